Source: an optimization exercise on an open RTL-to-GDS flow (aim: small area). Production flows keep margins and buffers that such runs may drop. At most, simulation tests tie the RTL to the original design; equivalence was not proved. The runs stand in the order in which they began. Some may have run side by side, so a run need not build on the results above it, and the first need not be the original design. Some runs may be left out. An edit can pass the tests and still lose a function that they never use. No functional check of the RTL was part of runs 2 to 5 and 11 to 13.

<file path="config.mk">
export PLATFORM = sky130hd
export DESIGN_NAME = RV32I_Processor
export DESIGN_NICKNAME = RV32I_Processor
export VERILOG_FILES = /design/flow/design.v
export SDC_FILE = /design/flow/constraint.sdc
export NUM_CORES = 8
export LEC_CHECK = 0
export CAP_MARGIN = 20
export CORE_MARGIN = 2
export CORE_UTILIZATION = 35
export PLACE_DENSITY = 0.4
export SLEW_MARGIN = 20
</file>
<file path="constraint.sdc">
create_clock -name core_clock -period 240.0 [get_ports {clk}]
set_input_delay 48.0000 -clock core_clock [delete_from_list [all_inputs] [get_ports {clk}]]
set_output_delay 48.0000 -clock core_clock [all_outputs]
set_load 0.01 [all_outputs]
</file>
<file path="design.v">
`timescale 1ns / 1ps
module ALU (
    input [31:0] operand_a,
    input [31:0] operand_b,
    input [5:0] alu_control,  
    output reg [31:0] alu_result,
    output reg carry_out,
    output reg overflow,
    output reg negative,
    output zero
);
    assign zero = (alu_result == 0);
    always @(*) begin
        carry_out = 0;
        overflow = 0;
        negative = 0;
        case (alu_control)
            6'b000000: alu_result = operand_a + operand_b;              
            6'b000001: alu_result = operand_a - operand_b;              
            6'b000010: alu_result = operand_a * operand_b;              
            6'b000011: alu_result = (operand_b == 32'd0) ? 32'hFFFFFFFF : operand_a / operand_b;  
            6'b000100: alu_result = (operand_b == 32'd0) ? operand_a : operand_a % operand_b;  
            6'b000101: alu_result = -operand_a;                         
            6'b000110: alu_result = operand_a + 1;                      
            6'b000111: alu_result = operand_a - 1;                      
            6'b001001: alu_result = (operand_a < operand_b) ? operand_a : operand_b;  
            6'b001010: alu_result = (operand_a > operand_b) ? operand_a : operand_b;  
            6'b010000: alu_result = operand_a & operand_b;              
            6'b010001: alu_result = operand_a | operand_b;              
            6'b010010: alu_result = operand_a ^ operand_b;              
            6'b010011: alu_result = ~(operand_a & operand_b);           
            6'b010100: alu_result = ~(operand_a | operand_b);           
            6'b010101: alu_result = ~(operand_a ^ operand_b);           
            6'b010110: alu_result = ~operand_a;                         
            6'b010111: alu_result = operand_a & ~operand_b;             
            6'b011000: alu_result = |operand_a;                         
            6'b011001: alu_result = ^operand_a;                         
            6'b011010: alu_result = (operand_a != 0) ? 32'hFFFFFFFF : 0;  
            6'b100000: alu_result = operand_a << operand_b[4:0];        
            6'b100001: alu_result = operand_a >> operand_b[4:0];        
            6'b100010: alu_result = $signed(operand_a) >>> operand_b[4:0];  
            6'b100011: alu_result = {operand_a[30:0], operand_a[31]};   
            6'b100100: alu_result = {operand_a[0], operand_a[31:1]};    
            6'b100101: alu_result = operand_a << (32 - operand_b);      
            6'b100110: alu_result = operand_a >> (32 - operand_b);      
            6'b101000: alu_result = (operand_a == operand_b) ? 1 : 0;   
            6'b101001: alu_result = (operand_a < operand_b) ? 1 : 0;    
            6'b101010: alu_result = (operand_a > operand_b) ? 1 : 0;    
            6'b101011: alu_result = (operand_a <= operand_b) ? 1 : 0;   
            6'b101100: alu_result = (operand_a >= operand_b) ? 1 : 0;   
            6'b110000: alu_result = operand_a ^ operand_b;              
            6'b110001: alu_result = ~operand_a;                         
            6'b110010: alu_result = operand_a[operand_b[4:0]];          
            6'b110011: alu_result = {operand_a, operand_b};             
            6'b110100: alu_result = operand_a ^ (operand_a >> 1);       
            6'b111000: alu_result = operand_a * operand_a;              
            6'b111001: alu_result = operand_a / 2;                      
            6'b111010: alu_result = operand_a * operand_b / 1000;       
            6'b111100: alu_result = (operand_a & operand_b) ? 32'h1 : 0;  
            6'b111101: alu_result = operand_a | operand_b;              
            6'b111110: alu_result = ^(operand_a & operand_b);           
            default: alu_result = 32'b0;
        endcase
        if (alu_control == 6'b000000 || alu_control == 6'b000001) begin
            overflow = (~operand_a[31] & ~operand_b[31] & alu_result[31]) |
                       (operand_a[31] & operand_b[31] & ~alu_result[31]);
        end
        negative = alu_result[31];
    end
endmodule
`timescale 1ns / 1ps
module RegisterFile (
    input clk,
    input reset,
    input [4:0] rs1,            
    input [4:0] rs2,            
    input [4:0] rd,             
    input [31:0] write_data,    
    input reg_write,            
    output [31:0] read_data1,   
    output [31:0] read_data2    
);
    reg [31:0] registers [0:31];
    integer i;
    always @(posedge clk or posedge reset) begin
        if (reset) begin
            for (i = 0; i < 32; i = i + 1) begin
                registers[i] <= 32'b0;
            end
        end else if (reg_write && rd != 5'b0) begin
            registers[rd] <= write_data;
        end
    end
    assign read_data1 = registers[rs1];   
    assign read_data2 = registers[rs2];   
endmodule
`timescale 1ns / 1ps
module ControlUnit (
    input [6:0] opcode,           
    input [2:0] funct3,           
    input [6:0] funct7,           
    output reg reg_write,         
    output reg mem_read,          
    output reg mem_write,         
    output reg mem_to_reg,        
    output reg branch_taken,      
    output reg imm_select,        
    output reg jump               
);
    always @(*) begin
        reg_write = 0;
        mem_read = 0;
        mem_write = 0;
        mem_to_reg = 0;
        branch_taken = 0;
        imm_select = 0;
        jump = 0;
        case (opcode)
            7'b0110011: begin  
                reg_write = 1;          
                imm_select = 0;         
                mem_read = 0;
                mem_write = 0;
                mem_to_reg = 0;
                branch_taken = 0;
                jump = 0;
            end
            7'b0010011: begin  
                reg_write = 1;
                imm_select = 1;         
                mem_read = 0;
                mem_write = 0;
                mem_to_reg = 0;
                branch_taken = 0;
                jump = 0;
            end
            7'b0000011: begin  
                reg_write = 1;          
                mem_read = 1;           
                mem_write = 0;
                mem_to_reg = 1;         
                imm_select = 1;         
                branch_taken = 0;
                jump = 0;
            end
            7'b0100011: begin  
                reg_write = 0;          
                mem_read = 0;
                mem_write = 1;          
                mem_to_reg = 0;
                imm_select = 1;         
                branch_taken = 0;
                jump = 0;
            end
            7'b1100011: begin  
                reg_write = 0;          
                mem_read = 0;
                mem_write = 0;
                mem_to_reg = 0;
                imm_select = 1;         
                branch_taken = 1;       
                jump = 0;
            end
            7'b1101111: begin  
                reg_write = 1;          
                mem_read = 0;
                mem_write = 0;
                mem_to_reg = 0;
                imm_select = 1;         
                branch_taken = 0;
                jump = 1;               
            end
            7'b1100111: begin  
                reg_write = 1;          
                mem_read = 0;
                mem_write = 0;
                mem_to_reg = 0;
                imm_select = 1;         
                branch_taken = 0;
                jump = 1;               
            end
            default: begin
                reg_write = 0;
                mem_read = 0;
                mem_write = 0;
                mem_to_reg = 0;
                imm_select = 0;
                branch_taken = 0;
                jump = 0;
            end
        endcase
    end
endmodule
`timescale 1ns / 1ps
module InstructionFetch (
    input clk,
    input reset,
    input [31:0] branch_target,
    input branch_taken,
    input jump_taken,
    input [31:0] jump_target,
    input interrupt_taken,
    input [31:0] interrupt_vector,
    input stall,
    input [255:0] instruction_memory_input,
    output reg [31:0] pc,
    output reg [31:0] instruction,
    output reg exception
);
    reg [31:0] cache [0:15];
    reg cache_valid [0:15];
    integer i;
    always @(*) begin
        if (pc[31:8] == 24'd0 && cache_valid[pc[7:4]]) begin
            instruction = cache[pc[7:4]];
        end else begin
            instruction = instruction_memory_input[pc[4:2] * 32 +: 32];
        end
    end
    always @(posedge clk or posedge reset) begin
        if (reset) begin
            pc <= 32'b0;
        end else if (stall) begin
            pc <= pc;   
        end else if (interrupt_taken) begin
            pc <= interrupt_vector;
        end else if (branch_taken) begin
            pc <= branch_target;
        end else if (jump_taken) begin
            pc <= jump_target;
        end else begin
            pc <= pc + 4;
        end
    end
    always @(posedge clk or posedge reset) begin
        if (reset) begin
            for (i = 0; i < 16; i = i + 1) begin
                cache_valid[i] <= 1'b0;
            end
        end else if (!stall) begin
            if (pc[31:8] == 24'd0) begin
                cache[pc[7:4]] <= instruction_memory_input[pc[4:2] * 32 +: 32];
                cache_valid[pc[7:4]] <= 1'b1;
            end
        end
    end
    always @(*) begin
        if (pc > 255 || instruction == 32'hFFFFFFFF) begin
            exception = 1'b1;
        end else begin
            exception = 1'b0;
        end
    end
endmodule
`timescale 1ns / 1ps
module RV32I_Processor (
    input clk,
    input reset,
    input [31:0] branch_target,
    input [31:0] jump_target,
    input interrupt_taken,
    input [31:0] interrupt_vector,
    input stall,
    input [255:0] instruction_memory_input,   
    output [31:0] pc,
    output [31:0] alu_result,
    output wire [31:0] instruction,
    output reg_write,
    output [31:0] read_data1,
    output [31:0] read_data2,
    output zero,
    input [5:0] alu_control,
    output exception
);
    wire [31:0] branch_target_wire, jump_target_wire, interrupt_vector_wire;
    wire stall_wire, interrupt_taken_wire;
    wire [31:0] write_data;
    wire branch_taken, jump_taken, imm_select, mem_read, mem_write, mem_to_reg;
    wire [4:0] rs1, rs2, rd;
    assign rs1 = instruction[19:15];
    assign rs2 = instruction[24:20];
    assign rd = instruction[11:7];
    InstructionFetch IF (
        .clk(clk),
        .reset(reset),
        .branch_target(branch_target),   
        .branch_taken(branch_taken),        
        .jump_taken(jump_taken),            
        .jump_target(jump_target),       
        .interrupt_taken(interrupt_taken),   
        .interrupt_vector(interrupt_vector),  
        .stall(stall),   
        .instruction_memory_input(instruction_memory_input),
        .pc(pc),
        .instruction(instruction),       
        .exception(exception)
    );
    RegisterFile RF (
        .clk(clk),
        .reset(reset),
        .rs1(rs1),
        .rs2(rs2),
        .rd(rd),
        .write_data(write_data),
        .reg_write(reg_write),
        .read_data1(read_data1),
        .read_data2(read_data2)
    );
    ControlUnit CU (
        .opcode(instruction[6:0]),
        .funct3(instruction[14:12]),
        .funct7(instruction[31:25]),
        .reg_write(reg_write),
        .mem_read(mem_read),
        .mem_write(mem_write),
        .mem_to_reg(mem_to_reg),
        .branch_taken(branch_taken),
        .imm_select(imm_select),
        .jump(jump_taken)  
    );
    ALU ALU (
        .operand_a(read_data1),
        .operand_b(imm_select ? {{20{instruction[31]}}, instruction[31:20]} : read_data2),
        .alu_control(alu_control),
        .alu_result(alu_result),
        .carry_out(),
        .overflow(),
        .negative(),
        .zero(zero)
    );
    assign write_data = mem_to_reg ? alu_result : alu_result;  
    assign branch_target_wire = pc + {{19{instruction[31]}}, instruction[31], instruction[7], instruction[30:25], instruction[11:8], 1'b0};  
    assign jump_target_wire = pc + {{11{instruction[31]}}, instruction[31], instruction[19:12], instruction[20], instruction[30:21], 1'b0};  
endmodule
</file>
<file path="run.sh">
#!/bin/bash
# synth_recipe.tcl (not shown) runs the flow's synth.tcl, then flattens the netlist and writes it again
# the make line also repeats each setting of config.mk as NAME=value (left out here)
make -C /OpenROAD-flow-scripts/flow DESIGN_CONFIG=/design/flow/config.mk WORK_HOME=/design/flow/orfs CLKGATE_MAP_FILE= SYNTH_SCRIPT=/design/flow/synth_recipe.tcl finish
</file>
==> flow_summary.toml, run 1 <==
[global_route]
antenna_found_initial = 181
grt_usage = 0.462
grt_pass1_wl_um = 1530000
overflow = 0
grt_pass1_vias = 168763
grt_max_degree = 150

[floorplanning]
fp.dieH_um = 696
start_util = 0.351
die-area_um2 = 484000
die_w_um = 696
io_pins = 525
coreArea_um2 = 478000
num_rows = 254

[hold_path]
whs_endpoint = "RF.registers[0][1]$_DFFE_PP0P_"
min_path_type = "register to register"
min_path_cells = 0
min_from = "RF.registers[0][1]$_DFFE_PP0P_"

[clock_network]
cts_made_buffers = 170
clock_sink_count = 1584
htree_num_levels = 4
clockBufferDepth = 4
cts.clk_slew.worst_paths_ps = 60
cts_resized = 0
cts_tree = "built"
cts_root_buf = "clkbuf_16"
post_cts_buffers = 0
clock_latency_ps = 900
cts.hold.buffers_added = 0

[synth]
ys_warn_count = 7
async_reset_ff_frac = 0.677
ys_ff_latch = 1584
synth_area_um2 = 168000
synth_edf_count = 512
synth_top_area_share = 0.160
synth_area_leaders = "dfrtp_1, fa_1, edfxtp_1, nand2_1, ha_1"
synthCells = 20468
synth_cell_types = 163
ys_seq_area_frac = 0.252
synthTopCellsByCount = "nand2_1, inv_1, nor2_1, a21oi_1, o21ai_0"
post-synth-top-count-cell = "nand2_1"
synth_area_per_cell_um2 = 8.19
syn-num-nets = 22606
ys.flop_type = "dfrtp_1"
yosys.area.top_type = "dfrtp_1"

[worst_setup_path]
cp_num_cells = 674
r2r_cells = 684
critPathMostFrequentCell = "a21o_1"
start_kind = "input port"
critPathArrivalTime_ps = 181430
critPathLaunch = "instruction_memory_input[143]"
slowest_stage = "a2111oi_1"
timing.rr.start = "IF.pc[4]$_DFFE_PP0N_"
required_ps = 192000
critPathMaxFanout = 43
path_buf_inv = 43
crit_end = "zero"
cp-end-kind = "output pin"
cpPeakStageDelay_ps = 720
r2r-end = "RF.registers[20][31]$_DFFE_PP0P_"
rrSetupSlack_ps = 105880
setup.worst_path.class = "input port to output pin"
cpLargestDelayFamily = "compound AO/OA/AOI/OAI gates"

[place]
io_buffers = 524
place_congestion = 1.07
place_hpwl_um = 827000

[sta]
finalMaxSlewViolations = 0
skew_ps = 93.9
period_share = 0.956
tightest_slew_ps = 1310
tns_ps = 0
slew-limit-headroom = 0.124
rsz0062_at_grt = "no"
min_period_ps = 229430
setup_violations = 0
clock.fmax_mhz = 4.36
hold_viol = 0

[flow_run]
drv_cap = 0

[drt]
num_vias = 182978
drc = 0
avgRoutedWirePerCell_um = 42.0
antenna_left = 0
drt_first_iter_violations = 27748
wl_um = 1160000
via_per_inst = 6.64
drtPass1Iterations = 12

[final_layout]
syn2layout_area_growth_pct = 14.1
nets = 22987
drive_above_1_share = 0.105

[status]
status = "no timing/DRC/antenna violations"
-- state kept, by name, indices dropped and copies added (netlist names) --
register,flops
RF.registers,1024
IF.cache,512
IF.cache_valid,16
IF.pc,32
-- cell usage in the layout (no fill, tap or decap), types with 512 or more instances in the layout --
cell type / n
nand2_1: 3736
inv_1: 1434
nor2_1: 1336
a21oi_1: 1086
dfrtp_1: 1066
o21ai_0: 1065
ha_1: 998
buf_4: 906
fa_1: 778
xnor2_1: 650
clkdlybuf4s50_1: 520
edfxtp_1: 512
-- layer usage --
layer | global-route usage | up-vias | share of wire
met2 | 0.657 | 13788 | 0.41
met4 | 0.339 | 68 | 0.092
met5 | 0.0300 | - | 0.0015
met3 | 0.178 | 4461 | 0.12
met1 | 0.563 | 90755 | 0.38
li1 | - | 73906 | -
-- stage by stage --
step	hold slack (ps)	area (um^2)	cells	util	setup WS [ps]
2_1_floorplan	419	168000	20468	-	26910
3_3_place_gp	365	185000	27067	0.387	11100
3_5_place_dp	368	185000	27070	0.387	9650
4_1_cts	382	191000	27368	0.399	9080
5_1_grt	396	191000	27423	0.400	96.0
6_report	382	191000	27576	0.401	10570
-- final cells by class --
type                    instances  area [um^2]
inverters                    1492         5620
fillers                     48986       286000
flip-flops and latches       1584        42200
repair buffers               1442        12300
diodes                        201          503
clock inverters                72          886
well taps                    6400         8010
clock buffers                 226         4650
multi-input cells           16159       117000
-- cells by family (layout without fill, tap and decap cells) --
kind of cell,after synthesis,after routing,synth area share
simple gates,7302,7302,0.195
buf+inv,2728,3232,0.0670
mux,632,632,0.0452
fa+ha+maj,1792,1792,0.168
xor+xnor,918,918,0.0482
compound gates,5510,5513,0.225
other cells,2,203,0.0000448
flops,1584,1584,0.252
Power of run 1 is not shown: the default activity estimate is doubtful for this run.
==> run 2: changes to the inputs <==
==> design.v (replaced) <==
module ALU (
    input  [31:0] a,
    input  [31:0] b,
    input  [5:0]  op,
    output reg [31:0] alu_result,
    output        zero
);
    wire is_mul  = (op == 6'b000010);
    wire is_div  = (op == 6'b000011);
    wire is_mod  = (op == 6'b000100);
    wire is_sqr  = (op == 6'b111000);
    wire divmode = is_div | is_mod;
    wire [31:0] m = is_sqr ? a : b;            
    wire [32:0] big;                           
    assign big[0] = 1'b0;
    genvar gi;
    generate
        for (gi = 1; gi < 32; gi = gi + 1) begin : g_big
            assign big[gi] = big[gi-1] | b[32-gi];
        end
    endgenerate
    wire [31:0] e = {32{divmode}} & ~big[31:0];
    wire [31:0] f = {32{~divmode}} & m;
    wire [31:0] arr_y = divmode ? ~b : a;
    wire [31:0] arr_r0 = {32{divmode}} & a;
    wire [31:0] arr_r, arr_q;
    mdarr u_arr (
        .r_init(arr_r0), .y(arr_y), .cin(divmode), .e(e), .f(f),
        .r_out(arr_r), .sel(arr_q)
    );
    wire [22:0] scaled;
    cdiv125 u_cdiv (.y(arr_r[31:3]), .q(scaled));
    wire op_add = (op == 6'b000000);
    wire op_neg = (op == 6'b000101);
    wire op_inc = (op == 6'b000110);
    wire op_dec = (op == 6'b000111);
    wire [31:0] add_x = op_neg ? 32'd0 : a;
    wire [31:0] add_y = op_add ? b : op_inc ? 32'd0 : op_dec ? 32'hFFFFFFFF : op_neg ? ~a : ~b;
    wire        add_c = ~(op_add | op_dec);
    wire [31:0] sum;
    wire        cout;
    rca32 u_add (.x(add_x), .y(add_y), .ci(add_c), .s(sum), .co(cout));
    wire lt = ~cout;                           
    wire eq = ~|(a ^ b);
    wire sh_l   = (op == 6'b100000) | (op == 6'b100101);
    wire sh_rev = (op == 6'b100101) | (op == 6'b100110);
    wire sh_one = (op == 6'b111001);
    wire sh_sra = (op == 6'b100010);
    wire [4:0] nb = ~b[4:0] + 5'd1;            
    wire [4:0] amt = sh_rev ? nb : sh_one ? 5'd1 : b[4:0];
    wire rev_ok = ~|b[31:6] & (b[5] ? ~|b[4:0] : |b[4:0]);
    reg  [31:0] a_rev, sh_out_rev;
    integer k;
    always @(*) for (k = 0; k < 32; k = k + 1) a_rev[k] = a[31-k];
    wire [31:0] sh_in = sh_l ? a_rev : a;
    wire [31:0] sh_out = $signed({sh_sra & a[31], sh_in}) >>> amt;
    always @(*) for (k = 0; k < 32; k = k + 1) sh_out_rev[k] = sh_out[31-k];
    wire [31:0] ab_and = a & (op[5] ? b : 32'hFFFFFFFF);
    wire red_or  = |ab_and;
    wire red_xor = ^ab_and;
    always @(*) begin
        case (op)
            6'b000000: alu_result = sum;
            6'b000001: alu_result = sum;
            6'b000010: alu_result = arr_r;
            6'b000011: alu_result = arr_q;
            6'b000100: alu_result = arr_r;
            6'b000101: alu_result = sum;
            6'b000110: alu_result = sum;
            6'b000111: alu_result = sum;
            6'b001001: alu_result = lt ? a : b;
            6'b001010: alu_result = lt ? b : a;
            6'b010000: alu_result = a & b;
            6'b010001: alu_result = a | b;
            6'b010010: alu_result = a ^ b;
            6'b010011: alu_result = ~(a & b);
            6'b010100: alu_result = ~(a | b);
            6'b010101: alu_result = ~(a ^ b);
            6'b010110: alu_result = ~a;
            6'b010111: alu_result = a & ~b;
            6'b011000: alu_result = {31'd0, red_or};
            6'b011001: alu_result = {31'd0, red_xor};
            6'b011010: alu_result = {32{red_or}};
            6'b100000: alu_result = sh_out_rev;
            6'b100001: alu_result = sh_out;
            6'b100010: alu_result = sh_out;
            6'b100011: alu_result = {a[30:0], a[31]};
            6'b100100: alu_result = {a[0], a[31:1]};
            6'b100101: alu_result = rev_ok ? sh_out_rev : 32'd0;
            6'b100110: alu_result = rev_ok ? sh_out : 32'd0;
            6'b101000: alu_result = {31'd0, eq};
            6'b101001: alu_result = {31'd0, lt};
            6'b101010: alu_result = {31'd0, ~lt & ~eq};
            6'b101011: alu_result = {31'd0, lt | eq};
            6'b101100: alu_result = {31'd0, ~lt};
            6'b110000: alu_result = a ^ b;
            6'b110001: alu_result = ~a;
            6'b110010: alu_result = {31'd0, sh_out[0]};
            6'b110011: alu_result = b;
            6'b110100: alu_result = a ^ {1'b0, a[31:1]};
            6'b111000: alu_result = arr_r;
            6'b111001: alu_result = sh_out;
            6'b111010: alu_result = {9'd0, scaled};
            6'b111100: alu_result = {31'd0, red_or};
            6'b111101: alu_result = a | b;
            6'b111110: alu_result = {31'd0, red_xor};
            default:   alu_result = 32'd0;
        endcase
    end
    assign zero = ~|alu_result;
endmodule
module rca32 (
    input  [31:0] x,
    input  [31:0] y,
    input         ci,
    output [31:0] s,
    output        co
);
    wire [32:0] c;
    assign c[0] = ci;
    genvar k;
    generate
        for (k = 0; k < 32; k = k + 1) begin : g_fa
            assign s[k]   = x[k] ^ y[k] ^ c[k];
            assign c[k+1] = (x[k] & y[k]) | (x[k] & c[k]) | (y[k] & c[k]);
        end
    endgenerate
    assign co = c[32];
endmodule
module cdiv125 (
    input  [28:0] y,
    output [22:0] q
);
    wire [6:0]  r [0:29];
    wire [28:0] qq;
    assign r[29] = 7'd0;
    genvar k;
    generate
        for (k = 28; k >= 0; k = k - 1) begin : g_row
            wire [7:0] v = {r[k+1], y[k]};
            wire [6:0] c;
            wire [6:0] s;
            assign qq[k] = v[7] | (&v[6:2] & (v[1] | v[0]));
            assign s[0] = ~v[0];
            assign s[1] = ~(v[1] ^ v[0]);
            assign c[2] = v[1] | v[0];
            assign s[2] = v[2] ^ c[2];
            assign c[3] = v[2] & c[2];
            assign s[3] = v[3] ^ c[3];
            assign c[4] = v[3] & c[3];
            assign s[4] = v[4] ^ c[4];
            assign c[5] = v[4] & c[4];
            assign s[5] = v[5] ^ c[5];
            assign c[6] = v[5] & c[5];
            assign s[6] = v[6] ^ c[6];
            assign r[k] = qq[k] ? s : v[6:0];
        end
    endgenerate
    assign q = qq[22:0];
endmodule
module mdarr (
    input  [31:0] r_init,    
    input  [31:0] y,         
    input         cin,       
    input  [31:0] e,         
    input  [31:0] f,         
    output [31:0] r_out,     
    output [31:0] sel        
);
    wire [0:0] x31 = r_init[31:31];
    wire [1:0] c31;
    wire [0:0] t31;
    assign c31[0] = cin;
    wire [0:0] p31 = x31 ^ y[0:0];
    wire [0:0] g31 = x31 & y[0:0];
    assign c31[1] = (g31[0]) | (p31[0] & c31[0]);
    assign t31[0] = p31[0] ^ c31[0];
    assign sel[31] = (e[31] & c31[1]) | f[31];
    wire [31:0] r31 = {sel[31] ? t31 : x31, r_init[30:0]};
    wire [1:0] x30 = r31[31:30];
    wire [2:0] c30;
    wire [1:0] t30;
    assign c30[0] = cin;
    wire [1:0] p30 = x30 ^ y[1:0];
    wire [1:0] g30 = x30 & y[1:0];
    assign c30[1] = g30[0] | (p30[0] & c30[0]);
    assign c30[2] = (g30[0] & p30[1]) | (g30[1]) | (p30[0] & p30[1] & c30[0]);
    assign t30[0] = p30[0] ^ c30[0];
    assign t30[1] = p30[1] ^ c30[1];
    assign sel[30] = (e[30] & c30[2]) | f[30];
    wire [31:0] r30 = {sel[30] ? t30 : x30, r31[29:0]};
    wire [2:0] x29 = r30[31:29];
    wire [3:0] c29;
    wire [2:0] t29;
    assign c29[0] = cin;
    wire [2:0] p29 = x29 ^ y[2:0];
    wire [2:0] g29 = x29 & y[2:0];
    assign c29[1] = g29[0] | (p29[0] & c29[0]);
    assign c29[2] = (g29[0] & p29[1]) | (g29[1]) | (p29[0] & p29[1] & c29[0]);
    assign c29[3] = (g29[2]) | (p29[2] & c29[2]);
    assign t29[0] = p29[0] ^ c29[0];
    assign t29[1] = p29[1] ^ c29[1];
    assign t29[2] = p29[2] ^ c29[2];
    assign sel[29] = (e[29] & c29[3]) | f[29];
    wire [31:0] r29 = {sel[29] ? t29 : x29, r30[28:0]};
    wire [3:0] x28 = r29[31:28];
    wire [4:0] c28;
    wire [3:0] t28;
    assign c28[0] = cin;
    wire [3:0] p28 = x28 ^ y[3:0];
    wire [3:0] g28 = x28 & y[3:0];
    assign c28[1] = g28[0] | (p28[0] & c28[0]);
    assign c28[2] = (g28[0] & p28[1]) | (g28[1]) | (p28[0] & p28[1] & c28[0]);
    assign c28[3] = g28[2] | (p28[2] & c28[2]);
    assign c28[4] = (g28[2] & p28[3]) | (g28[3]) | (p28[2] & p28[3] & c28[2]);
    assign t28[0] = p28[0] ^ c28[0];
    assign t28[1] = p28[1] ^ c28[1];
    assign t28[2] = p28[2] ^ c28[2];
    assign t28[3] = p28[3] ^ c28[3];
    assign sel[28] = (e[28] & c28[4]) | f[28];
    wire [31:0] r28 = {sel[28] ? t28 : x28, r29[27:0]};
    wire [4:0] x27 = r28[31:27];
    wire [5:0] c27;
    wire [4:0] t27;
    assign c27[0] = cin;
    wire [4:0] p27 = x27 ^ y[4:0];
    wire [4:0] g27 = x27 & y[4:0];
    assign c27[1] = g27[0] | (p27[0] & c27[0]);
    assign c27[2] = (g27[0] & p27[1]) | (g27[1]) | (p27[0] & p27[1] & c27[0]);
    assign c27[3] = g27[2] | (p27[2] & c27[2]);
    assign c27[4] = (g27[2] & p27[3]) | (g27[3]) | (p27[2] & p27[3] & c27[2]);
    assign c27[5] = (g27[4]) | (p27[4] & c27[4]);
    assign t27[0] = p27[0] ^ c27[0];
    assign t27[1] = p27[1] ^ c27[1];
    assign t27[2] = p27[2] ^ c27[2];
    assign t27[3] = p27[3] ^ c27[3];
    assign t27[4] = p27[4] ^ c27[4];
    assign sel[27] = (e[27] & c27[5]) | f[27];
    wire [31:0] r27 = {sel[27] ? t27 : x27, r28[26:0]};
    wire [5:0] x26 = r27[31:26];
    wire [6:0] c26;
    wire [5:0] t26;
    assign c26[0] = cin;
    wire [5:0] p26 = x26 ^ y[5:0];
    wire [5:0] g26 = x26 & y[5:0];
    assign c26[1] = g26[0] | (p26[0] & c26[0]);
    assign c26[2] = (g26[0] & p26[1]) | (g26[1]) | (p26[0] & p26[1] & c26[0]);
    assign c26[3] = g26[2] | (p26[2] & c26[2]);
    assign c26[4] = (g26[2] & p26[3]) | (g26[3]) | (p26[2] & p26[3] & c26[2]);
    assign c26[5] = g26[4] | (p26[4] & c26[4]);
    assign c26[6] = (g26[4] & p26[5]) | (g26[5]) | (p26[4] & p26[5] & c26[4]);
    assign t26[0] = p26[0] ^ c26[0];
    assign t26[1] = p26[1] ^ c26[1];
    assign t26[2] = p26[2] ^ c26[2];
    assign t26[3] = p26[3] ^ c26[3];
    assign t26[4] = p26[4] ^ c26[4];
    assign t26[5] = p26[5] ^ c26[5];
    assign sel[26] = (e[26] & c26[6]) | f[26];
    wire [31:0] r26 = {sel[26] ? t26 : x26, r27[25:0]};
    wire [6:0] x25 = r26[31:25];
    wire [7:0] c25;
    wire [6:0] t25;
    assign c25[0] = cin;
    wire [6:0] p25 = x25 ^ y[6:0];
    wire [6:0] g25 = x25 & y[6:0];
    assign c25[1] = g25[0] | (p25[0] & c25[0]);
    assign c25[2] = (g25[0] & p25[1]) | (g25[1]) | (p25[0] & p25[1] & c25[0]);
    assign c25[3] = g25[2] | (p25[2] & c25[2]);
    assign c25[4] = (g25[2] & p25[3]) | (g25[3]) | (p25[2] & p25[3] & c25[2]);
    assign c25[5] = g25[4] | (p25[4] & c25[4]);
    assign c25[6] = (g25[4] & p25[5]) | (g25[5]) | (p25[4] & p25[5] & c25[4]);
    assign c25[7] = (g25[6]) | (p25[6] & c25[6]);
    assign t25[0] = p25[0] ^ c25[0];
    assign t25[1] = p25[1] ^ c25[1];
    assign t25[2] = p25[2] ^ c25[2];
    assign t25[3] = p25[3] ^ c25[3];
    assign t25[4] = p25[4] ^ c25[4];
    assign t25[5] = p25[5] ^ c25[5];
    assign t25[6] = p25[6] ^ c25[6];
    assign sel[25] = (e[25] & c25[7]) | f[25];
    wire [31:0] r25 = {sel[25] ? t25 : x25, r26[24:0]};
    wire [7:0] x24 = r25[31:24];
    wire [8:0] c24;
    wire [7:0] t24;
    assign c24[0] = cin;
    wire [7:0] p24 = x24 ^ y[7:0];
    wire [7:0] g24 = x24 & y[7:0];
    assign c24[1] = g24[0] | (p24[0] & c24[0]);
    assign c24[2] = (g24[0] & p24[1]) | (g24[1]) | (p24[0] & p24[1] & c24[0]);
    assign c24[3] = g24[2] | (p24[2] & c24[2]);
    assign c24[4] = (g24[2] & p24[3]) | (g24[3]) | (p24[2] & p24[3] & c24[2]);
    assign c24[5] = g24[4] | (p24[4] & c24[4]);
    assign c24[6] = (g24[4] & p24[5]) | (g24[5]) | (p24[4] & p24[5] & c24[4]);
    assign c24[7] = g24[6] | (p24[6] & c24[6]);
    assign c24[8] = (g24[6] & p24[7]) | (g24[7]) | (p24[6] & p24[7] & c24[6]);
    assign t24[0] = p24[0] ^ c24[0];
    assign t24[1] = p24[1] ^ c24[1];
    assign t24[2] = p24[2] ^ c24[2];
    assign t24[3] = p24[3] ^ c24[3];
    assign t24[4] = p24[4] ^ c24[4];
    assign t24[5] = p24[5] ^ c24[5];
    assign t24[6] = p24[6] ^ c24[6];
    assign t24[7] = p24[7] ^ c24[7];
    assign sel[24] = (e[24] & c24[8]) | f[24];
    wire [31:0] r24 = {sel[24] ? t24 : x24, r25[23:0]};
    wire [8:0] x23 = r24[31:23];
    wire [9:0] c23;
    wire [8:0] t23;
    assign c23[0] = cin;
    wire [8:0] p23 = x23 ^ y[8:0];
    wire [8:0] g23 = x23 & y[8:0];
    assign c23[1] = g23[0] | (p23[0] & c23[0]);
    assign c23[2] = (g23[0] & p23[1]) | (g23[1]) | (p23[0] & p23[1] & c23[0]);
    assign c23[3] = g23[2] | (p23[2] & c23[2]);
    assign c23[4] = (g23[2] & p23[3]) | (g23[3]) | (p23[2] & p23[3] & c23[2]);
    assign c23[5] = g23[4] | (p23[4] & c23[4]);
    assign c23[6] = (g23[4] & p23[5]) | (g23[5]) | (p23[4] & p23[5] & c23[4]);
    assign c23[7] = g23[6] | (p23[6] & c23[6]);
    assign c23[8] = (g23[6] & p23[7]) | (g23[7]) | (p23[6] & p23[7] & c23[6]);
    assign c23[9] = (g23[8]) | (p23[8] & c23[8]);
    assign t23[0] = p23[0] ^ c23[0];
    assign t23[1] = p23[1] ^ c23[1];
    assign t23[2] = p23[2] ^ c23[2];
    assign t23[3] = p23[3] ^ c23[3];
    assign t23[4] = p23[4] ^ c23[4];
    assign t23[5] = p23[5] ^ c23[5];
    assign t23[6] = p23[6] ^ c23[6];
    assign t23[7] = p23[7] ^ c23[7];
    assign t23[8] = p23[8] ^ c23[8];
    assign sel[23] = (e[23] & c23[9]) | f[23];
    wire [31:0] r23 = {sel[23] ? t23 : x23, r24[22:0]};
    wire [9:0] x22 = r23[31:22];
    wire [10:0] c22;
    wire [9:0] t22;
    assign c22[0] = cin;
    wire [9:0] p22 = x22 ^ y[9:0];
    wire [9:0] g22 = x22 & y[9:0];
    assign c22[1] = g22[0] | (p22[0] & c22[0]);
    assign c22[2] = (g22[0] & p22[1]) | (g22[1]) | (p22[0] & p22[1] & c22[0]);
    assign c22[3] = g22[2] | (p22[2] & c22[2]);
    assign c22[4] = (g22[2] & p22[3]) | (g22[3]) | (p22[2] & p22[3] & c22[2]);
    assign c22[5] = g22[4] | (p22[4] & c22[4]);
    assign c22[6] = (g22[4] & p22[5]) | (g22[5]) | (p22[4] & p22[5] & c22[4]);
    assign c22[7] = g22[6] | (p22[6] & c22[6]);
    assign c22[8] = (g22[6] & p22[7]) | (g22[7]) | (p22[6] & p22[7] & c22[6]);
    assign c22[9] = g22[8] | (p22[8] & c22[8]);
    assign c22[10] = (g22[8] & p22[9]) | (g22[9]) | (p22[8] & p22[9] & c22[8]);
    assign t22[0] = p22[0] ^ c22[0];
    assign t22[1] = p22[1] ^ c22[1];
    assign t22[2] = p22[2] ^ c22[2];
    assign t22[3] = p22[3] ^ c22[3];
    assign t22[4] = p22[4] ^ c22[4];
    assign t22[5] = p22[5] ^ c22[5];
    assign t22[6] = p22[6] ^ c22[6];
    assign t22[7] = p22[7] ^ c22[7];
    assign t22[8] = p22[8] ^ c22[8];
    assign t22[9] = p22[9] ^ c22[9];
    assign sel[22] = (e[22] & c22[10]) | f[22];
    wire [31:0] r22 = {sel[22] ? t22 : x22, r23[21:0]};
    wire [10:0] x21 = r22[31:21];
    wire [11:0] c21;
    wire [10:0] t21;
    assign c21[0] = cin;
    wire [10:0] p21 = x21 ^ y[10:0];
    wire [10:0] g21 = x21 & y[10:0];
    assign c21[1] = g21[0] | (p21[0] & c21[0]);
    assign c21[2] = (g21[0] & p21[1]) | (g21[1]) | (p21[0] & p21[1] & c21[0]);
    assign c21[3] = g21[2] | (p21[2] & c21[2]);
    assign c21[4] = (g21[2] & p21[3]) | (g21[3]) | (p21[2] & p21[3] & c21[2]);
    assign c21[5] = g21[4] | (p21[4] & c21[4]);
    assign c21[6] = (g21[4] & p21[5]) | (g21[5]) | (p21[4] & p21[5] & c21[4]);
    assign c21[7] = g21[6] | (p21[6] & c21[6]);
    assign c21[8] = (g21[6] & p21[7]) | (g21[7]) | (p21[6] & p21[7] & c21[6]);
    assign c21[9] = g21[8] | (p21[8] & c21[8]);
    assign c21[10] = (g21[8] & p21[9]) | (g21[9]) | (p21[8] & p21[9] & c21[8]);
    assign c21[11] = (g21[10]) | (p21[10] & c21[10]);
    assign t21[0] = p21[0] ^ c21[0];
    assign t21[1] = p21[1] ^ c21[1];
    assign t21[2] = p21[2] ^ c21[2];
    assign t21[3] = p21[3] ^ c21[3];
    assign t21[4] = p21[4] ^ c21[4];
    assign t21[5] = p21[5] ^ c21[5];
    assign t21[6] = p21[6] ^ c21[6];
    assign t21[7] = p21[7] ^ c21[7];
    assign t21[8] = p21[8] ^ c21[8];
    assign t21[9] = p21[9] ^ c21[9];
    assign t21[10] = p21[10] ^ c21[10];
    assign sel[21] = (e[21] & c21[11]) | f[21];
    wire [31:0] r21 = {sel[21] ? t21 : x21, r22[20:0]};
    wire [11:0] x20 = r21[31:20];
    wire [12:0] c20;
    wire [11:0] t20;
    assign c20[0] = cin;
    wire [11:0] p20 = x20 ^ y[11:0];
    wire [11:0] g20 = x20 & y[11:0];
    assign c20[1] = g20[0] | (p20[0] & c20[0]);
    assign c20[2] = (g20[0] & p20[1]) | (g20[1]) | (p20[0] & p20[1] & c20[0]);
    assign c20[3] = g20[2] | (p20[2] & c20[2]);
    assign c20[4] = (g20[2] & p20[3]) | (g20[3]) | (p20[2] & p20[3] & c20[2]);
    assign c20[5] = g20[4] | (p20[4] & c20[4]);
    assign c20[6] = (g20[4] & p20[5]) | (g20[5]) | (p20[4] & p20[5] & c20[4]);
    assign c20[7] = g20[6] | (p20[6] & c20[6]);
    assign c20[8] = (g20[6] & p20[7]) | (g20[7]) | (p20[6] & p20[7] & c20[6]);
    assign c20[9] = g20[8] | (p20[8] & c20[8]);
    assign c20[10] = (g20[8] & p20[9]) | (g20[9]) | (p20[8] & p20[9] & c20[8]);
    assign c20[11] = g20[10] | (p20[10] & c20[10]);
    assign c20[12] = (g20[10] & p20[11]) | (g20[11]) | (p20[10] & p20[11] & c20[10]);
    assign t20[0] = p20[0] ^ c20[0];
    assign t20[1] = p20[1] ^ c20[1];
    assign t20[2] = p20[2] ^ c20[2];
    assign t20[3] = p20[3] ^ c20[3];
    assign t20[4] = p20[4] ^ c20[4];
    assign t20[5] = p20[5] ^ c20[5];
    assign t20[6] = p20[6] ^ c20[6];
    assign t20[7] = p20[7] ^ c20[7];
    assign t20[8] = p20[8] ^ c20[8];
    assign t20[9] = p20[9] ^ c20[9];
    assign t20[10] = p20[10] ^ c20[10];
    assign t20[11] = p20[11] ^ c20[11];
    assign sel[20] = (e[20] & c20[12]) | f[20];
    wire [31:0] r20 = {sel[20] ? t20 : x20, r21[19:0]};
    wire [12:0] x19 = r20[31:19];
    wire [13:0] c19;
    wire [12:0] t19;
    assign c19[0] = cin;
    wire [12:0] p19 = x19 ^ y[12:0];
    wire [12:0] g19 = x19 & y[12:0];
    assign c19[1] = g19[0] | (p19[0] & c19[0]);
    assign c19[2] = (g19[0] & p19[1]) | (g19[1]) | (p19[0] & p19[1] & c19[0]);
    assign c19[3] = g19[2] | (p19[2] & c19[2]);
    assign c19[4] = (g19[2] & p19[3]) | (g19[3]) | (p19[2] & p19[3] & c19[2]);
    assign c19[5] = g19[4] | (p19[4] & c19[4]);
    assign c19[6] = (g19[4] & p19[5]) | (g19[5]) | (p19[4] & p19[5] & c19[4]);
    assign c19[7] = g19[6] | (p19[6] & c19[6]);
    assign c19[8] = (g19[6] & p19[7]) | (g19[7]) | (p19[6] & p19[7] & c19[6]);
    assign c19[9] = g19[8] | (p19[8] & c19[8]);
    assign c19[10] = (g19[8] & p19[9]) | (g19[9]) | (p19[8] & p19[9] & c19[8]);
    assign c19[11] = g19[10] | (p19[10] & c19[10]);
    assign c19[12] = (g19[10] & p19[11]) | (g19[11]) | (p19[10] & p19[11] & c19[10]);
    assign c19[13] = (g19[12]) | (p19[12] & c19[12]);
    assign t19[0] = p19[0] ^ c19[0];
    assign t19[1] = p19[1] ^ c19[1];
    assign t19[2] = p19[2] ^ c19[2];
    assign t19[3] = p19[3] ^ c19[3];
    assign t19[4] = p19[4] ^ c19[4];
    assign t19[5] = p19[5] ^ c19[5];
    assign t19[6] = p19[6] ^ c19[6];
    assign t19[7] = p19[7] ^ c19[7];
    assign t19[8] = p19[8] ^ c19[8];
    assign t19[9] = p19[9] ^ c19[9];
    assign t19[10] = p19[10] ^ c19[10];
    assign t19[11] = p19[11] ^ c19[11];
    assign t19[12] = p19[12] ^ c19[12];
    assign sel[19] = (e[19] & c19[13]) | f[19];
    wire [31:0] r19 = {sel[19] ? t19 : x19, r20[18:0]};
    wire [13:0] x18 = r19[31:18];
    wire [14:0] c18;
    wire [13:0] t18;
    assign c18[0] = cin;
    wire [13:0] p18 = x18 ^ y[13:0];
    wire [13:0] g18 = x18 & y[13:0];
    assign c18[1] = g18[0] | (p18[0] & c18[0]);
    assign c18[2] = (g18[0] & p18[1]) | (g18[1]) | (p18[0] & p18[1] & c18[0]);
    assign c18[3] = g18[2] | (p18[2] & c18[2]);
    assign c18[4] = (g18[2] & p18[3]) | (g18[3]) | (p18[2] & p18[3] & c18[2]);
    assign c18[5] = g18[4] | (p18[4] & c18[4]);
    assign c18[6] = (g18[4] & p18[5]) | (g18[5]) | (p18[4] & p18[5] & c18[4]);
    assign c18[7] = g18[6] | (p18[6] & c18[6]);
    assign c18[8] = (g18[6] & p18[7]) | (g18[7]) | (p18[6] & p18[7] & c18[6]);
    assign c18[9] = g18[8] | (p18[8] & c18[8]);
    assign c18[10] = (g18[8] & p18[9]) | (g18[9]) | (p18[8] & p18[9] & c18[8]);
    assign c18[11] = g18[10] | (p18[10] & c18[10]);
    assign c18[12] = (g18[10] & p18[11]) | (g18[11]) | (p18[10] & p18[11] & c18[10]);
    assign c18[13] = g18[12] | (p18[12] & c18[12]);
    assign c18[14] = (g18[12] & p18[13]) | (g18[13]) | (p18[12] & p18[13] & c18[12]);
    assign t18[0] = p18[0] ^ c18[0];
    assign t18[1] = p18[1] ^ c18[1];
    assign t18[2] = p18[2] ^ c18[2];
    assign t18[3] = p18[3] ^ c18[3];
    assign t18[4] = p18[4] ^ c18[4];
    assign t18[5] = p18[5] ^ c18[5];
    assign t18[6] = p18[6] ^ c18[6];
    assign t18[7] = p18[7] ^ c18[7];
    assign t18[8] = p18[8] ^ c18[8];
    assign t18[9] = p18[9] ^ c18[9];
    assign t18[10] = p18[10] ^ c18[10];
    assign t18[11] = p18[11] ^ c18[11];
    assign t18[12] = p18[12] ^ c18[12];
    assign t18[13] = p18[13] ^ c18[13];
    assign sel[18] = (e[18] & c18[14]) | f[18];
    wire [31:0] r18 = {sel[18] ? t18 : x18, r19[17:0]};
    wire [14:0] x17 = r18[31:17];
    wire [15:0] c17;
    wire [14:0] t17;
    assign c17[0] = cin;
    wire [14:0] p17 = x17 ^ y[14:0];
    wire [14:0] g17 = x17 & y[14:0];
    assign c17[1] = g17[0] | (p17[0] & c17[0]);
    assign c17[2] = (g17[0] & p17[1]) | (g17[1]) | (p17[0] & p17[1] & c17[0]);
    assign c17[3] = g17[2] | (p17[2] & c17[2]);
    assign c17[4] = (g17[2] & p17[3]) | (g17[3]) | (p17[2] & p17[3] & c17[2]);
    assign c17[5] = g17[4] | (p17[4] & c17[4]);
    assign c17[6] = (g17[4] & p17[5]) | (g17[5]) | (p17[4] & p17[5] & c17[4]);
    assign c17[7] = g17[6] | (p17[6] & c17[6]);
    assign c17[8] = (g17[6] & p17[7]) | (g17[7]) | (p17[6] & p17[7] & c17[6]);
    assign c17[9] = g17[8] | (p17[8] & c17[8]);
    assign c17[10] = (g17[8] & p17[9]) | (g17[9]) | (p17[8] & p17[9] & c17[8]);
    assign c17[11] = g17[10] | (p17[10] & c17[10]);
    assign c17[12] = (g17[10] & p17[11]) | (g17[11]) | (p17[10] & p17[11] & c17[10]);
    assign c17[13] = g17[12] | (p17[12] & c17[12]);
    assign c17[14] = (g17[12] & p17[13]) | (g17[13]) | (p17[12] & p17[13] & c17[12]);
    assign c17[15] = (g17[14]) | (p17[14] & c17[14]);
    assign t17[0] = p17[0] ^ c17[0];
    assign t17[1] = p17[1] ^ c17[1];
    assign t17[2] = p17[2] ^ c17[2];
    assign t17[3] = p17[3] ^ c17[3];
    assign t17[4] = p17[4] ^ c17[4];
    assign t17[5] = p17[5] ^ c17[5];
    assign t17[6] = p17[6] ^ c17[6];
    assign t17[7] = p17[7] ^ c17[7];
    assign t17[8] = p17[8] ^ c17[8];
    assign t17[9] = p17[9] ^ c17[9];
    assign t17[10] = p17[10] ^ c17[10];
    assign t17[11] = p17[11] ^ c17[11];
    assign t17[12] = p17[12] ^ c17[12];
    assign t17[13] = p17[13] ^ c17[13];
    assign t17[14] = p17[14] ^ c17[14];
    assign sel[17] = (e[17] & c17[15]) | f[17];
    wire [31:0] r17 = {sel[17] ? t17 : x17, r18[16:0]};
    wire [15:0] x16 = r17[31:16];
    wire [16:0] c16;
    wire [15:0] t16;
    assign c16[0] = cin;
    wire [15:0] p16 = x16 ^ y[15:0];
    wire [15:0] g16 = x16 & y[15:0];
    assign c16[1] = g16[0] | (p16[0] & c16[0]);
    assign c16[2] = (g16[0] & p16[1]) | (g16[1]) | (p16[0] & p16[1] & c16[0]);
    assign c16[3] = g16[2] | (p16[2] & c16[2]);
    assign c16[4] = (g16[2] & p16[3]) | (g16[3]) | (p16[2] & p16[3] & c16[2]);
    assign c16[5] = g16[4] | (p16[4] & c16[4]);
    assign c16[6] = (g16[4] & p16[5]) | (g16[5]) | (p16[4] & p16[5] & c16[4]);
    assign c16[7] = g16[6] | (p16[6] & c16[6]);
    assign c16[8] = (g16[6] & p16[7]) | (g16[7]) | (p16[6] & p16[7] & c16[6]);
    assign c16[9] = g16[8] | (p16[8] & c16[8]);
    assign c16[10] = (g16[8] & p16[9]) | (g16[9]) | (p16[8] & p16[9] & c16[8]);
    assign c16[11] = g16[10] | (p16[10] & c16[10]);
    assign c16[12] = (g16[10] & p16[11]) | (g16[11]) | (p16[10] & p16[11] & c16[10]);
    assign c16[13] = g16[12] | (p16[12] & c16[12]);
    assign c16[14] = (g16[12] & p16[13]) | (g16[13]) | (p16[12] & p16[13] & c16[12]);
    assign c16[15] = g16[14] | (p16[14] & c16[14]);
    assign c16[16] = (g16[14] & p16[15]) | (g16[15]) | (p16[14] & p16[15] & c16[14]);
    assign t16[0] = p16[0] ^ c16[0];
    assign t16[1] = p16[1] ^ c16[1];
    assign t16[2] = p16[2] ^ c16[2];
    assign t16[3] = p16[3] ^ c16[3];
    assign t16[4] = p16[4] ^ c16[4];
    assign t16[5] = p16[5] ^ c16[5];
    assign t16[6] = p16[6] ^ c16[6];
    assign t16[7] = p16[7] ^ c16[7];
    assign t16[8] = p16[8] ^ c16[8];
    assign t16[9] = p16[9] ^ c16[9];
    assign t16[10] = p16[10] ^ c16[10];
    assign t16[11] = p16[11] ^ c16[11];
    assign t16[12] = p16[12] ^ c16[12];
    assign t16[13] = p16[13] ^ c16[13];
    assign t16[14] = p16[14] ^ c16[14];
    assign t16[15] = p16[15] ^ c16[15];
    assign sel[16] = (e[16] & c16[16]) | f[16];
    wire [31:0] r16 = {sel[16] ? t16 : x16, r17[15:0]};
    wire [16:0] x15 = r16[31:15];
    wire [17:0] c15;
    wire [16:0] t15;
    assign c15[0] = cin;
    wire [16:0] p15 = x15 ^ y[16:0];
    wire [16:0] g15 = x15 & y[16:0];
    assign c15[1] = g15[0] | (p15[0] & c15[0]);
    assign c15[2] = (g15[0] & p15[1]) | (g15[1]) | (p15[0] & p15[1] & c15[0]);
    assign c15[3] = g15[2] | (p15[2] & c15[2]);
    assign c15[4] = (g15[2] & p15[3]) | (g15[3]) | (p15[2] & p15[3] & c15[2]);
    assign c15[5] = g15[4] | (p15[4] & c15[4]);
    assign c15[6] = (g15[4] & p15[5]) | (g15[5]) | (p15[4] & p15[5] & c15[4]);
    assign c15[7] = g15[6] | (p15[6] & c15[6]);
    assign c15[8] = (g15[6] & p15[7]) | (g15[7]) | (p15[6] & p15[7] & c15[6]);
    assign c15[9] = g15[8] | (p15[8] & c15[8]);
    assign c15[10] = (g15[8] & p15[9]) | (g15[9]) | (p15[8] & p15[9] & c15[8]);
    assign c15[11] = g15[10] | (p15[10] & c15[10]);
    assign c15[12] = (g15[10] & p15[11]) | (g15[11]) | (p15[10] & p15[11] & c15[10]);
    assign c15[13] = g15[12] | (p15[12] & c15[12]);
    assign c15[14] = (g15[12] & p15[13]) | (g15[13]) | (p15[12] & p15[13] & c15[12]);
    assign c15[15] = g15[14] | (p15[14] & c15[14]);
    assign c15[16] = (g15[14] & p15[15]) | (g15[15]) | (p15[14] & p15[15] & c15[14]);
    assign c15[17] = (g15[16]) | (p15[16] & c15[16]);
    assign t15[0] = p15[0] ^ c15[0];
    assign t15[1] = p15[1] ^ c15[1];
    assign t15[2] = p15[2] ^ c15[2];
    assign t15[3] = p15[3] ^ c15[3];
    assign t15[4] = p15[4] ^ c15[4];
    assign t15[5] = p15[5] ^ c15[5];
    assign t15[6] = p15[6] ^ c15[6];
    assign t15[7] = p15[7] ^ c15[7];
    assign t15[8] = p15[8] ^ c15[8];
    assign t15[9] = p15[9] ^ c15[9];
    assign t15[10] = p15[10] ^ c15[10];
    assign t15[11] = p15[11] ^ c15[11];
    assign t15[12] = p15[12] ^ c15[12];
    assign t15[13] = p15[13] ^ c15[13];
    assign t15[14] = p15[14] ^ c15[14];
    assign t15[15] = p15[15] ^ c15[15];
    assign t15[16] = p15[16] ^ c15[16];
    assign sel[15] = (e[15] & c15[17]) | f[15];
    wire [31:0] r15 = {sel[15] ? t15 : x15, r16[14:0]};
    wire [17:0] x14 = r15[31:14];
    wire [18:0] c14;
    wire [17:0] t14;
    assign c14[0] = cin;
    wire [17:0] p14 = x14 ^ y[17:0];
    wire [17:0] g14 = x14 & y[17:0];
    assign c14[1] = g14[0] | (p14[0] & c14[0]);
    assign c14[2] = (g14[0] & p14[1]) | (g14[1]) | (p14[0] & p14[1] & c14[0]);
    assign c14[3] = g14[2] | (p14[2] & c14[2]);
    assign c14[4] = (g14[2] & p14[3]) | (g14[3]) | (p14[2] & p14[3] & c14[2]);
    assign c14[5] = g14[4] | (p14[4] & c14[4]);
    assign c14[6] = (g14[4] & p14[5]) | (g14[5]) | (p14[4] & p14[5] & c14[4]);
    assign c14[7] = g14[6] | (p14[6] & c14[6]);
    assign c14[8] = (g14[6] & p14[7]) | (g14[7]) | (p14[6] & p14[7] & c14[6]);
    assign c14[9] = g14[8] | (p14[8] & c14[8]);
    assign c14[10] = (g14[8] & p14[9]) | (g14[9]) | (p14[8] & p14[9] & c14[8]);
    assign c14[11] = g14[10] | (p14[10] & c14[10]);
    assign c14[12] = (g14[10] & p14[11]) | (g14[11]) | (p14[10] & p14[11] & c14[10]);
    assign c14[13] = g14[12] | (p14[12] & c14[12]);
    assign c14[14] = (g14[12] & p14[13]) | (g14[13]) | (p14[12] & p14[13] & c14[12]);
    assign c14[15] = g14[14] | (p14[14] & c14[14]);
    assign c14[16] = (g14[14] & p14[15]) | (g14[15]) | (p14[14] & p14[15] & c14[14]);
    assign c14[17] = g14[16] | (p14[16] & c14[16]);
    assign c14[18] = (g14[16] & p14[17]) | (g14[17]) | (p14[16] & p14[17] & c14[16]);
    assign t14[0] = p14[0] ^ c14[0];
    assign t14[1] = p14[1] ^ c14[1];
    assign t14[2] = p14[2] ^ c14[2];
    assign t14[3] = p14[3] ^ c14[3];
    assign t14[4] = p14[4] ^ c14[4];
    assign t14[5] = p14[5] ^ c14[5];
    assign t14[6] = p14[6] ^ c14[6];
    assign t14[7] = p14[7] ^ c14[7];
    assign t14[8] = p14[8] ^ c14[8];
    assign t14[9] = p14[9] ^ c14[9];
    assign t14[10] = p14[10] ^ c14[10];
    assign t14[11] = p14[11] ^ c14[11];
    assign t14[12] = p14[12] ^ c14[12];
    assign t14[13] = p14[13] ^ c14[13];
    assign t14[14] = p14[14] ^ c14[14];
    assign t14[15] = p14[15] ^ c14[15];
    assign t14[16] = p14[16] ^ c14[16];
    assign t14[17] = p14[17] ^ c14[17];
    assign sel[14] = (e[14] & c14[18]) | f[14];
    wire [31:0] r14 = {sel[14] ? t14 : x14, r15[13:0]};
    wire [18:0] x13 = r14[31:13];
    wire [19:0] c13;
    wire [18:0] t13;
    assign c13[0] = cin;
    wire [18:0] p13 = x13 ^ y[18:0];
    wire [18:0] g13 = x13 & y[18:0];
    assign c13[1] = g13[0] | (p13[0] & c13[0]);
    assign c13[2] = (g13[0] & p13[1]) | (g13[1]) | (p13[0] & p13[1] & c13[0]);
    assign c13[3] = g13[2] | (p13[2] & c13[2]);
    assign c13[4] = (g13[2] & p13[3]) | (g13[3]) | (p13[2] & p13[3] & c13[2]);
    assign c13[5] = g13[4] | (p13[4] & c13[4]);
    assign c13[6] = (g13[4] & p13[5]) | (g13[5]) | (p13[4] & p13[5] & c13[4]);
    assign c13[7] = g13[6] | (p13[6] & c13[6]);
    assign c13[8] = (g13[6] & p13[7]) | (g13[7]) | (p13[6] & p13[7] & c13[6]);
    assign c13[9] = g13[8] | (p13[8] & c13[8]);
    assign c13[10] = (g13[8] & p13[9]) | (g13[9]) | (p13[8] & p13[9] & c13[8]);
    assign c13[11] = g13[10] | (p13[10] & c13[10]);
    assign c13[12] = (g13[10] & p13[11]) | (g13[11]) | (p13[10] & p13[11] & c13[10]);
    assign c13[13] = g13[12] | (p13[12] & c13[12]);
    assign c13[14] = (g13[12] & p13[13]) | (g13[13]) | (p13[12] & p13[13] & c13[12]);
    assign c13[15] = g13[14] | (p13[14] & c13[14]);
    assign c13[16] = (g13[14] & p13[15]) | (g13[15]) | (p13[14] & p13[15] & c13[14]);
    assign c13[17] = g13[16] | (p13[16] & c13[16]);
    assign c13[18] = (g13[16] & p13[17]) | (g13[17]) | (p13[16] & p13[17] & c13[16]);
    assign c13[19] = (g13[18]) | (p13[18] & c13[18]);
    assign t13[0] = p13[0] ^ c13[0];
    assign t13[1] = p13[1] ^ c13[1];
    assign t13[2] = p13[2] ^ c13[2];
    assign t13[3] = p13[3] ^ c13[3];
    assign t13[4] = p13[4] ^ c13[4];
    assign t13[5] = p13[5] ^ c13[5];
    assign t13[6] = p13[6] ^ c13[6];
    assign t13[7] = p13[7] ^ c13[7];
    assign t13[8] = p13[8] ^ c13[8];
    assign t13[9] = p13[9] ^ c13[9];
    assign t13[10] = p13[10] ^ c13[10];
    assign t13[11] = p13[11] ^ c13[11];
    assign t13[12] = p13[12] ^ c13[12];
    assign t13[13] = p13[13] ^ c13[13];
    assign t13[14] = p13[14] ^ c13[14];
    assign t13[15] = p13[15] ^ c13[15];
    assign t13[16] = p13[16] ^ c13[16];
    assign t13[17] = p13[17] ^ c13[17];
    assign t13[18] = p13[18] ^ c13[18];
    assign sel[13] = (e[13] & c13[19]) | f[13];
    wire [31:0] r13 = {sel[13] ? t13 : x13, r14[12:0]};
    wire [19:0] x12 = r13[31:12];
    wire [20:0] c12;
    wire [19:0] t12;
    assign c12[0] = cin;
    wire [19:0] p12 = x12 ^ y[19:0];
    wire [19:0] g12 = x12 & y[19:0];
    assign c12[1] = g12[0] | (p12[0] & c12[0]);
    assign c12[2] = (g12[0] & p12[1]) | (g12[1]) | (p12[0] & p12[1] & c12[0]);
    assign c12[3] = g12[2] | (p12[2] & c12[2]);
    assign c12[4] = (g12[2] & p12[3]) | (g12[3]) | (p12[2] & p12[3] & c12[2]);
    assign c12[5] = g12[4] | (p12[4] & c12[4]);
    assign c12[6] = (g12[4] & p12[5]) | (g12[5]) | (p12[4] & p12[5] & c12[4]);
    assign c12[7] = g12[6] | (p12[6] & c12[6]);
    assign c12[8] = (g12[6] & p12[7]) | (g12[7]) | (p12[6] & p12[7] & c12[6]);
    assign c12[9] = g12[8] | (p12[8] & c12[8]);
    assign c12[10] = (g12[8] & p12[9]) | (g12[9]) | (p12[8] & p12[9] & c12[8]);
    assign c12[11] = g12[10] | (p12[10] & c12[10]);
    assign c12[12] = (g12[10] & p12[11]) | (g12[11]) | (p12[10] & p12[11] & c12[10]);
    assign c12[13] = g12[12] | (p12[12] & c12[12]);
    assign c12[14] = (g12[12] & p12[13]) | (g12[13]) | (p12[12] & p12[13] & c12[12]);
    assign c12[15] = g12[14] | (p12[14] & c12[14]);
    assign c12[16] = (g12[14] & p12[15]) | (g12[15]) | (p12[14] & p12[15] & c12[14]);
    assign c12[17] = g12[16] | (p12[16] & c12[16]);
    assign c12[18] = (g12[16] & p12[17]) | (g12[17]) | (p12[16] & p12[17] & c12[16]);
    assign c12[19] = g12[18] | (p12[18] & c12[18]);
    assign c12[20] = (g12[18] & p12[19]) | (g12[19]) | (p12[18] & p12[19] & c12[18]);
    assign t12[0] = p12[0] ^ c12[0];
    assign t12[1] = p12[1] ^ c12[1];
    assign t12[2] = p12[2] ^ c12[2];
    assign t12[3] = p12[3] ^ c12[3];
    assign t12[4] = p12[4] ^ c12[4];
    assign t12[5] = p12[5] ^ c12[5];
    assign t12[6] = p12[6] ^ c12[6];
    assign t12[7] = p12[7] ^ c12[7];
    assign t12[8] = p12[8] ^ c12[8];
    assign t12[9] = p12[9] ^ c12[9];
    assign t12[10] = p12[10] ^ c12[10];
    assign t12[11] = p12[11] ^ c12[11];
    assign t12[12] = p12[12] ^ c12[12];
    assign t12[13] = p12[13] ^ c12[13];
    assign t12[14] = p12[14] ^ c12[14];
    assign t12[15] = p12[15] ^ c12[15];
    assign t12[16] = p12[16] ^ c12[16];
    assign t12[17] = p12[17] ^ c12[17];
    assign t12[18] = p12[18] ^ c12[18];
    assign t12[19] = p12[19] ^ c12[19];
    assign sel[12] = (e[12] & c12[20]) | f[12];
    wire [31:0] r12 = {sel[12] ? t12 : x12, r13[11:0]};
    wire [20:0] x11 = r12[31:11];
    wire [21:0] c11;
    wire [20:0] t11;
    assign c11[0] = cin;
    wire [20:0] p11 = x11 ^ y[20:0];
    wire [20:0] g11 = x11 & y[20:0];
    assign c11[1] = g11[0] | (p11[0] & c11[0]);
    assign c11[2] = (g11[0] & p11[1]) | (g11[1]) | (p11[0] & p11[1] & c11[0]);
    assign c11[3] = g11[2] | (p11[2] & c11[2]);
    assign c11[4] = (g11[2] & p11[3]) | (g11[3]) | (p11[2] & p11[3] & c11[2]);
    assign c11[5] = g11[4] | (p11[4] & c11[4]);
    assign c11[6] = (g11[4] & p11[5]) | (g11[5]) | (p11[4] & p11[5] & c11[4]);
    assign c11[7] = g11[6] | (p11[6] & c11[6]);
    assign c11[8] = (g11[6] & p11[7]) | (g11[7]) | (p11[6] & p11[7] & c11[6]);
    assign c11[9] = g11[8] | (p11[8] & c11[8]);
    assign c11[10] = (g11[8] & p11[9]) | (g11[9]) | (p11[8] & p11[9] & c11[8]);
    assign c11[11] = g11[10] | (p11[10] & c11[10]);
    assign c11[12] = (g11[10] & p11[11]) | (g11[11]) | (p11[10] & p11[11] & c11[10]);
    assign c11[13] = g11[12] | (p11[12] & c11[12]);
    assign c11[14] = (g11[12] & p11[13]) | (g11[13]) | (p11[12] & p11[13] & c11[12]);
    assign c11[15] = g11[14] | (p11[14] & c11[14]);
    assign c11[16] = (g11[14] & p11[15]) | (g11[15]) | (p11[14] & p11[15] & c11[14]);
    assign c11[17] = g11[16] | (p11[16] & c11[16]);
    assign c11[18] = (g11[16] & p11[17]) | (g11[17]) | (p11[16] & p11[17] & c11[16]);
    assign c11[19] = g11[18] | (p11[18] & c11[18]);
    assign c11[20] = (g11[18] & p11[19]) | (g11[19]) | (p11[18] & p11[19] & c11[18]);
    assign c11[21] = (g11[20]) | (p11[20] & c11[20]);
    assign t11[0] = p11[0] ^ c11[0];
    assign t11[1] = p11[1] ^ c11[1];
    assign t11[2] = p11[2] ^ c11[2];
    assign t11[3] = p11[3] ^ c11[3];
    assign t11[4] = p11[4] ^ c11[4];
    assign t11[5] = p11[5] ^ c11[5];
    assign t11[6] = p11[6] ^ c11[6];
    assign t11[7] = p11[7] ^ c11[7];
    assign t11[8] = p11[8] ^ c11[8];
    assign t11[9] = p11[9] ^ c11[9];
    assign t11[10] = p11[10] ^ c11[10];
    assign t11[11] = p11[11] ^ c11[11];
    assign t11[12] = p11[12] ^ c11[12];
    assign t11[13] = p11[13] ^ c11[13];
    assign t11[14] = p11[14] ^ c11[14];
    assign t11[15] = p11[15] ^ c11[15];
    assign t11[16] = p11[16] ^ c11[16];
    assign t11[17] = p11[17] ^ c11[17];
    assign t11[18] = p11[18] ^ c11[18];
    assign t11[19] = p11[19] ^ c11[19];
    assign t11[20] = p11[20] ^ c11[20];
    assign sel[11] = (e[11] & c11[21]) | f[11];
    wire [31:0] r11 = {sel[11] ? t11 : x11, r12[10:0]};
    wire [21:0] x10 = r11[31:10];
    wire [22:0] c10;
    wire [21:0] t10;
    assign c10[0] = cin;
    wire [21:0] p10 = x10 ^ y[21:0];
    wire [21:0] g10 = x10 & y[21:0];
    assign c10[1] = g10[0] | (p10[0] & c10[0]);
    assign c10[2] = (g10[0] & p10[1]) | (g10[1]) | (p10[0] & p10[1] & c10[0]);
    assign c10[3] = g10[2] | (p10[2] & c10[2]);
    assign c10[4] = (g10[2] & p10[3]) | (g10[3]) | (p10[2] & p10[3] & c10[2]);
    assign c10[5] = g10[4] | (p10[4] & c10[4]);
    assign c10[6] = (g10[4] & p10[5]) | (g10[5]) | (p10[4] & p10[5] & c10[4]);
    assign c10[7] = g10[6] | (p10[6] & c10[6]);
    assign c10[8] = (g10[6] & p10[7]) | (g10[7]) | (p10[6] & p10[7] & c10[6]);
    assign c10[9] = g10[8] | (p10[8] & c10[8]);
    assign c10[10] = (g10[8] & p10[9]) | (g10[9]) | (p10[8] & p10[9] & c10[8]);
    assign c10[11] = g10[10] | (p10[10] & c10[10]);
    assign c10[12] = (g10[10] & p10[11]) | (g10[11]) | (p10[10] & p10[11] & c10[10]);
    assign c10[13] = g10[12] | (p10[12] & c10[12]);
    assign c10[14] = (g10[12] & p10[13]) | (g10[13]) | (p10[12] & p10[13] & c10[12]);
    assign c10[15] = g10[14] | (p10[14] & c10[14]);
    assign c10[16] = (g10[14] & p10[15]) | (g10[15]) | (p10[14] & p10[15] & c10[14]);
    assign c10[17] = g10[16] | (p10[16] & c10[16]);
    assign c10[18] = (g10[16] & p10[17]) | (g10[17]) | (p10[16] & p10[17] & c10[16]);
    assign c10[19] = g10[18] | (p10[18] & c10[18]);
    assign c10[20] = (g10[18] & p10[19]) | (g10[19]) | (p10[18] & p10[19] & c10[18]);
    assign c10[21] = g10[20] | (p10[20] & c10[20]);
    assign c10[22] = (g10[20] & p10[21]) | (g10[21]) | (p10[20] & p10[21] & c10[20]);
    assign t10[0] = p10[0] ^ c10[0];
    assign t10[1] = p10[1] ^ c10[1];
    assign t10[2] = p10[2] ^ c10[2];
    assign t10[3] = p10[3] ^ c10[3];
    assign t10[4] = p10[4] ^ c10[4];
    assign t10[5] = p10[5] ^ c10[5];
    assign t10[6] = p10[6] ^ c10[6];
    assign t10[7] = p10[7] ^ c10[7];
    assign t10[8] = p10[8] ^ c10[8];
    assign t10[9] = p10[9] ^ c10[9];
    assign t10[10] = p10[10] ^ c10[10];
    assign t10[11] = p10[11] ^ c10[11];
    assign t10[12] = p10[12] ^ c10[12];
    assign t10[13] = p10[13] ^ c10[13];
    assign t10[14] = p10[14] ^ c10[14];
    assign t10[15] = p10[15] ^ c10[15];
    assign t10[16] = p10[16] ^ c10[16];
    assign t10[17] = p10[17] ^ c10[17];
    assign t10[18] = p10[18] ^ c10[18];
    assign t10[19] = p10[19] ^ c10[19];
    assign t10[20] = p10[20] ^ c10[20];
    assign t10[21] = p10[21] ^ c10[21];
    assign sel[10] = (e[10] & c10[22]) | f[10];
    wire [31:0] r10 = {sel[10] ? t10 : x10, r11[9:0]};
    wire [22:0] x9 = r10[31:9];
    wire [23:0] c9;
    wire [22:0] t9;
    assign c9[0] = cin;
    wire [22:0] p9 = x9 ^ y[22:0];
    wire [22:0] g9 = x9 & y[22:0];
    assign c9[1] = g9[0] | (p9[0] & c9[0]);
    assign c9[2] = (g9[0] & p9[1]) | (g9[1]) | (p9[0] & p9[1] & c9[0]);
    assign c9[3] = g9[2] | (p9[2] & c9[2]);
    assign c9[4] = (g9[2] & p9[3]) | (g9[3]) | (p9[2] & p9[3] & c9[2]);
    assign c9[5] = g9[4] | (p9[4] & c9[4]);
    assign c9[6] = (g9[4] & p9[5]) | (g9[5]) | (p9[4] & p9[5] & c9[4]);
    assign c9[7] = g9[6] | (p9[6] & c9[6]);
    assign c9[8] = (g9[6] & p9[7]) | (g9[7]) | (p9[6] & p9[7] & c9[6]);
    assign c9[9] = g9[8] | (p9[8] & c9[8]);
    assign c9[10] = (g9[8] & p9[9]) | (g9[9]) | (p9[8] & p9[9] & c9[8]);
    assign c9[11] = g9[10] | (p9[10] & c9[10]);
    assign c9[12] = (g9[10] & p9[11]) | (g9[11]) | (p9[10] & p9[11] & c9[10]);
    assign c9[13] = g9[12] | (p9[12] & c9[12]);
    assign c9[14] = (g9[12] & p9[13]) | (g9[13]) | (p9[12] & p9[13] & c9[12]);
    assign c9[15] = g9[14] | (p9[14] & c9[14]);
    assign c9[16] = (g9[14] & p9[15]) | (g9[15]) | (p9[14] & p9[15] & c9[14]);
    assign c9[17] = g9[16] | (p9[16] & c9[16]);
    assign c9[18] = (g9[16] & p9[17]) | (g9[17]) | (p9[16] & p9[17] & c9[16]);
    assign c9[19] = g9[18] | (p9[18] & c9[18]);
    assign c9[20] = (g9[18] & p9[19]) | (g9[19]) | (p9[18] & p9[19] & c9[18]);
    assign c9[21] = g9[20] | (p9[20] & c9[20]);
    assign c9[22] = (g9[20] & p9[21]) | (g9[21]) | (p9[20] & p9[21] & c9[20]);
    assign c9[23] = (g9[22]) | (p9[22] & c9[22]);
    assign t9[0] = p9[0] ^ c9[0];
    assign t9[1] = p9[1] ^ c9[1];
    assign t9[2] = p9[2] ^ c9[2];
    assign t9[3] = p9[3] ^ c9[3];
    assign t9[4] = p9[4] ^ c9[4];
    assign t9[5] = p9[5] ^ c9[5];
    assign t9[6] = p9[6] ^ c9[6];
    assign t9[7] = p9[7] ^ c9[7];
    assign t9[8] = p9[8] ^ c9[8];
    assign t9[9] = p9[9] ^ c9[9];
    assign t9[10] = p9[10] ^ c9[10];
    assign t9[11] = p9[11] ^ c9[11];
    assign t9[12] = p9[12] ^ c9[12];
    assign t9[13] = p9[13] ^ c9[13];
    assign t9[14] = p9[14] ^ c9[14];
    assign t9[15] = p9[15] ^ c9[15];
    assign t9[16] = p9[16] ^ c9[16];
    assign t9[17] = p9[17] ^ c9[17];
    assign t9[18] = p9[18] ^ c9[18];
    assign t9[19] = p9[19] ^ c9[19];
    assign t9[20] = p9[20] ^ c9[20];
    assign t9[21] = p9[21] ^ c9[21];
    assign t9[22] = p9[22] ^ c9[22];
    assign sel[9] = (e[9] & c9[23]) | f[9];
    wire [31:0] r9 = {sel[9] ? t9 : x9, r10[8:0]};
    wire [23:0] x8 = r9[31:8];
    wire [24:0] c8;
    wire [23:0] t8;
    assign c8[0] = cin;
    wire [23:0] p8 = x8 ^ y[23:0];
    wire [23:0] g8 = x8 & y[23:0];
    assign c8[1] = g8[0] | (p8[0] & c8[0]);
    assign c8[2] = (g8[0] & p8[1]) | (g8[1]) | (p8[0] & p8[1] & c8[0]);
    assign c8[3] = g8[2] | (p8[2] & c8[2]);
    assign c8[4] = (g8[2] & p8[3]) | (g8[3]) | (p8[2] & p8[3] & c8[2]);
    assign c8[5] = g8[4] | (p8[4] & c8[4]);
    assign c8[6] = (g8[4] & p8[5]) | (g8[5]) | (p8[4] & p8[5] & c8[4]);
    assign c8[7] = g8[6] | (p8[6] & c8[6]);
    assign c8[8] = (g8[6] & p8[7]) | (g8[7]) | (p8[6] & p8[7] & c8[6]);
    assign c8[9] = g8[8] | (p8[8] & c8[8]);
    assign c8[10] = (g8[8] & p8[9]) | (g8[9]) | (p8[8] & p8[9] & c8[8]);
    assign c8[11] = g8[10] | (p8[10] & c8[10]);
    assign c8[12] = (g8[10] & p8[11]) | (g8[11]) | (p8[10] & p8[11] & c8[10]);
    assign c8[13] = g8[12] | (p8[12] & c8[12]);
    assign c8[14] = (g8[12] & p8[13]) | (g8[13]) | (p8[12] & p8[13] & c8[12]);
    assign c8[15] = g8[14] | (p8[14] & c8[14]);
    assign c8[16] = (g8[14] & p8[15]) | (g8[15]) | (p8[14] & p8[15] & c8[14]);
    assign c8[17] = g8[16] | (p8[16] & c8[16]);
    assign c8[18] = (g8[16] & p8[17]) | (g8[17]) | (p8[16] & p8[17] & c8[16]);
    assign c8[19] = g8[18] | (p8[18] & c8[18]);
    assign c8[20] = (g8[18] & p8[19]) | (g8[19]) | (p8[18] & p8[19] & c8[18]);
    assign c8[21] = g8[20] | (p8[20] & c8[20]);
    assign c8[22] = (g8[20] & p8[21]) | (g8[21]) | (p8[20] & p8[21] & c8[20]);
    assign c8[23] = g8[22] | (p8[22] & c8[22]);
    assign c8[24] = (g8[22] & p8[23]) | (g8[23]) | (p8[22] & p8[23] & c8[22]);
    assign t8[0] = p8[0] ^ c8[0];
    assign t8[1] = p8[1] ^ c8[1];
    assign t8[2] = p8[2] ^ c8[2];
    assign t8[3] = p8[3] ^ c8[3];
    assign t8[4] = p8[4] ^ c8[4];
    assign t8[5] = p8[5] ^ c8[5];
    assign t8[6] = p8[6] ^ c8[6];
    assign t8[7] = p8[7] ^ c8[7];
    assign t8[8] = p8[8] ^ c8[8];
    assign t8[9] = p8[9] ^ c8[9];
    assign t8[10] = p8[10] ^ c8[10];
    assign t8[11] = p8[11] ^ c8[11];
    assign t8[12] = p8[12] ^ c8[12];
    assign t8[13] = p8[13] ^ c8[13];
    assign t8[14] = p8[14] ^ c8[14];
    assign t8[15] = p8[15] ^ c8[15];
    assign t8[16] = p8[16] ^ c8[16];
    assign t8[17] = p8[17] ^ c8[17];
    assign t8[18] = p8[18] ^ c8[18];
    assign t8[19] = p8[19] ^ c8[19];
    assign t8[20] = p8[20] ^ c8[20];
    assign t8[21] = p8[21] ^ c8[21];
    assign t8[22] = p8[22] ^ c8[22];
    assign t8[23] = p8[23] ^ c8[23];
    assign sel[8] = (e[8] & c8[24]) | f[8];
    wire [31:0] r8 = {sel[8] ? t8 : x8, r9[7:0]};
    wire [24:0] x7 = r8[31:7];
    wire [25:0] c7;
    wire [24:0] t7;
    assign c7[0] = cin;
    wire [24:0] p7 = x7 ^ y[24:0];
    wire [24:0] g7 = x7 & y[24:0];
    assign c7[1] = g7[0] | (p7[0] & c7[0]);
    assign c7[2] = (g7[0] & p7[1]) | (g7[1]) | (p7[0] & p7[1] & c7[0]);
    assign c7[3] = g7[2] | (p7[2] & c7[2]);
    assign c7[4] = (g7[2] & p7[3]) | (g7[3]) | (p7[2] & p7[3] & c7[2]);
    assign c7[5] = g7[4] | (p7[4] & c7[4]);
    assign c7[6] = (g7[4] & p7[5]) | (g7[5]) | (p7[4] & p7[5] & c7[4]);
    assign c7[7] = g7[6] | (p7[6] & c7[6]);
    assign c7[8] = (g7[6] & p7[7]) | (g7[7]) | (p7[6] & p7[7] & c7[6]);
    assign c7[9] = g7[8] | (p7[8] & c7[8]);
    assign c7[10] = (g7[8] & p7[9]) | (g7[9]) | (p7[8] & p7[9] & c7[8]);
    assign c7[11] = g7[10] | (p7[10] & c7[10]);
    assign c7[12] = (g7[10] & p7[11]) | (g7[11]) | (p7[10] & p7[11] & c7[10]);
    assign c7[13] = g7[12] | (p7[12] & c7[12]);
    assign c7[14] = (g7[12] & p7[13]) | (g7[13]) | (p7[12] & p7[13] & c7[12]);
    assign c7[15] = g7[14] | (p7[14] & c7[14]);
    assign c7[16] = (g7[14] & p7[15]) | (g7[15]) | (p7[14] & p7[15] & c7[14]);
    assign c7[17] = g7[16] | (p7[16] & c7[16]);
    assign c7[18] = (g7[16] & p7[17]) | (g7[17]) | (p7[16] & p7[17] & c7[16]);
    assign c7[19] = g7[18] | (p7[18] & c7[18]);
    assign c7[20] = (g7[18] & p7[19]) | (g7[19]) | (p7[18] & p7[19] & c7[18]);
    assign c7[21] = g7[20] | (p7[20] & c7[20]);
    assign c7[22] = (g7[20] & p7[21]) | (g7[21]) | (p7[20] & p7[21] & c7[20]);
    assign c7[23] = g7[22] | (p7[22] & c7[22]);
    assign c7[24] = (g7[22] & p7[23]) | (g7[23]) | (p7[22] & p7[23] & c7[22]);
    assign c7[25] = (g7[24]) | (p7[24] & c7[24]);
    assign t7[0] = p7[0] ^ c7[0];
    assign t7[1] = p7[1] ^ c7[1];
    assign t7[2] = p7[2] ^ c7[2];
    assign t7[3] = p7[3] ^ c7[3];
    assign t7[4] = p7[4] ^ c7[4];
    assign t7[5] = p7[5] ^ c7[5];
    assign t7[6] = p7[6] ^ c7[6];
    assign t7[7] = p7[7] ^ c7[7];
    assign t7[8] = p7[8] ^ c7[8];
    assign t7[9] = p7[9] ^ c7[9];
    assign t7[10] = p7[10] ^ c7[10];
    assign t7[11] = p7[11] ^ c7[11];
    assign t7[12] = p7[12] ^ c7[12];
    assign t7[13] = p7[13] ^ c7[13];
    assign t7[14] = p7[14] ^ c7[14];
    assign t7[15] = p7[15] ^ c7[15];
    assign t7[16] = p7[16] ^ c7[16];
    assign t7[17] = p7[17] ^ c7[17];
    assign t7[18] = p7[18] ^ c7[18];
    assign t7[19] = p7[19] ^ c7[19];
    assign t7[20] = p7[20] ^ c7[20];
    assign t7[21] = p7[21] ^ c7[21];
    assign t7[22] = p7[22] ^ c7[22];
    assign t7[23] = p7[23] ^ c7[23];
    assign t7[24] = p7[24] ^ c7[24];
    assign sel[7] = (e[7] & c7[25]) | f[7];
    wire [31:0] r7 = {sel[7] ? t7 : x7, r8[6:0]};
    wire [25:0] x6 = r7[31:6];
    wire [26:0] c6;
    wire [25:0] t6;
    assign c6[0] = cin;
    wire [25:0] p6 = x6 ^ y[25:0];
    wire [25:0] g6 = x6 & y[25:0];
    assign c6[1] = g6[0] | (p6[0] & c6[0]);
    assign c6[2] = (g6[0] & p6[1]) | (g6[1]) | (p6[0] & p6[1] & c6[0]);
    assign c6[3] = g6[2] | (p6[2] & c6[2]);
    assign c6[4] = (g6[2] & p6[3]) | (g6[3]) | (p6[2] & p6[3] & c6[2]);
    assign c6[5] = g6[4] | (p6[4] & c6[4]);
    assign c6[6] = (g6[4] & p6[5]) | (g6[5]) | (p6[4] & p6[5] & c6[4]);
    assign c6[7] = g6[6] | (p6[6] & c6[6]);
    assign c6[8] = (g6[6] & p6[7]) | (g6[7]) | (p6[6] & p6[7] & c6[6]);
    assign c6[9] = g6[8] | (p6[8] & c6[8]);
    assign c6[10] = (g6[8] & p6[9]) | (g6[9]) | (p6[8] & p6[9] & c6[8]);
    assign c6[11] = g6[10] | (p6[10] & c6[10]);
    assign c6[12] = (g6[10] & p6[11]) | (g6[11]) | (p6[10] & p6[11] & c6[10]);
    assign c6[13] = g6[12] | (p6[12] & c6[12]);
    assign c6[14] = (g6[12] & p6[13]) | (g6[13]) | (p6[12] & p6[13] & c6[12]);
    assign c6[15] = g6[14] | (p6[14] & c6[14]);
    assign c6[16] = (g6[14] & p6[15]) | (g6[15]) | (p6[14] & p6[15] & c6[14]);
    assign c6[17] = g6[16] | (p6[16] & c6[16]);
    assign c6[18] = (g6[16] & p6[17]) | (g6[17]) | (p6[16] & p6[17] & c6[16]);
    assign c6[19] = g6[18] | (p6[18] & c6[18]);
    assign c6[20] = (g6[18] & p6[19]) | (g6[19]) | (p6[18] & p6[19] & c6[18]);
    assign c6[21] = g6[20] | (p6[20] & c6[20]);
    assign c6[22] = (g6[20] & p6[21]) | (g6[21]) | (p6[20] & p6[21] & c6[20]);
    assign c6[23] = g6[22] | (p6[22] & c6[22]);
    assign c6[24] = (g6[22] & p6[23]) | (g6[23]) | (p6[22] & p6[23] & c6[22]);
    assign c6[25] = g6[24] | (p6[24] & c6[24]);
    assign c6[26] = (g6[24] & p6[25]) | (g6[25]) | (p6[24] & p6[25] & c6[24]);
    assign t6[0] = p6[0] ^ c6[0];
    assign t6[1] = p6[1] ^ c6[1];
    assign t6[2] = p6[2] ^ c6[2];
    assign t6[3] = p6[3] ^ c6[3];
    assign t6[4] = p6[4] ^ c6[4];
    assign t6[5] = p6[5] ^ c6[5];
    assign t6[6] = p6[6] ^ c6[6];
    assign t6[7] = p6[7] ^ c6[7];
    assign t6[8] = p6[8] ^ c6[8];
    assign t6[9] = p6[9] ^ c6[9];
    assign t6[10] = p6[10] ^ c6[10];
    assign t6[11] = p6[11] ^ c6[11];
    assign t6[12] = p6[12] ^ c6[12];
    assign t6[13] = p6[13] ^ c6[13];
    assign t6[14] = p6[14] ^ c6[14];
    assign t6[15] = p6[15] ^ c6[15];
    assign t6[16] = p6[16] ^ c6[16];
    assign t6[17] = p6[17] ^ c6[17];
    assign t6[18] = p6[18] ^ c6[18];
    assign t6[19] = p6[19] ^ c6[19];
    assign t6[20] = p6[20] ^ c6[20];
    assign t6[21] = p6[21] ^ c6[21];
    assign t6[22] = p6[22] ^ c6[22];
    assign t6[23] = p6[23] ^ c6[23];
    assign t6[24] = p6[24] ^ c6[24];
    assign t6[25] = p6[25] ^ c6[25];
    assign sel[6] = (e[6] & c6[26]) | f[6];
    wire [31:0] r6 = {sel[6] ? t6 : x6, r7[5:0]};
    wire [26:0] x5 = r6[31:5];
    wire [27:0] c5;
    wire [26:0] t5;
    assign c5[0] = cin;
    wire [26:0] p5 = x5 ^ y[26:0];
    wire [26:0] g5 = x5 & y[26:0];
    assign c5[1] = g5[0] | (p5[0] & c5[0]);
    assign c5[2] = (g5[0] & p5[1]) | (g5[1]) | (p5[0] & p5[1] & c5[0]);
    assign c5[3] = g5[2] | (p5[2] & c5[2]);
    assign c5[4] = (g5[2] & p5[3]) | (g5[3]) | (p5[2] & p5[3] & c5[2]);
    assign c5[5] = g5[4] | (p5[4] & c5[4]);
    assign c5[6] = (g5[4] & p5[5]) | (g5[5]) | (p5[4] & p5[5] & c5[4]);
    assign c5[7] = g5[6] | (p5[6] & c5[6]);
    assign c5[8] = (g5[6] & p5[7]) | (g5[7]) | (p5[6] & p5[7] & c5[6]);
    assign c5[9] = g5[8] | (p5[8] & c5[8]);
    assign c5[10] = (g5[8] & p5[9]) | (g5[9]) | (p5[8] & p5[9] & c5[8]);
    assign c5[11] = g5[10] | (p5[10] & c5[10]);
    assign c5[12] = (g5[10] & p5[11]) | (g5[11]) | (p5[10] & p5[11] & c5[10]);
    assign c5[13] = g5[12] | (p5[12] & c5[12]);
    assign c5[14] = (g5[12] & p5[13]) | (g5[13]) | (p5[12] & p5[13] & c5[12]);
    assign c5[15] = g5[14] | (p5[14] & c5[14]);
    assign c5[16] = (g5[14] & p5[15]) | (g5[15]) | (p5[14] & p5[15] & c5[14]);
    assign c5[17] = g5[16] | (p5[16] & c5[16]);
    assign c5[18] = (g5[16] & p5[17]) | (g5[17]) | (p5[16] & p5[17] & c5[16]);
    assign c5[19] = g5[18] | (p5[18] & c5[18]);
    assign c5[20] = (g5[18] & p5[19]) | (g5[19]) | (p5[18] & p5[19] & c5[18]);
    assign c5[21] = g5[20] | (p5[20] & c5[20]);
    assign c5[22] = (g5[20] & p5[21]) | (g5[21]) | (p5[20] & p5[21] & c5[20]);
    assign c5[23] = g5[22] | (p5[22] & c5[22]);
    assign c5[24] = (g5[22] & p5[23]) | (g5[23]) | (p5[22] & p5[23] & c5[22]);
    assign c5[25] = g5[24] | (p5[24] & c5[24]);
    assign c5[26] = (g5[24] & p5[25]) | (g5[25]) | (p5[24] & p5[25] & c5[24]);
    assign c5[27] = (g5[26]) | (p5[26] & c5[26]);
    assign t5[0] = p5[0] ^ c5[0];
    assign t5[1] = p5[1] ^ c5[1];
    assign t5[2] = p5[2] ^ c5[2];
    assign t5[3] = p5[3] ^ c5[3];
    assign t5[4] = p5[4] ^ c5[4];
    assign t5[5] = p5[5] ^ c5[5];
    assign t5[6] = p5[6] ^ c5[6];
    assign t5[7] = p5[7] ^ c5[7];
    assign t5[8] = p5[8] ^ c5[8];
    assign t5[9] = p5[9] ^ c5[9];
    assign t5[10] = p5[10] ^ c5[10];
    assign t5[11] = p5[11] ^ c5[11];
    assign t5[12] = p5[12] ^ c5[12];
    assign t5[13] = p5[13] ^ c5[13];
    assign t5[14] = p5[14] ^ c5[14];
    assign t5[15] = p5[15] ^ c5[15];
    assign t5[16] = p5[16] ^ c5[16];
    assign t5[17] = p5[17] ^ c5[17];
    assign t5[18] = p5[18] ^ c5[18];
    assign t5[19] = p5[19] ^ c5[19];
    assign t5[20] = p5[20] ^ c5[20];
    assign t5[21] = p5[21] ^ c5[21];
    assign t5[22] = p5[22] ^ c5[22];
    assign t5[23] = p5[23] ^ c5[23];
    assign t5[24] = p5[24] ^ c5[24];
    assign t5[25] = p5[25] ^ c5[25];
    assign t5[26] = p5[26] ^ c5[26];
    assign sel[5] = (e[5] & c5[27]) | f[5];
    wire [31:0] r5 = {sel[5] ? t5 : x5, r6[4:0]};
    wire [27:0] x4 = r5[31:4];
    wire [28:0] c4;
    wire [27:0] t4;
    assign c4[0] = cin;
    wire [27:0] p4 = x4 ^ y[27:0];
    wire [27:0] g4 = x4 & y[27:0];
    assign c4[1] = g4[0] | (p4[0] & c4[0]);
    assign c4[2] = (g4[0] & p4[1]) | (g4[1]) | (p4[0] & p4[1] & c4[0]);
    assign c4[3] = g4[2] | (p4[2] & c4[2]);
    assign c4[4] = (g4[2] & p4[3]) | (g4[3]) | (p4[2] & p4[3] & c4[2]);
    assign c4[5] = g4[4] | (p4[4] & c4[4]);
    assign c4[6] = (g4[4] & p4[5]) | (g4[5]) | (p4[4] & p4[5] & c4[4]);
    assign c4[7] = g4[6] | (p4[6] & c4[6]);
    assign c4[8] = (g4[6] & p4[7]) | (g4[7]) | (p4[6] & p4[7] & c4[6]);
    assign c4[9] = g4[8] | (p4[8] & c4[8]);
    assign c4[10] = (g4[8] & p4[9]) | (g4[9]) | (p4[8] & p4[9] & c4[8]);
    assign c4[11] = g4[10] | (p4[10] & c4[10]);
    assign c4[12] = (g4[10] & p4[11]) | (g4[11]) | (p4[10] & p4[11] & c4[10]);
    assign c4[13] = g4[12] | (p4[12] & c4[12]);
    assign c4[14] = (g4[12] & p4[13]) | (g4[13]) | (p4[12] & p4[13] & c4[12]);
    assign c4[15] = g4[14] | (p4[14] & c4[14]);
    assign c4[16] = (g4[14] & p4[15]) | (g4[15]) | (p4[14] & p4[15] & c4[14]);
    assign c4[17] = g4[16] | (p4[16] & c4[16]);
    assign c4[18] = (g4[16] & p4[17]) | (g4[17]) | (p4[16] & p4[17] & c4[16]);
    assign c4[19] = g4[18] | (p4[18] & c4[18]);
    assign c4[20] = (g4[18] & p4[19]) | (g4[19]) | (p4[18] & p4[19] & c4[18]);
    assign c4[21] = g4[20] | (p4[20] & c4[20]);
    assign c4[22] = (g4[20] & p4[21]) | (g4[21]) | (p4[20] & p4[21] & c4[20]);
    assign c4[23] = g4[22] | (p4[22] & c4[22]);
    assign c4[24] = (g4[22] & p4[23]) | (g4[23]) | (p4[22] & p4[23] & c4[22]);
    assign c4[25] = g4[24] | (p4[24] & c4[24]);
    assign c4[26] = (g4[24] & p4[25]) | (g4[25]) | (p4[24] & p4[25] & c4[24]);
    assign c4[27] = g4[26] | (p4[26] & c4[26]);
    assign c4[28] = (g4[26] & p4[27]) | (g4[27]) | (p4[26] & p4[27] & c4[26]);
    assign t4[0] = p4[0] ^ c4[0];
    assign t4[1] = p4[1] ^ c4[1];
    assign t4[2] = p4[2] ^ c4[2];
    assign t4[3] = p4[3] ^ c4[3];
    assign t4[4] = p4[4] ^ c4[4];
    assign t4[5] = p4[5] ^ c4[5];
    assign t4[6] = p4[6] ^ c4[6];
    assign t4[7] = p4[7] ^ c4[7];
    assign t4[8] = p4[8] ^ c4[8];
    assign t4[9] = p4[9] ^ c4[9];
    assign t4[10] = p4[10] ^ c4[10];
    assign t4[11] = p4[11] ^ c4[11];
    assign t4[12] = p4[12] ^ c4[12];
    assign t4[13] = p4[13] ^ c4[13];
    assign t4[14] = p4[14] ^ c4[14];
    assign t4[15] = p4[15] ^ c4[15];
    assign t4[16] = p4[16] ^ c4[16];
    assign t4[17] = p4[17] ^ c4[17];
    assign t4[18] = p4[18] ^ c4[18];
    assign t4[19] = p4[19] ^ c4[19];
    assign t4[20] = p4[20] ^ c4[20];
    assign t4[21] = p4[21] ^ c4[21];
    assign t4[22] = p4[22] ^ c4[22];
    assign t4[23] = p4[23] ^ c4[23];
    assign t4[24] = p4[24] ^ c4[24];
    assign t4[25] = p4[25] ^ c4[25];
    assign t4[26] = p4[26] ^ c4[26];
    assign t4[27] = p4[27] ^ c4[27];
    assign sel[4] = (e[4] & c4[28]) | f[4];
    wire [31:0] r4 = {sel[4] ? t4 : x4, r5[3:0]};
    wire [28:0] x3 = r4[31:3];
    wire [29:0] c3;
    wire [28:0] t3;
    assign c3[0] = cin;
    wire [28:0] p3 = x3 ^ y[28:0];
    wire [28:0] g3 = x3 & y[28:0];
    assign c3[1] = g3[0] | (p3[0] & c3[0]);
    assign c3[2] = (g3[0] & p3[1]) | (g3[1]) | (p3[0] & p3[1] & c3[0]);
    assign c3[3] = g3[2] | (p3[2] & c3[2]);
    assign c3[4] = (g3[2] & p3[3]) | (g3[3]) | (p3[2] & p3[3] & c3[2]);
    assign c3[5] = g3[4] | (p3[4] & c3[4]);
    assign c3[6] = (g3[4] & p3[5]) | (g3[5]) | (p3[4] & p3[5] & c3[4]);
    assign c3[7] = g3[6] | (p3[6] & c3[6]);
    assign c3[8] = (g3[6] & p3[7]) | (g3[7]) | (p3[6] & p3[7] & c3[6]);
    assign c3[9] = g3[8] | (p3[8] & c3[8]);
    assign c3[10] = (g3[8] & p3[9]) | (g3[9]) | (p3[8] & p3[9] & c3[8]);
    assign c3[11] = g3[10] | (p3[10] & c3[10]);
    assign c3[12] = (g3[10] & p3[11]) | (g3[11]) | (p3[10] & p3[11] & c3[10]);
    assign c3[13] = g3[12] | (p3[12] & c3[12]);
    assign c3[14] = (g3[12] & p3[13]) | (g3[13]) | (p3[12] & p3[13] & c3[12]);
    assign c3[15] = g3[14] | (p3[14] & c3[14]);
    assign c3[16] = (g3[14] & p3[15]) | (g3[15]) | (p3[14] & p3[15] & c3[14]);
    assign c3[17] = g3[16] | (p3[16] & c3[16]);
    assign c3[18] = (g3[16] & p3[17]) | (g3[17]) | (p3[16] & p3[17] & c3[16]);
    assign c3[19] = g3[18] | (p3[18] & c3[18]);
    assign c3[20] = (g3[18] & p3[19]) | (g3[19]) | (p3[18] & p3[19] & c3[18]);
    assign c3[21] = g3[20] | (p3[20] & c3[20]);
    assign c3[22] = (g3[20] & p3[21]) | (g3[21]) | (p3[20] & p3[21] & c3[20]);
    assign c3[23] = g3[22] | (p3[22] & c3[22]);
    assign c3[24] = (g3[22] & p3[23]) | (g3[23]) | (p3[22] & p3[23] & c3[22]);
    assign c3[25] = g3[24] | (p3[24] & c3[24]);
    assign c3[26] = (g3[24] & p3[25]) | (g3[25]) | (p3[24] & p3[25] & c3[24]);
    assign c3[27] = g3[26] | (p3[26] & c3[26]);
    assign c3[28] = (g3[26] & p3[27]) | (g3[27]) | (p3[26] & p3[27] & c3[26]);
    assign c3[29] = (g3[28]) | (p3[28] & c3[28]);
    assign t3[0] = p3[0] ^ c3[0];
    assign t3[1] = p3[1] ^ c3[1];
    assign t3[2] = p3[2] ^ c3[2];
    assign t3[3] = p3[3] ^ c3[3];
    assign t3[4] = p3[4] ^ c3[4];
    assign t3[5] = p3[5] ^ c3[5];
    assign t3[6] = p3[6] ^ c3[6];
    assign t3[7] = p3[7] ^ c3[7];
    assign t3[8] = p3[8] ^ c3[8];
    assign t3[9] = p3[9] ^ c3[9];
    assign t3[10] = p3[10] ^ c3[10];
    assign t3[11] = p3[11] ^ c3[11];
    assign t3[12] = p3[12] ^ c3[12];
    assign t3[13] = p3[13] ^ c3[13];
    assign t3[14] = p3[14] ^ c3[14];
    assign t3[15] = p3[15] ^ c3[15];
    assign t3[16] = p3[16] ^ c3[16];
    assign t3[17] = p3[17] ^ c3[17];
    assign t3[18] = p3[18] ^ c3[18];
    assign t3[19] = p3[19] ^ c3[19];
    assign t3[20] = p3[20] ^ c3[20];
    assign t3[21] = p3[21] ^ c3[21];
    assign t3[22] = p3[22] ^ c3[22];
    assign t3[23] = p3[23] ^ c3[23];
    assign t3[24] = p3[24] ^ c3[24];
    assign t3[25] = p3[25] ^ c3[25];
    assign t3[26] = p3[26] ^ c3[26];
    assign t3[27] = p3[27] ^ c3[27];
    assign t3[28] = p3[28] ^ c3[28];
    assign sel[3] = (e[3] & c3[29]) | f[3];
    wire [31:0] r3 = {sel[3] ? t3 : x3, r4[2:0]};
    wire [29:0] x2 = r3[31:2];
    wire [30:0] c2;
    wire [29:0] t2;
    assign c2[0] = cin;
    wire [29:0] p2 = x2 ^ y[29:0];
    wire [29:0] g2 = x2 & y[29:0];
    assign c2[1] = g2[0] | (p2[0] & c2[0]);
    assign c2[2] = (g2[0] & p2[1]) | (g2[1]) | (p2[0] & p2[1] & c2[0]);
    assign c2[3] = g2[2] | (p2[2] & c2[2]);
    assign c2[4] = (g2[2] & p2[3]) | (g2[3]) | (p2[2] & p2[3] & c2[2]);
    assign c2[5] = g2[4] | (p2[4] & c2[4]);
    assign c2[6] = (g2[4] & p2[5]) | (g2[5]) | (p2[4] & p2[5] & c2[4]);
    assign c2[7] = g2[6] | (p2[6] & c2[6]);
    assign c2[8] = (g2[6] & p2[7]) | (g2[7]) | (p2[6] & p2[7] & c2[6]);
    assign c2[9] = g2[8] | (p2[8] & c2[8]);
    assign c2[10] = (g2[8] & p2[9]) | (g2[9]) | (p2[8] & p2[9] & c2[8]);
    assign c2[11] = g2[10] | (p2[10] & c2[10]);
    assign c2[12] = (g2[10] & p2[11]) | (g2[11]) | (p2[10] & p2[11] & c2[10]);
    assign c2[13] = g2[12] | (p2[12] & c2[12]);
    assign c2[14] = (g2[12] & p2[13]) | (g2[13]) | (p2[12] & p2[13] & c2[12]);
    assign c2[15] = g2[14] | (p2[14] & c2[14]);
    assign c2[16] = (g2[14] & p2[15]) | (g2[15]) | (p2[14] & p2[15] & c2[14]);
    assign c2[17] = g2[16] | (p2[16] & c2[16]);
    assign c2[18] = (g2[16] & p2[17]) | (g2[17]) | (p2[16] & p2[17] & c2[16]);
    assign c2[19] = g2[18] | (p2[18] & c2[18]);
    assign c2[20] = (g2[18] & p2[19]) | (g2[19]) | (p2[18] & p2[19] & c2[18]);
    assign c2[21] = g2[20] | (p2[20] & c2[20]);
    assign c2[22] = (g2[20] & p2[21]) | (g2[21]) | (p2[20] & p2[21] & c2[20]);
    assign c2[23] = g2[22] | (p2[22] & c2[22]);
    assign c2[24] = (g2[22] & p2[23]) | (g2[23]) | (p2[22] & p2[23] & c2[22]);
    assign c2[25] = g2[24] | (p2[24] & c2[24]);
    assign c2[26] = (g2[24] & p2[25]) | (g2[25]) | (p2[24] & p2[25] & c2[24]);
    assign c2[27] = g2[26] | (p2[26] & c2[26]);
    assign c2[28] = (g2[26] & p2[27]) | (g2[27]) | (p2[26] & p2[27] & c2[26]);
    assign c2[29] = g2[28] | (p2[28] & c2[28]);
    assign c2[30] = (g2[28] & p2[29]) | (g2[29]) | (p2[28] & p2[29] & c2[28]);
    assign t2[0] = p2[0] ^ c2[0];
    assign t2[1] = p2[1] ^ c2[1];
    assign t2[2] = p2[2] ^ c2[2];
    assign t2[3] = p2[3] ^ c2[3];
    assign t2[4] = p2[4] ^ c2[4];
    assign t2[5] = p2[5] ^ c2[5];
    assign t2[6] = p2[6] ^ c2[6];
    assign t2[7] = p2[7] ^ c2[7];
    assign t2[8] = p2[8] ^ c2[8];
    assign t2[9] = p2[9] ^ c2[9];
    assign t2[10] = p2[10] ^ c2[10];
    assign t2[11] = p2[11] ^ c2[11];
    assign t2[12] = p2[12] ^ c2[12];
    assign t2[13] = p2[13] ^ c2[13];
    assign t2[14] = p2[14] ^ c2[14];
    assign t2[15] = p2[15] ^ c2[15];
    assign t2[16] = p2[16] ^ c2[16];
    assign t2[17] = p2[17] ^ c2[17];
    assign t2[18] = p2[18] ^ c2[18];
    assign t2[19] = p2[19] ^ c2[19];
    assign t2[20] = p2[20] ^ c2[20];
    assign t2[21] = p2[21] ^ c2[21];
    assign t2[22] = p2[22] ^ c2[22];
    assign t2[23] = p2[23] ^ c2[23];
    assign t2[24] = p2[24] ^ c2[24];
    assign t2[25] = p2[25] ^ c2[25];
    assign t2[26] = p2[26] ^ c2[26];
    assign t2[27] = p2[27] ^ c2[27];
    assign t2[28] = p2[28] ^ c2[28];
    assign t2[29] = p2[29] ^ c2[29];
    assign sel[2] = (e[2] & c2[30]) | f[2];
    wire [31:0] r2 = {sel[2] ? t2 : x2, r3[1:0]};
    wire [30:0] x1 = r2[31:1];
    wire [31:0] c1;
    wire [30:0] t1;
    assign c1[0] = cin;
    wire [30:0] p1 = x1 ^ y[30:0];
    wire [30:0] g1 = x1 & y[30:0];
    assign c1[1] = g1[0] | (p1[0] & c1[0]);
    assign c1[2] = (g1[0] & p1[1]) | (g1[1]) | (p1[0] & p1[1] & c1[0]);
    assign c1[3] = g1[2] | (p1[2] & c1[2]);
    assign c1[4] = (g1[2] & p1[3]) | (g1[3]) | (p1[2] & p1[3] & c1[2]);
    assign c1[5] = g1[4] | (p1[4] & c1[4]);
    assign c1[6] = (g1[4] & p1[5]) | (g1[5]) | (p1[4] & p1[5] & c1[4]);
    assign c1[7] = g1[6] | (p1[6] & c1[6]);
    assign c1[8] = (g1[6] & p1[7]) | (g1[7]) | (p1[6] & p1[7] & c1[6]);
    assign c1[9] = g1[8] | (p1[8] & c1[8]);
    assign c1[10] = (g1[8] & p1[9]) | (g1[9]) | (p1[8] & p1[9] & c1[8]);
    assign c1[11] = g1[10] | (p1[10] & c1[10]);
    assign c1[12] = (g1[10] & p1[11]) | (g1[11]) | (p1[10] & p1[11] & c1[10]);
    assign c1[13] = g1[12] | (p1[12] & c1[12]);
    assign c1[14] = (g1[12] & p1[13]) | (g1[13]) | (p1[12] & p1[13] & c1[12]);
    assign c1[15] = g1[14] | (p1[14] & c1[14]);
    assign c1[16] = (g1[14] & p1[15]) | (g1[15]) | (p1[14] & p1[15] & c1[14]);
    assign c1[17] = g1[16] | (p1[16] & c1[16]);
    assign c1[18] = (g1[16] & p1[17]) | (g1[17]) | (p1[16] & p1[17] & c1[16]);
    assign c1[19] = g1[18] | (p1[18] & c1[18]);
    assign c1[20] = (g1[18] & p1[19]) | (g1[19]) | (p1[18] & p1[19] & c1[18]);
    assign c1[21] = g1[20] | (p1[20] & c1[20]);
    assign c1[22] = (g1[20] & p1[21]) | (g1[21]) | (p1[20] & p1[21] & c1[20]);
    assign c1[23] = g1[22] | (p1[22] & c1[22]);
    assign c1[24] = (g1[22] & p1[23]) | (g1[23]) | (p1[22] & p1[23] & c1[22]);
    assign c1[25] = g1[24] | (p1[24] & c1[24]);
    assign c1[26] = (g1[24] & p1[25]) | (g1[25]) | (p1[24] & p1[25] & c1[24]);
    assign c1[27] = g1[26] | (p1[26] & c1[26]);
    assign c1[28] = (g1[26] & p1[27]) | (g1[27]) | (p1[26] & p1[27] & c1[26]);
    assign c1[29] = g1[28] | (p1[28] & c1[28]);
    assign c1[30] = (g1[28] & p1[29]) | (g1[29]) | (p1[28] & p1[29] & c1[28]);
    assign c1[31] = (g1[30]) | (p1[30] & c1[30]);
    assign t1[0] = p1[0] ^ c1[0];
    assign t1[1] = p1[1] ^ c1[1];
    assign t1[2] = p1[2] ^ c1[2];
    assign t1[3] = p1[3] ^ c1[3];
    assign t1[4] = p1[4] ^ c1[4];
    assign t1[5] = p1[5] ^ c1[5];
    assign t1[6] = p1[6] ^ c1[6];
    assign t1[7] = p1[7] ^ c1[7];
    assign t1[8] = p1[8] ^ c1[8];
    assign t1[9] = p1[9] ^ c1[9];
    assign t1[10] = p1[10] ^ c1[10];
    assign t1[11] = p1[11] ^ c1[11];
    assign t1[12] = p1[12] ^ c1[12];
    assign t1[13] = p1[13] ^ c1[13];
    assign t1[14] = p1[14] ^ c1[14];
    assign t1[15] = p1[15] ^ c1[15];
    assign t1[16] = p1[16] ^ c1[16];
    assign t1[17] = p1[17] ^ c1[17];
    assign t1[18] = p1[18] ^ c1[18];
    assign t1[19] = p1[19] ^ c1[19];
    assign t1[20] = p1[20] ^ c1[20];
    assign t1[21] = p1[21] ^ c1[21];
    assign t1[22] = p1[22] ^ c1[22];
    assign t1[23] = p1[23] ^ c1[23];
    assign t1[24] = p1[24] ^ c1[24];
    assign t1[25] = p1[25] ^ c1[25];
    assign t1[26] = p1[26] ^ c1[26];
    assign t1[27] = p1[27] ^ c1[27];
    assign t1[28] = p1[28] ^ c1[28];
    assign t1[29] = p1[29] ^ c1[29];
    assign t1[30] = p1[30] ^ c1[30];
    assign sel[1] = (e[1] & c1[31]) | f[1];
    wire [31:0] r1 = {sel[1] ? t1 : x1, r2[0:0]};
    wire [31:0] x0 = r1[31:0];
    wire [32:0] c0;
    wire [31:0] t0;
    assign c0[0] = cin;
    wire [31:0] p0 = x0 ^ y[31:0];
    wire [31:0] g0 = x0 & y[31:0];
    assign c0[1] = g0[0] | (p0[0] & c0[0]);
    assign c0[2] = (g0[0] & p0[1]) | (g0[1]) | (p0[0] & p0[1] & c0[0]);
    assign c0[3] = g0[2] | (p0[2] & c0[2]);
    assign c0[4] = (g0[2] & p0[3]) | (g0[3]) | (p0[2] & p0[3] & c0[2]);
    assign c0[5] = g0[4] | (p0[4] & c0[4]);
    assign c0[6] = (g0[4] & p0[5]) | (g0[5]) | (p0[4] & p0[5] & c0[4]);
    assign c0[7] = g0[6] | (p0[6] & c0[6]);
    assign c0[8] = (g0[6] & p0[7]) | (g0[7]) | (p0[6] & p0[7] & c0[6]);
    assign c0[9] = g0[8] | (p0[8] & c0[8]);
    assign c0[10] = (g0[8] & p0[9]) | (g0[9]) | (p0[8] & p0[9] & c0[8]);
    assign c0[11] = g0[10] | (p0[10] & c0[10]);
    assign c0[12] = (g0[10] & p0[11]) | (g0[11]) | (p0[10] & p0[11] & c0[10]);
    assign c0[13] = g0[12] | (p0[12] & c0[12]);
    assign c0[14] = (g0[12] & p0[13]) | (g0[13]) | (p0[12] & p0[13] & c0[12]);
    assign c0[15] = g0[14] | (p0[14] & c0[14]);
    assign c0[16] = (g0[14] & p0[15]) | (g0[15]) | (p0[14] & p0[15] & c0[14]);
    assign c0[17] = g0[16] | (p0[16] & c0[16]);
    assign c0[18] = (g0[16] & p0[17]) | (g0[17]) | (p0[16] & p0[17] & c0[16]);
    assign c0[19] = g0[18] | (p0[18] & c0[18]);
    assign c0[20] = (g0[18] & p0[19]) | (g0[19]) | (p0[18] & p0[19] & c0[18]);
    assign c0[21] = g0[20] | (p0[20] & c0[20]);
    assign c0[22] = (g0[20] & p0[21]) | (g0[21]) | (p0[20] & p0[21] & c0[20]);
    assign c0[23] = g0[22] | (p0[22] & c0[22]);
    assign c0[24] = (g0[22] & p0[23]) | (g0[23]) | (p0[22] & p0[23] & c0[22]);
    assign c0[25] = g0[24] | (p0[24] & c0[24]);
    assign c0[26] = (g0[24] & p0[25]) | (g0[25]) | (p0[24] & p0[25] & c0[24]);
    assign c0[27] = g0[26] | (p0[26] & c0[26]);
    assign c0[28] = (g0[26] & p0[27]) | (g0[27]) | (p0[26] & p0[27] & c0[26]);
    assign c0[29] = g0[28] | (p0[28] & c0[28]);
    assign c0[30] = (g0[28] & p0[29]) | (g0[29]) | (p0[28] & p0[29] & c0[28]);
    assign c0[31] = g0[30] | (p0[30] & c0[30]);
    assign c0[32] = (g0[30] & p0[31]) | (g0[31]) | (p0[30] & p0[31] & c0[30]);
    assign t0[0] = p0[0] ^ c0[0];
    assign t0[1] = p0[1] ^ c0[1];
    assign t0[2] = p0[2] ^ c0[2];
    assign t0[3] = p0[3] ^ c0[3];
    assign t0[4] = p0[4] ^ c0[4];
    assign t0[5] = p0[5] ^ c0[5];
    assign t0[6] = p0[6] ^ c0[6];
    assign t0[7] = p0[7] ^ c0[7];
    assign t0[8] = p0[8] ^ c0[8];
    assign t0[9] = p0[9] ^ c0[9];
    assign t0[10] = p0[10] ^ c0[10];
    assign t0[11] = p0[11] ^ c0[11];
    assign t0[12] = p0[12] ^ c0[12];
    assign t0[13] = p0[13] ^ c0[13];
    assign t0[14] = p0[14] ^ c0[14];
    assign t0[15] = p0[15] ^ c0[15];
    assign t0[16] = p0[16] ^ c0[16];
    assign t0[17] = p0[17] ^ c0[17];
    assign t0[18] = p0[18] ^ c0[18];
    assign t0[19] = p0[19] ^ c0[19];
    assign t0[20] = p0[20] ^ c0[20];
    assign t0[21] = p0[21] ^ c0[21];
    assign t0[22] = p0[22] ^ c0[22];
    assign t0[23] = p0[23] ^ c0[23];
    assign t0[24] = p0[24] ^ c0[24];
    assign t0[25] = p0[25] ^ c0[25];
    assign t0[26] = p0[26] ^ c0[26];
    assign t0[27] = p0[27] ^ c0[27];
    assign t0[28] = p0[28] ^ c0[28];
    assign t0[29] = p0[29] ^ c0[29];
    assign t0[30] = p0[30] ^ c0[30];
    assign t0[31] = p0[31] ^ c0[31];
    assign sel[0] = (e[0] & c0[32]) | f[0];
    wire [31:0] r0 = {sel[0] ? t0 : x0};
    assign r_out = r0;
endmodule
module RegisterFile (
    input         clk,
    input         reset,
    input  [4:0]  rs1,
    input  [4:0]  rs2,
    input  [4:0]  rd,
    input  [31:0] write_data,
    input         reg_write,
    output [31:0] read_data1,
    output [31:0] read_data2
);
    reg  [31:0] regs [0:31];
    reg  [31:1] valid;
    wire [31:1] we;
    genvar i;
    generate
        for (i = 1; i < 32; i = i + 1) begin : g_reg
            assign we[i] = reg_write && (rd == i);
            always @(posedge clk)
                if (we[i]) regs[i] <= write_data;
            always @(posedge clk or posedge reset)
                if (reset) valid[i] <= 1'b0;
                else if (we[i]) valid[i] <= 1'b1;
        end
    endgenerate
    wire [31:0] vld = {valid, 1'b0};
    assign read_data1 = vld[rs1] ? regs[rs1] : 32'd0;
    assign read_data2 = vld[rs2] ? regs[rs2] : 32'd0;
endmodule
module ControlUnit (
    input  [6:0] opcode,
    output       reg_write,      
    output       imm_select,     
    output       branch_taken,   
    output       jump            
);
    wire op_r    = (opcode == 7'b0110011);
    wire op_i    = (opcode == 7'b0010011);
    wire op_load = (opcode == 7'b0000011);
    wire op_st   = (opcode == 7'b0100011);
    wire op_br   = (opcode == 7'b1100011);
    wire op_jal  = (opcode == 7'b1101111);
    wire op_jalr = (opcode == 7'b1100111);
    assign reg_write    = op_r | op_i | op_load | op_jal | op_jalr;
    assign imm_select   = op_i | op_load | op_st | op_br | op_jal | op_jalr;
    assign branch_taken = op_br;
    assign jump         = op_jal | op_jalr;
endmodule
module InstructionFetch (
    input              clk,
    input              reset,
    input      [31:0]  branch_target,
    input              branch_taken,
    input              jump_taken,
    input      [31:0]  jump_target,
    input              interrupt_taken,
    input      [31:0]  interrupt_vector,
    input              stall,
    input      [255:0] instruction_memory_input,
    output reg [31:0]  pc,
    output     [31:0]  instruction,
    output             exception
);
    reg [31:0] cache [0:15];
    reg [15:0] cache_valid;
    wire       in_range = ~|pc[31:8];
    wire [3:0] line     = pc[7:4];
    reg [31:0] win;
    integer k;
    always @(*) begin
        win = 32'd0;
        for (k = 0; k < 8; k = k + 1)
            win = win | ({32{pc[4:2] == k}} & instruction_memory_input[k*32 +: 32]);
    end
    reg [31:0] hit_word;
    reg        hit;
    integer j;
    always @(*) begin
        hit_word = 32'd0;
        hit = 1'b0;
        for (j = 0; j < 16; j = j + 1) begin
            hit_word = hit_word | ({32{in_range && line == j && cache_valid[j]}} & cache[j]);
            hit = hit | (in_range && line == j && cache_valid[j]);
        end
    end
    assign instruction = hit_word | ({32{~hit}} & win);
    wire [29:0] pc_inc = pc[31:2] + 30'd1;
    always @(posedge clk or posedge reset) begin
        if (reset)
            pc <= 32'b0;
        else if (!stall) begin
            if (interrupt_taken)   pc <= interrupt_vector;
            else if (branch_taken) pc <= branch_target;
            else if (jump_taken)   pc <= jump_target;
            else                   pc <= {pc_inc, pc[1:0]};
        end
    end
    genvar g;
    generate
        for (g = 0; g < 16; g = g + 1) begin : g_line
            always @(posedge clk)
                if (!stall && in_range && line == g) cache[g] <= win;
            always @(posedge clk or posedge reset)
                if (reset) cache_valid[g] <= 1'b0;
                else if (!stall && in_range && line == g) cache_valid[g] <= 1'b1;
        end
    endgenerate
    assign exception = ~in_range | (&instruction);
endmodule
module RV32I_Processor (
    input clk,
    input reset,
    input [31:0] branch_target,
    input [31:0] jump_target,
    input interrupt_taken,
    input [31:0] interrupt_vector,
    input stall,
    input [255:0] instruction_memory_input,
    output [31:0] pc,
    output [31:0] alu_result,
    output wire [31:0] instruction,
    output reg_write,
    output [31:0] read_data1,
    output [31:0] read_data2,
    output zero,
    input [5:0] alu_control,
    output exception
);
    wire branch_taken, jump_taken, imm_select;
    InstructionFetch IF (
        .clk(clk),
        .reset(reset),
        .branch_target(branch_target),
        .branch_taken(branch_taken),
        .jump_taken(jump_taken),
        .jump_target(jump_target),
        .interrupt_taken(interrupt_taken),
        .interrupt_vector(interrupt_vector),
        .stall(stall),
        .instruction_memory_input(instruction_memory_input),
        .pc(pc),
        .instruction(instruction),
        .exception(exception)
    );
    RegisterFile RF (
        .clk(clk),
        .reset(reset),
        .rs1(instruction[19:15]),
        .rs2(instruction[24:20]),
        .rd(instruction[11:7]),
        .write_data(alu_result),
        .reg_write(reg_write),
        .read_data1(read_data1),
        .read_data2(read_data2)
    );
    ControlUnit CU (
        .opcode(instruction[6:0]),
        .reg_write(reg_write),
        .imm_select(imm_select),
        .branch_taken(branch_taken),
        .jump(jump_taken)
    );
    ALU ALU (
        .a(read_data1),
        .b(imm_select ? {{20{instruction[31]}}, instruction[31:20]} : read_data2),
        .op(alu_control),
        .alu_result(alu_result),
        .zero(zero)
    );
endmodule
--- a/config.mk
+++ b/config.mk
@@ -5,6 +5,7 @@
 export SDC_FILE = /design/flow/constraint.sdc
 export NUM_CORES = 8
 export LEC_CHECK = 0
+export ABC_AREA = 1
 export CAP_MARGIN = 20
 export CORE_MARGIN = 2
 export CORE_UTILIZATION = 35
==> run 2 against run 1 <==
The layout now fails its checks (capacitance limit, slew limit). Synthesized cell count shrank 34%. Final cell count shrank 32%. Setup slack gained 3900 ps. Critical path depth grew 213. Via count shrank 39%. Clock skew shrank 28 ps. Sequential share of layout area grew 12 points. Critical path type unchanged. Hold slack gained 94 ps. Wire length shrank 43%. Die area shrank 29%. Largest cell class unchanged.
==> flow_summary.toml, run 2 <==
[status]
status = "complete, but fails checks"
so_faults = "capacitance limit, slew limit"

[drt]
drt_first_iter_violations = 13073
drc = 0
wl_um = 656000
via_per_inst = 5.93
num_vias = 111774
antenna_left = 0
drtPass1Iterations = 8
avgRoutedWirePerCell_um = 34.8

[synth]
yosys.area.top_type = "edfxtp_1"
ys_seq_area_frac = 0.398
post-synth-top-count-cell = "nand2_1"
ys_ff_latch = 1583
synth_area_leaders = "edfxtp_1, nand2_1, ha_1, nand3_1, fa_1"
synth_area_per_cell_um2 = 8.78
async_reset_ff_frac = 0.0499
synth_top_area_share = 0.381
synthCells = 13496
synth_area_um2 = 118000
synth_edf_count = 1504
syn-num-nets = 14904
ys.flop_type = "edfxtp_1"
synth_cell_types = 93
ys_warn_count = 38
synthTopCellsByCount = "nand2_1, edfxtp_1, nand3_1, inv_1, nor2_1"

[worst_setup_path]
cpLargestDelayFamily = "compound AO/OA/AOI/OAI gates"
slowest_stage = "nor4_2"
setup.worst_path.class = "input port to output pin"
cp_num_cells = 887
path_buf_inv = 174
crit_end = "zero"
critPathArrivalTime_ps = 177570
timing.rr.start = "IF.pc[29]$_DFFE_PP0N_"
critPathMaxFanout = 38
required_ps = 192000
cp-end-kind = "output pin"
critPathLaunch = "instruction_memory_input[147]"
critPathMostFrequentCell = "inv_1"
start_kind = "input port"
cpPeakStageDelay_ps = 520
rrSetupSlack_ps = 108470
r2r_cells = 842
r2r-end = "RF.regs[13][0]$_DFFE_PP_"

[hold_path]
min_path_cells = 2
min_from = "RF.valid[30]$_DFFE_PP0P_"
whs_endpoint = "RF.valid[30]$_DFFE_PP0P_"
min_path_type = "register to register"

[sta]
tns_ps = 0
skew_ps = 65.9
period_share = 0.940
clock.fmax_mhz = 4.43
slew-limit-headroom = -1.14
setup_violations = 0
fin_ws_ps = 14430
tightest_slew_ps = 3190
finalMaxSlewViolations = 6
min_period_ps = 225570
hold_viol = 0

[place]
post-place-ws_ps = -4310
io_buffers = 524
place_congestion = 1.02
place_hpwl_um = 457000
place_inst = 18433

[global_route]
grt_pass1_vias = 108060
overflow = 0
grt_max_degree = 202
grt_pass1_wl_um = 887000
antenna_found_initial = 48
grt_usage = 0.371

[floorplanning]
start_util = 0.352
fp.dieH_um = 586
num_rows = 213
die_w_um = 586
die-area_um2 = 343000
coreArea_um2 = 337000
io_pins = 525

[clock_network]
cts_made_buffers = 172
cts.clk_slew.worst_paths_ps = 60
clock_sink_count = 1583
clockBufferDepth = 4
clock_latency_ps = 860
cts.hold.buffers_added = 0
cts_tree = "built"
cts_root_buf = "clkbuf_16"
htree_num_levels = 4

[final_layout]
layout_common_cells = "nand2_1, edfxtp_1, nand3_1"
nets = 15580
nFillCells = 33768
regMostFlops = "RF.regs"
stdcell_count = 18841
largest_reg_flops = 992
drive_above_1_share = 0.138
final_common_cell = "nand2_1"
syn2layout_area_growth_pct = 16.5

[flow_run]
drv_cap = 2
-- run 2: cell count changes after synthesis, moves of 407 or more --
cell	before	now
dfrtp_1	1072	79
a22oi_1	466	59
clkbuf_1	786	304
a21oi_1	1122	294
nand2_1	3767	3176
xnor2_1	662	102
nor2_1	1389	895
edfxtp_1	512	1504
fa_1	778	304
nand3_1	420	1226
-- run 2: stage by stage --
stage	area, um^2	hold WS [ps]	utilization
2_1_floorplan	118000	428	-
5_1_grt	138000	501	0.410
3_5_place_dp	131000	466	0.389
6_report	138000	476	0.410
3_3_place_gp	131000	464	0.389
4_1_cts	136000	481	0.405
-- run 2: layout make-up --
type	count	area, um^2	area share
repair inverters	5	25.0	0.000181
flip-flops and latches	1583	47100	0.342
repair buffers	1100	9790	0.0709
clock buffers	209	4500	0.0326
multi-input cells	10028	65000	0.471
well taps	4515	5650	0.0410
inverters	1282	4970	0.0361
diodes	28	70.1	0.000508
clock inverters	91	801	0.00581
-- run 2: logic make-up (layout without fill, tap and decap cells) --
| group | Yosys count | count (layout) | synth area share |
|---|---|---|---|
| compound gates | 2318 | 2319 | 0.125 |
| xor+xnor | 327 | 327 | 0.0273 |
| fa+ha+maj | 1046 | 1046 | 0.130 |
| buf+inv | 1891 | 2687 | 0.0706 |
| flops | 1583 | 1583 | 0.398 |
| mux | 2 | 2 | 0.000169 |
| other cells | 0 | 28 | 0 |
| simple gates | 6329 | 6334 | 0.249 |
-- run 2: repair_timing --
action | in CTS | in global routing
resized for setup | 19 | 198
pin swaps | 3 | 27
buffers inserted | 10 | 59
endpoints found under the setup margin | 7 | 18
gates cloned | 6 | 5
hold endpoints to repair | 0 | 0
-- run 2: per-layer routing --
metal | share of wire | global-route usage
met5 | 0.00018 | 0
met4 | 0.072 | 0.217
met3 | 0.089 | 0.0782
met2 | 0.45 | 0.587
met1 | 0.39 | 0.467
Power of run 2 is not shown: the default activity estimate is doubtful for this run.
==> run 3: changes to the inputs <==
--- a/config.mk
+++ b/config.mk
@@ -6,8 +6,8 @@
 export NUM_CORES = 8
 export LEC_CHECK = 0
 export ABC_AREA = 1
-export CAP_MARGIN = 20
+export CAP_MARGIN = 0
 export CORE_MARGIN = 2
 export CORE_UTILIZATION = 35
 export PLACE_DENSITY = 0.4
-export SLEW_MARGIN = 20
+export SLEW_MARGIN = 0
==> run 3 against run 2 <==
The layout still fails its checks (capacitance limit, slew limit). Synthesized area unchanged. First-iteration DRC count increased by 2.7%. Global-route usage about the same. Flip-flop and latch count unchanged. Utilization increased by 0.058 points. Final cell count about the same. Sequential share of layout area about the same. Setup slack got worse by 78 ps. Hold slack got worse by 1.3 ps. Critical path depth increased by 3. Wire length about the same. Non-clock buffer count increased by 6. Critical path type unchanged. Highest routed layer unchanged.
==> flow_summary.toml, run 3 <==
[clock_network]
clock_latency_ps = 880
htree_num_levels = 4
clock_sink_count = 1583
cts_made_buffers = 174
cts_root_buf = "clkbuf_16"
clockBufferDepth = 4
cts.clk_slew.worst_paths_ps = 50
cts_tree = "built"

[worst_setup_path]
setup.worst_path.class = "input port to output pin"
critPathMaxFanout = 38
critPathLaunch = "instruction_memory_input[147]"
start_kind = "input port"
r2r-end = "RF.regs[23][0]$_DFFE_PP_"
required_ps = 192000
slowest_stage = "nand2_1"
cpLargestDelayFamily = "compound AO/OA/AOI/OAI gates"
cp-end-kind = "output pin"
r2r_cells = 835
critPathMostFrequentCell = "inv_1"
crit_end = "zero"
critPathArrivalTime_ps = 177640
path_buf_inv = 172
rrSetupSlack_ps = 108280
cpPeakStageDelay_ps = 710
timing.rr.start = "IF.pc[29]$_DFFE_PP0N_"
cp_num_cells = 890

[drt]
drt_first_iter_violations = 13425
route.met3.wl_um = 60100
drtPass1Iterations = 9
met1_length_um = 256000
avgRoutedWirePerCell_um = 34.8
num_vias = 111838
drc = 0
antenna_left = 0
wl_um = 656000
wl_met2_um = 293000
topRoutingLayerUsed = "met5"
via_per_inst = 5.93

[synth]
async_reset_ff_frac = 0.0499
post-synth-top-count-cell = "nand2_1"
synth_edf_count = 1504
synthTopCellsByCount = "nand2_1, edfxtp_1, nand3_1, inv_1, nor2_1"
ys_seq_area_frac = 0.398
synth_area_um2 = 118000
synth_area_per_cell_um2 = 8.78
ys_ff_latch = 1583
yosys.area.top_type = "edfxtp_1"
syn-num-nets = 14904
synth_area_leaders = "edfxtp_1, nand2_1, ha_1, nand3_1, fa_1"
synth_cell_types = 93
synthCells = 13496
synth_top_area_share = 0.381
ys_warn_count = 38
ys.flop_type = "edfxtp_1"

[global_route]
grt_usage = 0.371
grt_pass1_wl_um = 886000
grt_pass1_vias = 107909
overflow = 0
grt_max_degree = 202
antenna_found_initial = 52

[sta]
slew-limit-headroom = -1.47
skew_ps = 77.0
finalMaxSlewViolations = 6
period_share = 0.940
setup_violations = 0
clock.fmax_mhz = 4.43
hold_viol = 0
fin_ws_ps = 14360
min_period_ps = 225640
tightest_slew_ps = 3680

[hold_path]
min_path_type = "register to register"
whs_endpoint = "RF.valid[30]$_DFFE_PP0P_"
min_from = "RF.valid[30]$_DFFE_PP0P_"
min_path_cells = 2

[flow_run]
drv_cap = 2

[floorplanning]
start_util = 0.352
fp.dieH_um = 586
io_pins = 525
die_w_um = 586
die-area_um2 = 343000
num_rows = 213
coreArea_um2 = 337000

[place]
post-place-ws_ps = -4260
place_hpwl_um = 457000
io_buffers = 524
place_congestion = 1.02

[final_layout]
regMostFlops = "RF.regs"
final_common_cell = "nand2_1"
drive_above_1_share = 0.139
nets = 15588
layout_common_cells = "nand2_1, edfxtp_1, nand3_1"
largest_reg_flops = 992
syn2layout_area_growth_pct = 16.6

[status]
so_faults = "capacitance limit, slew limit"
status = "complete, but fails checks"
run 3: changes by cell type in the layout (fill, tap and decap cells not counted), moves of 3 or more:
cell        previous run  this run
a31oi_1               71        74
a31oi_2               57        54
buf_4                557       562
clkinv_1              57        60
clkinv_2              40        36
clkinvlp_4            15        21
diode_2               28        31
nand2_1             3151      3147
nand2_2              186       190
run 3: per-stage QoR:
stage / instance area [um^2] / hold WS [ps] / std cells / TNS, ps / utilization
2_1_floorplan: 118000 / 428 / 13496 / 0 / -
3_3_place_gp: 131000 / 464 / 18430 / -3830 / 0.389
3_5_place_dp: 131000 / 467 / 18433 / -15950 / 0.389
4_1_cts: 137000 / 479 / 18756 / 0 / 0.406
5_1_grt: 138000 / 503 / 18831 / -838 / 0.410
6_report: 138000 / 475 / 18859 / 0 / 0.410
run 3: cell families (layout without fill, tap and decap cells):
group           count (synthesis)  in the layout  synth area share
simple gates                 6329           6334             0.249
compound gates               2318           2319             0.125
buf+inv                      1891           2702            0.0706
flops                        1583           1583             0.398
fa+ha+maj                    1046           1046             0.130
xor+xnor                      327            327            0.0273
mux                             2              2          0.000169
other cells                     0             31                 0
run 3: area by class of cell:
class	instances	area [um^2]
multi-input combinational	10028	65000
timing repair inverter	5	25.0
clock buffer	210	4540
sequential	1583	47100
tap	4515	5650
timing repair buffer	1106	9830
antenna	31	77.6
clock inverter	99	910
inverter	1282	4970
fill	33495	198000
run 3: what timing repair did:
item	CTS	global route
hold buffers	0	0
setup endpoints to repair	7	18
cloned	6	5
gates resized for setup	21	198
pin swaps	3	24
setup buffers	8	67
run 3: per-layer routing:
metal  vias up  GRT usage
met5         -          0
met4        18      0.221
met3      1671     0.0788
met2      6456      0.584
met1     55481      0.467
li1      48212          -
Power of run 3 is not shown: the default activity estimate is doubtful for this run.
==> run 4: changes to the inputs <==
--- a/config.mk
+++ b/config.mk
@@ -6,8 +6,8 @@
 export NUM_CORES = 8
 export LEC_CHECK = 0
 export ABC_AREA = 1
-export CAP_MARGIN = 0
+export CAP_MARGIN = 20
 export CORE_MARGIN = 2
-export CORE_UTILIZATION = 35
-export PLACE_DENSITY = 0.4
-export SLEW_MARGIN = 0
+export CORE_UTILIZATION = 55
+export PLACE_DENSITY = 0.65
+export SLEW_MARGIN = 20
==> run 4 against run 3 <==
Fmax is 1.0% lower. Highest routed layer unchanged. Die area fell by 36%. Setup slack worse by 2400 ps. Global-route usage is 14 points higher. The run now finishes clean. Design area decreased by 2.4%. Register-to-register slack worse by 2300 ps. Sequential share of layout area grew 0.85 points. Critical path depth increased by 5.
==> flow_summary.toml, run 4 <==
[status]
status = "no timing/DRC/antenna violations"

[place]
place_hpwl_um = 383000
post-place-ws_ps = -5240
place_congestion = 1.10
place_inst = 16654
io_buffers = 524

[drt]
drc = 0
wl_met2_um = 231000
antenna_left = 0
drtPass1Iterations = 13
wl_um = 573000
avgRoutedWirePerCell_um = 33.5
met1_length_um = 185000
route.met3.wl_um = 89800
drt_first_iter_violations = 19431
via_per_inst = 6.85
num_vias = 116946
topRoutingLayerUsed = "met5"

[floorplanning]
num_rows = 170
coreArea_um2 = 214000
die_w_um = 468
fp.dieH_um = 468
start_util = 0.552
die-area_um2 = 219000
io_pins = 525

[sta]
fin_ws_ps = 11980
tightest_slew_ps = 1300
skew_ps = 51.5
min_period_ps = 228020
hold_viol = 0
clock.fmax_mhz = 4.39
period_share = 0.950
finalMaxSlewViolations = 0
slew-limit-headroom = 0.130
fin_hold_ws_ps = 490
setup_violations = 0

[worst_setup_path]
r2r-end = "RF.regs[15][0]$_DFFE_PP_"
r2r_cells = 850
setup.worst_path.class = "input port to output pin"
critPathMostFrequentCell = "nand2_1"
path_buf_inv = 167
crit_end = "zero"
timing.rr.start = "IF.pc[16]$_DFFE_PP0N_"
start_kind = "input port"
cpPeakStageDelay_ps = 590
required_ps = 192000
critPathMaxFanout = 38
critPathArrivalTime_ps = 180020
cpLargestDelayFamily = "compound AO/OA/AOI/OAI gates"
cp_num_cells = 895
slowest_stage = "clkdlybuf4s50_1"
critPathLaunch = "instruction_memory_input[120]"
rrSetupSlack_ps = 105970
cp-end-kind = "output pin"

[synth]
yosys.area.top_type = "edfxtp_1"
post-synth-top-count-cell = "nand2_1"
synth_edf_count = 1504
syn-num-nets = 14904
synth_area_per_cell_um2 = 8.78
synth_top_area_share = 0.381
ys_seq_area_frac = 0.398
synth_cell_types = 93
ys_ff_latch = 1583
synth_area_leaders = "edfxtp_1, nand2_1, ha_1, nand3_1, fa_1"
synth_area_um2 = 118000
synthTopCellsByCount = "nand2_1, edfxtp_1, nand3_1, inv_1, nor2_1"
ys_warn_count = 38
async_reset_ff_frac = 0.0499
ys.flop_type = "edfxtp_1"
synthCells = 13496

[global_route]
grt_pass1_wl_um = 795000
grt_pass1_vias = 110849
grt_max_degree = 124
grt_usage = 0.510
overflow = 0
antenna_found_initial = 58

[clock_network]
cts.clk_slew.worst_paths_ps = 60
clock_latency_ps = 820
cts_root_buf = "clkbuf_16"
clock_sink_count = 1583
cts_tree = "built"
clockBufferDepth = 3
cts_made_buffers = 145
htree_num_levels = 4

[final_layout]
stdcell_count = 17077
largest_reg_flops = 992
seq_area_um2 = 47100
nets = 15476
drive_above_1_share = 0.132
multi_input_area_um2 = 65000
layout_common_cells = "nand2_1, edfxtp_1, nand3_1"
final_util = 0.629
final_common_cell = "nand2_1"
nFillCells = 18053
syn2layout_area_growth_pct = 13.8
regMostFlops = "RF.regs"

[flow_run]
drv_cap = 0

[hold_path]
min_path_type = "register to register"
min_from = "RF.valid[29]$_DFFE_PP0P_"
min_path_cells = 2
whs_endpoint = "RF.valid[29]$_DFFE_PP0P_"
[run 4: changes by cell type in the layout (fill, tap and decap cells not counted), moves of 7 or more]
cell	previous run	this run
nand2_1	3147	3137
clkbuf_16	176	150
buf_4	562	475
buf_6	4	11
clkinv_1	60	52
o21ai_2	66	77
diode_2	31	59
clkinvlp_4	21	13
o21ai_4	24	14
[run 4: cells by family after synthesis]
kind of cell | count (synthesis) | synth area share
adder cells (fa/ha/maj) | 1046 | 0.130
AND/OR/NAND/NOR | 6329 | 0.249
buffers and inverters | 1891 | 0.0706
multiplexers | 2 | 0.000169
AO/OA/AOI/OAI | 2318 | 0.125
XOR/XNOR | 327 | 0.0273
flip-flops | 1583 | 0.398
[run 4: timing repair]
action / CTS / global route
pin swaps: 10 / 31
setup buffers: 20 / 77
gates resized for setup: 52 / 234
setup endpoints to repair: 8 / 19
cloned: 5 / 2
hold buffers: 0 / 0
[run 4: area by class of cell]
class,count,area share
multi-input cells,10025,0.482
flip-flops and latches,1583,0.350
repair buffers,1027,0.0687
inverters,1282,0.0373
clock buffers,178,0.0286
well taps,2838,0.0263
clock inverters,81,0.00590
diodes,59,0.00110
repair inverters,4,0.000149
[run 4: layer usage]
layer  vias up  GRT usage
met5         -     0.0272
met4        46      0.439
met3      3562      0.227
met2     10458      0.723
met1     54894      0.582
li1      47986          -
[run 4: per-stage QoR]
stage / instance area (um^2) / TNS [ps]
finish: 135000 / 0
global route: 135000 / -1990
CTS: 133000 / 0
detailed placement: 128000 / -21890
global placement: 128000 / -60.0
floorplan: 118000 / 0
Power of run 4 is not shown: the default activity estimate is doubtful for this run.
--- run 5: outline of the changes from run 4 ---
design.v: 1653 -> 2230 lines; modules unchanged: 6
  ALU: edited, 111 -> 124 lines
  mdarr: edited, 1323 -> 1887 lines, shown in part
==> module ALU as of run 5 <==
module ALU (
    input  [31:0] a,
    input  [31:0] b,
    input  [5:0]  op,
    output [31:0] alu_result,
    output        zero
);
    wire o_add  = (op == 6'b000000);
    wire o_sub  = (op == 6'b000001);
    wire o_mul  = (op == 6'b000010);
    wire o_div  = (op == 6'b000011);
    wire o_mod  = (op == 6'b000100);
    wire o_neg  = (op == 6'b000101);
    wire o_inc  = (op == 6'b000110);
    wire o_dec  = (op == 6'b000111);
    wire o_min  = (op == 6'b001001);
    wire o_max  = (op == 6'b001010);
    wire o_and  = (op == 6'b010000);
    wire o_or   = (op == 6'b010001) | (op == 6'b111101);
    wire o_xor  = (op == 6'b010010) | (op == 6'b110000);
    wire o_nand = (op == 6'b010011);
    wire o_nor  = (op == 6'b010100);
    wire o_xnor = (op == 6'b010101);
    wire o_nota = (op == 6'b010110) | (op == 6'b110001);
    wire o_andn = (op == 6'b010111);
    wire o_rdor = (op == 6'b011000);
    wire o_par  = (op == 6'b011001);
    wire o_ones = (op == 6'b011010);
    wire o_sll  = (op == 6'b100000);
    wire o_srl  = (op == 6'b100001);
    wire o_sra  = (op == 6'b100010);
    wire o_rol  = (op == 6'b100011);
    wire o_ror  = (op == 6'b100100);
    wire o_cls  = (op == 6'b100101);
    wire o_crs  = (op == 6'b100110);
    wire o_eq   = (op == 6'b101000);
    wire o_lt   = (op == 6'b101001);
    wire o_gt   = (op == 6'b101010);
    wire o_le   = (op == 6'b101011);
    wire o_ge   = (op == 6'b101100);
    wire o_bsel = (op == 6'b110010);
    wire o_pasb = (op == 6'b110011);
    wire o_gray = (op == 6'b110100);
    wire o_sqr  = (op == 6'b111000);
    wire o_half = (op == 6'b111001);
    wire o_scl  = (op == 6'b111010);
    wire o_pand = (op == 6'b111100);
    wire o_pxor = (op == 6'b111110);
    wire divmode = o_div | o_mod;
    wire mulmode = o_mul | o_sqr | o_scl;
    wire cmpmode = o_min | o_max | o_eq | o_lt | o_gt | o_le | o_ge;
    wire addmode = o_add | o_sub | o_neg | o_inc | o_dec | cmpmode;
    wire [31:0] m = o_sqr ? a : b;             
    wire [32:0] big;                           
    assign big[0] = 1'b0;
    genvar gi;
    generate
        for (gi = 1; gi < 32; gi = gi + 1) begin : g_big
            assign big[gi] = big[gi-1] | b[32-gi];
        end
    endgenerate
    wire [31:0] e = {32{divmode}} & ~big[31:0];
    wire [31:0] f = ({32{mulmode}} & m) | {31'd0, addmode};
    wire y_b   = o_add;
    wire y_nb  = divmode | o_sub | cmpmode;
    wire y_a   = mulmode;
    wire y_na  = o_neg;
    wire y_one = o_dec;
    wire [31:0] arr_y = ({32{y_b}} & b) | ({32{y_nb}} & ~b) | ({32{y_a}} & a) |
                        ({32{y_na}} & ~a) | {32{y_one}};
    wire arr_c = divmode | o_sub | cmpmode | o_neg | o_inc;
    wire [31:0] arr_r0 = {32{divmode | o_add | o_sub | o_inc | o_dec | cmpmode}} & a;
    wire [31:0] arr_r, arr_q, sum;
    wire        cout;
    mdarr u_arr (
        .r_init(arr_r0), .y(arr_y), .cin(arr_c), .e(e), .f(f),
        .r_out(arr_r), .sel(arr_q), .t0(sum), .c0out(cout)
    );
    wire lt = ~cout;                           
    wire eq = ~|sum;
    wire [22:0] scaled;
    cdiv125 u_cdiv (.y(arr_r[31:3]), .q(scaled));
    wire [3:0] tt = ({4{o_and}}  & 4'b1000) | ({4{o_or}}   & 4'b1110) |
                    ({4{o_xor}}  & 4'b0110) | ({4{o_nand}} & 4'b0111) |
                    ({4{o_nor}}  & 4'b0001) | ({4{o_xnor}} & 4'b1001) |
                    ({4{o_nota}} & 4'b0011) | ({4{o_andn}} & 4'b0100) |
                    ({4{o_pasb}} & 4'b1010) |
                    ({4{o_min & lt}}  & 4'b1100) | ({4{o_min & ~lt}} & 4'b1010) |
                    ({4{o_max & ~lt}} & 4'b1100) | ({4{o_max & lt}}  & 4'b1010);
    wire [31:0] lg = (a & b & {32{tt[3]}}) | (a & ~b & {32{tt[2]}}) |
                     (~a & b & {32{tt[1]}}) | (~a & ~b & {32{tt[0]}});
    wire sh_l   = o_sll | o_cls;
    wire sh_rev = o_cls | o_crs;
    wire [4:0] nb = ~b[4:0] + 5'd1;            
    wire [4:0] amt = sh_rev ? nb : o_half ? 5'd1 : b[4:0];
    wire rev_ok = ~|b[31:6] & (b[5] ? ~|b[4:0] : |b[4:0]);
    reg  [31:0] a_rev, sh_out_rev;
    integer k;
    always @(*) for (k = 0; k < 32; k = k + 1) a_rev[k] = a[31-k];
    wire [31:0] sh_in = sh_l ? a_rev : a;
    wire [31:0] sh_out = $signed({o_sra & a[31], sh_in}) >>> amt;
    always @(*) for (k = 0; k < 32; k = k + 1) sh_out_rev[k] = sh_out[31-k];
    wire en_shr = o_srl | o_sra | o_half | (o_crs & rev_ok);
    wire en_shl = o_sll | (o_cls & rev_ok);
    wire [31:0] ab_and = a & (op[5] ? b : 32'hFFFFFFFF);
    wire red_or  = |ab_and;
    wire red_xor = ^ab_and;
    wire bit0 = ((o_rdor | o_pand) & red_or) | ((o_par | o_pxor) & red_xor) |
                (o_eq & eq) | (o_lt & lt) | (o_gt & ~lt & ~eq) | (o_le & (lt | eq)) |
                (o_ge & ~lt) | (o_bsel & sh_out[0]);
    assign alu_result =
        ({32{o_mul | o_mod | o_sqr | o_add | o_sub | o_neg | o_inc | o_dec}} & arr_r) |
        ({32{o_div}} & arr_q) |
        ({32{o_scl}} & {9'd0, scaled}) |
        lg |
        ({32{en_shr}} & sh_out) |
        ({32{en_shl}} & sh_out_rev) |
        ({32{o_rol}} & {a[30:0], a[31]}) |
        ({32{o_ror}} & {a[0], a[31:1]}) |
        ({32{o_gray}} & (a ^ {1'b0, a[31:1]})) |
        ({32{o_ones & red_or}}) |
        {31'd0, bit0};
    assign zero = ~|alu_result;
endmodule
==> module mdarr, changes in run 5, first 40 of 2990 lines <==
@@ -5,1319 +5,1883 @@
     input  [31:0] e,         
     input  [31:0] f,         
     output [31:0] r_out,     
-    output [31:0] sel        
+    output [31:0] sel,       
+    output [31:0] t0,        
+    output        c0out      
 );
     wire [0:0] x31 = r_init[31:31];
     wire [1:0] c31;
     wire [0:0] t31;
     assign c31[0] = cin;
-    wire [0:0] p31 = x31 ^ y[0:0];
+    wire [0:0] p31 = x31 | y[0:0];
     wire [0:0] g31 = x31 & y[0:0];
     assign c31[1] = (g31[0]) | (p31[0] & c31[0]);
-    assign t31[0] = p31[0] ^ c31[0];
     assign sel[31] = (e[31] & c31[1]) | f[31];
-    wire [31:0] r31 = {sel[31] ? t31 : x31, r_init[30:0]};
+    wire [0:0] o31;
+    assign t31[0] = (x31[0] & ~y[0] & ~c31[0]) | (~x31[0] & y[0] & ~c31[0]) | (~x31[0] & ~y[0] & c31[0]) | (x31[0] & y[0] & c31[0]);
+    assign o31[0] = (~sel[31] & x31[0]) | (sel[31] & x31[0] & ~y[0] & ~c31[0]) | (sel[31] & ~x31[0] & y[0] & ~c31[0]) | (sel[31] & ~x31[0] & ~y[0] & c31[0]) | (sel[31] & x31[0] & y[0] & c31[0]);
+    wire [31:0] r31 = {o31, r_init[30:0]};
     wire [1:0] x30 = r31[31:30];
     wire [2:0] c30;
     wire [1:0] t30;
     assign c30[0] = cin;
-    wire [1:0] p30 = x30 ^ y[1:0];
+    wire [1:0] p30 = x30 | y[1:0];
     wire [1:0] g30 = x30 & y[1:0];
-    assign c30[1] = g30[0] | (p30[0] & c30[0]);
-    assign c30[2] = (g30[0] & p30[1]) | (g30[1]) | (p30[0] & p30[1] & c30[0]);
-    assign t30[0] = p30[0] ^ c30[0];
-    assign t30[1] = p30[1] ^ c30[1];
+    assign c30[1] = (g30[0]) | (p30[0] & c30[0]);
+    assign c30[2] = (g30[1]) | (p30[1] & c30[1]);
     assign sel[30] = (e[30] & c30[2]) | f[30];
-    wire [31:0] r30 = {sel[30] ? t30 : x30, r31[29:0]};
+    wire [1:0] o30;
--- a/config.mk
+++ b/config.mk
@@ -8,6 +8,6 @@
 export ABC_AREA = 1
 export CAP_MARGIN = 20
 export CORE_MARGIN = 2
-export CORE_UTILIZATION = 55
-export PLACE_DENSITY = 0.65
+export CORE_UTILIZATION = 35
+export PLACE_DENSITY = 0.4
 export SLEW_MARGIN = 20
==> run 5 against run 4 <==
Synthesized cell count grew 5.9%. Global-route usage down 14 points. Via count decreased by 4.7%. First-iteration DRC count is 25% lower. Synthesized area fell by 2.2%. Count of clock-buffer cells in the layout grew 51. Clock skew grew 130 ps. Hold slack got worse by 32 ps. Register-to-register slack improved by 24000 ps. Design area down 3.1%.
==> flow_summary.toml, run 5 <==
[floorplanning]
coreArea_um2 = 330000
start_util = 0.351
fp.dieH_um = 579
io_pins = 525
die_w_um = 579
num_rows = 211
die-area_um2 = 336000

[clock_network]
cts_root_buf = "clkbuf_16"
cts.clk_slew.worst_paths_ps = 60
cts.hold.buffers_added = 0
cts_tree = "built"
cts_made_buffers = 186
cts_resized = 0
clock_latency_ps = 980
htree_num_levels = 4
clockBufferDepth = 4
clock_sink_count = 1583
post_cts_buffers = 0

[worst_setup_path]
critPathLaunch = "instruction_memory_input[53]"
slowest_stage = "a41oi_2"
critPathArrivalTime_ps = 157980
critPathMaxFanout = 37
required_ps = 192000
cpLargestDelayFamily = "simple AND/OR/NAND/NOR gates"
cp_num_cells = 883
start_kind = "input port"
r2r-end = "RF.regs[11][0]$_DFFE_PP_"
critPathMostFrequentCell = "nand3_2"
timing.rr.start = "IF.pc[4]$_DFFE_PP0N_"
setup.worst_path.class = "input port to output pin"
cp-end-kind = "output pin"
r2r_cells = 866
crit_end = "zero"
path_buf_inv = 50
cpPeakStageDelay_ps = 940
rrSetupSlack_ps = 129750

[synth]
ys_warn_count = 38
synth_area_leaders = "edfxtp_1, nand2_1, inv_1, nand3_1, xor2_1"
synth_area_per_cell_um2 = 8.11
synth_top_area_share = 0.390
synth_edf_count = 1504
async_reset_ff_frac = 0.0499
post-synth-top-count-cell = "nand2_1"
synth_cell_types = 91
ys.flop_type = "edfxtp_1"
syn-num-nets = 14817
synthCells = 14289
ys_ff_latch = 1583
synth_area_um2 = 116000
yosys.area.top_type = "edfxtp_1"
ys_seq_area_frac = 0.407
synthTopCellsByCount = "nand2_1, edfxtp_1, inv_1, nor2_1, nand3_1"

[final_layout]
regMostFlops = "RF.regs"
final_common_cell = "nand2_1"
nFillCells = 33654
layout_common_cells = "nand2_1, edfxtp_1, inv_1"
largest_reg_flops = 992
drive_above_1_share = 0.134
multi_input_area_um2 = 57400
nets = 15351
seq_area_um2 = 47100
syn2layout_area_growth_pct = 12.7

[sta]
fin_ws_ps = 34020
finalMaxSlewViolations = 0
setup_violations = 0
rsz0062_at_grt = "no"
hold_viol = 0
tightest_slew_ps = 1290
fin_hold_ws_ps = 458
period_share = 0.858
min_period_ps = 205980
slew-limit-headroom = 0.139
skew_ps = 182
tns_ps = 0
clock.fmax_mhz = 4.85

[flow_run]
drv_cap = 0

[global_route]
grt_max_degree = 74
grt_pass1_wl_um = 857000
grt_pass1_vias = 103682
grt_usage = 0.368
overflow = 0
antenna_found_initial = 80

[drt]
antenna_left = 0
wl_um = 635000
drtPass1Iterations = 8
drt_first_iter_violations = 14567
drc = 0
num_vias = 111395
avgRoutedWirePerCell_um = 32.8
via_per_inst = 5.75

[place]
post-place-ws_ps = 35030
io_buffers = 524
place_congestion = 1.02
place_hpwl_um = 449000

[hold_path]
min_path_cells = 2
whs_endpoint = "IF.cache_valid[8]$_DFFE_PP0P_"
min_path_type = "register to register"
min_from = "IF.cache_valid[8]$_DFFE_PP0P_"

[status]
status = "no timing/DRC/antenna violations"
[run 5: final cells by class]
class,instances,share of cell area
sequential,1583,0.361
timing repair buffer,952,0.0656
multi-input combinational,10472,0.439
inverter,1628,0.0470
clock buffer,229,0.0373
antenna,37,0.000709
clock inverter,112,0.00733
tap,4366,0.0418
[run 5: kinds of logic after synthesis]
group / Yosys count / share of synthesized area
simple gates: 7971 / 0.320
buf+inv: 2234 / 0.107
compound gates: 1702 / 0.0951
flops: 1583 / 0.407
xor+xnor: 626 / 0.0502
fa+ha+maj: 166 / 0.0200
mux: 7 / 0.000605
[run 5: metal layers]
metal	up-vias	global-route usage	routed length [um]	part of all wire
li1	48758	-	-	-
met1	54586	0.494	261000	0.41
met2	6652	0.554	271000	0.43
met3	1370	0.0919	67700	0.11
met4	29	0.169	34900	0.055
met5	-	0.00340	303	0.00048
[run 5: through the flow]
step | utilization | area, um^2 | cells
floorplan | - | 116000 | 14289
global placement | 0.377 | 125000 | 18993
detailed placement | 0.378 | 125000 | 19001
CTS | 0.396 | 131000 | 19342
global route | 0.396 | 131000 | 19346
finish | 0.396 | 131000 | 19379
Power of run 5 is not shown: the default activity estimate is doubtful for this run.
==> run 6: changes to the inputs <==
--- a/design.v
+++ b/design.v
@@ -122,24 +122,6 @@
         {31'd0, bit0};
     assign zero = ~|alu_result;
 endmodule
-module rca32 (
-    input  [31:0] x,
-    input  [31:0] y,
-    input         ci,
-    output [31:0] s,
-    output        co
-);
-    wire [32:0] c;
-    assign c[0] = ci;
-    genvar k;
-    generate
-        for (k = 0; k < 32; k = k + 1) begin : g_fa
-            assign s[k]   = x[k] ^ y[k] ^ c[k];
-            assign c[k+1] = (x[k] & y[k]) | (x[k] & c[k]) | (y[k] & c[k]);
-        end
-    endgenerate
-    assign co = c[32];
-endmodule
 module cdiv125 (
     input  [28:0] y,
     output [22:0] q
==> run 6 against run 5 <==
Still clean. Critical path depth unchanged. Flip-flop and latch count is the same. Count of clock-buffer cells in the layout is the same. Design area stayed put. Sequential share of layout area did not move. Synthesized cell count is the same. Fmax unchanged. Setup slack is the same. Utilization unchanged. Critical endpoint unchanged. Highest routed layer unchanged.
==> flow_summary.toml, run 6 <==
[final_layout]
stdcell_count = 19379
drive_above_1_share = 0.134
largest_reg_flops = 992
nFillCells = 33654
regMostFlops = "RF.regs"
syn2layout_area_growth_pct = 12.7
nets = 15351
layout_common_cells = "nand2_1, edfxtp_1, inv_1"
final_common_cell = "nand2_1"

[global_route]
grt_usage = 0.368
overflow = 0
grt_pass1_wl_um = 857000
grt_max_degree = 74
grt_pass1_vias = 103682
antenna_found_initial = 80

[drt]
via_per_inst = 5.75
drc = 0
antenna_left = 0
drt_first_iter_violations = 14567
wl_um = 635000
drtPass1Iterations = 8
avgRoutedWirePerCell_um = 32.8
num_vias = 111395

[worst_setup_path]
required_ps = 192000
cp_num_cells = 883
r2r-end = "RF.regs[11][0]$_DFFE_PP_"
critPathArrivalTime_ps = 157980
critPathLaunch = "instruction_memory_input[53]"
crit_end = "zero"
critPathMaxFanout = 37
cpLargestDelayFamily = "simple AND/OR/NAND/NOR gates"
rrSetupSlack_ps = 129750
cpPeakStageDelay_ps = 940
slowest_stage = "a41oi_2"
cp-end-kind = "output pin"
setup.worst_path.class = "input port to output pin"
path_buf_inv = 50
start_kind = "input port"
timing.rr.start = "IF.pc[4]$_DFFE_PP0N_"
critPathMostFrequentCell = "nand3_2"
r2r_cells = 866

[sta]
skew_ps = 182
tightest_slew_ps = 1290
slew-limit-headroom = 0.139
min_period_ps = 205980
tns_ps = 0
period_share = 0.858
finalMaxSlewViolations = 0
hold_viol = 0
setup_violations = 0
clock.fmax_mhz = 4.85
rsz0062_at_grt = "no"

[clock_network]
cts.clk_slew.worst_paths_ps = 60
cts_made_buffers = 186
post_cts_buffers = 0
clock_latency_ps = 980
cts.hold.buffers_added = 0
clockBufferDepth = 4
cts_resized = 0
clock_sink_count = 1583
cts_tree = "built"
htree_num_levels = 4
cts_root_buf = "clkbuf_16"

[place]
place_inst = 19001
place_congestion = 1.02
place_hpwl_um = 449000
io_buffers = 524

[synth]
synthCells = 14289
synth_top_area_share = 0.390
synth_edf_count = 1504
async_reset_ff_frac = 0.0499
synth_area_per_cell_um2 = 8.11
post-synth-top-count-cell = "nand2_1"
synth_area_um2 = 116000
ys.flop_type = "edfxtp_1"
synth_area_leaders = "edfxtp_1, nand2_1, inv_1, nand3_1, xor2_1"
synthTopCellsByCount = "nand2_1, edfxtp_1, inv_1, nor2_1, nand3_1"
ys_seq_area_frac = 0.407
synth_cell_types = 91
yosys.area.top_type = "edfxtp_1"
syn-num-nets = 14817
ys_warn_count = 38
ys_ff_latch = 1583

[floorplanning]
die_w_um = 579
coreArea_um2 = 330000
num_rows = 211
fp.dieH_um = 579
io_pins = 525
die-area_um2 = 336000
start_util = 0.351

[hold_path]
min_from = "IF.cache_valid[8]$_DFFE_PP0P_"
whs_endpoint = "IF.cache_valid[8]$_DFFE_PP0P_"
min_path_cells = 2
min_path_type = "register to register"

[status]
status = "no timing/DRC/antenna violations"

[flow_run]
drv_cap = 0
-- run 6: cell counts after synthesis --
Identical to the previous run, type by type.
-- run 6: logic make-up after synthesis --
logic type | share of synthesized area
xor gates and xnor gates | 0.0502
AOI/OAI and AO/OA | 0.0951
muxes | 0.000605
adders and majority gates | 0.0200
DFF | 0.407
and+or+nand+nor | 0.320
buffers and inverters | 0.107
-- run 6: metrics by stage --
stage / cell area (um^2) / utilization / setup WS (ps) / hold WS [ps]
final: 131000 / 0.396 / 34020 / 458
after global routing: 131000 / 0.396 / 23030 / 495
after CTS: 131000 / 0.396 / 34900 / 462
after detailed placement: 125000 / 0.378 / 35030 / 448
after global placement: 125000 / 0.377 / 37100 / 440
after floorplan: 116000 / - / 57140 / 428
-- run 6: layer usage --
layer	wire (um)	track usage	up-vias
met4	34900	0.169	29
met1	261000	0.494	54586
met5	303	0.00340	-
met2	271000	0.554	6652
met3	67700	0.0919	1370
li1	-	-	48758
-- run 6: cell type report --
type,count,area (um^2),area share
tap,4366,5460,0.0418
inverter,1628,6140,0.0470
antenna,37,92.6,0.000709
clock buffer,229,4870,0.0373
timing repair buffer,952,8570,0.0656
multi-input combinational,10472,57400,0.439
clock inverter,112,957,0.00733
sequential,1583,47100,0.361
Power of run 6 is not shown: the default activity estimate is doubtful for this run.
==> run 7: changes to the inputs <==
--- a/config.mk
+++ b/config.mk
@@ -9,5 +9,7 @@
 export CAP_MARGIN = 20
 export CORE_MARGIN = 2
 export CORE_UTILIZATION = 35
+export CTS_BUF_LIST = sky130_fd_sc_hd__clkbuf_4 sky130_fd_sc_hd__clkbuf_8
+export CTS_CLUSTER_SIZE = 30
 export PLACE_DENSITY = 0.4
 export SLEW_MARGIN = 20
==> run 7 against run 6 <==
Still clean on timing, DRC and antenna. Register-to-register slack worse by 110 ps. Global-route usage up 0.080 points. Count of clock-buffer cells in the layout rose by 163. Wire length grew 0.18%. Hold slack barely moved. Utilization barely moved. Synthesized area unchanged. Critical path depth stayed put. Clock skew decreased by 7.5 ps. Critical endpoint unchanged. Flip-flop and latch count is the same.
==> flow_summary.toml, run 7 <==
[place]
place_hpwl_um = 449000
place_congestion = 1.02
io_buffers = 524

[global_route]
grt_pass1_wl_um = 860000
grt_pass1_vias = 104706
antenna_found_initial = 88
grt_usage = 0.368
overflow = 0
grt_max_degree = 74

[final_layout]
syn2layout_area_growth_pct = 12.7
largest_reg_flops = 992
drive_above_1_share = 0.145
final_common_cell = "nand2_1"
nets = 15463
layout_common_cells = "nand2_1, edfxtp_1, inv_1"
regMostFlops = "RF.regs"

[worst_setup_path]
r2r-end = "RF.regs[11][0]$_DFFE_PP_"
required_ps = 192000
cpPeakStageDelay_ps = 960
critPathMaxFanout = 37
setup.worst_path.class = "input port to output pin"
cpLargestDelayFamily = "simple AND/OR/NAND/NOR gates"
cp-end-kind = "output pin"
crit_end = "zero"
cp_num_cells = 883
r2r_cells = 865
slowest_stage = "a41oi_2"
critPathArrivalTime_ps = 157890
critPathLaunch = "instruction_memory_input[53]"
rrSetupSlack_ps = 129640
timing.rr.start = "IF.pc[27]$_DFFE_PP0N_"
critPathMostFrequentCell = "nand3_2"
path_buf_inv = 49
start_kind = "input port"

[clock_network]
post_cts_buffers = 0
cts_root_buf = "clkbuf_8"
cts_made_buffers = 297
cts_resized = 0
cts.hold.buffers_added = 0
clock_sink_count = 1583
clockBufferDepth = 4
cts.clk_slew.worst_paths_ps = 60
cts_tree = "built"
htree_num_levels = 5
clock_latency_ps = 1120

[synth]
syn-num-nets = 14817
synth_top_area_share = 0.390
synthCells = 14289
ys_seq_area_frac = 0.407
ys_ff_latch = 1583
post-synth-top-count-cell = "nand2_1"
synth_area_um2 = 116000
synthTopCellsByCount = "nand2_1, edfxtp_1, inv_1, nor2_1, nand3_1"
ys.flop_type = "edfxtp_1"
synth_area_per_cell_um2 = 8.11
ys_warn_count = 38
yosys.area.top_type = "edfxtp_1"
async_reset_ff_frac = 0.0499
synth_area_leaders = "edfxtp_1, nand2_1, inv_1, nand3_1, xor2_1"
synth_edf_count = 1504
synth_cell_types = 91

[drt]
drc = 0
drt_first_iter_violations = 14811
antenna_left = 0
avgRoutedWirePerCell_um = 32.5
via_per_inst = 5.72
num_vias = 111908
drtPass1Iterations = 7
wl_um = 636000

[sta]
finalMaxSlewViolations = 0
period_share = 0.858
setup_violations = 0
skew_ps = 174
tns_ps = 0
min_period_ps = 205890
slew-limit-headroom = 0.151
hold_viol = 0
rsz0062_at_grt = "no"
clock.fmax_mhz = 4.86
tightest_slew_ps = 1270

[flow_run]
drv_cap = 0

[hold_path]
min_path_type = "register to register"
min_from = "IF.cache_valid[8]$_DFFE_PP0P_"
min_path_cells = 2
whs_endpoint = "IF.cache_valid[8]$_DFFE_PP0P_"

[floorplanning]
die-area_um2 = 336000
fp.dieH_um = 579
die_w_um = 579
start_util = 0.351
num_rows = 211
io_pins = 525
coreArea_um2 = 330000

[status]
status = "no timing/DRC/antenna violations"
## run 7: cell type report
type / count / area, um^2
clock buffer: 392 / 4830
antenna: 45 / 113
inverter: 1628 / 6140
timing repair buffer: 953 / 8590
fill: 33772 / 199000
tap: 4366 / 5460
sequential: 1583 / 47100
multi-input combinational: 10472 / 57400
clock inverter: 125 / 971
## run 7: stage by stage
step	area [um^2]	util	hold WS (ps)	setup WS (ps)	cells
floorplan	116000	-	428	57140	14289
global placement	125000	0.377	440	37100	18993
detailed placement	125000	0.378	448	35030	19001
CTS	130000	0.395	462	34890	19518
global route	131000	0.396	495	23070	19528
finish	131000	0.396	458	34110	19564
## run 7: cells by family (layout without fill, tap and decap cells)
kind of cell / Yosys count / after routing / synth area share
DFF: 1583 / 1583 / 0.407
adders and majority gates: 166 / 166 / 0.0200
xor gates and xnor gates: 626 / 626 / 0.0502
AOI/OAI and AO/OA: 1702 / 1702 / 0.0951
buffers and inverters: 2234 / 3098 / 0.107
muxes: 7 / 7 / 0.000605
other: 0 / 45 / 0
and+or+nand+nor: 7971 / 7971 / 0.320
## run 7: routing by layer
metal	part of all wire	global-route usage
met1	0.41	0.495
met2	0.43	0.555
met3	0.11	0.0932
met4	0.055	0.169
met5	0.00047	0.00241
Power of run 7 is not shown: the default activity estimate is doubtful for this run.
==> run 8: changes to the inputs <==
==> flow/run.sh (new file) <==
#!/bin/bash
# Own layout flow: the standard flow (standard.sh), with two changes:
#  - synthesis maps logic with an area-oriented ABC script (flow/abc.script,
#    delay-bounded mapping) instead of ORFS's abc_area.script; everything
#    else in synthesis is the standard script (flow/synth.tcl wraps it);
#  - the port buffers are sky130_fd_sc_hd__buf_1 instead of the default.
# Each tool's output goes to the ORFS logs (orfs/logs/...); the make output
# goes to standard.log.
set -euo pipefail
W=$(pwd)
export FLOW_ABC_SCRIPT="$W/flow/abc.script"
bash standard.sh SYNTH_SCRIPT="$W/flow/synth.tcl" \
    "BUFFER_PORTS_ARGS=-buffer_cell sky130_fd_sc_hd__buf_1" finish > standard.log 2>&1
==> flow/abc.script (new file) <==
strash
dc2
dch
map -D 95000
topo
stime -c
buffer -c
upsize -c
dnsize -c
==> flow/synth.tcl (new file) <==
# synth_recipe.tcl, with ORFS's synth.tcl run so that its abc call uses
# $FLOW_ABC_SCRIPT as the ABC script (all other abc arguments unchanged).
proc synth {args} { yosys synth -nofsm -noshare {*}$args }
set f [open $::env(SCRIPTS_DIR)/synth.tcl]
set txt [read $f]
close $f
set pat {log_cmd abc {*}$abc_args}
if { [string first $pat $txt] < 0 } { error "abc call not found in synth.tcl" }
set txt [string map [list $pat {log_cmd abc {*}[lreplace $abc_args 1 1 $::env(FLOW_ABC_SCRIPT)]}] $txt]
eval $txt
# left out here: clear keep_hierarchy, flatten, clean up, hide names made inside functions, write 1_2_yosys.v
==> standard.sh (new file) <==
#!/bin/bash
# synth_recipe.tcl (not shown) runs the flow's synth.tcl, then flattens the netlist and writes it again
# the make line also repeats each setting of config.mk as NAME=value (left out here)
make -C /OpenROAD-flow-scripts/flow DESIGN_CONFIG=/design/flow/config.mk WORK_HOME=/design/flow/orfs CLKGATE_MAP_FILE= SYNTH_SCRIPT=/design/flow/synth_recipe.tcl "${@:-finish}"
--- a/config.mk
+++ b/config.mk
@@ -9,7 +9,5 @@
 export CAP_MARGIN = 20
 export CORE_MARGIN = 2
 export CORE_UTILIZATION = 35
-export CTS_BUF_LIST = sky130_fd_sc_hd__clkbuf_4 sky130_fd_sc_hd__clkbuf_8
-export CTS_CLUSTER_SIZE = 30
 export PLACE_DENSITY = 0.4
 export SLEW_MARGIN = 20
removed: run.sh
==> run 8 against run 7 <==
Now fails the layout checks on setup timing. Flip-flop and latch count is the same. Clock skew shrank 43 ps. Sequential share of layout area shrank 3.3 points. Die area shrank 7.0%. Register-to-register slack lost 39000 ps. Utilization grew 7.4 points. Non-clock buffer count grew 2163. Design area grew 10%. Synthesized cell count shrank 21%. Synthesized area shrank 7.0%. Fmax shrank 15%. Critical path type unchanged. Critical endpoint unchanged. Largest cell class unchanged.
==> flow_summary.toml, run 8 <==
[sta]
min_period_ps = 241800
hold_viol = 0
rsz0062_at_grt = "yes"
tightest_slew_ps = 1380
finalMaxSlewViolations = 0
period_share = 1.01
skew_ps = 131
fin_ws_ps = -1800
clock.fmax_mhz = 4.14
setup_violations = 5
slew-limit-headroom = 0.0811

[synth]
synth_edf_count = 1504
synthTopCellsByCount = "nand2_1, edfxtp_1, nand3_1, inv_1, a22oi_1"
ys.flop_type = "edfxtp_1"
syn-num-nets = 11871
ys_ff_latch = 1583
ys_seq_area_frac = 0.438
synth_cell_types = 134
ys_warn_count = 38
synth_area_um2 = 108000
yosys.area.top_type = "edfxtp_1"
async_reset_ff_frac = 0.0499
synthCells = 11343
synth_top_area_share = 0.419
synth_area_per_cell_um2 = 9.50
synth_area_leaders = "edfxtp_1, nand2_1, a22oi_1, nand3_1, xor2_1"
post-synth-top-count-cell = "nand2_1"

[place]
place_congestion = 1.01
io_buffers = 524
post-place-ws_ps = -2990
place_hpwl_um = 440000

[global_route]
antenna_found_initial = 40
grt_pass1_wl_um = 820000
grt_max_degree = 57
overflow = 0
grt_usage = 0.376
grt_pass1_vias = 102313

[hold_path]
whs_endpoint = "RF.valid[19]$_DFFE_PP0P_"
min_from = "RF.valid[19]$_DFFE_PP0P_"
min_path_cells = 2
min_path_type = "register to register"

[worst_setup_path]
cp_num_cells = 797
timing.rr.start = "IF.pc[19]$_DFFE_PP0N_"
critPathLaunch = "instruction_memory_input[119]"
path_buf_inv = 76
setup.worst_path.class = "input port to output pin"
cpLargestDelayFamily = "simple AND/OR/NAND/NOR gates"
start_kind = "input port"
r2r_cells = 1188
required_ps = 192000
critPathArrivalTime_ps = 193800
slowest_stage = "nor4_4"
crit_end = "zero"
critPathMostFrequentCell = "nand2_2"
r2r-end = "RF.regs[23][0]$_DFFE_PP_"
critPathMaxFanout = 12
cp-end-kind = "output pin"
cpPeakStageDelay_ps = 360
rrSetupSlack_ps = 90990

[floorplanning]
coreArea_um2 = 306000
die_w_um = 559
start_util = 0.352
die-area_um2 = 312000
io_pins = 525
fp.dieH_um = 559
num_rows = 203

[clock_network]
clock_sink_count = 1583
clockBufferDepth = 4
htree_num_levels = 4
cts_made_buffers = 180
cts.clk_slew.worst_paths_ps = 60
clock_latency_ps = 910
cts_root_buf = "clkbuf_16"
cts_tree = "built"

[final_layout]
seq_area_um2 = 47100
final_common_cell = "buf_4"
largest_reg_flops = 992
regMostFlops = "RF.regs"
multi_input_area_um2 = 58100
syn2layout_area_growth_pct = 33.5
layout_common_cells = "buf_4, edfxtp_1, nand2_1"
drive_above_1_share = 0.366
nets = 14622
nFillCells = 29380

[drt]
via_per_inst = 5.97
drc = 0
drt_first_iter_violations = 13072
wl_um = 618000
avgRoutedWirePerCell_um = 33.7
num_vias = 109719
drtPass1Iterations = 9
antenna_left = 0

[status]
status = "complete, but fails checks"
so_faults = "setup timing"

[flow_run]
drv_cap = 0
[run 8: cell count changes after synthesis, moves of 243 or more]
cell     change
nand3_1    +244
inv_1      -523
nand3_2    -243
nand2_1   -2319
a22oi_1    +878
nor2_1     -643
[run 8: layout make-up]
class,instances,share of cell area
Timing Repair inverter,2,0.0000696
Antenna cell,32,0.000557
Multi-Input combinational cell,8111,0.404
Clock inverter,101,0.00652
Inverter,1100,0.0303
Clock buffer,219,0.0329
Timing Repair Buffer,3116,0.162
Tap cell,4100,0.0357
Sequential cell,1583,0.328
[run 8: through the flow]
step	instance area (um^2)	util	hold slack [ps]	setup TNS, ps	cells
CTS	136000	0.445	489	0	18160
floorplan	108000	-	439	0	11343
global placement	129000	0.423	463	-2960	17775
global route	144000	0.470	508	-108840	18339
finish	144000	0.470	485	-5870	18364
detailed placement	129000	0.423	475	-11690	17777
[run 8: layer usage]
metal | vias to the layer above | track usage | wire [um]
li1 | 46812 | - | -
met1 | 54797 | 0.483 | 241000
met2 | 6494 | 0.582 | 272000
met3 | 1603 | 0.0903 | 63400
met4 | 13 | 0.206 | 41100
met5 | - | 0 | 121
[run 8: what timing repair did]
| action | 4_1_cts | 5_1_grt |
|---|---|---|
| hold buffers | 0 | 0 |
| gates cloned | 0 | 8 |
| endpoints found under the setup margin | 6 | 21 |
| setup buffers | 63 | 165 |
| pin swaps | 59 | 634 |
| resized for setup | 137 | 1409 |
[run 8: cell families after synthesis]
| family | after synthesis | share of synthesized area |
|---|---|---|
| flip-flops | 1583 | 0.438 |
| XOR/XNOR | 529 | 0.0436 |
| adder cells (fa/ha/maj) | 166 | 0.0215 |
| AND/OR/NAND/NOR | 4834 | 0.228 |
| multiplexers | 16 | 0.00149 |
| AO/OA/AOI/OAI | 2566 | 0.176 |
| buffers and inverters | 1649 | 0.0919 |
Power of run 8 is not shown: the default activity estimate is doubtful for this run.
==> run 9: changes to the inputs <==
==> run.sh (new file) <==
#!/bin/bash
# synth_recipe.tcl (not shown) runs the flow's synth.tcl, then flattens the netlist and writes it again
# the make line also repeats each setting of config.mk as NAME=value (left out here)
make -C /OpenROAD-flow-scripts/flow DESIGN_CONFIG=/design/flow/config.mk WORK_HOME=/design/flow/orfs CLKGATE_MAP_FILE= SYNTH_SCRIPT=/design/flow/synth_recipe.tcl finish
--- a/config.mk
+++ b/config.mk
@@ -9,5 +9,8 @@
 export CAP_MARGIN = 20
 export CORE_MARGIN = 2
 export CORE_UTILIZATION = 35
+export CTS_BUF_LIST = sky130_fd_sc_hd__clkbuf_16
+export CTS_CLUSTER_DIAMETER = 80
+export CTS_CLUSTER_SIZE = 20
 export PLACE_DENSITY = 0.4
 export SLEW_MARGIN = 20
removed: flow/run.sh
removed: flow/abc.script
removed: flow/synth.tcl
removed: standard.sh
==> run 9 against run 8 <==
Now clean on timing, DRC and antenna. Register-to-register slack gained 39000 ps. Global-route usage is 0.99 points lower. Critical path type unchanged. Setup slack improved by 36000 ps. Clock skew rose by 14 ps. Wire length rose by 2.4%. Critical endpoint unchanged. Highest routed layer unchanged.
==> flow_summary.toml, run 9 <==
[status]
status = "no timing/DRC/antenna violations"

[hold_path]
min_from = "IF.cache_valid[8]$_DFFE_PP0P_"
min_path_type = "register to register"
min_path_cells = 2
whs_endpoint = "IF.cache_valid[8]$_DFFE_PP0P_"

[global_route]
grt_max_degree = 74
overflow = 0
grt_usage = 0.366
grt_pass1_wl_um = 854000
antenna_found_initial = 85
grt_pass1_vias = 102864

[drt]
num_vias = 110391
avgRoutedWirePerCell_um = 32.9
wl_um = 633000
drtPass1Iterations = 10
antenna_left = 0
drc = 0
via_per_inst = 5.74
drt_first_iter_violations = 14468

[final_layout]
syn2layout_area_growth_pct = 10.8
largest_reg_flops = 992
final_common_cell = "nand2_1"
nFillCells = 33799
regMostFlops = "RF.regs"
fin_area_um2 = 128000
drive_above_1_share = 0.129
nets = 15277
layout_common_cells = "nand2_1, inv_1, edfxtp_1"

[clock_network]
cts_resized = 0
cts.clk_slew.worst_paths_ps = 80
post_cts_buffers = 0
cts.hold.buffers_added = 0
clock_sink_count = 1583
clockBufferDepth = 4
cts_made_buffers = 111
htree_num_levels = 3
cts_root_buf = "clkbuf_16"
clock_latency_ps = 960
cts_tree = "built"

[worst_setup_path]
slowest_stage = "nand2_1"
cp-end-kind = "output pin"
critPathMostFrequentCell = "nand3_2"
crit_end = "zero"
cpLargestDelayFamily = "simple AND/OR/NAND/NOR gates"
start_kind = "input port"
critPathArrivalTime_ps = 157790
timing.rr.start = "IF.pc[27]$_DFFE_PP0N_"
rrSetupSlack_ps = 129850
cp_num_cells = 883
critPathMaxFanout = 50
cpPeakStageDelay_ps = 970
required_ps = 192000
path_buf_inv = 49
r2r-end = "RF.regs[11][0]$_DFFE_PP_"
critPathLaunch = "instruction_memory_input[88]"
r2r_cells = 867
setup.worst_path.class = "input port to output pin"

[floorplanning]
fp.dieH_um = 579
start_util = 0.351
num_rows = 211
coreArea_um2 = 330000
die-area_um2 = 336000
io_pins = 525
die_w_um = 579

[synth]
synth_area_per_cell_um2 = 8.11
synth_area_leaders = "edfxtp_1, nand2_1, inv_1, nand3_1, xor2_1"
synth_edf_count = 1504
yosys.area.top_type = "edfxtp_1"
synth_top_area_share = 0.390
post-synth-top-count-cell = "nand2_1"
async_reset_ff_frac = 0.0499
ys_warn_count = 38
syn-num-nets = 14817
synth_cell_types = 91
synthTopCellsByCount = "nand2_1, edfxtp_1, inv_1, nor2_1, nand3_1"
ys_ff_latch = 1583
ys.flop_type = "edfxtp_1"
synthCells = 14289
ys_seq_area_frac = 0.407
synth_area_um2 = 116000

[sta]
tns_ps = 0
period_share = 0.857
skew_ps = 145
setup_violations = 0
tightest_slew_ps = 1290
rsz0062_at_grt = "no"
clock.fmax_mhz = 4.86
finalMaxSlewViolations = 0
hold_viol = 0
min_period_ps = 205790
slew-limit-headroom = 0.142

[place]
io_buffers = 524
dpl_cell_area_um2 = 125000
place_congestion = 1.02
place_hpwl_um = 449000

[flow_run]
drv_cap = 0
==> run 9: cell count changes in the layout (fill, tap and decap cells not counted), sizes merged, moves of 183 or more <==
cell | previous run | this run
nand2 | 2106 | 4625
clkdlybuf4s50 | 0 | 524
o21ai | 487 | 699
a22oi | 964 | 15
nor2 | 727 | 1361
buf | 3107 | 429
inv | 1058 | 1619
a21oi | 438 | 255
==> run 9: area by class of cell <==
class | instances | area, um^2 | share of cell area
Inverter | 1628 | 6140 | 0.0479
Tap cell | 4366 | 5460 | 0.0426
Clock buffer | 112 | 2800 | 0.0218
Sequential cell | 1583 | 47100 | 0.367
Timing Repair Buffer | 953 | 8590 | 0.0669
Antenna cell | 35 | 87.6 | 0.000682
Clock inverter | 76 | 751 | 0.00585
Multi-Input combinational cell | 10472 | 57400 | 0.447
==> run 9: kinds of logic after synthesis <==
family          after synthesis  synth area share
mux                           7          0.000605
simple gates               7971             0.320
xor+xnor                    626            0.0502
buf+inv                    2234             0.107
compound gates             1702            0.0951
flops                      1583             0.407
fa+ha+maj                   166            0.0200
==> run 9: through the flow <==
stage | hold WS [ps] | std cells | util | worst slack, ps
finish | 464 | 19225 | 0.389 | 34210
CTS | 469 | 19189 | 0.389 | 34880
global placement | 440 | 18993 | 0.377 | 37100
detailed placement | 448 | 19001 | 0.378 | 35030
global route | 502 | 19195 | 0.389 | 23040
floorplan | 428 | 14289 | - | 57140
==> run 9: routing by layer <==
layer	GRT usage	part of all wire
met1	0.494	0.41
met3	0.0908	0.11
met2	0.554	0.43
met5	0.00241	0.00049
met4	0.162	0.055
Power of run 9 is not shown: the default activity estimate is doubtful for this run.
==> run 10: changes to the inputs <==
--- a/design.v
+++ b/design.v
@@ -46,17 +46,24 @@
     wire o_scl  = (op == 6'b111010);
     wire o_pand = (op == 6'b111100);
     wire o_pxor = (op == 6'b111110);
-    wire divmode = o_div | o_mod;
-    wire mulmode = o_mul | o_sqr | o_scl;
+    wire divmode = o_div | o_mod | o_srl | o_sra | o_crs | o_bsel | o_half;
+    wire mulmode = o_mul | o_sqr | o_scl | o_sll | o_cls;
     wire cmpmode = o_min | o_max | o_eq | o_lt | o_gt | o_le | o_ge;
     wire addmode = o_add | o_sub | o_neg | o_inc | o_dec | cmpmode;
-    wire [31:0] m = o_sqr ? a : b;             
+    wire sh_mul = o_sll | o_cls;
+    wire sh_div = o_srl | o_sra | o_crs | o_bsel | o_half;
+    wire sh_neg = o_cls | o_crs;
+    wire [4:0] nb  = ~b[4:0] + 5'd1;           
+    wire [4:0] amt = sh_neg ? nb : o_half ? 5'd1 : b[4:0];
+    wire [31:0] oh = {32{sh_mul | sh_div}} & (32'd1 << amt);
+    wire [31:0] d  = ({32{~sh_div}} & b) | oh;  
+    wire [31:0] m  = o_sqr ? a : (sh_mul ? oh : b);  
     wire [32:0] big;                           
     assign big[0] = 1'b0;
     genvar gi;
     generate
         for (gi = 1; gi < 32; gi = gi + 1) begin : g_big
-            assign big[gi] = big[gi-1] | b[32-gi];
+            assign big[gi] = big[gi-1] | d[32-gi];
         end
     endgenerate
     wire [31:0] e = {32{divmode}} & ~big[31:0];
@@ -66,7 +73,7 @@
     wire y_a   = mulmode;
     wire y_na  = o_neg;
     wire y_one = o_dec;
-    wire [31:0] arr_y = ({32{y_b}} & b) | ({32{y_nb}} & ~b) | ({32{y_a}} & a) |
+    wire [31:0] arr_y = ({32{y_b}} & b) | ({32{y_nb}} & ~d) | ({32{y_a}} & a) |
                         ({32{y_na}} & ~a) | {32{y_one}};
     wire arr_c = divmode | o_sub | cmpmode | o_neg | o_inc;
     wire [31:0] arr_r0 = {32{divmode | o_add | o_sub | o_inc | o_dec | cmpmode}} & a;
@@ -89,32 +96,35 @@
                     ({4{o_max & ~lt}} & 4'b1100) | ({4{o_max & lt}}  & 4'b1010);
     wire [31:0] lg = (a & b & {32{tt[3]}}) | (a & ~b & {32{tt[2]}}) |
                      (~a & b & {32{tt[1]}}) | (~a & ~b & {32{tt[0]}});
-    wire sh_l   = o_sll | o_cls;
-    wire sh_rev = o_cls | o_crs;
-    wire [4:0] nb = ~b[4:0] + 5'd1;            
-    wire [4:0] amt = sh_rev ? nb : o_half ? 5'd1 : b[4:0];
     wire rev_ok = ~|b[31:6] & (b[5] ? ~|b[4:0] : |b[4:0]);
-    reg  [31:0] a_rev, sh_out_rev;
-    integer k;
-    always @(*) for (k = 0; k < 32; k = k + 1) a_rev[k] = a[31-k];
-    wire [31:0] sh_in = sh_l ? a_rev : a;
-    wire [31:0] sh_out = $signed({o_sra & a[31], sh_in}) >>> amt;
-    always @(*) for (k = 0; k < 32; k = k + 1) sh_out_rev[k] = sh_out[31-k];
-    wire en_shr = o_srl | o_sra | o_half | (o_crs & rev_ok);
-    wire en_shl = o_sll | (o_cls & rev_ok);
+    wire [32:0] suf;                           
+    assign suf[32] = 1'b0;
+    generate
+        for (gi = 31; gi >= 0; gi = gi - 1) begin : g_suf
+            assign suf[gi] = suf[gi+1] | oh[gi];
+        end
+    endgenerate
+    wire [31:0] fill;
+    assign fill[0] = 1'b0;
+    generate
+        for (gi = 1; gi < 32; gi = gi + 1) begin : g_fill
+            assign fill[gi] = suf[32-gi];
+        end
+    endgenerate
+    wire en_q = o_srl | o_sra | o_half | (o_crs & rev_ok);
+    wire en_r = o_sll | (o_cls & rev_ok);
     wire [31:0] ab_and = a & (op[5] ? b : 32'hFFFFFFFF);
     wire red_or  = |ab_and;
     wire red_xor = ^ab_and;
     wire bit0 = ((o_rdor | o_pand) & red_or) | ((o_par | o_pxor) & red_xor) |
                 (o_eq & eq) | (o_lt & lt) | (o_gt & ~lt & ~eq) | (o_le & (lt | eq)) |
-                (o_ge & ~lt) | (o_bsel & sh_out[0]);
+                (o_ge & ~lt) | (o_bsel & arr_q[0]);
     assign alu_result =
-        ({32{o_mul | o_mod | o_sqr | o_add | o_sub | o_neg | o_inc | o_dec}} & arr_r) |
-        ({32{o_div}} & arr_q) |
+        ({32{o_mul | o_mod | o_sqr | o_add | o_sub | o_neg | o_inc | o_dec | en_r}} & arr_r) |
+        ({32{o_div | en_q}} & arr_q) |
+        ({32{o_sra & a[31]}} & fill) |
         ({32{o_scl}} & {9'd0, scaled}) |
         lg |
-        ({32{en_shr}} & sh_out) |
-        ({32{en_shl}} & sh_out_rev) |
         ({32{o_rol}} & {a[30:0], a[31]}) |
         ({32{o_ror}} & {a[0], a[31:1]}) |
         ({32{o_gray}} & (a ^ {1'b0, a[31:1]})) |
==> flow/run.sh (new file) <==
#!/bin/bash
# Own layout flow: the standard flow (standard.sh, standard synthesis),
# except that the port buffers are sky130_fd_sc_hd__buf_1 instead of the
# default. The ORFS tools write their logs under orfs/logs/; the make output
# goes to standard.log.
set -euo pipefail
bash standard.sh "BUFFER_PORTS_ARGS=-buffer_cell sky130_fd_sc_hd__buf_1" finish > standard.log 2>&1
==> standard.sh (new file) <==
#!/bin/bash
# synth_recipe.tcl (not shown) runs the flow's synth.tcl, then flattens the netlist and writes it again
# the make line also repeats each setting of config.mk as NAME=value (left out here)
make -C /OpenROAD-flow-scripts/flow DESIGN_CONFIG=/design/flow/config.mk WORK_HOME=/design/flow/orfs CLKGATE_MAP_FILE= SYNTH_SCRIPT=/design/flow/synth_recipe.tcl "${@:-finish}"
--- a/config.mk
+++ b/config.mk
@@ -6,11 +6,11 @@
 export NUM_CORES = 8
 export LEC_CHECK = 0
 export ABC_AREA = 1
-export CAP_MARGIN = 20
+export CAP_MARGIN = 30
 export CORE_MARGIN = 2
-export CORE_UTILIZATION = 35
+export CORE_UTILIZATION = 45
 export CTS_BUF_LIST = sky130_fd_sc_hd__clkbuf_16
 export CTS_CLUSTER_DIAMETER = 80
 export CTS_CLUSTER_SIZE = 20
-export PLACE_DENSITY = 0.4
+export PLACE_DENSITY = 0.55
 export SLEW_MARGIN = 20
removed: run.sh
==> run 10 against run 9 <==
Still clean. Setup slack lost 2700 ps. Fmax down 1.3%. Clock skew shrank 60 ps. Count of clock-buffer cells in the layout decreased by 13.
==> flow_summary.toml, run 10 <==
[worst_setup_path]
rrSetupSlack_ps = 125390
timing.rr.start = "IF.pc[11]$_DFFE_PP0N_"
slowest_stage = "nor2_2"
cpLargestDelayFamily = "simple AND/OR/NAND/NOR gates"
critPathArrivalTime_ps = 160500
setup.worst_path.class = "input port to output pin"
critPathMaxFanout = 45
cp_num_cells = 889
cp-end-kind = "output pin"
critPathMostFrequentCell = "nand3_2"
crit_end = "zero"
path_buf_inv = 43
critPathLaunch = "instruction_memory_input[212]"
r2r_cells = 872
required_ps = 192000
start_kind = "input port"
cpPeakStageDelay_ps = 860
r2r-end = "RF.regs[19][0]$_DFFE_PP_"

[synth]
synth_area_leaders = "edfxtp_1, nand2_1, inv_1, nand3_1, nand3_2"
ys_seq_area_frac = 0.409
muxShareOfSynthArea = 0
synthXorXnorAreaFrac = 0.0517
synth_compound_area_frac = 0.0997
synth_top_family_by_area = "simple AND/OR/NAND/NOR gates"
post-synth-top-count-cell = "nand2_1"
synth_area_um2 = 115000
synthCells = 13695
ys_warn_count = 37
synth_cell_types = 106
synth_top_area_share = 0.392
synthTopCellsByCount = "nand2_1, inv_1, edfxtp_1, nand3_1, nor2_1"
synthSimpleGateAreaFrac = 0.302
async_reset_ff_frac = 0.0499
synth_area_per_cell_um2 = 8.41
ys.flop_type = "edfxtp_1"
yosys.area.top_type = "edfxtp_1"
syn-num-nets = 14223
synthAdderAreaFrac = 0.0201
synth_edf_count = 1504
ys_ff_latch = 1583

[sta]
tns_ps = 0
period_share = 0.869
rsz0062_at_grt = "no"
tightest_slew_ps = 1260
setup_violations = 0
clock.fmax_mhz = 4.80
min_period_ps = 208500
skew_ps = 84.8
hold_viol = 0
slew-limit-headroom = 0.145
fin_hold_ws_ps = 479
finalMaxSlewViolations = 0

[clock_network]
cts.hold.buffers_added = 0
cts_made_buffers = 98
post_cts_buffers = 0
clock_sink_count = 1583
cts_tree = "built"
htree_num_levels = 3
cts_root_buf = "clkbuf_16"
clockBufferDepth = 3
cts.clk_slew.worst_paths_ps = 80
cts_resized = 0
clock_latency_ps = 820

[drt]
via_per_inst = 6.09
drtPass1Iterations = 18
drt_first_iter_violations = 14183
num_vias = 106537
drc = 0
avgRoutedWirePerCell_um = 29.8
antenna_left = 0
wl_um = 521000

[status]
status = "no timing/DRC/antenna violations"

[floorplanning]
num_rows = 185
die-area_um2 = 260000
coreArea_um2 = 254000
fp.dieH_um = 510
die_w_um = 510
io_pins = 525
start_util = 0.453

[final_layout]
layout_common_cells = "nand2_1, inv_1, edfxtp_1"
syn2layout_area_growth_pct = 6.18
fin_area_um2 = 122000
nFillCells = 24714
regMostFlops = "RF.regs"
nets = 14602
drive_above_1_share = 0.150
multi_input_area_um2 = 55400
seq_area_um2 = 47100
final_common_cell = "nand2_1"
stdcell_count = 17498
largest_reg_flops = 992

[global_route]
grt_pass1_wl_um = 732000
grt_usage = 0.391
grt_pass1_vias = 100516
antenna_found_initial = 19
grt_max_degree = 204
overflow = 0

[flow_run]
drv_cap = 0

[place]
io_buffers = 524
place_inst = 17332
place_hpwl_um = 364000
place_congestion = 1.04
dpl_cell_area_um2 = 119000

[hold_path]
min_path_cells = 1
whs_endpoint = "RF.valid[4]$_DFFE_PP0P_"
min_path_type = "register to register"
min_from = "RF.valid[4]$_DFFE_PP0P_"
==> run 10: cell families after synthesis <==
logic type / count (synthesis)
simple gates: 6974
compound gates: 1766
buf+inv: 2565
xor+xnor: 641
fa+ha+maj: 166
flops: 1583
==> run 10: cell type report <==
class / instances / share of cell area
multi-input combinational: 9547 / 0.453
sequential: 1583 / 0.385
inverter: 1938 / 0.0615
timing repair buffer: 906 / 0.0406
tap: 3366 / 0.0344
clock buffer: 99 / 0.0203
clock inverter: 49 / 0.00449
antenna: 10 / 0.000205
==> run 10: layer usage <==
| layer | up-vias | part of all wire | track usage |
|---|---|---|---|
| li1 | 47025 | - | - |
| met1 | 51493 | 0.38 | 0.499 |
| met2 | 6571 | 0.43 | 0.603 |
| met3 | 1440 | 0.11 | 0.0839 |
| met4 | 8 | 0.076 | 0.244 |
| met5 | - | 0.00010 | 0 |
==> run 10: metrics by stage <==
| stage | utilization | setup WS [ps] |
|---|---|---|
| floorplan | - | 56620 |
| global placement | 0.467 | 35150 |
| detailed placement | 0.468 | 32170 |
| CTS | 0.480 | 31860 |
| global route | 0.481 | 21020 |
| finish | 0.481 | 31500 |
Power of run 10 is not shown: the default activity estimate is doubtful for this run.
## Run 11: large edit since run 10, in outline
design.v: 2222 -> 1662 lines; modules unchanged: 6
  mdarr: edited, 1887 -> 1327 lines, shown in part
==> module mdarr, changes in run 11, first 32 of 2984 lines <==
@@ -13,1874 +13,1314 @@
     wire [1:0] c31;
     wire [0:0] t31;
     assign c31[0] = cin;
-    wire [0:0] p31 = x31 | y[0:0];
+    wire [0:0] p31 = x31 ^ y[0:0];
     wire [0:0] g31 = x31 & y[0:0];
     assign c31[1] = (g31[0]) | (p31[0] & c31[0]);
+    assign t31[0] = p31[0] ^ c31[0];
     assign sel[31] = (e[31] & c31[1]) | f[31];
-    wire [0:0] o31;
-    assign t31[0] = (x31[0] & ~y[0] & ~c31[0]) | (~x31[0] & y[0] & ~c31[0]) | (~x31[0] & ~y[0] & c31[0]) | (x31[0] & y[0] & c31[0]);
-    assign o31[0] = (~sel[31] & x31[0]) | (sel[31] & x31[0] & ~y[0] & ~c31[0]) | (sel[31] & ~x31[0] & y[0] & ~c31[0]) | (sel[31] & ~x31[0] & ~y[0] & c31[0]) | (sel[31] & x31[0] & y[0] & c31[0]);
-    wire [31:0] r31 = {o31, r_init[30:0]};
+    wire [31:0] r31 = {sel[31] ? t31 : x31, r_init[30:0]};
     wire [1:0] x30 = r31[31:30];
     wire [2:0] c30;
     wire [1:0] t30;
     assign c30[0] = cin;
-    wire [1:0] p30 = x30 | y[1:0];
+    wire [1:0] p30 = x30 ^ y[1:0];
     wire [1:0] g30 = x30 & y[1:0];
-    assign c30[1] = (g30[0]) | (p30[0] & c30[0]);
-    assign c30[2] = (g30[1]) | (p30[1] & c30[1]);
+    assign c30[1] = g30[0] | (p30[0] & c30[0]);
+    assign c30[2] = (g30[0] & p30[1]) | (g30[1]) | (p30[0] & p30[1] & c30[0]);
+    assign t30[0] = p30[0] ^ c30[0];
+    assign t30[1] = p30[1] ^ c30[1];
     assign sel[30] = (e[30] & c30[2]) | f[30];
-    wire [1:0] o30;
-    assign t30[0] = (x30[0] & ~y[0] & ~c30[0]) | (~x30[0] & y[0] & ~c30[0]) | (~x30[0] & ~y[0] & c30[0]) | (x30[0] & y[0] & c30[0]);
-    assign o30[0] = (~sel[30] & x30[0]) | (sel[30] & x30[0] & ~y[0] & ~c30[0]) | (sel[30] & ~x30[0] & y[0] & ~c30[0]) | (sel[30] & ~x30[0] & ~y[0] & c30[0]) | (sel[30] & x30[0] & y[0] & c30[0]);
==> run 11 against run 10 <==
The layout now fails its checks (capacitance limit, slew limit). Synthesized area down 1.4%. First-iteration DRC count rose by 8.4%. Utilization increased by 1.5 points.
==> flow_summary.toml, run 11 <==
[synth]
ys_ff_latch = 1583
synth_area_leaders = "edfxtp_1, nand2_1, ha_1, fa_1, inv_1"
synthCells = 12455
async_reset_ff_frac = 0.0499
synth_cell_types = 101
ys_seq_area_frac = 0.415
post-synth-top-count-cell = "nand2_1"
synth_area_um2 = 114000
synth_top_area_share = 0.398
ys_warn_count = 37
synth_edf_count = 1504
synth_area_per_cell_um2 = 9.12
yosys.area.top_type = "edfxtp_1"
ys.flop_type = "edfxtp_1"
synthTopCellsByCount = "nand2_1, edfxtp_1, inv_1, nand3_1, nor2_1"
syn-num-nets = 13820

[drt]
drc = 0
num_vias = 106216
drtPass1Iterations = 9
wl_um = 565000
antenna_left = 0
avgRoutedWirePerCell_um = 34.4
drt_first_iter_violations = 15379
via_per_inst = 6.46

[final_layout]
nFillCells = 23895
stdcell_count = 16453
layout_common_cells = "nand2_1, edfxtp_1, inv_1"
final_common_cell = "nand2_1"
multi_input_area_um2 = 58600
drive_above_1_share = 0.121
largest_reg_flops = 992
regMostFlops = "RF.regs"
fin_area_um2 = 124000
nets = 14401
syn2layout_area_growth_pct = 9.57
seq_area_um2 = 47100

[sta]
clock.fmax_mhz = 4.43
finalMaxSlewViolations = 3
slew-limit-headroom = -0.971
tightest_slew_ps = 2880
period_share = 0.940
setup_violations = 0
min_period_ps = 225530
tns_ps = 0
skew_ps = 54.1
hold_viol = 0

[place]
place_congestion = 1.06
dpl_cell_area_um2 = 121000
place_hpwl_um = 382000
io_buffers = 524
place_inst = 16222

[worst_setup_path]
critPathMaxFanout = 47
cp-end-kind = "output pin"
cp_num_cells = 890
crit_end = "zero"
critPathLaunch = "instruction_memory_input[181]"
critPathMostFrequentCell = "nand2_1"
timing.rr.start = "IF.pc[28]$_DFFE_PP0N_"
r2r-end = "RF.regs[23][0]$_DFFE_PP_"
slowest_stage = "nor2_4"
start_kind = "input port"
rrSetupSlack_ps = 108490
cpPeakStageDelay_ps = 730
cpLargestDelayFamily = "compound AO/OA/AOI/OAI gates"
r2r_cells = 866
critPathArrivalTime_ps = 177530
required_ps = 192000
path_buf_inv = 172
setup.worst_path.class = "input port to output pin"

[clock_network]
clock_sink_count = 1583
clockBufferDepth = 3
cts.clk_slew.worst_paths_ps = 90
cts_tree = "built"
clock_latency_ps = 800
cts_made_buffers = 92
htree_num_levels = 3
cts.hold.buffers_added = 0
cts_root_buf = "clkbuf_16"

[floorplanning]
die_w_um = 506
die-area_um2 = 256000
io_pins = 525
num_rows = 184
start_util = 0.452
coreArea_um2 = 251000
fp.dieH_um = 506

[status]
so_faults = "capacitance limit, slew limit"
status = "complete, but fails checks"

[hold_path]
min_path_cells = 1
min_from = "RF.valid[4]$_DFFE_PP0P_"
whs_endpoint = "RF.valid[4]$_DFFE_PP0P_"
min_path_type = "register to register"

[global_route]
grt_usage = 0.427
grt_pass1_wl_um = 772000
antenna_found_initial = 46
grt_max_degree = 267
overflow = 0
grt_pass1_vias = 99802

[flow_run]
drv_cap = 1
-- run 11: cell types whose count changed after synthesis, moves of 268 or more --
cell | previous run | this run
fa_1 | 32 | 352
ha_1 | 134 | 651
inv_1 | 1722 | 1435
nand2_1 | 3075 | 2656
nand3_1 | 1258 | 946
nand3_2 | 514 | 116
o22ai_1 | 428 | 160
xor2_1 | 520 | 206
-- run 11: metal layers --
metal  part of all wire  vias to the layer above  track usage
li1                   -                    44466            -
met1               0.36                    51662        0.525
met2               0.43                     7850        0.637
met3               0.13                     2212        0.135
met4              0.087                       26        0.294
met5            0.00097                        -      0.00463
-- run 11: cells by family after synthesis --
group	count (synthesis)	synth area share
AO/OA/AOI/OAI	2099	0.122
XOR/XNOR	252	0.0222
adder cells (fa/ha/maj)	1003	0.134
buffers and inverters	2084	0.0779
flip-flops	1583	0.415
AND/OR/NAND/NOR	5434	0.229
-- run 11: layout make-up --
cell class,count,share of cell area
Sequential cell,1583,0.379
Clock buffer,94,0.0189
Clock inverter,29,0.00168
Antenna cell,40,0.000804
Tap cell,3348,0.0337
Inverter,1574,0.0489
Multi-Input combinational cell,8790,0.471
Timing Repair Buffer,985,0.0456
Timing Repair inverter,10,0.000402
-- run 11: timing repair --
item                       in CTS  in global routing
resized for setup               0                 72
buffers inserted                0                 42
setup endpoints to repair       0                 13
-- run 11: per-stage QoR --
stage | worst slack (ps) | utilization | hold slack, ps
2_1_floorplan | 19990 | - | 438
3_3_place_gp | 6840 | 0.481 | 458
3_5_place_dp | 4090 | 0.481 | 456
4_1_cts | 3520 | 0.492 | 485
5_1_grt | -212 | 0.495 | 506
6_report | 14470 | 0.495 | 478
Power of run 11 is not shown: the default activity estimate is doubtful for this run.
==> run 12: changes to the inputs <==
--- a/design.v
+++ b/design.v
@@ -203,8 +203,8 @@
     wire [2:0] p29 = x29 ^ y[2:0];
     wire [2:0] g29 = x29 & y[2:0];
     assign c29[1] = g29[0] | (p29[0] & c29[0]);
-    assign c29[2] = g29[1] | (p29[1] & c29[1]);
-    assign c29[3] = (g29[0] & p29[1] & p29[2]) | (g29[1] & p29[2]) | (g29[2]) | (p29[0] & p29[1] & p29[2] & c29[0]);
+    assign c29[2] = (g29[0] & p29[1]) | (g29[1]) | (p29[0] & p29[1] & c29[0]);
+    assign c29[3] = (g29[2]) | (p29[2] & c29[2]);
     assign t29[0] = p29[0] ^ c29[0];
     assign t29[1] = p29[1] ^ c29[1];
     assign t29[2] = p29[2] ^ c29[2];
@@ -217,9 +217,9 @@
     wire [3:0] p28 = x28 ^ y[3:0];
     wire [3:0] g28 = x28 & y[3:0];
     assign c28[1] = g28[0] | (p28[0] & c28[0]);
-    assign c28[2] = g28[1] | (p28[1] & c28[1]);
-    assign c28[3] = (g28[0] & p28[1] & p28[2]) | (g28[1] & p28[2]) | (g28[2]) | (p28[0] & p28[1] & p28[2] & c28[0]);
-    assign c28[4] = (g28[3]) | (p28[3] & c28[3]);
+    assign c28[2] = (g28[0] & p28[1]) | (g28[1]) | (p28[0] & p28[1] & c28[0]);
+    assign c28[3] = g28[2] | (p28[2] & c28[2]);
+    assign c28[4] = (g28[2] & p28[3]) | (g28[3]) | (p28[2] & p28[3] & c28[2]);
     assign t28[0] = p28[0] ^ c28[0];
     assign t28[1] = p28[1] ^ c28[1];
     assign t28[2] = p28[2] ^ c28[2];
@@ -233,10 +233,10 @@
     wire [4:0] p27 = x27 ^ y[4:0];
     wire [4:0] g27 = x27 & y[4:0];
     assign c27[1] = g27[0] | (p27[0] & c27[0]);
-    assign c27[2] = g27[1] | (p27[1] & c27[1]);
-    assign c27[3] = (g27[0] & p27[1] & p27[2]) | (g27[1] & p27[2]) | (g27[2]) | (p27[0] & p27[1] & p27[2] & c27[0]);
-    assign c27[4] = g27[3] | (p27[3] & c27[3]);
-    assign c27[5] = (g27[3] & p27[4]) | (g27[4]) | (p27[3] & p27[4] & c27[3]);
+    assign c27[2] = (g27[0] & p27[1]) | (g27[1]) | (p27[0] & p27[1] & c27[0]);
+    assign c27[3] = g27[2] | (p27[2] & c27[2]);
+    assign c27[4] = (g27[2] & p27[3]) | (g27[3]) | (p27[2] & p27[3] & c27[2]);
+    assign c27[5] = (g27[4]) | (p27[4] & c27[4]);
     assign t27[0] = p27[0] ^ c27[0];
     assign t27[1] = p27[1] ^ c27[1];
     assign t27[2] = p27[2] ^ c27[2];
@@ -251,11 +251,11 @@
     wire [5:0] p26 = x26 ^ y[5:0];
     wire [5:0] g26 = x26 & y[5:0];
     assign c26[1] = g26[0] | (p26[0] & c26[0]);
-    assign c26[2] = g26[1] | (p26[1] & c26[1]);
-    assign c26[3] = (g26[0] & p26[1] & p26[2]) | (g26[1] & p26[2]) | (g26[2]) | (p26[0] & p26[1] & p26[2] & c26[0]);
-    assign c26[4] = g26[3] | (p26[3] & c26[3]);
+    assign c26[2] = (g26[0] & p26[1]) | (g26[1]) | (p26[0] & p26[1] & c26[0]);
+    assign c26[3] = g26[2] | (p26[2] & c26[2]);
+    assign c26[4] = (g26[2] & p26[3]) | (g26[3]) | (p26[2] & p26[3] & c26[2]);
     assign c26[5] = g26[4] | (p26[4] & c26[4]);
-    assign c26[6] = (g26[3] & p26[4] & p26[5]) | (g26[4] & p26[5]) | (g26[5]) | (p26[3] & p26[4] & p26[5] & c26[3]);
+    assign c26[6] = (g26[4] & p26[5]) | (g26[5]) | (p26[4] & p26[5] & c26[4]);
     assign t26[0] = p26[0] ^ c26[0];
     assign t26[1] = p26[1] ^ c26[1];
     assign t26[2] = p26[2] ^ c26[2];
@@ -271,11 +271,11 @@
     wire [6:0] p25 = x25 ^ y[6:0];
     wire [6:0] g25 = x25 & y[6:0];
     assign c25[1] = g25[0] | (p25[0] & c25[0]);
-    assign c25[2] = g25[1] | (p25[1] & c25[1]);
-    assign c25[3] = (g25[0] & p25[1] & p25[2]) | (g25[1] & p25[2]) | (g25[2]) | (p25[0] & p25[1] & p25[2] & c25[0]);
-    assign c25[4] = g25[3] | (p25[3] & c25[3]);
+    assign c25[2] = (g25[0] & p25[1]) | (g25[1]) | (p25[0] & p25[1] & c25[0]);
+    assign c25[3] = g25[2] | (p25[2] & c25[2]);
+    assign c25[4] = (g25[2] & p25[3]) | (g25[3]) | (p25[2] & p25[3] & c25[2]);
     assign c25[5] = g25[4] | (p25[4] & c25[4]);
-    assign c25[6] = (g25[3] & p25[4] & p25[5]) | (g25[4] & p25[5]) | (g25[5]) | (p25[3] & p25[4] & p25[5] & c25[3]);
+    assign c25[6] = (g25[4] & p25[5]) | (g25[5]) | (p25[4] & p25[5] & c25[4]);
     assign c25[7] = (g25[6]) | (p25[6] & c25[6]);
     assign t25[0] = p25[0] ^ c25[0];
     assign t25[1] = p25[1] ^ c25[1];
@@ -293,11 +293,11 @@
     wire [7:0] p24 = x24 ^ y[7:0];
     wire [7:0] g24 = x24 & y[7:0];
     assign c24[1] = g24[0] | (p24[0] & c24[0]);
-    assign c24[2] = g24[1] | (p24[1] & c24[1]);
-    assign c24[3] = (g24[0] & p24[1] & p24[2]) | (g24[1] & p24[2]) | (g24[2]) | (p24[0] & p24[1] & p24[2] & c24[0]);
-    assign c24[4] = g24[3] | (p24[3] & c24[3]);
+    assign c24[2] = (g24[0] & p24[1]) | (g24[1]) | (p24[0] & p24[1] & c24[0]);
+    assign c24[3] = g24[2] | (p24[2] & c24[2]);
+    assign c24[4] = (g24[2] & p24[3]) | (g24[3]) | (p24[2] & p24[3] & c24[2]);
     assign c24[5] = g24[4] | (p24[4] & c24[4]);
-    assign c24[6] = (g24[3] & p24[4] & p24[5]) | (g24[4] & p24[5]) | (g24[5]) | (p24[3] & p24[4] & p24[5] & c24[3]);
+    assign c24[6] = (g24[4] & p24[5]) | (g24[5]) | (p24[4] & p24[5] & c24[4]);
     assign c24[7] = g24[6] | (p24[6] & c24[6]);
     assign c24[8] = (g24[6] & p24[7]) | (g24[7]) | (p24[6] & p24[7] & c24[6]);
     assign t24[0] = p24[0] ^ c24[0];
@@ -317,14 +317,14 @@
     wire [8:0] p23 = x23 ^ y[8:0];
     wire [8:0] g23 = x23 & y[8:0];
     assign c23[1] = g23[0] | (p23[0] & c23[0]);
-    assign c23[2] = g23[1] | (p23[1] & c23[1]);
-    assign c23[3] = (g23[0] & p23[1] & p23[2]) | (g23[1] & p23[2]) | (g23[2]) | (p23[0] & p23[1] & p23[2] & c23[0]);
-    assign c23[4] = g23[3] | (p23[3] & c23[3]);
+    assign c23[2] = (g23[0] & p23[1]) | (g23[1]) | (p23[0] & p23[1] & c23[0]);
+    assign c23[3] = g23[2] | (p23[2] & c23[2]);
+    assign c23[4] = (g23[2] & p23[3]) | (g23[3]) | (p23[2] & p23[3] & c23[2]);
     assign c23[5] = g23[4] | (p23[4] & c23[4]);
-    assign c23[6] = (g23[3] & p23[4] & p23[5]) | (g23[4] & p23[5]) | (g23[5]) | (p23[3] & p23[4] & p23[5] & c23[3]);
+    assign c23[6] = (g23[4] & p23[5]) | (g23[5]) | (p23[4] & p23[5] & c23[4]);
     assign c23[7] = g23[6] | (p23[6] & c23[6]);
-    assign c23[8] = g23[7] | (p23[7] & c23[7]);
-    assign c23[9] = (g23[6] & p23[7] & p23[8]) | (g23[7] & p23[8]) | (g23[8]) | (p23[6] & p23[7] & p23[8] & c23[6]);
+    assign c23[8] = (g23[6] & p23[7]) | (g23[7]) | (p23[6] & p23[7] & c23[6]);
+    assign c23[9] = (g23[8]) | (p23[8] & c23[8]);
     assign t23[0] = p23[0] ^ c23[0];
     assign t23[1] = p23[1] ^ c23[1];
     assign t23[2] = p23[2] ^ c23[2];
@@ -343,15 +343,15 @@
     wire [9:0] p22 = x22 ^ y[9:0];
     wire [9:0] g22 = x22 & y[9:0];
     assign c22[1] = g22[0] | (p22[0] & c22[0]);
-    assign c22[2] = g22[1] | (p22[1] & c22[1]);
-    assign c22[3] = (g22[0] & p22[1] & p22[2]) | (g22[1] & p22[2]) | (g22[2]) | (p22[0] & p22[1] & p22[2] & c22[0]);
-    assign c22[4] = g22[3] | (p22[3] & c22[3]);
+    assign c22[2] = (g22[0] & p22[1]) | (g22[1]) | (p22[0] & p22[1] & c22[0]);
+    assign c22[3] = g22[2] | (p22[2] & c22[2]);
+    assign c22[4] = (g22[2] & p22[3]) | (g22[3]) | (p22[2] & p22[3] & c22[2]);
     assign c22[5] = g22[4] | (p22[4] & c22[4]);
-    assign c22[6] = (g22[3] & p22[4] & p22[5]) | (g22[4] & p22[5]) | (g22[5]) | (p22[3] & p22[4] & p22[5] & c22[3]);
+    assign c22[6] = (g22[4] & p22[5]) | (g22[5]) | (p22[4] & p22[5] & c22[4]);
     assign c22[7] = g22[6] | (p22[6] & c22[6]);
-    assign c22[8] = g22[7] | (p22[7] & c22[7]);
-    assign c22[9] = (g22[6] & p22[7] & p22[8]) | (g22[7] & p22[8]) | (g22[8]) | (p22[6] & p22[7] & p22[8] & c22[6]);
-    assign c22[10] = (g22[9]) | (p22[9] & c22[9]);
+    assign c22[8] = (g22[6] & p22[7]) | (g22[7]) | (p22[6] & p22[7] & c22[6]);
+    assign c22[9] = g22[8] | (p22[8] & c22[8]);
+    assign c22[10] = (g22[8] & p22[9]) | (g22[9]) | (p22[8] & p22[9] & c22[8]);
     assign t22[0] = p22[0] ^ c22[0];
     assign t22[1] = p22[1] ^ c22[1];
     assign t22[2] = p22[2] ^ c22[2];
@@ -371,16 +371,16 @@
     wire [10:0] p21 = x21 ^ y[10:0];
     wire [10:0] g21 = x21 & y[10:0];
     assign c21[1] = g21[0] | (p21[0] & c21[0]);
-    assign c21[2] = g21[1] | (p21[1] & c21[1]);
-    assign c21[3] = (g21[0] & p21[1] & p21[2]) | (g21[1] & p21[2]) | (g21[2]) | (p21[0] & p21[1] & p21[2] & c21[0]);
-    assign c21[4] = g21[3] | (p21[3] & c21[3]);
+    assign c21[2] = (g21[0] & p21[1]) | (g21[1]) | (p21[0] & p21[1] & c21[0]);
+    assign c21[3] = g21[2] | (p21[2] & c21[2]);
+    assign c21[4] = (g21[2] & p21[3]) | (g21[3]) | (p21[2] & p21[3] & c21[2]);
     assign c21[5] = g21[4] | (p21[4] & c21[4]);
-    assign c21[6] = (g21[3] & p21[4] & p21[5]) | (g21[4] & p21[5]) | (g21[5]) | (p21[3] & p21[4] & p21[5] & c21[3]);
+    assign c21[6] = (g21[4] & p21[5]) | (g21[5]) | (p21[4] & p21[5] & c21[4]);
     assign c21[7] = g21[6] | (p21[6] & c21[6]);
-    assign c21[8] = g21[7] | (p21[7] & c21[7]);
-    assign c21[9] = (g21[6] & p21[7] & p21[8]) | (g21[7] & p21[8]) | (g21[8]) | (p21[6] & p21[7] & p21[8] & c21[6]);
-    assign c21[10] = g21[9] | (p21[9] & c21[9]);
-    assign c21[11] = (g21[9] & p21[10]) | (g21[10]) | (p21[9] & p21[10] & c21[9]);
+    assign c21[8] = (g21[6] & p21[7]) | (g21[7]) | (p21[6] & p21[7] & c21[6]);
+    assign c21[9] = g21[8] | (p21[8] & c21[8]);
+    assign c21[10] = (g21[8] & p21[9]) | (g21[9]) | (p21[8] & p21[9] & c21[8]);
+    assign c21[11] = (g21[10]) | (p21[10] & c21[10]);
     assign t21[0] = p21[0] ^ c21[0];
     assign t21[1] = p21[1] ^ c21[1];
     assign t21[2] = p21[2] ^ c21[2];
@@ -401,17 +401,17 @@
     wire [11:0] p20 = x20 ^ y[11:0];
     wire [11:0] g20 = x20 & y[11:0];
     assign c20[1] = g20[0] | (p20[0] & c20[0]);
-    assign c20[2] = g20[1] | (p20[1] & c20[1]);
-    assign c20[3] = (g20[0] & p20[1] & p20[2]) | (g20[1] & p20[2]) | (g20[2]) | (p20[0] & p20[1] & p20[2] & c20[0]);
-    assign c20[4] = g20[3] | (p20[3] & c20[3]);
+    assign c20[2] = (g20[0] & p20[1]) | (g20[1]) | (p20[0] & p20[1] & c20[0]);
+    assign c20[3] = g20[2] | (p20[2] & c20[2]);
+    assign c20[4] = (g20[2] & p20[3]) | (g20[3]) | (p20[2] & p20[3] & c20[2]);
     assign c20[5] = g20[4] | (p20[4] & c20[4]);
-    assign c20[6] = (g20[3] & p20[4] & p20[5]) | (g20[4] & p20[5]) | (g20[5]) | (p20[3] & p20[4] & p20[5] & c20[3]);
+    assign c20[6] = (g20[4] & p20[5]) | (g20[5]) | (p20[4] & p20[5] & c20[4]);
     assign c20[7] = g20[6] | (p20[6] & c20[6]);
-    assign c20[8] = g20[7] | (p20[7] & c20[7]);
-    assign c20[9] = (g20[6] & p20[7] & p20[8]) | (g20[7] & p20[8]) | (g20[8]) | (p20[6] & p20[7] & p20[8] & c20[6]);
-    assign c20[10] = g20[9] | (p20[9] & c20[9]);
+    assign c20[8] = (g20[6] & p20[7]) | (g20[7]) | (p20[6] & p20[7] & c20[6]);
+    assign c20[9] = g20[8] | (p20[8] & c20[8]);
+    assign c20[10] = (g20[8] & p20[9]) | (g20[9]) | (p20[8] & p20[9] & c20[8]);
     assign c20[11] = g20[10] | (p20[10] & c20[10]);
-    assign c20[12] = (g20[9] & p20[10] & p20[11]) | (g20[10] & p20[11]) | (g20[11]) | (p20[9] & p20[10] & p20[11] & c20[9]);
+    assign c20[12] = (g20[10] & p20[11]) | (g20[11]) | (p20[10] & p20[11] & c20[10]);
     assign t20[0] = p20[0] ^ c20[0];
     assign t20[1] = p20[1] ^ c20[1];
     assign t20[2] = p20[2] ^ c20[2];
@@ -433,17 +433,17 @@
     wire [12:0] p19 = x19 ^ y[12:0];
     wire [12:0] g19 = x19 & y[12:0];
     assign c19[1] = g19[0] | (p19[0] & c19[0]);
-    assign c19[2] = g19[1] | (p19[1] & c19[1]);
-    assign c19[3] = (g19[0] & p19[1] & p19[2]) | (g19[1] & p19[2]) | (g19[2]) | (p19[0] & p19[1] & p19[2] & c19[0]);
-    assign c19[4] = g19[3] | (p19[3] & c19[3]);
+    assign c19[2] = (g19[0] & p19[1]) | (g19[1]) | (p19[0] & p19[1] & c19[0]);
+    assign c19[3] = g19[2] | (p19[2] & c19[2]);
+    assign c19[4] = (g19[2] & p19[3]) | (g19[3]) | (p19[2] & p19[3] & c19[2]);
     assign c19[5] = g19[4] | (p19[4] & c19[4]);
-    assign c19[6] = (g19[3] & p19[4] & p19[5]) | (g19[4] & p19[5]) | (g19[5]) | (p19[3] & p19[4] & p19[5] & c19[3]);
+    assign c19[6] = (g19[4] & p19[5]) | (g19[5]) | (p19[4] & p19[5] & c19[4]);
     assign c19[7] = g19[6] | (p19[6] & c19[6]);
-    assign c19[8] = g19[7] | (p19[7] & c19[7]);
-    assign c19[9] = (g19[6] & p19[7] & p19[8]) | (g19[7] & p19[8]) | (g19[8]) | (p19[6] & p19[7] & p19[8] & c19[6]);
-    assign c19[10] = g19[9] | (p19[9] & c19[9]);
+    assign c19[8] = (g19[6] & p19[7]) | (g19[7]) | (p19[6] & p19[7] & c19[6]);
+    assign c19[9] = g19[8] | (p19[8] & c19[8]);
+    assign c19[10] = (g19[8] & p19[9]) | (g19[9]) | (p19[8] & p19[9] & c19[8]);
     assign c19[11] = g19[10] | (p19[10] & c19[10]);
-    assign c19[12] = (g19[9] & p19[10] & p19[11]) | (g19[10] & p19[11]) | (g19[11]) | (p19[9] & p19[10] & p19[11] & c19[9]);
+    assign c19[12] = (g19[10] & p19[11]) | (g19[11]) | (p19[10] & p19[11] & c19[10]);
     assign c19[13] = (g19[12]) | (p19[12] & c19[12]);
     assign t19[0] = p19[0] ^ c19[0];
     assign t19[1] = p19[1] ^ c19[1];
@@ -467,17 +467,17 @@
     wire [13:0] p18 = x18 ^ y[13:0];
     wire [13:0] g18 = x18 & y[13:0];
     assign c18[1] = g18[0] | (p18[0] & c18[0]);
-    assign c18[2] = g18[1] | (p18[1] & c18[1]);
-    assign c18[3] = (g18[0] & p18[1] & p18[2]) | (g18[1] & p18[2]) | (g18[2]) | (p18[0] & p18[1] & p18[2] & c18[0]);
-    assign c18[4] = g18[3] | (p18[3] & c18[3]);
+    assign c18[2] = (g18[0] & p18[1]) | (g18[1]) | (p18[0] & p18[1] & c18[0]);
+    assign c18[3] = g18[2] | (p18[2] & c18[2]);
+    assign c18[4] = (g18[2] & p18[3]) | (g18[3]) | (p18[2] & p18[3] & c18[2]);
     assign c18[5] = g18[4] | (p18[4] & c18[4]);
-    assign c18[6] = (g18[3] & p18[4] & p18[5]) | (g18[4] & p18[5]) | (g18[5]) | (p18[3] & p18[4] & p18[5] & c18[3]);
+    assign c18[6] = (g18[4] & p18[5]) | (g18[5]) | (p18[4] & p18[5] & c18[4]);
     assign c18[7] = g18[6] | (p18[6] & c18[6]);
-    assign c18[8] = g18[7] | (p18[7] & c18[7]);
-    assign c18[9] = (g18[6] & p18[7] & p18[8]) | (g18[7] & p18[8]) | (g18[8]) | (p18[6] & p18[7] & p18[8] & c18[6]);
-    assign c18[10] = g18[9] | (p18[9] & c18[9]);
+    assign c18[8] = (g18[6] & p18[7]) | (g18[7]) | (p18[6] & p18[7] & c18[6]);
+    assign c18[9] = g18[8] | (p18[8] & c18[8]);
+    assign c18[10] = (g18[8] & p18[9]) | (g18[9]) | (p18[8] & p18[9] & c18[8]);
     assign c18[11] = g18[10] | (p18[10] & c18[10]);
-    assign c18[12] = (g18[9] & p18[10] & p18[11]) | (g18[10] & p18[11]) | (g18[11]) | (p18[9] & p18[10] & p18[11] & c18[9]);
+    assign c18[12] = (g18[10] & p18[11]) | (g18[11]) | (p18[10] & p18[11] & c18[10]);
     assign c18[13] = g18[12] | (p18[12] & c18[12]);
     assign c18[14] = (g18[12] & p18[13]) | (g18[13]) | (p18[12] & p18[13] & c18[12]);
     assign t18[0] = p18[0] ^ c18[0];
@@ -503,20 +503,20 @@
     wire [14:0] p17 = x17 ^ y[14:0];
     wire [14:0] g17 = x17 & y[14:0];
     assign c17[1] = g17[0] | (p17[0] & c17[0]);
-    assign c17[2] = g17[1] | (p17[1] & c17[1]);
-    assign c17[3] = (g17[0] & p17[1] & p17[2]) | (g17[1] & p17[2]) | (g17[2]) | (p17[0] & p17[1] & p17[2] & c17[0]);
-    assign c17[4] = g17[3] | (p17[3] & c17[3]);
+    assign c17[2] = (g17[0] & p17[1]) | (g17[1]) | (p17[0] & p17[1] & c17[0]);
+    assign c17[3] = g17[2] | (p17[2] & c17[2]);
+    assign c17[4] = (g17[2] & p17[3]) | (g17[3]) | (p17[2] & p17[3] & c17[2]);
     assign c17[5] = g17[4] | (p17[4] & c17[4]);
-    assign c17[6] = (g17[3] & p17[4] & p17[5]) | (g17[4] & p17[5]) | (g17[5]) | (p17[3] & p17[4] & p17[5] & c17[3]);
+    assign c17[6] = (g17[4] & p17[5]) | (g17[5]) | (p17[4] & p17[5] & c17[4]);
     assign c17[7] = g17[6] | (p17[6] & c17[6]);
-    assign c17[8] = g17[7] | (p17[7] & c17[7]);
-    assign c17[9] = (g17[6] & p17[7] & p17[8]) | (g17[7] & p17[8]) | (g17[8]) | (p17[6] & p17[7] & p17[8] & c17[6]);
-    assign c17[10] = g17[9] | (p17[9] & c17[9]);
+    assign c17[8] = (g17[6] & p17[7]) | (g17[7]) | (p17[6] & p17[7] & c17[6]);
+    assign c17[9] = g17[8] | (p17[8] & c17[8]);
+    assign c17[10] = (g17[8] & p17[9]) | (g17[9]) | (p17[8] & p17[9] & c17[8]);
     assign c17[11] = g17[10] | (p17[10] & c17[10]);
-    assign c17[12] = (g17[9] & p17[10] & p17[11]) | (g17[10] & p17[11]) | (g17[11]) | (p17[9] & p17[10] & p17[11] & c17[9]);
+    assign c17[12] = (g17[10] & p17[11]) | (g17[11]) | (p17[10] & p17[11] & c17[10]);
     assign c17[13] = g17[12] | (p17[12] & c17[12]);
-    assign c17[14] = g17[13] | (p17[13] & c17[13]);
-    assign c17[15] = (g17[12] & p17[13] & p17[14]) | (g17[13] & p17[14]) | (g17[14]) | (p17[12] & p17[13] & p17[14] & c17[12]);
+    assign c17[14] = (g17[12] & p17[13]) | (g17[13]) | (p17[12] & p17[13] & c17[12]);
+    assign c17[15] = (g17[14]) | (p17[14] & c17[14]);
     assign t17[0] = p17[0] ^ c17[0];
     assign t17[1] = p17[1] ^ c17[1];
     assign t17[2] = p17[2] ^ c17[2];
@@ -541,21 +541,21 @@
     wire [15:0] p16 = x16 ^ y[15:0];
     wire [15:0] g16 = x16 & y[15:0];
     assign c16[1] = g16[0] | (p16[0] & c16[0]);
-    assign c16[2] = g16[1] | (p16[1] & c16[1]);
-    assign c16[3] = (g16[0] & p16[1] & p16[2]) | (g16[1] & p16[2]) | (g16[2]) | (p16[0] & p16[1] & p16[2] & c16[0]);
-    assign c16[4] = g16[3] | (p16[3] & c16[3]);
+    assign c16[2] = (g16[0] & p16[1]) | (g16[1]) | (p16[0] & p16[1] & c16[0]);
+    assign c16[3] = g16[2] | (p16[2] & c16[2]);
+    assign c16[4] = (g16[2] & p16[3]) | (g16[3]) | (p16[2] & p16[3] & c16[2]);
     assign c16[5] = g16[4] | (p16[4] & c16[4]);
-    assign c16[6] = (g16[3] & p16[4] & p16[5]) | (g16[4] & p16[5]) | (g16[5]) | (p16[3] & p16[4] & p16[5] & c16[3]);
+    assign c16[6] = (g16[4] & p16[5]) | (g16[5]) | (p16[4] & p16[5] & c16[4]);
     assign c16[7] = g16[6] | (p16[6] & c16[6]);
-    assign c16[8] = g16[7] | (p16[7] & c16[7]);
-    assign c16[9] = (g16[6] & p16[7] & p16[8]) | (g16[7] & p16[8]) | (g16[8]) | (p16[6] & p16[7] & p16[8] & c16[6]);
-    assign c16[10] = g16[9] | (p16[9] & c16[9]);
+    assign c16[8] = (g16[6] & p16[7]) | (g16[7]) | (p16[6] & p16[7] & c16[6]);
+    assign c16[9] = g16[8] | (p16[8] & c16[8]);
+    assign c16[10] = (g16[8] & p16[9]) | (g16[9]) | (p16[8] & p16[9] & c16[8]);
     assign c16[11] = g16[10] | (p16[10] & c16[10]);
-    assign c16[12] = (g16[9] & p16[10] & p16[11]) | (g16[10] & p16[11]) | (g16[11]) | (p16[9] & p16[10] & p16[11] & c16[9]);
+    assign c16[12] = (g16[10] & p16[11]) | (g16[11]) | (p16[10] & p16[11] & c16[10]);
     assign c16[13] = g16[12] | (p16[12] & c16[12]);
-    assign c16[14] = g16[13] | (p16[13] & c16[13]);
-    assign c16[15] = (g16[12] & p16[13] & p16[14]) | (g16[13] & p16[14]) | (g16[14]) | (p16[12] & p16[13] & p16[14] & c16[12]);
-    assign c16[16] = (g16[15]) | (p16[15] & c16[15]);
+    assign c16[14] = (g16[12] & p16[13]) | (g16[13]) | (p16[12] & p16[13] & c16[12]);
+    assign c16[15] = g16[14] | (p16[14] & c16[14]);
+    assign c16[16] = (g16[14] & p16[15]) | (g16[15]) | (p16[14] & p16[15] & c16[14]);
     assign t16[0] = p16[0] ^ c16[0];
     assign t16[1] = p16[1] ^ c16[1];
     assign t16[2] = p16[2] ^ c16[2];
@@ -581,22 +581,22 @@
     wire [16:0] p15 = x15 ^ y[16:0];
     wire [16:0] g15 = x15 & y[16:0];
     assign c15[1] = g15[0] | (p15[0] & c15[0]);
-    assign c15[2] = g15[1] | (p15[1] & c15[1]);
-    assign c15[3] = (g15[0] & p15[1] & p15[2]) | (g15[1] & p15[2]) | (g15[2]) | (p15[0] & p15[1] & p15[2] & c15[0]);
-    assign c15[4] = g15[3] | (p15[3] & c15[3]);
+    assign c15[2] = (g15[0] & p15[1]) | (g15[1]) | (p15[0] & p15[1] & c15[0]);
+    assign c15[3] = g15[2] | (p15[2] & c15[2]);
+    assign c15[4] = (g15[2] & p15[3]) | (g15[3]) | (p15[2] & p15[3] & c15[2]);
     assign c15[5] = g15[4] | (p15[4] & c15[4]);
-    assign c15[6] = (g15[3] & p15[4] & p15[5]) | (g15[4] & p15[5]) | (g15[5]) | (p15[3] & p15[4] & p15[5] & c15[3]);
+    assign c15[6] = (g15[4] & p15[5]) | (g15[5]) | (p15[4] & p15[5] & c15[4]);
     assign c15[7] = g15[6] | (p15[6] & c15[6]);
-    assign c15[8] = g15[7] | (p15[7] & c15[7]);
-    assign c15[9] = (g15[6] & p15[7] & p15[8]) | (g15[7] & p15[8]) | (g15[8]) | (p15[6] & p15[7] & p15[8] & c15[6]);
-    assign c15[10] = g15[9] | (p15[9] & c15[9]);
+    assign c15[8] = (g15[6] & p15[7]) | (g15[7]) | (p15[6] & p15[7] & c15[6]);
+    assign c15[9] = g15[8] | (p15[8] & c15[8]);
+    assign c15[10] = (g15[8] & p15[9]) | (g15[9]) | (p15[8] & p15[9] & c15[8]);
     assign c15[11] = g15[10] | (p15[10] & c15[10]);
-    assign c15[12] = (g15[9] & p15[10] & p15[11]) | (g15[10] & p15[11]) | (g15[11]) | (p15[9] & p15[10] & p15[11] & c15[9]);
+    assign c15[12] = (g15[10] & p15[11]) | (g15[11]) | (p15[10] & p15[11] & c15[10]);
     assign c15[13] = g15[12] | (p15[12] & c15[12]);
-    assign c15[14] = g15[13] | (p15[13] & c15[13]);
-    assign c15[15] = (g15[12] & p15[13] & p15[14]) | (g15[13] & p15[14]) | (g15[14]) | (p15[12] & p15[13] & p15[14] & c15[12]);
-    assign c15[16] = g15[15] | (p15[15] & c15[15]);
-    assign c15[17] = (g15[15] & p15[16]) | (g15[16]) | (p15[15] & p15[16] & c15[15]);
+    assign c15[14] = (g15[12] & p15[13]) | (g15[13]) | (p15[12] & p15[13] & c15[12]);
+    assign c15[15] = g15[14] | (p15[14] & c15[14]);
+    assign c15[16] = (g15[14] & p15[15]) | (g15[15]) | (p15[14] & p15[15] & c15[14]);
+    assign c15[17] = (g15[16]) | (p15[16] & c15[16]);
     assign t15[0] = p15[0] ^ c15[0];
     assign t15[1] = p15[1] ^ c15[1];
     assign t15[2] = p15[2] ^ c15[2];
@@ -623,23 +623,23 @@
     wire [17:0] p14 = x14 ^ y[17:0];
     wire [17:0] g14 = x14 & y[17:0];
     assign c14[1] = g14[0] | (p14[0] & c14[0]);
-    assign c14[2] = g14[1] | (p14[1] & c14[1]);
-    assign c14[3] = (g14[0] & p14[1] & p14[2]) | (g14[1] & p14[2]) | (g14[2]) | (p14[0] & p14[1] & p14[2] & c14[0]);
-    assign c14[4] = g14[3] | (p14[3] & c14[3]);
+    assign c14[2] = (g14[0] & p14[1]) | (g14[1]) | (p14[0] & p14[1] & c14[0]);
+    assign c14[3] = g14[2] | (p14[2] & c14[2]);
+    assign c14[4] = (g14[2] & p14[3]) | (g14[3]) | (p14[2] & p14[3] & c14[2]);
     assign c14[5] = g14[4] | (p14[4] & c14[4]);
-    assign c14[6] = (g14[3] & p14[4] & p14[5]) | (g14[4] & p14[5]) | (g14[5]) | (p14[3] & p14[4] & p14[5] & c14[3]);
+    assign c14[6] = (g14[4] & p14[5]) | (g14[5]) | (p14[4] & p14[5] & c14[4]);
     assign c14[7] = g14[6] | (p14[6] & c14[6]);
-    assign c14[8] = g14[7] | (p14[7] & c14[7]);
-    assign c14[9] = (g14[6] & p14[7] & p14[8]) | (g14[7] & p14[8]) | (g14[8]) | (p14[6] & p14[7] & p14[8] & c14[6]);
-    assign c14[10] = g14[9] | (p14[9] & c14[9]);
+    assign c14[8] = (g14[6] & p14[7]) | (g14[7]) | (p14[6] & p14[7] & c14[6]);
+    assign c14[9] = g14[8] | (p14[8] & c14[8]);
+    assign c14[10] = (g14[8] & p14[9]) | (g14[9]) | (p14[8] & p14[9] & c14[8]);
     assign c14[11] = g14[10] | (p14[10] & c14[10]);
-    assign c14[12] = (g14[9] & p14[10] & p14[11]) | (g14[10] & p14[11]) | (g14[11]) | (p14[9] & p14[10] & p14[11] & c14[9]);
+    assign c14[12] = (g14[10] & p14[11]) | (g14[11]) | (p14[10] & p14[11] & c14[10]);
     assign c14[13] = g14[12] | (p14[12] & c14[12]);
-    assign c14[14] = g14[13] | (p14[13] & c14[13]);
-    assign c14[15] = (g14[12] & p14[13] & p14[14]) | (g14[13] & p14[14]) | (g14[14]) | (p14[12] & p14[13] & p14[14] & c14[12]);
-    assign c14[16] = g14[15] | (p14[15] & c14[15]);
+    assign c14[14] = (g14[12] & p14[13]) | (g14[13]) | (p14[12] & p14[13] & c14[12]);
+    assign c14[15] = g14[14] | (p14[14] & c14[14]);
+    assign c14[16] = (g14[14] & p14[15]) | (g14[15]) | (p14[14] & p14[15] & c14[14]);
     assign c14[17] = g14[16] | (p14[16] & c14[16]);
-    assign c14[18] = (g14[15] & p14[16] & p14[17]) | (g14[16] & p14[17]) | (g14[17]) | (p14[15] & p14[16] & p14[17] & c14[15]);
+    assign c14[18] = (g14[16] & p14[17]) | (g14[17]) | (p14[16] & p14[17] & c14[16]);
     assign t14[0] = p14[0] ^ c14[0];
     assign t14[1] = p14[1] ^ c14[1];
     assign t14[2] = p14[2] ^ c14[2];
@@ -667,23 +667,23 @@
     wire [18:0] p13 = x13 ^ y[18:0];
     wire [18:0] g13 = x13 & y[18:0];
     assign c13[1] = g13[0] | (p13[0] & c13[0]);
-    assign c13[2] = g13[1] | (p13[1] & c13[1]);
-    assign c13[3] = (g13[0] & p13[1] & p13[2]) | (g13[1] & p13[2]) | (g13[2]) | (p13[0] & p13[1] & p13[2] & c13[0]);
-    assign c13[4] = g13[3] | (p13[3] & c13[3]);
+    assign c13[2] = (g13[0] & p13[1]) | (g13[1]) | (p13[0] & p13[1] & c13[0]);
+    assign c13[3] = g13[2] | (p13[2] & c13[2]);
+    assign c13[4] = (g13[2] & p13[3]) | (g13[3]) | (p13[2] & p13[3] & c13[2]);
     assign c13[5] = g13[4] | (p13[4] & c13[4]);
-    assign c13[6] = (g13[3] & p13[4] & p13[5]) | (g13[4] & p13[5]) | (g13[5]) | (p13[3] & p13[4] & p13[5] & c13[3]);
+    assign c13[6] = (g13[4] & p13[5]) | (g13[5]) | (p13[4] & p13[5] & c13[4]);
     assign c13[7] = g13[6] | (p13[6] & c13[6]);
-    assign c13[8] = g13[7] | (p13[7] & c13[7]);
-    assign c13[9] = (g13[6] & p13[7] & p13[8]) | (g13[7] & p13[8]) | (g13[8]) | (p13[6] & p13[7] & p13[8] & c13[6]);
-    assign c13[10] = g13[9] | (p13[9] & c13[9]);
+    assign c13[8] = (g13[6] & p13[7]) | (g13[7]) | (p13[6] & p13[7] & c13[6]);
+    assign c13[9] = g13[8] | (p13[8] & c13[8]);
+    assign c13[10] = (g13[8] & p13[9]) | (g13[9]) | (p13[8] & p13[9] & c13[8]);
     assign c13[11] = g13[10] | (p13[10] & c13[10]);
-    assign c13[12] = (g13[9] & p13[10] & p13[11]) | (g13[10] & p13[11]) | (g13[11]) | (p13[9] & p13[10] & p13[11] & c13[9]);
+    assign c13[12] = (g13[10] & p13[11]) | (g13[11]) | (p13[10] & p13[11] & c13[10]);
     assign c13[13] = g13[12] | (p13[12] & c13[12]);
-    assign c13[14] = g13[13] | (p13[13] & c13[13]);
-    assign c13[15] = (g13[12] & p13[13] & p13[14]) | (g13[13] & p13[14]) | (g13[14]) | (p13[12] & p13[13] & p13[14] & c13[12]);
-    assign c13[16] = g13[15] | (p13[15] & c13[15]);
+    assign c13[14] = (g13[12] & p13[13]) | (g13[13]) | (p13[12] & p13[13] & c13[12]);
+    assign c13[15] = g13[14] | (p13[14] & c13[14]);
+    assign c13[16] = (g13[14] & p13[15]) | (g13[15]) | (p13[14] & p13[15] & c13[14]);
     assign c13[17] = g13[16] | (p13[16] & c13[16]);
-    assign c13[18] = (g13[15] & p13[16] & p13[17]) | (g13[16] & p13[17]) | (g13[17]) | (p13[15] & p13[16] & p13[17] & c13[15]);
+    assign c13[18] = (g13[16] & p13[17]) | (g13[17]) | (p13[16] & p13[17] & c13[16]);
     assign c13[19] = (g13[18]) | (p13[18] & c13[18]);
     assign t13[0] = p13[0] ^ c13[0];
     assign t13[1] = p13[1] ^ c13[1];
@@ -713,23 +713,23 @@
     wire [19:0] p12 = x12 ^ y[19:0];
     wire [19:0] g12 = x12 & y[19:0];
     assign c12[1] = g12[0] | (p12[0] & c12[0]);
-    assign c12[2] = g12[1] | (p12[1] & c12[1]);
-    assign c12[3] = (g12[0] & p12[1] & p12[2]) | (g12[1] & p12[2]) | (g12[2]) | (p12[0] & p12[1] & p12[2] & c12[0]);
-    assign c12[4] = g12[3] | (p12[3] & c12[3]);
+    assign c12[2] = (g12[0] & p12[1]) | (g12[1]) | (p12[0] & p12[1] & c12[0]);
+    assign c12[3] = g12[2] | (p12[2] & c12[2]);
+    assign c12[4] = (g12[2] & p12[3]) | (g12[3]) | (p12[2] & p12[3] & c12[2]);
     assign c12[5] = g12[4] | (p12[4] & c12[4]);
-    assign c12[6] = (g12[3] & p12[4] & p12[5]) | (g12[4] & p12[5]) | (g12[5]) | (p12[3] & p12[4] & p12[5] & c12[3]);
+    assign c12[6] = (g12[4] & p12[5]) | (g12[5]) | (p12[4] & p12[5] & c12[4]);
     assign c12[7] = g12[6] | (p12[6] & c12[6]);
-    assign c12[8] = g12[7] | (p12[7] & c12[7]);
-    assign c12[9] = (g12[6] & p12[7] & p12[8]) | (g12[7] & p12[8]) | (g12[8]) | (p12[6] & p12[7] & p12[8] & c12[6]);
-    assign c12[10] = g12[9] | (p12[9] & c12[9]);
+    assign c12[8] = (g12[6] & p12[7]) | (g12[7]) | (p12[6] & p12[7] & c12[6]);
+    assign c12[9] = g12[8] | (p12[8] & c12[8]);
+    assign c12[10] = (g12[8] & p12[9]) | (g12[9]) | (p12[8] & p12[9] & c12[8]);
     assign c12[11] = g12[10] | (p12[10] & c12[10]);
-    assign c12[12] = (g12[9] & p12[10] & p12[11]) | (g12[10] & p12[11]) | (g12[11]) | (p12[9] & p12[10] & p12[11] & c12[9]);
+    assign c12[12] = (g12[10] & p12[11]) | (g12[11]) | (p12[10] & p12[11] & c12[10]);
     assign c12[13] = g12[12] | (p12[12] & c12[12]);
-    assign c12[14] = g12[13] | (p12[13] & c12[13]);
-    assign c12[15] = (g12[12] & p12[13] & p12[14]) | (g12[13] & p12[14]) | (g12[14]) | (p12[12] & p12[13] & p12[14] & c12[12]);
-    assign c12[16] = g12[15] | (p12[15] & c12[15]);
+    assign c12[14] = (g12[12] & p12[13]) | (g12[13]) | (p12[12] & p12[13] & c12[12]);
+    assign c12[15] = g12[14] | (p12[14] & c12[14]);
+    assign c12[16] = (g12[14] & p12[15]) | (g12[15]) | (p12[14] & p12[15] & c12[14]);
     assign c12[17] = g12[16] | (p12[16] & c12[16]);
-    assign c12[18] = (g12[15] & p12[16] & p12[17]) | (g12[16] & p12[17]) | (g12[17]) | (p12[15] & p12[16] & p12[17] & c12[15]);
+    assign c12[18] = (g12[16] & p12[17]) | (g12[17]) | (p12[16] & p12[17] & c12[16]);
     assign c12[19] = g12[18] | (p12[18] & c12[18]);
     assign c12[20] = (g12[18] & p12[19]) | (g12[19]) | (p12[18] & p12[19] & c12[18]);
     assign t12[0] = p12[0] ^ c12[0];
@@ -761,26 +761,26 @@
     wire [20:0] p11 = x11 ^ y[20:0];
     wire [20:0] g11 = x11 & y[20:0];
     assign c11[1] = g11[0] | (p11[0] & c11[0]);
-    assign c11[2] = g11[1] | (p11[1] & c11[1]);
-    assign c11[3] = (g11[0] & p11[1] & p11[2]) | (g11[1] & p11[2]) | (g11[2]) | (p11[0] & p11[1] & p11[2] & c11[0]);
-    assign c11[4] = g11[3] | (p11[3] & c11[3]);
+    assign c11[2] = (g11[0] & p11[1]) | (g11[1]) | (p11[0] & p11[1] & c11[0]);
+    assign c11[3] = g11[2] | (p11[2] & c11[2]);
+    assign c11[4] = (g11[2] & p11[3]) | (g11[3]) | (p11[2] & p11[3] & c11[2]);
     assign c11[5] = g11[4] | (p11[4] & c11[4]);
-    assign c11[6] = (g11[3] & p11[4] & p11[5]) | (g11[4] & p11[5]) | (g11[5]) | (p11[3] & p11[4] & p11[5] & c11[3]);
+    assign c11[6] = (g11[4] & p11[5]) | (g11[5]) | (p11[4] & p11[5] & c11[4]);
     assign c11[7] = g11[6] | (p11[6] & c11[6]);
-    assign c11[8] = g11[7] | (p11[7] & c11[7]);
-    assign c11[9] = (g11[6] & p11[7] & p11[8]) | (g11[7] & p11[8]) | (g11[8]) | (p11[6] & p11[7] & p11[8] & c11[6]);
-    assign c11[10] = g11[9] | (p11[9] & c11[9]);
+    assign c11[8] = (g11[6] & p11[7]) | (g11[7]) | (p11[6] & p11[7] & c11[6]);
+    assign c11[9] = g11[8] | (p11[8] & c11[8]);
+    assign c11[10] = (g11[8] & p11[9]) | (g11[9]) | (p11[8] & p11[9] & c11[8]);
     assign c11[11] = g11[10] | (p11[10] & c11[10]);
-    assign c11[12] = (g11[9] & p11[10] & p11[11]) | (g11[10] & p11[11]) | (g11[11]) | (p11[9] & p11[10] & p11[11] & c11[9]);
+    assign c11[12] = (g11[10] & p11[11]) | (g11[11]) | (p11[10] & p11[11] & c11[10]);
     assign c11[13] = g11[12] | (p11[12] & c11[12]);
-    assign c11[14] = g11[13] | (p11[13] & c11[13]);
-    assign c11[15] = (g11[12] & p11[13] & p11[14]) | (g11[13] & p11[14]) | (g11[14]) | (p11[12] & p11[13] & p11[14] & c11[12]);
-    assign c11[16] = g11[15] | (p11[15] & c11[15]);
+    assign c11[14] = (g11[12] & p11[13]) | (g11[13]) | (p11[12] & p11[13] & c11[12]);
+    assign c11[15] = g11[14] | (p11[14] & c11[14]);
+    assign c11[16] = (g11[14] & p11[15]) | (g11[15]) | (p11[14] & p11[15] & c11[14]);
     assign c11[17] = g11[16] | (p11[16] & c11[16]);
-    assign c11[18] = (g11[15] & p11[16] & p11[17]) | (g11[16] & p11[17]) | (g11[17]) | (p11[15] & p11[16] & p11[17] & c11[15]);
+    assign c11[18] = (g11[16] & p11[17]) | (g11[17]) | (p11[16] & p11[17] & c11[16]);
     assign c11[19] = g11[18] | (p11[18] & c11[18]);
-    assign c11[20] = g11[19] | (p11[19] & c11[19]);
-    assign c11[21] = (g11[18] & p11[19] & p11[20]) | (g11[19] & p11[20]) | (g11[20]) | (p11[18] & p11[19] & p11[20] & c11[18]);
+    assign c11[20] = (g11[18] & p11[19]) | (g11[19]) | (p11[18] & p11[19] & c11[18]);
+    assign c11[21] = (g11[20]) | (p11[20] & c11[20]);
     assign t11[0] = p11[0] ^ c11[0];
     assign t11[1] = p11[1] ^ c11[1];
     assign t11[2] = p11[2] ^ c11[2];
@@ -811,27 +811,27 @@
     wire [21:0] p10 = x10 ^ y[21:0];
     wire [21:0] g10 = x10 & y[21:0];
     assign c10[1] = g10[0] | (p10[0] & c10[0]);
-    assign c10[2] = g10[1] | (p10[1] & c10[1]);
-    assign c10[3] = (g10[0] & p10[1] & p10[2]) | (g10[1] & p10[2]) | (g10[2]) | (p10[0] & p10[1] & p10[2] & c10[0]);
-    assign c10[4] = g10[3] | (p10[3] & c10[3]);
+    assign c10[2] = (g10[0] & p10[1]) | (g10[1]) | (p10[0] & p10[1] & c10[0]);
+    assign c10[3] = g10[2] | (p10[2] & c10[2]);
+    assign c10[4] = (g10[2] & p10[3]) | (g10[3]) | (p10[2] & p10[3] & c10[2]);
     assign c10[5] = g10[4] | (p10[4] & c10[4]);
-    assign c10[6] = (g10[3] & p10[4] & p10[5]) | (g10[4] & p10[5]) | (g10[5]) | (p10[3] & p10[4] & p10[5] & c10[3]);
+    assign c10[6] = (g10[4] & p10[5]) | (g10[5]) | (p10[4] & p10[5] & c10[4]);
     assign c10[7] = g10[6] | (p10[6] & c10[6]);
-    assign c10[8] = g10[7] | (p10[7] & c10[7]);
-    assign c10[9] = (g10[6] & p10[7] & p10[8]) | (g10[7] & p10[8]) | (g10[8]) | (p10[6] & p10[7] & p10[8] & c10[6]);
-    assign c10[10] = g10[9] | (p10[9] & c10[9]);
+    assign c10[8] = (g10[6] & p10[7]) | (g10[7]) | (p10[6] & p10[7] & c10[6]);
+    assign c10[9] = g10[8] | (p10[8] & c10[8]);
+    assign c10[10] = (g10[8] & p10[9]) | (g10[9]) | (p10[8] & p10[9] & c10[8]);
     assign c10[11] = g10[10] | (p10[10] & c10[10]);
-    assign c10[12] = (g10[9] & p10[10] & p10[11]) | (g10[10] & p10[11]) | (g10[11]) | (p10[9] & p10[10] & p10[11] & c10[9]);
+    assign c10[12] = (g10[10] & p10[11]) | (g10[11]) | (p10[10] & p10[11] & c10[10]);
     assign c10[13] = g10[12] | (p10[12] & c10[12]);
-    assign c10[14] = g10[13] | (p10[13] & c10[13]);
-    assign c10[15] = (g10[12] & p10[13] & p10[14]) | (g10[13] & p10[14]) | (g10[14]) | (p10[12] & p10[13] & p10[14] & c10[12]);
-    assign c10[16] = g10[15] | (p10[15] & c10[15]);
+    assign c10[14] = (g10[12] & p10[13]) | (g10[13]) | (p10[12] & p10[13] & c10[12]);
+    assign c10[15] = g10[14] | (p10[14] & c10[14]);
+    assign c10[16] = (g10[14] & p10[15]) | (g10[15]) | (p10[14] & p10[15] & c10[14]);
     assign c10[17] = g10[16] | (p10[16] & c10[16]);
-    assign c10[18] = (g10[15] & p10[16] & p10[17]) | (g10[16] & p10[17]) | (g10[17]) | (p10[15] & p10[16] & p10[17] & c10[15]);
+    assign c10[18] = (g10[16] & p10[17]) | (g10[17]) | (p10[16] & p10[17] & c10[16]);
     assign c10[19] = g10[18] | (p10[18] & c10[18]);
-    assign c10[20] = g10[19] | (p10[19] & c10[19]);
-    assign c10[21] = (g10[18] & p10[19] & p10[20]) | (g10[19] & p10[20]) | (g10[20]) | (p10[18] & p10[19] & p10[20] & c10[18]);
-    assign c10[22] = (g10[21]) | (p10[21] & c10[21]);
+    assign c10[20] = (g10[18] & p10[19]) | (g10[19]) | (p10[18] & p10[19] & c10[18]);
+    assign c10[21] = g10[20] | (p10[20] & c10[20]);
+    assign c10[22] = (g10[20] & p10[21]) | (g10[21]) | (p10[20] & p10[21] & c10[20]);
     assign t10[0] = p10[0] ^ c10[0];
     assign t10[1] = p10[1] ^ c10[1];
     assign t10[2] = p10[2] ^ c10[2];
@@ -863,28 +863,28 @@
     wire [22:0] p9 = x9 ^ y[22:0];
     wire [22:0] g9 = x9 & y[22:0];
     assign c9[1] = g9[0] | (p9[0] & c9[0]);
-    assign c9[2] = g9[1] | (p9[1] & c9[1]);
-    assign c9[3] = (g9[0] & p9[1] & p9[2]) | (g9[1] & p9[2]) | (g9[2]) | (p9[0] & p9[1] & p9[2] & c9[0]);
-    assign c9[4] = g9[3] | (p9[3] & c9[3]);
+    assign c9[2] = (g9[0] & p9[1]) | (g9[1]) | (p9[0] & p9[1] & c9[0]);
+    assign c9[3] = g9[2] | (p9[2] & c9[2]);
+    assign c9[4] = (g9[2] & p9[3]) | (g9[3]) | (p9[2] & p9[3] & c9[2]);
     assign c9[5] = g9[4] | (p9[4] & c9[4]);
-    assign c9[6] = (g9[3] & p9[4] & p9[5]) | (g9[4] & p9[5]) | (g9[5]) | (p9[3] & p9[4] & p9[5] & c9[3]);
+    assign c9[6] = (g9[4] & p9[5]) | (g9[5]) | (p9[4] & p9[5] & c9[4]);
     assign c9[7] = g9[6] | (p9[6] & c9[6]);
-    assign c9[8] = g9[7] | (p9[7] & c9[7]);
-    assign c9[9] = (g9[6] & p9[7] & p9[8]) | (g9[7] & p9[8]) | (g9[8]) | (p9[6] & p9[7] & p9[8] & c9[6]);
-    assign c9[10] = g9[9] | (p9[9] & c9[9]);
+    assign c9[8] = (g9[6] & p9[7]) | (g9[7]) | (p9[6] & p9[7] & c9[6]);
+    assign c9[9] = g9[8] | (p9[8] & c9[8]);
+    assign c9[10] = (g9[8] & p9[9]) | (g9[9]) | (p9[8] & p9[9] & c9[8]);
     assign c9[11] = g9[10] | (p9[10] & c9[10]);
-    assign c9[12] = (g9[9] & p9[10] & p9[11]) | (g9[10] & p9[11]) | (g9[11]) | (p9[9] & p9[10] & p9[11] & c9[9]);
+    assign c9[12] = (g9[10] & p9[11]) | (g9[11]) | (p9[10] & p9[11] & c9[10]);
     assign c9[13] = g9[12] | (p9[12] & c9[12]);
-    assign c9[14] = g9[13] | (p9[13] & c9[13]);
-    assign c9[15] = (g9[12] & p9[13] & p9[14]) | (g9[13] & p9[14]) | (g9[14]) | (p9[12] & p9[13] & p9[14] & c9[12]);
-    assign c9[16] = g9[15] | (p9[15] & c9[15]);
+    assign c9[14] = (g9[12] & p9[13]) | (g9[13]) | (p9[12] & p9[13] & c9[12]);
+    assign c9[15] = g9[14] | (p9[14] & c9[14]);
+    assign c9[16] = (g9[14] & p9[15]) | (g9[15]) | (p9[14] & p9[15] & c9[14]);
     assign c9[17] = g9[16] | (p9[16] & c9[16]);
-    assign c9[18] = (g9[15] & p9[16] & p9[17]) | (g9[16] & p9[17]) | (g9[17]) | (p9[15] & p9[16] & p9[17] & c9[15]);
+    assign c9[18] = (g9[16] & p9[17]) | (g9[17]) | (p9[16] & p9[17] & c9[16]);
     assign c9[19] = g9[18] | (p9[18] & c9[18]);
-    assign c9[20] = g9[19] | (p9[19] & c9[19]);
-    assign c9[21] = (g9[18] & p9[19] & p9[20]) | (g9[19] & p9[20]) | (g9[20]) | (p9[18] & p9[19] & p9[20] & c9[18]);
-    assign c9[22] = g9[21] | (p9[21] & c9[21]);
-    assign c9[23] = (g9[21] & p9[22]) | (g9[22]) | (p9[21] & p9[22] & c9[21]);
+    assign c9[20] = (g9[18] & p9[19]) | (g9[19]) | (p9[18] & p9[19] & c9[18]);
+    assign c9[21] = g9[20] | (p9[20] & c9[20]);
+    assign c9[22] = (g9[20] & p9[21]) | (g9[21]) | (p9[20] & p9[21] & c9[20]);
+    assign c9[23] = (g9[22]) | (p9[22] & c9[22]);
     assign t9[0] = p9[0] ^ c9[0];
     assign t9[1] = p9[1] ^ c9[1];
     assign t9[2] = p9[2] ^ c9[2];
@@ -917,29 +917,29 @@
     wire [23:0] p8 = x8 ^ y[23:0];
     wire [23:0] g8 = x8 & y[23:0];
     assign c8[1] = g8[0] | (p8[0] & c8[0]);
-    assign c8[2] = g8[1] | (p8[1] & c8[1]);
-    assign c8[3] = (g8[0] & p8[1] & p8[2]) | (g8[1] & p8[2]) | (g8[2]) | (p8[0] & p8[1] & p8[2] & c8[0]);
-    assign c8[4] = g8[3] | (p8[3] & c8[3]);
+    assign c8[2] = (g8[0] & p8[1]) | (g8[1]) | (p8[0] & p8[1] & c8[0]);
+    assign c8[3] = g8[2] | (p8[2] & c8[2]);
+    assign c8[4] = (g8[2] & p8[3]) | (g8[3]) | (p8[2] & p8[3] & c8[2]);
     assign c8[5] = g8[4] | (p8[4] & c8[4]);
-    assign c8[6] = (g8[3] & p8[4] & p8[5]) | (g8[4] & p8[5]) | (g8[5]) | (p8[3] & p8[4] & p8[5] & c8[3]);
+    assign c8[6] = (g8[4] & p8[5]) | (g8[5]) | (p8[4] & p8[5] & c8[4]);
     assign c8[7] = g8[6] | (p8[6] & c8[6]);
-    assign c8[8] = g8[7] | (p8[7] & c8[7]);
-    assign c8[9] = (g8[6] & p8[7] & p8[8]) | (g8[7] & p8[8]) | (g8[8]) | (p8[6] & p8[7] & p8[8] & c8[6]);
-    assign c8[10] = g8[9] | (p8[9] & c8[9]);
+    assign c8[8] = (g8[6] & p8[7]) | (g8[7]) | (p8[6] & p8[7] & c8[6]);
+    assign c8[9] = g8[8] | (p8[8] & c8[8]);
+    assign c8[10] = (g8[8] & p8[9]) | (g8[9]) | (p8[8] & p8[9] & c8[8]);
     assign c8[11] = g8[10] | (p8[10] & c8[10]);
-    assign c8[12] = (g8[9] & p8[10] & p8[11]) | (g8[10] & p8[11]) | (g8[11]) | (p8[9] & p8[10] & p8[11] & c8[9]);
+    assign c8[12] = (g8[10] & p8[11]) | (g8[11]) | (p8[10] & p8[11] & c8[10]);
     assign c8[13] = g8[12] | (p8[12] & c8[12]);
-    assign c8[14] = g8[13] | (p8[13] & c8[13]);
-    assign c8[15] = (g8[12] & p8[13] & p8[14]) | (g8[13] & p8[14]) | (g8[14]) | (p8[12] & p8[13] & p8[14] & c8[12]);
-    assign c8[16] = g8[15] | (p8[15] & c8[15]);
+    assign c8[14] = (g8[12] & p8[13]) | (g8[13]) | (p8[12] & p8[13] & c8[12]);
+    assign c8[15] = g8[14] | (p8[14] & c8[14]);
+    assign c8[16] = (g8[14] & p8[15]) | (g8[15]) | (p8[14] & p8[15] & c8[14]);
     assign c8[17] = g8[16] | (p8[16] & c8[16]);
-    assign c8[18] = (g8[15] & p8[16] & p8[17]) | (g8[16] & p8[17]) | (g8[17]) | (p8[15] & p8[16] & p8[17] & c8[15]);
+    assign c8[18] = (g8[16] & p8[17]) | (g8[17]) | (p8[16] & p8[17] & c8[16]);
     assign c8[19] = g8[18] | (p8[18] & c8[18]);
-    assign c8[20] = g8[19] | (p8[19] & c8[19]);
-    assign c8[21] = (g8[18] & p8[19] & p8[20]) | (g8[19] & p8[20]) | (g8[20]) | (p8[18] & p8[19] & p8[20] & c8[18]);
-    assign c8[22] = g8[21] | (p8[21] & c8[21]);
+    assign c8[20] = (g8[18] & p8[19]) | (g8[19]) | (p8[18] & p8[19] & c8[18]);
+    assign c8[21] = g8[20] | (p8[20] & c8[20]);
+    assign c8[22] = (g8[20] & p8[21]) | (g8[21]) | (p8[20] & p8[21] & c8[20]);
     assign c8[23] = g8[22] | (p8[22] & c8[22]);
-    assign c8[24] = (g8[21] & p8[22] & p8[23]) | (g8[22] & p8[23]) | (g8[23]) | (p8[21] & p8[22] & p8[23] & c8[21]);
+    assign c8[24] = (g8[22] & p8[23]) | (g8[23]) | (p8[22] & p8[23] & c8[22]);
     assign t8[0] = p8[0] ^ c8[0];
     assign t8[1] = p8[1] ^ c8[1];
     assign t8[2] = p8[2] ^ c8[2];
@@ -973,29 +973,29 @@
     wire [24:0] p7 = x7 ^ y[24:0];
     wire [24:0] g7 = x7 & y[24:0];
     assign c7[1] = g7[0] | (p7[0] & c7[0]);
-    assign c7[2] = g7[1] | (p7[1] & c7[1]);
-    assign c7[3] = (g7[0] & p7[1] & p7[2]) | (g7[1] & p7[2]) | (g7[2]) | (p7[0] & p7[1] & p7[2] & c7[0]);
-    assign c7[4] = g7[3] | (p7[3] & c7[3]);
+    assign c7[2] = (g7[0] & p7[1]) | (g7[1]) | (p7[0] & p7[1] & c7[0]);
+    assign c7[3] = g7[2] | (p7[2] & c7[2]);
+    assign c7[4] = (g7[2] & p7[3]) | (g7[3]) | (p7[2] & p7[3] & c7[2]);
     assign c7[5] = g7[4] | (p7[4] & c7[4]);
-    assign c7[6] = (g7[3] & p7[4] & p7[5]) | (g7[4] & p7[5]) | (g7[5]) | (p7[3] & p7[4] & p7[5] & c7[3]);
+    assign c7[6] = (g7[4] & p7[5]) | (g7[5]) | (p7[4] & p7[5] & c7[4]);
     assign c7[7] = g7[6] | (p7[6] & c7[6]);
-    assign c7[8] = g7[7] | (p7[7] & c7[7]);
-    assign c7[9] = (g7[6] & p7[7] & p7[8]) | (g7[7] & p7[8]) | (g7[8]) | (p7[6] & p7[7] & p7[8] & c7[6]);
-    assign c7[10] = g7[9] | (p7[9] & c7[9]);
+    assign c7[8] = (g7[6] & p7[7]) | (g7[7]) | (p7[6] & p7[7] & c7[6]);
+    assign c7[9] = g7[8] | (p7[8] & c7[8]);
+    assign c7[10] = (g7[8] & p7[9]) | (g7[9]) | (p7[8] & p7[9] & c7[8]);
     assign c7[11] = g7[10] | (p7[10] & c7[10]);
-    assign c7[12] = (g7[9] & p7[10] & p7[11]) | (g7[10] & p7[11]) | (g7[11]) | (p7[9] & p7[10] & p7[11] & c7[9]);
+    assign c7[12] = (g7[10] & p7[11]) | (g7[11]) | (p7[10] & p7[11] & c7[10]);
     assign c7[13] = g7[12] | (p7[12] & c7[12]);
-    assign c7[14] = g7[13] | (p7[13] & c7[13]);
-    assign c7[15] = (g7[12] & p7[13] & p7[14]) | (g7[13] & p7[14]) | (g7[14]) | (p7[12] & p7[13] & p7[14] & c7[12]);
-    assign c7[16] = g7[15] | (p7[15] & c7[15]);
+    assign c7[14] = (g7[12] & p7[13]) | (g7[13]) | (p7[12] & p7[13] & c7[12]);
+    assign c7[15] = g7[14] | (p7[14] & c7[14]);
+    assign c7[16] = (g7[14] & p7[15]) | (g7[15]) | (p7[14] & p7[15] & c7[14]);
     assign c7[17] = g7[16] | (p7[16] & c7[16]);
-    assign c7[18] = (g7[15] & p7[16] & p7[17]) | (g7[16] & p7[17]) | (g7[17]) | (p7[15] & p7[16] & p7[17] & c7[15]);
+    assign c7[18] = (g7[16] & p7[17]) | (g7[17]) | (p7[16] & p7[17] & c7[16]);
     assign c7[19] = g7[18] | (p7[18] & c7[18]);
-    assign c7[20] = g7[19] | (p7[19] & c7[19]);
-    assign c7[21] = (g7[18] & p7[19] & p7[20]) | (g7[19] & p7[20]) | (g7[20]) | (p7[18] & p7[19] & p7[20] & c7[18]);
-    assign c7[22] = g7[21] | (p7[21] & c7[21]);
+    assign c7[20] = (g7[18] & p7[19]) | (g7[19]) | (p7[18] & p7[19] & c7[18]);
+    assign c7[21] = g7[20] | (p7[20] & c7[20]);
+    assign c7[22] = (g7[20] & p7[21]) | (g7[21]) | (p7[20] & p7[21] & c7[20]);
     assign c7[23] = g7[22] | (p7[22] & c7[22]);
-    assign c7[24] = (g7[21] & p7[22] & p7[23]) | (g7[22] & p7[23]) | (g7[23]) | (p7[21] & p7[22] & p7[23] & c7[21]);
+    assign c7[24] = (g7[22] & p7[23]) | (g7[23]) | (p7[22] & p7[23] & c7[22]);
     assign c7[25] = (g7[24]) | (p7[24] & c7[24]);
     assign t7[0] = p7[0] ^ c7[0];
     assign t7[1] = p7[1] ^ c7[1];
@@ -1031,29 +1031,29 @@
     wire [25:0] p6 = x6 ^ y[25:0];
     wire [25:0] g6 = x6 & y[25:0];
     assign c6[1] = g6[0] | (p6[0] & c6[0]);
-    assign c6[2] = g6[1] | (p6[1] & c6[1]);
-    assign c6[3] = (g6[0] & p6[1] & p6[2]) | (g6[1] & p6[2]) | (g6[2]) | (p6[0] & p6[1] & p6[2] & c6[0]);
-    assign c6[4] = g6[3] | (p6[3] & c6[3]);
+    assign c6[2] = (g6[0] & p6[1]) | (g6[1]) | (p6[0] & p6[1] & c6[0]);
+    assign c6[3] = g6[2] | (p6[2] & c6[2]);
+    assign c6[4] = (g6[2] & p6[3]) | (g6[3]) | (p6[2] & p6[3] & c6[2]);
     assign c6[5] = g6[4] | (p6[4] & c6[4]);
-    assign c6[6] = (g6[3] & p6[4] & p6[5]) | (g6[4] & p6[5]) | (g6[5]) | (p6[3] & p6[4] & p6[5] & c6[3]);
+    assign c6[6] = (g6[4] & p6[5]) | (g6[5]) | (p6[4] & p6[5] & c6[4]);
     assign c6[7] = g6[6] | (p6[6] & c6[6]);
-    assign c6[8] = g6[7] | (p6[7] & c6[7]);
-    assign c6[9] = (g6[6] & p6[7] & p6[8]) | (g6[7] & p6[8]) | (g6[8]) | (p6[6] & p6[7] & p6[8] & c6[6]);
-    assign c6[10] = g6[9] | (p6[9] & c6[9]);
+    assign c6[8] = (g6[6] & p6[7]) | (g6[7]) | (p6[6] & p6[7] & c6[6]);
+    assign c6[9] = g6[8] | (p6[8] & c6[8]);
+    assign c6[10] = (g6[8] & p6[9]) | (g6[9]) | (p6[8] & p6[9] & c6[8]);
     assign c6[11] = g6[10] | (p6[10] & c6[10]);
-    assign c6[12] = (g6[9] & p6[10] & p6[11]) | (g6[10] & p6[11]) | (g6[11]) | (p6[9] & p6[10] & p6[11] & c6[9]);
+    assign c6[12] = (g6[10] & p6[11]) | (g6[11]) | (p6[10] & p6[11] & c6[10]);
     assign c6[13] = g6[12] | (p6[12] & c6[12]);
-    assign c6[14] = g6[13] | (p6[13] & c6[13]);
-    assign c6[15] = (g6[12] & p6[13] & p6[14]) | (g6[13] & p6[14]) | (g6[14]) | (p6[12] & p6[13] & p6[14] & c6[12]);
-    assign c6[16] = g6[15] | (p6[15] & c6[15]);
+    assign c6[14] = (g6[12] & p6[13]) | (g6[13]) | (p6[12] & p6[13] & c6[12]);
+    assign c6[15] = g6[14] | (p6[14] & c6[14]);
+    assign c6[16] = (g6[14] & p6[15]) | (g6[15]) | (p6[14] & p6[15] & c6[14]);
     assign c6[17] = g6[16] | (p6[16] & c6[16]);
-    assign c6[18] = (g6[15] & p6[16] & p6[17]) | (g6[16] & p6[17]) | (g6[17]) | (p6[15] & p6[16] & p6[17] & c6[15]);
+    assign c6[18] = (g6[16] & p6[17]) | (g6[17]) | (p6[16] & p6[17] & c6[16]);
     assign c6[19] = g6[18] | (p6[18] & c6[18]);
-    assign c6[20] = g6[19] | (p6[19] & c6[19]);
-    assign c6[21] = (g6[18] & p6[19] & p6[20]) | (g6[19] & p6[20]) | (g6[20]) | (p6[18] & p6[19] & p6[20] & c6[18]);
-    assign c6[22] = g6[21] | (p6[21] & c6[21]);
+    assign c6[20] = (g6[18] & p6[19]) | (g6[19]) | (p6[18] & p6[19] & c6[18]);
+    assign c6[21] = g6[20] | (p6[20] & c6[20]);
+    assign c6[22] = (g6[20] & p6[21]) | (g6[21]) | (p6[20] & p6[21] & c6[20]);
     assign c6[23] = g6[22] | (p6[22] & c6[22]);
-    assign c6[24] = (g6[21] & p6[22] & p6[23]) | (g6[22] & p6[23]) | (g6[23]) | (p6[21] & p6[22] & p6[23] & c6[21]);
+    assign c6[24] = (g6[22] & p6[23]) | (g6[23]) | (p6[22] & p6[23] & c6[22]);
     assign c6[25] = g6[24] | (p6[24] & c6[24]);
     assign c6[26] = (g6[24] & p6[25]) | (g6[25]) | (p6[24] & p6[25] & c6[24]);
     assign t6[0] = p6[0] ^ c6[0];
@@ -1091,32 +1091,32 @@
     wire [26:0] p5 = x5 ^ y[26:0];
     wire [26:0] g5 = x5 & y[26:0];
     assign c5[1] = g5[0] | (p5[0] & c5[0]);
-    assign c5[2] = g5[1] | (p5[1] & c5[1]);
-    assign c5[3] = (g5[0] & p5[1] & p5[2]) | (g5[1] & p5[2]) | (g5[2]) | (p5[0] & p5[1] & p5[2] & c5[0]);
-    assign c5[4] = g5[3] | (p5[3] & c5[3]);
+    assign c5[2] = (g5[0] & p5[1]) | (g5[1]) | (p5[0] & p5[1] & c5[0]);
+    assign c5[3] = g5[2] | (p5[2] & c5[2]);
+    assign c5[4] = (g5[2] & p5[3]) | (g5[3]) | (p5[2] & p5[3] & c5[2]);
     assign c5[5] = g5[4] | (p5[4] & c5[4]);
-    assign c5[6] = (g5[3] & p5[4] & p5[5]) | (g5[4] & p5[5]) | (g5[5]) | (p5[3] & p5[4] & p5[5] & c5[3]);
+    assign c5[6] = (g5[4] & p5[5]) | (g5[5]) | (p5[4] & p5[5] & c5[4]);
     assign c5[7] = g5[6] | (p5[6] & c5[6]);
-    assign c5[8] = g5[7] | (p5[7] & c5[7]);
-    assign c5[9] = (g5[6] & p5[7] & p5[8]) | (g5[7] & p5[8]) | (g5[8]) | (p5[6] & p5[7] & p5[8] & c5[6]);
-    assign c5[10] = g5[9] | (p5[9] & c5[9]);
+    assign c5[8] = (g5[6] & p5[7]) | (g5[7]) | (p5[6] & p5[7] & c5[6]);
+    assign c5[9] = g5[8] | (p5[8] & c5[8]);
+    assign c5[10] = (g5[8] & p5[9]) | (g5[9]) | (p5[8] & p5[9] & c5[8]);
     assign c5[11] = g5[10] | (p5[10] & c5[10]);
-    assign c5[12] = (g5[9] & p5[10] & p5[11]) | (g5[10] & p5[11]) | (g5[11]) | (p5[9] & p5[10] & p5[11] & c5[9]);
+    assign c5[12] = (g5[10] & p5[11]) | (g5[11]) | (p5[10] & p5[11] & c5[10]);
     assign c5[13] = g5[12] | (p5[12] & c5[12]);
-    assign c5[14] = g5[13] | (p5[13] & c5[13]);
-    assign c5[15] = (g5[12] & p5[13] & p5[14]) | (g5[13] & p5[14]) | (g5[14]) | (p5[12] & p5[13] & p5[14] & c5[12]);
-    assign c5[16] = g5[15] | (p5[15] & c5[15]);
+    assign c5[14] = (g5[12] & p5[13]) | (g5[13]) | (p5[12] & p5[13] & c5[12]);
+    assign c5[15] = g5[14] | (p5[14] & c5[14]);
+    assign c5[16] = (g5[14] & p5[15]) | (g5[15]) | (p5[14] & p5[15] & c5[14]);
     assign c5[17] = g5[16] | (p5[16] & c5[16]);
-    assign c5[18] = (g5[15] & p5[16] & p5[17]) | (g5[16] & p5[17]) | (g5[17]) | (p5[15] & p5[16] & p5[17] & c5[15]);
+    assign c5[18] = (g5[16] & p5[17]) | (g5[17]) | (p5[16] & p5[17] & c5[16]);
     assign c5[19] = g5[18] | (p5[18] & c5[18]);
-    assign c5[20] = g5[19] | (p5[19] & c5[19]);
-    assign c5[21] = (g5[18] & p5[19] & p5[20]) | (g5[19] & p5[20]) | (g5[20]) | (p5[18] & p5[19] & p5[20] & c5[18]);
-    assign c5[22] = g5[21] | (p5[21] & c5[21]);
+    assign c5[20] = (g5[18] & p5[19]) | (g5[19]) | (p5[18] & p5[19] & c5[18]);
+    assign c5[21] = g5[20] | (p5[20] & c5[20]);
+    assign c5[22] = (g5[20] & p5[21]) | (g5[21]) | (p5[20] & p5[21] & c5[20]);
     assign c5[23] = g5[22] | (p5[22] & c5[22]);
-    assign c5[24] = (g5[21] & p5[22] & p5[23]) | (g5[22] & p5[23]) | (g5[23]) | (p5[21] & p5[22] & p5[23] & c5[21]);
+    assign c5[24] = (g5[22] & p5[23]) | (g5[23]) | (p5[22] & p5[23] & c5[22]);
     assign c5[25] = g5[24] | (p5[24] & c5[24]);
-    assign c5[26] = g5[25] | (p5[25] & c5[25]);
-    assign c5[27] = (g5[24] & p5[25] & p5[26]) | (g5[25] & p5[26]) | (g5[26]) | (p5[24] & p5[25] & p5[26] & c5[24]);
+    assign c5[26] = (g5[24] & p5[25]) | (g5[25]) | (p5[24] & p5[25] & c5[24]);
+    assign c5[27] = (g5[26]) | (p5[26] & c5[26]);
     assign t5[0] = p5[0] ^ c5[0];
     assign t5[1] = p5[1] ^ c5[1];
     assign t5[2] = p5[2] ^ c5[2];
@@ -1153,33 +1153,33 @@
     wire [27:0] p4 = x4 ^ y[27:0];
     wire [27:0] g4 = x4 & y[27:0];
     assign c4[1] = g4[0] | (p4[0] & c4[0]);
-    assign c4[2] = g4[1] | (p4[1] & c4[1]);
-    assign c4[3] = (g4[0] & p4[1] & p4[2]) | (g4[1] & p4[2]) | (g4[2]) | (p4[0] & p4[1] & p4[2] & c4[0]);
-    assign c4[4] = g4[3] | (p4[3] & c4[3]);
+    assign c4[2] = (g4[0] & p4[1]) | (g4[1]) | (p4[0] & p4[1] & c4[0]);
+    assign c4[3] = g4[2] | (p4[2] & c4[2]);
+    assign c4[4] = (g4[2] & p4[3]) | (g4[3]) | (p4[2] & p4[3] & c4[2]);
     assign c4[5] = g4[4] | (p4[4] & c4[4]);
-    assign c4[6] = (g4[3] & p4[4] & p4[5]) | (g4[4] & p4[5]) | (g4[5]) | (p4[3] & p4[4] & p4[5] & c4[3]);
+    assign c4[6] = (g4[4] & p4[5]) | (g4[5]) | (p4[4] & p4[5] & c4[4]);
     assign c4[7] = g4[6] | (p4[6] & c4[6]);
-    assign c4[8] = g4[7] | (p4[7] & c4[7]);
-    assign c4[9] = (g4[6] & p4[7] & p4[8]) | (g4[7] & p4[8]) | (g4[8]) | (p4[6] & p4[7] & p4[8] & c4[6]);
-    assign c4[10] = g4[9] | (p4[9] & c4[9]);
+    assign c4[8] = (g4[6] & p4[7]) | (g4[7]) | (p4[6] & p4[7] & c4[6]);
+    assign c4[9] = g4[8] | (p4[8] & c4[8]);
+    assign c4[10] = (g4[8] & p4[9]) | (g4[9]) | (p4[8] & p4[9] & c4[8]);
     assign c4[11] = g4[10] | (p4[10] & c4[10]);
-    assign c4[12] = (g4[9] & p4[10] & p4[11]) | (g4[10] & p4[11]) | (g4[11]) | (p4[9] & p4[10] & p4[11] & c4[9]);
+    assign c4[12] = (g4[10] & p4[11]) | (g4[11]) | (p4[10] & p4[11] & c4[10]);
     assign c4[13] = g4[12] | (p4[12] & c4[12]);
-    assign c4[14] = g4[13] | (p4[13] & c4[13]);
-    assign c4[15] = (g4[12] & p4[13] & p4[14]) | (g4[13] & p4[14]) | (g4[14]) | (p4[12] & p4[13] & p4[14] & c4[12]);
-    assign c4[16] = g4[15] | (p4[15] & c4[15]);
+    assign c4[14] = (g4[12] & p4[13]) | (g4[13]) | (p4[12] & p4[13] & c4[12]);
+    assign c4[15] = g4[14] | (p4[14] & c4[14]);
+    assign c4[16] = (g4[14] & p4[15]) | (g4[15]) | (p4[14] & p4[15] & c4[14]);
     assign c4[17] = g4[16] | (p4[16] & c4[16]);
-    assign c4[18] = (g4[15] & p4[16] & p4[17]) | (g4[16] & p4[17]) | (g4[17]) | (p4[15] & p4[16] & p4[17] & c4[15]);
+    assign c4[18] = (g4[16] & p4[17]) | (g4[17]) | (p4[16] & p4[17] & c4[16]);
     assign c4[19] = g4[18] | (p4[18] & c4[18]);
-    assign c4[20] = g4[19] | (p4[19] & c4[19]);
-    assign c4[21] = (g4[18] & p4[19] & p4[20]) | (g4[19] & p4[20]) | (g4[20]) | (p4[18] & p4[19] & p4[20] & c4[18]);
-    assign c4[22] = g4[21] | (p4[21] & c4[21]);
+    assign c4[20] = (g4[18] & p4[19]) | (g4[19]) | (p4[18] & p4[19] & c4[18]);
+    assign c4[21] = g4[20] | (p4[20] & c4[20]);
+    assign c4[22] = (g4[20] & p4[21]) | (g4[21]) | (p4[20] & p4[21] & c4[20]);
     assign c4[23] = g4[22] | (p4[22] & c4[22]);
-    assign c4[24] = (g4[21] & p4[22] & p4[23]) | (g4[22] & p4[23]) | (g4[23]) | (p4[21] & p4[22] & p4[23] & c4[21]);
+    assign c4[24] = (g4[22] & p4[23]) | (g4[23]) | (p4[22] & p4[23] & c4[22]);
     assign c4[25] = g4[24] | (p4[24] & c4[24]);
-    assign c4[26] = g4[25] | (p4[25] & c4[25]);
-    assign c4[27] = (g4[24] & p4[25] & p4[26]) | (g4[25] & p4[26]) | (g4[26]) | (p4[24] & p4[25] & p4[26] & c4[24]);
-    assign c4[28] = (g4[27]) | (p4[27] & c4[27]);
+    assign c4[26] = (g4[24] & p4[25]) | (g4[25]) | (p4[24] & p4[25] & c4[24]);
+    assign c4[27] = g4[26] | (p4[26] & c4[26]);
+    assign c4[28] = (g4[26] & p4[27]) | (g4[27]) | (p4[26] & p4[27] & c4[26]);
     assign t4[0] = p4[0] ^ c4[0];
     assign t4[1] = p4[1] ^ c4[1];
     assign t4[2] = p4[2] ^ c4[2];
@@ -1217,34 +1217,34 @@
     wire [28:0] p3 = x3 ^ y[28:0];
     wire [28:0] g3 = x3 & y[28:0];
     assign c3[1] = g3[0] | (p3[0] & c3[0]);
-    assign c3[2] = g3[1] | (p3[1] & c3[1]);
-    assign c3[3] = (g3[0] & p3[1] & p3[2]) | (g3[1] & p3[2]) | (g3[2]) | (p3[0] & p3[1] & p3[2] & c3[0]);
-    assign c3[4] = g3[3] | (p3[3] & c3[3]);
+    assign c3[2] = (g3[0] & p3[1]) | (g3[1]) | (p3[0] & p3[1] & c3[0]);
+    assign c3[3] = g3[2] | (p3[2] & c3[2]);
+    assign c3[4] = (g3[2] & p3[3]) | (g3[3]) | (p3[2] & p3[3] & c3[2]);
     assign c3[5] = g3[4] | (p3[4] & c3[4]);
-    assign c3[6] = (g3[3] & p3[4] & p3[5]) | (g3[4] & p3[5]) | (g3[5]) | (p3[3] & p3[4] & p3[5] & c3[3]);
+    assign c3[6] = (g3[4] & p3[5]) | (g3[5]) | (p3[4] & p3[5] & c3[4]);
     assign c3[7] = g3[6] | (p3[6] & c3[6]);
-    assign c3[8] = g3[7] | (p3[7] & c3[7]);
-    assign c3[9] = (g3[6] & p3[7] & p3[8]) | (g3[7] & p3[8]) | (g3[8]) | (p3[6] & p3[7] & p3[8] & c3[6]);
-    assign c3[10] = g3[9] | (p3[9] & c3[9]);
+    assign c3[8] = (g3[6] & p3[7]) | (g3[7]) | (p3[6] & p3[7] & c3[6]);
+    assign c3[9] = g3[8] | (p3[8] & c3[8]);
+    assign c3[10] = (g3[8] & p3[9]) | (g3[9]) | (p3[8] & p3[9] & c3[8]);
     assign c3[11] = g3[10] | (p3[10] & c3[10]);
-    assign c3[12] = (g3[9] & p3[10] & p3[11]) | (g3[10] & p3[11]) | (g3[11]) | (p3[9] & p3[10] & p3[11] & c3[9]);
+    assign c3[12] = (g3[10] & p3[11]) | (g3[11]) | (p3[10] & p3[11] & c3[10]);
     assign c3[13] = g3[12] | (p3[12] & c3[12]);
-    assign c3[14] = g3[13] | (p3[13] & c3[13]);
-    assign c3[15] = (g3[12] & p3[13] & p3[14]) | (g3[13] & p3[14]) | (g3[14]) | (p3[12] & p3[13] & p3[14] & c3[12]);
-    assign c3[16] = g3[15] | (p3[15] & c3[15]);
+    assign c3[14] = (g3[12] & p3[13]) | (g3[13]) | (p3[12] & p3[13] & c3[12]);
+    assign c3[15] = g3[14] | (p3[14] & c3[14]);
+    assign c3[16] = (g3[14] & p3[15]) | (g3[15]) | (p3[14] & p3[15] & c3[14]);
     assign c3[17] = g3[16] | (p3[16] & c3[16]);
-    assign c3[18] = (g3[15] & p3[16] & p3[17]) | (g3[16] & p3[17]) | (g3[17]) | (p3[15] & p3[16] & p3[17] & c3[15]);
+    assign c3[18] = (g3[16] & p3[17]) | (g3[17]) | (p3[16] & p3[17] & c3[16]);
     assign c3[19] = g3[18] | (p3[18] & c3[18]);
-    assign c3[20] = g3[19] | (p3[19] & c3[19]);
-    assign c3[21] = (g3[18] & p3[19] & p3[20]) | (g3[19] & p3[20]) | (g3[20]) | (p3[18] & p3[19] & p3[20] & c3[18]);
-    assign c3[22] = g3[21] | (p3[21] & c3[21]);
+    assign c3[20] = (g3[18] & p3[19]) | (g3[19]) | (p3[18] & p3[19] & c3[18]);
+    assign c3[21] = g3[20] | (p3[20] & c3[20]);
+    assign c3[22] = (g3[20] & p3[21]) | (g3[21]) | (p3[20] & p3[21] & c3[20]);
     assign c3[23] = g3[22] | (p3[22] & c3[22]);
-    assign c3[24] = (g3[21] & p3[22] & p3[23]) | (g3[22] & p3[23]) | (g3[23]) | (p3[21] & p3[22] & p3[23] & c3[21]);
+    assign c3[24] = (g3[22] & p3[23]) | (g3[23]) | (p3[22] & p3[23] & c3[22]);
     assign c3[25] = g3[24] | (p3[24] & c3[24]);
-    assign c3[26] = g3[25] | (p3[25] & c3[25]);
-    assign c3[27] = (g3[24] & p3[25] & p3[26]) | (g3[25] & p3[26]) | (g3[26]) | (p3[24] & p3[25] & p3[26] & c3[24]);
-    assign c3[28] = g3[27] | (p3[27] & c3[27]);
-    assign c3[29] = (g3[27] & p3[28]) | (g3[28]) | (p3[27] & p3[28] & c3[27]);
+    assign c3[26] = (g3[24] & p3[25]) | (g3[25]) | (p3[24] & p3[25] & c3[24]);
+    assign c3[27] = g3[26] | (p3[26] & c3[26]);
+    assign c3[28] = (g3[26] & p3[27]) | (g3[27]) | (p3[26] & p3[27] & c3[26]);
+    assign c3[29] = (g3[28]) | (p3[28] & c3[28]);
     assign t3[0] = p3[0] ^ c3[0];
     assign t3[1] = p3[1] ^ c3[1];
     assign t3[2] = p3[2] ^ c3[2];
@@ -1283,35 +1283,35 @@
     wire [29:0] p2 = x2 ^ y[29:0];
     wire [29:0] g2 = x2 & y[29:0];
     assign c2[1] = g2[0] | (p2[0] & c2[0]);
-    assign c2[2] = g2[1] | (p2[1] & c2[1]);
-    assign c2[3] = (g2[0] & p2[1] & p2[2]) | (g2[1] & p2[2]) | (g2[2]) | (p2[0] & p2[1] & p2[2] & c2[0]);
-    assign c2[4] = g2[3] | (p2[3] & c2[3]);
+    assign c2[2] = (g2[0] & p2[1]) | (g2[1]) | (p2[0] & p2[1] & c2[0]);
+    assign c2[3] = g2[2] | (p2[2] & c2[2]);
+    assign c2[4] = (g2[2] & p2[3]) | (g2[3]) | (p2[2] & p2[3] & c2[2]);
     assign c2[5] = g2[4] | (p2[4] & c2[4]);
-    assign c2[6] = (g2[3] & p2[4] & p2[5]) | (g2[4] & p2[5]) | (g2[5]) | (p2[3] & p2[4] & p2[5] & c2[3]);
+    assign c2[6] = (g2[4] & p2[5]) | (g2[5]) | (p2[4] & p2[5] & c2[4]);
     assign c2[7] = g2[6] | (p2[6] & c2[6]);
-    assign c2[8] = g2[7] | (p2[7] & c2[7]);
-    assign c2[9] = (g2[6] & p2[7] & p2[8]) | (g2[7] & p2[8]) | (g2[8]) | (p2[6] & p2[7] & p2[8] & c2[6]);
-    assign c2[10] = g2[9] | (p2[9] & c2[9]);
+    assign c2[8] = (g2[6] & p2[7]) | (g2[7]) | (p2[6] & p2[7] & c2[6]);
+    assign c2[9] = g2[8] | (p2[8] & c2[8]);
+    assign c2[10] = (g2[8] & p2[9]) | (g2[9]) | (p2[8] & p2[9] & c2[8]);
     assign c2[11] = g2[10] | (p2[10] & c2[10]);
-    assign c2[12] = (g2[9] & p2[10] & p2[11]) | (g2[10] & p2[11]) | (g2[11]) | (p2[9] & p2[10] & p2[11] & c2[9]);
+    assign c2[12] = (g2[10] & p2[11]) | (g2[11]) | (p2[10] & p2[11] & c2[10]);
     assign c2[13] = g2[12] | (p2[12] & c2[12]);
-    assign c2[14] = g2[13] | (p2[13] & c2[13]);
-    assign c2[15] = (g2[12] & p2[13] & p2[14]) | (g2[13] & p2[14]) | (g2[14]) | (p2[12] & p2[13] & p2[14] & c2[12]);
-    assign c2[16] = g2[15] | (p2[15] & c2[15]);
+    assign c2[14] = (g2[12] & p2[13]) | (g2[13]) | (p2[12] & p2[13] & c2[12]);
+    assign c2[15] = g2[14] | (p2[14] & c2[14]);
+    assign c2[16] = (g2[14] & p2[15]) | (g2[15]) | (p2[14] & p2[15] & c2[14]);
     assign c2[17] = g2[16] | (p2[16] & c2[16]);
-    assign c2[18] = (g2[15] & p2[16] & p2[17]) | (g2[16] & p2[17]) | (g2[17]) | (p2[15] & p2[16] & p2[17] & c2[15]);
+    assign c2[18] = (g2[16] & p2[17]) | (g2[17]) | (p2[16] & p2[17] & c2[16]);
     assign c2[19] = g2[18] | (p2[18] & c2[18]);
-    assign c2[20] = g2[19] | (p2[19] & c2[19]);
-    assign c2[21] = (g2[18] & p2[19] & p2[20]) | (g2[19] & p2[20]) | (g2[20]) | (p2[18] & p2[19] & p2[20] & c2[18]);
-    assign c2[22] = g2[21] | (p2[21] & c2[21]);
+    assign c2[20] = (g2[18] & p2[19]) | (g2[19]) | (p2[18] & p2[19] & c2[18]);
+    assign c2[21] = g2[20] | (p2[20] & c2[20]);
+    assign c2[22] = (g2[20] & p2[21]) | (g2[21]) | (p2[20] & p2[21] & c2[20]);
     assign c2[23] = g2[22] | (p2[22] & c2[22]);
-    assign c2[24] = (g2[21] & p2[22] & p2[23]) | (g2[22] & p2[23]) | (g2[23]) | (p2[21] & p2[22] & p2[23] & c2[21]);
+    assign c2[24] = (g2[22] & p2[23]) | (g2[23]) | (p2[22] & p2[23] & c2[22]);
     assign c2[25] = g2[24] | (p2[24] & c2[24]);
-    assign c2[26] = g2[25] | (p2[25] & c2[25]);
-    assign c2[27] = (g2[24] & p2[25] & p2[26]) | (g2[25] & p2[26]) | (g2[26]) | (p2[24] & p2[25] & p2[26] & c2[24]);
-    assign c2[28] = g2[27] | (p2[27] & c2[27]);
+    assign c2[26] = (g2[24] & p2[25]) | (g2[25]) | (p2[24] & p2[25] & c2[24]);
+    assign c2[27] = g2[26] | (p2[26] & c2[26]);
+    assign c2[28] = (g2[26] & p2[27]) | (g2[27]) | (p2[26] & p2[27] & c2[26]);
     assign c2[29] = g2[28] | (p2[28] & c2[28]);
-    assign c2[30] = (g2[27] & p2[28] & p2[29]) | (g2[28] & p2[29]) | (g2[29]) | (p2[27] & p2[28] & p2[29] & c2[27]);
+    assign c2[30] = (g2[28] & p2[29]) | (g2[29]) | (p2[28] & p2[29] & c2[28]);
     assign t2[0] = p2[0] ^ c2[0];
     assign t2[1] = p2[1] ^ c2[1];
     assign t2[2] = p2[2] ^ c2[2];
@@ -1351,35 +1351,35 @@
     wire [30:0] p1 = x1 ^ y[30:0];
     wire [30:0] g1 = x1 & y[30:0];
     assign c1[1] = g1[0] | (p1[0] & c1[0]);
-    assign c1[2] = g1[1] | (p1[1] & c1[1]);
-    assign c1[3] = (g1[0] & p1[1] & p1[2]) | (g1[1] & p1[2]) | (g1[2]) | (p1[0] & p1[1] & p1[2] & c1[0]);
-    assign c1[4] = g1[3] | (p1[3] & c1[3]);
+    assign c1[2] = (g1[0] & p1[1]) | (g1[1]) | (p1[0] & p1[1] & c1[0]);
+    assign c1[3] = g1[2] | (p1[2] & c1[2]);
+    assign c1[4] = (g1[2] & p1[3]) | (g1[3]) | (p1[2] & p1[3] & c1[2]);
     assign c1[5] = g1[4] | (p1[4] & c1[4]);
-    assign c1[6] = (g1[3] & p1[4] & p1[5]) | (g1[4] & p1[5]) | (g1[5]) | (p1[3] & p1[4] & p1[5] & c1[3]);
+    assign c1[6] = (g1[4] & p1[5]) | (g1[5]) | (p1[4] & p1[5] & c1[4]);
     assign c1[7] = g1[6] | (p1[6] & c1[6]);
-    assign c1[8] = g1[7] | (p1[7] & c1[7]);
-    assign c1[9] = (g1[6] & p1[7] & p1[8]) | (g1[7] & p1[8]) | (g1[8]) | (p1[6] & p1[7] & p1[8] & c1[6]);
-    assign c1[10] = g1[9] | (p1[9] & c1[9]);
+    assign c1[8] = (g1[6] & p1[7]) | (g1[7]) | (p1[6] & p1[7] & c1[6]);
+    assign c1[9] = g1[8] | (p1[8] & c1[8]);
+    assign c1[10] = (g1[8] & p1[9]) | (g1[9]) | (p1[8] & p1[9] & c1[8]);
     assign c1[11] = g1[10] | (p1[10] & c1[10]);
-    assign c1[12] = (g1[9] & p1[10] & p1[11]) | (g1[10] & p1[11]) | (g1[11]) | (p1[9] & p1[10] & p1[11] & c1[9]);
+    assign c1[12] = (g1[10] & p1[11]) | (g1[11]) | (p1[10] & p1[11] & c1[10]);
     assign c1[13] = g1[12] | (p1[12] & c1[12]);
-    assign c1[14] = g1[13] | (p1[13] & c1[13]);
-    assign c1[15] = (g1[12] & p1[13] & p1[14]) | (g1[13] & p1[14]) | (g1[14]) | (p1[12] & p1[13] & p1[14] & c1[12]);
-    assign c1[16] = g1[15] | (p1[15] & c1[15]);
+    assign c1[14] = (g1[12] & p1[13]) | (g1[13]) | (p1[12] & p1[13] & c1[12]);
+    assign c1[15] = g1[14] | (p1[14] & c1[14]);
+    assign c1[16] = (g1[14] & p1[15]) | (g1[15]) | (p1[14] & p1[15] & c1[14]);
     assign c1[17] = g1[16] | (p1[16] & c1[16]);
-    assign c1[18] = (g1[15] & p1[16] & p1[17]) | (g1[16] & p1[17]) | (g1[17]) | (p1[15] & p1[16] & p1[17] & c1[15]);
+    assign c1[18] = (g1[16] & p1[17]) | (g1[17]) | (p1[16] & p1[17] & c1[16]);
     assign c1[19] = g1[18] | (p1[18] & c1[18]);
-    assign c1[20] = g1[19] | (p1[19] & c1[19]);
-    assign c1[21] = (g1[18] & p1[19] & p1[20]) | (g1[19] & p1[20]) | (g1[20]) | (p1[18] & p1[19] & p1[20] & c1[18]);
-    assign c1[22] = g1[21] | (p1[21] & c1[21]);
+    assign c1[20] = (g1[18] & p1[19]) | (g1[19]) | (p1[18] & p1[19] & c1[18]);
+    assign c1[21] = g1[20] | (p1[20] & c1[20]);
+    assign c1[22] = (g1[20] & p1[21]) | (g1[21]) | (p1[20] & p1[21] & c1[20]);
     assign c1[23] = g1[22] | (p1[22] & c1[22]);
-    assign c1[24] = (g1[21] & p1[22] & p1[23]) | (g1[22] & p1[23]) | (g1[23]) | (p1[21] & p1[22] & p1[23] & c1[21]);
+    assign c1[24] = (g1[22] & p1[23]) | (g1[23]) | (p1[22] & p1[23] & c1[22]);
     assign c1[25] = g1[24] | (p1[24] & c1[24]);
-    assign c1[26] = g1[25] | (p1[25] & c1[25]);
-    assign c1[27] = (g1[24] & p1[25] & p1[26]) | (g1[25] & p1[26]) | (g1[26]) | (p1[24] & p1[25] & p1[26] & c1[24]);
-    assign c1[28] = g1[27] | (p1[27] & c1[27]);
+    assign c1[26] = (g1[24] & p1[25]) | (g1[25]) | (p1[24] & p1[25] & c1[24]);
+    assign c1[27] = g1[26] | (p1[26] & c1[26]);
+    assign c1[28] = (g1[26] & p1[27]) | (g1[27]) | (p1[26] & p1[27] & c1[26]);
     assign c1[29] = g1[28] | (p1[28] & c1[28]);
-    assign c1[30] = (g1[27] & p1[28] & p1[29]) | (g1[28] & p1[29]) | (g1[29]) | (p1[27] & p1[28] & p1[29] & c1[27]);
+    assign c1[30] = (g1[28] & p1[29]) | (g1[29]) | (p1[28] & p1[29] & c1[28]);
     assign c1[31] = (g1[30]) | (p1[30] & c1[30]);
     assign t1[0] = p1[0] ^ c1[0];
     assign t1[1] = p1[1] ^ c1[1];
@@ -1421,35 +1421,35 @@
     wire [31:0] p0 = x0 ^ y[31:0];
     wire [31:0] g0 = x0 & y[31:0];
     assign c0[1] = g0[0] | (p0[0] & c0[0]);
-    assign c0[2] = g0[1] | (p0[1] & c0[1]);
-    assign c0[3] = (g0[0] & p0[1] & p0[2]) | (g0[1] & p0[2]) | (g0[2]) | (p0[0] & p0[1] & p0[2] & c0[0]);
-    assign c0[4] = g0[3] | (p0[3] & c0[3]);
+    assign c0[2] = (g0[0] & p0[1]) | (g0[1]) | (p0[0] & p0[1] & c0[0]);
+    assign c0[3] = g0[2] | (p0[2] & c0[2]);
+    assign c0[4] = (g0[2] & p0[3]) | (g0[3]) | (p0[2] & p0[3] & c0[2]);
     assign c0[5] = g0[4] | (p0[4] & c0[4]);
-    assign c0[6] = (g0[3] & p0[4] & p0[5]) | (g0[4] & p0[5]) | (g0[5]) | (p0[3] & p0[4] & p0[5] & c0[3]);
+    assign c0[6] = (g0[4] & p0[5]) | (g0[5]) | (p0[4] & p0[5] & c0[4]);
     assign c0[7] = g0[6] | (p0[6] & c0[6]);
-    assign c0[8] = g0[7] | (p0[7] & c0[7]);
-    assign c0[9] = (g0[6] & p0[7] & p0[8]) | (g0[7] & p0[8]) | (g0[8]) | (p0[6] & p0[7] & p0[8] & c0[6]);
-    assign c0[10] = g0[9] | (p0[9] & c0[9]);
+    assign c0[8] = (g0[6] & p0[7]) | (g0[7]) | (p0[6] & p0[7] & c0[6]);
+    assign c0[9] = g0[8] | (p0[8] & c0[8]);
+    assign c0[10] = (g0[8] & p0[9]) | (g0[9]) | (p0[8] & p0[9] & c0[8]);
     assign c0[11] = g0[10] | (p0[10] & c0[10]);
-    assign c0[12] = (g0[9] & p0[10] & p0[11]) | (g0[10] & p0[11]) | (g0[11]) | (p0[9] & p0[10] & p0[11] & c0[9]);
+    assign c0[12] = (g0[10] & p0[11]) | (g0[11]) | (p0[10] & p0[11] & c0[10]);
     assign c0[13] = g0[12] | (p0[12] & c0[12]);
-    assign c0[14] = g0[13] | (p0[13] & c0[13]);
-    assign c0[15] = (g0[12] & p0[13] & p0[14]) | (g0[13] & p0[14]) | (g0[14]) | (p0[12] & p0[13] & p0[14] & c0[12]);
-    assign c0[16] = g0[15] | (p0[15] & c0[15]);
+    assign c0[14] = (g0[12] & p0[13]) | (g0[13]) | (p0[12] & p0[13] & c0[12]);
+    assign c0[15] = g0[14] | (p0[14] & c0[14]);
+    assign c0[16] = (g0[14] & p0[15]) | (g0[15]) | (p0[14] & p0[15] & c0[14]);
     assign c0[17] = g0[16] | (p0[16] & c0[16]);
-    assign c0[18] = (g0[15] & p0[16] & p0[17]) | (g0[16] & p0[17]) | (g0[17]) | (p0[15] & p0[16] & p0[17] & c0[15]);
+    assign c0[18] = (g0[16] & p0[17]) | (g0[17]) | (p0[16] & p0[17] & c0[16]);
     assign c0[19] = g0[18] | (p0[18] & c0[18]);
-    assign c0[20] = g0[19] | (p0[19] & c0[19]);
-    assign c0[21] = (g0[18] & p0[19] & p0[20]) | (g0[19] & p0[20]) | (g0[20]) | (p0[18] & p0[19] & p0[20] & c0[18]);
-    assign c0[22] = g0[21] | (p0[21] & c0[21]);
+    assign c0[20] = (g0[18] & p0[19]) | (g0[19]) | (p0[18] & p0[19] & c0[18]);
+    assign c0[21] = g0[20] | (p0[20] & c0[20]);
+    assign c0[22] = (g0[20] & p0[21]) | (g0[21]) | (p0[20] & p0[21] & c0[20]);
     assign c0[23] = g0[22] | (p0[22] & c0[22]);
-    assign c0[24] = (g0[21] & p0[22] & p0[23]) | (g0[22] & p0[23]) | (g0[23]) | (p0[21] & p0[22] & p0[23] & c0[21]);
+    assign c0[24] = (g0[22] & p0[23]) | (g0[23]) | (p0[22] & p0[23] & c0[22]);
     assign c0[25] = g0[24] | (p0[24] & c0[24]);
-    assign c0[26] = g0[25] | (p0[25] & c0[25]);
-    assign c0[27] = (g0[24] & p0[25] & p0[26]) | (g0[25] & p0[26]) | (g0[26]) | (p0[24] & p0[25] & p0[26] & c0[24]);
-    assign c0[28] = g0[27] | (p0[27] & c0[27]);
+    assign c0[26] = (g0[24] & p0[25]) | (g0[25]) | (p0[24] & p0[25] & c0[24]);
+    assign c0[27] = g0[26] | (p0[26] & c0[26]);
+    assign c0[28] = (g0[26] & p0[27]) | (g0[27]) | (p0[26] & p0[27] & c0[26]);
     assign c0[29] = g0[28] | (p0[28] & c0[28]);
-    assign c0[30] = (g0[27] & p0[28] & p0[29]) | (g0[28] & p0[29]) | (g0[29]) | (p0[27] & p0[28] & p0[29] & c0[27]);
+    assign c0[30] = (g0[28] & p0[29]) | (g0[29]) | (p0[28] & p0[29] & c0[28]);
     assign c0[31] = g0[30] | (p0[30] & c0[30]);
     assign c0[32] = (g0[30] & p0[31]) | (g0[31]) | (p0[30] & p0[31] & c0[30]);
     assign t0_[0] = p0[0] ^ c0[0];
==> run 12 against run 11 <==
Now clean on timing, DRC and antenna. First-iteration DRC count decreased by 13%. Register-to-register slack got worse by 1800 ps. Design area shrank 1.7%. Critical path depth increased by 5. Sequential share of layout area up 0.64 points. Hold slack gained 16 ps. Global-route usage decreased by 1.8 points. Synthesized cell count shrank 3.3%. Count of clock-buffer cells in the layout did not move.
==> flow_summary.toml, run 12 <==
[synth]
synth_edf_count = 1504
syn-num-nets = 13324
ys_ff_latch = 1583
ys_warn_count = 37
synthAdderAreaFrac = 0.123
post-synth-top-count-cell = "nand2_1"
synth_top_family_by_area = "simple AND/OR/NAND/NOR gates"
async_reset_ff_frac = 0.0499
synth_area_leaders = "edfxtp_1, nand2_1, ha_1, fa_1, nand3_1"
synth_top_area_share = 0.410
synth_cell_types = 84
synth_compound_area_frac = 0.137
muxShareOfSynthArea = 0
yosys.area.top_type = "edfxtp_1"
synthTopCellsByCount = "nand2_1, edfxtp_1, inv_1, nand3_1, o21ai_0"
synthXorXnorAreaFrac = 0.0292
synthCells = 12044
synthSimpleGateAreaFrac = 0.214
synth_area_per_cell_um2 = 9.14
synth_area_um2 = 110000
ys_seq_area_frac = 0.428
ys.flop_type = "edfxtp_1"

[final_layout]
stdcell_count = 15945
multi_input_area_um2 = 57300
nets = 13979
regMostFlops = "RF.regs"
syn2layout_area_growth_pct = 11.1
drive_above_1_share = 0.125
nFillCells = 22889
largest_reg_flops = 992
final_common_cell = "nand2_1"
seq_area_um2 = 47100
layout_common_cells = "nand2_1, edfxtp_1, inv_1"

[sta]
clock.fmax_mhz = 4.42
tightest_slew_ps = 1240
finalMaxSlewViolations = 0
slew-limit-headroom = 0.173
skew_ps = 56.4
min_period_ps = 226470
period_share = 0.944
setup_violations = 0
hold_viol = 0
fin_ws_ps = 13530

[floorplanning]
die-area_um2 = 249000
coreArea_um2 = 243000
die_w_um = 499
fp.dieH_um = 499
io_pins = 525
num_rows = 181
start_util = 0.453

[clock_network]
htree_num_levels = 3
clock_latency_ps = 790
clock_sink_count = 1583
cts_tree = "built"
clockBufferDepth = 3
cts.hold.buffers_added = 0
cts.clk_slew.worst_paths_ps = 90
cts_root_buf = "clkbuf_16"
cts_made_buffers = 92

[global_route]
overflow = 0
use_met3 = 0.0986
met2_usage = 0.651
grt_pass1_vias = 98175
grt_usage = 0.409
grt_pass1_wl_um = 729000
grt_max_degree = 244
antenna_found_initial = 25
grt.busiest_layer = "met2"
grt_util_met1 = 0.501

[worst_setup_path]
critPathLaunch = "instruction_memory_input[183]"
crit_end = "alu_result[0]"
critPathMostFrequentCell = "inv_1"
slowest_stage = "nor4_1"
setup.worst_path.class = "input port to output pin"
cpPeakStageDelay_ps = 880
cp-end-kind = "output pin"
critPathArrivalTime_ps = 178470
cpLargestDelayFamily = "compound AO/OA/AOI/OAI gates"
r2r-end = "RF.regs[12][0]$_DFFE_PP_"
required_ps = 192000
rrSetupSlack_ps = 106660
path_buf_inv = 177
critPathMaxFanout = 42
r2r_cells = 841
timing.rr.start = "IF.pc[28]$_DFFE_PP0N_"
start_kind = "input port"
cp_num_cells = 895

[hold_path]
min_path_type = "register to register"
min_from = "IF.cache_valid[6]$_DFFE_PP0P_"
whs_endpoint = "IF.cache_valid[6]$_DFFE_PP0P_"
min_path_cells = 2

[flow_run]
drv_cap = 0

[drt]
avgRoutedWirePerCell_um = 33.1
drc = 0
via_per_inst = 6.43
drtPass1Iterations = 8
drt_first_iter_violations = 13323
wl_um = 527000
antenna_left = 0
num_vias = 102564

[place]
io_buffers = 524
place_inst = 15727
place_hpwl_um = 370000
post-place-ws_ps = -4460
place_congestion = 1.05

[status]
status = "no timing/DRC/antenna violations"
-- run 12: cell count changes after synthesis, moves of 53 or more --
| cell | previous run | this run |
|---|---|---|
| inv_1 | 1435 | 1243 |
| nand2_1 | 2656 | 2503 |
| nor2_1 | 713 | 572 |
| a31oi_1 | 15 | 148 |
| o22ai_1 | 160 | 282 |
| a21o_1 | 40 | 120 |
| fa_1 | 352 | 272 |
| nand3_1 | 946 | 1011 |
| a2111oi_0 | 72 | 16 |
| nand3_2 | 116 | 61 |
| nand4_1 | 286 | 232 |
| xnor2_1 | 27 | 80 |
-- run 12: through the flow --
| stage | hold WS (ps) | utilization | area (um^2) | setup TNS (ps) |
|---|---|---|---|---|
| floorplan | 428 | - | 110000 | 0 |
| global placement | 466 | 0.484 | 118000 | -3860 |
| detailed placement | 472 | 0.485 | 118000 | -21320 |
| CTS | 491 | 0.497 | 121000 | 0 |
| global route | 517 | 0.503 | 122000 | -1720 |
| finish | 494 | 0.503 | 122000 | 0 |
-- run 12: per-layer routing --
layer / vias up / routed length (um)
met5: - / 125
li1: 43797 / -
met1: 50115 / 190000
met2: 6872 / 237000
met4: 18 / 40600
met3: 1762 / 58700
-- run 12: kinds of logic after synthesis --
family,count (synthesis)
fa+ha+maj,918
flops,1583
buf+inv,1851
compound gates,2317
simple gates,5042
xor+xnor,333
-- run 12: layout make-up --
type,count,area share
diodes,10,0.000204
inverters,1343,0.0416
flip-flops and latches,1583,0.385
clock inverters,34,0.00225
multi-input cells,8617,0.468
repair buffers,1057,0.0507
repair inverters,5,0.000204
clock buffers,94,0.0192
well taps,3202,0.0327
-- run 12: repair_timing --
| action | 4_1_cts | 5_1_grt |
|---|---|---|
| cloned | 5 | 7 |
| resized for setup | 35 | 229 |
| setup buffers | 16 | 46 |
| pin swaps | 6 | 26 |
| setup endpoints to repair | 8 | 21 |
| endpoints found under the hold margin | 0 | 0 |
Power of run 12 is not shown: the default activity estimate is doubtful for this run.
==> run 13: changes to the inputs <==
--- a/config.mk
+++ b/config.mk
@@ -5,7 +5,7 @@
 export SDC_FILE = /design/flow/constraint.sdc
 export NUM_CORES = 8
 export LEC_CHECK = 0
-export ABC_AREA = 1
+export ABC_AREA = 0
 export CAP_MARGIN = 30
 export CORE_MARGIN = 2
 export CORE_UTILIZATION = 45
@@ -14,3 +14,4 @@
 export CTS_CLUSTER_SIZE = 20
 export PLACE_DENSITY = 0.55
 export SLEW_MARGIN = 20
+export SYNTH_HIERARCHICAL = 1
==> run 13 against run 12 <==
Utilization fell by 0.39 points. Synthesized area grew 4.3%. Die area rose by 4.3%. Setup slack got worse by 5600 ps. Clock skew is 9.2 ps higher. First-iteration DRC count up 47%. Non-clock buffer count up 31. Final cell count is 6.0% lower. Via count rose by 7.7%. Count of clock-buffer cells in the layout down 2. Wire length grew 17%.
==> flow_summary.toml, run 13 <==
[place]
post-place-ws_ps = 587
place_hpwl_um = 418000
io_buffers = 524
place_congestion = 1.06

[sta]
period_share = 0.967
clock.fmax_mhz = 4.31
finalMaxSlewViolations = 0
setup_violations = 0
slew-limit-headroom = 0.133
fin_ws_ps = 7970
fin_hold_ws_ps = 481
hold_viol = 0
tightest_slew_ps = 1300
min_period_ps = 232030
skew_ps = 65.7

[worst_setup_path]
path_buf_inv = 80
slowest_stage = "a22oi_1"
crit_end = "zero"
start_kind = "input port"
cp_num_cells = 573
critPathLaunch = "instruction_memory_input[24]"
rrSetupSlack_ps = 102480
cpLargestDelayFamily = "compound AO/OA/AOI/OAI gates"
r2r_cells = 574
cpPeakStageDelay_ps = 790
critPathArrivalTime_ps = 184030
critPathMaxFanout = 47
setup.worst_path.class = "input port to output pin"
required_ps = 192000
r2r-end = "RF.regs[25][0]$_DFFE_PP_"
cp-end-kind = "output pin"
timing.rr.start = "IF.pc[4]$_DFFE_PP0N_"
critPathMostFrequentCell = "ha_1"

[drt]
drt_first_iter_violations = 19565
avgRoutedWirePerCell_um = 41.0
wl_um = 615000
antenna_left = 0
drc = 0
num_vias = 110451
via_per_inst = 7.37
drtPass1Iterations = 13

[clock_network]
cts_root_buf = "clkbuf_16"
clock_sink_count = 1583
cts_tree = "built"
htree_num_levels = 3
cts.hold.buffers_added = 0
clockBufferDepth = 3
clock_latency_ps = 820
cts_made_buffers = 90
cts.clk_slew.worst_paths_ps = 90

[flow_run]
drv_cap = 0

[synth]
synth_area_per_cell_um2 = 10.5
synth_top_area_share = 0.393
syn-num-nets = 12269
ys.flop_type = "edfxtp_1"
synth_cell_types = 165
synth_area_um2 = 115000
yosys.area.top_type = "edfxtp_1"
synth_edf_count = 1504
ys_warn_count = 75
synthTopCellsByCount = "edfxtp_1, nand2_1, a22oi_1, nor2_1, ha_1"
synthCells = 10989
ys_ff_latch = 1583
post-synth-top-count-cell = "edfxtp_1"
ys_seq_area_frac = 0.410
synth_area_leaders = "edfxtp_1, ha_1, a22oi_1, fa_1, nand2_1"
async_reset_ff_frac = 0.0499

[final_layout]
nets = 12802
regMostFlops = "RF.regs"
final_util = 0.499
syn2layout_area_growth_pct = 10.3
drive_above_1_share = 0.122
nFillCells = 23155
final_common_cell = "edfxtp_1"
largest_reg_flops = 992
layout_common_cells = "edfxtp_1, nand2_1, a22oi_1"

[hold_path]
min_path_type = "register to register"
whs_endpoint = "IF.cache_valid[15]$_DFFE_PP0P_"
min_from = "IF.cache_valid[15]$_DFFE_PP0P_"
min_path_cells = 1

[floorplanning]
num_rows = 185
die_w_um = 509
coreArea_um2 = 254000
start_util = 0.452
die-area_um2 = 259000
fp.dieH_um = 509
io_pins = 525

[global_route]
overflow = 0
grt_pass1_wl_um = 833000
grt_pass1_vias = 102887
grt_usage = 0.459
antenna_found_initial = 62
grt_max_degree = 65

[status]
status = "no timing/DRC/antenna violations"
## run 13: cell count changes in the layout (fill, tap and decap cells not counted), moves of 182 or more
cell      previous run  this run
mux2i_1              0       208
a221oi_1           252        70
o22ai_1            282        55
inv_1             1248       423
nand3_1           1009       232
a21oi_1            273       505
o21ai_0            616       425
a22oi_1             26       905
nand2_1           2486       920
## run 13: logic make-up after synthesis
group,after synthesis,share of synthesized area
AO/OA/AOI/OAI,3569,0.228
AND/OR/NAND/NOR,3110,0.136
flip-flops,1583,0.410
buffers and inverters,1088,0.0431
adder cells (fa/ha/maj),918,0.118
multiplexers,376,0.0385
XOR/XNOR,345,0.0264
## run 13: metrics by stage
stage	TNS, ps	area, um^2	instances
final	0	127000	14986
after CTS	0	126000	14854
after global routing	-52.8	127000	14934
after detailed placement	0	123000	14729
after global placement	0	123000	14694
after floorplan	0	115000	10989
## run 13: Yosys stat by module, one instance, submodules excluded
module            cell area (um^2)  flip-flops and latches  copies in the design  cells inside
InstructionFetch             24100                     560                     1          1697
RegisterFile                 45600                    1023                     1          3259
ALU                           7620                       0                     1          1232
mdarr                        30300                       0                     1          3881
RV32I_Processor                552                       0                     1            38
cdiv125                       6620                       0                     1           868
ControlUnit                   90.1                       0                     1            14
## run 13: layer usage
metal | GRT usage | wire [um] | vias to the layer above
met4 | 0.332 | 55800 | 42
met5 | 0.0190 | 1050 | -
met3 | 0.162 | 82700 | 2688
met2 | 0.666 | 256000 | 9604
met1 | 0.563 | 219000 | 54357
li1 | - | - | 43760
## run 13: repair_timing
item / CTS / global route
resized for setup: 1 / 74
gates cloned: 0 / 6
buffers inserted: 0 / 38
endpoints found under the setup margin: 1 / 9
pin swaps: 0 / 11
## run 13: layout make-up
class,count,area [um^2],area share
repair buffers,1088,6640,0.0524
multi-input cells,8320,64400,0.508
well taps,3366,4210,0.0332
clock buffers,92,2300,0.0182
flip-flops and latches,1583,47100,0.372
repair inverters,4,20.0,0.000158
diodes,65,163,0.00128
inverters,435,1680,0.0132
clock inverters,33,196,0.00155
Power of run 13 is not shown: the default activity estimate is doubtful for this run.
==> run 14: changes to the inputs <==
==> design.v: back to that of run 10 <==
==> flow/run.sh (replaced) <==
#!/bin/bash
# Own layout flow: the standard flow (standard.sh, standard synthesis),
# with two changes:
#  - the port buffers are sky130_fd_sc_hd__buf_1 instead of the default;
#  - after global routing, ORFS's power recovery (RECOVER_POWER) downsizes
#    gates on paths with positive slack.
# The ORFS tools write their logs under orfs/logs/; the make output goes to
# standard.log.
set -euo pipefail
bash standard.sh "BUFFER_PORTS_ARGS=-buffer_cell sky130_fd_sc_hd__buf_1" \
    RECOVER_POWER=100 finish > standard.log 2>&1
==> config.mk (replaced) <==
export PLATFORM = sky130hd
export DESIGN_NAME = RV32I_Processor
export DESIGN_NICKNAME = RV32I_Processor
export VERILOG_FILES = /design/flow/design.v
export SDC_FILE = /design/flow/constraint.sdc
export NUM_CORES = 8
export LEC_CHECK = 0
export ABC_AREA = 1
export CAP_MARGIN = 30
export CORE_MARGIN = 2
export CORE_UTILIZATION = 45
export CTS_BUF_LIST = sky130_fd_sc_hd__clkbuf_16
export CTS_CLUSTER_DIAMETER = 100
export CTS_CLUSTER_SIZE = 24
export PLACE_DENSITY = 0.55
export SLEW_MARGIN = 20
==> run 14 against run 13 <==
Now fails the layout checks on capacitance limit, slew limit. Flip-flop and latch count did not move. Synthesized area rose by 0.27%. Critical path depth fell by 570. Setup slack improved by 13000 ps. Sequential share of layout area rose by 1.9 points. Clock skew rose by 8.8 ps. Utilization fell by 2.5 points. Hold slack improved by 1.9 ps. Via count fell by 3.8%. Wire length fell by 16%. Global-route usage fell by 6.9 points. Non-clock buffer count fell by 182. Critical path type is now input port to async pin. Highest routed layer unchanged.
==> flow_summary.toml, run 14 <==
[status]
status = "complete, but fails checks"
so_faults = "capacitance limit, slew limit"

[final_layout]
largest_reg_flops = 992
layout_common_cells = "nand2_1, inv_1, edfxtp_1"
nFillCells = 24937
drive_above_1_share = 0.135
final_util = 0.475
syn2layout_area_growth_pct = 4.79
regMostFlops = "RF.regs"
fin_area_um2 = 121000
final_common_cell = "nand2_1"
nets = 14582

[worst_setup_path]
r2r-end = "RF.regs[12][1]$_DFFE_PP_"
crit_chain = "buf_1 -> clkinvlp_2 -> clkbuf_1"
slowest_stage = "clkbuf_1"
critPathArrivalTime_ps = 51290
crit_end = "IF.cache_valid[13]$_DFFE_PP0P_"
required_ps = 240090
start_kind = "input port"
cp_num_cells = 3
r2r_cells = 864
cpPeakStageDelay_ps = 2560
cpLargestDelayFamily = "buffers and inverters"
critPathMaxFanout = 61
path_buf_inv = 3
timing.rr.start = "IF.pc[24]$_DFFE_PP0N_"
cp-end-kind = "async pin"
rrSetupSlack_ps = 115250
critPathLaunch = "reset"
setup.worst_path.class = "input port to async pin"

[synth]
post-synth-top-count-cell = "nand2_1"
synth_edf_count = 1504
syn-num-nets = 14223
ys.flop_type = "edfxtp_1"
synthCells = 13695
synth_area_per_cell_um2 = 8.41
synth_area_leaders = "edfxtp_1, nand2_1, inv_1, nand3_1, nand3_2"
ys_warn_count = 37
ys_seq_area_frac = 0.409
ys_ff_latch = 1583
synthTopCellsByCount = "nand2_1, inv_1, edfxtp_1, nand3_1, nor2_1"
yosys.area.top_type = "edfxtp_1"
synth_top_area_share = 0.392
synth_area_um2 = 115000
synth_cell_types = 106
async_reset_ff_frac = 0.0499

[place]
dpl_cell_area_um2 = 119000
place_hpwl_um = 364000
io_buffers = 524
post-place-ws_ps = 32170
place_congestion = 1.04

[drt]
via_per_inst = 6.08
num_vias = 106240
wl_um = 519000
antenna_left = 0
drt_first_iter_violations = 14243
drc = 0
drtPass1Iterations = 6
avgRoutedWirePerCell_um = 29.7

[sta]
fin_ws_ps = 21350
setup_violations = 0
slew-limit-headroom = -2.04
tightest_slew_ps = 4510
finalMaxSlewViolations = 2968
hold_viol = 0
clock.fmax_mhz = 4.57
rsz0062_at_grt = "no"
period_share = 0.911
tns_ps = 0
skew_ps = 74.4
min_period_ps = 218650

[global_route]
grt_pass1_vias = 100196
grt_usage = 0.390
antenna_found_initial = 27
overflow = 0
grt_max_degree = 204
grt_pass1_wl_um = 730000

[flow_run]
drv_cap = 94

[clock_network]
cts_resized = 0
post_cts_buffers = 0
clock_sink_count = 1583
cts_root_buf = "clkbuf_16"
clock_latency_ps = 800
cts.clk_slew.worst_paths_ps = 100
cts_tree = "built"
clockBufferDepth = 3
cts_made_buffers = 78
cts.hold.buffers_added = 0
htree_num_levels = 3

[floorplanning]
num_rows = 185
fp.dieH_um = 510
coreArea_um2 = 254000
io_pins = 525
die_w_um = 510
start_util = 0.453
die-area_um2 = 260000

[hold_path]
min_path_cells = 1
min_path_type = "register to register"
min_from = "RF.valid[4]$_DFFE_PP0P_"
whs_endpoint = "RF.valid[4]$_DFFE_PP0P_"
[run 14: cell families after synthesis]
logic type      count (synthesis)  synth area share
flops                        1583             0.409
compound gates               1766            0.0997
xor+xnor                      641            0.0517
fa+ha+maj                     166            0.0201
simple gates                 6974             0.302
buf+inv                      2565             0.117
[run 14: layout make-up]
| cell class | count | area (um^2) | area share |
|---|---|---|---|
| Multi-Input combinational cell | 9547 | 55100 | 0.456 |
| Sequential cell | 1583 | 47100 | 0.391 |
| Inverter | 1938 | 7530 | 0.0623 |
| Timing Repair Buffer | 906 | 4500 | 0.0373 |
| Tap cell | 3366 | 4210 | 0.0349 |
| Clock buffer | 78 | 1950 | 0.0162 |
| Clock inverter | 32 | 282 | 0.00233 |
| Antenna cell | 13 | 32.5 | 0.000270 |
[run 14: through the flow]
stage,hold WS (ps),cells
after floorplan,438,13695
after global placement,458,17317
after detailed placement,465,17332
after CTS,491,17442
after global routing,513,17451
final,483,17463
[run 14: layer usage]
| layer | routed length, um | up-vias | global-route usage |
|---|---|---|---|
| li1 | - | 46961 | - |
| met4 | 39800 | 10 | 0.247 |
| met3 | 55400 | 1441 | 0.0787 |
| met1 | 198000 | 51385 | 0.501 |
| met2 | 226000 | 6443 | 0.602 |
| met5 | 69 | - | 0 |
Power of run 14 is not shown: the default activity estimate is doubtful for this run.
==> run 15: changes to the inputs <==
==> flow/run.sh (replaced) <==
#!/bin/bash
# Own layout flow: the standard flow (standard.sh, standard synthesis),
# except that the port buffers are sky130_fd_sc_hd__buf_1 instead of the
# default. The ORFS tools write their logs under orfs/logs/; the make output
# goes to standard.log.
set -euo pipefail
bash standard.sh "BUFFER_PORTS_ARGS=-buffer_cell sky130_fd_sc_hd__buf_1" finish > standard.log 2>&1
==> run 15 against run 14 <==
The run now finishes clean. Largest cell class unchanged. Synthesized area unchanged. Sequential share of layout area down 0.26 points. Wire length about the same. Non-clock buffer count unchanged. Critical path type is now input port to output pin.
==> flow_summary.toml, run 15 <==
[final_layout]
nets = 14582
regMostFlops = "RF.regs"
layout_common_cells = "nand2_1, inv_1, edfxtp_1"
nFillCells = 24758
drive_above_1_share = 0.148
fin_area_um2 = 122000
final_common_cell = "nand2_1"
largest_reg_flops = 992
syn2layout_area_growth_pct = 5.48

[floorplanning]
fp.dieH_um = 510
die-area_um2 = 260000
num_rows = 185
start_util = 0.453
io_pins = 525
coreArea_um2 = 254000
die_w_um = 510

[drt]
avgRoutedWirePerCell_um = 29.7
route.met3.wl_um = 54300
met1_length_um = 199000
drtPass1Iterations = 7
drc = 0
wl_met2_um = 226000
num_vias = 106439
via_per_inst = 6.10
drt_first_iter_violations = 14366
topRoutingLayerUsed = "met5"
antenna_left = 0
wl_um = 519000

[sta]
tns_ps = 0
tightest_slew_ps = 1270
hold_viol = 0
clock.fmax_mhz = 4.80
period_share = 0.868
skew_ps = 75.6
min_period_ps = 208340
finalMaxSlewViolations = 0
slew-limit-headroom = 0.141
setup_violations = 0
rsz0062_at_grt = "no"

[hold_path]
min_from = "RF.valid[4]$_DFFE_PP0P_"
min_path_type = "register to register"
min_path_cells = 1
whs_endpoint = "RF.valid[4]$_DFFE_PP0P_"

[place]
dpl_cell_area_um2 = 119000
place_hpwl_um = 364000
place_congestion = 1.04
io_buffers = 524

[clock_network]
htree_num_levels = 3
cts.clk_slew.worst_paths_ps = 100
cts_resized = 0
cts_made_buffers = 78
cts_root_buf = "clkbuf_16"
clock_sink_count = 1583
cts_tree = "built"
cts.hold.buffers_added = 0
clockBufferDepth = 3
clock_latency_ps = 810
post_cts_buffers = 0

[worst_setup_path]
r2r-end = "RF.regs[3][0]$_DFFE_PP_"
cp_num_cells = 888
rrSetupSlack_ps = 125620
required_ps = 192000
crit_end = "zero"
setup.worst_path.class = "input port to output pin"
slowest_stage = "nor2_2"
critPathLaunch = "instruction_memory_input[212]"
path_buf_inv = 42
start_kind = "input port"
cpLargestDelayFamily = "simple AND/OR/NAND/NOR gates"
critPathMostFrequentCell = "nand3_2"
cp-end-kind = "output pin"
timing.rr.start = "IF.pc[11]$_DFFE_PP0N_"
critPathArrivalTime_ps = 160340
critPathMaxFanout = 45
cpPeakStageDelay_ps = 820
r2r_cells = 875

[global_route]
grt_pass1_wl_um = 730000
grt_pass1_vias = 100196
antenna_found_initial = 25
overflow = 0
grt_max_degree = 204
grt_usage = 0.390

[synth]
synthTopCellsByCount = "nand2_1, inv_1, edfxtp_1, nand3_1, nor2_1"
ys.flop_type = "edfxtp_1"
ys_seq_area_frac = 0.409
ys_ff_latch = 1583
ys_warn_count = 37
yosys.area.top_type = "edfxtp_1"
synth_top_area_share = 0.392
synth_area_per_cell_um2 = 8.41
synth_area_leaders = "edfxtp_1, nand2_1, inv_1, nand3_1, nand3_2"
synth_cell_types = 106
synth_edf_count = 1504
synth_area_um2 = 115000
async_reset_ff_frac = 0.0499
synthCells = 13695
post-synth-top-count-cell = "nand2_1"
syn-num-nets = 14223

[status]
status = "no timing/DRC/antenna violations"

[flow_run]
drv_cap = 0
## run 15: layout make-up
| cell class | instances | area [um^2] | share of cell area |
|---|---|---|---|
| antenna | 12 | 30.0 | 0.000247 |
| clock buffer | 78 | 1950 | 0.0161 |
| clock inverter | 32 | 282 | 0.00232 |
| inverter | 1938 | 7530 | 0.0619 |
| multi-input combinational | 9547 | 55400 | 0.456 |
| sequential | 1583 | 47100 | 0.388 |
| tap | 3366 | 4210 | 0.0347 |
| timing repair buffer | 906 | 4960 | 0.0408 |
## run 15: cell families (layout without fill, tap and decap cells)
family	Yosys count	count (layout)	share of synthesized area
XOR/XNOR	641	641	0.0517
other	0	12	0
flip-flops	1583	1583	0.409
adder cells (fa/ha/maj)	166	166	0.0201
AND/OR/NAND/NOR	6974	6974	0.302
buffers and inverters	2565	2954	0.117
AO/OA/AOI/OAI	1766	1766	0.0997
## run 15: metrics by stage
stage / instances / setup slack [ps] / utilization / hold slack (ps)
final: 17462 / 31660 / 0.478 / 484
after global routing: 17452 / 20960 / 0.478 / 513
after CTS: 17442 / 31870 / 0.477 / 491
after detailed placement: 17332 / 32170 / 0.468 / 465
after global placement: 17317 / 35150 / 0.467 / 458
after floorplan: 13695 / 56620 / - / 438
## run 15: per-layer routing
layer	global-route usage	up-vias
li1	-	46959
met1	0.501	51587
met2	0.602	6420
met3	0.0787	1463
met4	0.247	10
met5	0	-
Power of run 15 is not shown: the default activity estimate is doubtful for this run.
==> run 16: changes to the inputs <==
--- a/design.v
+++ b/design.v
@@ -143,22 +143,14 @@
     generate
         for (k = 28; k >= 0; k = k - 1) begin : g_row
             wire [7:0] v = {r[k+1], y[k]};
-            wire [6:0] c;
-            wire [6:0] s;
-            assign qq[k] = v[7] | (&v[6:2] & (v[1] | v[0]));
-            assign s[0] = ~v[0];
-            assign s[1] = ~(v[1] ^ v[0]);
+            wire [6:2] c;
             assign c[2] = v[1] | v[0];
-            assign s[2] = v[2] ^ c[2];
             assign c[3] = v[2] & c[2];
-            assign s[3] = v[3] ^ c[3];
             assign c[4] = v[3] & c[3];
-            assign s[4] = v[4] ^ c[4];
             assign c[5] = v[4] & c[4];
-            assign s[5] = v[5] ^ c[5];
             assign c[6] = v[5] & c[5];
-            assign s[6] = v[6] ^ c[6];
-            assign r[k] = qq[k] ? s : v[6:0];
+            assign qq[k] = v[7] | (v[6] & c[6]);
+            assign r[k] = v[6:0] ^ ({7{qq[k]}} & {c[6:2], ~v[0], 1'b1});
         end
     endgenerate
     assign q = qq[22:0];
==> run 16 against run 15 <==
Synthesized area shrank 2.4%. Critical path depth decreased by 4. Wire length is 5.8% higher. Design area down 2.1%. Global-route usage rose by 2.8 points. Still clean on timing, DRC and antenna. First-iteration DRC count increased by 3.9%. Via count grew 0.34%. Utilization grew 0.13 points. Synthesized cell count down 2.4%. Register-to-register slack gained 2000 ps. Hold slack lost 3.3 ps. Non-clock buffer count rose by 33.
==> flow_summary.toml, run 16 <==
[status]
status = "no timing/DRC/antenna violations"

[worst_setup_path]
cpPeakStageDelay_ps = 840
critPathMostFrequentCell = "nand3_2"
cp_num_cells = 884
path_buf_inv = 37
critPathLaunch = "instruction_memory_input[116]"
slowest_stage = "nor2_1"
r2r-end = "RF.regs[7][0]$_DFFE_PP_"
timing.rr.start = "IF.pc[3]$_DFFE_PP0N_"
critPathMaxFanout = 36
rrSetupSlack_ps = 127670
start_kind = "input port"
r2r_cells = 880
crit_end = "zero"
required_ps = 192000
cp-end-kind = "output pin"
cpLargestDelayFamily = "simple AND/OR/NAND/NOR gates"
critPathArrivalTime_ps = 159160
setup.worst_path.class = "input port to output pin"

[clock_network]
clock_sink_count = 1583
htree_num_levels = 3
cts_tree = "built"
clock_latency_ps = 800
cts.clk_slew.worst_paths_ps = 90
cts_root_buf = "clkbuf_16"
cts_made_buffers = 82
cts.hold.buffers_added = 0
cts_resized = 0
clockBufferDepth = 3
post_cts_buffers = 0

[sta]
finalMaxSlewViolations = 0
skew_ps = 79.0
tightest_slew_ps = 1290
hold_viol = 0
period_share = 0.863
clock.fmax_mhz = 4.83
rsz0062_at_grt = "no"
setup_violations = 0
slew-limit-headroom = 0.141
tns_ps = 0
min_period_ps = 207160

[synth]
ys_warn_count = 37
synth_area_per_cell_um2 = 8.41
synth_area_leaders = "edfxtp_1, nand2_1, nand3_1, inv_1, nand3_2"
synth_top_area_share = 0.402
async_reset_ff_frac = 0.0499
syn-num-nets = 13807
synthTopCellsByCount = "nand2_1, inv_1, edfxtp_1, nand3_1, nor2_1"
ys_ff_latch = 1583
ys_seq_area_frac = 0.419
synth_cell_types = 111
ys.flop_type = "edfxtp_1"
synth_edf_count = 1504
post-synth-top-count-cell = "nand2_1"
synthCells = 13367
yosys.area.top_type = "edfxtp_1"
synth_area_um2 = 112000

[final_layout]
layout_common_cells = "nand2_1, inv_1, edfxtp_1"
drive_above_1_share = 0.132
syn2layout_area_growth_pct = 5.87
largest_reg_flops = 992
stdcell_count = 17168
final_common_cell = "nand2_1"
nFillCells = 24296
regMostFlops = "RF.regs"
nets = 14216
fin_area_um2 = 119000

[place]
place_hpwl_um = 384000
io_buffers = 524
place_congestion = 1.07
place_inst = 17014
dpl_cell_area_um2 = 116000

[drt]
via_per_inst = 6.22
drt_first_iter_violations = 14928
num_vias = 106799
antenna_left = 0
drtPass1Iterations = 6
wl_um = 549000
avgRoutedWirePerCell_um = 32.0
drc = 0

[floorplanning]
fp.dieH_um = 504
coreArea_um2 = 248000
start_util = 0.452
die_w_um = 504
io_pins = 525
die-area_um2 = 254000
num_rows = 183

[global_route]
antenna_found_initial = 34
grt_max_degree = 258
met2_usage = 0.631
grt.busiest_layer = "met2"
use_met3 = 0.110
grt_usage = 0.418
grt_pass1_vias = 99354
overflow = 0
grt_util_met1 = 0.521
grt_pass1_wl_um = 758000

[hold_path]
min_from = "RF.valid[25]$_DFFE_PP0P_"
min_path_cells = 2
min_path_type = "register to register"
whs_endpoint = "RF.valid[25]$_DFFE_PP0P_"

[flow_run]
drv_cap = 0
run 16: changes by cell type after synthesis, moves of 45 or more:
cell / before / now
ha_1: 134 / 46
nand2_2: 408 / 261
inv_1: 1722 / 1652
o21ai_0: 453 / 408
inv_2: 121 / 64
o22ai_1: 428 / 374
nand2_1: 3075 / 3245
clkbuf_8: 195 / 254
run 16: final cells by class:
| type | count | area (um^2) | area share |
|---|---|---|---|
| multi-input cells | 9390 | 53200 | 0.447 |
| flip-flops and latches | 1583 | 47100 | 0.396 |
| inverters | 1780 | 6750 | 0.0567 |
| repair buffers | 939 | 5190 | 0.0436 |
| well taps | 3330 | 4170 | 0.0350 |
| clock buffers | 84 | 2100 | 0.0177 |
| clock inverters | 39 | 397 | 0.00333 |
| diodes | 23 | 57.6 | 0.000484 |
run 16: per-layer routing:
layer	share of wire	up-vias	wire length, um
li1	-	46242	-
met2	0.43	7084	235000
met3	0.11	1840	62300
met5	0.00045	-	248
met4	0.086	14	47000
met1	0.37	51619	205000
run 16: per-stage QoR:
step | hold slack, ps | setup WS [ps] | utilization
2_1_floorplan | 428 | 55730 | -
3_3_place_gp | 464 | 37430 | 0.468
3_5_place_dp | 464 | 34560 | 0.468
4_1_cts | 484 | 34300 | 0.478
5_1_grt | 516 | 21880 | 0.479
6_report | 480 | 32840 | 0.479
run 16: logic make-up after synthesis:
family,Yosys count,share of synthesized area
simple gates,6938,0.302
buf+inv,2394,0.114
compound gates,1753,0.104
flops,1583,0.419
xor+xnor,621,0.0502
fa+ha+maj,78,0.0108
Power of run 16 is not shown: the default activity estimate is doubtful for this run.
==> run 17: changes to the inputs <==
--- a/config.mk
+++ b/config.mk
@@ -8,9 +8,9 @@
 export ABC_AREA = 1
 export CAP_MARGIN = 30
 export CORE_MARGIN = 2
-export CORE_UTILIZATION = 45
+export CORE_UTILIZATION = 55
 export CTS_BUF_LIST = sky130_fd_sc_hd__clkbuf_16
 export CTS_CLUSTER_DIAMETER = 100
 export CTS_CLUSTER_SIZE = 24
-export PLACE_DENSITY = 0.55
+export PLACE_DENSITY = 0.65
 export SLEW_MARGIN = 20
==> run 17 against run 16 <==
Synthesized cell count is the same. Synthesized area stayed put. Die area fell by 18%. Critical path depth rose by 2. Setup slack improved by 1200 ps. Global-route usage increased by 4.2 points. Largest cell class unchanged.
==> flow_summary.toml, run 17 <==
[worst_setup_path]
cpPeakStageDelay_ps = 800
required_ps = 192000
cp_num_cells = 886
critPathMostFrequentCell = "nand3_2"
setup.worst_path.class = "input port to output pin"
cpLargestDelayFamily = "simple AND/OR/NAND/NOR gates"
slowest_stage = "nor2_2"
crit_end = "zero"
critPathArrivalTime_ps = 157920
start_kind = "input port"
cp-end-kind = "output pin"
r2r-end = "RF.regs[24][0]$_DFFE_PP_"
rrSetupSlack_ps = 128800
r2r_cells = 870
timing.rr.start = "IF.pc[2]$_DFFE_PP0N_"
critPathLaunch = "instruction_memory_input[247]"
critPathMaxFanout = 37
path_buf_inv = 40

[floorplanning]
coreArea_um2 = 203000
start_util = 0.554
io_pins = 525
num_rows = 165
die-area_um2 = 208000
fp.dieH_um = 456
die_w_um = 456

[synth]
synth_area_per_cell_um2 = 8.41
synth_area_leaders = "edfxtp_1, nand2_1, nand3_1, inv_1, nand3_2"
ys_warn_count = 37
yosys.area.top_type = "edfxtp_1"
synthTopCellsByCount = "nand2_1, inv_1, edfxtp_1, nand3_1, nor2_1"
syn-num-nets = 13807
async_reset_ff_frac = 0.0499
synth_top_area_share = 0.402
ys_ff_latch = 1583
synth_edf_count = 1504
post-synth-top-count-cell = "nand2_1"
ys.flop_type = "edfxtp_1"
ys_seq_area_frac = 0.419
synth_cell_types = 111
synth_area_um2 = 112000
synthCells = 13367

[drt]
avgRoutedWirePerCell_um = 30.1
drt_first_iter_violations = 16813
drtPass1Iterations = 10
via_per_inst = 6.55
drc = 0
num_vias = 107777
wl_um = 496000
antenna_left = 0

[clock_network]
clockBufferDepth = 3
post_cts_buffers = 0
clock_sink_count = 1583
cts_root_buf = "clkbuf_16"
cts_resized = 0
cts.clk_slew.worst_paths_ps = 90
cts_made_buffers = 80
htree_num_levels = 3
clock_latency_ps = 810
cts.hold.buffers_added = 0
cts_tree = "built"

[hold_path]
min_path_cells = 2
min_from = "RF.valid[17]$_DFFE_PP0P_"
min_path_type = "register to register"
whs_endpoint = "RF.valid[17]$_DFFE_PP0P_"

[status]
status = "no timing/DRC/antenna violations"

[final_layout]
syn2layout_area_growth_pct = 4.61
nFillCells = 18308
final_util = 0.580
largest_reg_flops = 992
layout_common_cells = "nand2_1, inv_1, edfxtp_1"
drive_above_1_share = 0.128
regMostFlops = "RF.regs"
seq_area_um2 = 47100
final_common_cell = "nand2_1"
multi_input_area_um2 = 53100
nets = 14165

[global_route]
grt_usage = 0.460
grt_pass1_wl_um = 696000
antenna_found_initial = 35
overflow = 0
grt_pass1_vias = 100084
grt_max_degree = 98

[place]
place_hpwl_um = 338000
io_buffers = 524
place_congestion = 1.07
post-place-ws_ps = 35940

[flow_run]
drv_cap = 0

[sta]
tns_ps = 0
fin_ws_ps = 34080
period_share = 0.858
skew_ps = 74.8
fin_hold_ws_ps = 496
slew-limit-headroom = 0.229
rsz0062_at_grt = "no"
hold_viol = 0
tightest_slew_ps = 1140
min_period_ps = 205920
setup_violations = 0
clock.fmax_mhz = 4.86
finalMaxSlewViolations = 0
## run 17: cell counts after synthesis
Identical to the previous run, type by type.
## run 17: per-layer routing
metal | global-route usage | wire length, um
met3 | 0.154 | 69200
met4 | 0.337 | 44800
met2 | 0.685 | 210000
met5 | 0.0106 | 592
met1 | 0.556 | 171000
## run 17: cell families (layout without fill, tap and decap cells)
family          Yosys count  in the layout  synth area share
compound gates         1753           1753             0.104
xor+xnor                621            621            0.0502
fa+ha+maj                78             78            0.0108
buf+inv                2394           2780             0.114
flops                  1583           1583             0.419
other cells               0             32                 0
simple gates           6938           6938             0.302
## run 17: layout make-up
class	instances	share of cell area
tap	2672	0.0284
antenna	32	0.000681
multi-input combinational	9390	0.452
inverter	1780	0.0574
timing repair buffer	890	0.0408
clock buffer	81	0.0172
sequential	1583	0.401
clock inverter	29	0.00254
## run 17: metrics by stage
stage               instances  cell area, um^2
floorplan               13367           112000
global placement        16298           115000
detailed placement      16311           115000
CTS                     16421           117000
global route            16428           117000
finish                  16457           118000
Power of run 17 is not shown: the default activity estimate is doubtful for this run.

[afterwards: timing with drivers on the ports]
No port has a modelled driver above. Below, the same layouts with a new extraction and two added sets of constraints. Step 1 (the two cells are an assumption about what drives the block):
set clk [get_ports {clk}]
set_driving_cell -lib_cell sky130_fd_sc_hd__clkbuf_16 $clk
set_driving_cell -lib_cell sky130_fd_sc_hd__buf_2 [delete_from_list [all_inputs] $clk]
Step 2, shift: input delay + t, output delay - t, t = (earliest + latest rising clock arrival at the registers) / 2. This alone moves slack from input paths to output paths. Slacks: ideal / step 1 / step 2; pairs: ideal / step 1.
| run | shift t [ns] | slack for setup (ns) | clock arrival spread, ns |
|---|---|---|---|
| run 1 | 0.962 | 10.571 / 10.549 / 10.549 | 0.094 / 0.094 |
| run 2 | 0.923 | 14.433 / 14.406 / 14.406 | 0.066 / 0.066 |
| run 3 | 0.930 | 14.355 / 14.313 / 14.313 | 0.077 / 0.077 |
| run 4 | 0.885 | 11.981 / 11.955 / 11.955 | 0.052 / 0.051 |
| run 5 | 0.974 | 34.017 / 33.995 / 33.995 | 0.182 / 0.182 |
| run 6 | 0.974 | 34.017 / 33.995 / 33.995 | 0.182 / 0.182 |
| run 7 | 1.103 | 34.106 / 34.083 / 34.083 | 0.174 / 0.174 |
| run 8 | 0.956 | -1.795 / -1.817 / -1.817 | 0.131 / 0.131 |
| run 9 | 0.964 | 34.206 / 34.161 / 34.161 | 0.145 / 0.145 |
| run 10 | 0.878 | 31.500 / 31.469 / 31.469 | 0.085 / 0.084 |
| run 11 | 0.863 | 14.472 / 14.443 / 14.443 | 0.054 / 0.055 |
| run 12 | 0.849 | 13.527 / 13.506 / 13.506 | 0.057 / 0.057 |
| run 13 | 0.873 | 7.968 / 7.937 / 7.937 | 0.066 / 0.066 |
| run 14 | 0.873 | 21.352 / 21.320 / 21.320 | 0.074 / 0.074 |
| run 15 | 0.874 | 31.663 / 31.632 / 31.632 | 0.076 / 0.076 |
| run 16 | 0.881 | 32.842 / 32.803 / 32.803 | 0.079 / 0.079 |
| run 17 | 0.879 | 34.076 / 34.056 / 34.056 | 0.074 / 0.074 |
For run 9, which loses most, drivers alone change the setup slack by -0.045 ns; drivers and shift together by -0.045 ns.
